Source: an optimization exercise on an open RTL-to-GDS flow (aim: small area). Production flows keep margins and buffers that such runs may drop. The RTL was checked by simulation tests, not by an equivalence proof against the original design. Runs are listed by start time; runs that overlapped did not see each other's results, and the first one shown may already differ from the original design. Not every run is shown, and edits may drop behaviour that the tests do not exercise. Power is estimated from default activity; no workload was simulated.

## flow/run.sh

```bash
#!/bin/bash
# synth_recipe.tcl (not shown) runs the flow's synth.tcl, then flattens the netlist and writes it again
# the make line also repeats each setting of config.mk as NAME=value (left out here)
make -C /OpenROAD-flow-scripts/flow DESIGN_CONFIG=/design/flow/config.mk WORK_HOME=/design/flow/orfs CLKGATE_MAP_FILE= SYNTH_SCRIPT=/design/flow/synth_recipe.tcl finish
```

## flow/constraint.sdc

```tcl
create_clock -name core_clock -period 13.0 [get_ports {clk}]
set_input_delay 2.6000 -clock core_clock [delete_from_list [all_inputs] [get_ports {clk}]]
set_output_delay 2.6000 -clock core_clock [all_outputs]
set_load 0.01 [all_outputs]
```

## flow/config.mk

```make
export PLATFORM = sky130hd
export DESIGN_NAME = fpu_exec
export DESIGN_NICKNAME = fpu_exec
export VERILOG_FILES = /design/flow/design.v
export SDC_FILE = /design/flow/constraint.sdc
export NUM_CORES = 4
export LEC_CHECK = 0
export CAP_MARGIN = 20
export CORE_MARGIN = 2
export CORE_UTILIZATION = 40
export SLEW_MARGIN = 20
export SYNTH_MEMORY_MAX_BITS = 65536
```

## flow/design.v

```verilog
module msb32 (
    input wire [31:0] x,
    output wire [4:0] y );
    function msb2 (input [1:0] in);
    begin
        msb2 = ~in[1];
    end
    endfunction
    function [1:0] msb4 (input [3:0] in);
    begin
        msb4 = |(in[3:2]) ? {1'b0, msb2(in[3:2])} : {1'b1, msb2(in[1:0])};
    end
    endfunction
    function [2:0] msb8 (input [7:0] in);
    begin
        msb8 = |(in[7:4]) ? {1'b0, msb4(in[7:4])} : {1'b1, msb4(in[3:0])};
    end
    endfunction
    function [3:0] msb16 (input [15:0] in);
    begin
        msb16 = |(in[15:8]) ? {1'b0, msb8(in[15:8])} : {1'b1, msb8(in[7:0])};
    end
    endfunction
    assign y = |(x[31:16]) ? {1'b0, msb16(x[31:16])} : {1'b1, msb16(x[15:0])};
endmodule
module cfneg (
    input wire [31:0] x,
    output wire [31:0] y );
    assign y = {~x[31], x[30:0]};
endmodule
module fneg (
    input wire [31:0] x,
    output wire [31:0] y,
    input wire clk );
    cfneg cfneg0 (
        .x(x),
        .y(y)
    );
endmodule
module fadd (
    input wire [31:0] x1,
    input wire [31:0] x2,
    output wire [31:0] y,
    input wire clk );
    wire s1 = x1[31];
    wire s2 = x2[31];
    wire [7:0] e1 = x1[30:23];
    wire [7:0] e2 = x2[30:23];
    wire [22:0] m1 = x1[22:0];
    wire [22:0] m2 = x2[22:0];
    wire [24:0] m1a = {2'b1, m1};
    wire [24:0] m2a = {2'b1, m2};
    wire [7:0] e1a = e1;
    wire [7:0] e2a = e2;
    wire [7:0] e2ai = ~e2a;
    wire [8:0] te = {1'b0, e1a} + {1'b0, e2ai};
    wire ce = ~(te[8]);
    wire [9:0] tdetmp = ce ? {1'b0, ~te} : ({1'b0, te} + 1);
    wire [7:0] tde = tdetmp[7:0];
    wire [4:0] de = tde > 8'd31 ? 5'd31 : tde[4:0];
    wire de2 = de[0];
    wire use2 = de[4:1] == 4'b0 && s1 != s2;
    wire sel = de == 5'b0 ? (m1a > m2a ? 1'b0 : 1'b1) : ce;
    wire [24:0] mi = sel ? m1a : m2a;
    wire [24:0] ms = sel ? m2a : m1a;
    wire [7:0] ei = sel ? e1a : e2a;
    wire [7:0] es = sel ? e2a : e1a;
    wire ss = sel ? s2 : s1;
    wire [55:0] mie = {mi, 31'b0};
    wire [25:0] mie2 = {mi, 1'b0};
    wire [55:0] mia = (mie >> de);
    wire [25:0] mia2 = (mie2 >> de2);
    wire [31:0] y_if_add0 = e2 == 8'b0 ? x1 : x2;
    wire if_add0 = e1 == 8'b0 || e2 == 8'b0;
    wire [26:0] mye2 = {ms, 2'b0} - {mia2, 1'b0};
    wire tstck2 = 0;
    wire [7:0] eyd2 = es;
    wire [26:0] myd2 = mye2;
    wire stck2 = tstck2;
    wire [4:0] se2;
    msb32 msb32_1 (
        .x({myd2[25:0], 1'b1, 5'b0}),
        .y(se2)
    );
    wire tstck = |(mia_[28:0]);
    wire [26:0] mye = s1_ == s2_ ? ({ms_, 2'b0} + mia_[55:29]) : ({ms_, 2'b0} - mia_[55:29]);
    wire [7:0] esi = es_ + 1;
    wire [7:0] eyd = mye[26] ? esi : es_;
    wire [26:0] myd = mye[26] ? (mye >> 1) : mye;
    wire stck = mye[26] ? (tstck | mye[0]) : tstck;
    wire se = ~myd[25];
    wire [8:0] eyf = {1'b0, eyd} <= {8'b0, se} ? 0 : {1'b0, eyd} - {8'b0, se};
    wire [8:0] eyf2 = {1'b0, eyd2_} <= {4'b0, se2_} ? 0 : {1'b0, eyd2_} - {4'b0, se2_};
    wire [7:0] eyr1 = eyf[7:0];
    wire [26:0] myf = eyf == 9'b0 ? (myd << (eyd[4:0] - 1)) : (myd << se);
    wire [7:0] eyr2 = eyf2[7:0];
    wire [26:0] myf2 = eyf2 == 9'b0 ? (myd2_ << (eyd2_[4:0] - 1)) : (myd2_ << se2_);
    wire [24:0] myrr = (myf[1] && ~myf[0] && ~stck && myf[2])
        || (myf[1] && ~myf[0] && s1_ == s2_ && stck)
        || (myf[1] && myf[0]) ? (myf[26:2] + 25'b1) : myf[26:2];
    wire [24:0] myrr2 = (myf2[1] && ~myf2[0] && ~stck2_ && myf2[2])
        || (myf2[1] && ~myf2[0] && s1_ == s2_ && stck2_)
        || (myf2[1] && myf2[0]) ? (myf2[26:2] + 25'b1) : myf2[26:2];
    wire [24:0] myr = use2_ ? myrr2 : myrr;
    wire [7:0] eyrri1 = eyr1 + 8'b1;
    wire [7:0] eyrri2 = eyr2 + 8'b1;
    wire [7:0] eyri = use2_ ? eyrri2 : eyrri1;
    wire [7:0] eyr = use2_ ? eyr2 : eyr1;
    wire [7:0] ey = myr[24] ? eyri : (myr[23:0] == 24'b0 ? 8'b0 : eyr);
    wire [22:0] my = myr[24] ? 23'b0 : myr[22:0];
    wire sy = ss_;
    assign y = if_add0_ ? y_if_add0_ : {sy, ey, my};
    reg s1_;
    reg s2_;
    reg [7:0] e1_;
    reg [7:0] e2_;
    reg [22:0] m1_;
    reg [22:0] m2_;
    reg [24:0] m1a_;
    reg [24:0] m2a_;
    reg [7:0] e1a_;
    reg [7:0] e2a_;
    reg [7:0] e2ai_;
    reg [8:0] te_;
    reg ce_;
    reg [9:0] tdetmp_;
    reg [7:0] tde_;
    reg [4:0] de_;
    reg de2_;
    reg use2_;
    reg sel_;
    reg [24:0] ms_;
    reg [24:0] mi_;
    reg [7:0] es_;
    reg [7:0] ei_;
    reg ss_;
    reg [55:0] mie_;
    reg [55:0] mie2_;
    reg [55:0] mia_;
    reg [55:0] mia2_;
    reg [31:0] y_if_add0_;
    reg if_add0_;
    reg tstck_;
    reg tstck2_;
    reg [26:0] mye_;
    reg [26:0] mye2_;
    reg [7:0] esi_;
    reg [7:0] eyd_;
    reg [26:0] myd_;
    reg stck_;
    reg [7:0] eyd2_;
    reg [26:0] myd2_;
    reg stck2_;
    reg [4:0] se_;
    reg [4:0] se2_;
    reg [8:0] eyf_;
    reg [8:0] eyf2_;
    reg [7:0] eyr_;
    reg [26:0] myf_;
    reg [7:0] eyr2_;
    reg [26:0] myf2_;
    reg [24:0] myrr_;
    reg [24:0] myrr2_;
    reg [24:0] myr_;
    reg [7:0] eyri_;
    reg [7:0] ey_;
    reg [22:0] my_;
    reg sy_;
    always @(posedge clk) begin
        s1_ <= s1;
        s2_ <= s2;
        e1_ <= e1;
        e2_ <= e2;
        m1_ <= m1;
        m2_ <= m2;
        m1a_ <= m1a;
        m2a_ <= m2a;
        e1a_ <= e1a;
        e2a_ <= e2a;
        e2ai_ <= e2ai;
        te_ <= te;
        ce_ <= ce;
        tdetmp_ <= tdetmp;
        tde_ <= tde;
        de_ <= de;
        de2_ <= de2;
        use2_ <= use2;
        sel_ <= sel;
        ms_ <= ms;
        mi_ <= mi;
        es_ <= es;
        ei_ <= ei;
        ss_ <= ss;
        mie_ <= mie;
        mie2_ <= mie2;
        mia_ <= mia;
        mia2_ <= mia2;
        y_if_add0_ <= y_if_add0;
        if_add0_ <= if_add0;
        tstck_ <= tstck;
        tstck2_ <= tstck2;
        mye_ <= mye;
        mye2_ <= mye2;
        esi_ <= esi;
        eyd_ <= eyd;
        myd_ <= myd;
        stck_ <= stck;
        eyd2_ <= eyd2;
        myd2_ <= myd2;
        stck2_ <= stck2;
        se_ <= se;
        se2_ <= se2;
        eyf_ <= eyf;
        eyf2_ <= eyf2;
        eyr_ <= eyr;
        myf_ <= myf;
        eyr2_ <= eyr2;
        myf2_ <= myf2;
        myrr_ <= myrr;
        myrr2_ <= myrr2;
        myr_ <= myr;
        eyri_ <= eyri;
        ey_ <= ey;
        my_ <= my;
        sy_ <= sy;
    end
endmodule
module fsub (
    input wire [31:0] x1,
    input wire [31:0] x2,
    output wire [31:0] y,
    input wire clk );
    wire [31:0] negx2;
    cfneg cfneg0(
        .x(x2),
        .y(negx2)
    );
    fadd fadd0 (
        .x1(x1),
        .x2(negx2),
        .y(y),
        .clk(clk)
    );
endmodule
module fmul (
    input wire [31:0] x1,
    input wire [31:0] x2,
    output wire [31:0] y,
    input wire clk );
    wire s1 = x1[31];
    wire s2 = x2[31];
    wire [7:0] e1 = x1[30:23];
    wire [7:0] e2 = x2[30:23];
    wire [22:0] m1 = x1[22:0];
    wire [22:0] m2 = x2[22:0];
    wire [23:0] m1_ext = {1'b1, m1};
    wire [23:0] m2_ext = {1'b1, m2};
    wire [17:0] m2_low = m2_ext[17:0];
    wire [5:0] m2_high = m2_ext[23:18];
    wire [8:0] emuled = {1'b0, e1} + {1'b0, e2};
    wire [8:0] emuled_plus1 = emuled + 9'b1;
    wire [8:0] emuled_biased_ext = emuled <= 9'd127 ? 9'd0 : emuled - 9'd127;
    wire [8:0] emuled_plus1_biased_ext =
        emuled_plus1 <= 9'd127 ? 9'd0 : emuled_plus1 - 9'd127;
    wire [7:0] emuled_biased = emuled_biased_ext[7:0];
    wire [7:0] emuled_plus1_biased = emuled_plus1_biased_ext[7:0];
    wire is_y_neg = s1 != s2;
    wire is_y_0 = e1 == 8'b0 || e2 == 8'b0;
    wire [47:0] mmuled = {mul_h, 18'b0} + {6'b0, mul_l};
    wire [48:0] mmuled_aligned =
        mmuled[47] ? {1'b0, mmuled} : {1'b0, mmuled << 1};
    wire least_bit = mmuled_aligned[24];
    wire guard_bit = mmuled_aligned[23];
    wire round_bit = mmuled_aligned[22];
    wire sticky_bit = |(mmuled_aligned[21:0]);
    wire if_round_up =
        (least_bit && guard_bit && ~round_bit && ~sticky_bit)
        || (guard_bit && ~round_bit && sticky_bit)
        || (guard_bit && round_bit);
    wire [24:0] mrounded =
        if_round_up ? mmuled_aligned[48:24] + 25'b1 : mmuled_aligned[48:24];
    wire carry = mmuled[47] || mrounded[24];
    wire [22:0] mlast = mrounded[24] ? 23'b0 : mrounded[22:0];
    wire [7:0] elast = carry ? emuled_plus1_biased_ : emuled_biased_;
    assign y[31] = is_y_neg_;
    assign y[30:0] = is_y_0_ ? 31'b0 : {elast, mlast};
    reg [29:0] mul_h;
    reg [41:0] mul_l;
    always @(posedge clk) begin
        mul_h <= $unsigned(m1_ext) * $unsigned(m2_high);
        mul_l <= $unsigned(m1_ext) * $unsigned(m2_low);
    end
    reg [7:0] emuled_biased_;
    reg [7:0] emuled_plus1_biased_;
    reg is_y_neg_;
    reg is_y_0_;
    always @(posedge clk) begin
        emuled_biased_ <= emuled_biased;
        emuled_plus1_biased_ <= emuled_plus1_biased;
        is_y_neg_ <= is_y_neg;
        is_y_0_ <= is_y_0;
    end
endmodule
module fabs (
    input wire [31:0] x,
    output wire [31:0] y,
    input wire clk );
    assign y = {1'b0, x[30:0]};
endmodule
module fclt (
    input wire [31:0] x1,
    input wire [31:0] x2,
    output wire y,
    input wire clk );
    wire s1 = x1[31];
    wire s2 = x2[31];
    wire [30:0] em1 = x1[30:0];
    wire [30:0] em2 = x2[30:0];
    wire [7:0] e1 = x1[30:23];
    wire [7:0] e2 = x2[30:23];
    assign y = ~(e1 == '0 && e2 == '0)
        && ((s1 && ~s2) || (s1 && s2 && em1 > em2) || (~s1 && ~s2 && em1 < em2));
endmodule
module fcz (
    input wire [31:0] x,
    output wire y,
    input wire clk );
    wire [7:0] e = x[30:23];
    assign y = e == 8'b0;
endmodule
module finv_init_m (
    input wire [10:0] m,
    output wire [10:0] m_ );
    function [10:0] f(input [10:0] in);
    begin
        case (in)
            11'b00000000000: f = 11'b00000000000;
            11'b00000000001: f = 11'b11111111110;
            11'b00000000010: f = 11'b11111111100;
            11'b00000000011: f = 11'b11111111010;
            11'b00000000100: f = 11'b11111111000;
            11'b00000000101: f = 11'b11111110110;
            11'b00000000110: f = 11'b11111110100;
            11'b00000000111: f = 11'b11111110010;
            11'b00000001000: f = 11'b11111110000;
            11'b00000001001: f = 11'b11111101110;
            11'b00000001010: f = 11'b11111101100;
            11'b00000001011: f = 11'b11111101010;
            11'b00000001100: f = 11'b11111101000;
            11'b00000001101: f = 11'b11111100110;
            11'b00000001110: f = 11'b11111100100;
            11'b00000001111: f = 11'b11111100010;
            11'b00000010000: f = 11'b11111100000;
            11'b00000010001: f = 11'b11111011110;
            11'b00000010010: f = 11'b11111011100;
            11'b00000010011: f = 11'b11111011010;
            11'b00000010100: f = 11'b11111011000;
            11'b00000010101: f = 11'b11111010110;
            11'b00000010110: f = 11'b11111010100;
            11'b00000010111: f = 11'b11111010010;
            11'b00000011000: f = 11'b11111010000;
            11'b00000011001: f = 11'b11111001110;
            11'b00000011010: f = 11'b11111001100;
            11'b00000011011: f = 11'b11111001010;
            11'b00000011100: f = 11'b11111001000;
            11'b00000011101: f = 11'b11111000110;
            11'b00000011110: f = 11'b11111000100;
            11'b00000011111: f = 11'b11111000010;
            11'b00000100000: f = 11'b11111000000;
            11'b00000100001: f = 11'b11110111111;
            11'b00000100010: f = 11'b11110111101;
            11'b00000100011: f = 11'b11110111011;
            11'b00000100100: f = 11'b11110111001;
            11'b00000100101: f = 11'b11110110111;
            11'b00000100110: f = 11'b11110110101;
            11'b00000100111: f = 11'b11110110011;
            11'b00000101000: f = 11'b11110110001;
            11'b00000101001: f = 11'b11110101111;
            11'b00000101010: f = 11'b11110101101;
            11'b00000101011: f = 11'b11110101011;
            11'b00000101100: f = 11'b11110101001;
            11'b00000101101: f = 11'b11110100111;
            11'b00000101110: f = 11'b11110100110;
            11'b00000101111: f = 11'b11110100100;
            11'b00000110000: f = 11'b11110100010;
            11'b00000110001: f = 11'b11110100000;
            11'b00000110010: f = 11'b11110011110;
            11'b00000110011: f = 11'b11110011100;
            11'b00000110100: f = 11'b11110011010;
            11'b00000110101: f = 11'b11110011000;
            11'b00000110110: f = 11'b11110010110;
            11'b00000110111: f = 11'b11110010100;
            11'b00000111000: f = 11'b11110010010;
            11'b00000111001: f = 11'b11110010001;
            11'b00000111010: f = 11'b11110001111;
            11'b00000111011: f = 11'b11110001101;
            11'b00000111100: f = 11'b11110001011;
            11'b00000111101: f = 11'b11110001001;
            11'b00000111110: f = 11'b11110000111;
            11'b00000111111: f = 11'b11110000101;
            11'b00001000000: f = 11'b11110000011;
            11'b00001000001: f = 11'b11110000001;
            11'b00001000010: f = 11'b11110000000;
            11'b00001000011: f = 11'b11101111110;
            11'b00001000100: f = 11'b11101111100;
            11'b00001000101: f = 11'b11101111010;
            11'b00001000110: f = 11'b11101111000;
            11'b00001000111: f = 11'b11101110110;
            11'b00001001000: f = 11'b11101110100;
            11'b00001001001: f = 11'b11101110011;
            11'b00001001010: f = 11'b11101110001;
            11'b00001001011: f = 11'b11101101111;
            11'b00001001100: f = 11'b11101101101;
            11'b00001001101: f = 11'b11101101011;
            11'b00001001110: f = 11'b11101101001;
            11'b00001001111: f = 11'b11101100111;
            11'b00001010000: f = 11'b11101100110;
            11'b00001010001: f = 11'b11101100100;
            11'b00001010010: f = 11'b11101100010;
            11'b00001010011: f = 11'b11101100000;
            11'b00001010100: f = 11'b11101011110;
            11'b00001010101: f = 11'b11101011100;
            11'b00001010110: f = 11'b11101011010;
            11'b00001010111: f = 11'b11101011001;
            11'b00001011000: f = 11'b11101010111;
            11'b00001011001: f = 11'b11101010101;
            11'b00001011010: f = 11'b11101010011;
            11'b00001011011: f = 11'b11101010001;
            11'b00001011100: f = 11'b11101001111;
            11'b00001011101: f = 11'b11101001110;
            11'b00001011110: f = 11'b11101001100;
            11'b00001011111: f = 11'b11101001010;
            11'b00001100000: f = 11'b11101001000;
            11'b00001100001: f = 11'b11101000110;
            11'b00001100010: f = 11'b11101000100;
            11'b00001100011: f = 11'b11101000011;
            11'b00001100100: f = 11'b11101000001;
            11'b00001100101: f = 11'b11100111111;
            11'b00001100110: f = 11'b11100111101;
            11'b00001100111: f = 11'b11100111011;
            11'b00001101000: f = 11'b11100111010;
            11'b00001101001: f = 11'b11100111000;
            11'b00001101010: f = 11'b11100110110;
            11'b00001101011: f = 11'b11100110100;
            11'b00001101100: f = 11'b11100110010;
            11'b00001101101: f = 11'b11100110001;
            11'b00001101110: f = 11'b11100101111;
            11'b00001101111: f = 11'b11100101101;
            11'b00001110000: f = 11'b11100101011;
            11'b00001110001: f = 11'b11100101001;
            11'b00001110010: f = 11'b11100101000;
            11'b00001110011: f = 11'b11100100110;
            11'b00001110100: f = 11'b11100100100;
            11'b00001110101: f = 11'b11100100010;
            11'b00001110110: f = 11'b11100100000;
            11'b00001110111: f = 11'b11100011111;
            11'b00001111000: f = 11'b11100011101;
            11'b00001111001: f = 11'b11100011011;
            11'b00001111010: f = 11'b11100011001;
            11'b00001111011: f = 11'b11100010111;
            11'b00001111100: f = 11'b11100010110;
            11'b00001111101: f = 11'b11100010100;
            11'b00001111110: f = 11'b11100010010;
            11'b00001111111: f = 11'b11100010000;
            11'b00010000000: f = 11'b11100001111;
            11'b00010000001: f = 11'b11100001101;
            11'b00010000010: f = 11'b11100001011;
            11'b00010000011: f = 11'b11100001001;
            11'b00010000100: f = 11'b11100000111;
            11'b00010000101: f = 11'b11100000110;
            11'b00010000110: f = 11'b11100000100;
            11'b00010000111: f = 11'b11100000010;
            11'b00010001000: f = 11'b11100000000;
            11'b00010001001: f = 11'b11011111111;
            11'b00010001010: f = 11'b11011111101;
            11'b00010001011: f = 11'b11011111011;
            11'b00010001100: f = 11'b11011111001;
            11'b00010001101: f = 11'b11011111000;
            11'b00010001110: f = 11'b11011110110;
            11'b00010001111: f = 11'b11011110100;
            11'b00010010000: f = 11'b11011110010;
            11'b00010010001: f = 11'b11011110001;
            11'b00010010010: f = 11'b11011101111;
            11'b00010010011: f = 11'b11011101101;
            11'b00010010100: f = 11'b11011101011;
            11'b00010010101: f = 11'b11011101010;
            11'b00010010110: f = 11'b11011101000;
            11'b00010010111: f = 11'b11011100110;
            11'b00010011000: f = 11'b11011100101;
            11'b00010011001: f = 11'b11011100011;
            11'b00010011010: f = 11'b11011100001;
            11'b00010011011: f = 11'b11011011111;
            11'b00010011100: f = 11'b11011011110;
            11'b00010011101: f = 11'b11011011100;
            11'b00010011110: f = 11'b11011011010;
            11'b00010011111: f = 11'b11011011000;
            11'b00010100000: f = 11'b11011010111;
            11'b00010100001: f = 11'b11011010101;
            11'b00010100010: f = 11'b11011010011;
            11'b00010100011: f = 11'b11011010010;
            11'b00010100100: f = 11'b11011010000;
            11'b00010100101: f = 11'b11011001110;
            11'b00010100110: f = 11'b11011001100;
            11'b00010100111: f = 11'b11011001011;
            11'b00010101000: f = 11'b11011001001;
            11'b00010101001: f = 11'b11011000111;
            11'b00010101010: f = 11'b11011000110;
            11'b00010101011: f = 11'b11011000100;
            11'b00010101100: f = 11'b11011000010;
            11'b00010101101: f = 11'b11011000000;
            11'b00010101110: f = 11'b11010111111;
            11'b00010101111: f = 11'b11010111101;
            11'b00010110000: f = 11'b11010111011;
            11'b00010110001: f = 11'b11010111010;
            11'b00010110010: f = 11'b11010111000;
            11'b00010110011: f = 11'b11010110110;
            11'b00010110100: f = 11'b11010110101;
            11'b00010110101: f = 11'b11010110011;
            11'b00010110110: f = 11'b11010110001;
            11'b00010110111: f = 11'b11010110000;
            11'b00010111000: f = 11'b11010101110;
            11'b00010111001: f = 11'b11010101100;
            11'b00010111010: f = 11'b11010101010;
            11'b00010111011: f = 11'b11010101001;
            11'b00010111100: f = 11'b11010100111;
            11'b00010111101: f = 11'b11010100101;
            11'b00010111110: f = 11'b11010100100;
            11'b00010111111: f = 11'b11010100010;
            11'b00011000000: f = 11'b11010100000;
            11'b00011000001: f = 11'b11010011111;
            11'b00011000010: f = 11'b11010011101;
            11'b00011000011: f = 11'b11010011011;
            11'b00011000100: f = 11'b11010011010;
            11'b00011000101: f = 11'b11010011000;
            11'b00011000110: f = 11'b11010010110;
            11'b00011000111: f = 11'b11010010101;
            11'b00011001000: f = 11'b11010010011;
            11'b00011001001: f = 11'b11010010001;
            11'b00011001010: f = 11'b11010010000;
            11'b00011001011: f = 11'b11010001110;
            11'b00011001100: f = 11'b11010001100;
            11'b00011001101: f = 11'b11010001011;
            11'b00011001110: f = 11'b11010001001;
            11'b00011001111: f = 11'b11010001000;
            11'b00011010000: f = 11'b11010000110;
            11'b00011010001: f = 11'b11010000100;
            11'b00011010010: f = 11'b11010000011;
            11'b00011010011: f = 11'b11010000001;
            11'b00011010100: f = 11'b11001111111;
            11'b00011010101: f = 11'b11001111110;
            11'b00011010110: f = 11'b11001111100;
            11'b00011010111: f = 11'b11001111010;
            11'b00011011000: f = 11'b11001111001;
            11'b00011011001: f = 11'b11001110111;
            11'b00011011010: f = 11'b11001110101;
            11'b00011011011: f = 11'b11001110100;
            11'b00011011100: f = 11'b11001110010;
            11'b00011011101: f = 11'b11001110001;
            11'b00011011110: f = 11'b11001101111;
            11'b00011011111: f = 11'b11001101101;
            11'b00011100000: f = 11'b11001101100;
            11'b00011100001: f = 11'b11001101010;
            11'b00011100010: f = 11'b11001101000;
            11'b00011100011: f = 11'b11001100111;
            11'b00011100100: f = 11'b11001100101;
            11'b00011100101: f = 11'b11001100100;
            11'b00011100110: f = 11'b11001100010;
            11'b00011100111: f = 11'b11001100000;
            11'b00011101000: f = 11'b11001011111;
            11'b00011101001: f = 11'b11001011101;
            11'b00011101010: f = 11'b11001011011;
            11'b00011101011: f = 11'b11001011010;
            11'b00011101100: f = 11'b11001011000;
            11'b00011101101: f = 11'b11001010111;
            11'b00011101110: f = 11'b11001010101;
            11'b00011101111: f = 11'b11001010011;
            11'b00011110000: f = 11'b11001010010;
            11'b00011110001: f = 11'b11001010000;
            11'b00011110010: f = 11'b11001001111;
            11'b00011110011: f = 11'b11001001101;
            11'b00011110100: f = 11'b11001001011;
            11'b00011110101: f = 11'b11001001010;
            11'b00011110110: f = 11'b11001001000;
            11'b00011110111: f = 11'b11001000111;
            11'b00011111000: f = 11'b11001000101;
            11'b00011111001: f = 11'b11001000011;
            11'b00011111010: f = 11'b11001000010;
            11'b00011111011: f = 11'b11001000000;
            11'b00011111100: f = 11'b11000111111;
            11'b00011111101: f = 11'b11000111101;
            11'b00011111110: f = 11'b11000111100;
            11'b00011111111: f = 11'b11000111010;
            11'b00100000000: f = 11'b11000111000;
            11'b00100000001: f = 11'b11000110111;
            11'b00100000010: f = 11'b11000110101;
            11'b00100000011: f = 11'b11000110100;
            11'b00100000100: f = 11'b11000110010;
            11'b00100000101: f = 11'b11000110001;
            11'b00100000110: f = 11'b11000101111;
            11'b00100000111: f = 11'b11000101101;
            11'b00100001000: f = 11'b11000101100;
            11'b00100001001: f = 11'b11000101010;
            11'b00100001010: f = 11'b11000101001;
            11'b00100001011: f = 11'b11000100111;
            11'b00100001100: f = 11'b11000100110;
            11'b00100001101: f = 11'b11000100100;
            11'b00100001110: f = 11'b11000100010;
            11'b00100001111: f = 11'b11000100001;
            11'b00100010000: f = 11'b11000011111;
            11'b00100010001: f = 11'b11000011110;
            11'b00100010010: f = 11'b11000011100;
            11'b00100010011: f = 11'b11000011011;
            11'b00100010100: f = 11'b11000011001;
            11'b00100010101: f = 11'b11000011000;
            11'b00100010110: f = 11'b11000010110;
            11'b00100010111: f = 11'b11000010100;
            11'b00100011000: f = 11'b11000010011;
            11'b00100011001: f = 11'b11000010001;
            11'b00100011010: f = 11'b11000010000;
            11'b00100011011: f = 11'b11000001110;
            11'b00100011100: f = 11'b11000001101;
            11'b00100011101: f = 11'b11000001011;
            11'b00100011110: f = 11'b11000001010;
            11'b00100011111: f = 11'b11000001000;
            11'b00100100000: f = 11'b11000000111;
            11'b00100100001: f = 11'b11000000101;
            11'b00100100010: f = 11'b11000000011;
            11'b00100100011: f = 11'b11000000010;
            11'b00100100100: f = 11'b11000000000;
            11'b00100100101: f = 11'b10111111111;
            11'b00100100110: f = 11'b10111111101;
            11'b00100100111: f = 11'b10111111100;
            11'b00100101000: f = 11'b10111111010;
            11'b00100101001: f = 11'b10111111001;
            11'b00100101010: f = 11'b10111110111;
            11'b00100101011: f = 11'b10111110110;
            11'b00100101100: f = 11'b10111110100;
            11'b00100101101: f = 11'b10111110011;
            11'b00100101110: f = 11'b10111110001;
            11'b00100101111: f = 11'b10111110000;
            11'b00100110000: f = 11'b10111101110;
            11'b00100110001: f = 11'b10111101101;
            11'b00100110010: f = 11'b10111101011;
            11'b00100110011: f = 11'b10111101010;
            11'b00100110100: f = 11'b10111101000;
            11'b00100110101: f = 11'b10111100111;
            11'b00100110110: f = 11'b10111100101;
            11'b00100110111: f = 11'b10111100100;
            11'b00100111000: f = 11'b10111100010;
            11'b00100111001: f = 11'b10111100000;
            11'b00100111010: f = 11'b10111011111;
            11'b00100111011: f = 11'b10111011101;
            11'b00100111100: f = 11'b10111011100;
            11'b00100111101: f = 11'b10111011010;
            11'b00100111110: f = 11'b10111011001;
            11'b00100111111: f = 11'b10111010111;
            11'b00101000000: f = 11'b10111010110;
            11'b00101000001: f = 11'b10111010100;
            11'b00101000010: f = 11'b10111010011;
            11'b00101000011: f = 11'b10111010010;
            11'b00101000100: f = 11'b10111010000;
            11'b00101000101: f = 11'b10111001111;
            11'b00101000110: f = 11'b10111001101;
            11'b00101000111: f = 11'b10111001100;
            11'b00101001000: f = 11'b10111001010;
            11'b00101001001: f = 11'b10111001001;
            11'b00101001010: f = 11'b10111000111;
            11'b00101001011: f = 11'b10111000110;
            11'b00101001100: f = 11'b10111000100;
            11'b00101001101: f = 11'b10111000011;
            11'b00101001110: f = 11'b10111000001;
            11'b00101001111: f = 11'b10111000000;
            11'b00101010000: f = 11'b10110111110;
            11'b00101010001: f = 11'b10110111101;
            11'b00101010010: f = 11'b10110111011;
            11'b00101010011: f = 11'b10110111010;
            11'b00101010100: f = 11'b10110111000;
            11'b00101010101: f = 11'b10110110111;
            11'b00101010110: f = 11'b10110110101;
            11'b00101010111: f = 11'b10110110100;
            11'b00101011000: f = 11'b10110110010;
            11'b00101011001: f = 11'b10110110001;
            11'b00101011010: f = 11'b10110110000;
            11'b00101011011: f = 11'b10110101110;
            11'b00101011100: f = 11'b10110101101;
            11'b00101011101: f = 11'b10110101011;
            11'b00101011110: f = 11'b10110101010;
            11'b00101011111: f = 11'b10110101000;
            11'b00101100000: f = 11'b10110100111;
            11'b00101100001: f = 11'b10110100101;
            11'b00101100010: f = 11'b10110100100;
            11'b00101100011: f = 11'b10110100010;
            11'b00101100100: f = 11'b10110100001;
            11'b00101100101: f = 11'b10110011111;
            11'b00101100110: f = 11'b10110011110;
            11'b00101100111: f = 11'b10110011101;
            11'b00101101000: f = 11'b10110011011;
            11'b00101101001: f = 11'b10110011010;
            11'b00101101010: f = 11'b10110011000;
            11'b00101101011: f = 11'b10110010111;
            11'b00101101100: f = 11'b10110010101;
            11'b00101101101: f = 11'b10110010100;
            11'b00101101110: f = 11'b10110010010;
            11'b00101101111: f = 11'b10110010001;
            11'b00101110000: f = 11'b10110010000;
            11'b00101110001: f = 11'b10110001110;
            11'b00101110010: f = 11'b10110001101;
            11'b00101110011: f = 11'b10110001011;
            11'b00101110100: f = 11'b10110001010;
            11'b00101110101: f = 11'b10110001000;
            11'b00101110110: f = 11'b10110000111;
            11'b00101110111: f = 11'b10110000110;
            11'b00101111000: f = 11'b10110000100;
            11'b00101111001: f = 11'b10110000011;
            11'b00101111010: f = 11'b10110000001;
            11'b00101111011: f = 11'b10110000000;
            11'b00101111100: f = 11'b10101111110;
            11'b00101111101: f = 11'b10101111101;
            11'b00101111110: f = 11'b10101111100;
            11'b00101111111: f = 11'b10101111010;
            11'b00110000000: f = 11'b10101111001;
            11'b00110000001: f = 11'b10101110111;
            11'b00110000010: f = 11'b10101110110;
            11'b00110000011: f = 11'b10101110101;
            11'b00110000100: f = 11'b10101110011;
            11'b00110000101: f = 11'b10101110010;
            11'b00110000110: f = 11'b10101110000;
            11'b00110000111: f = 11'b10101101111;
            11'b00110001000: f = 11'b10101101101;
            11'b00110001001: f = 11'b10101101100;
            11'b00110001010: f = 11'b10101101011;
            11'b00110001011: f = 11'b10101101001;
            11'b00110001100: f = 11'b10101101000;
            11'b00110001101: f = 11'b10101100110;
            11'b00110001110: f = 11'b10101100101;
            11'b00110001111: f = 11'b10101100100;
            11'b00110010000: f = 11'b10101100010;
            11'b00110010001: f = 11'b10101100001;
            11'b00110010010: f = 11'b10101011111;
            11'b00110010011: f = 11'b10101011110;
            11'b00110010100: f = 11'b10101011101;
            11'b00110010101: f = 11'b10101011011;
            11'b00110010110: f = 11'b10101011010;
            11'b00110010111: f = 11'b10101011000;
            11'b00110011000: f = 11'b10101010111;
            11'b00110011001: f = 11'b10101010110;
            11'b00110011010: f = 11'b10101010100;
            11'b00110011011: f = 11'b10101010011;
            11'b00110011100: f = 11'b10101010010;
            11'b00110011101: f = 11'b10101010000;
            11'b00110011110: f = 11'b10101001111;
            11'b00110011111: f = 11'b10101001101;
            11'b00110100000: f = 11'b10101001100;
            11'b00110100001: f = 11'b10101001011;
            11'b00110100010: f = 11'b10101001001;
            11'b00110100011: f = 11'b10101001000;
            11'b00110100100: f = 11'b10101000110;
            11'b00110100101: f = 11'b10101000101;
            11'b00110100110: f = 11'b10101000100;
            11'b00110100111: f = 11'b10101000010;
            11'b00110101000: f = 11'b10101000001;
            11'b00110101001: f = 11'b10101000000;
            11'b00110101010: f = 11'b10100111110;
            11'b00110101011: f = 11'b10100111101;
            11'b00110101100: f = 11'b10100111011;
            11'b00110101101: f = 11'b10100111010;
            11'b00110101110: f = 11'b10100111001;
            11'b00110101111: f = 11'b10100110111;
            11'b00110110000: f = 11'b10100110110;
            11'b00110110001: f = 11'b10100110101;
            11'b00110110010: f = 11'b10100110011;
            11'b00110110011: f = 11'b10100110010;
            11'b00110110100: f = 11'b10100110001;
            11'b00110110101: f = 11'b10100101111;
            11'b00110110110: f = 11'b10100101110;
            11'b00110110111: f = 11'b10100101100;
            11'b00110111000: f = 11'b10100101011;
            11'b00110111001: f = 11'b10100101010;
            11'b00110111010: f = 11'b10100101000;
            11'b00110111011: f = 11'b10100100111;
            11'b00110111100: f = 11'b10100100110;
            11'b00110111101: f = 11'b10100100100;
            11'b00110111110: f = 11'b10100100011;
            11'b00110111111: f = 11'b10100100010;
            11'b00111000000: f = 11'b10100100000;
            11'b00111000001: f = 11'b10100011111;
            11'b00111000010: f = 11'b10100011110;
            11'b00111000011: f = 11'b10100011100;
            11'b00111000100: f = 11'b10100011011;
            11'b00111000101: f = 11'b10100011010;
            11'b00111000110: f = 11'b10100011000;
            11'b00111000111: f = 11'b10100010111;
            11'b00111001000: f = 11'b10100010110;
            11'b00111001001: f = 11'b10100010100;
            11'b00111001010: f = 11'b10100010011;
            11'b00111001011: f = 11'b10100010010;
            11'b00111001100: f = 11'b10100010000;
            11'b00111001101: f = 11'b10100001111;
            11'b00111001110: f = 11'b10100001110;
            11'b00111001111: f = 11'b10100001100;
            11'b00111010000: f = 11'b10100001011;
            11'b00111010001: f = 11'b10100001010;
            11'b00111010010: f = 11'b10100001000;
            11'b00111010011: f = 11'b10100000111;
            11'b00111010100: f = 11'b10100000110;
            11'b00111010101: f = 11'b10100000100;
            11'b00111010110: f = 11'b10100000011;
            11'b00111010111: f = 11'b10100000010;
            11'b00111011000: f = 11'b10100000000;
            11'b00111011001: f = 11'b10011111111;
            11'b00111011010: f = 11'b10011111110;
            11'b00111011011: f = 11'b10011111100;
            11'b00111011100: f = 11'b10011111011;
            11'b00111011101: f = 11'b10011111010;
            11'b00111011110: f = 11'b10011111000;
            11'b00111011111: f = 11'b10011110111;
            11'b00111100000: f = 11'b10011110110;
            11'b00111100001: f = 11'b10011110100;
            11'b00111100010: f = 11'b10011110011;
            11'b00111100011: f = 11'b10011110010;
            11'b00111100100: f = 11'b10011110001;
            11'b00111100101: f = 11'b10011101111;
            11'b00111100110: f = 11'b10011101110;
            11'b00111100111: f = 11'b10011101101;
            11'b00111101000: f = 11'b10011101011;
            11'b00111101001: f = 11'b10011101010;
            11'b00111101010: f = 11'b10011101001;
            11'b00111101011: f = 11'b10011100111;
            11'b00111101100: f = 11'b10011100110;
            11'b00111101101: f = 11'b10011100101;
            11'b00111101110: f = 11'b10011100100;
            11'b00111101111: f = 11'b10011100010;
            11'b00111110000: f = 11'b10011100001;
            11'b00111110001: f = 11'b10011100000;
            11'b00111110010: f = 11'b10011011110;
            11'b00111110011: f = 11'b10011011101;
            11'b00111110100: f = 11'b10011011100;
            11'b00111110101: f = 11'b10011011010;
            11'b00111110110: f = 11'b10011011001;
            11'b00111110111: f = 11'b10011011000;
            11'b00111111000: f = 11'b10011010111;
            11'b00111111001: f = 11'b10011010101;
            11'b00111111010: f = 11'b10011010100;
            11'b00111111011: f = 11'b10011010011;
            11'b00111111100: f = 11'b10011010001;
            11'b00111111101: f = 11'b10011010000;
            11'b00111111110: f = 11'b10011001111;
            11'b00111111111: f = 11'b10011001110;
            11'b01000000000: f = 11'b10011001100;
            11'b01000000001: f = 11'b10011001011;
            11'b01000000010: f = 11'b10011001010;
            11'b01000000011: f = 11'b10011001000;
            11'b01000000100: f = 11'b10011000111;
            11'b01000000101: f = 11'b10011000110;
            11'b01000000110: f = 11'b10011000101;
            11'b01000000111: f = 11'b10011000011;
            11'b01000001000: f = 11'b10011000010;
            11'b01000001001: f = 11'b10011000001;
            11'b01000001010: f = 11'b10011000000;
            11'b01000001011: f = 11'b10010111110;
            11'b01000001100: f = 11'b10010111101;
            11'b01000001101: f = 11'b10010111100;
            11'b01000001110: f = 11'b10010111010;
            11'b01000001111: f = 11'b10010111001;
            11'b01000010000: f = 11'b10010111000;
            11'b01000010001: f = 11'b10010110111;
            11'b01000010010: f = 11'b10010110101;
            11'b01000010011: f = 11'b10010110100;
            11'b01000010100: f = 11'b10010110011;
            11'b01000010101: f = 11'b10010110010;
            11'b01000010110: f = 11'b10010110000;
            11'b01000010111: f = 11'b10010101111;
            11'b01000011000: f = 11'b10010101110;
            11'b01000011001: f = 11'b10010101101;
            11'b01000011010: f = 11'b10010101011;
            11'b01000011011: f = 11'b10010101010;
            11'b01000011100: f = 11'b10010101001;
            11'b01000011101: f = 11'b10010101000;
            11'b01000011110: f = 11'b10010100110;
            11'b01000011111: f = 11'b10010100101;
            11'b01000100000: f = 11'b10010100100;
            11'b01000100001: f = 11'b10010100011;
            11'b01000100010: f = 11'b10010100001;
            11'b01000100011: f = 11'b10010100000;
            11'b01000100100: f = 11'b10010011111;
            11'b01000100101: f = 11'b10010011110;
            11'b01000100110: f = 11'b10010011100;
            11'b01000100111: f = 11'b10010011011;
            11'b01000101000: f = 11'b10010011010;
            11'b01000101001: f = 11'b10010011001;
            11'b01000101010: f = 11'b10010010111;
            11'b01000101011: f = 11'b10010010110;
            11'b01000101100: f = 11'b10010010101;
            11'b01000101101: f = 11'b10010010100;
            11'b01000101110: f = 11'b10010010010;
            11'b01000101111: f = 11'b10010010001;
            11'b01000110000: f = 11'b10010010000;
            11'b01000110001: f = 11'b10010001111;
            11'b01000110010: f = 11'b10010001110;
            11'b01000110011: f = 11'b10010001100;
            11'b01000110100: f = 11'b10010001011;
            11'b01000110101: f = 11'b10010001010;
            11'b01000110110: f = 11'b10010001001;
            11'b01000110111: f = 11'b10010000111;
            11'b01000111000: f = 11'b10010000110;
            11'b01000111001: f = 11'b10010000101;
            11'b01000111010: f = 11'b10010000100;
            11'b01000111011: f = 11'b10010000010;
            11'b01000111100: f = 11'b10010000001;
            11'b01000111101: f = 11'b10010000000;
            11'b01000111110: f = 11'b10001111111;
            11'b01000111111: f = 11'b10001111110;
            11'b01001000000: f = 11'b10001111100;
            11'b01001000001: f = 11'b10001111011;
            11'b01001000010: f = 11'b10001111010;
            11'b01001000011: f = 11'b10001111001;
            11'b01001000100: f = 11'b10001111000;
            11'b01001000101: f = 11'b10001110110;
            11'b01001000110: f = 11'b10001110101;
            11'b01001000111: f = 11'b10001110100;
            11'b01001001000: f = 11'b10001110011;
            11'b01001001001: f = 11'b10001110001;
            11'b01001001010: f = 11'b10001110000;
            11'b01001001011: f = 11'b10001101111;
            11'b01001001100: f = 11'b10001101110;
            11'b01001001101: f = 11'b10001101101;
            11'b01001001110: f = 11'b10001101011;
            11'b01001001111: f = 11'b10001101010;
            11'b01001010000: f = 11'b10001101001;
            11'b01001010001: f = 11'b10001101000;
            11'b01001010010: f = 11'b10001100111;
            11'b01001010011: f = 11'b10001100101;
            11'b01001010100: f = 11'b10001100100;
            11'b01001010101: f = 11'b10001100011;
            11'b01001010110: f = 11'b10001100010;
            11'b01001010111: f = 11'b10001100001;
            11'b01001011000: f = 11'b10001011111;
            11'b01001011001: f = 11'b10001011110;
            11'b01001011010: f = 11'b10001011101;
            11'b01001011011: f = 11'b10001011100;
            11'b01001011100: f = 11'b10001011011;
            11'b01001011101: f = 11'b10001011001;
            11'b01001011110: f = 11'b10001011000;
            11'b01001011111: f = 11'b10001010111;
            11'b01001100000: f = 11'b10001010110;
            11'b01001100001: f = 11'b10001010101;
            11'b01001100010: f = 11'b10001010011;
            11'b01001100011: f = 11'b10001010010;
            11'b01001100100: f = 11'b10001010001;
            11'b01001100101: f = 11'b10001010000;
            11'b01001100110: f = 11'b10001001111;
            11'b01001100111: f = 11'b10001001110;
            11'b01001101000: f = 11'b10001001100;
            11'b01001101001: f = 11'b10001001011;
            11'b01001101010: f = 11'b10001001010;
            11'b01001101011: f = 11'b10001001001;
            11'b01001101100: f = 11'b10001001000;
            11'b01001101101: f = 11'b10001000110;
            11'b01001101110: f = 11'b10001000101;
            11'b01001101111: f = 11'b10001000100;
            11'b01001110000: f = 11'b10001000011;
            11'b01001110001: f = 11'b10001000010;
            11'b01001110010: f = 11'b10001000001;
            11'b01001110011: f = 11'b10000111111;
            11'b01001110100: f = 11'b10000111110;
            11'b01001110101: f = 11'b10000111101;
            11'b01001110110: f = 11'b10000111100;
            11'b01001110111: f = 11'b10000111011;
            11'b01001111000: f = 11'b10000111010;
            11'b01001111001: f = 11'b10000111000;
            11'b01001111010: f = 11'b10000110111;
            11'b01001111011: f = 11'b10000110110;
            11'b01001111100: f = 11'b10000110101;
            11'b01001111101: f = 11'b10000110100;
            11'b01001111110: f = 11'b10000110011;
            11'b01001111111: f = 11'b10000110001;
            11'b01010000000: f = 11'b10000110000;
            11'b01010000001: f = 11'b10000101111;
            11'b01010000010: f = 11'b10000101110;
            11'b01010000011: f = 11'b10000101101;
            11'b01010000100: f = 11'b10000101100;
            11'b01010000101: f = 11'b10000101010;
            11'b01010000110: f = 11'b10000101001;
            11'b01010000111: f = 11'b10000101000;
            11'b01010001000: f = 11'b10000100111;
            11'b01010001001: f = 11'b10000100110;
            11'b01010001010: f = 11'b10000100101;
            11'b01010001011: f = 11'b10000100100;
            11'b01010001100: f = 11'b10000100010;
            11'b01010001101: f = 11'b10000100001;
            11'b01010001110: f = 11'b10000100000;
            11'b01010001111: f = 11'b10000011111;
            11'b01010010000: f = 11'b10000011110;
            11'b01010010001: f = 11'b10000011101;
            11'b01010010010: f = 11'b10000011100;
            11'b01010010011: f = 11'b10000011010;
            11'b01010010100: f = 11'b10000011001;
            11'b01010010101: f = 11'b10000011000;
            11'b01010010110: f = 11'b10000010111;
            11'b01010010111: f = 11'b10000010110;
            11'b01010011000: f = 11'b10000010101;
            11'b01010011001: f = 11'b10000010100;
            11'b01010011010: f = 11'b10000010010;
            11'b01010011011: f = 11'b10000010001;
            11'b01010011100: f = 11'b10000010000;
            11'b01010011101: f = 11'b10000001111;
            11'b01010011110: f = 11'b10000001110;
            11'b01010011111: f = 11'b10000001101;
            11'b01010100000: f = 11'b10000001100;
            11'b01010100001: f = 11'b10000001010;
            11'b01010100010: f = 11'b10000001001;
            11'b01010100011: f = 11'b10000001000;
            11'b01010100100: f = 11'b10000000111;
            11'b01010100101: f = 11'b10000000110;
            11'b01010100110: f = 11'b10000000101;
            11'b01010100111: f = 11'b10000000100;
            11'b01010101000: f = 11'b10000000011;
            11'b01010101001: f = 11'b10000000001;
            11'b01010101010: f = 11'b10000000000;
            11'b01010101011: f = 11'b01111111111;
            11'b01010101100: f = 11'b01111111110;
            11'b01010101101: f = 11'b01111111101;
            11'b01010101110: f = 11'b01111111100;
            11'b01010101111: f = 11'b01111111011;
            11'b01010110000: f = 11'b01111111010;
            11'b01010110001: f = 11'b01111111000;
            11'b01010110010: f = 11'b01111110111;
            11'b01010110011: f = 11'b01111110110;
            11'b01010110100: f = 11'b01111110101;
            11'b01010110101: f = 11'b01111110100;
            11'b01010110110: f = 11'b01111110011;
            11'b01010110111: f = 11'b01111110010;
            11'b01010111000: f = 11'b01111110001;
            11'b01010111001: f = 11'b01111101111;
            11'b01010111010: f = 11'b01111101110;
            11'b01010111011: f = 11'b01111101101;
            11'b01010111100: f = 11'b01111101100;
            11'b01010111101: f = 11'b01111101011;
            11'b01010111110: f = 11'b01111101010;
            11'b01010111111: f = 11'b01111101001;
            11'b01011000000: f = 11'b01111101000;
            11'b01011000001: f = 11'b01111100111;
            11'b01011000010: f = 11'b01111100101;
            11'b01011000011: f = 11'b01111100100;
            11'b01011000100: f = 11'b01111100011;
            11'b01011000101: f = 11'b01111100010;
            11'b01011000110: f = 11'b01111100001;
            11'b01011000111: f = 11'b01111100000;
            11'b01011001000: f = 11'b01111011111;
            11'b01011001001: f = 11'b01111011110;
            11'b01011001010: f = 11'b01111011101;
            11'b01011001011: f = 11'b01111011100;
            11'b01011001100: f = 11'b01111011010;
            11'b01011001101: f = 11'b01111011001;
            11'b01011001110: f = 11'b01111011000;
            11'b01011001111: f = 11'b01111010111;
            11'b01011010000: f = 11'b01111010110;
            11'b01011010001: f = 11'b01111010101;
            11'b01011010010: f = 11'b01111010100;
            11'b01011010011: f = 11'b01111010011;
            11'b01011010100: f = 11'b01111010010;
            11'b01011010101: f = 11'b01111010001;
            11'b01011010110: f = 11'b01111010000;
            11'b01011010111: f = 11'b01111001110;
            11'b01011011000: f = 11'b01111001101;
            11'b01011011001: f = 11'b01111001100;
            11'b01011011010: f = 11'b01111001011;
            11'b01011011011: f = 11'b01111001010;
            11'b01011011100: f = 11'b01111001001;
            11'b01011011101: f = 11'b01111001000;
            11'b01011011110: f = 11'b01111000111;
            11'b01011011111: f = 11'b01111000110;
            11'b01011100000: f = 11'b01111000101;
            11'b01011100001: f = 11'b01111000100;
            11'b01011100010: f = 11'b01111000010;
            11'b01011100011: f = 11'b01111000001;
            11'b01011100100: f = 11'b01111000000;
            11'b01011100101: f = 11'b01110111111;
            11'b01011100110: f = 11'b01110111110;
            11'b01011100111: f = 11'b01110111101;
            11'b01011101000: f = 11'b01110111100;
            11'b01011101001: f = 11'b01110111011;
            11'b01011101010: f = 11'b01110111010;
            11'b01011101011: f = 11'b01110111001;
            11'b01011101100: f = 11'b01110111000;
            11'b01011101101: f = 11'b01110110111;
            11'b01011101110: f = 11'b01110110110;
            11'b01011101111: f = 11'b01110110101;
            11'b01011110000: f = 11'b01110110011;
            11'b01011110001: f = 11'b01110110010;
            11'b01011110010: f = 11'b01110110001;
            11'b01011110011: f = 11'b01110110000;
            11'b01011110100: f = 11'b01110101111;
            11'b01011110101: f = 11'b01110101110;
            11'b01011110110: f = 11'b01110101101;
            11'b01011110111: f = 11'b01110101100;
            11'b01011111000: f = 11'b01110101011;
            11'b01011111001: f = 11'b01110101010;
            11'b01011111010: f = 11'b01110101001;
            11'b01011111011: f = 11'b01110101000;
            11'b01011111100: f = 11'b01110100111;
            11'b01011111101: f = 11'b01110100110;
            11'b01011111110: f = 11'b01110100101;
            11'b01011111111: f = 11'b01110100011;
            11'b01100000000: f = 11'b01110100010;
            11'b01100000001: f = 11'b01110100001;
            11'b01100000010: f = 11'b01110100000;
            11'b01100000011: f = 11'b01110011111;
            11'b01100000100: f = 11'b01110011110;
            11'b01100000101: f = 11'b01110011101;
            11'b01100000110: f = 11'b01110011100;
            11'b01100000111: f = 11'b01110011011;
            11'b01100001000: f = 11'b01110011010;
            11'b01100001001: f = 11'b01110011001;
            11'b01100001010: f = 11'b01110011000;
            11'b01100001011: f = 11'b01110010111;
            11'b01100001100: f = 11'b01110010110;
            11'b01100001101: f = 11'b01110010101;
            11'b01100001110: f = 11'b01110010100;
            11'b01100001111: f = 11'b01110010011;
            11'b01100010000: f = 11'b01110010010;
            11'b01100010001: f = 11'b01110010001;
            11'b01100010010: f = 11'b01110001111;
            11'b01100010011: f = 11'b01110001110;
            11'b01100010100: f = 11'b01110001101;
            11'b01100010101: f = 11'b01110001100;
            11'b01100010110: f = 11'b01110001011;
            11'b01100010111: f = 11'b01110001010;
            11'b01100011000: f = 11'b01110001001;
            11'b01100011001: f = 11'b01110001000;
            11'b01100011010: f = 11'b01110000111;
            11'b01100011011: f = 11'b01110000110;
            11'b01100011100: f = 11'b01110000101;
            11'b01100011101: f = 11'b01110000100;
            11'b01100011110: f = 11'b01110000011;
            11'b01100011111: f = 11'b01110000010;
            11'b01100100000: f = 11'b01110000001;
            11'b01100100001: f = 11'b01110000000;
            11'b01100100010: f = 11'b01101111111;
            11'b01100100011: f = 11'b01101111110;
            11'b01100100100: f = 11'b01101111101;
            11'b01100100101: f = 11'b01101111100;
            11'b01100100110: f = 11'b01101111011;
            11'b01100100111: f = 11'b01101111010;
            11'b01100101000: f = 11'b01101111001;
            11'b01100101001: f = 11'b01101111000;
            11'b01100101010: f = 11'b01101110111;
            11'b01100101011: f = 11'b01101110110;
            11'b01100101100: f = 11'b01101110101;
            11'b01100101101: f = 11'b01101110100;
            11'b01100101110: f = 11'b01101110011;
            11'b01100101111: f = 11'b01101110010;
            11'b01100110000: f = 11'b01101110000;
            11'b01100110001: f = 11'b01101101111;
            11'b01100110010: f = 11'b01101101110;
            11'b01100110011: f = 11'b01101101101;
            11'b01100110100: f = 11'b01101101100;
            11'b01100110101: f = 11'b01101101011;
            11'b01100110110: f = 11'b01101101010;
            11'b01100110111: f = 11'b01101101001;
            11'b01100111000: f = 11'b01101101000;
            11'b01100111001: f = 11'b01101100111;
            11'b01100111010: f = 11'b01101100110;
            11'b01100111011: f = 11'b01101100101;
            11'b01100111100: f = 11'b01101100100;
            11'b01100111101: f = 11'b01101100011;
            11'b01100111110: f = 11'b01101100010;
            11'b01100111111: f = 11'b01101100001;
            11'b01101000000: f = 11'b01101100000;
            11'b01101000001: f = 11'b01101011111;
            11'b01101000010: f = 11'b01101011110;
            11'b01101000011: f = 11'b01101011101;
            11'b01101000100: f = 11'b01101011100;
            11'b01101000101: f = 11'b01101011011;
            11'b01101000110: f = 11'b01101011010;
            11'b01101000111: f = 11'b01101011001;
            11'b01101001000: f = 11'b01101011000;
            11'b01101001001: f = 11'b01101010111;
            11'b01101001010: f = 11'b01101010110;
            11'b01101001011: f = 11'b01101010101;
            11'b01101001100: f = 11'b01101010100;
            11'b01101001101: f = 11'b01101010011;
            11'b01101001110: f = 11'b01101010010;
            11'b01101001111: f = 11'b01101010001;
            11'b01101010000: f = 11'b01101010000;
            11'b01101010001: f = 11'b01101001111;
            11'b01101010010: f = 11'b01101001110;
            11'b01101010011: f = 11'b01101001101;
            11'b01101010100: f = 11'b01101001100;
            11'b01101010101: f = 11'b01101001011;
            11'b01101010110: f = 11'b01101001010;
            11'b01101010111: f = 11'b01101001001;
            11'b01101011000: f = 11'b01101001000;
            11'b01101011001: f = 11'b01101000111;
            11'b01101011010: f = 11'b01101000110;
            11'b01101011011: f = 11'b01101000101;
            11'b01101011100: f = 11'b01101000100;
            11'b01101011101: f = 11'b01101000011;
            11'b01101011110: f = 11'b01101000010;
            11'b01101011111: f = 11'b01101000001;
            11'b01101100000: f = 11'b01101000000;
            11'b01101100001: f = 11'b01100111111;
            11'b01101100010: f = 11'b01100111110;
            11'b01101100011: f = 11'b01100111101;
            11'b01101100100: f = 11'b01100111100;
            11'b01101100101: f = 11'b01100111011;
            11'b01101100110: f = 11'b01100111010;
            11'b01101100111: f = 11'b01100111001;
            11'b01101101000: f = 11'b01100111000;
            11'b01101101001: f = 11'b01100110111;
            11'b01101101010: f = 11'b01100110110;
            11'b01101101011: f = 11'b01100110101;
            11'b01101101100: f = 11'b01100110100;
            11'b01101101101: f = 11'b01100110011;
            11'b01101101110: f = 11'b01100110010;
            11'b01101101111: f = 11'b01100110001;
            11'b01101110000: f = 11'b01100110000;
            11'b01101110001: f = 11'b01100101111;
            11'b01101110010: f = 11'b01100101111;
            11'b01101110011: f = 11'b01100101110;
            11'b01101110100: f = 11'b01100101101;
            11'b01101110101: f = 11'b01100101100;
            11'b01101110110: f = 11'b01100101011;
            11'b01101110111: f = 11'b01100101010;
            11'b01101111000: f = 11'b01100101001;
            11'b01101111001: f = 11'b01100101000;
            11'b01101111010: f = 11'b01100100111;
            11'b01101111011: f = 11'b01100100110;
            11'b01101111100: f = 11'b01100100101;
            11'b01101111101: f = 11'b01100100100;
            11'b01101111110: f = 11'b01100100011;
            11'b01101111111: f = 11'b01100100010;
            11'b01110000000: f = 11'b01100100001;
            11'b01110000001: f = 11'b01100100000;
            11'b01110000010: f = 11'b01100011111;
            11'b01110000011: f = 11'b01100011110;
            11'b01110000100: f = 11'b01100011101;
            11'b01110000101: f = 11'b01100011100;
            11'b01110000110: f = 11'b01100011011;
            11'b01110000111: f = 11'b01100011010;
            11'b01110001000: f = 11'b01100011001;
            11'b01110001001: f = 11'b01100011000;
            11'b01110001010: f = 11'b01100010111;
            11'b01110001011: f = 11'b01100010110;
            11'b01110001100: f = 11'b01100010101;
            11'b01110001101: f = 11'b01100010100;
            11'b01110001110: f = 11'b01100010011;
            11'b01110001111: f = 11'b01100010010;
            11'b01110010000: f = 11'b01100010001;
            11'b01110010001: f = 11'b01100010001;
            11'b01110010010: f = 11'b01100010000;
            11'b01110010011: f = 11'b01100001111;
            11'b01110010100: f = 11'b01100001110;
            11'b01110010101: f = 11'b01100001101;
            11'b01110010110: f = 11'b01100001100;
            11'b01110010111: f = 11'b01100001011;
            11'b01110011000: f = 11'b01100001010;
            11'b01110011001: f = 11'b01100001001;
            11'b01110011010: f = 11'b01100001000;
            11'b01110011011: f = 11'b01100000111;
            11'b01110011100: f = 11'b01100000110;
            11'b01110011101: f = 11'b01100000101;
            11'b01110011110: f = 11'b01100000100;
            11'b01110011111: f = 11'b01100000011;
            11'b01110100000: f = 11'b01100000010;
            11'b01110100001: f = 11'b01100000001;
            11'b01110100010: f = 11'b01100000000;
            11'b01110100011: f = 11'b01011111111;
            11'b01110100100: f = 11'b01011111110;
            11'b01110100101: f = 11'b01011111110;
            11'b01110100110: f = 11'b01011111101;
            11'b01110100111: f = 11'b01011111100;
            11'b01110101000: f = 11'b01011111011;
            11'b01110101001: f = 11'b01011111010;
            11'b01110101010: f = 11'b01011111001;
            11'b01110101011: f = 11'b01011111000;
            11'b01110101100: f = 11'b01011110111;
            11'b01110101101: f = 11'b01011110110;
            11'b01110101110: f = 11'b01011110101;
            11'b01110101111: f = 11'b01011110100;
            11'b01110110000: f = 11'b01011110011;
            11'b01110110001: f = 11'b01011110010;
            11'b01110110010: f = 11'b01011110001;
            11'b01110110011: f = 11'b01011110000;
            11'b01110110100: f = 11'b01011101111;
            11'b01110110101: f = 11'b01011101111;
            11'b01110110110: f = 11'b01011101110;
            11'b01110110111: f = 11'b01011101101;
            11'b01110111000: f = 11'b01011101100;
            11'b01110111001: f = 11'b01011101011;
            11'b01110111010: f = 11'b01011101010;
            11'b01110111011: f = 11'b01011101001;
            11'b01110111100: f = 11'b01011101000;
            11'b01110111101: f = 11'b01011100111;
            11'b01110111110: f = 11'b01011100110;
            11'b01110111111: f = 11'b01011100101;
            11'b01111000000: f = 11'b01011100100;
            11'b01111000001: f = 11'b01011100011;
            11'b01111000010: f = 11'b01011100010;
            11'b01111000011: f = 11'b01011100001;
            11'b01111000100: f = 11'b01011100001;
            11'b01111000101: f = 11'b01011100000;
            11'b01111000110: f = 11'b01011011111;
            11'b01111000111: f = 11'b01011011110;
            11'b01111001000: f = 11'b01011011101;
            11'b01111001001: f = 11'b01011011100;
            11'b01111001010: f = 11'b01011011011;
            11'b01111001011: f = 11'b01011011010;
            11'b01111001100: f = 11'b01011011001;
            11'b01111001101: f = 11'b01011011000;
            11'b01111001110: f = 11'b01011010111;
            11'b01111001111: f = 11'b01011010110;
            11'b01111010000: f = 11'b01011010110;
            11'b01111010001: f = 11'b01011010101;
            11'b01111010010: f = 11'b01011010100;
            11'b01111010011: f = 11'b01011010011;
            11'b01111010100: f = 11'b01011010010;
            11'b01111010101: f = 11'b01011010001;
            11'b01111010110: f = 11'b01011010000;
            11'b01111010111: f = 11'b01011001111;
            11'b01111011000: f = 11'b01011001110;
            11'b01111011001: f = 11'b01011001101;
            11'b01111011010: f = 11'b01011001100;
            11'b01111011011: f = 11'b01011001011;
            11'b01111011100: f = 11'b01011001011;
            11'b01111011101: f = 11'b01011001010;
            11'b01111011110: f = 11'b01011001001;
            11'b01111011111: f = 11'b01011001000;
            11'b01111100000: f = 11'b01011000111;
            11'b01111100001: f = 11'b01011000110;
            11'b01111100010: f = 11'b01011000101;
            11'b01111100011: f = 11'b01011000100;
            11'b01111100100: f = 11'b01011000011;
            11'b01111100101: f = 11'b01011000010;
            11'b01111100110: f = 11'b01011000001;
            11'b01111100111: f = 11'b01011000001;
            11'b01111101000: f = 11'b01011000000;
            11'b01111101001: f = 11'b01010111111;
            11'b01111101010: f = 11'b01010111110;
            11'b01111101011: f = 11'b01010111101;
            11'b01111101100: f = 11'b01010111100;
            11'b01111101101: f = 11'b01010111011;
            11'b01111101110: f = 11'b01010111010;
            11'b01111101111: f = 11'b01010111001;
            11'b01111110000: f = 11'b01010111000;
            11'b01111110001: f = 11'b01010111000;
            11'b01111110010: f = 11'b01010110111;
            11'b01111110011: f = 11'b01010110110;
            11'b01111110100: f = 11'b01010110101;
            11'b01111110101: f = 11'b01010110100;
            11'b01111110110: f = 11'b01010110011;
            11'b01111110111: f = 11'b01010110010;
            11'b01111111000: f = 11'b01010110001;
            11'b01111111001: f = 11'b01010110000;
            11'b01111111010: f = 11'b01010110000;
            11'b01111111011: f = 11'b01010101111;
            11'b01111111100: f = 11'b01010101110;
            11'b01111111101: f = 11'b01010101101;
            11'b01111111110: f = 11'b01010101100;
            11'b01111111111: f = 11'b01010101011;
            11'b10000000000: f = 11'b01010101010;
            11'b10000000001: f = 11'b01010101001;
            11'b10000000010: f = 11'b01010101000;
            11'b10000000011: f = 11'b01010101000;
            11'b10000000100: f = 11'b01010100111;
            11'b10000000101: f = 11'b01010100110;
            11'b10000000110: f = 11'b01010100101;
            11'b10000000111: f = 11'b01010100100;
            11'b10000001000: f = 11'b01010100011;
            11'b10000001001: f = 11'b01010100010;
            11'b10000001010: f = 11'b01010100001;
            11'b10000001011: f = 11'b01010100000;
            11'b10000001100: f = 11'b01010100000;
            11'b10000001101: f = 11'b01010011111;
            11'b10000001110: f = 11'b01010011110;
            11'b10000001111: f = 11'b01010011101;
            11'b10000010000: f = 11'b01010011100;
            11'b10000010001: f = 11'b01010011011;
            11'b10000010010: f = 11'b01010011010;
            11'b10000010011: f = 11'b01010011001;
            11'b10000010100: f = 11'b01010011001;
            11'b10000010101: f = 11'b01010011000;
            11'b10000010110: f = 11'b01010010111;
            11'b10000010111: f = 11'b01010010110;
            11'b10000011000: f = 11'b01010010101;
            11'b10000011001: f = 11'b01010010100;
            11'b10000011010: f = 11'b01010010011;
            11'b10000011011: f = 11'b01010010010;
            11'b10000011100: f = 11'b01010010010;
            11'b10000011101: f = 11'b01010010001;
            11'b10000011110: f = 11'b01010010000;
            11'b10000011111: f = 11'b01010001111;
            11'b10000100000: f = 11'b01010001110;
            11'b10000100001: f = 11'b01010001101;
            11'b10000100010: f = 11'b01010001100;
            11'b10000100011: f = 11'b01010001011;
            11'b10000100100: f = 11'b01010001011;
            11'b10000100101: f = 11'b01010001010;
            11'b10000100110: f = 11'b01010001001;
            11'b10000100111: f = 11'b01010001000;
            11'b10000101000: f = 11'b01010000111;
            11'b10000101001: f = 11'b01010000110;
            11'b10000101010: f = 11'b01010000101;
            11'b10000101011: f = 11'b01010000100;
            11'b10000101100: f = 11'b01010000100;
            11'b10000101101: f = 11'b01010000011;
            11'b10000101110: f = 11'b01010000010;
            11'b10000101111: f = 11'b01010000001;
            11'b10000110000: f = 11'b01010000000;
            11'b10000110001: f = 11'b01001111111;
            11'b10000110010: f = 11'b01001111110;
            11'b10000110011: f = 11'b01001111110;
            11'b10000110100: f = 11'b01001111101;
            11'b10000110101: f = 11'b01001111100;
            11'b10000110110: f = 11'b01001111011;
            11'b10000110111: f = 11'b01001111010;
            11'b10000111000: f = 11'b01001111001;
            11'b10000111001: f = 11'b01001111000;
            11'b10000111010: f = 11'b01001111000;
            11'b10000111011: f = 11'b01001110111;
            11'b10000111100: f = 11'b01001110110;
            11'b10000111101: f = 11'b01001110101;
            11'b10000111110: f = 11'b01001110100;
            11'b10000111111: f = 11'b01001110011;
            11'b10001000000: f = 11'b01001110010;
            11'b10001000001: f = 11'b01001110010;
            11'b10001000010: f = 11'b01001110001;
            11'b10001000011: f = 11'b01001110000;
            11'b10001000100: f = 11'b01001101111;
            11'b10001000101: f = 11'b01001101110;
            11'b10001000110: f = 11'b01001101101;
            11'b10001000111: f = 11'b01001101100;
            11'b10001001000: f = 11'b01001101100;
            11'b10001001001: f = 11'b01001101011;
            11'b10001001010: f = 11'b01001101010;
            11'b10001001011: f = 11'b01001101001;
            11'b10001001100: f = 11'b01001101000;
            11'b10001001101: f = 11'b01001100111;
            11'b10001001110: f = 11'b01001100111;
            11'b10001001111: f = 11'b01001100110;
            11'b10001010000: f = 11'b01001100101;
            11'b10001010001: f = 11'b01001100100;
            11'b10001010010: f = 11'b01001100011;
            11'b10001010011: f = 11'b01001100010;
            11'b10001010100: f = 11'b01001100001;
            11'b10001010101: f = 11'b01001100001;
            11'b10001010110: f = 11'b01001100000;
            11'b10001010111: f = 11'b01001011111;
            11'b10001011000: f = 11'b01001011110;
            11'b10001011001: f = 11'b01001011101;
            11'b10001011010: f = 11'b01001011100;
            11'b10001011011: f = 11'b01001011100;
            11'b10001011100: f = 11'b01001011011;
            11'b10001011101: f = 11'b01001011010;
            11'b10001011110: f = 11'b01001011001;
            11'b10001011111: f = 11'b01001011000;
            11'b10001100000: f = 11'b01001010111;
            11'b10001100001: f = 11'b01001010111;
            11'b10001100010: f = 11'b01001010110;
            11'b10001100011: f = 11'b01001010101;
            11'b10001100100: f = 11'b01001010100;
            11'b10001100101: f = 11'b01001010011;
            11'b10001100110: f = 11'b01001010010;
            11'b10001100111: f = 11'b01001010010;
            11'b10001101000: f = 11'b01001010001;
            11'b10001101001: f = 11'b01001010000;
            11'b10001101010: f = 11'b01001001111;
            11'b10001101011: f = 11'b01001001110;
            11'b10001101100: f = 11'b01001001101;
            11'b10001101101: f = 11'b01001001101;
            11'b10001101110: f = 11'b01001001100;
            11'b10001101111: f = 11'b01001001011;
            11'b10001110000: f = 11'b01001001010;
            11'b10001110001: f = 11'b01001001001;
            11'b10001110010: f = 11'b01001001000;
            11'b10001110011: f = 11'b01001001000;
            11'b10001110100: f = 11'b01001000111;
            11'b10001110101: f = 11'b01001000110;
            11'b10001110110: f = 11'b01001000101;
            11'b10001110111: f = 11'b01001000100;
            11'b10001111000: f = 11'b01001000100;
            11'b10001111001: f = 11'b01001000011;
            11'b10001111010: f = 11'b01001000010;
            11'b10001111011: f = 11'b01001000001;
            11'b10001111100: f = 11'b01001000000;
            11'b10001111101: f = 11'b01000111111;
            11'b10001111110: f = 11'b01000111111;
            11'b10001111111: f = 11'b01000111110;
            11'b10010000000: f = 11'b01000111101;
            11'b10010000001: f = 11'b01000111100;
            11'b10010000010: f = 11'b01000111011;
            11'b10010000011: f = 11'b01000111010;
            11'b10010000100: f = 11'b01000111010;
            11'b10010000101: f = 11'b01000111001;
            11'b10010000110: f = 11'b01000111000;
            11'b10010000111: f = 11'b01000110111;
            11'b10010001000: f = 11'b01000110110;
            11'b10010001001: f = 11'b01000110110;
            11'b10010001010: f = 11'b01000110101;
            11'b10010001011: f = 11'b01000110100;
            11'b10010001100: f = 11'b01000110011;
            11'b10010001101: f = 11'b01000110010;
            11'b10010001110: f = 11'b01000110010;
            11'b10010001111: f = 11'b01000110001;
            11'b10010010000: f = 11'b01000110000;
            11'b10010010001: f = 11'b01000101111;
            11'b10010010010: f = 11'b01000101110;
            11'b10010010011: f = 11'b01000101101;
            11'b10010010100: f = 11'b01000101101;
            11'b10010010101: f = 11'b01000101100;
            11'b10010010110: f = 11'b01000101011;
            11'b10010010111: f = 11'b01000101010;
            11'b10010011000: f = 11'b01000101001;
            11'b10010011001: f = 11'b01000101001;
            11'b10010011010: f = 11'b01000101000;
            11'b10010011011: f = 11'b01000100111;
            11'b10010011100: f = 11'b01000100110;
            11'b10010011101: f = 11'b01000100101;
            11'b10010011110: f = 11'b01000100101;
            11'b10010011111: f = 11'b01000100100;
            11'b10010100000: f = 11'b01000100011;
            11'b10010100001: f = 11'b01000100010;
            11'b10010100010: f = 11'b01000100001;
            11'b10010100011: f = 11'b01000100001;
            11'b10010100100: f = 11'b01000100000;
            11'b10010100101: f = 11'b01000011111;
            11'b10010100110: f = 11'b01000011110;
            11'b10010100111: f = 11'b01000011101;
            11'b10010101000: f = 11'b01000011101;
            11'b10010101001: f = 11'b01000011100;
            11'b10010101010: f = 11'b01000011011;
            11'b10010101011: f = 11'b01000011010;
            11'b10010101100: f = 11'b01000011001;
            11'b10010101101: f = 11'b01000011001;
            11'b10010101110: f = 11'b01000011000;
            11'b10010101111: f = 11'b01000010111;
            11'b10010110000: f = 11'b01000010110;
            11'b10010110001: f = 11'b01000010101;
            11'b10010110010: f = 11'b01000010101;
            11'b10010110011: f = 11'b01000010100;
            11'b10010110100: f = 11'b01000010011;
            11'b10010110101: f = 11'b01000010010;
            11'b10010110110: f = 11'b01000010001;
            11'b10010110111: f = 11'b01000010001;
            11'b10010111000: f = 11'b01000010000;
            11'b10010111001: f = 11'b01000001111;
            11'b10010111010: f = 11'b01000001110;
            11'b10010111011: f = 11'b01000001101;
            11'b10010111100: f = 11'b01000001101;
            11'b10010111101: f = 11'b01000001100;
            11'b10010111110: f = 11'b01000001011;
            11'b10010111111: f = 11'b01000001010;
            11'b10011000000: f = 11'b01000001010;
            11'b10011000001: f = 11'b01000001001;
            11'b10011000010: f = 11'b01000001000;
            11'b10011000011: f = 11'b01000000111;
            11'b10011000100: f = 11'b01000000110;
            11'b10011000101: f = 11'b01000000110;
            11'b10011000110: f = 11'b01000000101;
            11'b10011000111: f = 11'b01000000100;
            11'b10011001000: f = 11'b01000000011;
            11'b10011001001: f = 11'b01000000010;
            11'b10011001010: f = 11'b01000000010;
            11'b10011001011: f = 11'b01000000001;
            11'b10011001100: f = 11'b01000000000;
            11'b10011001101: f = 11'b00111111111;
            11'b10011001110: f = 11'b00111111111;
            11'b10011001111: f = 11'b00111111110;
            11'b10011010000: f = 11'b00111111101;
            11'b10011010001: f = 11'b00111111100;
            11'b10011010010: f = 11'b00111111011;
            11'b10011010011: f = 11'b00111111011;
            11'b10011010100: f = 11'b00111111010;
            11'b10011010101: f = 11'b00111111001;
            11'b10011010110: f = 11'b00111111000;
            11'b10011010111: f = 11'b00111111000;
            11'b10011011000: f = 11'b00111110111;
            11'b10011011001: f = 11'b00111110110;
            11'b10011011010: f = 11'b00111110101;
            11'b10011011011: f = 11'b00111110100;
            11'b10011011100: f = 11'b00111110100;
            11'b10011011101: f = 11'b00111110011;
            11'b10011011110: f = 11'b00111110010;
            11'b10011011111: f = 11'b00111110001;
            11'b10011100000: f = 11'b00111110001;
            11'b10011100001: f = 11'b00111110000;
            11'b10011100010: f = 11'b00111101111;
            11'b10011100011: f = 11'b00111101110;
            11'b10011100100: f = 11'b00111101110;
            11'b10011100101: f = 11'b00111101101;
            11'b10011100110: f = 11'b00111101100;
            11'b10011100111: f = 11'b00111101011;
            11'b10011101000: f = 11'b00111101010;
            11'b10011101001: f = 11'b00111101010;
            11'b10011101010: f = 11'b00111101001;
            11'b10011101011: f = 11'b00111101000;
            11'b10011101100: f = 11'b00111100111;
            11'b10011101101: f = 11'b00111100111;
            11'b10011101110: f = 11'b00111100110;
            11'b10011101111: f = 11'b00111100101;
            11'b10011110000: f = 11'b00111100100;
            11'b10011110001: f = 11'b00111100100;
            11'b10011110010: f = 11'b00111100011;
            11'b10011110011: f = 11'b00111100010;
            11'b10011110100: f = 11'b00111100001;
            11'b10011110101: f = 11'b00111100000;
            11'b10011110110: f = 11'b00111100000;
            11'b10011110111: f = 11'b00111011111;
            11'b10011111000: f = 11'b00111011110;
            11'b10011111001: f = 11'b00111011101;
            11'b10011111010: f = 11'b00111011101;
            11'b10011111011: f = 11'b00111011100;
            11'b10011111100: f = 11'b00111011011;
            11'b10011111101: f = 11'b00111011010;
            11'b10011111110: f = 11'b00111011010;
            11'b10011111111: f = 11'b00111011001;
            11'b10100000000: f = 11'b00111011000;
            11'b10100000001: f = 11'b00111010111;
            11'b10100000010: f = 11'b00111010111;
            11'b10100000011: f = 11'b00111010110;
            11'b10100000100: f = 11'b00111010101;
            11'b10100000101: f = 11'b00111010100;
            11'b10100000110: f = 11'b00111010100;
            11'b10100000111: f = 11'b00111010011;
            11'b10100001000: f = 11'b00111010010;
            11'b10100001001: f = 11'b00111010001;
            11'b10100001010: f = 11'b00111010001;
            11'b10100001011: f = 11'b00111010000;
            11'b10100001100: f = 11'b00111001111;
            11'b10100001101: f = 11'b00111001110;
            11'b10100001110: f = 11'b00111001110;
            11'b10100001111: f = 11'b00111001101;
            11'b10100010000: f = 11'b00111001100;
            11'b10100010001: f = 11'b00111001011;
            11'b10100010010: f = 11'b00111001011;
            11'b10100010011: f = 11'b00111001010;
            11'b10100010100: f = 11'b00111001001;
            11'b10100010101: f = 11'b00111001000;
            11'b10100010110: f = 11'b00111001000;
            11'b10100010111: f = 11'b00111000111;
            11'b10100011000: f = 11'b00111000110;
            11'b10100011001: f = 11'b00111000101;
            11'b10100011010: f = 11'b00111000101;
            11'b10100011011: f = 11'b00111000100;
            11'b10100011100: f = 11'b00111000011;
            11'b10100011101: f = 11'b00111000010;
            11'b10100011110: f = 11'b00111000010;
            11'b10100011111: f = 11'b00111000001;
            11'b10100100000: f = 11'b00111000000;
            11'b10100100001: f = 11'b00110111111;
            11'b10100100010: f = 11'b00110111111;
            11'b10100100011: f = 11'b00110111110;
            11'b10100100100: f = 11'b00110111101;
            11'b10100100101: f = 11'b00110111100;
            11'b10100100110: f = 11'b00110111100;
            11'b10100100111: f = 11'b00110111011;
            11'b10100101000: f = 11'b00110111010;
            11'b10100101001: f = 11'b00110111001;
            11'b10100101010: f = 11'b00110111001;
            11'b10100101011: f = 11'b00110111000;
            11'b10100101100: f = 11'b00110110111;
            11'b10100101101: f = 11'b00110110110;
            11'b10100101110: f = 11'b00110110110;
            11'b10100101111: f = 11'b00110110101;
            11'b10100110000: f = 11'b00110110100;
            11'b10100110001: f = 11'b00110110100;
            11'b10100110010: f = 11'b00110110011;
            11'b10100110011: f = 11'b00110110010;
            11'b10100110100: f = 11'b00110110001;
            11'b10100110101: f = 11'b00110110001;
            11'b10100110110: f = 11'b00110110000;
            11'b10100110111: f = 11'b00110101111;
            11'b10100111000: f = 11'b00110101110;
            11'b10100111001: f = 11'b00110101110;
            11'b10100111010: f = 11'b00110101101;
            11'b10100111011: f = 11'b00110101100;
            11'b10100111100: f = 11'b00110101011;
            11'b10100111101: f = 11'b00110101011;
            11'b10100111110: f = 11'b00110101010;
            11'b10100111111: f = 11'b00110101001;
            11'b10101000000: f = 11'b00110101001;
            11'b10101000001: f = 11'b00110101000;
            11'b10101000010: f = 11'b00110100111;
            11'b10101000011: f = 11'b00110100110;
            11'b10101000100: f = 11'b00110100110;
            11'b10101000101: f = 11'b00110100101;
            11'b10101000110: f = 11'b00110100100;
            11'b10101000111: f = 11'b00110100011;
            11'b10101001000: f = 11'b00110100011;
            11'b10101001001: f = 11'b00110100010;
            11'b10101001010: f = 11'b00110100001;
            11'b10101001011: f = 11'b00110100001;
            11'b10101001100: f = 11'b00110100000;
            11'b10101001101: f = 11'b00110011111;
            11'b10101001110: f = 11'b00110011110;
            11'b10101001111: f = 11'b00110011110;
            11'b10101010000: f = 11'b00110011101;
            11'b10101010001: f = 11'b00110011100;
            11'b10101010010: f = 11'b00110011100;
            11'b10101010011: f = 11'b00110011011;
            11'b10101010100: f = 11'b00110011010;
            11'b10101010101: f = 11'b00110011001;
            11'b10101010110: f = 11'b00110011001;
            11'b10101010111: f = 11'b00110011000;
            11'b10101011000: f = 11'b00110010111;
            11'b10101011001: f = 11'b00110010110;
            11'b10101011010: f = 11'b00110010110;
            11'b10101011011: f = 11'b00110010101;
            11'b10101011100: f = 11'b00110010100;
            11'b10101011101: f = 11'b00110010100;
            11'b10101011110: f = 11'b00110010011;
            11'b10101011111: f = 11'b00110010010;
            11'b10101100000: f = 11'b00110010001;
            11'b10101100001: f = 11'b00110010001;
            11'b10101100010: f = 11'b00110010000;
            11'b10101100011: f = 11'b00110001111;
            11'b10101100100: f = 11'b00110001111;
            11'b10101100101: f = 11'b00110001110;
            11'b10101100110: f = 11'b00110001101;
            11'b10101100111: f = 11'b00110001100;
            11'b10101101000: f = 11'b00110001100;
            11'b10101101001: f = 11'b00110001011;
            11'b10101101010: f = 11'b00110001010;
            11'b10101101011: f = 11'b00110001010;
            11'b10101101100: f = 11'b00110001001;
            11'b10101101101: f = 11'b00110001000;
            11'b10101101110: f = 11'b00110000111;
            11'b10101101111: f = 11'b00110000111;
            11'b10101110000: f = 11'b00110000110;
            11'b10101110001: f = 11'b00110000101;
            11'b10101110010: f = 11'b00110000101;
            11'b10101110011: f = 11'b00110000100;
            11'b10101110100: f = 11'b00110000011;
            11'b10101110101: f = 11'b00110000011;
            11'b10101110110: f = 11'b00110000010;
            11'b10101110111: f = 11'b00110000001;
            11'b10101111000: f = 11'b00110000000;
            11'b10101111001: f = 11'b00110000000;
            11'b10101111010: f = 11'b00101111111;
            11'b10101111011: f = 11'b00101111110;
            11'b10101111100: f = 11'b00101111110;
            11'b10101111101: f = 11'b00101111101;
            11'b10101111110: f = 11'b00101111100;
            11'b10101111111: f = 11'b00101111011;
            11'b10110000000: f = 11'b00101111011;
            11'b10110000001: f = 11'b00101111010;
            11'b10110000010: f = 11'b00101111001;
            11'b10110000011: f = 11'b00101111001;
            11'b10110000100: f = 11'b00101111000;
            11'b10110000101: f = 11'b00101110111;
            11'b10110000110: f = 11'b00101110111;
            11'b10110000111: f = 11'b00101110110;
            11'b10110001000: f = 11'b00101110101;
            11'b10110001001: f = 11'b00101110100;
            11'b10110001010: f = 11'b00101110100;
            11'b10110001011: f = 11'b00101110011;
            11'b10110001100: f = 11'b00101110010;
            11'b10110001101: f = 11'b00101110010;
            11'b10110001110: f = 11'b00101110001;
            11'b10110001111: f = 11'b00101110000;
            11'b10110010000: f = 11'b00101110000;
            11'b10110010001: f = 11'b00101101111;
            11'b10110010010: f = 11'b00101101110;
            11'b10110010011: f = 11'b00101101101;
            11'b10110010100: f = 11'b00101101101;
            11'b10110010101: f = 11'b00101101100;
            11'b10110010110: f = 11'b00101101011;
            11'b10110010111: f = 11'b00101101011;
            11'b10110011000: f = 11'b00101101010;
            11'b10110011001: f = 11'b00101101001;
            11'b10110011010: f = 11'b00101101001;
            11'b10110011011: f = 11'b00101101000;
            11'b10110011100: f = 11'b00101100111;
            11'b10110011101: f = 11'b00101100111;
            11'b10110011110: f = 11'b00101100110;
            11'b10110011111: f = 11'b00101100101;
            11'b10110100000: f = 11'b00101100100;
            11'b10110100001: f = 11'b00101100100;
            11'b10110100010: f = 11'b00101100011;
            11'b10110100011: f = 11'b00101100010;
            11'b10110100100: f = 11'b00101100010;
            11'b10110100101: f = 11'b00101100001;
            11'b10110100110: f = 11'b00101100000;
            11'b10110100111: f = 11'b00101100000;
            11'b10110101000: f = 11'b00101011111;
            11'b10110101001: f = 11'b00101011110;
            11'b10110101010: f = 11'b00101011110;
            11'b10110101011: f = 11'b00101011101;
            11'b10110101100: f = 11'b00101011100;
            11'b10110101101: f = 11'b00101011100;
            11'b10110101110: f = 11'b00101011011;
            11'b10110101111: f = 11'b00101011010;
            11'b10110110000: f = 11'b00101011010;
            11'b10110110001: f = 11'b00101011001;
            11'b10110110010: f = 11'b00101011000;
            11'b10110110011: f = 11'b00101010111;
            11'b10110110100: f = 11'b00101010111;
            11'b10110110101: f = 11'b00101010110;
            11'b10110110110: f = 11'b00101010101;
            11'b10110110111: f = 11'b00101010101;
            11'b10110111000: f = 11'b00101010100;
            11'b10110111001: f = 11'b00101010011;
            11'b10110111010: f = 11'b00101010011;
            11'b10110111011: f = 11'b00101010010;
            11'b10110111100: f = 11'b00101010001;
            11'b10110111101: f = 11'b00101010001;
            11'b10110111110: f = 11'b00101010000;
            11'b10110111111: f = 11'b00101001111;
            11'b10111000000: f = 11'b00101001111;
            11'b10111000001: f = 11'b00101001110;
            11'b10111000010: f = 11'b00101001101;
            11'b10111000011: f = 11'b00101001101;
            11'b10111000100: f = 11'b00101001100;
            11'b10111000101: f = 11'b00101001011;
            11'b10111000110: f = 11'b00101001011;
            11'b10111000111: f = 11'b00101001010;
            11'b10111001000: f = 11'b00101001001;
            11'b10111001001: f = 11'b00101001001;
            11'b10111001010: f = 11'b00101001000;
            11'b10111001011: f = 11'b00101000111;
            11'b10111001100: f = 11'b00101000111;
            11'b10111001101: f = 11'b00101000110;
            11'b10111001110: f = 11'b00101000101;
            11'b10111001111: f = 11'b00101000101;
            11'b10111010000: f = 11'b00101000100;
            11'b10111010001: f = 11'b00101000011;
            11'b10111010010: f = 11'b00101000011;
            11'b10111010011: f = 11'b00101000010;
            11'b10111010100: f = 11'b00101000001;
            11'b10111010101: f = 11'b00101000000;
            11'b10111010110: f = 11'b00101000000;
            11'b10111010111: f = 11'b00100111111;
            11'b10111011000: f = 11'b00100111110;
            11'b10111011001: f = 11'b00100111110;
            11'b10111011010: f = 11'b00100111101;
            11'b10111011011: f = 11'b00100111100;
            11'b10111011100: f = 11'b00100111100;
            11'b10111011101: f = 11'b00100111011;
            11'b10111011110: f = 11'b00100111010;
            11'b10111011111: f = 11'b00100111010;
            11'b10111100000: f = 11'b00100111001;
            11'b10111100001: f = 11'b00100111000;
            11'b10111100010: f = 11'b00100111000;
            11'b10111100011: f = 11'b00100110111;
            11'b10111100100: f = 11'b00100110111;
            11'b10111100101: f = 11'b00100110110;
            11'b10111100110: f = 11'b00100110101;
            11'b10111100111: f = 11'b00100110101;
            11'b10111101000: f = 11'b00100110100;
            11'b10111101001: f = 11'b00100110011;
            11'b10111101010: f = 11'b00100110011;
            11'b10111101011: f = 11'b00100110010;
            11'b10111101100: f = 11'b00100110001;
            11'b10111101101: f = 11'b00100110001;
            11'b10111101110: f = 11'b00100110000;
            11'b10111101111: f = 11'b00100101111;
            11'b10111110000: f = 11'b00100101111;
            11'b10111110001: f = 11'b00100101110;
            11'b10111110010: f = 11'b00100101101;
            11'b10111110011: f = 11'b00100101101;
            11'b10111110100: f = 11'b00100101100;
            11'b10111110101: f = 11'b00100101011;
            11'b10111110110: f = 11'b00100101011;
            11'b10111110111: f = 11'b00100101010;
            11'b10111111000: f = 11'b00100101001;
            11'b10111111001: f = 11'b00100101001;
            11'b10111111010: f = 11'b00100101000;
            11'b10111111011: f = 11'b00100100111;
            11'b10111111100: f = 11'b00100100111;
            11'b10111111101: f = 11'b00100100110;
            11'b10111111110: f = 11'b00100100101;
            11'b10111111111: f = 11'b00100100101;
            11'b11000000000: f = 11'b00100100100;
            11'b11000000001: f = 11'b00100100011;
            11'b11000000010: f = 11'b00100100011;
            11'b11000000011: f = 11'b00100100010;
            11'b11000000100: f = 11'b00100100001;
            11'b11000000101: f = 11'b00100100001;
            11'b11000000110: f = 11'b00100100000;
            11'b11000000111: f = 11'b00100100000;
            11'b11000001000: f = 11'b00100011111;
            11'b11000001001: f = 11'b00100011110;
            11'b11000001010: f = 11'b00100011110;
            11'b11000001011: f = 11'b00100011101;
            11'b11000001100: f = 11'b00100011100;
            11'b11000001101: f = 11'b00100011100;
            11'b11000001110: f = 11'b00100011011;
            11'b11000001111: f = 11'b00100011010;
            11'b11000010000: f = 11'b00100011010;
            11'b11000010001: f = 11'b00100011001;
            11'b11000010010: f = 11'b00100011000;
            11'b11000010011: f = 11'b00100011000;
            11'b11000010100: f = 11'b00100010111;
            11'b11000010101: f = 11'b00100010110;
            11'b11000010110: f = 11'b00100010110;
            11'b11000010111: f = 11'b00100010101;
            11'b11000011000: f = 11'b00100010101;
            11'b11000011001: f = 11'b00100010100;
            11'b11000011010: f = 11'b00100010011;
            11'b11000011011: f = 11'b00100010011;
            11'b11000011100: f = 11'b00100010010;
            11'b11000011101: f = 11'b00100010001;
            11'b11000011110: f = 11'b00100010001;
            11'b11000011111: f = 11'b00100010000;
            11'b11000100000: f = 11'b00100001111;
            11'b11000100001: f = 11'b00100001111;
            11'b11000100010: f = 11'b00100001110;
            11'b11000100011: f = 11'b00100001101;
            11'b11000100100: f = 11'b00100001101;
            11'b11000100101: f = 11'b00100001100;
            11'b11000100110: f = 11'b00100001100;
            11'b11000100111: f = 11'b00100001011;
            11'b11000101000: f = 11'b00100001010;
            11'b11000101001: f = 11'b00100001010;
            11'b11000101010: f = 11'b00100001001;
            11'b11000101011: f = 11'b00100001000;
            11'b11000101100: f = 11'b00100001000;
            11'b11000101101: f = 11'b00100000111;
            11'b11000101110: f = 11'b00100000110;
            11'b11000101111: f = 11'b00100000110;
            11'b11000110000: f = 11'b00100000101;
            11'b11000110001: f = 11'b00100000101;
            11'b11000110010: f = 11'b00100000100;
            11'b11000110011: f = 11'b00100000011;
            11'b11000110100: f = 11'b00100000011;
            11'b11000110101: f = 11'b00100000010;
            11'b11000110110: f = 11'b00100000001;
            11'b11000110111: f = 11'b00100000001;
            11'b11000111000: f = 11'b00100000000;
            11'b11000111001: f = 11'b00011111111;
            11'b11000111010: f = 11'b00011111111;
            11'b11000111011: f = 11'b00011111110;
            11'b11000111100: f = 11'b00011111110;
            11'b11000111101: f = 11'b00011111101;
            11'b11000111110: f = 11'b00011111100;
            11'b11000111111: f = 11'b00011111100;
            11'b11001000000: f = 11'b00011111011;
            11'b11001000001: f = 11'b00011111010;
            11'b11001000010: f = 11'b00011111010;
            11'b11001000011: f = 11'b00011111001;
            11'b11001000100: f = 11'b00011111000;
            11'b11001000101: f = 11'b00011111000;
            11'b11001000110: f = 11'b00011110111;
            11'b11001000111: f = 11'b00011110111;
            11'b11001001000: f = 11'b00011110110;
            11'b11001001001: f = 11'b00011110101;
            11'b11001001010: f = 11'b00011110101;
            11'b11001001011: f = 11'b00011110100;
            11'b11001001100: f = 11'b00011110011;
            11'b11001001101: f = 11'b00011110011;
            11'b11001001110: f = 11'b00011110010;
            11'b11001001111: f = 11'b00011110010;
            11'b11001010000: f = 11'b00011110001;
            11'b11001010001: f = 11'b00011110000;
            11'b11001010010: f = 11'b00011110000;
            11'b11001010011: f = 11'b00011101111;
            11'b11001010100: f = 11'b00011101110;
            11'b11001010101: f = 11'b00011101110;
            11'b11001010110: f = 11'b00011101101;
            11'b11001010111: f = 11'b00011101101;
            11'b11001011000: f = 11'b00011101100;
            11'b11001011001: f = 11'b00011101011;
            11'b11001011010: f = 11'b00011101011;
            11'b11001011011: f = 11'b00011101010;
            11'b11001011100: f = 11'b00011101001;
            11'b11001011101: f = 11'b00011101001;
            11'b11001011110: f = 11'b00011101000;
            11'b11001011111: f = 11'b00011101000;
            11'b11001100000: f = 11'b00011100111;
            11'b11001100001: f = 11'b00011100110;
            11'b11001100010: f = 11'b00011100110;
            11'b11001100011: f = 11'b00011100101;
            11'b11001100100: f = 11'b00011100101;
            11'b11001100101: f = 11'b00011100100;
            11'b11001100110: f = 11'b00011100011;
            11'b11001100111: f = 11'b00011100011;
            11'b11001101000: f = 11'b00011100010;
            11'b11001101001: f = 11'b00011100001;
            11'b11001101010: f = 11'b00011100001;
            11'b11001101011: f = 11'b00011100000;
            11'b11001101100: f = 11'b00011100000;
            11'b11001101101: f = 11'b00011011111;
            11'b11001101110: f = 11'b00011011110;
            11'b11001101111: f = 11'b00011011110;
            11'b11001110000: f = 11'b00011011101;
            11'b11001110001: f = 11'b00011011101;
            11'b11001110010: f = 11'b00011011100;
            11'b11001110011: f = 11'b00011011011;
            11'b11001110100: f = 11'b00011011011;
            11'b11001110101: f = 11'b00011011010;
            11'b11001110110: f = 11'b00011011001;
            11'b11001110111: f = 11'b00011011001;
            11'b11001111000: f = 11'b00011011000;
            11'b11001111001: f = 11'b00011011000;
            11'b11001111010: f = 11'b00011010111;
            11'b11001111011: f = 11'b00011010110;
            11'b11001111100: f = 11'b00011010110;
            11'b11001111101: f = 11'b00011010101;
            11'b11001111110: f = 11'b00011010101;
            11'b11001111111: f = 11'b00011010100;
            11'b11010000000: f = 11'b00011010011;
            11'b11010000001: f = 11'b00011010011;
            11'b11010000010: f = 11'b00011010010;
            11'b11010000011: f = 11'b00011010010;
            11'b11010000100: f = 11'b00011010001;
            11'b11010000101: f = 11'b00011010000;
            11'b11010000110: f = 11'b00011010000;
            11'b11010000111: f = 11'b00011001111;
            11'b11010001000: f = 11'b00011001111;
            11'b11010001001: f = 11'b00011001110;
            11'b11010001010: f = 11'b00011001101;
            11'b11010001011: f = 11'b00011001101;
            11'b11010001100: f = 11'b00011001100;
            11'b11010001101: f = 11'b00011001011;
            11'b11010001110: f = 11'b00011001011;
            11'b11010001111: f = 11'b00011001010;
            11'b11010010000: f = 11'b00011001010;
            11'b11010010001: f = 11'b00011001001;
            11'b11010010010: f = 11'b00011001000;
            11'b11010010011: f = 11'b00011001000;
            11'b11010010100: f = 11'b00011000111;
            11'b11010010101: f = 11'b00011000111;
            11'b11010010110: f = 11'b00011000110;
            11'b11010010111: f = 11'b00011000101;
            11'b11010011000: f = 11'b00011000101;
            11'b11010011001: f = 11'b00011000100;
            11'b11010011010: f = 11'b00011000100;
            11'b11010011011: f = 11'b00011000011;
            11'b11010011100: f = 11'b00011000010;
            11'b11010011101: f = 11'b00011000010;
            11'b11010011110: f = 11'b00011000001;
            11'b11010011111: f = 11'b00011000001;
            11'b11010100000: f = 11'b00011000000;
            11'b11010100001: f = 11'b00010111111;
            11'b11010100010: f = 11'b00010111111;
            11'b11010100011: f = 11'b00010111110;
            11'b11010100100: f = 11'b00010111110;
            11'b11010100101: f = 11'b00010111101;
            11'b11010100110: f = 11'b00010111100;
            11'b11010100111: f = 11'b00010111100;
            11'b11010101000: f = 11'b00010111011;
            11'b11010101001: f = 11'b00010111011;
            11'b11010101010: f = 11'b00010111010;
            11'b11010101011: f = 11'b00010111001;
            11'b11010101100: f = 11'b00010111001;
            11'b11010101101: f = 11'b00010111000;
            11'b11010101110: f = 11'b00010111000;
            11'b11010101111: f = 11'b00010110111;
            11'b11010110000: f = 11'b00010110111;
            11'b11010110001: f = 11'b00010110110;
            11'b11010110010: f = 11'b00010110101;
            11'b11010110011: f = 11'b00010110101;
            11'b11010110100: f = 11'b00010110100;
            11'b11010110101: f = 11'b00010110100;
            11'b11010110110: f = 11'b00010110011;
            11'b11010110111: f = 11'b00010110010;
            11'b11010111000: f = 11'b00010110010;
            11'b11010111001: f = 11'b00010110001;
            11'b11010111010: f = 11'b00010110001;
            11'b11010111011: f = 11'b00010110000;
            11'b11010111100: f = 11'b00010101111;
            11'b11010111101: f = 11'b00010101111;
            11'b11010111110: f = 11'b00010101110;
            11'b11010111111: f = 11'b00010101110;
            11'b11011000000: f = 11'b00010101101;
            11'b11011000001: f = 11'b00010101100;
            11'b11011000010: f = 11'b00010101100;
            11'b11011000011: f = 11'b00010101011;
            11'b11011000100: f = 11'b00010101011;
            11'b11011000101: f = 11'b00010101010;
            11'b11011000110: f = 11'b00010101010;
            11'b11011000111: f = 11'b00010101001;
            11'b11011001000: f = 11'b00010101000;
            11'b11011001001: f = 11'b00010101000;
            11'b11011001010: f = 11'b00010100111;
            11'b11011001011: f = 11'b00010100111;
            11'b11011001100: f = 11'b00010100110;
            11'b11011001101: f = 11'b00010100101;
            11'b11011001110: f = 11'b00010100101;
            11'b11011001111: f = 11'b00010100100;
            11'b11011010000: f = 11'b00010100100;
            11'b11011010001: f = 11'b00010100011;
            11'b11011010010: f = 11'b00010100011;
            11'b11011010011: f = 11'b00010100010;
            11'b11011010100: f = 11'b00010100001;
            11'b11011010101: f = 11'b00010100001;
            11'b11011010110: f = 11'b00010100000;
            11'b11011010111: f = 11'b00010100000;
            11'b11011011000: f = 11'b00010011111;
            11'b11011011001: f = 11'b00010011110;
            11'b11011011010: f = 11'b00010011110;
            11'b11011011011: f = 11'b00010011101;
            11'b11011011100: f = 11'b00010011101;
            11'b11011011101: f = 11'b00010011100;
            11'b11011011110: f = 11'b00010011100;
            11'b11011011111: f = 11'b00010011011;
            11'b11011100000: f = 11'b00010011010;
            11'b11011100001: f = 11'b00010011010;
            11'b11011100010: f = 11'b00010011001;
            11'b11011100011: f = 11'b00010011001;
            11'b11011100100: f = 11'b00010011000;
            11'b11011100101: f = 11'b00010011000;
            11'b11011100110: f = 11'b00010010111;
            11'b11011100111: f = 11'b00010010110;
            11'b11011101000: f = 11'b00010010110;
            11'b11011101001: f = 11'b00010010101;
            11'b11011101010: f = 11'b00010010101;
            11'b11011101011: f = 11'b00010010100;
            11'b11011101100: f = 11'b00010010011;
            11'b11011101101: f = 11'b00010010011;
            11'b11011101110: f = 11'b00010010010;
            11'b11011101111: f = 11'b00010010010;
            11'b11011110000: f = 11'b00010010001;
            11'b11011110001: f = 11'b00010010001;
            11'b11011110010: f = 11'b00010010000;
            11'b11011110011: f = 11'b00010001111;
            11'b11011110100: f = 11'b00010001111;
            11'b11011110101: f = 11'b00010001110;
            11'b11011110110: f = 11'b00010001110;
            11'b11011110111: f = 11'b00010001101;
            11'b11011111000: f = 11'b00010001101;
            11'b11011111001: f = 11'b00010001100;
            11'b11011111010: f = 11'b00010001011;
            11'b11011111011: f = 11'b00010001011;
            11'b11011111100: f = 11'b00010001010;
            11'b11011111101: f = 11'b00010001010;
            11'b11011111110: f = 11'b00010001001;
            11'b11011111111: f = 11'b00010001001;
            11'b11100000000: f = 11'b00010001000;
            11'b11100000001: f = 11'b00010000111;
            11'b11100000010: f = 11'b00010000111;
            11'b11100000011: f = 11'b00010000110;
            11'b11100000100: f = 11'b00010000110;
            11'b11100000101: f = 11'b00010000101;
            11'b11100000110: f = 11'b00010000101;
            11'b11100000111: f = 11'b00010000100;
            11'b11100001000: f = 11'b00010000011;
            11'b11100001001: f = 11'b00010000011;
            11'b11100001010: f = 11'b00010000010;
            11'b11100001011: f = 11'b00010000010;
            11'b11100001100: f = 11'b00010000001;
            11'b11100001101: f = 11'b00010000001;
            11'b11100001110: f = 11'b00010000000;
            11'b11100001111: f = 11'b00010000000;
            11'b11100010000: f = 11'b00001111111;
            11'b11100010001: f = 11'b00001111110;
            11'b11100010010: f = 11'b00001111110;
            11'b11100010011: f = 11'b00001111101;
            11'b11100010100: f = 11'b00001111101;
            11'b11100010101: f = 11'b00001111100;
            11'b11100010110: f = 11'b00001111100;
            11'b11100010111: f = 11'b00001111011;
            11'b11100011000: f = 11'b00001111010;
            11'b11100011001: f = 11'b00001111010;
            11'b11100011010: f = 11'b00001111001;
            11'b11100011011: f = 11'b00001111001;
            11'b11100011100: f = 11'b00001111000;
            11'b11100011101: f = 11'b00001111000;
            11'b11100011110: f = 11'b00001110111;
            11'b11100011111: f = 11'b00001110111;
            11'b11100100000: f = 11'b00001110110;
            11'b11100100001: f = 11'b00001110101;
            11'b11100100010: f = 11'b00001110101;
            11'b11100100011: f = 11'b00001110100;
            11'b11100100100: f = 11'b00001110100;
            11'b11100100101: f = 11'b00001110011;
            11'b11100100110: f = 11'b00001110011;
            11'b11100100111: f = 11'b00001110010;
            11'b11100101000: f = 11'b00001110010;
            11'b11100101001: f = 11'b00001110001;
            11'b11100101010: f = 11'b00001110000;
            11'b11100101011: f = 11'b00001110000;
            11'b11100101100: f = 11'b00001101111;
            11'b11100101101: f = 11'b00001101111;
            11'b11100101110: f = 11'b00001101110;
            11'b11100101111: f = 11'b00001101110;
            11'b11100110000: f = 11'b00001101101;
            11'b11100110001: f = 11'b00001101101;
            11'b11100110010: f = 11'b00001101100;
            11'b11100110011: f = 11'b00001101011;
            11'b11100110100: f = 11'b00001101011;
            11'b11100110101: f = 11'b00001101010;
            11'b11100110110: f = 11'b00001101010;
            11'b11100110111: f = 11'b00001101001;
            11'b11100111000: f = 11'b00001101001;
            11'b11100111001: f = 11'b00001101000;
            11'b11100111010: f = 11'b00001101000;
            11'b11100111011: f = 11'b00001100111;
            11'b11100111100: f = 11'b00001100110;
            11'b11100111101: f = 11'b00001100110;
            11'b11100111110: f = 11'b00001100101;
            11'b11100111111: f = 11'b00001100101;
            11'b11101000000: f = 11'b00001100100;
            11'b11101000001: f = 11'b00001100100;
            11'b11101000010: f = 11'b00001100011;
            11'b11101000011: f = 11'b00001100011;
            11'b11101000100: f = 11'b00001100010;
            11'b11101000101: f = 11'b00001100001;
            11'b11101000110: f = 11'b00001100001;
            11'b11101000111: f = 11'b00001100000;
            11'b11101001000: f = 11'b00001100000;
            11'b11101001001: f = 11'b00001011111;
            11'b11101001010: f = 11'b00001011111;
            11'b11101001011: f = 11'b00001011110;
            11'b11101001100: f = 11'b00001011110;
            11'b11101001101: f = 11'b00001011101;
            11'b11101001110: f = 11'b00001011101;
            11'b11101001111: f = 11'b00001011100;
            11'b11101010000: f = 11'b00001011011;
            11'b11101010001: f = 11'b00001011011;
            11'b11101010010: f = 11'b00001011010;
            11'b11101010011: f = 11'b00001011010;
            11'b11101010100: f = 11'b00001011001;
            11'b11101010101: f = 11'b00001011001;
            11'b11101010110: f = 11'b00001011000;
            11'b11101010111: f = 11'b00001011000;
            11'b11101011000: f = 11'b00001010111;
            11'b11101011001: f = 11'b00001010111;
            11'b11101011010: f = 11'b00001010110;
            11'b11101011011: f = 11'b00001010101;
            11'b11101011100: f = 11'b00001010101;
            11'b11101011101: f = 11'b00001010100;
            11'b11101011110: f = 11'b00001010100;
            11'b11101011111: f = 11'b00001010011;
            11'b11101100000: f = 11'b00001010011;
            11'b11101100001: f = 11'b00001010010;
            11'b11101100010: f = 11'b00001010010;
            11'b11101100011: f = 11'b00001010001;
            11'b11101100100: f = 11'b00001010001;
            11'b11101100101: f = 11'b00001010000;
            11'b11101100110: f = 11'b00001010000;
            11'b11101100111: f = 11'b00001001111;
            11'b11101101000: f = 11'b00001001110;
            11'b11101101001: f = 11'b00001001110;
            11'b11101101010: f = 11'b00001001101;
            11'b11101101011: f = 11'b00001001101;
            11'b11101101100: f = 11'b00001001100;
            11'b11101101101: f = 11'b00001001100;
            11'b11101101110: f = 11'b00001001011;
            11'b11101101111: f = 11'b00001001011;
            11'b11101110000: f = 11'b00001001010;
            11'b11101110001: f = 11'b00001001010;
            11'b11101110010: f = 11'b00001001001;
            11'b11101110011: f = 11'b00001001001;
            11'b11101110100: f = 11'b00001001000;
            11'b11101110101: f = 11'b00001000111;
            11'b11101110110: f = 11'b00001000111;
            11'b11101110111: f = 11'b00001000110;
            11'b11101111000: f = 11'b00001000110;
            11'b11101111001: f = 11'b00001000101;
            11'b11101111010: f = 11'b00001000101;
            11'b11101111011: f = 11'b00001000100;
            11'b11101111100: f = 11'b00001000100;
            11'b11101111101: f = 11'b00001000011;
            11'b11101111110: f = 11'b00001000011;
            11'b11101111111: f = 11'b00001000010;
            11'b11110000000: f = 11'b00001000010;
            11'b11110000001: f = 11'b00001000001;
            11'b11110000010: f = 11'b00001000000;
            11'b11110000011: f = 11'b00001000000;
            11'b11110000100: f = 11'b00000111111;
            11'b11110000101: f = 11'b00000111111;
            11'b11110000110: f = 11'b00000111110;
            11'b11110000111: f = 11'b00000111110;
            11'b11110001000: f = 11'b00000111101;
            11'b11110001001: f = 11'b00000111101;
            11'b11110001010: f = 11'b00000111100;
            11'b11110001011: f = 11'b00000111100;
            11'b11110001100: f = 11'b00000111011;
            11'b11110001101: f = 11'b00000111011;
            11'b11110001110: f = 11'b00000111010;
            11'b11110001111: f = 11'b00000111010;
            11'b11110010000: f = 11'b00000111001;
            11'b11110010001: f = 11'b00000111001;
            11'b11110010010: f = 11'b00000111000;
            11'b11110010011: f = 11'b00000110111;
            11'b11110010100: f = 11'b00000110111;
            11'b11110010101: f = 11'b00000110110;
            11'b11110010110: f = 11'b00000110110;
            11'b11110010111: f = 11'b00000110101;
            11'b11110011000: f = 11'b00000110101;
            11'b11110011001: f = 11'b00000110100;
            11'b11110011010: f = 11'b00000110100;
            11'b11110011011: f = 11'b00000110011;
            11'b11110011100: f = 11'b00000110011;
            11'b11110011101: f = 11'b00000110010;
            11'b11110011110: f = 11'b00000110010;
            11'b11110011111: f = 11'b00000110001;
            11'b11110100000: f = 11'b00000110001;
            11'b11110100001: f = 11'b00000110000;
            11'b11110100010: f = 11'b00000110000;
            11'b11110100011: f = 11'b00000101111;
            11'b11110100100: f = 11'b00000101111;
            11'b11110100101: f = 11'b00000101110;
            11'b11110100110: f = 11'b00000101110;
            11'b11110100111: f = 11'b00000101101;
            11'b11110101000: f = 11'b00000101100;
            11'b11110101001: f = 11'b00000101100;
            11'b11110101010: f = 11'b00000101011;
            11'b11110101011: f = 11'b00000101011;
            11'b11110101100: f = 11'b00000101010;
            11'b11110101101: f = 11'b00000101010;
            11'b11110101110: f = 11'b00000101001;
            11'b11110101111: f = 11'b00000101001;
            11'b11110110000: f = 11'b00000101000;
            11'b11110110001: f = 11'b00000101000;
            11'b11110110010: f = 11'b00000100111;
            11'b11110110011: f = 11'b00000100111;
            11'b11110110100: f = 11'b00000100110;
            11'b11110110101: f = 11'b00000100110;
            11'b11110110110: f = 11'b00000100101;
            11'b11110110111: f = 11'b00000100101;
            11'b11110111000: f = 11'b00000100100;
            11'b11110111001: f = 11'b00000100100;
            11'b11110111010: f = 11'b00000100011;
            11'b11110111011: f = 11'b00000100011;
            11'b11110111100: f = 11'b00000100010;
            11'b11110111101: f = 11'b00000100010;
            11'b11110111110: f = 11'b00000100001;
            11'b11110111111: f = 11'b00000100001;
            11'b11111000000: f = 11'b00000100000;
            11'b11111000001: f = 11'b00000011111;
            11'b11111000010: f = 11'b00000011111;
            11'b11111000011: f = 11'b00000011110;
            11'b11111000100: f = 11'b00000011110;
            11'b11111000101: f = 11'b00000011101;
            11'b11111000110: f = 11'b00000011101;
            11'b11111000111: f = 11'b00000011100;
            11'b11111001000: f = 11'b00000011100;
            11'b11111001001: f = 11'b00000011011;
            11'b11111001010: f = 11'b00000011011;
            11'b11111001011: f = 11'b00000011010;
            11'b11111001100: f = 11'b00000011010;
            11'b11111001101: f = 11'b00000011001;
            11'b11111001110: f = 11'b00000011001;
            11'b11111001111: f = 11'b00000011000;
            11'b11111010000: f = 11'b00000011000;
            11'b11111010001: f = 11'b00000010111;
            11'b11111010010: f = 11'b00000010111;
            11'b11111010011: f = 11'b00000010110;
            11'b11111010100: f = 11'b00000010110;
            11'b11111010101: f = 11'b00000010101;
            11'b11111010110: f = 11'b00000010101;
            11'b11111010111: f = 11'b00000010100;
            11'b11111011000: f = 11'b00000010100;
            11'b11111011001: f = 11'b00000010011;
            11'b11111011010: f = 11'b00000010011;
            11'b11111011011: f = 11'b00000010010;
            11'b11111011100: f = 11'b00000010010;
            11'b11111011101: f = 11'b00000010001;
            11'b11111011110: f = 11'b00000010001;
            11'b11111011111: f = 11'b00000010000;
            11'b11111100000: f = 11'b00000010000;
            11'b11111100001: f = 11'b00000001111;
            11'b11111100010: f = 11'b00000001111;
            11'b11111100011: f = 11'b00000001110;
            11'b11111100100: f = 11'b00000001110;
            11'b11111100101: f = 11'b00000001101;
            11'b11111100110: f = 11'b00000001101;
            11'b11111100111: f = 11'b00000001100;
            11'b11111101000: f = 11'b00000001100;
            11'b11111101001: f = 11'b00000001011;
            11'b11111101010: f = 11'b00000001011;
            11'b11111101011: f = 11'b00000001010;
            11'b11111101100: f = 11'b00000001010;
            11'b11111101101: f = 11'b00000001001;
            11'b11111101110: f = 11'b00000001001;
            11'b11111101111: f = 11'b00000001000;
            11'b11111110000: f = 11'b00000001000;
            11'b11111110001: f = 11'b00000000111;
            11'b11111110010: f = 11'b00000000111;
            11'b11111110011: f = 11'b00000000110;
            11'b11111110100: f = 11'b00000000110;
            11'b11111110101: f = 11'b00000000101;
            11'b11111110110: f = 11'b00000000101;
            11'b11111110111: f = 11'b00000000100;
            11'b11111111000: f = 11'b00000000100;
            11'b11111111001: f = 11'b00000000011;
            11'b11111111010: f = 11'b00000000011;
            11'b11111111011: f = 11'b00000000010;
            11'b11111111100: f = 11'b00000000010;
            11'b11111111101: f = 11'b00000000001;
            11'b11111111110: f = 11'b00000000001;
            11'b11111111111: f = 11'b00000000000;
            default: f = 'x;
        endcase
    end
    endfunction
    assign m_ = f(m);
endmodule
module sqrt_init_m (
    input wire [10:0] m,
    output wire [10:0] m_ );
    function [10:0] f(input [10:0] in);
    begin
        case (in)
            11'b00000000000: f = 11'b01101010000;
            11'b00000000001: f = 11'b01101001110;
            11'b00000000010: f = 11'b01101001101;
            11'b00000000011: f = 11'b01101001100;
            11'b00000000100: f = 11'b01101001010;
            11'b00000000101: f = 11'b01101001001;
            11'b00000000110: f = 11'b01101000111;
            11'b00000000111: f = 11'b01101000110;
            11'b00000001000: f = 11'b01101000101;
            11'b00000001001: f = 11'b01101000011;
            11'b00000001010: f = 11'b01101000010;
            11'b00000001011: f = 11'b01101000000;
            11'b00000001100: f = 11'b01100111111;
            11'b00000001101: f = 11'b01100111110;
            11'b00000001110: f = 11'b01100111100;
            11'b00000001111: f = 11'b01100111011;
            11'b00000010000: f = 11'b01100111001;
            11'b00000010001: f = 11'b01100111000;
            11'b00000010010: f = 11'b01100110111;
            11'b00000010011: f = 11'b01100110101;
            11'b00000010100: f = 11'b01100110100;
            11'b00000010101: f = 11'b01100110011;
            11'b00000010110: f = 11'b01100110001;
            11'b00000010111: f = 11'b01100110000;
            11'b00000011000: f = 11'b01100101110;
            11'b00000011001: f = 11'b01100101101;
            11'b00000011010: f = 11'b01100101100;
            11'b00000011011: f = 11'b01100101010;
            11'b00000011100: f = 11'b01100101001;
            11'b00000011101: f = 11'b01100101000;
            11'b00000011110: f = 11'b01100100110;
            11'b00000011111: f = 11'b01100100101;
            11'b00000100000: f = 11'b01100100100;
            11'b00000100001: f = 11'b01100100010;
            11'b00000100010: f = 11'b01100100001;
            11'b00000100011: f = 11'b01100100000;
            11'b00000100100: f = 11'b01100011110;
            11'b00000100101: f = 11'b01100011101;
            11'b00000100110: f = 11'b01100011100;
            11'b00000100111: f = 11'b01100011010;
            11'b00000101000: f = 11'b01100011001;
            11'b00000101001: f = 11'b01100011000;
            11'b00000101010: f = 11'b01100010110;
            11'b00000101011: f = 11'b01100010101;
            11'b00000101100: f = 11'b01100010100;
            11'b00000101101: f = 11'b01100010010;
            11'b00000101110: f = 11'b01100010001;
            11'b00000101111: f = 11'b01100010000;
            11'b00000110000: f = 11'b01100001110;
            11'b00000110001: f = 11'b01100001101;
            11'b00000110010: f = 11'b01100001100;
            11'b00000110011: f = 11'b01100001010;
            11'b00000110100: f = 11'b01100001001;
            11'b00000110101: f = 11'b01100001000;
            11'b00000110110: f = 11'b01100000110;
            11'b00000110111: f = 11'b01100000101;
            11'b00000111000: f = 11'b01100000100;
            11'b00000111001: f = 11'b01100000010;
            11'b00000111010: f = 11'b01100000001;
            11'b00000111011: f = 11'b01100000000;
            11'b00000111100: f = 11'b01011111111;
            11'b00000111101: f = 11'b01011111101;
            11'b00000111110: f = 11'b01011111100;
            11'b00000111111: f = 11'b01011111011;
            11'b00001000000: f = 11'b01011111001;
            11'b00001000001: f = 11'b01011111000;
            11'b00001000010: f = 11'b01011110111;
            11'b00001000011: f = 11'b01011110101;
            11'b00001000100: f = 11'b01011110100;
            11'b00001000101: f = 11'b01011110011;
            11'b00001000110: f = 11'b01011110010;
            11'b00001000111: f = 11'b01011110000;
            11'b00001001000: f = 11'b01011101111;
            11'b00001001001: f = 11'b01011101110;
            11'b00001001010: f = 11'b01011101101;
            11'b00001001011: f = 11'b01011101011;
            11'b00001001100: f = 11'b01011101010;
            11'b00001001101: f = 11'b01011101001;
            11'b00001001110: f = 11'b01011100111;
            11'b00001001111: f = 11'b01011100110;
            11'b00001010000: f = 11'b01011100101;
            11'b00001010001: f = 11'b01011100100;
            11'b00001010010: f = 11'b01011100010;
            11'b00001010011: f = 11'b01011100001;
            11'b00001010100: f = 11'b01011100000;
            11'b00001010101: f = 11'b01011011111;
            11'b00001010110: f = 11'b01011011101;
            11'b00001010111: f = 11'b01011011100;
            11'b00001011000: f = 11'b01011011011;
            11'b00001011001: f = 11'b01011011010;
            11'b00001011010: f = 11'b01011011000;
            11'b00001011011: f = 11'b01011010111;
            11'b00001011100: f = 11'b01011010110;
            11'b00001011101: f = 11'b01011010101;
            11'b00001011110: f = 11'b01011010011;
            11'b00001011111: f = 11'b01011010010;
            11'b00001100000: f = 11'b01011010001;
            11'b00001100001: f = 11'b01011010000;
            11'b00001100010: f = 11'b01011001110;
            11'b00001100011: f = 11'b01011001101;
            11'b00001100100: f = 11'b01011001100;
            11'b00001100101: f = 11'b01011001011;
            11'b00001100110: f = 11'b01011001010;
            11'b00001100111: f = 11'b01011001000;
            11'b00001101000: f = 11'b01011000111;
            11'b00001101001: f = 11'b01011000110;
            11'b00001101010: f = 11'b01011000101;
            11'b00001101011: f = 11'b01011000011;
            11'b00001101100: f = 11'b01011000010;
            11'b00001101101: f = 11'b01011000001;
            11'b00001101110: f = 11'b01011000000;
            11'b00001101111: f = 11'b01010111111;
            11'b00001110000: f = 11'b01010111101;
            11'b00001110001: f = 11'b01010111100;
            11'b00001110010: f = 11'b01010111011;
            11'b00001110011: f = 11'b01010111010;
            11'b00001110100: f = 11'b01010111001;
            11'b00001110101: f = 11'b01010110111;
            11'b00001110110: f = 11'b01010110110;
            11'b00001110111: f = 11'b01010110101;
            11'b00001111000: f = 11'b01010110100;
            11'b00001111001: f = 11'b01010110011;
            11'b00001111010: f = 11'b01010110001;
            11'b00001111011: f = 11'b01010110000;
            11'b00001111100: f = 11'b01010101111;
            11'b00001111101: f = 11'b01010101110;
            11'b00001111110: f = 11'b01010101101;
            11'b00001111111: f = 11'b01010101011;
            11'b00010000000: f = 11'b01010101010;
            11'b00010000001: f = 11'b01010101001;
            11'b00010000010: f = 11'b01010101000;
            11'b00010000011: f = 11'b01010100111;
            11'b00010000100: f = 11'b01010100101;
            11'b00010000101: f = 11'b01010100100;
            11'b00010000110: f = 11'b01010100011;
            11'b00010000111: f = 11'b01010100010;
            11'b00010001000: f = 11'b01010100001;
            11'b00010001001: f = 11'b01010100000;
            11'b00010001010: f = 11'b01010011110;
            11'b00010001011: f = 11'b01010011101;
            11'b00010001100: f = 11'b01010011100;
            11'b00010001101: f = 11'b01010011011;
            11'b00010001110: f = 11'b01010011010;
            11'b00010001111: f = 11'b01010011001;
            11'b00010010000: f = 11'b01010010111;
            11'b00010010001: f = 11'b01010010110;
            11'b00010010010: f = 11'b01010010101;
            11'b00010010011: f = 11'b01010010100;
            11'b00010010100: f = 11'b01010010011;
            11'b00010010101: f = 11'b01010010010;
            11'b00010010110: f = 11'b01010010000;
            11'b00010010111: f = 11'b01010001111;
            11'b00010011000: f = 11'b01010001110;
            11'b00010011001: f = 11'b01010001101;
            11'b00010011010: f = 11'b01010001100;
            11'b00010011011: f = 11'b01010001011;
            11'b00010011100: f = 11'b01010001010;
            11'b00010011101: f = 11'b01010001000;
            11'b00010011110: f = 11'b01010000111;
            11'b00010011111: f = 11'b01010000110;
            11'b00010100000: f = 11'b01010000101;
            11'b00010100001: f = 11'b01010000100;
            11'b00010100010: f = 11'b01010000011;
            11'b00010100011: f = 11'b01010000010;
            11'b00010100100: f = 11'b01010000000;
            11'b00010100101: f = 11'b01001111111;
            11'b00010100110: f = 11'b01001111110;
            11'b00010100111: f = 11'b01001111101;
            11'b00010101000: f = 11'b01001111100;
            11'b00010101001: f = 11'b01001111011;
            11'b00010101010: f = 11'b01001111010;
            11'b00010101011: f = 11'b01001111001;
            11'b00010101100: f = 11'b01001110111;
            11'b00010101101: f = 11'b01001110110;
            11'b00010101110: f = 11'b01001110101;
            11'b00010101111: f = 11'b01001110100;
            11'b00010110000: f = 11'b01001110011;
            11'b00010110001: f = 11'b01001110010;
            11'b00010110010: f = 11'b01001110001;
            11'b00010110011: f = 11'b01001110000;
            11'b00010110100: f = 11'b01001101111;
            11'b00010110101: f = 11'b01001101101;
            11'b00010110110: f = 11'b01001101100;
            11'b00010110111: f = 11'b01001101011;
            11'b00010111000: f = 11'b01001101010;
            11'b00010111001: f = 11'b01001101001;
            11'b00010111010: f = 11'b01001101000;
            11'b00010111011: f = 11'b01001100111;
            11'b00010111100: f = 11'b01001100110;
            11'b00010111101: f = 11'b01001100101;
            11'b00010111110: f = 11'b01001100100;
            11'b00010111111: f = 11'b01001100010;
            11'b00011000000: f = 11'b01001100001;
            11'b00011000001: f = 11'b01001100000;
            11'b00011000010: f = 11'b01001011111;
            11'b00011000011: f = 11'b01001011110;
            11'b00011000100: f = 11'b01001011101;
            11'b00011000101: f = 11'b01001011100;
            11'b00011000110: f = 11'b01001011011;
            11'b00011000111: f = 11'b01001011010;
            11'b00011001000: f = 11'b01001011001;
            11'b00011001001: f = 11'b01001011000;
            11'b00011001010: f = 11'b01001010110;
            11'b00011001011: f = 11'b01001010101;
            11'b00011001100: f = 11'b01001010100;
            11'b00011001101: f = 11'b01001010011;
            11'b00011001110: f = 11'b01001010010;
            11'b00011001111: f = 11'b01001010001;
            11'b00011010000: f = 11'b01001010000;
            11'b00011010001: f = 11'b01001001111;
            11'b00011010010: f = 11'b01001001110;
            11'b00011010011: f = 11'b01001001101;
            11'b00011010100: f = 11'b01001001100;
            11'b00011010101: f = 11'b01001001011;
            11'b00011010110: f = 11'b01001001010;
            11'b00011010111: f = 11'b01001001001;
            11'b00011011000: f = 11'b01001000111;
            11'b00011011001: f = 11'b01001000110;
            11'b00011011010: f = 11'b01001000101;
            11'b00011011011: f = 11'b01001000100;
            11'b00011011100: f = 11'b01001000011;
            11'b00011011101: f = 11'b01001000010;
            11'b00011011110: f = 11'b01001000001;
            11'b00011011111: f = 11'b01001000000;
            11'b00011100000: f = 11'b01000111111;
            11'b00011100001: f = 11'b01000111110;
            11'b00011100010: f = 11'b01000111101;
            11'b00011100011: f = 11'b01000111100;
            11'b00011100100: f = 11'b01000111011;
            11'b00011100101: f = 11'b01000111010;
            11'b00011100110: f = 11'b01000111001;
            11'b00011100111: f = 11'b01000111000;
            11'b00011101000: f = 11'b01000110111;
            11'b00011101001: f = 11'b01000110110;
            11'b00011101010: f = 11'b01000110101;
            11'b00011101011: f = 11'b01000110100;
            11'b00011101100: f = 11'b01000110011;
            11'b00011101101: f = 11'b01000110001;
            11'b00011101110: f = 11'b01000110000;
            11'b00011101111: f = 11'b01000101111;
            11'b00011110000: f = 11'b01000101110;
            11'b00011110001: f = 11'b01000101101;
            11'b00011110010: f = 11'b01000101100;
            11'b00011110011: f = 11'b01000101011;
            11'b00011110100: f = 11'b01000101010;
            11'b00011110101: f = 11'b01000101001;
            11'b00011110110: f = 11'b01000101000;
            11'b00011110111: f = 11'b01000100111;
            11'b00011111000: f = 11'b01000100110;
            11'b00011111001: f = 11'b01000100101;
            11'b00011111010: f = 11'b01000100100;
            11'b00011111011: f = 11'b01000100011;
            11'b00011111100: f = 11'b01000100010;
            11'b00011111101: f = 11'b01000100001;
            11'b00011111110: f = 11'b01000100000;
            11'b00011111111: f = 11'b01000011111;
            11'b00100000000: f = 11'b01000011110;
            11'b00100000001: f = 11'b01000011101;
            11'b00100000010: f = 11'b01000011100;
            11'b00100000011: f = 11'b01000011011;
            11'b00100000100: f = 11'b01000011010;
            11'b00100000101: f = 11'b01000011001;
            11'b00100000110: f = 11'b01000011000;
            11'b00100000111: f = 11'b01000010111;
            11'b00100001000: f = 11'b01000010110;
            11'b00100001001: f = 11'b01000010101;
            11'b00100001010: f = 11'b01000010100;
            11'b00100001011: f = 11'b01000010011;
            11'b00100001100: f = 11'b01000010010;
            11'b00100001101: f = 11'b01000010001;
            11'b00100001110: f = 11'b01000010000;
            11'b00100001111: f = 11'b01000001111;
            11'b00100010000: f = 11'b01000001110;
            11'b00100010001: f = 11'b01000001101;
            11'b00100010010: f = 11'b01000001100;
            11'b00100010011: f = 11'b01000001011;
            11'b00100010100: f = 11'b01000001010;
            11'b00100010101: f = 11'b01000001001;
            11'b00100010110: f = 11'b01000001000;
            11'b00100010111: f = 11'b01000000111;
            11'b00100011000: f = 11'b01000000110;
            11'b00100011001: f = 11'b01000000101;
            11'b00100011010: f = 11'b01000000100;
            11'b00100011011: f = 11'b01000000011;
            11'b00100011100: f = 11'b01000000010;
            11'b00100011101: f = 11'b01000000001;
            11'b00100011110: f = 11'b01000000000;
            11'b00100011111: f = 11'b00111111111;
            11'b00100100000: f = 11'b00111111110;
            11'b00100100001: f = 11'b00111111101;
            11'b00100100010: f = 11'b00111111100;
            11'b00100100011: f = 11'b00111111011;
            11'b00100100100: f = 11'b00111111010;
            11'b00100100101: f = 11'b00111111001;
            11'b00100100110: f = 11'b00111111000;
            11'b00100100111: f = 11'b00111110111;
            11'b00100101000: f = 11'b00111110110;
            11'b00100101001: f = 11'b00111110110;
            11'b00100101010: f = 11'b00111110101;
            11'b00100101011: f = 11'b00111110100;
            11'b00100101100: f = 11'b00111110011;
            11'b00100101101: f = 11'b00111110010;
            11'b00100101110: f = 11'b00111110001;
            11'b00100101111: f = 11'b00111110000;
            11'b00100110000: f = 11'b00111101111;
            11'b00100110001: f = 11'b00111101110;
            11'b00100110010: f = 11'b00111101101;
            11'b00100110011: f = 11'b00111101100;
            11'b00100110100: f = 11'b00111101011;
            11'b00100110101: f = 11'b00111101010;
            11'b00100110110: f = 11'b00111101001;
            11'b00100110111: f = 11'b00111101000;
            11'b00100111000: f = 11'b00111100111;
            11'b00100111001: f = 11'b00111100110;
            11'b00100111010: f = 11'b00111100101;
            11'b00100111011: f = 11'b00111100100;
            11'b00100111100: f = 11'b00111100011;
            11'b00100111101: f = 11'b00111100010;
            11'b00100111110: f = 11'b00111100001;
            11'b00100111111: f = 11'b00111100001;
            11'b00101000000: f = 11'b00111100000;
            11'b00101000001: f = 11'b00111011111;
            11'b00101000010: f = 11'b00111011110;
            11'b00101000011: f = 11'b00111011101;
            11'b00101000100: f = 11'b00111011100;
            11'b00101000101: f = 11'b00111011011;
            11'b00101000110: f = 11'b00111011010;
            11'b00101000111: f = 11'b00111011001;
            11'b00101001000: f = 11'b00111011000;
            11'b00101001001: f = 11'b00111010111;
            11'b00101001010: f = 11'b00111010110;
            11'b00101001011: f = 11'b00111010101;
            11'b00101001100: f = 11'b00111010100;
            11'b00101001101: f = 11'b00111010011;
            11'b00101001110: f = 11'b00111010011;
            11'b00101001111: f = 11'b00111010010;
            11'b00101010000: f = 11'b00111010001;
            11'b00101010001: f = 11'b00111010000;
            11'b00101010010: f = 11'b00111001111;
            11'b00101010011: f = 11'b00111001110;
            11'b00101010100: f = 11'b00111001101;
            11'b00101010101: f = 11'b00111001100;
            11'b00101010110: f = 11'b00111001011;
            11'b00101010111: f = 11'b00111001010;
            11'b00101011000: f = 11'b00111001001;
            11'b00101011001: f = 11'b00111001000;
            11'b00101011010: f = 11'b00111001000;
            11'b00101011011: f = 11'b00111000111;
            11'b00101011100: f = 11'b00111000110;
            11'b00101011101: f = 11'b00111000101;
            11'b00101011110: f = 11'b00111000100;
            11'b00101011111: f = 11'b00111000011;
            11'b00101100000: f = 11'b00111000010;
            11'b00101100001: f = 11'b00111000001;
            11'b00101100010: f = 11'b00111000000;
            11'b00101100011: f = 11'b00110111111;
            11'b00101100100: f = 11'b00110111110;
            11'b00101100101: f = 11'b00110111110;
            11'b00101100110: f = 11'b00110111101;
            11'b00101100111: f = 11'b00110111100;
            11'b00101101000: f = 11'b00110111011;
            11'b00101101001: f = 11'b00110111010;
            11'b00101101010: f = 11'b00110111001;
            11'b00101101011: f = 11'b00110111000;
            11'b00101101100: f = 11'b00110110111;
            11'b00101101101: f = 11'b00110110110;
            11'b00101101110: f = 11'b00110110101;
            11'b00101101111: f = 11'b00110110101;
            11'b00101110000: f = 11'b00110110100;
            11'b00101110001: f = 11'b00110110011;
            11'b00101110010: f = 11'b00110110010;
            11'b00101110011: f = 11'b00110110001;
            11'b00101110100: f = 11'b00110110000;
            11'b00101110101: f = 11'b00110101111;
            11'b00101110110: f = 11'b00110101110;
            11'b00101110111: f = 11'b00110101101;
            11'b00101111000: f = 11'b00110101101;
            11'b00101111001: f = 11'b00110101100;
            11'b00101111010: f = 11'b00110101011;
            11'b00101111011: f = 11'b00110101010;
            11'b00101111100: f = 11'b00110101001;
            11'b00101111101: f = 11'b00110101000;
            11'b00101111110: f = 11'b00110100111;
            11'b00101111111: f = 11'b00110100110;
            11'b00110000000: f = 11'b00110100101;
            11'b00110000001: f = 11'b00110100101;
            11'b00110000010: f = 11'b00110100100;
            11'b00110000011: f = 11'b00110100011;
            11'b00110000100: f = 11'b00110100010;
            11'b00110000101: f = 11'b00110100001;
            11'b00110000110: f = 11'b00110100000;
            11'b00110000111: f = 11'b00110011111;
            11'b00110001000: f = 11'b00110011110;
            11'b00110001001: f = 11'b00110011110;
            11'b00110001010: f = 11'b00110011101;
            11'b00110001011: f = 11'b00110011100;
            11'b00110001100: f = 11'b00110011011;
            11'b00110001101: f = 11'b00110011010;
            11'b00110001110: f = 11'b00110011001;
            11'b00110001111: f = 11'b00110011000;
            11'b00110010000: f = 11'b00110011000;
            11'b00110010001: f = 11'b00110010111;
            11'b00110010010: f = 11'b00110010110;
            11'b00110010011: f = 11'b00110010101;
            11'b00110010100: f = 11'b00110010100;
            11'b00110010101: f = 11'b00110010011;
            11'b00110010110: f = 11'b00110010010;
            11'b00110010111: f = 11'b00110010010;
            11'b00110011000: f = 11'b00110010001;
            11'b00110011001: f = 11'b00110010000;
            11'b00110011010: f = 11'b00110001111;
            11'b00110011011: f = 11'b00110001110;
            11'b00110011100: f = 11'b00110001101;
            11'b00110011101: f = 11'b00110001100;
            11'b00110011110: f = 11'b00110001100;
            11'b00110011111: f = 11'b00110001011;
            11'b00110100000: f = 11'b00110001010;
            11'b00110100001: f = 11'b00110001001;
            11'b00110100010: f = 11'b00110001000;
            11'b00110100011: f = 11'b00110000111;
            11'b00110100100: f = 11'b00110000110;
            11'b00110100101: f = 11'b00110000110;
            11'b00110100110: f = 11'b00110000101;
            11'b00110100111: f = 11'b00110000100;
            11'b00110101000: f = 11'b00110000011;
            11'b00110101001: f = 11'b00110000010;
            11'b00110101010: f = 11'b00110000001;
            11'b00110101011: f = 11'b00110000001;
            11'b00110101100: f = 11'b00110000000;
            11'b00110101101: f = 11'b00101111111;
            11'b00110101110: f = 11'b00101111110;
            11'b00110101111: f = 11'b00101111101;
            11'b00110110000: f = 11'b00101111100;
            11'b00110110001: f = 11'b00101111100;
            11'b00110110010: f = 11'b00101111011;
            11'b00110110011: f = 11'b00101111010;
            11'b00110110100: f = 11'b00101111001;
            11'b00110110101: f = 11'b00101111000;
            11'b00110110110: f = 11'b00101110111;
            11'b00110110111: f = 11'b00101110111;
            11'b00110111000: f = 11'b00101110110;
            11'b00110111001: f = 11'b00101110101;
            11'b00110111010: f = 11'b00101110100;
            11'b00110111011: f = 11'b00101110011;
            11'b00110111100: f = 11'b00101110010;
            11'b00110111101: f = 11'b00101110010;
            11'b00110111110: f = 11'b00101110001;
            11'b00110111111: f = 11'b00101110000;
            11'b00111000000: f = 11'b00101101111;
            11'b00111000001: f = 11'b00101101110;
            11'b00111000010: f = 11'b00101101110;
            11'b00111000011: f = 11'b00101101101;
            11'b00111000100: f = 11'b00101101100;
            11'b00111000101: f = 11'b00101101011;
            11'b00111000110: f = 11'b00101101010;
            11'b00111000111: f = 11'b00101101001;
            11'b00111001000: f = 11'b00101101001;
            11'b00111001001: f = 11'b00101101000;
            11'b00111001010: f = 11'b00101100111;
            11'b00111001011: f = 11'b00101100110;
            11'b00111001100: f = 11'b00101100101;
            11'b00111001101: f = 11'b00101100101;
            11'b00111001110: f = 11'b00101100100;
            11'b00111001111: f = 11'b00101100011;
            11'b00111010000: f = 11'b00101100010;
            11'b00111010001: f = 11'b00101100001;
            11'b00111010010: f = 11'b00101100001;
            11'b00111010011: f = 11'b00101100000;
            11'b00111010100: f = 11'b00101011111;
            11'b00111010101: f = 11'b00101011110;
            11'b00111010110: f = 11'b00101011101;
            11'b00111010111: f = 11'b00101011101;
            11'b00111011000: f = 11'b00101011100;
            11'b00111011001: f = 11'b00101011011;
            11'b00111011010: f = 11'b00101011010;
            11'b00111011011: f = 11'b00101011001;
            11'b00111011100: f = 11'b00101011001;
            11'b00111011101: f = 11'b00101011000;
            11'b00111011110: f = 11'b00101010111;
            11'b00111011111: f = 11'b00101010110;
            11'b00111100000: f = 11'b00101010101;
            11'b00111100001: f = 11'b00101010101;
            11'b00111100010: f = 11'b00101010100;
            11'b00111100011: f = 11'b00101010011;
            11'b00111100100: f = 11'b00101010010;
            11'b00111100101: f = 11'b00101010001;
            11'b00111100110: f = 11'b00101010001;
            11'b00111100111: f = 11'b00101010000;
            11'b00111101000: f = 11'b00101001111;
            11'b00111101001: f = 11'b00101001110;
            11'b00111101010: f = 11'b00101001101;
            11'b00111101011: f = 11'b00101001101;
            11'b00111101100: f = 11'b00101001100;
            11'b00111101101: f = 11'b00101001011;
            11'b00111101110: f = 11'b00101001010;
            11'b00111101111: f = 11'b00101001010;
            11'b00111110000: f = 11'b00101001001;
            11'b00111110001: f = 11'b00101001000;
            11'b00111110010: f = 11'b00101000111;
            11'b00111110011: f = 11'b00101000110;
            11'b00111110100: f = 11'b00101000110;
            11'b00111110101: f = 11'b00101000101;
            11'b00111110110: f = 11'b00101000100;
            11'b00111110111: f = 11'b00101000011;
            11'b00111111000: f = 11'b00101000011;
            11'b00111111001: f = 11'b00101000010;
            11'b00111111010: f = 11'b00101000001;
            11'b00111111011: f = 11'b00101000000;
            11'b00111111100: f = 11'b00100111111;
            11'b00111111101: f = 11'b00100111111;
            11'b00111111110: f = 11'b00100111110;
            11'b00111111111: f = 11'b00100111101;
            11'b01000000000: f = 11'b00100111100;
            11'b01000000001: f = 11'b00100111100;
            11'b01000000010: f = 11'b00100111011;
            11'b01000000011: f = 11'b00100111010;
            11'b01000000100: f = 11'b00100111001;
            11'b01000000101: f = 11'b00100111000;
            11'b01000000110: f = 11'b00100111000;
            11'b01000000111: f = 11'b00100110111;
            11'b01000001000: f = 11'b00100110110;
            11'b01000001001: f = 11'b00100110101;
            11'b01000001010: f = 11'b00100110101;
            11'b01000001011: f = 11'b00100110100;
            11'b01000001100: f = 11'b00100110011;
            11'b01000001101: f = 11'b00100110010;
            11'b01000001110: f = 11'b00100110010;
            11'b01000001111: f = 11'b00100110001;
            11'b01000010000: f = 11'b00100110000;
            11'b01000010001: f = 11'b00100101111;
            11'b01000010010: f = 11'b00100101111;
            11'b01000010011: f = 11'b00100101110;
            11'b01000010100: f = 11'b00100101101;
            11'b01000010101: f = 11'b00100101100;
            11'b01000010110: f = 11'b00100101100;
            11'b01000010111: f = 11'b00100101011;
            11'b01000011000: f = 11'b00100101010;
            11'b01000011001: f = 11'b00100101001;
            11'b01000011010: f = 11'b00100101001;
            11'b01000011011: f = 11'b00100101000;
            11'b01000011100: f = 11'b00100100111;
            11'b01000011101: f = 11'b00100100110;
            11'b01000011110: f = 11'b00100100110;
            11'b01000011111: f = 11'b00100100101;
            11'b01000100000: f = 11'b00100100100;
            11'b01000100001: f = 11'b00100100011;
            11'b01000100010: f = 11'b00100100011;
            11'b01000100011: f = 11'b00100100010;
            11'b01000100100: f = 11'b00100100001;
            11'b01000100101: f = 11'b00100100000;
            11'b01000100110: f = 11'b00100100000;
            11'b01000100111: f = 11'b00100011111;
            11'b01000101000: f = 11'b00100011110;
            11'b01000101001: f = 11'b00100011101;
            11'b01000101010: f = 11'b00100011101;
            11'b01000101011: f = 11'b00100011100;
            11'b01000101100: f = 11'b00100011011;
            11'b01000101101: f = 11'b00100011010;
            11'b01000101110: f = 11'b00100011010;
            11'b01000101111: f = 11'b00100011001;
            11'b01000110000: f = 11'b00100011000;
            11'b01000110001: f = 11'b00100010111;
            11'b01000110010: f = 11'b00100010111;
            11'b01000110011: f = 11'b00100010110;
            11'b01000110100: f = 11'b00100010101;
            11'b01000110101: f = 11'b00100010101;
            11'b01000110110: f = 11'b00100010100;
            11'b01000110111: f = 11'b00100010011;
            11'b01000111000: f = 11'b00100010010;
            11'b01000111001: f = 11'b00100010010;
            11'b01000111010: f = 11'b00100010001;
            11'b01000111011: f = 11'b00100010000;
            11'b01000111100: f = 11'b00100001111;
            11'b01000111101: f = 11'b00100001111;
            11'b01000111110: f = 11'b00100001110;
            11'b01000111111: f = 11'b00100001101;
            11'b01001000000: f = 11'b00100001101;
            11'b01001000001: f = 11'b00100001100;
            11'b01001000010: f = 11'b00100001011;
            11'b01001000011: f = 11'b00100001010;
            11'b01001000100: f = 11'b00100001010;
            11'b01001000101: f = 11'b00100001001;
            11'b01001000110: f = 11'b00100001000;
            11'b01001000111: f = 11'b00100000111;
            11'b01001001000: f = 11'b00100000111;
            11'b01001001001: f = 11'b00100000110;
            11'b01001001010: f = 11'b00100000101;
            11'b01001001011: f = 11'b00100000101;
            11'b01001001100: f = 11'b00100000100;
            11'b01001001101: f = 11'b00100000011;
            11'b01001001110: f = 11'b00100000010;
            11'b01001001111: f = 11'b00100000010;
            11'b01001010000: f = 11'b00100000001;
            11'b01001010001: f = 11'b00100000000;
            11'b01001010010: f = 11'b00100000000;
            11'b01001010011: f = 11'b00011111111;
            11'b01001010100: f = 11'b00011111110;
            11'b01001010101: f = 11'b00011111101;
            11'b01001010110: f = 11'b00011111101;
            11'b01001010111: f = 11'b00011111100;
            11'b01001011000: f = 11'b00011111011;
            11'b01001011001: f = 11'b00011111011;
            11'b01001011010: f = 11'b00011111010;
            11'b01001011011: f = 11'b00011111001;
            11'b01001011100: f = 11'b00011111001;
            11'b01001011101: f = 11'b00011111000;
            11'b01001011110: f = 11'b00011110111;
            11'b01001011111: f = 11'b00011110110;
            11'b01001100000: f = 11'b00011110110;
            11'b01001100001: f = 11'b00011110101;
            11'b01001100010: f = 11'b00011110100;
            11'b01001100011: f = 11'b00011110100;
            11'b01001100100: f = 11'b00011110011;
            11'b01001100101: f = 11'b00011110010;
            11'b01001100110: f = 11'b00011110010;
            11'b01001100111: f = 11'b00011110001;
            11'b01001101000: f = 11'b00011110000;
            11'b01001101001: f = 11'b00011101111;
            11'b01001101010: f = 11'b00011101111;
            11'b01001101011: f = 11'b00011101110;
            11'b01001101100: f = 11'b00011101101;
            11'b01001101101: f = 11'b00011101101;
            11'b01001101110: f = 11'b00011101100;
            11'b01001101111: f = 11'b00011101011;
            11'b01001110000: f = 11'b00011101011;
            11'b01001110001: f = 11'b00011101010;
            11'b01001110010: f = 11'b00011101001;
            11'b01001110011: f = 11'b00011101000;
            11'b01001110100: f = 11'b00011101000;
            11'b01001110101: f = 11'b00011100111;
            11'b01001110110: f = 11'b00011100110;
            11'b01001110111: f = 11'b00011100110;
            11'b01001111000: f = 11'b00011100101;
            11'b01001111001: f = 11'b00011100100;
            11'b01001111010: f = 11'b00011100100;
            11'b01001111011: f = 11'b00011100011;
            11'b01001111100: f = 11'b00011100010;
            11'b01001111101: f = 11'b00011100010;
            11'b01001111110: f = 11'b00011100001;
            11'b01001111111: f = 11'b00011100000;
            11'b01010000000: f = 11'b00011100000;
            11'b01010000001: f = 11'b00011011111;
            11'b01010000010: f = 11'b00011011110;
            11'b01010000011: f = 11'b00011011110;
            11'b01010000100: f = 11'b00011011101;
            11'b01010000101: f = 11'b00011011100;
            11'b01010000110: f = 11'b00011011011;
            11'b01010000111: f = 11'b00011011011;
            11'b01010001000: f = 11'b00011011010;
            11'b01010001001: f = 11'b00011011001;
            11'b01010001010: f = 11'b00011011001;
            11'b01010001011: f = 11'b00011011000;
            11'b01010001100: f = 11'b00011010111;
            11'b01010001101: f = 11'b00011010111;
            11'b01010001110: f = 11'b00011010110;
            11'b01010001111: f = 11'b00011010101;
            11'b01010010000: f = 11'b00011010101;
            11'b01010010001: f = 11'b00011010100;
            11'b01010010010: f = 11'b00011010011;
            11'b01010010011: f = 11'b00011010011;
            11'b01010010100: f = 11'b00011010010;
            11'b01010010101: f = 11'b00011010001;
            11'b01010010110: f = 11'b00011010001;
            11'b01010010111: f = 11'b00011010000;
            11'b01010011000: f = 11'b00011001111;
            11'b01010011001: f = 11'b00011001111;
            11'b01010011010: f = 11'b00011001110;
            11'b01010011011: f = 11'b00011001101;
            11'b01010011100: f = 11'b00011001101;
            11'b01010011101: f = 11'b00011001100;
            11'b01010011110: f = 11'b00011001011;
            11'b01010011111: f = 11'b00011001011;
            11'b01010100000: f = 11'b00011001010;
            11'b01010100001: f = 11'b00011001001;
            11'b01010100010: f = 11'b00011001001;
            11'b01010100011: f = 11'b00011001000;
            11'b01010100100: f = 11'b00011000111;
            11'b01010100101: f = 11'b00011000111;
            11'b01010100110: f = 11'b00011000110;
            11'b01010100111: f = 11'b00011000101;
            11'b01010101000: f = 11'b00011000101;
            11'b01010101001: f = 11'b00011000100;
            11'b01010101010: f = 11'b00011000011;
            11'b01010101011: f = 11'b00011000011;
            11'b01010101100: f = 11'b00011000010;
            11'b01010101101: f = 11'b00011000001;
            11'b01010101110: f = 11'b00011000001;
            11'b01010101111: f = 11'b00011000000;
            11'b01010110000: f = 11'b00010111111;
            11'b01010110001: f = 11'b00010111111;
            11'b01010110010: f = 11'b00010111110;
            11'b01010110011: f = 11'b00010111110;
            11'b01010110100: f = 11'b00010111101;
            11'b01010110101: f = 11'b00010111100;
            11'b01010110110: f = 11'b00010111100;
            11'b01010110111: f = 11'b00010111011;
            11'b01010111000: f = 11'b00010111010;
            11'b01010111001: f = 11'b00010111010;
            11'b01010111010: f = 11'b00010111001;
            11'b01010111011: f = 11'b00010111000;
            11'b01010111100: f = 11'b00010111000;
            11'b01010111101: f = 11'b00010110111;
            11'b01010111110: f = 11'b00010110110;
            11'b01010111111: f = 11'b00010110110;
            11'b01011000000: f = 11'b00010110101;
            11'b01011000001: f = 11'b00010110100;
            11'b01011000010: f = 11'b00010110100;
            11'b01011000011: f = 11'b00010110011;
            11'b01011000100: f = 11'b00010110011;
            11'b01011000101: f = 11'b00010110010;
            11'b01011000110: f = 11'b00010110001;
            11'b01011000111: f = 11'b00010110001;
            11'b01011001000: f = 11'b00010110000;
            11'b01011001001: f = 11'b00010101111;
            11'b01011001010: f = 11'b00010101111;
            11'b01011001011: f = 11'b00010101110;
            11'b01011001100: f = 11'b00010101101;
            11'b01011001101: f = 11'b00010101101;
            11'b01011001110: f = 11'b00010101100;
            11'b01011001111: f = 11'b00010101011;
            11'b01011010000: f = 11'b00010101011;
            11'b01011010001: f = 11'b00010101010;
            11'b01011010010: f = 11'b00010101010;
            11'b01011010011: f = 11'b00010101001;
            11'b01011010100: f = 11'b00010101000;
            11'b01011010101: f = 11'b00010101000;
            11'b01011010110: f = 11'b00010100111;
            11'b01011010111: f = 11'b00010100110;
            11'b01011011000: f = 11'b00010100110;
            11'b01011011001: f = 11'b00010100101;
            11'b01011011010: f = 11'b00010100100;
            11'b01011011011: f = 11'b00010100100;
            11'b01011011100: f = 11'b00010100011;
            11'b01011011101: f = 11'b00010100011;
            11'b01011011110: f = 11'b00010100010;
            11'b01011011111: f = 11'b00010100001;
            11'b01011100000: f = 11'b00010100001;
            11'b01011100001: f = 11'b00010100000;
            11'b01011100010: f = 11'b00010011111;
            11'b01011100011: f = 11'b00010011111;
            11'b01011100100: f = 11'b00010011110;
            11'b01011100101: f = 11'b00010011110;
            11'b01011100110: f = 11'b00010011101;
            11'b01011100111: f = 11'b00010011100;
            11'b01011101000: f = 11'b00010011100;
            11'b01011101001: f = 11'b00010011011;
            11'b01011101010: f = 11'b00010011010;
            11'b01011101011: f = 11'b00010011010;
            11'b01011101100: f = 11'b00010011001;
            11'b01011101101: f = 11'b00010011001;
            11'b01011101110: f = 11'b00010011000;
            11'b01011101111: f = 11'b00010010111;
            11'b01011110000: f = 11'b00010010111;
            11'b01011110001: f = 11'b00010010110;
            11'b01011110010: f = 11'b00010010110;
            11'b01011110011: f = 11'b00010010101;
            11'b01011110100: f = 11'b00010010100;
            11'b01011110101: f = 11'b00010010100;
            11'b01011110110: f = 11'b00010010011;
            11'b01011110111: f = 11'b00010010010;
            11'b01011111000: f = 11'b00010010010;
            11'b01011111001: f = 11'b00010010001;
            11'b01011111010: f = 11'b00010010001;
            11'b01011111011: f = 11'b00010010000;
            11'b01011111100: f = 11'b00010001111;
            11'b01011111101: f = 11'b00010001111;
            11'b01011111110: f = 11'b00010001110;
            11'b01011111111: f = 11'b00010001110;
            11'b01100000000: f = 11'b00010001101;
            11'b01100000001: f = 11'b00010001100;
            11'b01100000010: f = 11'b00010001100;
            11'b01100000011: f = 11'b00010001011;
            11'b01100000100: f = 11'b00010001010;
            11'b01100000101: f = 11'b00010001010;
            11'b01100000110: f = 11'b00010001001;
            11'b01100000111: f = 11'b00010001001;
            11'b01100001000: f = 11'b00010001000;
            11'b01100001001: f = 11'b00010000111;
            11'b01100001010: f = 11'b00010000111;
            11'b01100001011: f = 11'b00010000110;
            11'b01100001100: f = 11'b00010000110;
            11'b01100001101: f = 11'b00010000101;
            11'b01100001110: f = 11'b00010000100;
            11'b01100001111: f = 11'b00010000100;
            11'b01100010000: f = 11'b00010000011;
            11'b01100010001: f = 11'b00010000011;
            11'b01100010010: f = 11'b00010000010;
            11'b01100010011: f = 11'b00010000001;
            11'b01100010100: f = 11'b00010000001;
            11'b01100010101: f = 11'b00010000000;
            11'b01100010110: f = 11'b00010000000;
            11'b01100010111: f = 11'b00001111111;
            11'b01100011000: f = 11'b00001111110;
            11'b01100011001: f = 11'b00001111110;
            11'b01100011010: f = 11'b00001111101;
            11'b01100011011: f = 11'b00001111101;
            11'b01100011100: f = 11'b00001111100;
            11'b01100011101: f = 11'b00001111011;
            11'b01100011110: f = 11'b00001111011;
            11'b01100011111: f = 11'b00001111010;
            11'b01100100000: f = 11'b00001111010;
            11'b01100100001: f = 11'b00001111001;
            11'b01100100010: f = 11'b00001111000;
            11'b01100100011: f = 11'b00001111000;
            11'b01100100100: f = 11'b00001110111;
            11'b01100100101: f = 11'b00001110111;
            11'b01100100110: f = 11'b00001110110;
            11'b01100100111: f = 11'b00001110101;
            11'b01100101000: f = 11'b00001110101;
            11'b01100101001: f = 11'b00001110100;
            11'b01100101010: f = 11'b00001110100;
            11'b01100101011: f = 11'b00001110011;
            11'b01100101100: f = 11'b00001110011;
            11'b01100101101: f = 11'b00001110010;
            11'b01100101110: f = 11'b00001110001;
            11'b01100101111: f = 11'b00001110001;
            11'b01100110000: f = 11'b00001110000;
            11'b01100110001: f = 11'b00001110000;
            11'b01100110010: f = 11'b00001101111;
            11'b01100110011: f = 11'b00001101110;
            11'b01100110100: f = 11'b00001101110;
            11'b01100110101: f = 11'b00001101101;
            11'b01100110110: f = 11'b00001101101;
            11'b01100110111: f = 11'b00001101100;
            11'b01100111000: f = 11'b00001101011;
            11'b01100111001: f = 11'b00001101011;
            11'b01100111010: f = 11'b00001101010;
            11'b01100111011: f = 11'b00001101010;
            11'b01100111100: f = 11'b00001101001;
            11'b01100111101: f = 11'b00001101001;
            11'b01100111110: f = 11'b00001101000;
            11'b01100111111: f = 11'b00001100111;
            11'b01101000000: f = 11'b00001100111;
            11'b01101000001: f = 11'b00001100110;
            11'b01101000010: f = 11'b00001100110;
            11'b01101000011: f = 11'b00001100101;
            11'b01101000100: f = 11'b00001100101;
            11'b01101000101: f = 11'b00001100100;
            11'b01101000110: f = 11'b00001100011;
            11'b01101000111: f = 11'b00001100011;
            11'b01101001000: f = 11'b00001100010;
            11'b01101001001: f = 11'b00001100010;
            11'b01101001010: f = 11'b00001100001;
            11'b01101001011: f = 11'b00001100000;
            11'b01101001100: f = 11'b00001100000;
            11'b01101001101: f = 11'b00001011111;
            11'b01101001110: f = 11'b00001011111;
            11'b01101001111: f = 11'b00001011110;
            11'b01101010000: f = 11'b00001011110;
            11'b01101010001: f = 11'b00001011101;
            11'b01101010010: f = 11'b00001011100;
            11'b01101010011: f = 11'b00001011100;
            11'b01101010100: f = 11'b00001011011;
            11'b01101010101: f = 11'b00001011011;
            11'b01101010110: f = 11'b00001011010;
            11'b01101010111: f = 11'b00001011010;
            11'b01101011000: f = 11'b00001011001;
            11'b01101011001: f = 11'b00001011000;
            11'b01101011010: f = 11'b00001011000;
            11'b01101011011: f = 11'b00001010111;
            11'b01101011100: f = 11'b00001010111;
            11'b01101011101: f = 11'b00001010110;
            11'b01101011110: f = 11'b00001010110;
            11'b01101011111: f = 11'b00001010101;
            11'b01101100000: f = 11'b00001010101;
            11'b01101100001: f = 11'b00001010100;
            11'b01101100010: f = 11'b00001010011;
            11'b01101100011: f = 11'b00001010011;
            11'b01101100100: f = 11'b00001010010;
            11'b01101100101: f = 11'b00001010010;
            11'b01101100110: f = 11'b00001010001;
            11'b01101100111: f = 11'b00001010001;
            11'b01101101000: f = 11'b00001010000;
            11'b01101101001: f = 11'b00001001111;
            11'b01101101010: f = 11'b00001001111;
            11'b01101101011: f = 11'b00001001110;
            11'b01101101100: f = 11'b00001001110;
            11'b01101101101: f = 11'b00001001101;
            11'b01101101110: f = 11'b00001001101;
            11'b01101101111: f = 11'b00001001100;
            11'b01101110000: f = 11'b00001001100;
            11'b01101110001: f = 11'b00001001011;
            11'b01101110010: f = 11'b00001001010;
            11'b01101110011: f = 11'b00001001010;
            11'b01101110100: f = 11'b00001001001;
            11'b01101110101: f = 11'b00001001001;
            11'b01101110110: f = 11'b00001001000;
            11'b01101110111: f = 11'b00001001000;
            11'b01101111000: f = 11'b00001000111;
            11'b01101111001: f = 11'b00001000111;
            11'b01101111010: f = 11'b00001000110;
            11'b01101111011: f = 11'b00001000101;
            11'b01101111100: f = 11'b00001000101;
            11'b01101111101: f = 11'b00001000100;
            11'b01101111110: f = 11'b00001000100;
            11'b01101111111: f = 11'b00001000011;
            11'b01110000000: f = 11'b00001000011;
            11'b01110000001: f = 11'b00001000010;
            11'b01110000010: f = 11'b00001000010;
            11'b01110000011: f = 11'b00001000001;
            11'b01110000100: f = 11'b00001000000;
            11'b01110000101: f = 11'b00001000000;
            11'b01110000110: f = 11'b00000111111;
            11'b01110000111: f = 11'b00000111111;
            11'b01110001000: f = 11'b00000111110;
            11'b01110001001: f = 11'b00000111110;
            11'b01110001010: f = 11'b00000111101;
            11'b01110001011: f = 11'b00000111101;
            11'b01110001100: f = 11'b00000111100;
            11'b01110001101: f = 11'b00000111100;
            11'b01110001110: f = 11'b00000111011;
            11'b01110001111: f = 11'b00000111010;
            11'b01110010000: f = 11'b00000111010;
            11'b01110010001: f = 11'b00000111001;
            11'b01110010010: f = 11'b00000111001;
            11'b01110010011: f = 11'b00000111000;
            11'b01110010100: f = 11'b00000111000;
            11'b01110010101: f = 11'b00000110111;
            11'b01110010110: f = 11'b00000110111;
            11'b01110010111: f = 11'b00000110110;
            11'b01110011000: f = 11'b00000110110;
            11'b01110011001: f = 11'b00000110101;
            11'b01110011010: f = 11'b00000110100;
            11'b01110011011: f = 11'b00000110100;
            11'b01110011100: f = 11'b00000110011;
            11'b01110011101: f = 11'b00000110011;
            11'b01110011110: f = 11'b00000110010;
            11'b01110011111: f = 11'b00000110010;
            11'b01110100000: f = 11'b00000110001;
            11'b01110100001: f = 11'b00000110001;
            11'b01110100010: f = 11'b00000110000;
            11'b01110100011: f = 11'b00000110000;
            11'b01110100100: f = 11'b00000101111;
            11'b01110100101: f = 11'b00000101111;
            11'b01110100110: f = 11'b00000101110;
            11'b01110100111: f = 11'b00000101110;
            11'b01110101000: f = 11'b00000101101;
            11'b01110101001: f = 11'b00000101100;
            11'b01110101010: f = 11'b00000101100;
            11'b01110101011: f = 11'b00000101011;
            11'b01110101100: f = 11'b00000101011;
            11'b01110101101: f = 11'b00000101010;
            11'b01110101110: f = 11'b00000101010;
            11'b01110101111: f = 11'b00000101001;
            11'b01110110000: f = 11'b00000101001;
            11'b01110110001: f = 11'b00000101000;
            11'b01110110010: f = 11'b00000101000;
            11'b01110110011: f = 11'b00000100111;
            11'b01110110100: f = 11'b00000100111;
            11'b01110110101: f = 11'b00000100110;
            11'b01110110110: f = 11'b00000100110;
            11'b01110110111: f = 11'b00000100101;
            11'b01110111000: f = 11'b00000100100;
            11'b01110111001: f = 11'b00000100100;
            11'b01110111010: f = 11'b00000100011;
            11'b01110111011: f = 11'b00000100011;
            11'b01110111100: f = 11'b00000100010;
            11'b01110111101: f = 11'b00000100010;
            11'b01110111110: f = 11'b00000100001;
            11'b01110111111: f = 11'b00000100001;
            11'b01111000000: f = 11'b00000100000;
            11'b01111000001: f = 11'b00000100000;
            11'b01111000010: f = 11'b00000011111;
            11'b01111000011: f = 11'b00000011111;
            11'b01111000100: f = 11'b00000011110;
            11'b01111000101: f = 11'b00000011110;
            11'b01111000110: f = 11'b00000011101;
            11'b01111000111: f = 11'b00000011101;
            11'b01111001000: f = 11'b00000011100;
            11'b01111001001: f = 11'b00000011100;
            11'b01111001010: f = 11'b00000011011;
            11'b01111001011: f = 11'b00000011011;
            11'b01111001100: f = 11'b00000011010;
            11'b01111001101: f = 11'b00000011001;
            11'b01111001110: f = 11'b00000011001;
            11'b01111001111: f = 11'b00000011000;
            11'b01111010000: f = 11'b00000011000;
            11'b01111010001: f = 11'b00000010111;
            11'b01111010010: f = 11'b00000010111;
            11'b01111010011: f = 11'b00000010110;
            11'b01111010100: f = 11'b00000010110;
            11'b01111010101: f = 11'b00000010101;
            11'b01111010110: f = 11'b00000010101;
            11'b01111010111: f = 11'b00000010100;
            11'b01111011000: f = 11'b00000010100;
            11'b01111011001: f = 11'b00000010011;
            11'b01111011010: f = 11'b00000010011;
            11'b01111011011: f = 11'b00000010010;
            11'b01111011100: f = 11'b00000010010;
            11'b01111011101: f = 11'b00000010001;
            11'b01111011110: f = 11'b00000010001;
            11'b01111011111: f = 11'b00000010000;
            11'b01111100000: f = 11'b00000010000;
            11'b01111100001: f = 11'b00000001111;
            11'b01111100010: f = 11'b00000001111;
            11'b01111100011: f = 11'b00000001110;
            11'b01111100100: f = 11'b00000001110;
            11'b01111100101: f = 11'b00000001101;
            11'b01111100110: f = 11'b00000001101;
            11'b01111100111: f = 11'b00000001100;
            11'b01111101000: f = 11'b00000001100;
            11'b01111101001: f = 11'b00000001011;
            11'b01111101010: f = 11'b00000001011;
            11'b01111101011: f = 11'b00000001010;
            11'b01111101100: f = 11'b00000001010;
            11'b01111101101: f = 11'b00000001001;
            11'b01111101110: f = 11'b00000001001;
            11'b01111101111: f = 11'b00000001000;
            11'b01111110000: f = 11'b00000001000;
            11'b01111110001: f = 11'b00000000111;
            11'b01111110010: f = 11'b00000000111;
            11'b01111110011: f = 11'b00000000110;
            11'b01111110100: f = 11'b00000000110;
            11'b01111110101: f = 11'b00000000101;
            11'b01111110110: f = 11'b00000000101;
            11'b01111110111: f = 11'b00000000100;
            11'b01111111000: f = 11'b00000000100;
            11'b01111111001: f = 11'b00000000011;
            11'b01111111010: f = 11'b00000000011;
            11'b01111111011: f = 11'b00000000010;
            11'b01111111100: f = 11'b00000000010;
            11'b01111111101: f = 11'b00000000001;
            11'b01111111110: f = 11'b00000000001;
            11'b01111111111: f = 11'b00000000000;
            11'b10000000000: f = 11'b00000000000;
            11'b10000000001: f = 11'b11111111110;
            11'b10000000010: f = 11'b11111111100;
            11'b10000000011: f = 11'b11111111010;
            11'b10000000100: f = 11'b11111111000;
            11'b10000000101: f = 11'b11111110110;
            11'b10000000110: f = 11'b11111110100;
            11'b10000000111: f = 11'b11111110010;
            11'b10000001000: f = 11'b11111110000;
            11'b10000001001: f = 11'b11111101110;
            11'b10000001010: f = 11'b11111101100;
            11'b10000001011: f = 11'b11111101010;
            11'b10000001100: f = 11'b11111101000;
            11'b10000001101: f = 11'b11111100110;
            11'b10000001110: f = 11'b11111100100;
            11'b10000001111: f = 11'b11111100010;
            11'b10000010000: f = 11'b11111100000;
            11'b10000010001: f = 11'b11111011110;
            11'b10000010010: f = 11'b11111011100;
            11'b10000010011: f = 11'b11111011010;
            11'b10000010100: f = 11'b11111011000;
            11'b10000010101: f = 11'b11111010110;
            11'b10000010110: f = 11'b11111010100;
            11'b10000010111: f = 11'b11111010010;
            11'b10000011000: f = 11'b11111010000;
            11'b10000011001: f = 11'b11111001110;
            11'b10000011010: f = 11'b11111001100;
            11'b10000011011: f = 11'b11111001011;
            11'b10000011100: f = 11'b11111001001;
            11'b10000011101: f = 11'b11111000111;
            11'b10000011110: f = 11'b11111000101;
            11'b10000011111: f = 11'b11111000011;
            11'b10000100000: f = 11'b11111000001;
            11'b10000100001: f = 11'b11110111111;
            11'b10000100010: f = 11'b11110111101;
            11'b10000100011: f = 11'b11110111011;
            11'b10000100100: f = 11'b11110111001;
            11'b10000100101: f = 11'b11110110111;
            11'b10000100110: f = 11'b11110110110;
            11'b10000100111: f = 11'b11110110100;
            11'b10000101000: f = 11'b11110110010;
            11'b10000101001: f = 11'b11110110000;
            11'b10000101010: f = 11'b11110101110;
            11'b10000101011: f = 11'b11110101100;
            11'b10000101100: f = 11'b11110101010;
            11'b10000101101: f = 11'b11110101000;
            11'b10000101110: f = 11'b11110100110;
            11'b10000101111: f = 11'b11110100101;
            11'b10000110000: f = 11'b11110100011;
            11'b10000110001: f = 11'b11110100001;
            11'b10000110010: f = 11'b11110011111;
            11'b10000110011: f = 11'b11110011101;
            11'b10000110100: f = 11'b11110011011;
            11'b10000110101: f = 11'b11110011001;
            11'b10000110110: f = 11'b11110011000;
            11'b10000110111: f = 11'b11110010110;
            11'b10000111000: f = 11'b11110010100;
            11'b10000111001: f = 11'b11110010010;
            11'b10000111010: f = 11'b11110010000;
            11'b10000111011: f = 11'b11110001110;
            11'b10000111100: f = 11'b11110001101;
            11'b10000111101: f = 11'b11110001011;
            11'b10000111110: f = 11'b11110001001;
            11'b10000111111: f = 11'b11110000111;
            11'b10001000000: f = 11'b11110000101;
            11'b10001000001: f = 11'b11110000011;
            11'b10001000010: f = 11'b11110000010;
            11'b10001000011: f = 11'b11110000000;
            11'b10001000100: f = 11'b11101111110;
            11'b10001000101: f = 11'b11101111100;
            11'b10001000110: f = 11'b11101111010;
            11'b10001000111: f = 11'b11101111000;
            11'b10001001000: f = 11'b11101110111;
            11'b10001001001: f = 11'b11101110101;
            11'b10001001010: f = 11'b11101110011;
            11'b10001001011: f = 11'b11101110001;
            11'b10001001100: f = 11'b11101101111;
            11'b10001001101: f = 11'b11101101110;
            11'b10001001110: f = 11'b11101101100;
            11'b10001001111: f = 11'b11101101010;
            11'b10001010000: f = 11'b11101101000;
            11'b10001010001: f = 11'b11101100111;
            11'b10001010010: f = 11'b11101100101;
            11'b10001010011: f = 11'b11101100011;
            11'b10001010100: f = 11'b11101100001;
            11'b10001010101: f = 11'b11101011111;
            11'b10001010110: f = 11'b11101011110;
            11'b10001010111: f = 11'b11101011100;
            11'b10001011000: f = 11'b11101011010;
            11'b10001011001: f = 11'b11101011000;
            11'b10001011010: f = 11'b11101010111;
            11'b10001011011: f = 11'b11101010101;
            11'b10001011100: f = 11'b11101010011;
            11'b10001011101: f = 11'b11101010001;
            11'b10001011110: f = 11'b11101010000;
            11'b10001011111: f = 11'b11101001110;
            11'b10001100000: f = 11'b11101001100;
            11'b10001100001: f = 11'b11101001010;
            11'b10001100010: f = 11'b11101001001;
            11'b10001100011: f = 11'b11101000111;
            11'b10001100100: f = 11'b11101000101;
            11'b10001100101: f = 11'b11101000011;
            11'b10001100110: f = 11'b11101000010;
            11'b10001100111: f = 11'b11101000000;
            11'b10001101000: f = 11'b11100111110;
            11'b10001101001: f = 11'b11100111100;
            11'b10001101010: f = 11'b11100111011;
            11'b10001101011: f = 11'b11100111001;
            11'b10001101100: f = 11'b11100110111;
            11'b10001101101: f = 11'b11100110101;
            11'b10001101110: f = 11'b11100110100;
            11'b10001101111: f = 11'b11100110010;
            11'b10001110000: f = 11'b11100110000;
            11'b10001110001: f = 11'b11100101111;
            11'b10001110010: f = 11'b11100101101;
            11'b10001110011: f = 11'b11100101011;
            11'b10001110100: f = 11'b11100101010;
            11'b10001110101: f = 11'b11100101000;
            11'b10001110110: f = 11'b11100100110;
            11'b10001110111: f = 11'b11100100100;
            11'b10001111000: f = 11'b11100100011;
            11'b10001111001: f = 11'b11100100001;
            11'b10001111010: f = 11'b11100011111;
            11'b10001111011: f = 11'b11100011110;
            11'b10001111100: f = 11'b11100011100;
            11'b10001111101: f = 11'b11100011010;
            11'b10001111110: f = 11'b11100011001;
            11'b10001111111: f = 11'b11100010111;
            11'b10010000000: f = 11'b11100010101;
            11'b10010000001: f = 11'b11100010100;
            11'b10010000010: f = 11'b11100010010;
            11'b10010000011: f = 11'b11100010000;
            11'b10010000100: f = 11'b11100001111;
            11'b10010000101: f = 11'b11100001101;
            11'b10010000110: f = 11'b11100001011;
            11'b10010000111: f = 11'b11100001010;
            11'b10010001000: f = 11'b11100001000;
            11'b10010001001: f = 11'b11100000110;
            11'b10010001010: f = 11'b11100000101;
            11'b10010001011: f = 11'b11100000011;
            11'b10010001100: f = 11'b11100000001;
            11'b10010001101: f = 11'b11100000000;
            11'b10010001110: f = 11'b11011111110;
            11'b10010001111: f = 11'b11011111100;
            11'b10010010000: f = 11'b11011111011;
            11'b10010010001: f = 11'b11011111001;
            11'b10010010010: f = 11'b11011110111;
            11'b10010010011: f = 11'b11011110110;
            11'b10010010100: f = 11'b11011110100;
            11'b10010010101: f = 11'b11011110011;
            11'b10010010110: f = 11'b11011110001;
            11'b10010010111: f = 11'b11011101111;
            11'b10010011000: f = 11'b11011101110;
            11'b10010011001: f = 11'b11011101100;
            11'b10010011010: f = 11'b11011101010;
            11'b10010011011: f = 11'b11011101001;
            11'b10010011100: f = 11'b11011100111;
            11'b10010011101: f = 11'b11011100110;
            11'b10010011110: f = 11'b11011100100;
            11'b10010011111: f = 11'b11011100010;
            11'b10010100000: f = 11'b11011100001;
            11'b10010100001: f = 11'b11011011111;
            11'b10010100010: f = 11'b11011011101;
            11'b10010100011: f = 11'b11011011100;
            11'b10010100100: f = 11'b11011011010;
            11'b10010100101: f = 11'b11011011001;
            11'b10010100110: f = 11'b11011010111;
            11'b10010100111: f = 11'b11011010101;
            11'b10010101000: f = 11'b11011010100;
            11'b10010101001: f = 11'b11011010010;
            11'b10010101010: f = 11'b11011010001;
            11'b10010101011: f = 11'b11011001111;
            11'b10010101100: f = 11'b11011001110;
            11'b10010101101: f = 11'b11011001100;
            11'b10010101110: f = 11'b11011001010;
            11'b10010101111: f = 11'b11011001001;
            11'b10010110000: f = 11'b11011000111;
            11'b10010110001: f = 11'b11011000110;
            11'b10010110010: f = 11'b11011000100;
            11'b10010110011: f = 11'b11011000011;
            11'b10010110100: f = 11'b11011000001;
            11'b10010110101: f = 11'b11010111111;
            11'b10010110110: f = 11'b11010111110;
            11'b10010110111: f = 11'b11010111100;
            11'b10010111000: f = 11'b11010111011;
            11'b10010111001: f = 11'b11010111001;
            11'b10010111010: f = 11'b11010111000;
            11'b10010111011: f = 11'b11010110110;
            11'b10010111100: f = 11'b11010110100;
            11'b10010111101: f = 11'b11010110011;
            11'b10010111110: f = 11'b11010110001;
            11'b10010111111: f = 11'b11010110000;
            11'b10011000000: f = 11'b11010101110;
            11'b10011000001: f = 11'b11010101101;
            11'b10011000010: f = 11'b11010101011;
            11'b10011000011: f = 11'b11010101010;
            11'b10011000100: f = 11'b11010101000;
            11'b10011000101: f = 11'b11010100111;
            11'b10011000110: f = 11'b11010100101;
            11'b10011000111: f = 11'b11010100011;
            11'b10011001000: f = 11'b11010100010;
            11'b10011001001: f = 11'b11010100000;
            11'b10011001010: f = 11'b11010011111;
            11'b10011001011: f = 11'b11010011101;
            11'b10011001100: f = 11'b11010011100;
            11'b10011001101: f = 11'b11010011010;
            11'b10011001110: f = 11'b11010011001;
            11'b10011001111: f = 11'b11010010111;
            11'b10011010000: f = 11'b11010010110;
            11'b10011010001: f = 11'b11010010100;
            11'b10011010010: f = 11'b11010010011;
            11'b10011010011: f = 11'b11010010001;
            11'b10011010100: f = 11'b11010010000;
            11'b10011010101: f = 11'b11010001110;
            11'b10011010110: f = 11'b11010001101;
            11'b10011010111: f = 11'b11010001011;
            11'b10011011000: f = 11'b11010001010;
            11'b10011011001: f = 11'b11010001000;
            11'b10011011010: f = 11'b11010000111;
            11'b10011011011: f = 11'b11010000101;
            11'b10011011100: f = 11'b11010000100;
            11'b10011011101: f = 11'b11010000010;
            11'b10011011110: f = 11'b11010000001;
            11'b10011011111: f = 11'b11001111111;
            11'b10011100000: f = 11'b11001111110;
            11'b10011100001: f = 11'b11001111100;
            11'b10011100010: f = 11'b11001111011;
            11'b10011100011: f = 11'b11001111001;
            11'b10011100100: f = 11'b11001111000;
            11'b10011100101: f = 11'b11001110110;
            11'b10011100110: f = 11'b11001110101;
            11'b10011100111: f = 11'b11001110011;
            11'b10011101000: f = 11'b11001110010;
            11'b10011101001: f = 11'b11001110000;
            11'b10011101010: f = 11'b11001101111;
            11'b10011101011: f = 11'b11001101110;
            11'b10011101100: f = 11'b11001101100;
            11'b10011101101: f = 11'b11001101011;
            11'b10011101110: f = 11'b11001101001;
            11'b10011101111: f = 11'b11001101000;
            11'b10011110000: f = 11'b11001100110;
            11'b10011110001: f = 11'b11001100101;
            11'b10011110010: f = 11'b11001100011;
            11'b10011110011: f = 11'b11001100010;
            11'b10011110100: f = 11'b11001100000;
            11'b10011110101: f = 11'b11001011111;
            11'b10011110110: f = 11'b11001011101;
            11'b10011110111: f = 11'b11001011100;
            11'b10011111000: f = 11'b11001011011;
            11'b10011111001: f = 11'b11001011001;
            11'b10011111010: f = 11'b11001011000;
            11'b10011111011: f = 11'b11001010110;
            11'b10011111100: f = 11'b11001010101;
            11'b10011111101: f = 11'b11001010011;
            11'b10011111110: f = 11'b11001010010;
            11'b10011111111: f = 11'b11001010001;
            11'b10100000000: f = 11'b11001001111;
            11'b10100000001: f = 11'b11001001110;
            11'b10100000010: f = 11'b11001001100;
            11'b10100000011: f = 11'b11001001011;
            11'b10100000100: f = 11'b11001001001;
            11'b10100000101: f = 11'b11001001000;
            11'b10100000110: f = 11'b11001000111;
            11'b10100000111: f = 11'b11001000101;
            11'b10100001000: f = 11'b11001000100;
            11'b10100001001: f = 11'b11001000010;
            11'b10100001010: f = 11'b11001000001;
            11'b10100001011: f = 11'b11000111111;
            11'b10100001100: f = 11'b11000111110;
            11'b10100001101: f = 11'b11000111101;
            11'b10100001110: f = 11'b11000111011;
            11'b10100001111: f = 11'b11000111010;
            11'b10100010000: f = 11'b11000111000;
            11'b10100010001: f = 11'b11000110111;
            11'b10100010010: f = 11'b11000110110;
            11'b10100010011: f = 11'b11000110100;
            11'b10100010100: f = 11'b11000110011;
            11'b10100010101: f = 11'b11000110001;
            11'b10100010110: f = 11'b11000110000;
            11'b10100010111: f = 11'b11000101111;
            11'b10100011000: f = 11'b11000101101;
            11'b10100011001: f = 11'b11000101100;
            11'b10100011010: f = 11'b11000101010;
            11'b10100011011: f = 11'b11000101001;
            11'b10100011100: f = 11'b11000101000;
            11'b10100011101: f = 11'b11000100110;
            11'b10100011110: f = 11'b11000100101;
            11'b10100011111: f = 11'b11000100100;
            11'b10100100000: f = 11'b11000100010;
            11'b10100100001: f = 11'b11000100001;
            11'b10100100010: f = 11'b11000011111;
            11'b10100100011: f = 11'b11000011110;
            11'b10100100100: f = 11'b11000011101;
            11'b10100100101: f = 11'b11000011011;
            11'b10100100110: f = 11'b11000011010;
            11'b10100100111: f = 11'b11000011001;
            11'b10100101000: f = 11'b11000010111;
            11'b10100101001: f = 11'b11000010110;
            11'b10100101010: f = 11'b11000010100;
            11'b10100101011: f = 11'b11000010011;
            11'b10100101100: f = 11'b11000010010;
            11'b10100101101: f = 11'b11000010000;
            11'b10100101110: f = 11'b11000001111;
            11'b10100101111: f = 11'b11000001110;
            11'b10100110000: f = 11'b11000001100;
            11'b10100110001: f = 11'b11000001011;
            11'b10100110010: f = 11'b11000001010;
            11'b10100110011: f = 11'b11000001000;
            11'b10100110100: f = 11'b11000000111;
            11'b10100110101: f = 11'b11000000110;
            11'b10100110110: f = 11'b11000000100;
            11'b10100110111: f = 11'b11000000011;
            11'b10100111000: f = 11'b11000000001;
            11'b10100111001: f = 11'b11000000000;
            11'b10100111010: f = 11'b10111111111;
            11'b10100111011: f = 11'b10111111101;
            11'b10100111100: f = 11'b10111111100;
            11'b10100111101: f = 11'b10111111011;
            11'b10100111110: f = 11'b10111111001;
            11'b10100111111: f = 11'b10111111000;
            11'b10101000000: f = 11'b10111110111;
            11'b10101000001: f = 11'b10111110101;
            11'b10101000010: f = 11'b10111110100;
            11'b10101000011: f = 11'b10111110011;
            11'b10101000100: f = 11'b10111110001;
            11'b10101000101: f = 11'b10111110000;
            11'b10101000110: f = 11'b10111101111;
            11'b10101000111: f = 11'b10111101110;
            11'b10101001000: f = 11'b10111101100;
            11'b10101001001: f = 11'b10111101011;
            11'b10101001010: f = 11'b10111101010;
            11'b10101001011: f = 11'b10111101000;
            11'b10101001100: f = 11'b10111100111;
            11'b10101001101: f = 11'b10111100110;
            11'b10101001110: f = 11'b10111100100;
            11'b10101001111: f = 11'b10111100011;
            11'b10101010000: f = 11'b10111100010;
            11'b10101010001: f = 11'b10111100000;
            11'b10101010010: f = 11'b10111011111;
            11'b10101010011: f = 11'b10111011110;
            11'b10101010100: f = 11'b10111011100;
            11'b10101010101: f = 11'b10111011011;
            11'b10101010110: f = 11'b10111011010;
            11'b10101010111: f = 11'b10111011001;
            11'b10101011000: f = 11'b10111010111;
            11'b10101011001: f = 11'b10111010110;
            11'b10101011010: f = 11'b10111010101;
            11'b10101011011: f = 11'b10111010011;
            11'b10101011100: f = 11'b10111010010;
            11'b10101011101: f = 11'b10111010001;
            11'b10101011110: f = 11'b10111010000;
            11'b10101011111: f = 11'b10111001110;
            11'b10101100000: f = 11'b10111001101;
            11'b10101100001: f = 11'b10111001100;
            11'b10101100010: f = 11'b10111001010;
            11'b10101100011: f = 11'b10111001001;
            11'b10101100100: f = 11'b10111001000;
            11'b10101100101: f = 11'b10111000111;
            11'b10101100110: f = 11'b10111000101;
            11'b10101100111: f = 11'b10111000100;
            11'b10101101000: f = 11'b10111000011;
            11'b10101101001: f = 11'b10111000001;
            11'b10101101010: f = 11'b10111000000;
            11'b10101101011: f = 11'b10110111111;
            11'b10101101100: f = 11'b10110111110;
            11'b10101101101: f = 11'b10110111100;
            11'b10101101110: f = 11'b10110111011;
            11'b10101101111: f = 11'b10110111010;
            11'b10101110000: f = 11'b10110111001;
            11'b10101110001: f = 11'b10110110111;
            11'b10101110010: f = 11'b10110110110;
            11'b10101110011: f = 11'b10110110101;
            11'b10101110100: f = 11'b10110110100;
            11'b10101110101: f = 11'b10110110010;
            11'b10101110110: f = 11'b10110110001;
            11'b10101110111: f = 11'b10110110000;
            11'b10101111000: f = 11'b10110101111;
            11'b10101111001: f = 11'b10110101101;
            11'b10101111010: f = 11'b10110101100;
            11'b10101111011: f = 11'b10110101011;
            11'b10101111100: f = 11'b10110101010;
            11'b10101111101: f = 11'b10110101000;
            11'b10101111110: f = 11'b10110100111;
            11'b10101111111: f = 11'b10110100110;
            11'b10110000000: f = 11'b10110100101;
            11'b10110000001: f = 11'b10110100011;
            11'b10110000010: f = 11'b10110100010;
            11'b10110000011: f = 11'b10110100001;
            11'b10110000100: f = 11'b10110100000;
            11'b10110000101: f = 11'b10110011110;
            11'b10110000110: f = 11'b10110011101;
            11'b10110000111: f = 11'b10110011100;
            11'b10110001000: f = 11'b10110011011;
            11'b10110001001: f = 11'b10110011001;
            11'b10110001010: f = 11'b10110011000;
            11'b10110001011: f = 11'b10110010111;
            11'b10110001100: f = 11'b10110010110;
            11'b10110001101: f = 11'b10110010101;
            11'b10110001110: f = 11'b10110010011;
            11'b10110001111: f = 11'b10110010010;
            11'b10110010000: f = 11'b10110010001;
            11'b10110010001: f = 11'b10110010000;
            11'b10110010010: f = 11'b10110001110;
            11'b10110010011: f = 11'b10110001101;
            11'b10110010100: f = 11'b10110001100;
            11'b10110010101: f = 11'b10110001011;
            11'b10110010110: f = 11'b10110001010;
            11'b10110010111: f = 11'b10110001000;
            11'b10110011000: f = 11'b10110000111;
            11'b10110011001: f = 11'b10110000110;
            11'b10110011010: f = 11'b10110000101;
            11'b10110011011: f = 11'b10110000100;
            11'b10110011100: f = 11'b10110000010;
            11'b10110011101: f = 11'b10110000001;
            11'b10110011110: f = 11'b10110000000;
            11'b10110011111: f = 11'b10101111111;
            11'b10110100000: f = 11'b10101111110;
            11'b10110100001: f = 11'b10101111100;
            11'b10110100010: f = 11'b10101111011;
            11'b10110100011: f = 11'b10101111010;
            11'b10110100100: f = 11'b10101111001;
            11'b10110100101: f = 11'b10101111000;
            11'b10110100110: f = 11'b10101110110;
            11'b10110100111: f = 11'b10101110101;
            11'b10110101000: f = 11'b10101110100;
            11'b10110101001: f = 11'b10101110011;
            11'b10110101010: f = 11'b10101110010;
            11'b10110101011: f = 11'b10101110000;
            11'b10110101100: f = 11'b10101101111;
            11'b10110101101: f = 11'b10101101110;
            11'b10110101110: f = 11'b10101101101;
            11'b10110101111: f = 11'b10101101100;
            11'b10110110000: f = 11'b10101101011;
            11'b10110110001: f = 11'b10101101001;
            11'b10110110010: f = 11'b10101101000;
            11'b10110110011: f = 11'b10101100111;
            11'b10110110100: f = 11'b10101100110;
            11'b10110110101: f = 11'b10101100101;
            11'b10110110110: f = 11'b10101100011;
            11'b10110110111: f = 11'b10101100010;
            11'b10110111000: f = 11'b10101100001;
            11'b10110111001: f = 11'b10101100000;
            11'b10110111010: f = 11'b10101011111;
            11'b10110111011: f = 11'b10101011110;
            11'b10110111100: f = 11'b10101011100;
            11'b10110111101: f = 11'b10101011011;
            11'b10110111110: f = 11'b10101011010;
            11'b10110111111: f = 11'b10101011001;
            11'b10111000000: f = 11'b10101011000;
            11'b10111000001: f = 11'b10101010111;
            11'b10111000010: f = 11'b10101010101;
            11'b10111000011: f = 11'b10101010100;
            11'b10111000100: f = 11'b10101010011;
            11'b10111000101: f = 11'b10101010010;
            11'b10111000110: f = 11'b10101010001;
            11'b10111000111: f = 11'b10101010000;
            11'b10111001000: f = 11'b10101001111;
            11'b10111001001: f = 11'b10101001101;
            11'b10111001010: f = 11'b10101001100;
            11'b10111001011: f = 11'b10101001011;
            11'b10111001100: f = 11'b10101001010;
            11'b10111001101: f = 11'b10101001001;
            11'b10111001110: f = 11'b10101001000;
            11'b10111001111: f = 11'b10101000111;
            11'b10111010000: f = 11'b10101000101;
            11'b10111010001: f = 11'b10101000100;
            11'b10111010010: f = 11'b10101000011;
            11'b10111010011: f = 11'b10101000010;
            11'b10111010100: f = 11'b10101000001;
            11'b10111010101: f = 11'b10101000000;
            11'b10111010110: f = 11'b10100111111;
            11'b10111010111: f = 11'b10100111101;
            11'b10111011000: f = 11'b10100111100;
            11'b10111011001: f = 11'b10100111011;
            11'b10111011010: f = 11'b10100111010;
            11'b10111011011: f = 11'b10100111001;
            11'b10111011100: f = 11'b10100111000;
            11'b10111011101: f = 11'b10100110111;
            11'b10111011110: f = 11'b10100110110;
            11'b10111011111: f = 11'b10100110100;
            11'b10111100000: f = 11'b10100110011;
            11'b10111100001: f = 11'b10100110010;
            11'b10111100010: f = 11'b10100110001;
            11'b10111100011: f = 11'b10100110000;
            11'b10111100100: f = 11'b10100101111;
            11'b10111100101: f = 11'b10100101110;
            11'b10111100110: f = 11'b10100101101;
            11'b10111100111: f = 11'b10100101011;
            11'b10111101000: f = 11'b10100101010;
            11'b10111101001: f = 11'b10100101001;
            11'b10111101010: f = 11'b10100101000;
            11'b10111101011: f = 11'b10100100111;
            11'b10111101100: f = 11'b10100100110;
            11'b10111101101: f = 11'b10100100101;
            11'b10111101110: f = 11'b10100100100;
            11'b10111101111: f = 11'b10100100011;
            11'b10111110000: f = 11'b10100100001;
            11'b10111110001: f = 11'b10100100000;
            11'b10111110010: f = 11'b10100011111;
            11'b10111110011: f = 11'b10100011110;
            11'b10111110100: f = 11'b10100011101;
            11'b10111110101: f = 11'b10100011100;
            11'b10111110110: f = 11'b10100011011;
            11'b10111110111: f = 11'b10100011010;
            11'b10111111000: f = 11'b10100011001;
            11'b10111111001: f = 11'b10100011000;
            11'b10111111010: f = 11'b10100010110;
            11'b10111111011: f = 11'b10100010101;
            11'b10111111100: f = 11'b10100010100;
            11'b10111111101: f = 11'b10100010011;
            11'b10111111110: f = 11'b10100010010;
            11'b10111111111: f = 11'b10100010001;
            11'b11000000000: f = 11'b10100010000;
            11'b11000000001: f = 11'b10100001111;
            11'b11000000010: f = 11'b10100001110;
            11'b11000000011: f = 11'b10100001101;
            11'b11000000100: f = 11'b10100001100;
            11'b11000000101: f = 11'b10100001010;
            11'b11000000110: f = 11'b10100001001;
            11'b11000000111: f = 11'b10100001000;
            11'b11000001000: f = 11'b10100000111;
            11'b11000001001: f = 11'b10100000110;
            11'b11000001010: f = 11'b10100000101;
            11'b11000001011: f = 11'b10100000100;
            11'b11000001100: f = 11'b10100000011;
            11'b11000001101: f = 11'b10100000010;
            11'b11000001110: f = 11'b10100000001;
            11'b11000001111: f = 11'b10100000000;
            11'b11000010000: f = 11'b10011111111;
            11'b11000010001: f = 11'b10011111110;
            11'b11000010010: f = 11'b10011111100;
            11'b11000010011: f = 11'b10011111011;
            11'b11000010100: f = 11'b10011111010;
            11'b11000010101: f = 11'b10011111001;
            11'b11000010110: f = 11'b10011111000;
            11'b11000010111: f = 11'b10011110111;
            11'b11000011000: f = 11'b10011110110;
            11'b11000011001: f = 11'b10011110101;
            11'b11000011010: f = 11'b10011110100;
            11'b11000011011: f = 11'b10011110011;
            11'b11000011100: f = 11'b10011110010;
            11'b11000011101: f = 11'b10011110001;
            11'b11000011110: f = 11'b10011110000;
            11'b11000011111: f = 11'b10011101111;
            11'b11000100000: f = 11'b10011101110;
            11'b11000100001: f = 11'b10011101101;
            11'b11000100010: f = 11'b10011101011;
            11'b11000100011: f = 11'b10011101010;
            11'b11000100100: f = 11'b10011101001;
            11'b11000100101: f = 11'b10011101000;
            11'b11000100110: f = 11'b10011100111;
            11'b11000100111: f = 11'b10011100110;
            11'b11000101000: f = 11'b10011100101;
            11'b11000101001: f = 11'b10011100100;
            11'b11000101010: f = 11'b10011100011;
            11'b11000101011: f = 11'b10011100010;
            11'b11000101100: f = 11'b10011100001;
            11'b11000101101: f = 11'b10011100000;
            11'b11000101110: f = 11'b10011011111;
            11'b11000101111: f = 11'b10011011110;
            11'b11000110000: f = 11'b10011011101;
            11'b11000110001: f = 11'b10011011100;
            11'b11000110010: f = 11'b10011011011;
            11'b11000110011: f = 11'b10011011010;
            11'b11000110100: f = 11'b10011011001;
            11'b11000110101: f = 11'b10011011000;
            11'b11000110110: f = 11'b10011010111;
            11'b11000110111: f = 11'b10011010110;
            11'b11000111000: f = 11'b10011010101;
            11'b11000111001: f = 11'b10011010011;
            11'b11000111010: f = 11'b10011010010;
            11'b11000111011: f = 11'b10011010001;
            11'b11000111100: f = 11'b10011010000;
            11'b11000111101: f = 11'b10011001111;
            11'b11000111110: f = 11'b10011001110;
            11'b11000111111: f = 11'b10011001101;
            11'b11001000000: f = 11'b10011001100;
            11'b11001000001: f = 11'b10011001011;
            11'b11001000010: f = 11'b10011001010;
            11'b11001000011: f = 11'b10011001001;
            11'b11001000100: f = 11'b10011001000;
            11'b11001000101: f = 11'b10011000111;
            11'b11001000110: f = 11'b10011000110;
            11'b11001000111: f = 11'b10011000101;
            11'b11001001000: f = 11'b10011000100;
            11'b11001001001: f = 11'b10011000011;
            11'b11001001010: f = 11'b10011000010;
            11'b11001001011: f = 11'b10011000001;
            11'b11001001100: f = 11'b10011000000;
            11'b11001001101: f = 11'b10010111111;
            11'b11001001110: f = 11'b10010111110;
            11'b11001001111: f = 11'b10010111101;
            11'b11001010000: f = 11'b10010111100;
            11'b11001010001: f = 11'b10010111011;
            11'b11001010010: f = 11'b10010111010;
            11'b11001010011: f = 11'b10010111001;
            11'b11001010100: f = 11'b10010111000;
            11'b11001010101: f = 11'b10010110111;
            11'b11001010110: f = 11'b10010110110;
            11'b11001010111: f = 11'b10010110101;
            11'b11001011000: f = 11'b10010110100;
            11'b11001011001: f = 11'b10010110011;
            11'b11001011010: f = 11'b10010110010;
            11'b11001011011: f = 11'b10010110001;
            11'b11001011100: f = 11'b10010110000;
            11'b11001011101: f = 11'b10010101111;
            11'b11001011110: f = 11'b10010101110;
            11'b11001011111: f = 11'b10010101101;
            11'b11001100000: f = 11'b10010101100;
            11'b11001100001: f = 11'b10010101011;
            11'b11001100010: f = 11'b10010101010;
            11'b11001100011: f = 11'b10010101001;
            11'b11001100100: f = 11'b10010101000;
            11'b11001100101: f = 11'b10010100111;
            11'b11001100110: f = 11'b10010100110;
            11'b11001100111: f = 11'b10010100101;
            11'b11001101000: f = 11'b10010100100;
            11'b11001101001: f = 11'b10010100011;
            11'b11001101010: f = 11'b10010100010;
            11'b11001101011: f = 11'b10010100001;
            11'b11001101100: f = 11'b10010100000;
            11'b11001101101: f = 11'b10010011111;
            11'b11001101110: f = 11'b10010011110;
            11'b11001101111: f = 11'b10010011101;
            11'b11001110000: f = 11'b10010011100;
            11'b11001110001: f = 11'b10010011011;
            11'b11001110010: f = 11'b10010011010;
            11'b11001110011: f = 11'b10010011001;
            11'b11001110100: f = 11'b10010011000;
            11'b11001110101: f = 11'b10010010111;
            11'b11001110110: f = 11'b10010010110;
            11'b11001110111: f = 11'b10010010101;
            11'b11001111000: f = 11'b10010010100;
            11'b11001111001: f = 11'b10010010011;
            11'b11001111010: f = 11'b10010010010;
            11'b11001111011: f = 11'b10010010010;
            11'b11001111100: f = 11'b10010010001;
            11'b11001111101: f = 11'b10010010000;
            11'b11001111110: f = 11'b10010001111;
            11'b11001111111: f = 11'b10010001110;
            11'b11010000000: f = 11'b10010001101;
            11'b11010000001: f = 11'b10010001100;
            11'b11010000010: f = 11'b10010001011;
            11'b11010000011: f = 11'b10010001010;
            11'b11010000100: f = 11'b10010001001;
            11'b11010000101: f = 11'b10010001000;
            11'b11010000110: f = 11'b10010000111;
            11'b11010000111: f = 11'b10010000110;
            11'b11010001000: f = 11'b10010000101;
            11'b11010001001: f = 11'b10010000100;
            11'b11010001010: f = 11'b10010000011;
            11'b11010001011: f = 11'b10010000010;
            11'b11010001100: f = 11'b10010000001;
            11'b11010001101: f = 11'b10010000000;
            11'b11010001110: f = 11'b10001111111;
            11'b11010001111: f = 11'b10001111110;
            11'b11010010000: f = 11'b10001111101;
            11'b11010010001: f = 11'b10001111100;
            11'b11010010010: f = 11'b10001111011;
            11'b11010010011: f = 11'b10001111010;
            11'b11010010100: f = 11'b10001111010;
            11'b11010010101: f = 11'b10001111001;
            11'b11010010110: f = 11'b10001111000;
            11'b11010010111: f = 11'b10001110111;
            11'b11010011000: f = 11'b10001110110;
            11'b11010011001: f = 11'b10001110101;
            11'b11010011010: f = 11'b10001110100;
            11'b11010011011: f = 11'b10001110011;
            11'b11010011100: f = 11'b10001110010;
            11'b11010011101: f = 11'b10001110001;
            11'b11010011110: f = 11'b10001110000;
            11'b11010011111: f = 11'b10001101111;
            11'b11010100000: f = 11'b10001101110;
            11'b11010100001: f = 11'b10001101101;
            11'b11010100010: f = 11'b10001101100;
            11'b11010100011: f = 11'b10001101011;
            11'b11010100100: f = 11'b10001101010;
            11'b11010100101: f = 11'b10001101010;
            11'b11010100110: f = 11'b10001101001;
            11'b11010100111: f = 11'b10001101000;
            11'b11010101000: f = 11'b10001100111;
            11'b11010101001: f = 11'b10001100110;
            11'b11010101010: f = 11'b10001100101;
            11'b11010101011: f = 11'b10001100100;
            11'b11010101100: f = 11'b10001100011;
            11'b11010101101: f = 11'b10001100010;
            11'b11010101110: f = 11'b10001100001;
            11'b11010101111: f = 11'b10001100000;
            11'b11010110000: f = 11'b10001011111;
            11'b11010110001: f = 11'b10001011110;
            11'b11010110010: f = 11'b10001011101;
            11'b11010110011: f = 11'b10001011101;
            11'b11010110100: f = 11'b10001011100;
            11'b11010110101: f = 11'b10001011011;
            11'b11010110110: f = 11'b10001011010;
            11'b11010110111: f = 11'b10001011001;
            11'b11010111000: f = 11'b10001011000;
            11'b11010111001: f = 11'b10001010111;
            11'b11010111010: f = 11'b10001010110;
            11'b11010111011: f = 11'b10001010101;
            11'b11010111100: f = 11'b10001010100;
            11'b11010111101: f = 11'b10001010011;
            11'b11010111110: f = 11'b10001010010;
            11'b11010111111: f = 11'b10001010010;
            11'b11011000000: f = 11'b10001010001;
            11'b11011000001: f = 11'b10001010000;
            11'b11011000010: f = 11'b10001001111;
            11'b11011000011: f = 11'b10001001110;
            11'b11011000100: f = 11'b10001001101;
            11'b11011000101: f = 11'b10001001100;
            11'b11011000110: f = 11'b10001001011;
            11'b11011000111: f = 11'b10001001010;
            11'b11011001000: f = 11'b10001001001;
            11'b11011001001: f = 11'b10001001000;
            11'b11011001010: f = 11'b10001001000;
            11'b11011001011: f = 11'b10001000111;
            11'b11011001100: f = 11'b10001000110;
            11'b11011001101: f = 11'b10001000101;
            11'b11011001110: f = 11'b10001000100;
            11'b11011001111: f = 11'b10001000011;
            11'b11011010000: f = 11'b10001000010;
            11'b11011010001: f = 11'b10001000001;
            11'b11011010010: f = 11'b10001000000;
            11'b11011010011: f = 11'b10000111111;
            11'b11011010100: f = 11'b10000111111;
            11'b11011010101: f = 11'b10000111110;
            11'b11011010110: f = 11'b10000111101;
            11'b11011010111: f = 11'b10000111100;
            11'b11011011000: f = 11'b10000111011;
            11'b11011011001: f = 11'b10000111010;
            11'b11011011010: f = 11'b10000111001;
            11'b11011011011: f = 11'b10000111000;
            11'b11011011100: f = 11'b10000110111;
            11'b11011011101: f = 11'b10000110110;
            11'b11011011110: f = 11'b10000110110;
            11'b11011011111: f = 11'b10000110101;
            11'b11011100000: f = 11'b10000110100;
            11'b11011100001: f = 11'b10000110011;
            11'b11011100010: f = 11'b10000110010;
            11'b11011100011: f = 11'b10000110001;
            11'b11011100100: f = 11'b10000110000;
            11'b11011100101: f = 11'b10000101111;
            11'b11011100110: f = 11'b10000101110;
            11'b11011100111: f = 11'b10000101110;
            11'b11011101000: f = 11'b10000101101;
            11'b11011101001: f = 11'b10000101100;
            11'b11011101010: f = 11'b10000101011;
            11'b11011101011: f = 11'b10000101010;
            11'b11011101100: f = 11'b10000101001;
            11'b11011101101: f = 11'b10000101000;
            11'b11011101110: f = 11'b10000100111;
            11'b11011101111: f = 11'b10000100111;
            11'b11011110000: f = 11'b10000100110;
            11'b11011110001: f = 11'b10000100101;
            11'b11011110010: f = 11'b10000100100;
            11'b11011110011: f = 11'b10000100011;
            11'b11011110100: f = 11'b10000100010;
            11'b11011110101: f = 11'b10000100001;
            11'b11011110110: f = 11'b10000100000;
            11'b11011110111: f = 11'b10000100000;
            11'b11011111000: f = 11'b10000011111;
            11'b11011111001: f = 11'b10000011110;
            11'b11011111010: f = 11'b10000011101;
            11'b11011111011: f = 11'b10000011100;
            11'b11011111100: f = 11'b10000011011;
            11'b11011111101: f = 11'b10000011010;
            11'b11011111110: f = 11'b10000011010;
            11'b11011111111: f = 11'b10000011001;
            11'b11100000000: f = 11'b10000011000;
            11'b11100000001: f = 11'b10000010111;
            11'b11100000010: f = 11'b10000010110;
            11'b11100000011: f = 11'b10000010101;
            11'b11100000100: f = 11'b10000010100;
            11'b11100000101: f = 11'b10000010011;
            11'b11100000110: f = 11'b10000010011;
            11'b11100000111: f = 11'b10000010010;
            11'b11100001000: f = 11'b10000010001;
            11'b11100001001: f = 11'b10000010000;
            11'b11100001010: f = 11'b10000001111;
            11'b11100001011: f = 11'b10000001110;
            11'b11100001100: f = 11'b10000001101;
            11'b11100001101: f = 11'b10000001101;
            11'b11100001110: f = 11'b10000001100;
            11'b11100001111: f = 11'b10000001011;
            11'b11100010000: f = 11'b10000001010;
            11'b11100010001: f = 11'b10000001001;
            11'b11100010010: f = 11'b10000001000;
            11'b11100010011: f = 11'b10000000111;
            11'b11100010100: f = 11'b10000000111;
            11'b11100010101: f = 11'b10000000110;
            11'b11100010110: f = 11'b10000000101;
            11'b11100010111: f = 11'b10000000100;
            11'b11100011000: f = 11'b10000000011;
            11'b11100011001: f = 11'b10000000010;
            11'b11100011010: f = 11'b10000000010;
            11'b11100011011: f = 11'b10000000001;
            11'b11100011100: f = 11'b10000000000;
            11'b11100011101: f = 11'b01111111111;
            11'b11100011110: f = 11'b01111111110;
            11'b11100011111: f = 11'b01111111101;
            11'b11100100000: f = 11'b01111111101;
            11'b11100100001: f = 11'b01111111100;
            11'b11100100010: f = 11'b01111111011;
            11'b11100100011: f = 11'b01111111010;
            11'b11100100100: f = 11'b01111111001;
            11'b11100100101: f = 11'b01111111000;
            11'b11100100110: f = 11'b01111110111;
            11'b11100100111: f = 11'b01111110111;
            11'b11100101000: f = 11'b01111110110;
            11'b11100101001: f = 11'b01111110101;
            11'b11100101010: f = 11'b01111110100;
            11'b11100101011: f = 11'b01111110011;
            11'b11100101100: f = 11'b01111110010;
            11'b11100101101: f = 11'b01111110010;
            11'b11100101110: f = 11'b01111110001;
            11'b11100101111: f = 11'b01111110000;
            11'b11100110000: f = 11'b01111101111;
            11'b11100110001: f = 11'b01111101110;
            11'b11100110010: f = 11'b01111101101;
            11'b11100110011: f = 11'b01111101101;
            11'b11100110100: f = 11'b01111101100;
            11'b11100110101: f = 11'b01111101011;
            11'b11100110110: f = 11'b01111101010;
            11'b11100110111: f = 11'b01111101001;
            11'b11100111000: f = 11'b01111101001;
            11'b11100111001: f = 11'b01111101000;
            11'b11100111010: f = 11'b01111100111;
            11'b11100111011: f = 11'b01111100110;
            11'b11100111100: f = 11'b01111100101;
            11'b11100111101: f = 11'b01111100100;
            11'b11100111110: f = 11'b01111100100;
            11'b11100111111: f = 11'b01111100011;
            11'b11101000000: f = 11'b01111100010;
            11'b11101000001: f = 11'b01111100001;
            11'b11101000010: f = 11'b01111100000;
            11'b11101000011: f = 11'b01111011111;
            11'b11101000100: f = 11'b01111011111;
            11'b11101000101: f = 11'b01111011110;
            11'b11101000110: f = 11'b01111011101;
            11'b11101000111: f = 11'b01111011100;
            11'b11101001000: f = 11'b01111011011;
            11'b11101001001: f = 11'b01111011011;
            11'b11101001010: f = 11'b01111011010;
            11'b11101001011: f = 11'b01111011001;
            11'b11101001100: f = 11'b01111011000;
            11'b11101001101: f = 11'b01111010111;
            11'b11101001110: f = 11'b01111010111;
            11'b11101001111: f = 11'b01111010110;
            11'b11101010000: f = 11'b01111010101;
            11'b11101010001: f = 11'b01111010100;
            11'b11101010010: f = 11'b01111010011;
            11'b11101010011: f = 11'b01111010010;
            11'b11101010100: f = 11'b01111010010;
            11'b11101010101: f = 11'b01111010001;
            11'b11101010110: f = 11'b01111010000;
            11'b11101010111: f = 11'b01111001111;
            11'b11101011000: f = 11'b01111001110;
            11'b11101011001: f = 11'b01111001110;
            11'b11101011010: f = 11'b01111001101;
            11'b11101011011: f = 11'b01111001100;
            11'b11101011100: f = 11'b01111001011;
            11'b11101011101: f = 11'b01111001010;
            11'b11101011110: f = 11'b01111001010;
            11'b11101011111: f = 11'b01111001001;
            11'b11101100000: f = 11'b01111001000;
            11'b11101100001: f = 11'b01111000111;
            11'b11101100010: f = 11'b01111000110;
            11'b11101100011: f = 11'b01111000110;
            11'b11101100100: f = 11'b01111000101;
            11'b11101100101: f = 11'b01111000100;
            11'b11101100110: f = 11'b01111000011;
            11'b11101100111: f = 11'b01111000010;
            11'b11101101000: f = 11'b01111000010;
            11'b11101101001: f = 11'b01111000001;
            11'b11101101010: f = 11'b01111000000;
            11'b11101101011: f = 11'b01110111111;
            11'b11101101100: f = 11'b01110111110;
            11'b11101101101: f = 11'b01110111110;
            11'b11101101110: f = 11'b01110111101;
            11'b11101101111: f = 11'b01110111100;
            11'b11101110000: f = 11'b01110111011;
            11'b11101110001: f = 11'b01110111011;
            11'b11101110010: f = 11'b01110111010;
            11'b11101110011: f = 11'b01110111001;
            11'b11101110100: f = 11'b01110111000;
            11'b11101110101: f = 11'b01110110111;
            11'b11101110110: f = 11'b01110110111;
            11'b11101110111: f = 11'b01110110110;
            11'b11101111000: f = 11'b01110110101;
            11'b11101111001: f = 11'b01110110100;
            11'b11101111010: f = 11'b01110110011;
            11'b11101111011: f = 11'b01110110011;
            11'b11101111100: f = 11'b01110110010;
            11'b11101111101: f = 11'b01110110001;
            11'b11101111110: f = 11'b01110110000;
            11'b11101111111: f = 11'b01110110000;
            11'b11110000000: f = 11'b01110101111;
            11'b11110000001: f = 11'b01110101110;
            11'b11110000010: f = 11'b01110101101;
            11'b11110000011: f = 11'b01110101100;
            11'b11110000100: f = 11'b01110101100;
            11'b11110000101: f = 11'b01110101011;
            11'b11110000110: f = 11'b01110101010;
            11'b11110000111: f = 11'b01110101001;
            11'b11110001000: f = 11'b01110101001;
            11'b11110001001: f = 11'b01110101000;
            11'b11110001010: f = 11'b01110100111;
            11'b11110001011: f = 11'b01110100110;
            11'b11110001100: f = 11'b01110100101;
            11'b11110001101: f = 11'b01110100101;
            11'b11110001110: f = 11'b01110100100;
            11'b11110001111: f = 11'b01110100011;
            11'b11110010000: f = 11'b01110100010;
            11'b11110010001: f = 11'b01110100010;
            11'b11110010010: f = 11'b01110100001;
            11'b11110010011: f = 11'b01110100000;
            11'b11110010100: f = 11'b01110011111;
            11'b11110010101: f = 11'b01110011111;
            11'b11110010110: f = 11'b01110011110;
            11'b11110010111: f = 11'b01110011101;
            11'b11110011000: f = 11'b01110011100;
            11'b11110011001: f = 11'b01110011100;
            11'b11110011010: f = 11'b01110011011;
            11'b11110011011: f = 11'b01110011010;
            11'b11110011100: f = 11'b01110011001;
            11'b11110011101: f = 11'b01110011000;
            11'b11110011110: f = 11'b01110011000;
            11'b11110011111: f = 11'b01110010111;
            11'b11110100000: f = 11'b01110010110;
            11'b11110100001: f = 11'b01110010101;
            11'b11110100010: f = 11'b01110010101;
            11'b11110100011: f = 11'b01110010100;
            11'b11110100100: f = 11'b01110010011;
            11'b11110100101: f = 11'b01110010010;
            11'b11110100110: f = 11'b01110010010;
            11'b11110100111: f = 11'b01110010001;
            11'b11110101000: f = 11'b01110010000;
            11'b11110101001: f = 11'b01110001111;
            11'b11110101010: f = 11'b01110001111;
            11'b11110101011: f = 11'b01110001110;
            11'b11110101100: f = 11'b01110001101;
            11'b11110101101: f = 11'b01110001100;
            11'b11110101110: f = 11'b01110001100;
            11'b11110101111: f = 11'b01110001011;
            11'b11110110000: f = 11'b01110001010;
            11'b11110110001: f = 11'b01110001001;
            11'b11110110010: f = 11'b01110001001;
            11'b11110110011: f = 11'b01110001000;
            11'b11110110100: f = 11'b01110000111;
            11'b11110110101: f = 11'b01110000110;
            11'b11110110110: f = 11'b01110000110;
            11'b11110110111: f = 11'b01110000101;
            11'b11110111000: f = 11'b01110000100;
            11'b11110111001: f = 11'b01110000011;
            11'b11110111010: f = 11'b01110000011;
            11'b11110111011: f = 11'b01110000010;
            11'b11110111100: f = 11'b01110000001;
            11'b11110111101: f = 11'b01110000000;
            11'b11110111110: f = 11'b01110000000;
            11'b11110111111: f = 11'b01101111111;
            11'b11111000000: f = 11'b01101111110;
            11'b11111000001: f = 11'b01101111101;
            11'b11111000010: f = 11'b01101111101;
            11'b11111000011: f = 11'b01101111100;
            11'b11111000100: f = 11'b01101111011;
            11'b11111000101: f = 11'b01101111010;
            11'b11111000110: f = 11'b01101111010;
            11'b11111000111: f = 11'b01101111001;
            11'b11111001000: f = 11'b01101111000;
            11'b11111001001: f = 11'b01101111000;
            11'b11111001010: f = 11'b01101110111;
            11'b11111001011: f = 11'b01101110110;
            11'b11111001100: f = 11'b01101110101;
            11'b11111001101: f = 11'b01101110101;
            11'b11111001110: f = 11'b01101110100;
            11'b11111001111: f = 11'b01101110011;
            11'b11111010000: f = 11'b01101110010;
            11'b11111010001: f = 11'b01101110010;
            11'b11111010010: f = 11'b01101110001;
            11'b11111010011: f = 11'b01101110000;
            11'b11111010100: f = 11'b01101101111;
            11'b11111010101: f = 11'b01101101111;
            11'b11111010110: f = 11'b01101101110;
            11'b11111010111: f = 11'b01101101101;
            11'b11111011000: f = 11'b01101101101;
            11'b11111011001: f = 11'b01101101100;
            11'b11111011010: f = 11'b01101101011;
            11'b11111011011: f = 11'b01101101010;
            11'b11111011100: f = 11'b01101101010;
            11'b11111011101: f = 11'b01101101001;
            11'b11111011110: f = 11'b01101101000;
            11'b11111011111: f = 11'b01101100111;
            11'b11111100000: f = 11'b01101100111;
            11'b11111100001: f = 11'b01101100110;
            11'b11111100010: f = 11'b01101100101;
            11'b11111100011: f = 11'b01101100101;
            11'b11111100100: f = 11'b01101100100;
            11'b11111100101: f = 11'b01101100011;
            11'b11111100110: f = 11'b01101100010;
            11'b11111100111: f = 11'b01101100010;
            11'b11111101000: f = 11'b01101100001;
            11'b11111101001: f = 11'b01101100000;
            11'b11111101010: f = 11'b01101011111;
            11'b11111101011: f = 11'b01101011111;
            11'b11111101100: f = 11'b01101011110;
            11'b11111101101: f = 11'b01101011101;
            11'b11111101110: f = 11'b01101011101;
            11'b11111101111: f = 11'b01101011100;
            11'b11111110000: f = 11'b01101011011;
            11'b11111110001: f = 11'b01101011010;
            11'b11111110010: f = 11'b01101011010;
            11'b11111110011: f = 11'b01101011001;
            11'b11111110100: f = 11'b01101011000;
            11'b11111110101: f = 11'b01101011000;
            11'b11111110110: f = 11'b01101010111;
            11'b11111110111: f = 11'b01101010110;
            11'b11111111000: f = 11'b01101010101;
            11'b11111111001: f = 11'b01101010101;
            11'b11111111010: f = 11'b01101010100;
            11'b11111111011: f = 11'b01101010011;
            11'b11111111100: f = 11'b01101010011;
            11'b11111111101: f = 11'b01101010010;
            11'b11111111110: f = 11'b01101010001;
            11'b11111111111: f = 11'b01101010001;
            default: f = 'x;
        endcase
    end
    endfunction
    assign m_ = f(m);
endmodule
module finv_init (
    input wire [31:0] x,
    output wire [31:0] y,
    input wire clk );
    wire s = x[31];
    wire [7:0] e = x[30:23];
    wire [22:0] m = x[22:0];
    wire ys = s;
    wire [7:0] ye = 8'd253 - e + (m[22:12] == '0 ? 8'd1 : 8'd0);  
    wire [22:0] ym;
    finv_init_m finv_init_m0 (m[22:12], ym[22:12]);
    assign ym[11:0] = '0;
    assign y = e == '0 ? 32'b0 : {ys, ye, ym};
endmodule
module sqrt_init (
    input wire [31:0] x,
    output wire [31:0] y,
    input wire clk );
    wire s = x[31];
    wire [7:0] e = x[30:23];
    wire [22:0] m = x[22:0];
    wire ys = s;
    wire [7:0] ye = 8'd189 - ((e - 8'd1) >> 1) + {7'b0, m[22:13] == '0 && e[0]};
    wire [22:0] ym;
    sqrt_init_m sqrt_init_m0({e[0], m[22:13]}, ym[22:12]);
    assign ym[11:0] = '0;
    assign y = e == '0 ? 32'b0 : {ys, ye, ym};
endmodule
module ftoi (
    input wire [31:0] x,
    output wire [31:0] y,
    input wire clk );
    wire s = x[31];
    wire [7:0] e = x[30:23];
    wire [22:0] m = x[22:0];
    wire [7:0] e_unbised_8 = e - 8'd127;
    wire [4:0] e_unbised = e_unbised_8[4:0];
    wire [53:0] ext_abs_ans = ({31'b1, m} << e_unbised);
    wire [30:0] abs_ans = ext_abs_ans[53:23];
    wire [31:0] ans = s ? (~{1'b0, abs_ans} + 32'b1) : {1'b0, abs_ans};
    assign y =  
        e <= 8'd126
            ? 32'b0
            : (e >= 8'd158
                ? (s
                    ? {1'b1, {31{1'b0}}}
                    : {1'b0, {31{1'b1}}})
                : ans);
endmodule
module itof (
    input wire [31:0] x,
    output wire [31:0] y,
    input wire clk );
    wire [31:0] abs_x = x[31] ? (~x + 32'b1) : x;
    wire [4:0] m_shift;
    msb32 msb32_0 (
        .x(abs_x),
        .y(m_shift)
    );
    wire [31:0] m_unround = (abs_x << m_shift);
    wire [22:0] m = abs_x == 32'b0 ? 23'b0 : m_unround[30:8];
    wire [7:0] e = abs_x == 32'b0 ? 8'b0 : (8'd158 - {3'b0, m_shift});
    wire s = x[31];
    assign y = {s, e, m};
endmodule
module fpu_exec (
    input wire clk,
    input wire [5:0] operation,
    input wire [31:0] x1,
    input wire [31:0] x2,
    input wire [31:0] in_data,
    output wire [31:0] y );
    localparam [5:0] OP_FADD      = 6'b000000;
    localparam [5:0] OP_FSUB      = 6'b000001;
    localparam [5:0] OP_FMUL      = 6'b000010;
    localparam [5:0] OP_FABS      = 6'b000101;
    localparam [5:0] OP_FMV       = 6'b000110;
    localparam [5:0] OP_FNEG      = 6'b010000;
    localparam [5:0] OP_FCLT      = 6'b100000;
    localparam [5:0] OP_FCZ       = 6'b101000;
    localparam [5:0] OP_SQRT_INIT = 6'b110000;
    localparam [5:0] OP_FINV_INIT = 6'b110001;
    localparam [5:0] OP_FTOI      = 6'b111000;
    localparam [5:0] OP_ITOF      = 6'b111001;
    localparam [5:0] OP_FORI      = 6'b111101;
    localparam [5:0] OP_SET       = 6'b111110;
    localparam [5:0] OP_GET       = 6'b111111;
    wire [31:0] fadd_y;
    wire [31:0] fsub_y;
    wire [31:0] fmul_y;
    wire [31:0] fneg_y;
    wire [31:0] fabs_y;
    wire fclt_y;
    wire fcz_y;
    wire [31:0] sqrt_init_y;
    wire [31:0] finv_init_y;
    wire [31:0] ftoi_y;
    wire [31:0] itof_y;
    fadd fadd0 (.x1(x1), .x2(x2), .y(fadd_y), .clk(clk));
    fsub fsub0 (.x1(x1), .x2(x2), .y(fsub_y), .clk(clk));
    fmul fmul0 (.x1(x1), .x2(x2), .y(fmul_y), .clk(clk));
    fneg fneg0 (.x(x1), .y(fneg_y), .clk(clk));
    fabs fabs0 (.x(x1), .y(fabs_y), .clk(clk));
    fclt fclt0 (.x1(x1), .x2(x2), .y(fclt_y), .clk(clk));
    fcz fcz0 (.x(x1), .y(fcz_y), .clk(clk));
    sqrt_init sqrt_init0 (.x(x1), .y(sqrt_init_y), .clk(clk));
    finv_init finv_init0 (.x(x1), .y(finv_init_y), .clk(clk));
    ftoi ftoi0 (.x(x1), .y(ftoi_y), .clk(clk));
    itof itof0 (.x(in_data), .y(itof_y), .clk(clk));
    reg [31:0] simple_y;
    always @(*) begin
        case (operation)
            OP_FABS:      simple_y = fabs_y;
            OP_FMV:       simple_y = x1;
            OP_FNEG:      simple_y = fneg_y;
            OP_FCLT:      simple_y = {31'b0, fclt_y};
            OP_FCZ:       simple_y = {31'b0, fcz_y};
            OP_SQRT_INIT: simple_y = sqrt_init_y;
            OP_FINV_INIT: simple_y = finv_init_y;
            OP_FTOI:      simple_y = ftoi_y;
            OP_ITOF:      simple_y = itof_y;
            OP_FORI:      simple_y = x1 | in_data;
            OP_SET:       simple_y = in_data;
            OP_GET:       simple_y = x1;
            default:      simple_y = 32'b0;
        endcase
    end
    reg [31:0] simple_y_;
    reg [1:0] sel_;
    always @(posedge clk) begin
        simple_y_ <= simple_y;
        sel_ <= operation == OP_FADD ? 2'd1
              : operation == OP_FSUB ? 2'd2
              : operation == OP_FMUL ? 2'd3
              : 2'd0;
    end
    assign y = sel_ == 2'd1 ? fadd_y
             : sel_ == 2'd2 ? fsub_y
             : sel_ == 2'd3 ? fmul_y
             : simple_y_;
endmodule
```

==> results of run 1 <==
[area by class of cell]
class	count	area (sq um)	area share (%)
timing repair buffer	597	4898	6.308
clock buffer	45	985.9	1.270
inverter	785	2960	3.812
clock inverter	19	324.1	0.4173
antenna	29	72.57	0.09345
multi-input combinational	8678	59860	77.08
tap	2340	2928	3.770
sequential	281	5628	7.247
[worst max-delay path, delay by kind of cell, from the launching register on]
kind	cells	cell delay, ps
XOR/XNOR	2	350
adder cells (fa/ha/maj)	3	900
AO/OA/AOI/OAI	13	3420
multiplexers	1	300
flip-flops	1	340
buffers and inverters	8	1500
AND/OR/NAND/NOR	10	2810
[registers in the layout, indices dropped and copies added (netlist names), 5 cells and up]
register and flops:
fsub0.fadd0.mia_ 55, fadd0.se2_ 5, fmul0.emuled_plus1_biased_ 8, fmul0.mul_h 30, fmul0.emuled_biased_ 8, fsub0.fadd0.eyd2_ 8
simple_y_ 32, fsub0.fadd0.y_if_add0_ 32, fsub0.fadd0.ms_ 23, fmul0.mul_l 42, fsub0.fadd0.myd2_ 26
[cells by family (layout without fill, tap and decap cells)]
group	Yosys count	count (layout)	share of synthesized area, %
buffers and inverters	1617	1446	8.693
and+or+nand+nor	3756	3756	23.46
xor gates and xnor gates	353	353	4.383
adders and majority gates	819	819	19.12
muxes	325	325	5.404
other	0	29	0
DFF	281	281	7.907
AOI/OAI and AO/OA	3424	3425	31.03
[timing repair]
action	4_1_cts	5_1_grt
buffers inserted	1	6
endpoints found under the setup margin	9	31
pin swaps	1	6
cloned	0	1
gates resized for setup	8	50
[worst min-delay path by stage]
stage / to / slack [ps] / startpoint / cells past startpoint
after floorplan: fadd0.s2_$_DFF_P_ / 2630 / x2[31] / 0
after global placement: fsub0.fadd0.y_if_add0_[7]$_DFF_P_ / 3120 / x1[7] / 3
after detailed placement: fsub0.fadd0.y_if_add0_[4]$_DFF_P_ / 3130 / x1[4] / 3
after CTS: fsub0.fadd0.y_if_add0_[4]$_DFF_P_ / 2490 / x1[4] / 3
after global routing: fsub0.fadd0.y_if_add0_[7]$_DFF_P_ / 2520 / x1[7] / 3
final: fsub0.fadd0.y_if_add0_[4]$_DFF_P_ / 2520 / x1[4] / 3
[report_power, final]
group	switching [mW]	total (mW)	internal, mW
sequential	0.168	1.37	1.21
clock	0.443	1.13	0.683
combinational	7.98	12.6	4.59
total	8.59	15.1	6.48
[placed cells by master (no fill, tap or decap), drive strengths merged, types with 92 or more instances in the layout]
cell type      count
a211oi           203
a21oi            944
a221oi            92
a31oi            178
and2             136
buf              484
clkdlybuf4s50    112
dfxtp            281
fa               447
ha               372
inv              774
mux2i            215
nand2           1417
nand3            284
nor2            1144
nor3             265
o211ai           158
o21ai            844
o22ai            113
xnor2            230
xor2             123
[metal layers]
metal | GRT usage [%] | wire length [um]
met1 | 54.66 | 157400
met5 | 0 | 180
met4 | 33.67 | 39840
met2 | 68.53 | 180800
met3 | 11.47 | 44130
[stage by stage]
step	hold WS, ps	TNS [ps]	setup WS, ps	std cells	area, sq um
finish	2523	0	163.8	12770	77650
detailed placement	3127	0	81.95	12670	75880
global placement	3120	0	113.0	12670	75870
floorplan	2628	0	1497	10580	71150
global route	2516	-270.2	-62.28	12750	77590
CTS	2490	0	21.67	12740	77230
==> flow_summary.yaml, run 1 <==
pwr:
  power.density_nw_per_um2: 194.0
  ir_worst_vdd_v: 0.0003362
  total_power_mw: 15.07
  total_leakage_power_nw: 32.40
global_routing:
  grt_pass1_vias: 83020
  overflow: 0
  track_usage_pct: 45.03
  grt_pass1_wl_mm: 601.2
  antenna_found_initial: 38
  grt_max_degree: 133
critical_path:
  cp.required_ps: 10400
  crit_start: "fsub0.fadd0.mia_[33]$_DFF_P_"
  path_class: "reg -> out"
  critical_path.most_common_cell: "buf_4"
  critPathArrivalTime_ps: 10240
  endpoint_kind: "primary output"
  slowest_delay_ps: 650
  cp-endpoint: "y[23]"
  cpMaxStageDelayCell: "or4_4"
  cp-start-kind: "flop"
  path_max_fanout: 7
drt:
  first_iter_violations: 13670
  totalWireLength_mm: 422.4
  num_vias: 87400
  wl_per_cell_um: 33.06
  firstDrtPassIters: 10
  final_antenna_net_count: 0
  via_per_inst: 6.842
  drc: 0
synth:
  synth.most_common_cell: "nand2_1"
  synth_top_area_share_pct: 12.58
  yosys_warnings: 6
  synth_edf_count: 0
  ys_seq_elements: 281
  ys.flop_type: "dfxtp_1"
  syn_area_sq_um: 71150
  yosys.area.top_type: "fa_1"
  synth-async-reset-ratio_pct: 0
  synth.cells.most_frequent: "nand2_1 (1416), nor2_1 (1140), a21oi_1 (941), o21ai_0 (830), inv_1 (768)"
  netlist_instances: 10580
  synth.area.top_cells: "fa_1 (13%), dfxtp_1 (7.9%), nand2_1 (7.5%)"
  syn_avg_cell_area_sq_um: 6.728
  seq_area_frac_synth_pct: 7.907
  synth_cell_types: 118
clock_network:
  cts.sinks: 281
  clk_pin_slew_ps: 60
  htree_levels: 2
  root_buffer: "clkbuf_16"
  tritoncts: "built"
  numCtsBuffers: 36
  hold_buffers: 0
  cts_buffer_depth: 3
final_layout:
  post-route-util_pct: 44.00
  n_fill_cell: 18750
  nets: 11300
  drive_gt1_share_pct: 8.265
  area_growth_pct: 9.148
timing:
  finalSetupViolations: 0
  final_max_slew_viol_count: 0
  hold_violations: 0
  tightestPinTransition_ps: 1308
  max_freq_mhz: 77.90
  slew_headroom_pct: 12.47
  fin_crit_ps: 12840
  fin_crit_sh_pct: 98.74
job:
  cap_viol_max_count: 0
floorplan:
  die_h_um: 425.7
  die_area_sq_um: 181300
  row_count: 154
  top_level_ports: 135
  coreArea_sq_um: 176500
  start_util_pct: 40.31
  dieWidth_um: 425.7
hold_path:
  hp-class: "in -> reg"
placement:
  hpwl_mm: 319.0
  port_buffers: 134
  place_congestion: 1.085
outcome:
  status: "finished clean"
==> run 2, diff against run 1 <==
--- a/flow/design.v
+++ b/flow/design.v
@@ -4546,8 +4546,10 @@
     wire [31:0] finv_init_y;
     wire [31:0] ftoi_y;
     wire [31:0] itof_y;
-    fadd fadd0 (.x1(x1), .x2(x2), .y(fadd_y), .clk(clk));
-    fsub fsub0 (.x1(x1), .x2(x2), .y(fsub_y), .clk(clk));
+    wire [31:0] addsub_y;
+    fadd fadd0 (.x1(x1), .x2({x2[31] ^ (operation == OP_FSUB), x2[30:0]}), .y(addsub_y), .clk(clk));
+    assign fadd_y = addsub_y;
+    assign fsub_y = addsub_y;
     fmul fmul0 (.x1(x1), .x2(x2), .y(fmul_y), .clk(clk));
     fneg fneg0 (.x(x1), .y(fneg_y), .clk(clk));
     fabs fabs0 (.x(x1), .y(fabs_y), .clk(clk));
@@ -4580,7 +4582,7 @@
     always @(posedge clk) begin
         simple_y_ <= simple_y;
         sel_ <= operation == OP_FADD ? 2'd1
-              : operation == OP_FSUB ? 2'd2
+              : operation == OP_FSUB ? 2'd1
               : operation == OP_FMUL ? 2'd3
               : 2'd0;
     end
--- a/flow/config.mk
+++ b/flow/config.mk
@@ -5,6 +5,7 @@
 export SDC_FILE = /design/flow/constraint.sdc
 export NUM_CORES = 4
 export LEC_CHECK = 0
+export ABC_AREA = 1
 export CAP_MARGIN = 20
 export CORE_MARGIN = 2
 export CORE_UTILIZATION = 40
==> flow_summary.yaml, run 2 <==
outcome:
  status: "finished clean"
synth:
  synth.cells.most_frequent: "nand2_1 (2609), inv_1 (1584), o21ai_0 (883), nor2_1 (873), nand3_1 (649)"
  yosys.area.top_type: "nand2_1"
  netlist_instances: 10290
  synth_top_area_share_pct: 15.85
  ys_seq_elements: 277
  synth_edf_count: 0
  seq_area_frac_synth_pct: 8.978
  yosys_warnings: 6
  synth.most_common_cell: "nand2_1"
  synth_cell_types: 80
  synth-async-reset-ratio_pct: 0
  ys.flop_type: "dfxtp_1"
  synth.area.top_cells: "nand2_1 (16%), fa_1 (14%), inv_1 (9.6%)"
  syn_avg_cell_area_sq_um: 6.006
  syn_area_sq_um: 61770
floorplan:
  die_area_sq_um: 157600
  dieWidth_um: 397.0
  coreArea_sq_um: 153700
  row_count: 144
  die_h_um: 397.0
  start_util_pct: 40.19
  top_level_ports: 135
timing:
  fin_crit_sh_pct: 88.80
  hold_violations: 0
  max_freq_mhz: 86.62
  slew_headroom_pct: 16.15
  tightestPinTransition_ps: 1252
  rsz0062_at_grt: "false"
  fin_crit_ps: 11540
  final_max_slew_viol_count: 0
  final.setup.tns_ps: 0
  finalSetupViolations: 0
  setup_ws_ps: 1456
placement:
  port_buffers: 134
  place_congestion: 1.077
  place_ws_ps: 1772
  hpwl_mm: 254.4
final_layout:
  nets: 11010
  final_common_cell: "nand2_1"
  area_growth_pct: 7.248
  final_cell_mix: "nand2_1 (2606), inv_1 (1577), o21ai_0 (881), nor2_1 (858), nand3_1 (649)"
  reg_top3: "fadd0.mia_: 55 flops, fmul0.mul_l: 42 flops"
  largest-register: "fadd0.mia_"
  largest_register_ffs: 55
  drive_gt1_share_pct: 4.780
global_routing:
  grt_pass1_vias: 71840
  track_usage_pct: 41.21
  overflow: 0
  grt_max_degree: 107
  grt_pass1_wl_mm: 484.7
  antenna_found_initial: 25
pwr:
  total_leakage_power_nw: 32.96
  power.density_nw_per_um2: 188.7
  ir_worst_vdd_v: 0.0004051
clock_network:
  cts_resized: 0
  cts_setup_buffers: 0
  numCtsBuffers: 36
  tritoncts: "built"
  clk_pin_slew_ps: 60
  hold_buffers: 0
  cts_buffer_depth: 3
  cts.sinks: 277
  root_buffer: "clkbuf_16"
  htree_levels: 2
drt:
  final_antenna_net_count: 0
  drc: 0
  first_iter_violations: 9496
  wl_per_cell_um: 27.47
  via_per_inst: 6.095
  totalWireLength_mm: 334.7
  firstDrtPassIters: 7
  num_vias: 74240
critical_path:
  critPathArrivalTime_ps: 8940
  slowest_delay_ps: 660
  path_max_fanout: 53
  cp-start-kind: "flop"
  path_class: "reg -> out"
  critical_path.most_common_cell: "nand2_1"
  cpMaxStageDelayCell: "clkdlybuf4s50_1"
  cp.required_ps: 10400
  endpoint_kind: "primary output"
hold_path:
  hp-class: "in -> reg"
job:
  cap_viol_max_count: 0
==> run 2: layout make-up <==
class | instances | area (sq um)
inverter | 1644 | 6177
clock buffer | 45 | 1016
sequential | 277 | 5545
timing repair buffer | 315 | 2704
antenna | 11 | 27.53
multi-input combinational | 7827 | 47950
tap | 2044 | 2557
clock inverter | 18 | 265.3
fill | 16840 | 87440
==> run 2: metal layers <==
| metal | up-vias | GRT usage [%] | wire length (um) |
|---|---|---|---|
| met2 | 4666 | 63.39 | 143500 |
| li1 | 33050 | - | - |
| met4 | 20 | 26.51 | 25800 |
| met1 | 35250 | 51.48 | 130200 |
| met3 | 1262 | 9.944 | 35090 |
| met5 | - | 0 | 133 |
==> run 2: power breakdown <==
part           switching [mW]  internal, mW
clock                   0.456         0.647
combinational            6.59          3.44
sequential              0.158          1.21
==> run 2: through the flow <==
step / hold slack, ps / total power [mW] / utilization (%) / cells / cell area [sq um]
floorplan: 2628 / 8.420 / - / 10290 / 61770
global placement: 3125 / 11.10 / 42.25 / 12110 / 64930
detailed placement: 3187 / 11.21 / 42.25 / 12110 / 64940
CTS: 2568 / 12.37 / 43.09 / 12170 / 66220
global route: 2595 / 13.77 / 43.09 / 12170 / 66220
finish: 2591 / 12.50 / 43.10 / 12180 / 66240
==> run 2: cells by family (layout without fill, tap and decap cells) <==
family | Yosys count | in the layout | synth area share [%]
buffers and inverters | 2181 | 2022 | 13.52
multiplexers | 40 | 40 | 0.6482
AO/OA/AOI/OAI | 2198 | 2198 | 20.88
XOR/XNOR | 220 | 220 | 3.168
flip-flops | 277 | 277 | 8.978
other | 0 | 11 | 0
AND/OR/NAND/NOR | 4560 | 4560 | 30.99
adder cells (fa/ha/maj) | 809 | 809 | 21.82
==> run 2: worst paths after layout <==
check,from,endpoint,slack [ps],cells past startpoint
worst min-delay path,x1[23],fmul0.emuled_biased_[0]$_SDFF_PP0_,2590,4
worst max-delay path,fadd0.mia_[31]$_DFF_P_,y[9],1460,33
==> run 2: worst max-delay path, delay by kind of cell, from the launching register on <==
| kind | cells | cell delay [ps] |
|---|---|---|
| and+or+nand+nor | 21 | 4330 |
| AOI/OAI and AO/OA | 5 | 1380 |
| buffers and inverters | 4 | 1310 |
| adders and majority gates | 3 | 900 |
| DFF | 1 | 310 |
==> run 3: too many edits to list; what changed since run 2 <==
flow/design.v: 4593 -> 3426 lines; modules unchanged: 0
  mul24: new, 2992 lines, shown in part
  mul_fa: new, 9 lines
  mul_ha: new, 8 lines
  finv_init_m: edited, 2060 -> 138 lines
  sqrt_init_m: edited, 2060 -> 138 lines
  fpu_exec: edited, 78 -> 141 lines
  removed: msb32, cfneg, fneg, fadd, fsub, fmul, fabs, fclt, fcz, finv_init, sqrt_init, ftoi, itof
==> module mul24 as of run 3, first 116 of 2992 lines <==
module mul24 (
    input wire [22:0] a,
    input wire [22:0] b,
    output wire [47:21] p,
    output wire sticky );
    wire pp1;
    wire pp2;
    wire pp3;
    wire pp4;
    wire pp5;
    wire pp6;
    wire pp7;
    wire pp8;
    wire pp9;
    wire pp10;
    wire pp11;
    wire pp12;
    wire pp13;
    wire pp14;
    wire pp15;
    wire pp16;
    wire pp17;
    wire pp18;
    wire pp19;
    wire pp20;
    wire pp21;
    wire pp22;
    wire pp23;
    wire pp24;
    wire pp25;
    wire pp26;
    wire pp27;
    wire pp28;
    wire pp29;
    wire pp30;
    wire pp31;
    wire pp32;
    wire pp33;
    wire pp34;
    wire pp35;
    wire pp36;
    wire pp37;
    wire pp38;
    wire pp39;
    wire pp40;
    wire pp41;
    wire pp42;
    wire pp43;
    wire pp44;
    wire pp45;
    wire pp46;
    wire pp47;
    wire pp48;
    wire pp49;
    wire pp50;
    wire pp51;
    wire pp52;
    wire pp53;
    wire pp54;
    wire pp55;
    wire pp56;
    wire pp57;
    wire pp58;
    wire pp59;
    wire pp60;
    wire pp61;
    wire pp62;
    wire pp63;
    wire pp64;
    wire pp65;
    wire pp66;
    wire pp67;
    wire pp68;
    wire pp69;
    wire pp70;
    wire pp71;
    wire pp72;
    wire pp73;
    wire pp74;
    wire pp75;
    wire pp76;
    wire pp77;
    wire pp78;
    wire pp79;
    wire pp80;
    wire pp81;
    wire pp82;
    wire pp83;
    wire pp84;
    wire pp85;
    wire pp86;
    wire pp87;
    wire pp88;
    wire pp89;
    wire pp90;
    wire pp91;
    wire pp92;
    wire pp93;
    wire pp94;
    wire pp95;
    wire pp96;
    wire pp97;
    wire pp98;
    wire pp99;
    wire pp100;
    wire pp101;
    wire pp102;
    wire pp103;
    wire pp104;
    wire pp105;
    wire pp106;
    wire pp107;
    wire pp108;
    wire pp109;
    wire pp110;
    wire pp111;
==> module mul_fa as of run 3 <==
module mul_fa (
    input wire a,
    input wire b,
    input wire c,
    output wire s,
    output wire co );
    assign s = a ^ b ^ c;
    assign co = (a & b) | (a & c) | (b & c);
endmodule
==> module mul_ha as of run 3 <==
module mul_ha (
    input wire a,
    input wire b,
    output wire s,
    output wire co );
    assign s = a ^ b;
    assign co = a & b;
endmodule
==> module finv_init_m as of run 3 <==
module finv_init_m (
    input wire [6:0] a,
    output reg [16:0] c0,
    output reg [7:0] c1 );
    always @(*) begin
        case (a)
            7'd0: begin c0 = 17'd0; c1 = 8'd128; end
            7'd1: begin c0 = 17'd129024; c1 = 8'd128; end
            7'd2: begin c0 = 17'd127036; c1 = 8'd123; end
            7'd3: begin c0 = 17'd125076; c1 = 8'd123; end
            7'd4: begin c0 = 17'd123120; c1 = 8'd119; end
            7'd5: begin c0 = 17'd121216; c1 = 8'd118; end
            7'd6: begin c0 = 17'd119328; c1 = 8'd115; end
            7'd7: begin c0 = 17'd117488; c1 = 8'd115; end
            7'd8: begin c0 = 17'd115648; c1 = 8'd113; end
            7'd9: begin c0 = 17'd113840; c1 = 8'd110; end
            7'd10: begin c0 = 17'd112080; c1 = 8'd110; end
            7'd11: begin c0 = 17'd110317; c1 = 8'd107; end
            7'd12: begin c0 = 17'd108586; c1 = 8'd105; end
            7'd13: begin c0 = 17'd106914; c1 = 8'd106; end
            7'd14: begin c0 = 17'd105224; c1 = 8'd104; end
            7'd15: begin c0 = 17'd103572; c1 = 8'd102; end
            7'd16: begin c0 = 17'd101940; c1 = 8'd100; end
            7'd17: begin c0 = 17'd100332; c1 = 8'd98; end
            7'd18: begin c0 = 17'd98752; c1 = 8'd98; end
            7'd19: begin c0 = 17'd97200; c1 = 8'd98; end
            7'd20: begin c0 = 17'd95644; c1 = 8'd94; end
            7'd21: begin c0 = 17'd94116; c1 = 8'd93; end
            7'd22: begin c0 = 17'd92624; c1 = 8'd93; end
            7'd23: begin c0 = 17'd91144; c1 = 8'd92; end
            7'd24: begin c0 = 17'd89678; c1 = 8'd90; end
            7'd25: begin c0 = 17'd88236; c1 = 8'd89; end
            7'd26: begin c0 = 17'd86818; c1 = 8'd89; end
            7'd27: begin c0 = 17'd85400; c1 = 8'd86; end
            7'd28: begin c0 = 17'd84016; c1 = 8'd85; end
            7'd29: begin c0 = 17'd82656; c1 = 8'd85; end
            7'd30: begin c0 = 17'd81296; c1 = 8'd83; end
            7'd31: begin c0 = 17'd79956; c1 = 8'd82; end
            7'd32: begin c0 = 17'd78636; c1 = 8'd81; end
            7'd33: begin c0 = 17'd77344; c1 = 8'd81; end
            7'd34: begin c0 = 17'd76064; c1 = 8'd81; end
            7'd35: begin c0 = 17'd74788; c1 = 8'd79; end
            7'd36: begin c0 = 17'd73524; c1 = 8'd77; end
            7'd37: begin c0 = 17'd72280; c1 = 8'd76; end
            7'd38: begin c0 = 17'd71060; c1 = 8'd76; end
            7'd39: begin c0 = 17'd69856; c1 = 8'd75; end
            7'd40: begin c0 = 17'd68648; c1 = 8'd73; end
            7'd41: begin c0 = 17'd67480; c1 = 8'd73; end
            7'd42: begin c0 = 17'd66304; c1 = 8'd72; end
            7'd43: begin c0 = 17'd65152; c1 = 8'd72; end
            7'd44: begin c0 = 17'd64013; c1 = 8'd71; end
            7'd45: begin c0 = 17'd62872; c1 = 8'd68; end
            7'd46: begin c0 = 17'd61764; c1 = 8'd68; end
            7'd47: begin c0 = 17'd60664; c1 = 8'd68; end
            7'd48: begin c0 = 17'd59520; c1 = 8'd64; end
            7'd49: begin c0 = 17'd58500; c1 = 8'd68; end
            7'd50: begin c0 = 17'd57408; c1 = 8'd64; end
            7'd51: begin c0 = 17'd56320; c1 = 8'd64; end
            7'd52: begin c0 = 17'd55296; c1 = 8'd64; end
            7'd53: begin c0 = 17'd54272; c1 = 8'd64; end
            7'd54: begin c0 = 17'd53248; c1 = 8'd64; end
            7'd55: begin c0 = 17'd52280; c1 = 8'd60; end
            7'd56: begin c0 = 17'd51264; c1 = 8'd64; end
            7'd57: begin c0 = 17'd50300; c1 = 8'd60; end
            7'd58: begin c0 = 17'd49320; c1 = 8'd59; end
            7'd59: begin c0 = 17'd48360; c1 = 8'd59; end
            7'd60: begin c0 = 17'd47408; c1 = 8'd59; end
            7'd61: begin c0 = 17'd46472; c1 = 8'd59; end
            7'd62: begin c0 = 17'd45536; c1 = 8'd59; end
            7'd63: begin c0 = 17'd44604; c1 = 8'd57; end
            7'd64: begin c0 = 17'd43696; c1 = 8'd57; end
            7'd65: begin c0 = 17'd42780; c1 = 8'd55; end
            7'd66: begin c0 = 17'd41884; c1 = 8'd55; end
            7'd67: begin c0 = 17'd41000; c1 = 8'd55; end
            7'd68: begin c0 = 17'd40120; c1 = 8'd54; end
            7'd69: begin c0 = 17'd39252; c1 = 8'd54; end
            7'd70: begin c0 = 17'd38392; c1 = 8'd53; end
            7'd71: begin c0 = 17'd37536; c1 = 8'd52; end
            7'd72: begin c0 = 17'd36688; c1 = 8'd51; end
            7'd73: begin c0 = 17'd35856; c1 = 8'd51; end
            7'd74: begin c0 = 17'd35040; c1 = 8'd51; end
            7'd75: begin c0 = 17'd34224; c1 = 8'd51; end
            7'd76: begin c0 = 17'd33418; c1 = 8'd51; end
            7'd77: begin c0 = 17'd32613; c1 = 8'd51; end
            7'd78: begin c0 = 17'd31831; c1 = 8'd51; end
            7'd79: begin c0 = 17'd31028; c1 = 8'd49; end
            7'd80: begin c0 = 17'd30240; c1 = 8'd47; end
            7'd81: begin c0 = 17'd29472; c1 = 8'd47; end
            7'd82: begin c0 = 17'd28704; c1 = 8'd47; end
            7'd83: begin c0 = 17'd27952; c1 = 8'd47; end
            7'd84: begin c0 = 17'd27200; c1 = 8'd46; end
            7'd85: begin c0 = 17'd26460; c1 = 8'd46; end
            7'd86: begin c0 = 17'd25716; c1 = 8'd45; end
            7'd87: begin c0 = 17'd25000; c1 = 8'd46; end
            7'd88: begin c0 = 17'd24280; c1 = 8'd46; end
            7'd89: begin c0 = 17'd23552; c1 = 8'd44; end
            7'd90: begin c0 = 17'd22832; c1 = 8'd42; end
            7'd91: begin c0 = 17'd22144; c1 = 8'd44; end
            7'd92: begin c0 = 17'd21440; c1 = 8'd42; end
            7'd93: begin c0 = 17'd20758; c1 = 8'd43; end
            7'd94: begin c0 = 17'd20072; c1 = 8'd42; end
            7'd95: begin c0 = 17'd19392; c1 = 8'd42; end
            7'd96: begin c0 = 17'd18726; c1 = 8'd42; end
            7'd97: begin c0 = 17'd18064; c1 = 8'd42; end
            7'd98: begin c0 = 17'd17400; c1 = 8'd41; end
            7'd99: begin c0 = 17'd16752; c1 = 8'd41; end
            7'd100: begin c0 = 17'd16082; c1 = 8'd39; end
            7'd101: begin c0 = 17'd15442; c1 = 8'd39; end
            7'd102: begin c0 = 17'd14812; c1 = 8'd39; end
            7'd103: begin c0 = 17'd14184; c1 = 8'd39; end
            7'd104: begin c0 = 17'd13560; c1 = 8'd39; end
            7'd105: begin c0 = 17'd12928; c1 = 8'd38; end
            7'd106: begin c0 = 17'd12320; c1 = 8'd38; end
            7'd107: begin c0 = 17'd11712; c1 = 8'd38; end
            7'd108: begin c0 = 17'd11108; c1 = 8'd38; end
            7'd109: begin c0 = 17'd10516; c1 = 8'd38; end
            7'd110: begin c0 = 17'd9914; c1 = 8'd37; end
            7'd111: begin c0 = 17'd9316; c1 = 8'd36; end
            7'd112: begin c0 = 17'd8716; c1 = 8'd34; end
            7'd113: begin c0 = 17'd8140; c1 = 8'd34; end
            7'd114: begin c0 = 17'd7568; c1 = 8'd34; end
            7'd115: begin c0 = 17'd7011; c1 = 8'd35; end
            7'd116: begin c0 = 17'd6440; c1 = 8'd34; end
            7'd117: begin c0 = 17'd5876; c1 = 8'd34; end
            7'd118: begin c0 = 17'd5324; c1 = 8'd34; end
            7'd119: begin c0 = 17'd4776; c1 = 8'd34; end
            7'd120: begin c0 = 17'd4224; c1 = 8'd34; end
            7'd121: begin c0 = 17'd3684; c1 = 8'd34; end
            7'd122: begin c0 = 17'd3148; c1 = 8'd34; end
            7'd123: begin c0 = 17'd2592; c1 = 8'd30; end
            7'd124: begin c0 = 17'd2080; c1 = 8'd34; end
            7'd125: begin c0 = 17'd1568; c1 = 8'd34; end
            7'd126: begin c0 = 17'd1056; c1 = 8'd34; end
            7'd127: begin c0 = 17'd544; c1 = 8'd34; end
            default: begin c0 = 17'd0; c1 = 8'd0; end
        endcase
    end
endmodule
==> module sqrt_init_m as of run 3 <==
module sqrt_init_m (
    input wire [6:0] a,
    output reg [16:0] c0,
    output reg [7:0] c1 );
    always @(*) begin
        case (a)
            7'd0: begin c0 = 17'd54288; c1 = 8'd89; end
            7'd1: begin c0 = 17'd52846; c1 = 8'd86; end
            7'd2: begin c0 = 17'd51456; c1 = 8'd85; end
            7'd3: begin c0 = 17'd50088; c1 = 8'd83; end
            7'd4: begin c0 = 17'd48748; c1 = 8'd81; end
            7'd5: begin c0 = 17'd47456; c1 = 8'd81; end
            7'd6: begin c0 = 17'd46158; c1 = 8'd77; end
            7'd7: begin c0 = 17'd44912; c1 = 8'd76; end
            7'd8: begin c0 = 17'd43680; c1 = 8'd74; end
            7'd9: begin c0 = 17'd42480; c1 = 8'd73; end
            7'd10: begin c0 = 17'd41304; c1 = 8'd72; end
            7'd11: begin c0 = 17'd40162; c1 = 8'd71; end
            7'd12: begin c0 = 17'd39012; c1 = 8'd68; end
            7'd13: begin c0 = 17'd37916; c1 = 8'd68; end
            7'd14: begin c0 = 17'd36848; c1 = 8'd68; end
            7'd15: begin c0 = 17'd35712; c1 = 8'd64; end
            7'd16: begin c0 = 17'd34688; c1 = 8'd64; end
            7'd17: begin c0 = 17'd33664; c1 = 8'd64; end
            7'd18: begin c0 = 17'd32660; c1 = 8'd59; end
            7'd19: begin c0 = 17'd31684; c1 = 8'd60; end
            7'd20: begin c0 = 17'd30728; c1 = 8'd60; end
            7'd21: begin c0 = 17'd29776; c1 = 8'd59; end
            7'd22: begin c0 = 17'd28829; c1 = 8'd57; end
            7'd23: begin c0 = 17'd27928; c1 = 8'd59; end
            7'd24: begin c0 = 17'd26999; c1 = 8'd55; end
            7'd25: begin c0 = 17'd26120; c1 = 8'd55; end
            7'd26: begin c0 = 17'd25236; c1 = 8'd54; end
            7'd27: begin c0 = 17'd24376; c1 = 8'd53; end
            7'd28: begin c0 = 17'd23528; c1 = 8'd52; end
            7'd29: begin c0 = 17'd22704; c1 = 8'd51; end
            7'd30: begin c0 = 17'd21874; c1 = 8'd50; end
            7'd31: begin c0 = 17'd21080; c1 = 8'd51; end
            7'd32: begin c0 = 17'd20276; c1 = 8'd49; end
            7'd33: begin c0 = 17'd19488; c1 = 8'd47; end
            7'd34: begin c0 = 17'd18720; c1 = 8'd47; end
            7'd35: begin c0 = 17'd17958; c1 = 8'd46; end
            7'd36: begin c0 = 17'd17216; c1 = 8'd46; end
            7'd37: begin c0 = 17'd16480; c1 = 8'd45; end
            7'd38: begin c0 = 17'd15768; c1 = 8'd46; end
            7'd39: begin c0 = 17'd15040; c1 = 8'd44; end
            7'd40: begin c0 = 17'd14348; c1 = 8'd45; end
            7'd41: begin c0 = 17'd13632; c1 = 8'd42; end
            7'd42: begin c0 = 17'd12960; c1 = 8'd42; end
            7'd43: begin c0 = 17'd12284; c1 = 8'd41; end
            7'd44: begin c0 = 17'd11624; c1 = 8'd42; end
            7'd45: begin c0 = 17'd10978; c1 = 8'd42; end
            7'd46: begin c0 = 17'd10312; c1 = 8'd40; end
            7'd47: begin c0 = 17'd9680; c1 = 8'd39; end
            7'd48: begin c0 = 17'd9040; c1 = 8'd38; end
            7'd49: begin c0 = 17'd8424; c1 = 8'd38; end
            7'd50: begin c0 = 17'd7816; c1 = 8'd38; end
            7'd51: begin c0 = 17'd7214; c1 = 8'd38; end
            7'd52: begin c0 = 17'd6624; c1 = 8'd38; end
            7'd53: begin c0 = 17'd6024; c1 = 8'd37; end
            7'd54: begin c0 = 17'd5448; c1 = 8'd37; end
            7'd55: begin c0 = 17'd4868; c1 = 8'd36; end
            7'd56: begin c0 = 17'd4296; c1 = 8'd35; end
            7'd57: begin c0 = 17'd3728; c1 = 8'd34; end
            7'd58: begin c0 = 17'd3184; c1 = 8'd34; end
            7'd59: begin c0 = 17'd2636; c1 = 8'd34; end
            7'd60: begin c0 = 17'd2104; c1 = 8'd34; end
            7'd61: begin c0 = 17'd1568; c1 = 8'd34; end
            7'd62: begin c0 = 17'd1056; c1 = 8'd34; end
            7'd63: begin c0 = 17'd544; c1 = 8'd34; end
            7'd64: begin c0 = 17'd0; c1 = 8'd128; end
            7'd65: begin c0 = 17'd129036; c1 = 8'd123; end
            7'd66: begin c0 = 17'd127064; c1 = 8'd121; end
            7'd67: begin c0 = 17'd125128; c1 = 8'd118; end
            7'd68: begin c0 = 17'd123240; c1 = 8'd116; end
            7'd69: begin c0 = 17'd121396; c1 = 8'd113; end
            7'd70: begin c0 = 17'd119584; c1 = 8'd111; end
            7'd71: begin c0 = 17'd117804; c1 = 8'd107; end
            7'd72: begin c0 = 17'd116080; c1 = 8'd106; end
            7'd73: begin c0 = 17'd114376; c1 = 8'd104; end
            7'd74: begin c0 = 17'd112712; c1 = 8'd102; end
            7'd75: begin c0 = 17'd111084; c1 = 8'd100; end
            7'd76: begin c0 = 17'd109484; c1 = 8'd98; end
            7'd77: begin c0 = 17'd107936; c1 = 8'd98; end
            7'd78: begin c0 = 17'd106368; c1 = 8'd93; end
            7'd79: begin c0 = 17'd104860; c1 = 8'd91; end
            7'd80: begin c0 = 17'd103388; c1 = 8'd90; end
            7'd81: begin c0 = 17'd101944; c1 = 8'd89; end
            7'd82: begin c0 = 17'd100506; c1 = 8'd86; end
            7'd83: begin c0 = 17'd99118; c1 = 8'd86; end
            7'd84: begin c0 = 17'd97747; c1 = 8'd85; end
            7'd85: begin c0 = 17'd96394; c1 = 8'd83; end
            7'd86: begin c0 = 17'd95064; c1 = 8'd81; end
            7'd87: begin c0 = 17'd93776; c1 = 8'd81; end
            7'd88: begin c0 = 17'd92484; c1 = 8'd79; end
            7'd89: begin c0 = 17'd91212; c1 = 8'd76; end
            7'd90: begin c0 = 17'd89984; c1 = 8'd76; end
            7'd91: begin c0 = 17'd88772; c1 = 8'd76; end
            7'd92: begin c0 = 17'd87568; c1 = 8'd73; end
            7'd93: begin c0 = 17'd86384; c1 = 8'd72; end
            7'd94: begin c0 = 17'd85208; c1 = 8'd68; end
            7'd95: begin c0 = 17'd84068; c1 = 8'd68; end
            7'd96: begin c0 = 17'd82960; c1 = 8'd68; end
            7'd97: begin c0 = 17'd81860; c1 = 8'd68; end
            7'd98: begin c0 = 17'd80772; c1 = 8'd68; end
            7'd99: begin c0 = 17'd79712; c1 = 8'd68; end
            7'd100: begin c0 = 17'd78592; c1 = 8'd64; end
            7'd101: begin c0 = 17'd77568; c1 = 8'd64; end
            7'd102: begin c0 = 17'd76544; c1 = 8'd64; end
            7'd103: begin c0 = 17'd75532; c1 = 8'd59; end
            7'd104: begin c0 = 17'd74560; c1 = 8'd64; end
            7'd105: begin c0 = 17'd73584; c1 = 8'd59; end
            7'd106: begin c0 = 17'd72616; c1 = 8'd59; end
            7'd107: begin c0 = 17'd71669; c1 = 8'd59; end
            7'd108: begin c0 = 17'd70736; c1 = 8'd59; end
            7'd109: begin c0 = 17'd69796; c1 = 8'd57; end
            7'd110: begin c0 = 17'd68865; c1 = 8'd55; end
            7'd111: begin c0 = 17'd67976; c1 = 8'd55; end
            7'd112: begin c0 = 17'd67088; c1 = 8'd55; end
            7'd113: begin c0 = 17'd66208; c1 = 8'd54; end
            7'd114: begin c0 = 17'd65344; c1 = 8'd54; end
            7'd115: begin c0 = 17'd64480; c1 = 8'd52; end
            7'd116: begin c0 = 17'd63632; c1 = 8'd51; end
            7'd117: begin c0 = 17'd62800; c1 = 8'd51; end
            7'd118: begin c0 = 17'd61984; c1 = 8'd51; end
            7'd119: begin c0 = 17'd61170; c1 = 8'd50; end
            7'd120: begin c0 = 17'd60376; c1 = 8'd51; end
            7'd121: begin c0 = 17'd59580; c1 = 8'd49; end
            7'd122: begin c0 = 17'd58784; c1 = 8'd47; end
            7'd123: begin c0 = 17'd58016; c1 = 8'd47; end
            7'd124: begin c0 = 17'd57248; c1 = 8'd46; end
            7'd125: begin c0 = 17'd56496; c1 = 8'd46; end
            7'd126: begin c0 = 17'd55754; c1 = 8'd46; end
            7'd127: begin c0 = 17'd54999; c1 = 8'd43; end
            default: begin c0 = 17'd0; c1 = 8'd0; end
        endcase
    end
endmodule
==> module fpu_exec as of run 3 <==
module fpu_exec (
    input wire clk,
    input wire [5:0] operation,
    input wire [31:0] x1,
    input wire [31:0] x2,
    input wire [31:0] in_data,
    output wire [31:0] y );
    function [4:0] lzc32 (input [31:0] x);
        integer i;
        begin
            lzc32 = 5'd31;
            for (i = 0; i < 32; i = i + 1)
                if (x[i]) lzc32 = 5'd31 - i[4:0];
        end
    endfunction
    wire [5:0] op = operation;
    wire op_fsub   = op == 6'b000001;
    wire op_fmul   = op == 6'b000010;
    wire op_addsub = op[5:1] == 5'b00000;
    wire op_ftoi   = op == 6'b111000;
    wire op_itof   = op == 6'b111001;
    wire s1 = x1[31];
    wire s2 = x2[31] ^ op_fsub;
    wire [7:0] e1 = x1[30:23];
    wire [7:0] e2 = x2[30:23];
    wire [22:0] m1 = x1[22:0];
    wire [22:0] m2 = x2[22:0];
    wire e1_zero = e1 == 8'b0;
    wire e2_zero = e2 == 8'b0;
    wire any_zero = e1_zero | e2_zero;
    wire [7:0] e2x = op_ftoi ? 8'd158 : e2;
    wire [8:0] dexp = {1'b0, e1} - {1'b0, e2x};
    wire e1_lt_e2 = dexp[8];
    wire e_eq = dexp[7:0] == 8'b0;
    wire [7:0] ade = e1_lt_e2 ? (~dexp[7:0] + 8'd1) : dexp[7:0];
    wire [4:0] de = ade[7:5] != 3'b0 ? 5'd31 : ade[4:0];
    wire m1_gt_m2 = m1 > m2;
    wire m_eq = m1 == m2;
    wire sel = e_eq ? ~m1_gt_m2 : e1_lt_e2;
    wire [22:0] mi = sel ? m1 : m2;
    wire [22:0] ms = sel ? m2 : m1;
    wire [7:0] es = sel ? e2 : e1;
    wire ss = sel ? s2 : s1;
    wire same = s1 == s2;
    wire [31:0] al32 = {1'b1, mi, 8'b0} >> de;
    wire [25:0] mi_ext = {1'b1, mi, 2'b0};
    wire [25:0] shmask = ~({26{1'b1}} << de);
    wire stk_add = |(mi_ext & shmask);
    wire [26:0] addend = {1'b0, al32[31:6]} ^ {27{~same}};
    wire [26:0] mye_add = {2'b01, ms, 2'b00} + addend + {26'b0, ~same};
    wire [31:0] add_zero_y = e2_zero ? x1 : {s2, x2[30:0]};
    wire [47:21] prod;
    wire stk_mul;
    mul24 mul24_0 (.a(m1), .b(m2), .p(prod), .sticky(stk_mul));
    wire [8:0] emuled = {1'b0, e1} + {1'b0, e2};
    wire [8:0] emb = emuled - 9'd127;
    wire mul_ge127 = emuled >= 9'd127;
    wire [7:0] mul_eb = emuled <= 9'd127 ? 8'd0 : emb[7:0];
    wire mul_neg = x1[31] ^ x2[31];
    wire em_gt = (~e1_lt_e2 & ~e_eq) | (e_eq & m1_gt_m2);
    wire em_lt = e1_lt_e2 | (e_eq & ~m1_gt_m2 & ~m_eq);
    wire fclt_y = ~(e1_zero & e2_zero)
        & ((x1[31] & ~x2[31]) | (x1[31] & x2[31] & em_gt) | (~x1[31] & ~x2[31] & em_lt));
    wire [31:0] ftoi_abs = {1'b0, al32[30:0]};
    wire [31:0] ftoi_ans = s1 ? (~ftoi_abs + 32'd1) : ftoi_abs;
    wire [31:0] ftoi_y = e1 <= 8'd126 ? 32'b0
                       : e1 >= 8'd158 ? (s1 ? 32'h80000000 : 32'h7fffffff)
                       : ftoi_ans;
    wire [31:0] itof_abs = in_data[31] ? (~in_data + 32'd1) : in_data;
    wire [16:0] fc0, sc0;
    wire [7:0] fc1, sc1;
    finv_init_m finv_tab (.a(m1[22:16]), .c0(fc0), .c1(fc1));
    sqrt_init_m sqrt_tab (.a({e1[0], m1[22:17]}), .c0(sc0), .c1(sc1));
    wire tsel = op[0];
    wire [16:0] tc0 = tsel ? fc0 : sc0;
    wire [7:0] tc1 = tsel ? fc1 : sc1;
    wire [3:0] tb = tsel ? m1[15:12] : m1[16:13];
    wire [16:0] tt = tc0 - tb * tc1;
    wire [7:0] finv_e = 8'd253 - e1 + {7'b0, m1[22:12] == 11'b0};
    wire [7:0] e1m1 = e1 - 8'd1;
    wire [7:0] sqrt_e = 8'd189 - {1'b0, e1m1[7:1]} + {7'b0, m1[22:13] == 10'b0 && e1[0]};
    wire [31:0] tab_y = e1_zero ? 32'b0 : {s1, tsel ? finv_e : sqrt_e, tt[16:6], 12'b0};
    reg [31:0] r;
    always @(*) begin
        casez (op)
            6'b00000?: r = any_zero ? add_zero_y : {5'b0, mye_add};
            6'b000010: r = any_zero ? {mul_neg, 31'b0} : {5'b0, prod};
            6'b000101: r = {1'b0, x1[30:0]};
            6'b010000: r = {~x1[31], x1[30:0]};
            6'b100000: r = {31'b0, fclt_y};
            6'b101000: r = {31'b0, e1_zero};
            6'b11000?: r = tab_y;
            6'b111000: r = ftoi_y;
            6'b111001: r = itof_abs;
            6'b111101: r = x1 | in_data;
            6'b111110: r = in_data;
            default:   r = x1;
        endcase
    end
    wire arith = ((op_addsub | op_fmul) & ~any_zero) | op_itof;
    reg [31:0] r_;
    reg arith_;
    reg mul_;
    reg itof_;
    reg stk_;
    reg [7:0] ex_;
    reg rnd_same_;
    reg ge127_;
    reg sy_;
    always @(posedge clk) begin
        r_ <= r;
        arith_ <= arith;
        mul_ <= op_fmul;
        itof_ <= op_itof;
        stk_ <= op_fmul ? stk_mul : stk_add;
        ex_ <= op_fmul ? mul_eb : op_itof ? 8'd158 : es;
        rnd_same_ <= op_fmul | same;
        ge127_ <= mul_ge127;
        sy_ <= op_fmul ? mul_neg : op_itof ? in_data[31] : ss;
    end
    wire ovf = r_[26] & ~itof_;
    wire [7:0] exi = ex_ + 8'd1;
    wire [7:0] eyd = ovf ? exi : ex_;
    wire [25:0] myd = ovf ? r_[26:1] : r_[25:0];
    wire stck = ovf ? (stk_ | r_[0]) : stk_;
    wire [31:0] nx = itof_ ? r_ : {myd, 6'b0};
    wire [4:0] se = lzc32(nx);
    wire [8:0] eyf = {1'b0, eyd} <= {4'b0, se} ? 9'd0 : {1'b0, eyd} - {4'b0, se};
    wire quirk = (eyf == 9'd0) & ~mul_;
    wire [4:0] sh = quirk ? (eyd[4:0] - 5'd1) : se;
    wire [31:0] ny = nx << sh;
    wire [26:0] myf = {1'b0, ny[31:6]};
    wire up = ~itof_ & myf[1] & (myf[0] | (~stck & myf[2]) | (rnd_same_ & stck));
    wire [24:0] myr = myf[26:2] + {24'b0, up};
    wire [7:0] eyr = eyf[7:0];
    wire [7:0] ey_add = myr[24] ? (eyr + 8'd1) : (myr[23:0] == 24'b0 ? 8'd0 : eyr);
    wire [7:0] ey_mul = (ovf | myr[24]) ? (ge127_ ? exi : 8'd0) : ex_;
    wire [7:0] ey = mul_ ? ey_mul : ey_add;
    wire [22:0] my = myr[24] ? 23'b0 : myr[22:0];
    assign y = arith_ ? {sy_, ey, my} : r_;
endmodule
--- a/flow/config.mk
+++ b/flow/config.mk
@@ -8,6 +8,6 @@
 export ABC_AREA = 1
 export CAP_MARGIN = 20
 export CORE_MARGIN = 2
-export CORE_UTILIZATION = 40
+export CORE_UTILIZATION = 60
 export SLEW_MARGIN = 20
-export SYNTH_MEMORY_MAX_BITS = 65536
+export SYNTH_HIERARCHICAL = 1
==> flow_summary.yaml, run 3 <==
critical_path:
  path_max_fanout: 4
  path_class: "in -> reg"
  critPathArrivalTime_ps: 12870
  cp.buffers_inverters: 4
  cp.required_ps: 13190
  slowest_delay_ps: 610
  critical_path.most_common_cell: "fa_1"
  path_delay_family: "adder cells"
  crit_start: "x2[5]"
  cp-start-kind: "input port"
  cpMaxStageDelayCell: "clkdlybuf4s50_1"
  endpoint_kind: "flop"
global_routing:
  grt_pass1_wl_mm: 255.9
  antenna_found_initial: 12
  grt_max_degree: 50
  track_usage_pct: 49.53
  grt_pass1_vias: 43310
  overflow: 0
pwr:
  total_power_mw: 9.622
  total_leakage_power_nw: 23.75
  seqPwrFrac_pct: 2.3
  ir_worst_vdd_v: 0.0005478
  p_int_mw: 3.735
  pwr-share-clk_pct: 1.5
  power.density_nw_per_um2: 231.6
  pwr-share-comb_pct: 96.2
  swShare_pct: 61.19
  p_switching_mw: 5.887
drt:
  firstDrtPassIters: 12
  final_antenna_net_count: 0
  num_vias: 45380
  drc: 0
  via_per_inst: 6.271
  first_iter_violations: 7697
  wl_per_cell_um: 23.32
  totalWireLength_mm: 168.7
timing:
  tightestPinTransition_ps: 1001
  max_freq_mhz: 78.91
  fin_crit_sh_pct: 97.49
  final_max_slew_viol_count: 0
  hold_violations: 0
  final.setup.tns_ps: 0
  fin_crit_ps: 12670
  hold_slack_ps: 2835
  slew_headroom_pct: 33.08
  finalSetupViolations: 0
  setup_ws_ps: 326.6
  rsz0062_at_grt: "false"
floorplan:
  coreArea_sq_um: 64700
  start_util_pct: 60.91
  dieWidth_um: 260.3
  die_h_um: 260.3
  die_area_sq_um: 67740
  row_count: 93
  top_level_ports: 135
hold_path:
  hp-class: "in -> reg"
  min_from: "x1[21]"
clock_network:
  hold_buffers: 0
  cts_resized: 0
  cts.sinks: 47
  root_buffer: "clkbuf_16"
  clk_pin_slew_ps: 90
  htree_levels: 2
  numCtsBuffers: 5
  cts_setup_buffers: 0
  cts_buffer_depth: 2
  tritoncts: "built"
synth:
  synth-async-reset-ratio_pct: 0
  syn_area_sq_um: 39400
  syn_avg_cell_area_sq_um: 6.144
  synth.cells.most_frequent: "nand2_1 (1985), inv_1 (1029), fa_1 (526), nand3_1 (526), nor2_1 (398)"
  synth.most_common_cell: "nand2_1"
  yosys_warnings: 9
  yosys.area.top_type: "fa_1"
  synth_edf_count: 0
  synth.area.top_cells: "fa_1 (27%), nand2_1 (19%), inv_1 (9.8%)"
  netlist_instances: 6413
  seq_area_frac_synth_pct: 2.388
  ys_seq_elements: 47
  synth_cell_types: 78
  synth_top_area_share_pct: 26.72
  ys.flop_type: "dfxtp_1"
final_layout:
  n_fill_cell: 6256
  multi_input_area_sq_um: 32940
  fin_area_sq_um: 41550
  final_cells: 7236
  reg_top3: "r_: 32 flops, ex_: 8 flops"
  regArea_sq_um: 945.9
  post-route-util_pct: 64.22
  largest-register: "r_"
  final_common_cell: "nand2_1"
  area_growth_pct: 5.442
  nets: 7194
  largest_register_ffs: 32
  drive_gt1_share_pct: 5.881
  final_cell_mix: "nand2_1 (1985), inv_1 (1029), nand3_1 (526), fa_1 (526), nor2_1 (397)"
placement:
  place_ws_ps: 37.52
  dp.cells: 7224
  hpwl_mm: 131.3
  place_area_sq_um: 41370
  place_congestion: 1.089
  port_buffers: 134
outcome:
  status: "finished clean"
job:
  cap_viol_max_count: 0
[run 3: changes by cell type in the layout (fill, tap and decap cells not counted), sizes merged, moves of 230 or more]
cell   before   now
nor2      905   431
nand2    2642  2025
inv      1625  1093
o21ai     922   422
a21oi     635   280
dfxtp     277    47
[run 3: layout make-up]
class	instances	area share, %
antenna	4	0.02409
clock buffer	5	0.3011
clock inverter	3	0.05421
inverter	1095	9.923
multi-input combinational	4959	79.28
sequential	47	2.277
tap	855	2.575
timing repair buffer	268	5.565
[run 3: cells by family after synthesis]
family,share of synthesized area [%]
and+or+nand+nor,33.83
xor gates and xnor gates,2.550
muxes,0.2286
AOI/OAI and AO/OA,14.15
adders and majority gates,32.72
DFF,2.388
buffers and inverters,14.14
[run 3: metal layers]
| layer | part of all wire, % | GRT usage [%] | up-vias |
|---|---|---|---|
| met5 | 0.060 | 0 | - |
| met1 | 37 | 65.80 | 20750 |
| met2 | 40 | 71.71 | 3780 |
| met4 | 6.5 | 25.33 | 16 |
| met3 | 17 | 16.59 | 806 |
| li1 | - | - | 20030 |
[run 3: per-module statistics from Yosys (local to each module, per instance)]
module | flops+latches | cells inside
finv_init_m | 0 | 626
fpu_exec | 47 | 3236
mul24 | 0 | 1359
mul_fa | 0 | 1
mul_ha | 0 | 1
sqrt_init_m | 0 | 686
[run 3: power by group through the flow]
stage	clock [mW]	combinational (mW)	sequential, mW
6_report	0.146	9.26	0.220
2_1_floorplan	0	6.51	0.185
5_1_grt	0.149	10.1	0.217
3_5_place_dp	0	8.90	0.218
4_1_cts	0.143	8.96	0.214
3_3_place_gp	0	8.71	0.218
[run 3: path summary, 6_finish.rpt]
check | end | cells after the start | slack (ps)
hold / removal | r_[21]$_DFF_P_ | 3 | 2840
setup / recovery | r_[13]$_DFF_P_ | 33 | 330
--- run 4: outline of the changes from run 3 ---
flow/design.v: 3426 -> 2337 lines; modules unchanged: 5
  mul24: edited, 2992 -> 1903 lines, shown in part
==> module mul24, changes in run 4, first 99 of 4350 lines <==
@@ -3,6 +3,7 @@
     input wire [22:0] b,
     output wire [47:21] p,
     output wire sticky );
+    wire bo0, bt0, bn0;
     wire pp1;
     wire pp2;
     wire pp3;
@@ -28,7 +29,8 @@
     wire pp23;
     wire pp24;
     wire pp25;
-    wire pp26;
+    wire ns26;
+    wire bo1, bt1, bn1;
     wire pp27;
     wire pp28;
     wire pp29;
@@ -54,7 +56,8 @@
     wire pp49;
     wire pp50;
     wire pp51;
-    wire pp52;
+    wire ns52;
+    wire bo2, bt2, bn2;
     wire pp53;
     wire pp54;
     wire pp55;
@@ -80,7 +83,8 @@
     wire pp75;
     wire pp76;
     wire pp77;
-    wire pp78;
+    wire ns78;
+    wire bo3, bt3, bn3;
     wire pp79;
     wire pp80;
     wire pp81;
@@ -106,7 +110,8 @@
     wire pp101;
     wire pp102;
     wire pp103;
-    wire pp104;
+    wire ns104;
+    wire bo4, bt4, bn4;
     wire pp105;
     wire pp106;
     wire pp107;
@@ -132,7 +137,8 @@
     wire pp127;
     wire pp128;
     wire pp129;
-    wire pp130;
+    wire ns130;
+    wire bo5, bt5, bn5;
     wire pp131;
     wire pp132;
     wire pp133;
@@ -158,7 +164,8 @@
     wire pp153;
     wire pp154;
     wire pp155;
-    wire pp156;
+    wire ns156;
+    wire bo6, bt6, bn6;
     wire pp157;
     wire pp158;
     wire pp159;
@@ -184,7 +191,8 @@
     wire pp179;
     wire pp180;
     wire pp181;
-    wire pp182;
+    wire ns182;
+    wire bo7, bt7, bn7;
     wire pp183;
     wire pp184;
     wire pp185;
@@ -210,7 +218,8 @@
     wire pp205;
     wire pp206;
     wire pp207;
-    wire pp208;
+    wire ns208;
+    wire bo8, bt8, bn8;
     wire pp209;
     wire pp210;
     wire pp211;
@@ -236,7 +245,8 @@
     wire pp231;
     wire pp232;
     wire pp233;
-    wire pp234;
+    wire ns234;
+    wire bo9, bt9, bn9;
     wire pp235;
     wire pp236;
     wire pp237;
@@ -262,7 +272,8 @@
--- a/flow/config.mk
+++ b/flow/config.mk
@@ -6,8 +6,8 @@
 export NUM_CORES = 4
 export LEC_CHECK = 0
 export ABC_AREA = 1
-export CAP_MARGIN = 20
+export CAP_MARGIN = 40
 export CORE_MARGIN = 2
 export CORE_UTILIZATION = 60
-export SLEW_MARGIN = 20
+export SLEW_MARGIN = 40
 export SYNTH_HIERARCHICAL = 1
==> flow_summary.yaml, run 4 <==
outcome:
  status: "finished clean"
clock_network:
  htree_levels: 2
  hold_buffers: 0
  clk_pin_slew_ps: 90
  numCtsBuffers: 5
  cts.sinks: 47
  tritoncts: "built"
  cts_buffer_depth: 2
  root_buffer: "clkbuf_16"
synth:
  syn_area_sq_um: 36940
  seq_area_frac_synth_pct: 2.547
  ys_seq_elements: 47
  synth.cells.most_frequent: "nand2_1 (1646), inv_1 (620), nand3_1 (590), nor2_1 (466), o21ai_0 (371)"
  syn_avg_cell_area_sq_um: 6.029
  netlist_instances: 6128
  synth_edf_count: 0
  yosys.area.top_type: "nand2_1"
  yosys_warnings: 9
  synth_cell_types: 82
  synth.area.top_cells: "nand2_1 (17%), fa_1 (16%), xor2_1 (8.4%)"
  synth-async-reset-ratio_pct: 0
  ys.flop_type: "dfxtp_1"
  synth.most_common_cell: "nand2_1"
  synth_top_area_share_pct: 16.72
pwr:
  p_switching_mw: 6.541
  seqPwrFrac_pct: 2.1
  pwr-share-clk_pct: 1.4
  ir_worst_vdd_v: 0.0007150
  total_leakage_power_nw: 19.16
  swShare_pct: 60.41
  total_power_mw: 10.83
  p_int_mw: 4.286
  power.density_nw_per_um2: 278.3
  pwr-share-comb_pct: 96.5
final_layout:
  area_growth_pct: 5.321
  final_cells: 6866
  fin_area_sq_um: 38910
  drive_gt1_share_pct: 6.455
  reg_top3: "r_: 32 flops, ex_: 8 flops"
  final_common_cell: "nand2_1"
  largest-register: "r_"
  largest_register_ffs: 32
  final_cell_mix: "nand2_1 (1646), inv_1 (617), nand3_1 (590), nor2_1 (462), o21ai_0 (367)"
  nets: 6680
  post-route-util_pct: 64.22
global_routing:
  track_usage_pct: 51.65
  grt_pass1_vias: 42810
  grt_max_degree: 50
  antenna_found_initial: 13
  overflow: 0
  grt_pass1_wl_mm: 252.7
critical_path:
  endpoint_kind: "flop"
  path_max_fanout: 5
  path_depth: 38
  cp-start-kind: "input port"
  cpMaxStageDelayCell: "clkdlybuf4s50_1"
  slowest_delay_ps: 490
  critPathArrivalTime_ps: 12880
  cp.buffers_inverters: 4
  critical_path.most_common_cell: "fa_1"
  cp.required_ps: 13180
  path_class: "in -> reg"
  path_delay_family: "adder cells"
timing:
  final_max_slew_viol_count: 0
  tightestPinTransition_ps: 954.0
  max_freq_mhz: 78.80
  hold_violations: 0
  rsz0062_at_grt: "false"
  fin_crit_ps: 12690
  fin_crit_sh_pct: 97.62
  slew_headroom_pct: 35.73
  finalSetupViolations: 0
placement:
  port_buffers: 134
  place_congestion: 1.168
  hpwl_mm: 129.3
  place_area_sq_um: 38650
  dp.cells: 6843
drt:
  drc: 0
  firstDrtPassIters: 12
  via_per_inst: 6.721
  totalWireLength_mm: 169.1
  wl_per_cell_um: 24.64
  final_antenna_net_count: 0
  first_iter_violations: 7335
  num_vias: 46150
hold_path:
  whs_path_depth: 6
  hp-class: "in -> reg"
floorplan:
  dieWidth_um: 252.1
  die_area_sq_um: 63570
  die_h_um: 252.1
  coreArea_sq_um: 60580
  start_util_pct: 60.98
  top_level_ports: 135
  row_count: 90
job:
  cap_viol_max_count: 0
[run 4: cell types whose count changed after synthesis, moves of 69 or more]
cell / previous run / this run
inv_1: 1029 / 620
nand2_1: 1985 / 1646
xor2_1: 91 / 355
o22ai_1: 13 / 276
fa_1: 526 / 296
o21ai_0: 302 / 371
[run 4: power groups by stage]
| stage | registers [mW] | logic, mW | clock network (mW) |
|---|---|---|---|
| floorplan | 0.183 | 7.28 | 0 |
| global placement | 0.222 | 9.59 | 0 |
| detailed placement | 0.222 | 9.86 | 0 |
| CTS | 0.219 | 9.91 | 0.147 |
| global route | 0.223 | 11.3 | 0.152 |
| finish | 0.229 | 10.4 | 0.149 |
[run 4: tightest hold or removal path, delay by kind of cell]
kind / cells / cell delay [ps]
AOI/OAI and AO/OA: 2 / 150
and+or+nand+nor: 2 / 200
buffers and inverters: 2 / 160
[run 4: cells by family after synthesis]
logic type	synth area share [%]
simple gates	34.54
compound gates	18.64
buf+inv	11.74
fa+ha+maj	23.12
xor+xnor	9.077
flops	2.547
mux	0.3252
other cells	0.01015
[run 4: layout make-up]
type,count,area [sq um]
flip-flops and latches,47,944.7
fillers,5895,21670
multi-input cells,5043,31740
clock inverters,2,16.27
diodes,11,27.53
repair buffers,296,2507
well taps,782,978.4
inverters,679,2564
clock buffers,6,128.9
[run 4: per-stage QoR]
step	hold slack, ps	TNS (ps)	setup slack, ps
final	2846	0	309.3
after global routing	2878	0	3.868
after CTS	2833	0	153.2
after detailed placement	3166	-725.0	-193.8
after global placement	3162	-4.446	-4.446
after floorplan	2735	0	560.6
[run 4: final timing paths]
kind                    startpoint              to  slack [ps]
worst max-delay path         x1[0]  r_[18]$_DFF_P_         310
worst min-delay path  operation[0]  r_[31]$_DFF_P_        2850
[run 4: layer usage]
metal | routed length [um] | GRT usage [%]
met1 | 58440 | 63.11
met5 | 128 | 0
met3 | 27260 | 18.93
met2 | 66800 | 74.57
met4 | 16520 | 37.50
[run 4: what timing repair did]
action,CTS,global route
hold endpoints to repair,0,0
buffers inserted,0,1
setup endpoints to repair,0,34
resized for setup,0,19
[run 4: modules after synthesis, one instance, submodules excluded]
module,cells,times used,flip-flops and latches,cell area (sq um)
mul_ha,1,32,0,12.51
mul_fa,1,253,0,20.02
fpu_exec,3410,1,47,18250
finv_init_m,669,1,0,3008
sqrt_init_m,686,1,0,3128
mul24,1078,1,0,7096
==> run 5, diff against run 4 <==
--- a/flow/design.v
+++ b/flow/design.v
@@ -1774,8 +1774,7 @@
     assign lc[0] = 1'b0;
     genvar gi;
     generate for (gi = 0; gi < 21; gi = gi + 1) begin : lo
-        assign ls[gi] = ra[gi] ^ rb[gi] ^ lc[gi];
-        assign lc[gi+1] = (ra[gi] & rb[gi]) | (ra[gi] & lc[gi]) | (rb[gi] & lc[gi]);
+        mul_fa u (.a(ra[gi]), .b(rb[gi]), .c(lc[gi]), .s(ls[gi]), .co(lc[gi+1]));
     end endgenerate
     assign sticky = |ls;
     wire [26:0] hg = ra[47:21] & rb[47:21];
@@ -2201,13 +2200,17 @@
     input wire [31:0] x2,
     input wire [31:0] in_data,
     output wire [31:0] y );
+    function [1:0] lzc4 (input [3:0] x);
+        lzc4 = x[3] ? 2'd0 : x[2] ? 2'd1 : x[1] ? 2'd2 : 2'd3;
+    endfunction
+    function [2:0] lzc8 (input [7:0] x);
+        lzc8 = |x[7:4] ? {1'b0, lzc4(x[7:4])} : {1'b1, lzc4(x[3:0])};
+    endfunction
+    function [3:0] lzc16 (input [15:0] x);
+        lzc16 = |x[15:8] ? {1'b0, lzc8(x[15:8])} : {1'b1, lzc8(x[7:0])};
+    endfunction
     function [4:0] lzc32 (input [31:0] x);
-        integer i;
-        begin
-            lzc32 = 5'd31;
-            for (i = 0; i < 32; i = i + 1)
-                if (x[i]) lzc32 = 5'd31 - i[4:0];
-        end
+        lzc32 = |x[31:16] ? {1'b0, lzc16(x[31:16])} : {1'b1, lzc16(x[15:0])};
     endfunction
     wire [5:0] op = operation;
     wire op_fsub   = op == 6'b000001;
@@ -2243,26 +2246,29 @@
     wire [25:0] shmask = ~({26{1'b1}} << de);
     wire stk_add = |(mi_ext & shmask);
     wire [26:0] addend = {1'b0, al32[31:6]} ^ {27{~same}};
-    wire [26:0] mye_add = {2'b01, ms, 2'b00} + addend + {26'b0, ~same};
+    wire [27:0] mye_add_c = {2'b01, ms, 2'b00, 1'b1} + {addend, ~same};
+    wire [26:0] mye_add = mye_add_c[27:1];
     wire [31:0] add_zero_y = e2_zero ? x1 : {s2, x2[30:0]};
     wire [47:21] prod;
     wire stk_mul;
     mul24 mul24_0 (.a(m1), .b(m2), .p(prod), .sticky(stk_mul));
     wire [8:0] emuled = {1'b0, e1} + {1'b0, e2};
-    wire [8:0] emb = emuled - 9'd127;
-    wire mul_ge127 = emuled >= 9'd127;
-    wire [7:0] mul_eb = emuled <= 9'd127 ? 8'd0 : emb[7:0];
+    wire [9:0] emb = {1'b0, emuled} - 10'd127;
+    wire mul_ge127 = ~emb[9];
+    wire [7:0] mul_eb = (emb[9] | emb == 10'd0) ? 8'd0 : emb[7:0];
     wire mul_neg = x1[31] ^ x2[31];
     wire em_gt = (~e1_lt_e2 & ~e_eq) | (e_eq & m1_gt_m2);
     wire em_lt = e1_lt_e2 | (e_eq & ~m1_gt_m2 & ~m_eq);
     wire fclt_y = ~(e1_zero & e2_zero)
         & ((x1[31] & ~x2[31]) | (x1[31] & x2[31] & em_gt) | (~x1[31] & ~x2[31] & em_lt));
-    wire [31:0] ftoi_abs = {1'b0, al32[30:0]};
-    wire [31:0] ftoi_ans = s1 ? (~ftoi_abs + 32'd1) : ftoi_abs;
+    wire [31:0] neg_in = op_itof ? in_data : {1'b0, al32[30:0]};
+    wire neg_do = op_itof ? in_data[31] : s1;
+    wire [31:0] neg_out = neg_do ? (~neg_in + 32'd1) : neg_in;
+    wire [31:0] ftoi_ans = neg_out;
     wire [31:0] ftoi_y = e1 <= 8'd126 ? 32'b0
                        : e1 >= 8'd158 ? (s1 ? 32'h80000000 : 32'h7fffffff)
                        : ftoi_ans;
-    wire [31:0] itof_abs = in_data[31] ? (~in_data + 32'd1) : in_data;
+    wire [31:0] itof_abs = neg_out;
     wire [16:0] fc0, sc0;
     wire [7:0] fc1, sc1;
     finv_init_m finv_tab (.a(m1[22:16]), .c0(fc0), .c1(fc1));
@@ -2321,14 +2327,15 @@
     wire stck = ovf ? (stk_ | r_[0]) : stk_;
     wire [31:0] nx = itof_ ? r_ : {myd, 6'b0};
     wire [4:0] se = lzc32(nx);
-    wire [8:0] eyf = {1'b0, eyd} <= {4'b0, se} ? 9'd0 : {1'b0, eyd} - {4'b0, se};
-    wire quirk = (eyf == 9'd0) & ~mul_;
+    wire [8:0] eyd_se = {1'b0, eyd} - {4'b0, se};
+    wire eyf_zero = eyd_se[8] | (eyd_se == 9'd0);
+    wire [7:0] eyr = eyf_zero ? 8'd0 : eyd_se[7:0];
+    wire quirk = eyf_zero & ~mul_;
     wire [4:0] sh = quirk ? (eyd[4:0] - 5'd1) : se;
     wire [31:0] ny = nx << sh;
     wire [26:0] myf = {1'b0, ny[31:6]};
     wire up = ~itof_ & myf[1] & (myf[0] | (~stck & myf[2]) | (rnd_same_ & stck));
     wire [24:0] myr = myf[26:2] + {24'b0, up};
-    wire [7:0] eyr = eyf[7:0];
     wire [7:0] ey_add = myr[24] ? (eyr + 8'd1) : (myr[23:0] == 24'b0 ? 8'd0 : eyr);
     wire [7:0] ey_mul = (ovf | myr[24]) ? (ge127_ ? exi : 8'd0) : ex_;
     wire [7:0] ey = mul_ ? ey_mul : ey_add;
==> flow_summary.yaml, run 5 <==
outcome:
  status: "finished clean"
timing:
  hold_violations: 0
  setup_ws_ps: 244.1
  slew_headroom_pct: 33.42
  tightestPinTransition_ps: 988.2
  rsz0062_at_grt: "false"
  hold_slack_ps: 2953
  fin_crit_ps: 12760
  final_max_slew_viol_count: 0
  max_freq_mhz: 78.39
  finalSetupViolations: 0
  final.setup.tns_ps: 0
  fin_crit_sh_pct: 98.12
synth:
  seq_area_frac_synth_pct: 2.607
  yosys_warnings: 9
  synth.area.top_cells: "nand2_1 (18%), fa_1 (16%), nand3_1 (8.7%)"
  synth-xor-area-share_pct: 8.978
  synth_edf_count: 0
  ys_seq_elements: 47
  synth.cells.most_frequent: "nand2_1 (1765), nand3_1 (625), inv_1 (624), nor2_1 (438), xor2_1 (340)"
  ys.flop_type: "dfxtp_1"
  synth_cell_types: 66
  synth_top_area_share_pct: 18.35
  netlist_instances: 6057
  synth.area.mux_share_pct: 0.2496
  synth_compound_area_share_pct: 17.02
  syn_avg_cell_area_sq_um: 5.959
  synth_top_family_by_area: "simple AND/OR/NAND/NOR gates"
  synth_fa_ha_area_share_pct: 23.75
  yosys.area.top_type: "nand2_1"
  syn_area_sq_um: 36090
  synth.most_common_cell: "nand2_1"
  synth-async-reset-ratio_pct: 0
  synthSimpleGateAreaFrac_pct: 36.12
hold_path:
  hp-class: "in -> reg"
job:
  cap_viol_max_count: 0
placement:
  place_area_sq_um: 38010
  port_buffers: 134
  place_ws_ps: -641.4
  dp.cells: 6792
  place_congestion: 1.188
  hpwl_mm: 129.6
floorplan:
  die_h_um: 249.3
  top_level_ports: 135
  start_util_pct: 60.93
  dieWidth_um: 249.3
  row_count: 89
  coreArea_sq_um: 59240
  die_area_sq_um: 62140
drt:
  num_vias: 45400
  wl_per_cell_um: 24.52
  firstDrtPassIters: 10
  final_antenna_net_count: 0
  first_iter_violations: 7325
  drc: 0
  via_per_inst: 6.674
  totalWireLength_mm: 166.8
final_layout:
  area_growth_pct: 5.945
  fin_area_sq_um: 38240
  nets: 6637
  drive_gt1_share_pct: 5.691
  post-route-util_pct: 64.55
  final_cells: 6803
  n_fill_cell: 5670
  final_common_cell: "nand2_1"
  largest_register_ffs: 32
  largest-register: "r_"
  reg_top3: "r_: 32 flops, ex_: 8 flops"
  final_cell_mix: "nand2_1 (1761), nand3_1 (625), inv_1 (618), nor2_1 (436), xor2_1 (340)"
critical_path:
  path_max_fanout: 3
  path_class: "in -> reg"
  cp.buffers_inverters: 3
  endpoint_kind: "flop"
  slowest_delay_ps: 550
  critPathArrivalTime_ps: 12950
  path_delay_family: "adder cells"
  critical_path.most_common_cell: "fa_1"
  cp.required_ps: 13190
  cp-start-kind: "input port"
  cpMaxStageDelayCell: "a2111oi_0"
global_routing:
  grt_pass1_vias: 42750
  grt_max_degree: 68
  track_usage_pct: 51.89
  overflow: 0
  antenna_found_initial: 7
  grt_pass1_wl_mm: 251.8
clock_network:
  cts_buffer_depth: 2
  cts.sinks: 47
  clk_pin_slew_ps: 80
  root_buffer: "clkbuf_16"
  tritoncts: "built"
  numCtsBuffers: 5
  htree_levels: 2
  hold_buffers: 0
pwr:
  total_power_mw: 11.07
  power.density_nw_per_um2: 289.4
  total_leakage_power_nw: 18.99
  ir_worst_vdd_v: 0.0006240
==> run 5: cell types whose count changed after synthesis, sizes merged, moves of 26 or more <==
| cell | previous run | this run |
|---|---|---|
| nand2 | 1678 | 1797 |
| nand3 | 609 | 635 |
| o21ai | 428 | 367 |
| buf | 216 | 168 |
| nor2 | 501 | 464 |
| o211ai | 56 | 28 |
==> run 5: per-module statistics from Yosys, one instance, submodules excluded <==
module,copies in the design,cells
finv_init_m,1,634
mul_ha,32,1
mul24,1,1046
mul_fa,274,1
sqrt_init_m,1,686
fpu_exec,1,3385
==> run 5: kinds of logic (layout without fill, tap and decap cells) <==
family	count (synthesis)	after routing
simple gates	3071	3071
compound gates	1051	1051
buf+inv	1000	969
fa+ha+maj	507	507
xor+xnor	370	370
flops	47	47
mux	9	9
other cells	2	6
==> run 5: what timing repair did <==
action / CTS / global route
buffers inserted: 0 / 0
resized for setup: 8 / 16
endpoints found under the setup margin: 12 / 19
pin swaps: 5 / 2
==> run 5: per-layer routing <==
| layer | part of all wire [%] | GRT usage, % | vias to the layer above |
|---|---|---|---|
| met5 | 0.040 | 0 | - |
| li1 | - | - | 19840 |
| met2 | 40 | 75.91 | 4030 |
| met3 | 16 | 18.88 | 1070 |
| met1 | 34 | 63.02 | 20450 |
| met4 | 9.1 | 36.71 | 10 |
==> run 5: path summary, 6_finish.rpt <==
path	slack (ps)	to	cells after the start	from
setup / recovery	240	r_[0]$_DFF_P_	30	x1[0]
hold / removal	2950	r_[19]$_DFF_P_	5	x1[19]
==> run 5: power breakdown <==
group	leakage [nW]	internal, mW	switching (mW)
Combinational	18.5	4.31	6.37
Clock	0.0770	0.0903	0.0717
Sequential	0.395	0.170	0.0561
Total	19.0	4.57	6.50
==> run 5: final cells by class <==
cell class              instances  area [sq um]  area share [%]
diodes                          3         7.507         0.01963
multi-input cells            5011         31180           81.55
flip-flops and latches         47         940.9           2.460
inverters                     673          2536           6.632
clock inverters                 1         30.03         0.07853
well taps                     773         967.2           2.529
repair buffers                289          2446           6.397
clock buffers                   6         128.9          0.3370
==> run 6, diff against run 5 <==
==> flow/flow/run.sh (new file) <==
#!/bin/bash
# The standard layout (standard.sh: ORFS synthesis through finish, unchanged), except
# that each input and output port is buffered with sky130_fd_sc_hd__buf_1 instead of the
# default clkdlybuf4s50_1 delay cell. Every port still gets its own buffer.
set -euo pipefail
bash standard.sh "BUFFER_PORTS_ARGS=-buffer_cell sky130_fd_sc_hd__buf_1" finish > standard_finish.log 2>&1
test -s out/final.def
==> flow/standard.sh (new file) <==
#!/bin/bash
# synth_recipe.tcl (not shown) runs the flow's synth.tcl, then flattens the netlist and writes it again
# the make line also repeats each setting of config.mk as NAME=value (left out here)
make -C /OpenROAD-flow-scripts/flow DESIGN_CONFIG=/design/flow/config.mk WORK_HOME=/design/flow/orfs CLKGATE_MAP_FILE= SYNTH_SCRIPT=/design/flow/synth_recipe.tcl "${@:-finish}"
removed: flow/run.sh
==> flow_summary.yaml, run 6 <==
outcome:
  status: "finished clean"
global_routing:
  grt_max_degree: 50
  grt_pass1_vias: 43360
  overflow: 0
  antenna_found_initial: 12
  grt_pass1_wl_mm: 255.9
  track_usage_pct: 53.02
synth:
  synth.area.top_cells: "nand2_1 (18%), fa_1 (16%), nand3_1 (8.7%)"
  synth_cell_types: 66
  synth-async-reset-ratio_pct: 0
  yosys.area.top_type: "nand2_1"
  syn_area_sq_um: 36090
  synth_top_area_share_pct: 18.35
  synth.most_common_cell: "nand2_1"
  yosys_warnings: 9
  ys_seq_elements: 47
  synth_edf_count: 0
  syn_avg_cell_area_sq_um: 5.959
  ys.flop_type: "dfxtp_1"
  seq_area_frac_synth_pct: 2.607
  netlist_instances: 6057
  synth.cells.most_frequent: "nand2_1 (1765), nand3_1 (625), inv_1 (624), nor2_1 (438), xor2_1 (340)"
clock_network:
  clk_pin_slew_ps: 80
  tritoncts: "built"
  root_buffer: "clkbuf_16"
  numCtsBuffers: 5
  cts.sinks: 47
  cts_buffer_depth: 2
  htree_levels: 2
  cts_setup_buffers: 0
drt:
  totalWireLength_mm: 171.1
  final_antenna_net_count: 0
  num_vias: 45990
  wl_per_cell_um: 25.09
  first_iter_violations: 8478
  via_per_inst: 6.744
  firstDrtPassIters: 17
  drc: 0
critical_path:
  path_class: "in -> reg"
  cp-start-kind: "input port"
  slowest_delay_ps: 500
  cpMaxStageDelayCell: "a2111oi_0"
  path_max_fanout: 5
  critPathArrivalTime_ps: 13060
  critical_path.most_common_cell: "fa_1"
  cp.required_ps: 13230
  endpoint_kind: "flop"
pwr:
  ir_worst_vdd_v: 0.0006420
  pwr-share-clk_pct: 1.7
  power.density_nw_per_um2: 291.4
  p_switching_mw: 6.540
  seqPwrFrac_pct: 2.1
  pwr-share-comb_pct: 96.2
  swShare_pct: 59.68
  p_int_mw: 4.417
  total_leakage_power_nw: 18.73
timing:
  max_freq_mhz: 77.94
  finalSetupViolations: 0
  fin_crit_ps: 12830
  tightestPinTransition_ps: 1033
  rsz0062_at_grt: "false"
  hold_violations: 0
  final_max_slew_viol_count: 0
  setup_ws_ps: 169.7
  fin_crit_sh_pct: 98.69
  slew_headroom_pct: 31.14
  hold_slack_ps: 2707
floorplan:
  die_area_sq_um: 62140
  coreArea_sq_um: 59240
  top_level_ports: 135
  die_h_um: 249.3
  start_util_pct: 60.93
  row_count: 89
  dieWidth_um: 249.3
final_layout:
  nets: 6640
  fin_area_sq_um: 37600
  reg_top3: "r_: 32 flops, ex_: 8 flops"
  largest_register_ffs: 32
  post-route-util_pct: 63.47
  drive_gt1_share_pct: 5.621
  final_common_cell: "nand2_1"
  area_growth_pct: 4.177
  largest-register: "r_"
  final_cell_mix: "nand2_1 (1762), nand3_1 (624), inv_1 (621), nor2_1 (436), xor2_1 (340)"
hold_path:
  min_to: "ex_[0]$_DFF_P_"
  whs_path_depth: 3
  hp-class: "in -> reg"
  min_from: "x2[23]"
placement:
  port_buffers: 134
  place_ws_ps: -418.8
  place_area_sq_um: 37280
  place_congestion: 1.153
  hpwl_mm: 131.2
job:
  cap_viol_max_count: 0
==> run 6: changes by cell type in the layout (fill, tap and decap cells not counted), moves of 3 or more <==
cell | previous run | this run
inv_2 | 37 | 34
a2111oi_1 | 4 | 1
fa_1 | 288 | 291
buf_8 | 0 | 3
clkbuf_2 | 0 | 17
buf_1 | 0 | 115
inv_1 | 618 | 621
clkdlybuf4s50_1 | 116 | 0
fa_2 | 9 | 6
buf_2 | 17 | 0
diode_2 | 3 | 16
==> run 6: metrics by stage <==
step | total power [mW] | TNS (ps) | cells
2_1_floorplan | 7.257 | 0 | 6058
3_3_place_gp | 9.790 | -13.85 | 6791
6_report | 10.96 | 0 | 6820
3_5_place_dp | 10.21 | -5152 | 6793
5_1_grt | 11.77 | 0 | 6808
4_1_cts | 10.46 | 0 | 6801
==> run 6: worst max-delay path, delay by kind of cell <==
family | cells | cell delay [ps]
buffers and inverters | 2 | 170
AND/OR/NAND/NOR | 11 | 1100
XOR/XNOR | 2 | 360
adder cells (fa/ha/maj) | 21 | 8330
AO/OA/AOI/OAI | 1 | 500
==> run 6: cells by family after synthesis <==
family,count (synthesis),share of synthesized area (%)
AOI/OAI and AO/OA,1051,17.02
xor gates and xnor gates,370,8.978
adders and majority gates,507,23.75
buffers and inverters,1000,11.25
DFF,47,2.607
muxes,9,0.2496
other,2,0.02081
and+or+nand+nor,3071,36.12
==> run 6: final cells by class <==
class,instances,area (sq um)
tap,773,967.2
fill,5625,21640
clock inverter,2,60.06
timing repair buffer,292,1757
clock buffer,6,128.9
multi-input combinational,5011,31170
sequential,47,940.9
inverter,673,2534
antenna,16,40.04
==> run 6: worst max path at each step <==
stage | start | end | cells after the start
5_1_grt | x1[0] | r_[22]$_DFF_P_ | 38
3_3_place_gp | x2[0] | r_[22]$_DFF_P_ | 38
6_report | x1[0] | r_[24]$_DFF_P_ | 37
2_1_floorplan | x2[1] | r_[22]$_DFF_P_ | 39
4_1_cts | x2[0] | r_[22]$_DFF_P_ | 38
3_5_place_dp | x2[0] | r_[22]$_DFF_P_ | 38
==> run 6: power by group through the flow <==
| stage | registers, mW | logic (mW) | clock network (mW) |
|---|---|---|---|
| after floorplan | 0.188 | 7.07 | 0 |
| after global placement | 0.221 | 9.57 | 0 |
| after detailed placement | 0.221 | 9.99 | 0 |
| after CTS | 0.218 | 10.1 | 0.183 |
| after global routing | 0.222 | 11.4 | 0.187 |
| final | 0.227 | 10.5 | 0.186 |
==> run 6: modules after synthesis, one instance, submodules excluded <==
| module | cells inside | flops+latches |
|---|---|---|
| fpu_exec | 3385 | 47 |
| mul24 | 1046 | 0 |
| sqrt_init_m | 686 | 0 |
| finv_init_m | 634 | 0 |
| mul_fa | 1 | 0 |
| mul_ha | 1 | 0 |
==> run 6: per-layer routing <==
metal	GRT usage [%]	vias to the layer above	share of wire, %
met5	0.3089	-	0.032
met4	37.92	2	9.5
met3	21.62	1309	17
met2	75.47	4340	39
met1	64.48	20480	34
li1	-	19860	-
==> run 6: repair_timing <==
| item | 4_1_cts | 5_1_grt |
|---|---|---|
| resized for setup | 1 | 19 |
| setup endpoints to repair | 4 | 14 |
| pin swaps | 0 | 2 |
| hold buffers | 0 | 0 |
--- run 7: outline of the changes from run 6 ---
flow/design.v: 2344 -> 3603 lines; modules unchanged: 3
  finv_init_m: edited, 138 -> 1538 lines, shown in part
  fpu_exec: edited, 149 -> 146 lines
  removed: sqrt_init_m
==> module finv_init_m as of run 7, first 30 of 1538 lines <==
module finv_init_m (
    input wire sel,
    input wire [6:0] a,
    output wire [16:0] c0,
    output wire [7:0] c1 );
    wire [7:0] i = {sel, a};
    wire [24:0] v;
    assign c0 = v[16:0];
    assign c1 = v[24:17];
  wire new_n34, new_n35, new_n36, new_n37, new_n38, new_n39, new_n40,
    new_n41, new_n42, new_n43, new_n44, new_n45, new_n46, new_n47, new_n48,
    new_n49, new_n50, new_n51, new_n52, new_n53, new_n54, new_n55, new_n56,
    new_n57, new_n58, new_n59, new_n61, new_n62, new_n63, new_n64, new_n65,
    new_n66, new_n67, new_n68, new_n69, new_n70, new_n71, new_n72, new_n73,
    new_n74, new_n75, new_n76, new_n77, new_n78, new_n79, new_n80, new_n81,
    new_n82, new_n83, new_n84, new_n85, new_n86, new_n87, new_n88, new_n89,
    new_n90, new_n91, new_n92, new_n93, new_n94, new_n95, new_n96, new_n97,
    new_n98, new_n99, new_n100, new_n101, new_n102, new_n103, new_n104,
    new_n105, new_n106, new_n107, new_n108, new_n109, new_n110, new_n111,
    new_n112, new_n113, new_n114, new_n115, new_n116, new_n117, new_n118,
    new_n119, new_n120, new_n121, new_n122, new_n123, new_n124, new_n125,
    new_n126, new_n127, new_n128, new_n129, new_n130, new_n131, new_n132,
    new_n133, new_n134, new_n135, new_n136, new_n137, new_n138, new_n139,
    new_n140, new_n141, new_n142, new_n143, new_n144, new_n145, new_n146,
    new_n147, new_n148, new_n150, new_n151, new_n152, new_n153, new_n154,
    new_n155, new_n156, new_n157, new_n158, new_n159, new_n160, new_n161,
    new_n162, new_n163, new_n164, new_n165, new_n166, new_n167, new_n168,
    new_n169, new_n170, new_n171, new_n172, new_n173, new_n174, new_n175,
    new_n176, new_n177, new_n178, new_n180, new_n181, new_n183, new_n184,
    new_n185, new_n186, new_n187, new_n188, new_n189, new_n190, new_n191,
==> module fpu_exec, changes in run 7 <==
@@ -74,13 +74,10 @@
                        : e1 >= 8'd158 ? (s1 ? 32'h80000000 : 32'h7fffffff)
                        : ftoi_ans;
     wire [31:0] itof_abs = neg_out;
-    wire [16:0] fc0, sc0;
-    wire [7:0] fc1, sc1;
-    finv_init_m finv_tab (.a(m1[22:16]), .c0(fc0), .c1(fc1));
-    sqrt_init_m sqrt_tab (.a({e1[0], m1[22:17]}), .c0(sc0), .c1(sc1));
     wire tsel = op[0];
-    wire [16:0] tc0 = tsel ? fc0 : sc0;
-    wire [7:0] tc1 = tsel ? fc1 : sc1;
+    wire [16:0] tc0;
+    wire [7:0] tc1;
+    finv_init_m seed_tab (.sel(tsel), .a(tsel ? m1[22:16] : {e1[0], m1[22:17]}), .c0(tc0), .c1(tc1));
     wire [3:0] tb = tsel ? m1[15:12] : m1[16:13];
     wire [16:0] tt = tc0 - tb * tc1;
     wire [7:0] finv_e = 8'd253 - e1 + {7'b0, m1[22:12] == 11'b0};
--- a/flow/config.mk
+++ b/flow/config.mk
@@ -8,6 +8,6 @@
 export ABC_AREA = 1
 export CAP_MARGIN = 40
 export CORE_MARGIN = 2
-export CORE_UTILIZATION = 60
+export CORE_UTILIZATION = 50
 export SLEW_MARGIN = 40
 export SYNTH_HIERARCHICAL = 1
==> flow_summary.yaml, run 7 <==
clock_network:
  cts_resized: 0
  root_buffer: "clkbuf_16"
  htree_levels: 2
  numCtsBuffers: 5
  cts.sinks: 47
  cts_setup_buffers: 0
  tritoncts: "built"
  hold_buffers: 0
  cts_buffer_depth: 2
  clk_pin_slew_ps: 100
floorplan:
  die_h_um: 269.8
  die_area_sq_um: 72780
  start_util_pct: 50.43
  coreArea_sq_um: 70030
  top_level_ports: 135
  dieWidth_um: 269.8
  row_count: 97
timing:
  slew_headroom_pct: 37.79
  fin_crit_sh_pct: 96.83
  max_freq_mhz: 79.44
  final_max_slew_viol_count: 0
  rsz0062_at_grt: "false"
  tightestPinTransition_ps: 923.5
  hold_violations: 0
  finalSetupViolations: 0
  final.setup.tns_ps: 0
  fin_crit_ps: 12590
  setup_ws_ps: 412.0
critical_path:
  path_class: "in -> reg"
  critical_path.most_common_cell: "fa_1"
  cp.required_ps: 13210
  endpoint_kind: "flop"
  critPathArrivalTime_ps: 12800
  slowest_delay_ps: 450
  path_max_fanout: 5
  cp.buffers_inverters: 2
  cp-start-kind: "input port"
  path_delay_family: "adder cells"
  cpMaxStageDelayCell: "fa_1"
drt:
  via_per_inst: 6.709
  totalWireLength_mm: 193.9
  num_vias: 44970
  wl_per_cell_um: 28.93
  drc: 0
  final_antenna_net_count: 0
  first_iter_violations: 7907
  firstDrtPassIters: 8
synth:
  synth_compound_area_share_pct: 19.96
  syn_area_sq_um: 35320
  ys_seq_elements: 47
  netlist_instances: 5728
  synth.cells.most_frequent: "nand2_1 (1335), inv_1 (664), nand3_1 (512), nor2_1 (441), o21ai_0 (397)"
  syn_avg_cell_area_sq_um: 6.166
  yosys_warnings: 7
  ys.flop_type: "dfxtp_1"
  seq_area_frac_synth_pct: 2.664
  synth.most_common_cell: "nand2_1"
  yosys.area.top_type: "fa_1"
  synth_edf_count: 0
  synth_top_area_share_pct: 16.84
  synth.area.top_cells: "fa_1 (17%), nand2_1 (14%), xor2_1 (8.6%)"
  synth-async-reset-ratio_pct: 0
  synthSimpleGateAreaFrac_pct: 31.57
  synth_cell_types: 71
  synth_top_family_by_area: "simple AND/OR/NAND/NOR gates"
  synth_fa_ha_area_share_pct: 24.95
  synth-xor-area-share_pct: 9.300
  synth.area.mux_share_pct: 0.1417
placement:
  place_ws_ps: -203.9
  port_buffers: 134
  hpwl_mm: 151.0
  dp.cells: 6688
  place_congestion: 1.171
pwr:
  total_leakage_power_nw: 18.15
  power.density_nw_per_um2: 311.9
  ir_worst_vdd_v: 0.0006946
final_layout:
  multi_input_area_sq_um: 30470
  area_growth_pct: 5.800
  drive_gt1_share_pct: 6.686
  largest-register: "r_"
  nets: 6386
  final_cell_mix: "nand2_1 (1331), inv_1 (663), nand3_1 (512), nor2_1 (438), o21ai_0 (387)"
  final_cells: 6703
  n_fill_cell: 7245
  post-route-util_pct: 53.36
  reg_top3: "r_: 32 flops, ex_: 8 flops"
  regArea_sq_um: 940.9
  final_common_cell: "nand2_1"
  largest_register_ffs: 32
hold_path:
  hp-class: "in -> reg"
global_routing:
  grt_pass1_wl_mm: 278.7
  antenna_found_initial: 10
  grt_pass1_vias: 41910
  track_usage_pct: 51.38
  grt_max_degree: 48
  overflow: 0
outcome:
  status: "finished clean"
job:
  cap_viol_max_count: 0
## run 7: changes by cell type in the layout (fill, tap and decap cells not counted), moves of 12 or more
cell | before | now
nand2_1 | 1762 | 1331
ha_1 | 210 | 228
a211oi_1 | 11 | 23
o21ai_0 | 329 | 387
buf_4 | 153 | 186
inv_1 | 621 | 663
nand3_1 | 624 | 512
nor3_1 | 45 | 71
## run 7: path summary, 6_finish.rpt
| kind | from | to | slack, ps | cells after the start |
|---|---|---|---|---|
| max | x2[0] | r_[19]$_DFF_P_ | 410 | 36 |
| min | in_data[25] | r_[25]$_DFF_P_ | 2720 | 4 |
## run 7: routing by layer
layer	wire length [um]	track usage, %	part of all wire, %	vias up
li1	-	-	-	19130
met5	106	0	0.055	-
met3	29710	18.38	15	1104
met2	77720	75.38	40	4100
met4	17990	34.34	9.3	10
met1	68410	63.13	35	20630
## run 7: power breakdown
group / internal, mW / total, mW / switching [mW]
Clock: 0.0920 / 0.168 / 0.0765
Combinational: 4.24 / 11.3 / 7.04
Sequential: 0.166 / 0.212 / 0.0460
Total: 4.49 / 11.7 / 7.16
## run 7: cells by family (layout without fill, tap and decap cells)
group           after synthesis  after routing
xor+xnor                    375            375
other cells                   2              8
buf+inv                    1005           1034
mux                           5              5
simple gates               2574           2574
compound gates             1194           1194
fa+ha+maj                   526            526
flops                        47             47
## run 7: Yosys stat by module (local to each module, per instance)
module | flip-flops and latches | area (sq um)
mul_fa | 0 | 20.02
finv_init_m | 0 | 5187
mul_ha | 0 | 12.51
fpu_exec | 47 | 17640
mul24 | 0 | 6605
## run 7: area by class of cell
class | count | area share [%]
multi-input cells | 4677 | 81.56
inverters | 704 | 7.086
repair buffers | 322 | 5.200
well taps | 940 | 3.148
flip-flops and latches | 47 | 2.518
clock buffers | 5 | 0.3349
clock inverters | 3 | 0.1239
diodes | 5 | 0.03349
## run 7: metrics by stage
step | hold WS, ps | cell area (sq um) | power (mW)
floorplan | 2716 | 35320 | 7.317
global placement | 3048 | 37090 | 10.70
detailed placement | 3055 | 37130 | 10.89
CTS | 2727 | 37300 | 11.12
global route | 2744 | 37350 | 12.41
finish | 2720 | 37360 | 11.65
==> run 8, diff against run 7 <==
--- a/flow/config.mk
+++ b/flow/config.mk
@@ -6,8 +6,8 @@
 export NUM_CORES = 4
 export LEC_CHECK = 0
 export ABC_AREA = 1
-export CAP_MARGIN = 40
+export CAP_MARGIN = 20
 export CORE_MARGIN = 2
 export CORE_UTILIZATION = 50
-export SLEW_MARGIN = 40
+export SLEW_MARGIN = 20
 export SYNTH_HIERARCHICAL = 1
==> flow_summary.yaml, run 8 <==
synth:
  seq_area_frac_synth_pct: 2.664
  synth_top_area_share_pct: 16.84
  synth.area.top_cells: "fa_1 (17%), nand2_1 (14%), xor2_1 (8.6%)"
  synth-async-reset-ratio_pct: 0
  ys_seq_elements: 47
  yosys.area.top_type: "fa_1"
  syn_area_sq_um: 35320
  synth.cells.most_frequent: "nand2_1 (1335), inv_1 (664), nand3_1 (512), nor2_1 (441), o21ai_0 (397)"
  ys.flop_type: "dfxtp_1"
  netlist_instances: 5728
  synth_cell_types: 71
  synth_edf_count: 0
  yosys_warnings: 7
  synth.most_common_cell: "nand2_1"
  syn_avg_cell_area_sq_um: 6.166
clock_network:
  clk_pin_slew_ps: 100
  tritoncts: "built"
  htree_levels: 2
  root_buffer: "clkbuf_16"
  cts_buffer_depth: 2
  numCtsBuffers: 5
  cts.sinks: 47
placement:
  place_congestion: 1.171
  port_buffers: 134
  hpwl_mm: 150.9
  place_area_sq_um: 37090
  dp.cells: 6687
final_layout:
  largest-register: "r_"
  final_cells: 6702
  reg_top3: "r_: 32 flops, ex_: 8 flops"
  largest_register_ffs: 32
  final_common_cell: "nand2_1"
  drive_gt1_share_pct: 6.463
  final_cell_mix: "nand2_1 (1335), inv_1 (664), nand3_1 (512), nor2_1 (438), o21ai_0 (389)"
  area_growth_pct: 5.658
  nets: 6384
  fin_area_sq_um: 37310
timing:
  rsz0062_at_grt: "false"
  hold_slack_ps: 2721
  finalSetupViolations: 0
  slew_headroom_pct: 24.62
  final_max_slew_viol_count: 0
  tightestPinTransition_ps: 1129
  max_freq_mhz: 79.68
  final.setup.tns_ps: 0
  fin_crit_ps: 12550
  hold_violations: 0
  fin_crit_sh_pct: 96.54
job:
  cap_viol_max_count: 0
pwr:
  pwr-share-clk_pct: 1.4
  pwr-share-comb_pct: 96.8
  p_switching_mw: 7.201
  power.density_nw_per_um2: 315.0
  swShare_pct: 61.26
  ir_worst_vdd_v: 0.0007893
  p_int_mw: 4.553
  total_leakage_power_nw: 18.13
  seqPwrFrac_pct: 1.8
  total_power_mw: 11.75
global_routing:
  antenna_found_initial: 11
  grt_pass1_vias: 42140
  track_usage_pct: 51.71
  grt_pass1_wl_mm: 280.8
  overflow: 0
  grt_max_degree: 48
critical_path:
  path_max_fanout: 5
  slowest_delay_ps: 440
  critPathArrivalTime_ps: 12760
  endpoint_kind: "flop"
  path_class: "in -> reg"
  critical_path.most_common_cell: "fa_1"
  cp-start-kind: "input port"
  path_delay_family: "adder cells"
  cpMaxStageDelayCell: "fa_1"
  cp.buffers_inverters: 1
  cp.required_ps: 13210
drt:
  via_per_inst: 6.696
  num_vias: 44880
  totalWireLength_mm: 194.2
  drc: 0
  wl_per_cell_um: 28.97
  firstDrtPassIters: 10
  final_antenna_net_count: 0
  first_iter_violations: 7916
floorplan:
  row_count: 97
  die_h_um: 269.8
  die_area_sq_um: 72780
  coreArea_sq_um: 70030
  dieWidth_um: 269.8
  top_level_ports: 135
  start_util_pct: 50.43
hold_path:
  min_from: "x1[6]"
  hp-class: "in -> reg"
  min_to: "r_[6]$_DFF_P_"
  whs_path_depth: 4
outcome:
  status: "finished clean"
==> run 8: through the flow <==
stage	util [%]	worst slack, ps
CTS	53.21	120.8
global placement	52.96	-40.93
detailed placement	52.96	-174.5
finish	53.28	449.6
floorplan	-	445.4
global route	53.27	41.71
==> run 8: worst max path at each step <==
stage / startpoint / end / slack (ps) / cells past startpoint
4_1_cts: x2[0] / r_[19]$_DFF_P_ / 120 / 36
2_1_floorplan: x2[1] / r_[11]$_DFF_P_ / 450 / 37
6_report: x2[0] / r_[23]$_DFF_P_ / 450 / 38
3_5_place_dp: x2[0] / r_[23]$_DFF_P_ / -170 / 38
5_1_grt: x2[0] / r_[7]$_DFF_P_ / 40 / 37
3_3_place_gp: x2[0] / r_[23]$_DFF_P_ / -40 / 38
==> run 8: kinds of logic (layout without fill, tap and decap cells) <==
kind of cell | count (synthesis) | in the layout | share of synthesized area (%)
buffers and inverters | 1005 | 1032 | 11.39
AO/OA/AOI/OAI | 1194 | 1194 | 19.96
AND/OR/NAND/NOR | 2574 | 2574 | 31.57
multiplexers | 5 | 5 | 0.1417
XOR/XNOR | 375 | 375 | 9.300
flip-flops | 47 | 47 | 2.664
other | 2 | 9 | 0.02126
adder cells (fa/ha/maj) | 526 | 526 | 24.95
==> run 8: cell type report <==
class | count | area, sq um
fill | 7372 | 32710
multi-input combinational | 4677 | 30450
inverter | 704 | 2648
timing repair buffer | 320 | 1917
tap | 940 | 1176
sequential | 47 | 940.9
clock buffer | 5 | 125.1
clock inverter | 3 | 46.29
antenna | 6 | 15.01
==> run 8: Yosys stat by module, one instance, submodules excluded <==
module       times used  cells inside  flip-flops and latches
fpu_exec              1          3330                      47
mul_fa              274             1                       0
finv_init_m           1          1046                       0
mul24                 1          1046                       0
mul_ha               32             1                       0
==> run 8: power by group through the flow <==
stage | sequential, mW | clock [mW] | combinational (mW)
after detailed placement | 0.211 | 0 | 10.7
after global routing | 0.211 | 0.170 | 12.2
final | 0.212 | 0.168 | 11.4
after global placement | 0.211 | 0 | 10.5
after CTS | 0.207 | 0.165 | 10.7
after floorplan | 0.181 | 0 | 7.14
==> run 8: what timing repair did <==
| action | 4_1_cts | 5_1_grt |
|---|---|---|
| resized for setup | 0 | 13 |
| hold buffers | 0 | 0 |
| endpoints found under the setup margin | 0 | 18 |
| endpoints found under the hold margin | 0 | 0 |
| setup buffers | 0 | 1 |
==> run 8: metal layers <==
layer	wire (um)	track usage, %
met5	167	1.053
met4	17930	36.36
met3	29550	18.39
met2	77850	74.92
met1	68670	63.62
==> run 9, diff against run 8 <==
--- a/flow/config.mk
+++ b/flow/config.mk
@@ -6,8 +6,8 @@
 export NUM_CORES = 4
 export LEC_CHECK = 0
 export ABC_AREA = 1
-export CAP_MARGIN = 20
+export CAP_MARGIN = 40
 export CORE_MARGIN = 2
-export CORE_UTILIZATION = 50
-export SLEW_MARGIN = 20
+export CORE_UTILIZATION = 45
+export SLEW_MARGIN = 40
 export SYNTH_HIERARCHICAL = 1
==> flow_summary.yaml, run 9 <==
timing:
  rsz0062_at_grt: "false"
  final_max_slew_viol_count: 0
  slew_headroom_pct: 35.90
  hold_violations: 0
  finalSetupViolations: 0
  fin_crit_ps: 12580
  tightestPinTransition_ps: 961.6
  fin_crit_sh_pct: 96.77
  max_freq_mhz: 79.49
critical_path:
  path_depth: 36
  critical_path.most_common_cell: "fa_1"
  endpoint_kind: "flop"
  cpMaxStageDelayCell: "fa_1"
  path_delay_family: "adder cells"
  cp.required_ps: 13200
  slowest_delay_ps: 450
  path_max_fanout: 5
  cp-endpoint: "r_[20]$_DFF_P_"
  path_class: "in -> reg"
  crit_start: "x2[1]"
  cp-start-kind: "input port"
  cp.buffers_inverters: 4
  critPathArrivalTime_ps: 12780
clock_network:
  cts_buffer_depth: 2
  tritoncts: "built"
  cts_setup_buffers: 0
  root_buffer: "clkbuf_16"
  cts.sinks: 47
  clk_pin_slew_ps: 90
  htree_levels: 2
  numCtsBuffers: 5
synth:
  synth.most_common_cell: "nand2_1"
  synth_top_area_share_pct: 16.84
  yosys_warnings: 7
  netlist_instances: 5728
  syn_avg_cell_area_sq_um: 6.166
  ys_seq_elements: 47
  ys.flop_type: "dfxtp_1"
  synth.cells.most_frequent: "nand2_1 (1335), inv_1 (664), nand3_1 (512), nor2_1 (441), o21ai_0 (397)"
  synth.area.top_cells: "fa_1 (17%), nand2_1 (14%), xor2_1 (8.6%)"
  seq_area_frac_synth_pct: 2.664
  syn_area_sq_um: 35320
  synth_edf_count: 0
  yosys.area.top_type: "fa_1"
  synth_cell_types: 71
  synth-async-reset-ratio_pct: 0
drt:
  via_per_inst: 6.534
  totalWireLength_mm: 200.6
  drc: 0
  first_iter_violations: 7174
  wl_per_cell_um: 29.32
  final_antenna_net_count: 0
  num_vias: 44700
  firstDrtPassIters: 8
placement:
  dp.cells: 6823
  place_area_sq_um: 37540
  hpwl_mm: 157.4
  port_buffers: 134
  place_congestion: 1.144
final_layout:
  fin_area_sq_um: 37840
  final_common_cell: "nand2_1"
  area_growth_pct: 7.149
  reg_top3: "r_: 32 flops, ex_: 8 flops"
  largest_register_ffs: 32
  nets: 6421
  final_cells: 6841
  drive_gt1_share_pct: 7.526
  largest-register: "r_"
  final_cell_mix: "nand2_1 (1332), inv_1 (661), nand3_1 (512), nor2_1 (432), o21ai_0 (385)"
floorplan:
  dieWidth_um: 284.1
  coreArea_sq_um: 77590
  die_h_um: 284.1
  start_util_pct: 45.51
  row_count: 102
  top_level_ports: 135
  die_area_sq_um: 80740
pwr:
  seqPwrFrac_pct: 1.9
  p_int_mw: 4.620
  p_switching_mw: 7.004
  total_leakage_power_nw: 18.33
  power.density_nw_per_um2: 307.2
  swShare_pct: 60.25
  pwr-share-comb_pct: 96.7
  pwr-share-clk_pct: 1.5
  ir_worst_vdd_v: 0.0006123
global_routing:
  track_usage_pct: 48.30
  antenna_found_initial: 6
  overflow: 0
  grt_pass1_wl_mm: 289.5
  grt_pass1_vias: 42160
  grt_max_degree: 70
hold_path:
  hp-class: "in -> reg"
  min_from: "in_data[25]"
outcome:
  status: "finished clean"
job:
  cap_viol_max_count: 0
run 9: cell count changes in the layout (fill, tap and decap cells not counted), moves of 4 or more:
cell     previous run  this run
buf_4             186       218
fa_1              294       289
fa_2                3         8
inv_2              27        31
nor2_1            438       432
nor2_2             22        28
o21ai_0           389       385
o21ai_1            25        29
run 9: layout make-up:
class,instances,area [sq um]
Clock inverter,2,35.03
Timing Repair Buffer,357,2231
Inverter,704,2648
Antenna cell,8,20.02
Multi-Input combinational cell,4677,30530
Tap cell,1040,1301
Sequential cell,47,940.9
Fill cell,8404,39750
Clock buffer,6,138.9
run 9: what timing repair did:
item	in CTS	in global routing
endpoints found under the setup margin	8	23
gates resized for setup	1	18
pin swaps	0	2
hold buffers	0	0
run 9: per-module statistics from Yosys (local to each module, per instance):
module,flops+latches,area [sq um],cells
fpu_exec,47,17640,3330
mul_fa,0,20.02,1
mul_ha,0,12.51,1
mul24,0,6605,1046
finv_init_m,0,5187,1046
run 9: power by group through the flow:
stage                     Combinational (mW)  Sequential [mW]  Clock, mW
after floorplan                         7.14            0.181          0
after global placement                  10.5            0.219          0
after detailed placement                10.7            0.217          0
after CTS                               10.8            0.214      0.166
after global routing                    12.2            0.217      0.170
final                                   11.2            0.219      0.169
run 9: worst min path at each step:
stage                           endpoint  cells after the start
after floorplan           r_[19]$_DFF_P_                      2
after global placement    r_[25]$_DFF_P_                      4
after detailed placement  r_[25]$_DFF_P_                      4
after CTS                 r_[25]$_DFF_P_                      4
after global routing      r_[25]$_DFF_P_                      4
final                     r_[25]$_DFF_P_                      4
run 9: logic make-up after synthesis:
logic type,count (synthesis),synth area share (%)
flip-flops,47,2.664
other,2,0.02126
adder cells (fa/ha/maj),526,24.95
XOR/XNOR,375,9.300
AO/OA/AOI/OAI,1194,19.96
multiplexers,5,0.1417
buffers and inverters,1005,11.39
AND/OR/NAND/NOR,2574,31.57
run 9: per-stage QoR:
stage	power (mW)	TNS [ps]	hold slack (ps)	worst slack [ps]	util [%]
after floorplan	7.317	0	2716	445.4	-
after global placement	10.73	-2142	3002	-238.6	48.32
after detailed placement	10.90	-5507	2992	-393.6	48.38
after CTS	11.16	0	2670	1.062	48.61
after global routing	12.62	0	2709	49.61	48.75
final	11.62	0	2678	420.0	48.77
run 9: per-layer routing:
metal / global-route usage [%] / wire (um)
met2: 71.87 / 83240
met4: 32.18 / 17610
met5: 0 / 31
met1: 60.12 / 72940
met3: 14.61 / 26740

## afterwards: timing with drivers on the ports
In the flow no input, the clock included, has a driving cell. The finished layouts below were timed again as built, in two steps.
Step 1 assumes that a clkbuf_16 drives the clock port and a buf_2 every other input.
Step 2 also shifts input and output timing later by t, the mid clock arrival at the registers, as if the neighbouring blocks saw the same clock.
a / b / c = ideal ports / drivers / drivers and shift; a / b = the first two.
run | t (ns) | setup slack, ns | worst hold slack (ns) | clock arrival spread, ns
run 1 | 0.673 | 0.164 / 0.079 / 0.567 | 2.523 / 2.456 / 3.129 | 0.048 / 0.048
run 2 | 0.676 | 1.456 / 1.376 / 1.682 | 2.591 / 2.533 / 3.209 | 0.050 / 0.050
run 3 | 0.362 | 0.327 / 0.340 / -0.022 | 2.835 / 2.825 / 3.187 | 0.014 / 0.014
run 4 | 0.372 | 0.309 / 0.338 / -0.034 | 2.846 / 2.817 / 3.189 | 0.012 / 0.012
run 5 | 0.374 | 0.244 / 0.251 / -0.123 | 2.953 / 2.945 / 3.319 | 0.011 / 0.011
run 6 | 0.377 | 0.170 / 0.200 / -0.176 | 2.707 / 2.675 / 3.052 | 0.007 / 0.007
run 7 | 0.378 | 0.412 / 0.442 / 0.064 | 2.720 / 2.697 / 3.075 | 0.036 / 0.036
run 8 | 0.366 | 0.450 / 0.472 / 0.106 | 2.721 / 2.700 / 3.066 | 0.028 / 0.028
run 9 | 0.357 | 0.420 / 0.446 / 0.089 | 2.678 / 2.709 / 3.066 | 0.015 / 0.014
Met with ideal ports but missed after step 2: setup timing in run 3, run 4, run 5 and run 6. The setup slack of run 5, which loses most, moves by +0.007 ns with the drivers and by -0.367 ns with both steps.
